This design comes from an exercise in tuning for small area, a short achievable clock period and few clock cycles per item on the open sky130 flow, not from production work. Where RTL was checked, it was by simulation tests only, not by an equivalence proof against the original. Order is by start time. A run may have started before the one above it ended, and the first run may already hold edits. Not every run is shown, and edits may drop behaviour that the tests do not exercise. The RTL of runs 1 to 8, 11, 13 to 22, 24 to 28 and 30 to 32 was laid out without a check of its function.

--- flow/config.mk ---
export PLATFORM = sky130hd
export DESIGN_NAME = block_solver
export DESIGN_NICKNAME = block_solver
export VERILOG_FILES = /design/flow/design.v
export SDC_FILE = /design/flow/constraint.sdc
export NUM_CORES = 8
export LEC_CHECK = 0
export CAP_MARGIN = 20
export CORE_MARGIN = 2
export CORE_UTILIZATION = 40
export SLEW_MARGIN = 20
--- flow/constraint.sdc ---
create_clock -name core_clock -period 16.0 [get_ports {clk}]
set_input_delay 3.2000 -clock core_clock [delete_from_list [all_inputs] [get_ports {clk}]]
set_output_delay 3.2000 -clock core_clock [all_outputs]
set_load 0.01 [all_outputs]
--- flow/design.v ---
`timescale 1ns / 1ps
module k_table(
    input [5:0] round,
    output reg [31:0] constant
    );
    always @*
    begin
    case (round)
        6'h00 : constant <= 32'h428a2f98;
        6'h01 : constant <= 32'h71374491;
        6'h02 : constant <= 32'hb5c0fbcf;
        6'h03 : constant <= 32'he9b5dba5;
        6'h04 : constant <= 32'h3956c25b;
        6'h05 : constant <= 32'h59f111f1;
        6'h06 : constant <= 32'h923f82a4;
        6'h07 : constant <= 32'hab1c5ed5;
        6'h08 : constant <= 32'hd807aa98;
        6'h09 : constant <= 32'h12835b01;
        6'h0a : constant <= 32'h243185be;
        6'h0b : constant <= 32'h550c7dc3;
        6'h0c : constant <= 32'h72be5d74;
        6'h0d : constant <= 32'h80deb1fe;
        6'h0e : constant <= 32'h9bdc06a7;
        6'h0f : constant <= 32'hc19bf174;
        6'h10 : constant <= 32'he49b69c1;
        6'h11 : constant <= 32'hefbe4786;
        6'h12 : constant <= 32'h0fc19dc6;
        6'h13 : constant <= 32'h240ca1cc;
        6'h14 : constant <= 32'h2de92c6f;
        6'h15 : constant <= 32'h4a7484aa;
        6'h16 : constant <= 32'h5cb0a9dc;
        6'h17 : constant <= 32'h76f988da;
        6'h18 : constant <= 32'h983e5152;
        6'h19 : constant <= 32'ha831c66d;
        6'h1a : constant <= 32'hb00327c8;
        6'h1b : constant <= 32'hbf597fc7;
        6'h1c : constant <= 32'hc6e00bf3;
        6'h1d : constant <= 32'hd5a79147;
        6'h1e : constant <= 32'h06ca6351;
        6'h1f : constant <= 32'h14292967;
        6'h20 : constant <= 32'h27b70a85;
        6'h21 : constant <= 32'h2e1b2138;
        6'h22 : constant <= 32'h4d2c6dfc;
        6'h23 : constant <= 32'h53380d13;
        6'h24 : constant <= 32'h650a7354;
        6'h25 : constant <= 32'h766a0abb;
        6'h26 : constant <= 32'h81c2c92e;
        6'h27 : constant <= 32'h92722c85;
        6'h28 : constant <= 32'ha2bfe8a1;
        6'h29 : constant <= 32'ha81a664b;
        6'h2a : constant <= 32'hc24b8b70;
        6'h2b : constant <= 32'hc76c51a3;
        6'h2c : constant <= 32'hd192e819;
        6'h2d : constant <= 32'hd6990624;
        6'h2e : constant <= 32'hf40e3585;
        6'h2f : constant <= 32'h106aa070;
        6'h30 : constant <= 32'h19a4c116;
        6'h31 : constant <= 32'h1e376c08;
        6'h32 : constant <= 32'h2748774c;
        6'h33 : constant <= 32'h34b0bcb5;
        6'h34 : constant <= 32'h391c0cb3;
        6'h35 : constant <= 32'h4ed8aa4a;
        6'h36 : constant <= 32'h5b9cca4f;
        6'h37 : constant <= 32'h682e6ff3;
        6'h38 : constant <= 32'h748f82ee;
        6'h39 : constant <= 32'h78a5636f;
        6'h3a : constant <= 32'h84c87814;
        6'h3b : constant <= 32'h8cc70208;
        6'h3c : constant <= 32'h90befffa;
        6'h3d : constant <= 32'ha4506ceb;
        6'h3e : constant <= 32'hbef9a3f7;
        default: constant <= 32'hc67178f2;
endcase
end
endmodule
`timescale 1ns / 1ps
module sha_round(start_state, round_constant, message, result);
input [255:0] start_state;
input [31:0] round_constant;
input [31:0] message;
output [255:0] result;
wire [31:0] a;
wire [31:0] b;
wire [31:0] c;
wire [31:0] d;
wire [31:0] e;
wire [31:0] f;
wire [31:0] g;
wire [31:0] h;
wire [31:0] a_out;
wire [31:0] b_out;
wire [31:0] c_out;
wire [31:0] d_out;
wire [31:0] e_out;
wire [31:0] f_out;
wire [31:0] g_out;
wire [31:0] h_out;
wire [31:0]ch;
wire [31:0]ma;
wire [31:0]sum0;
wire [31:0]sum1;
wire [31:0] temp;
assign a = start_state[255:224];
assign b = start_state[223:192];
assign c = start_state[191:160];
assign d = start_state[159:128];
assign e = start_state[127:96];
assign f = start_state[95:64];
assign g = start_state[63:32];
assign h = start_state[31:0];
assign ch = (e & f) ^ (~e & g);
assign ma = (a & b) ^ (a & c) ^ (b & c);
assign sum0 = {a[1:0], a[31:2]} ^ {a[12:0], a[31:13]} ^ {a[21:0], a[31:22]};
assign sum1 = {e[5:0], e[31:6]} ^ {e[10:0], e[31:11]} ^ {e[24:0], e[31:25]};
assign temp = h + round_constant + message + ch + sum1;
assign a_out = temp + ma + sum0;
assign b_out = a;
assign c_out = b;
assign d_out = c;
assign e_out = d + temp;
assign f_out = e;
assign g_out = f;
assign h_out = g;
assign result = {a_out, b_out, c_out, d_out, e_out, f_out, g_out, h_out};
endmodule
`timescale 1ns / 1ps
module message_schedule(addr_a, addr_b, addr_c, addr_d, a, b, c, d, round, message);
output [5:0] addr_a;
output [5:0] addr_b;
output [5:0] addr_c;
output [5:0] addr_d;
input [5:0] round;
input [31:0] a;
input [31:0] b;
input [31:0] c;
input [31:0] d;
output [31:0] message;
wire [31:0] s0;
wire [31:0] s1;
assign s0 = {a[6:0], a[31:7]} ^ {a[17:0], a[31:18]} ^ {3'b0, a[31:3]};
assign s1 = {b[16:0], b[31:17]} ^ {b[18:0], b[31:19]} ^ {10'b0, b[31:10]};
assign addr_a = (round < 6'd16) ? round : round - 15;
assign addr_b = round - 2;
assign addr_c = round - 16;
assign addr_d = round - 7;
assign message = (round < 16) ? a : c + s0 + d + s1;
endmodule
`timescale 1ns / 1ps
module sha_core(
    input [255:0] start_state,
    input start,
    input clk,
    input [511:0] input_message,
    input rst,
    output [255:0] result,
    output done
    );
    reg state;
    reg [255:0] current_state;
    reg [5:0] round;
    reg [31:0] message_state [0:15];
    wire [31:0] round_constant;
    wire [255:0] output_state;
    wire [31:0] current_message;
    wire [31:0] word_a;
    wire [31:0] word_b;
    wire [31:0] word_c;
    wire [31:0] word_d;
    wire [5:0] addr_a;
    wire [5:0] addr_b;
    wire [5:0] addr_c;
    wire [5:0] addr_d;
    wire [31:0] message_chunk [0:15];
    wire [31:0] combined_result_chunk [0:7];
    wire [255:0] combined_result;
    generate
    genvar i;
    for (i = 0; i < 16; i=i+1) assign message_chunk[i] = input_message[511 - i * 32: 512 - (i + 1) * 32];
    for (i = 0; i < 8; i=i+1)
    begin
        assign combined_result_chunk[i] = output_state[255 - i * 32: 256 - (i + 1) * 32] + start_state[255 - i * 32: 256 - (i + 1) * 32];
        assign result[255 - i * 32: 256 - (i + 1) * 32] = combined_result_chunk[i];
    end
    endgenerate
    assign word_a = (addr_a < 16) ? message_chunk[addr_a[3:0]] : message_state[addr_a[3:0]];
    assign word_b = (addr_b < 16) ? message_chunk[addr_b[3:0]] : message_state[addr_b[3:0]];
    assign word_c = (addr_c < 16) ? message_chunk[addr_c[3:0]] : message_state[addr_c[3:0]];
    assign word_d = (addr_d < 16) ? message_chunk[addr_d[3:0]] : message_state[addr_d[3:0]];
    assign done = (round == 6'b111111) ? 1 : 0;
    k_table constants (
        .round (round),
        .constant (round_constant)
    );
    sha_round core_op (
        .start_state (current_state),
        .result (output_state),
        .round_constant (round_constant),
        .message (current_message)
    );
    message_schedule messages (
        .addr_a (addr_a),
        .addr_b (addr_b),
        .addr_c (addr_c),
        .addr_d (addr_d),
        .a (word_a),
        .b (word_b),
        .c (word_c),
        .d (word_d),
        .message (current_message),
        .round(round)
    );
    always @ (posedge clk)
    begin
        if (!rst) begin
            state <= 0;
        end
        else begin
            case (state)
                1'b0 : begin
                    if (start) begin
                        state <= 1;
                        current_state <= start_state;
                        round <= 0;
                    end
                end
                1'b1 : begin
                    if (round == 6'b111111) begin
                        state <= 0;
                    end
                    else
                    begin
                        current_state <= output_state;
                        round <= round + 1;
                        if (round >= 16) begin
                            message_state[round[3:0]] <= current_message;
                        end
                    end
                end
            endcase
        end
    end
endmodule
`timescale 1ns / 1ps
module block_solver (
	input clk,     
	input rst_n,   
	input [255:0] midstate,
	input [95:0] header_leftovers,
	input [255:0] target,
	input [31:0] nonce_start,
	output [2:0] state_out,
	output [31:0] current_nonce
);
reg [2:0] state;
reg [31:0] nonce;
reg inner_valid;
reg [255:0] inner_hash;
reg [31:0] inner_nonce;
reg outer_valid;
reg [255:0] outer_hash;
reg [31:0] outer_nonce;
wire [255:0] reversed_hash;
wire [511:0] first_hash_start = {header_leftovers, nonce, 8'h80, 360'b0, 16'h0280};
wire [511:0] second_hash_start = {inner_hash, 8'h80, 232'b0, 16'h0100};
wire [255:0] sha_initial_values = {
	32'h6a09e667,
    32'hbb67ae85,
    32'h3c6ef372,
    32'ha54ff53a,
    32'h510e527f,
    32'h9b05688c,
    32'h1f83d9ab,
    32'h5be0cd19
};
wire [255:0] finished_inner;
wire [255:0] finished_outer;
wire inner_sha_done;
wire outer_sha_done;
wire inner_sha_start;
wire sha_start;
wire outer_sha_start;
sha_core inner_score(
	.clk(clk),
	.start_state  (midstate),
	.input_message(first_hash_start),
	.result       (finished_inner),
	.start        (inner_sha_start),
	.done         (inner_sha_done),
	.rst          (rst_n)
	);
sha_core outer_score(
	.clk          (clk),
	.start_state  (sha_initial_values),
	.input_message(second_hash_start),
	.result       (finished_outer),
	.start        (outer_sha_start),
	.done         (outer_sha_done),
	.rst          (rst_n)
	);
generate 
	genvar i;
	for (i = 0; i < 32; i=i+1)
	begin: something
		localparam integer j = 31 - i;
		assign reversed_hash[8 * (i + 1) - 1 : 8 * i] = outer_hash[8 * (j + 1) - 1 : 8 * j];
	end
endgenerate
parameter WORKING = 0;
parameter TRANSITION = 1;
parameter SOLUTION_FOUND = 2;
parameter NO_SOLUTION = 3;
assign state_out = state;
assign inner_sha_start = (state == TRANSITION && (!inner_valid || nonce != 0)) ? 1 : 0;
assign outer_sha_start = (state == TRANSITION && inner_valid) ? 1 : 0;
assign current_nonce = outer_nonce;
always @ (posedge clk)
begin
	if (!rst_n) begin
		nonce <= nonce_start;
		state <= TRANSITION;
		inner_valid <= 0;
		outer_valid <= 0;
	end
	else
	begin
		case (state)
			WORKING: begin
				if (inner_sha_done && (outer_sha_done || !inner_valid)) begin
					state <= TRANSITION;
					nonce <= nonce + 1;
					inner_nonce <= nonce;
					outer_nonce <= inner_nonce;
					inner_valid <= 1;
					outer_valid <= inner_valid;
					inner_hash  <= finished_inner;
					outer_hash  <= finished_outer;
				end
			end
			TRANSITION: begin
				if (reversed_hash < target && outer_valid) begin
					state <= SOLUTION_FOUND;
				end
				else if (outer_valid && outer_nonce == {32{1'b1}}) begin
					state <= NO_SOLUTION;
				end
				else begin
					state <= WORKING;
				end
			end
			default: begin
				state <= state;
			end
		endcase
	end
end
endmodule
--- flow/run.sh ---
#!/bin/bash
# synth_recipe.tcl (not shown) runs the flow's synth.tcl, then flattens the netlist and writes it again
# the make line also repeats each setting of config.mk as NAME=value (left out here)
make -C /OpenROAD-flow-scripts/flow DESIGN_CONFIG=/design/flow/config.mk WORK_HOME=/design/flow/orfs CLKGATE_MAP_FILE= SYNTH_SCRIPT=/design/flow/synth_recipe.tcl finish
==> results_dict.tcl, run 1 <==
set metrics [dict create \
    hold_violations 0 \
    numCtsBuffers 271 \
    drc 0 \
    ys_seq_area_share_pct 39.23 \
    yosys-top-cells-count "edfxtp_1, mux4_2, inv_1, a21oi_1, nand2_1" \
    die_w_um 653.3 \
    fmax_mhz 65.13 \
    r2r_setup_slack_ns 0.65 \
    cap_viol_max_count 0 \
    cp_slowest_cell "and3_1" \
    cts_root_buf "clkbuf_16" \
    cts_tree "done" \
    syn_to_final_growth_pct 15.18 \
    grt-ovfl-total 0 \
    grt_pass1_wl_um 999000 \
    ys.flop_type "edfxtp_1" \
    drt_wl_total_um 726100 \
    syn_area_per_cell_sq_um 11.86 \
    dieArea_sq_mm 0.4267 \
    top_layer_used "met5" \
    grt_max_degree 192 \
    nNetsFinal 16770 \
    clk_path_buf_depth 4 \
    antenna_found_initial 59 \
    dr.pass1.iters 13 \
    timing.final.ws_setup_ns 0.6452 \
    dp_cells 20170 \
    track_usage_pct 33.03 \
    worst_pin_slew_ns 1.285 \
    clk_latency_ns 0.97 \
    io_buffers 675 \
    synth_edf_count 2156 \
    cpPeakStageDelay_ns 0.89 \
    synth_cell_types 95 \
    synth-seq-cells 2226 \
    wl_met1_um 276900 \
    htreeDepth 5 \
    yosysWarningCount 3 \
    post-synth-top-count-cell "edfxtp_1" \
    status "finished clean" \
    clk_pin_slew_worst_paths_ns 0.06 \
    critPathKind "flop to flop" \
    period_minus_slack_ns 15.35 \
    crit_path_end "outer_hash[255]$_DFFE_PP_" \
    drive_gt1_share_pct 18.39 \
    synthesis.area_sq_mm 0.1686 \
    hp-class "flop to flop" \
    dr_wl_met3_um 85750 \
    hold_ws_ns 0.4066 \
    core_sq_mm 0.4199 \
    r2r_cells 48 \
    worstSetupStartpointType "flop" \
    ctsHoldBuffers 0 \
    die_h_um 653.3 \
    crit_start "outer_score.round[3]$_DFFE_PP_" \
    drtIter0Drc 21050 \
    critPathRequiredTime_ns 16.66 \
    synth_top_area_share_pct 38.40 \
    slew_headroom_pct 13.42 \
    routedWlPerCell_um 35.10 \
    start_util_pct 40.16 \
    fillerInstances 37940 \
    via_per_inst 6.536 \
    arrival_ns 16.02 \
    setup_viol 0 \
    drtAntennaViolNets 0 \
    worstReg2RegEnd "outer_hash[255]$_DFFE_PP_" \
    path_max_fanout 13 \
    hold_path_startpoint "inner_nonce[14]$_DFFE_PP_" \
    fp-row-count 238 \
    rr_startpoint "outer_score.round[3]$_DFFE_PP_" \
    wl_met2_um 317900 \
    dp_hpwl_um 542400 \
    synth.area.top_cells "edfxtp_1, mux4_2, ha_1" \
    cts_sinks 2226 \
    fin_crit_sh_pct 95.97 \
    maxSlewViolCount 0 \
    path_common_cell "a21oi_1" \
    rsz0062_at_grt "no" \
    boundaryPins 677 \
    num_vias 135200 \
    final-instance-count-excl-fill 20690 \
    place_congestion 1.048 \
    dp_worst_setup_slack_ns -0.2269 \
    synth_top_area_cell "edfxtp_1" \
    setup.worst_path.end_class "flop" \
    grt_pass1_vias 128200 \
    fin_skew_ns 0.08468 \
    synthCells 14210 \
    synthArstFlopShare_pct 0 \
    synthesis.nets 16050 \
]
cells in the final DEF (no fill, tap or decap), types with 159 or more instances in the layout:
| cell type | n |
|---|---|
| nand3_1 | 237 |
| nand2b_1 | 208 |
| a21o_1 | 298 |
| a22oi_1 | 287 |
| xor2_1 | 329 |
| o21ai_0 | 654 |
| nor2_1 | 648 |
| clkbuf_16 | 279 |
| a222oi_1 | 171 |
| nand2_1 | 869 |
| mux2_2 | 303 |
| inv_1 | 884 |
| clkdlybuf4s50_1 | 674 |
| fa_1 | 382 |
| ha_1 | 805 |
| xnor2_1 | 835 |
| a21oi_1 | 860 |
| buf_4 | 655 |
| mux4_2 | 1210 |
| edfxtp_1 | 2156 |
| and2_1 | 159 |
flip-flops by register name, indices dropped and copies added, names as in the netlist, 2 cells and up:
signal,count
inner_score.message_state,512
outer_score.message_state,512
inner_hash,256
inner_score.current_state,256
outer_hash,256
outer_score.current_state,256
inner_nonce,32
inner_score.core_op.round_constant,32
nonce,32
outer_nonce,32
outer_score.core_op.round_constant,32
inner_score.round,6
outer_score.round,6
state,2
critical path: cells and delay by family, from the launching register on:
| kind | cells | cell delay (ns) |
|---|---|---|
| xor gates and xnor gates | 6 | 1.63 |
| and+or+nand+nor | 9 | 2.04 |
| buffers and inverters | 5 | 0.86 |
| DFF | 1 | 0.82 |
| adders and majority gates | 8 | 3.83 |
| AOI/OAI and AO/OA | 20 | 5.83 |
what timing repair did:
action                                 4_1_cts  5_1_grt
buffers inserted                             0        7
resized for setup                            0       17
endpoints found under the hold margin        0        0
setup endpoints to repair                    0       17
worst min path at each step:
stage,end,depth (start not counted)
2_1_floorplan,outer_nonce[0]$_DFFE_PP_,0
5_1_grt,outer_nonce[0]$_DFFE_PP_,0
3_3_place_gp,outer_nonce[25]$_DFFE_PP_,0
6_report,outer_nonce[14]$_DFFE_PP_,0
3_5_place_dp,outer_nonce[6]$_DFFE_PP_,0
4_1_cts,outer_nonce[14]$_DFFE_PP_,0
logic make-up after synthesis:
family          after synthesis  synth area share, %
compound gates             3280                12.76
xor+xnor                   1191                6.285
fa+ha+maj                  1247                10.87
buf+inv                    1821                4.074
flops                      2226                39.23
mux                        1591                18.65
other cells                   1             0.002224
simple gates               2857                8.135
routing by layer:
layer,GRT usage [%],vias to the layer above
met2,49.96,9200
met1,43.63,68010
met3,9.127,1854
met4,16.35,38
li1,-,56120
met5,0,-
cell type report:
| class | instances | area, sq um | share of cell area [%] |
|---|---|---|---|
| diodes | 27 | 67.56 | 0.03479 |
| clock buffers | 335 | 7222 | 3.719 |
| clock inverters | 147 | 1607 | 0.8273 |
| inverters | 895 | 3372 | 1.736 |
| multi-input cells | 10170 | 96380 | 49.63 |
| flip-flops and latches | 2226 | 66150 | 34.06 |
| well taps | 5520 | 6907 | 3.556 |
| repair buffers | 1371 | 12500 | 6.436 |
per-stage QoR:
stage | utilization [%] | setup TNS [ns] | instance area, sq um
floorplan | - | 0 | 168600
global placement | 44.09 | -0.4109 | 185100
detailed placement | 44.09 | -0.2269 | 185100
CTS | 46.20 | 0 | 194000
global route | 46.24 | 0 | 194200
finish | 46.25 | 0 | 194200
Power of run 1 is not shown: default switching activity piles up to over one toggle a cycle in this logic, so the estimate is an artifact.
==> run 2, diff against run 1 <==
==> flow/design.v (replaced) <==
`timescale 1ns / 1ps
module k_table(
    input [5:0] round,
    output reg [31:0] constant
    );
    always @*
    begin
    case (round)
        6'h00 : constant <= 32'h428a2f98;
        6'h01 : constant <= 32'h71374491;
        6'h02 : constant <= 32'hb5c0fbcf;
        6'h03 : constant <= 32'he9b5dba5;
        6'h04 : constant <= 32'h3956c25b;
        6'h05 : constant <= 32'h59f111f1;
        6'h06 : constant <= 32'h923f82a4;
        6'h07 : constant <= 32'hab1c5ed5;
        6'h08 : constant <= 32'hd807aa98;
        6'h09 : constant <= 32'h12835b01;
        6'h0a : constant <= 32'h243185be;
        6'h0b : constant <= 32'h550c7dc3;
        6'h0c : constant <= 32'h72be5d74;
        6'h0d : constant <= 32'h80deb1fe;
        6'h0e : constant <= 32'h9bdc06a7;
        6'h0f : constant <= 32'hc19bf174;
        6'h10 : constant <= 32'he49b69c1;
        6'h11 : constant <= 32'hefbe4786;
        6'h12 : constant <= 32'h0fc19dc6;
        6'h13 : constant <= 32'h240ca1cc;
        6'h14 : constant <= 32'h2de92c6f;
        6'h15 : constant <= 32'h4a7484aa;
        6'h16 : constant <= 32'h5cb0a9dc;
        6'h17 : constant <= 32'h76f988da;
        6'h18 : constant <= 32'h983e5152;
        6'h19 : constant <= 32'ha831c66d;
        6'h1a : constant <= 32'hb00327c8;
        6'h1b : constant <= 32'hbf597fc7;
        6'h1c : constant <= 32'hc6e00bf3;
        6'h1d : constant <= 32'hd5a79147;
        6'h1e : constant <= 32'h06ca6351;
        6'h1f : constant <= 32'h14292967;
        6'h20 : constant <= 32'h27b70a85;
        6'h21 : constant <= 32'h2e1b2138;
        6'h22 : constant <= 32'h4d2c6dfc;
        6'h23 : constant <= 32'h53380d13;
        6'h24 : constant <= 32'h650a7354;
        6'h25 : constant <= 32'h766a0abb;
        6'h26 : constant <= 32'h81c2c92e;
        6'h27 : constant <= 32'h92722c85;
        6'h28 : constant <= 32'ha2bfe8a1;
        6'h29 : constant <= 32'ha81a664b;
        6'h2a : constant <= 32'hc24b8b70;
        6'h2b : constant <= 32'hc76c51a3;
        6'h2c : constant <= 32'hd192e819;
        6'h2d : constant <= 32'hd6990624;
        6'h2e : constant <= 32'hf40e3585;
        6'h2f : constant <= 32'h106aa070;
        6'h30 : constant <= 32'h19a4c116;
        6'h31 : constant <= 32'h1e376c08;
        6'h32 : constant <= 32'h2748774c;
        6'h33 : constant <= 32'h34b0bcb5;
        6'h34 : constant <= 32'h391c0cb3;
        6'h35 : constant <= 32'h4ed8aa4a;
        6'h36 : constant <= 32'h5b9cca4f;
        6'h37 : constant <= 32'h682e6ff3;
        6'h38 : constant <= 32'h748f82ee;
        6'h39 : constant <= 32'h78a5636f;
        6'h3a : constant <= 32'h84c87814;
        6'h3b : constant <= 32'h8cc70208;
        6'h3c : constant <= 32'h90befffa;
        6'h3d : constant <= 32'ha4506ceb;
        6'h3e : constant <= 32'hbef9a3f7;
        default: constant <= 32'hc67178f2;
endcase
end
endmodule
`timescale 1ns / 1ps
module sha_round(start_state, round_constant, message, result);
input [255:0] start_state;
input [31:0] round_constant;
input [31:0] message;
output [255:0] result;
function [63:0] csa;
    input [31:0] x;
    input [31:0] y;
    input [31:0] z;
    reg [31:0] cy;
    begin
        cy = (x & y) | (z & (x | y));
        csa = {cy[30:0], 1'b0, x ^ y ^ z};
    end
endfunction
wire [31:0] a = start_state[255:224];
wire [31:0] b = start_state[223:192];
wire [31:0] c = start_state[191:160];
wire [31:0] d = start_state[159:128];
wire [31:0] e = start_state[127:96];
wire [31:0] f = start_state[95:64];
wire [31:0] g = start_state[63:32];
wire [31:0] h = start_state[31:0];
wire [31:0] ch = (e & f) ^ (~e & g);
wire [31:0] ma = (a & b) | (c & (a | b));
wire [31:0] sum0 = {a[1:0], a[31:2]} ^ {a[12:0], a[31:13]} ^ {a[21:0], a[31:22]};
wire [31:0] sum1 = {e[5:0], e[31:6]} ^ {e[10:0], e[31:11]} ^ {e[24:0], e[31:25]};
wire [63:0] x = csa(h, round_constant, message);       
wire [63:0] ey = csa(d, ch, sum1);
wire [63:0] ez = csa(x[31:0], x[63:32], ey[31:0]);
wire [63:0] ev = csa(ez[31:0], ez[63:32], ey[63:32]);
wire [31:0] e_out = ev[31:0] + ev[63:32];
wire [63:0] ap = csa(ch, sum1, sum0);
wire [63:0] aq = csa(x[31:0], x[63:32], ma);
wire [63:0] ar = csa(ap[31:0], ap[63:32], aq[31:0]);
wire [63:0] au = csa(ar[31:0], ar[63:32], aq[63:32]);
wire [31:0] a_out = au[31:0] + au[63:32];
assign result = {a_out, a, b, c, e_out, e, f, g};
endmodule
`timescale 1ns / 1ps
module message_schedule(w0, w1, w9, w14, message);
input [31:0] w0;
input [31:0] w1;
input [31:0] w9;
input [31:0] w14;
output [31:0] message;
wire [31:0] s0 = {w1[6:0], w1[31:7]} ^ {w1[17:0], w1[31:18]} ^ {3'b0, w1[31:3]};
wire [31:0] s1 = {w14[16:0], w14[31:17]} ^ {w14[18:0], w14[31:19]} ^ {10'b0, w14[31:10]};
wire [31:0] p = w0 ^ w9 ^ s0;
wire [31:0] pc = (w0 & w9) | (s0 & (w0 | w9));
wire [31:0] pcs = {pc[30:0], 1'b0};
wire [31:0] q = p ^ pcs ^ s1;
wire [31:0] qc = (p & pcs) | (s1 & (p | pcs));
wire [31:0] qcs = {qc[30:0], 1'b0};
assign message = q + qcs;
endmodule
`timescale 1ns / 1ps
module sha_core #(parameter LOADLO = 0) (
    input clk,
    input ld,
    input [31:0] k,
    input [255:0] init,
    input head_comp,
    input [31:0] head_alt,
    input [31:0] wa,
    input [31:0] we,
    input r61,
    input r62,
    input r63,
    output [255:0] st
);
    reg [255:0] s;
    reg [511:0] w;
    wire [255:0] s_next;
    wire [31:0] wnew;
    sha_round core_op (
        .start_state (s),
        .round_constant (k),
        .message (w[31:0]),
        .result (s_next)
    );
    message_schedule messages (
        .w0 (w[31:0]),
        .w1 (w[63:32]),
        .w9 (w[9*32 +: 32]),
        .w14 (w[14*32 +: 32]),
        .message (wnew)
    );
    wire [31:0] head = head_comp ? wnew : head_alt;
    wire [511:0] shifted = {head, w[511:32]};
    always @(posedge clk) begin
        s <= ld ? init : s_next;
        if (LOADLO) begin
            w[511:352] <= shifted[511:352];
            w[351:320] <= r61 ? we : shifted[351:320];                  
            w[319:288] <= shifted[319:288];
            w[287:256] <= r62 ? we : shifted[287:256];                  
            w[255:224] <= shifted[255:224];
            w[223:192] <= r61 ? wa : (r63 ? we : shifted[223:192]);     
            w[191:160] <= shifted[191:160];
            w[159:128] <= r62 ? wa : (ld ? we : shifted[159:128]);      
            w[127:96]  <= shifted[127:96];
            w[95:64]   <= r63 ? wa : shifted[95:64];                    
            w[63:32]   <= shifted[63:32];
            w[31:0]    <= ld ? wa : shifted[31:0];                      
        end else begin
            w <= shifted;
        end
    end
    assign st = s;
endmodule
`timescale 1ns / 1ps
module block_solver (
	input clk,
	input rst_n,
	input [255:0] midstate,
	input [95:0] header_leftovers,
	input [255:0] target,
	input [31:0] nonce_start,
	output [2:0] state_out,
	output [31:0] current_nonce
);
localparam [255:0] IV = {
	32'h6a09e667, 32'hbb67ae85, 32'h3c6ef372, 32'ha54ff53a,
	32'h510e527f, 32'h9b05688c, 32'h1f83d9ab, 32'h5be0cd19};
reg [5:0] t;         
reg ld;              
reg [1:0] fill;      
reg done;
reg nosol;
reg [31:0] cur;      
reg [31:0] mwa, mwe;  
reg hlt, hgt, llt, lgt;    
reg r61, r62, r63;         
reg p0;                    
wire [31:0] k;
k_table constants (.round(t), .constant(k));
wire [255:0] s_in;
wire [255:0] s_out;
wire [31:0] cur1 = cur + 32'd1;
wire [31:0] feed = fill[1] ? {cur[31:1] + 31'd1, cur[0]} : (fill[0] ? cur1 : cur);
reg [31:0] in_alt;
always @(*) begin
	in_alt = 32'h0;
	if (ld) in_alt = 32'h00000280;
	else case (t)
		6'd49: in_alt = header_leftovers[95:64];
		6'd50: in_alt = header_leftovers[63:32];
		6'd51: in_alt = header_leftovers[31:0];
		6'd52: in_alt = feed;    
		6'd53: in_alt = 32'h80000000;
		default: in_alt = 32'h0;
	endcase
end
wire head_comp = !ld && (t < 6'd48);
wire [31:0] out_alt = ld ? 32'h00000100 : (t == 6'd57 ? 32'h80000000 : 32'h0);
reg [31:0] ia_w, ie_w, ta_w, te_w;
always @(*) begin
	if (r61) begin
		ia_w = IV[159:128];       ie_w = IV[31:0];
		ta_w = target[127:96];    te_w = target[255:224];
	end else if (r62) begin
		ia_w = IV[191:160];       ie_w = IV[63:32];
		ta_w = target[95:64];     te_w = target[223:192];
	end else if (r63) begin
		ia_w = IV[223:192];       ie_w = IV[95:64];
		ta_w = target[63:32];     te_w = target[191:160];
	end else begin
		ia_w = IV[255:224];       ie_w = IV[127:96];
		ta_w = target[31:0];      te_w = target[159:128];
	end
end
always @(posedge clk) begin
	if (!ld && t == 6'd60) begin
		mwa <= midstate[159:128]; mwe <= midstate[31:0];
	end else if (r61) begin
		mwa <= midstate[191:160]; mwe <= midstate[63:32];
	end else if (r62) begin
		mwa <= midstate[223:192]; mwe <= midstate[95:64];
	end else begin
		mwa <= midstate[255:224]; mwe <= midstate[127:96];
	end
end
wire [31:0] h1a = s_in[255:224] + mwa;
wire [31:0] h1e = s_in[127:96] + mwe;
wire [31:0] h2a = s_out[255:224] + ia_w;
wire [31:0] h2e = s_out[127:96] + ie_w;
wire [31:0] hva = {h2a[7:0], h2a[15:8], h2a[23:16], h2a[31:24]};
wire [31:0] hve = {h2e[7:0], h2e[15:8], h2e[23:16], h2e[31:24]};
sha_core #(.LOADLO(0)) inner_core (
	.clk(clk), .ld(ld), .k(k), .init(midstate),
	.head_comp(head_comp), .head_alt(in_alt),
	.wa(32'b0), .we(32'b0), .r61(r61), .r62(r62), .r63(r63), .st(s_in));
sha_core #(.LOADLO(1)) outer_core (
	.clk(clk), .ld(ld), .k(k), .init(IV),
	.head_comp(head_comp), .head_alt(out_alt),
	.wa(h1a), .we(h1e), .r61(r61), .r62(r62), .r63(r63), .st(s_out));
wire hi_lt = hve < te_w;
wire hi_gt = hve > te_w;
wire lo_lt = hva < ta_w;
wire lo_gt = hva > ta_w;
wire hlt_n = (hlt | (!hgt & hi_lt)) & !r61 | r61 & hi_lt;
wire hgt_n = (hgt | (!hlt & hi_gt)) & !r61 | r61 & hi_gt;
wire llt_n = (llt | (!lgt & lo_lt)) & !r61 | r61 & lo_lt;
wire lgt_n = (lgt | (!llt & lo_gt)) & !r61 | r61 & lo_gt;
wire found = hlt | (!hgt & llt);
wire last = &cur;    
always @(posedge clk) begin
	hlt <= hlt_n;
	hgt <= hgt_n;
	llt <= llt_n;
	lgt <= lgt_n;
	if (!rst_n) begin
		t <= 6'd49;
		ld <= 1'b0;
		fill <= 2'd0;
		done <= 1'b0;
		nosol <= 1'b0;
		cur <= nonce_start;
		r61 <= 1'b0;
		r62 <= 1'b0;
		r63 <= 1'b0;
		p0 <= 1'b0;
	end else begin
		r61 <= !ld && (t == 6'd60);
		r62 <= r61;
		r63 <= r62;
		p0 <= ld;
		if (!ld) t <= t + 6'd1;
		ld <= r63;
		if (p0 && !done) begin
			if (fill != 2'd2) begin
				fill <= fill + 2'd1;
			end else if (found) begin
				done <= 1'b1;
			end else if (last) begin
				done <= 1'b1;
				nosol <= 1'b1;
			end else begin
				cur <= cur1;
			end
		end
	end
end
assign state_out = {1'b0, done, nosol};
assign current_nonce = cur;
endmodule
==> results_dict.tcl, run 2 <==
set metrics [dict create \
    synthCells 8515 \
    final_common_cell "dfxtp_1" \
    die_w_um 470.2 \
    clk_pin_slew_worst_paths_ns 0.06 \
    slew_headroom_pct 21.96 \
    fin_skew_ns 0.08430 \
    ctsHoldBuffers 0 \
    worst_pin_slew_ns 1.160 \
    r2r_setup_slack_ns 9.34 \
    grt_pass1_vias 65100 \
    dp_hpwl_um 268000 \
    cts_setup_buffers 0 \
    whs_path_depth 0 \
    dieArea_sq_mm 0.2211 \
    rsz0062_at_grt "no" \
    whs_endpoint "outer_core.w[380]$_DFF_P_" \
    io_buffers 675 \
    grt_max_degree 217 \
    synth_top_area_share_pct 38.01 \
    grt-ovfl-total 0 \
    worstReg2RegEnd "inner_core.s[126]$_DFF_P_" \
    dr.pass1.iters 7 \
    synthesis.nets 10150 \
    fin_crit_sh_pct 41.65 \
    period_minus_slack_ns 6.664 \
    start_util_pct 40.16 \
    status "finished clean" \
    nNetsFinal 10680 \
    synthesis.area_sq_mm 0.08695 \
    synth_cell_types 96 \
    place_congestion 0.9926 \
    worstSetupStartpointType "flop" \
    crit_start "inner_core.s[123]$_DFF_P_" \
    arrival_ns 7.31 \
    clk_latency_ns 0.86 \
    num_vias 64590 \
    syn_to_final_growth_pct 18.37 \
    boundaryPins 677 \
    path_max_fanout 6 \
    synth.area.top_cells "dfxtp_1, fa_1, xnor2_1" \
    track_usage_pct 29.47 \
    cts_resized 0 \
    yosys-top-cells-count "dfxtp_1, xnor2_1, fa_1, inv_1, nor2_1" \
    core_sq_mm 0.2165 \
    drive_gt1_share_pct 10.05 \
    cts_root_buf "clkbuf_16" \
    via_per_inst 5.357 \
    clk_path_buf_depth 3 \
    drc 0 \
    routedWlPerCell_um 27.51 \
    hp-class "flop to flop" \
    hold_violations 0 \
    ys.flop_type "dfxtp_1" \
    synth_edf_count 32 \
    final.setup.tns_ns 0 \
    drt_wl_total_um 331700 \
    setup_viol 0 \
    grt_pass1_wl_um 470800 \
    yosysWarningCount 5 \
    antenna_found_initial 26 \
    maxSlewViolCount 0 \
    rr_startpoint "inner_core.s[123]$_DFF_P_" \
    fp-row-count 171 \
    post-synth-top-count-cell "dfxtp_1" \
    critPathRequiredTime_ns 16.65 \
    die_h_um 470.2 \
    cts_sinks 1683 \
    ys_seq_area_share_pct 39.12 \
    synthArstFlopShare_pct 0 \
    drtAntennaViolNets 0 \
    fmax_mhz 150.1 \
    layout_common_cells "dfxtp_1, clkdlybuf4s50_1, xnor2_1, fa_1, inv_1" \
    htreeDepth 4 \
    r2r_cells 21 \
    numCtsBuffers 181 \
    synth-seq-cells 1683 \
    drtIter0Drc 5243 \
    synth_top_area_cell "dfxtp_1" \
    hold_path_startpoint "outer_core.w[412]$_DFF_P_" \
    cts_tree "done" \
    cap_viol_max_count 0 \
    syn_area_per_cell_sq_um 10.21 \
    critPathKind "flop to flop" \
    setup.worst_path.end_class "flop" \
]
==> run 2: cell types whose count changed in the layout (fill, tap and decap cells not counted), moves of 302 or more <==
cell      delta
ha_1       -433
buf_4      -557
a21oi_1    -302
edfxtp_1  -2124
mux4_2    -1209
nand2_1    -395
dfxtp_1   +1579
==> run 2: metrics by stage <==
step | worst slack [ns] | util, % | area (sq um) | hold WS (ns) | std cells
finish | 9.336 | 47.53 | 102900 | 0.2763 | 12060
global route | 9.101 | 47.53 | 102900 | 0.2654 | 12060
CTS | 9.461 | 47.52 | 102900 | 0.2657 | 12050
detailed placement | 9.064 | 44.58 | 96520 | 0.3121 | 11720
global placement | 8.661 | 44.56 | 96490 | 0.3095 | 11720
floorplan | 10.26 | - | 86950 | 0.3096 | 8515
==> run 2: cell families (layout without fill, tap and decap cells) <==
kind of cell	count (synthesis)	count (layout)	share of synthesized area, %
xor gates and xnor gates	858	858	8.643
and+or+nand+nor	1689	1689	9.077
DFF	1683	1683	39.12
adders and majority gates	1031	1031	20.03
other	1	5	0.004313
buffers and inverters	1041	1726	4.530
muxes	531	531	6.619
AOI/OAI and AO/OA	1681	1681	11.98
==> run 2: critical path: stages, from the launching register on <==
cell and delay, ns:
dfxtp_1 0.48, xnor2_1 0.54, xnor2_1 0.24, fa_1 0.55, inv_1 0.06, fa_1 0.53, inv_1 0.05, fa_1 0.43
ha_1 0.23, inv_1 0.09, fa_1 0.21, nor2b_1 0.05, o21ai_0 0.20, a21oi_1 0.17, o2111ai_1 0.58, a311oi_1 0.31
o31ai_1 0.54, a41oi_1 0.30, or4_1 0.45, a31oi_1 0.20, xor2_1 0.17, o21ai_0 0.09
==> run 2: metal layers <==
layer / GRT usage, % / routed length, um / up-vias
li1: - / - / 29600
met1: 39.34 / 142500 / 32220
met2: 47.29 / 151600 / 2294
met3: 4.218 / 20430 / 467
met4: 13.35 / 17080 / 10
met5: 0 / 60 / -
==> run 2: final cells by class <==
type / count / area [sq um]
clock inverters: 89 / 1256
repair buffers: 777 / 7575
flip-flops and latches: 1683 / 34030
fillers: 20090 / 113600
multi-input cells: 5791 / 49050
clock buffers: 241 / 5109
inverters: 619 / 2323
well taps: 2854 / 3571
diodes: 4 / 10.01
==> run 2: how the worst max path moves through the flow <==
| stage | endpoint | slack (ns) |
|---|---|---|
| detailed placement | inner_core.core_op.round_constant[1]$_DFF_P_ | 9.06 |
| finish | inner_core.s[126]$_DFF_P_ | 9.34 |
| CTS | inner_core.s[126]$_DFF_P_ | 9.46 |
| global route | lgt$_DFF_P_ | 9.10 |
| floorplan | cur[0]$_DFFE_PP_ | 10.26 |
| global placement | inner_core.core_op.round_constant[0]$_DFF_P_ | 8.66 |
Power of run 2 is left out for the same reason.
==> run 3, diff against run 2 <==
--- a/flow/config.mk
+++ b/flow/config.mk
@@ -5,7 +5,7 @@
 export SDC_FILE = /design/flow/constraint.sdc
 export NUM_CORES = 8
 export LEC_CHECK = 0
-export CAP_MARGIN = 20
+export CAP_MARGIN = 80
 export CORE_MARGIN = 2
 export CORE_UTILIZATION = 40
-export SLEW_MARGIN = 20
+export SLEW_MARGIN = 80
==> results_dict.tcl, run 3 <==
set metrics [dict create \
    grt_pass1_vias 66930 \
    synth.area.top_cells "dfxtp_1, fa_1, xnor2_1" \
    synth_top_area_share_pct 38.01 \
    setup.worst_path.end_class "flop" \
    fillerInstances 19130 \
    rsz0062_at_grt "no" \
    grt_pass1_wl_um 477000 \
    clk_path_buf_depth 3 \
    clk_pin_slew_worst_paths_ns 0.07 \
    path_common_cell "o21a_1" \
    cts_resized 0 \
    hold_violations 0 \
    cts_sinks 1683 \
    syn_area_per_cell_sq_um 10.21 \
    drive_gt1_share_pct 23.49 \
    die_h_um 470.2 \
    yosysWarningCount 5 \
    synthesis.nets 10150 \
    drtAntennaViolNets 0 \
    post-synth-top-count-cell "dfxtp_1" \
    fmax_mhz 148.4 \
    drc 0 \
    ys.flop_type "dfxtp_1" \
    io_buffers 675 \
    numCtsBuffers 182 \
    dieArea_sq_mm 0.2211 \
    grt_max_degree 52 \
    synth_edf_count 32 \
    drtIter0Drc 5080 \
    whs_path_depth 0 \
    final.setup.tns_ns 0 \
    final_common_cell "dfxtp_1" \
    die_w_um 470.2 \
    r2r_cells 34 \
    nNetsFinal 11010 \
    synthesis.area_sq_mm 0.08695 \
    ys_seq_area_share_pct 39.12 \
    grt-ovfl-total 0 \
    critPathKind "flop to flop" \
    status "finished clean" \
    dp_hpwl_um 277700 \
    rr_startpoint "r61$_SDFF_PN0_" \
    hold_path_startpoint "outer_core.w[416]$_DFF_P_" \
    dr.pass1.iters 9 \
    fp-row-count 171 \
    hp-class "flop to flop" \
    cap_viol_max_count 0 \
    syn_to_final_growth_pct 28.98 \
    ctsHoldBuffers 0 \
    cts_tree "done" \
    whs_endpoint "outer_core.w[384]$_DFF_P_" \
    clk_latency_ns 0.87 \
    fin_crit_sh_pct 42.12 \
    start_util_pct 40.16 \
    worstReg2RegEnd "hgt$_DFF_P_" \
    track_usage_pct 29.77 \
    synth_cell_types 96 \
    yosys-top-cells-count "dfxtp_1, xnor2_1, fa_1, inv_1, nor2_1" \
    cts_setup_buffers 0 \
    period_minus_slack_ns 6.739 \
    synthArstFlopShare_pct 0 \
    arrival_ns 7.43 \
    place_congestion 0.9926 \
    synth_top_area_cell "dfxtp_1" \
    synthCells 8515 \
    cp_slowest_cell "dfxtp_4" \
    path_max_fanout 36 \
    routedWlPerCell_um 27.11 \
    via_per_inst 5.349 \
    core_sq_mm 0.2165 \
    cpPeakStageDelay_ns 0.40 \
    worstSetupStartpointType "flop" \
    critPathRequiredTime_ns 16.69 \
    cts_root_buf "clkbuf_16" \
    antenna_found_initial 23 \
    maxSlewViolCount 0 \
    synth-seq-cells 1683 \
    boundaryPins 677 \
    fin_skew_ns 0.08400 \
    drt_wl_total_um 335900 \
    setup_viol 0 \
    htreeDepth 4 \
    r2r_setup_slack_ns 9.26 \
    num_vias 66290 \
    layout_common_cells "dfxtp_1, fa_1, clkdlybuf4s50_1, inv_1, nor2_1" \
]
==> run 3: cell counts after synthesis <==
No cell type changed its count.
==> run 3: metrics by stage <==
step | setup WS, ns | hold WS (ns) | utilization [%] | instances | area [sq um]
floorplan | 10.26 | 0.3096 | - | 8515 | 86950
global placement | 8.661 | 0.3095 | 44.56 | 11720 | 96490
detailed placement | 9.697 | 0.3120 | 48.17 | 12020 | 104300
CTS | 9.638 | 0.2957 | 51.15 | 12370 | 110800
global route | 8.896 | 0.3005 | 51.79 | 12390 | 112100
finish | 9.261 | 0.2930 | 51.79 | 12390 | 112100
==> run 3: critical path: cells and delay by family (launching register included) <==
family          cells  cell delay [ns]
xor+xnor            1             0.14
compound gates     18             3.02
flops               1             0.40
simple gates        4             0.49
buf+inv             9             1.95
fa+ha+maj           2             0.54
==> run 3: layer usage <==
layer,wire length (um),global-route usage [%],share of wire (%)
met5,76,0,0.023
met3,21080,4.791,6.3
met2,152700,47.49,45
met4,19520,14.86,5.8
met1,142500,39.14,42
==> run 3: layout make-up <==
cell class | instances | area [sq um] | area share [%]
sequential | 1683 | 34590 | 30.84
clock inverter | 84 | 1205 | 1.074
tap | 2854 | 3571 | 3.184
timing repair buffer | 1103 | 10760 | 9.595
multi-input combinational | 5791 | 54440 | 48.55
inverter | 619 | 2330 | 2.077
antenna | 1 | 2.502 | 0.002231
clock buffer | 257 | 5241 | 4.674
==> run 3: worst max-delay path by stage <==
| stage | startpoint | to | slack (ns) | depth (start not counted) |
|---|---|---|---|---|
| 6_report | r61$_SDFF_PN0_ | hgt$_DFF_P_ | 9.26 | 34 |
| 5_1_grt | r61$_SDFF_PN0_ | hgt$_DFF_P_ | 8.90 | 34 |
| 2_1_floorplan | rst_n | cur[0]$_DFFE_PP_ | 10.26 | 4 |
| 3_5_place_dp | target[129] | hgt$_DFF_P_ | 9.70 | 18 |
| 3_3_place_gp | rst_n | inner_core.core_op.round_constant[0]$_DFF_P_ | 8.66 | 9 |
| 4_1_cts | inner_core.core_op.round_constant[2]$_DFF_P_ | inner_core.s[254]$_DFF_P_ | 9.64 | 23 |
==> run 3: kinds of logic (layout without fill, tap and decap cells) <==
family,Yosys count,after routing,synth area share [%]
muxes,531,531,6.619
adders and majority gates,1031,1031,20.03
AOI/OAI and AO/OA,1681,1681,11.98
buffers and inverters,1041,2063,4.530
xor gates and xnor gates,858,858,8.643
and+or+nand+nor,1689,1689,9.077
other,1,2,0.004313
DFF,1683,1683,39.12
Power of run 3 is left out for the same reason.
==> run 4, diff against run 3 <==
==> flow/flow/run.sh (new file) <==
#!/bin/bash
# Standard layout, with the resizer asked for 11 ns of setup slack (a 5 ns
# period) instead of none.
set -euo pipefail
export SETUP_SLACK_MARGIN=11
bash standard.sh > standard.log 2>&1
==> flow/standard.sh (new file) <==
#!/bin/bash
# synth_recipe.tcl (not shown) runs the flow's synth.tcl, then flattens the netlist and writes it again
# the make line also repeats each setting of config.mk as NAME=value (left out here)
make -C /OpenROAD-flow-scripts/flow DESIGN_CONFIG=/design/flow/config.mk WORK_HOME=/design/flow/orfs CLKGATE_MAP_FILE= SYNTH_SCRIPT=/design/flow/synth_recipe.tcl "${@:-finish}"
--- a/flow/config.mk
+++ b/flow/config.mk
@@ -5,7 +5,7 @@
 export SDC_FILE = /design/flow/constraint.sdc
 export NUM_CORES = 8
 export LEC_CHECK = 0
-export CAP_MARGIN = 80
+export CAP_MARGIN = 20
 export CORE_MARGIN = 2
 export CORE_UTILIZATION = 40
-export SLEW_MARGIN = 80
+export SLEW_MARGIN = 20
removed: flow/run.sh
==> results_dict.tcl, run 4 <==
set metrics [dict create \
    whs_path_depth 0 \
    ys_seq_area_share_pct 39.12 \
    clk_path_buf_depth 3 \
    clk_pin_slew_worst_paths_ns 0.06 \
    critPathTopFamily "adder cells" \
    maxSlewViolCount 0 \
    cp_cell_sequence "buf_6 > buf_12 > fa_1 > inv_2 > fa_1 > inv_1 > fa_1 > fa_1 > ha_2 > inv_2 > fa_2 > nor2b_1 > o21a_1 > o21ai_2 > a21oi_2 > a31o_4 > a2111oi_4 > buf_4 > nor3_4 > o211ai_1 > buf_4 > a21oi_2 > mux2i_1 > nand2_1" \
    cp_slowest_cell "fa_1" \
    drtIter0Drc 6168 \
    period_minus_slack_ns 5.421 \
    synth.area.top_cells "dfxtp_1, fa_1, xnor2_1" \
    grt_pass1_wl_um 474700 \
    num_vias 66370 \
    fin_skew_ns 0.05324 \
    track_usage_pct 29.72 \
    synth_top_area_share_pct 38.01 \
    dieArea_sq_mm 0.2211 \
    rr_startpoint "inner_core.core_op.round_constant[1]$_DFF_P_" \
    hold_path_startpoint "outer_core.w[84]$_DFF_P_" \
    htreeDepth 4 \
    final.setup.tns_ns 0 \
    whs_endpoint "outer_core.w[52]$_DFF_P_" \
    yosysWarningCount 5 \
    grt_pass1_vias 66170 \
    core_sq_mm 0.2165 \
    worst_pin_slew_ns 1.211 \
    fp-row-count 171 \
    drive_gt1_share_pct 17.32 \
    routedWlPerCell_um 27.54 \
    cts_tree "done" \
    yosys-top-cells-count "dfxtp_1, xnor2_1, fa_1, inv_1, nor2_1" \
    synth_edf_count 32 \
    dr.pass1.iters 7 \
    r2r_cells 24 \
    rsz0062_at_grt "yes" \
    nNetsFinal 10890 \
    grt-ovfl-total 0 \
    status "finished clean" \
    fin_crit_sh_pct 33.88 \
    layout_common_cells "dfxtp_1, clkdlybuf4s50_1, fa_1, inv_1, nor2_1" \
    dr_wl_met3_um 23390 \
    die_w_um 470.2 \
    ys.flop_type "dfxtp_1" \
    syn_area_per_cell_sq_um 10.21 \
    drc 0 \
    final_common_cell "dfxtp_1" \
    synthesis.area_sq_mm 0.08695 \
    io_buffers 675 \
    critPathRequiredTime_ns 16.72 \
    synth_cell_types 96 \
    dp_hpwl_um 264200 \
    via_per_inst 5.408 \
    synthesis.nets 10150 \
    synth_top_area_cell "dfxtp_1" \
    syn_to_final_growth_pct 24.09 \
    boundaryPins 677 \
    arrival_ns 6.14 \
    setup.worst_path.end_class "flop" \
    place_congestion 1.010 \
    worstSetupStartpointType "flop" \
    start_util_pct 40.16 \
    synthArstFlopShare_pct 0 \
    antenna_found_initial 16 \
    slew_headroom_pct 18.71 \
    synthCells 8515 \
    hp-class "flop to flop" \
    setup_viol 0 \
    grt_max_degree 178 \
    path_max_fanout 2 \
    r2r_setup_slack_ns 10.58 \
    cts_sinks 1683 \
    post-synth-top-count-cell "dfxtp_1" \
    ctsHoldBuffers 0 \
    wl_met1_um 142300 \
    numCtsBuffers 176 \
    cts_root_buf "clkbuf_16" \
    die_h_um 470.2 \
    cpPeakStageDelay_ns 0.51 \
    cap_viol_max_count 0 \
    critPathKind "flop to flop" \
    synth-seq-cells 1683 \
    drtAntennaViolNets 0 \
    drt_wl_total_um 338000 \
    clk_latency_ns 0.84 \
    crit_buf_inv 7 \
    top_layer_used "met5" \
    wl_met2_um 151200 \
    fmax_mhz 184.5 \
    hold_violations 0 \
    worstReg2RegEnd "inner_core.s[254]$_DFF_P_" \
    path_common_cell "fa_1" \
]
==> run 4: layout make-up <==
cell class | count | area [sq um]
fill | 19820 | 108600
multi-input combinational | 5791 | 51750
sequential | 1683 | 34340
timing repair buffer | 990 | 9751
clock buffer | 228 | 4871
tap | 2854 | 3571
inverter | 619 | 2364
clock inverter | 92 | 1206
antenna | 16 | 40.04
==> run 4: through the flow <==
step           cell area (sq um)  hold WS [ns]  setup WS, ns  util (%)  instances
2_1_floorplan              87000        0.3096         10.52         -       8515
3_3_place_gp               96570        0.3096         8.444     44.60      11730
3_5_place_dp               96610        0.3121         9.074     44.62      11730
4_1_cts                   106300        0.3143         10.59     49.11      12200
5_1_grt                   107900        0.3233         10.46     49.82      12260
6_report                  107900        0.3182         10.58     49.83      12270
==> run 4: what timing repair did <==
action | CTS | global route
setup buffers | 145 | 54
pin swaps | 178 | 122
setup endpoints to repair | 157 | 74
gates cloned | 3 | 4
gates resized for setup | 611 | 221
==> run 4: cell families (layout without fill, tap and decap cells) <==
group                    Yosys count  in the layout  synth area share (%)
AO/OA/AOI/OAI                   1681           1681                 11.98
XOR/XNOR                         858            858                 8.643
adder cells (fa/ha/maj)         1031           1031                 20.03
buffers and inverters           1041           1929                 4.530
flip-flops                      1683           1683                 39.12
multiplexers                     531            531                 6.619
other                              1             17              0.004313
AND/OR/NAND/NOR                 1689           1689                 9.077
==> run 4: worst max path at each step <==
stage | depth (start not counted) | from | end | slack [ns]
2_1_floorplan | 17 | target[161] | hgt$_DFF_P_ | 10.52
3_3_place_gp | 11 | rst_n | inner_core.core_op.round_constant[2]$_DFF_P_ | 8.44
3_5_place_dp | 11 | rst_n | inner_core.core_op.round_constant[3]$_DFF_P_ | 9.07
4_1_cts | 20 | outer_core.w[2]$_DFF_P_ | outer_core.s[254]$_SDFF_PP1_ | 10.59
5_1_grt | 24 | inner_core.core_op.round_constant[1]$_DFF_P_ | inner_core.s[254]$_DFF_P_ | 10.46
6_report | 24 | inner_core.core_op.round_constant[1]$_DFF_P_ | inner_core.s[254]$_DFF_P_ | 10.58
==> run 4: per-layer routing <==
metal	global-route usage, %	vias up
li1	-	30090
met1	39.27	32920
met2	46.58	2721
met3	4.953	625
met4	15.80	8
met5	0	-
==> run 4: worst reg2reg max path, stage by stage (launching register included) <==
cell       delay [ns]
dfxtp_4          0.40
buf_6            0.15
buf_12           0.12
fa_1             0.37
inv_2            0.10
fa_1             0.41
inv_1            0.09
fa_1             0.44
fa_1             0.51
ha_2             0.20
inv_2            0.05
fa_2             0.36
nor2b_1          0.13
o21a_1           0.19
o21ai_2          0.09
a21oi_2          0.24
a31o_4           0.23
a2111oi_4        0.08
buf_4            0.15
nor3_4           0.25
o211ai_1         0.13
buf_4            0.18
a21oi_2          0.15
mux2i_1          0.21
nand2_1          0.06
Power of run 4 is left out for the same reason.
==> run 5, diff against run 4 <==
==> flow/flow/run.sh (replaced) <==
#!/bin/bash
# Standard layout, with the resizer asked for 12 ns of setup slack (a 4 ns
# period) instead of none.
set -euo pipefail
export SETUP_SLACK_MARGIN=12
bash standard.sh > standard.log 2>&1
==> results_dict.tcl, run 5 <==
set metrics [dict create \
    fmax_mhz 179.3 \
    arrival_ns 6.34 \
    drtIter0Drc 5812 \
    cpPeakStageDelay_ns 0.54 \
    clk_latency_ns 0.88 \
    crit_buf_inv 3 \
    drtAntennaViolNets 0 \
    fin_crit_sh_pct 34.85 \
    synthesis.nets 10150 \
    crit_path_end "outer_core.s[254]$_SDFF_PP1_" \
    start_util_pct 40.16 \
    drive_gt1_share_pct 23.75 \
    path_common_cell "fa_1" \
    cp_slowest_cell "fa_1" \
    io_buffers 675 \
    final.setup.tns_ns 0 \
    final_common_cell "dfxtp_1" \
    status "finished clean" \
    drc 0 \
    fillerInstances 19020 \
    place_congestion 0.9869 \
    post-synth-top-count-cell "dfxtp_1" \
    final-instance-count-excl-fill 12470 \
    core_sq_mm 0.2165 \
    antenna_found_initial 14 \
    fp-row-count 171 \
    boundaryPins 677 \
    fin_skew_ns 0.06884 \
    grt-ovfl-total 0 \
    maxSlewViolCount 0 \
    yosys-top-cells-count "dfxtp_1, xnor2_1, fa_1, inv_1, nor2_1" \
    cp_cell_sequence "fa_1 > fa_1 > inv_1 > fa_1 > fa_2 > inv_2 > ha_4 > inv_2 > fa_2 > nor2b_4 > o21ai_2 > a21oi_2 > o21ai_2 > o22ai_4 > a221o_2 > a2111o_1 > a41o_1 > o21ba_4 > a31oi_4 > mux2i_1" \
    cap_viol_max_count 0 \
    dieArea_sq_mm 0.2211 \
    worstSetupStartpointType "flop" \
    syn_area_per_cell_sq_um 10.21 \
    nNetsFinal 11080 \
    path_depth 20 \
    cts_tree "done" \
    synth_edf_count 32 \
    cts_sinks 1683 \
    ctsHoldBuffers 0 \
    period_minus_slack_ns 5.576 \
    rr_startpoint "inner_core.core_op.round_constant[2]$_DFF_P_" \
    die_w_um 470.2 \
    numCtsBuffers 180 \
    synthArstFlopShare_pct 0 \
    synth.area.top_cells "dfxtp_1, fa_1, xnor2_1" \
    synthesis.area_sq_mm 0.08695 \
    slew_headroom_pct 26.70 \
    yosysWarningCount 5 \
    synth_cell_types 96 \
    critPathKind "flop to flop" \
    ys.flop_type "dfxtp_1" \
    multi_input_area_sq_mm 0.05479 \
    synthCells 8515 \
    critPathRequiredTime_ns 16.77 \
    critPathTopFamily "adder cells" \
    worst_pin_slew_ns 1.092 \
    synth_top_area_share_pct 38.01 \
    dp_cells 11720 \
    rsz0062_at_grt "yes" \
    cts_root_buf "clkbuf_16" \
    via_per_inst 5.385 \
    setup_viol 0 \
    r2r_cells 20 \
    r2r_setup_slack_ns 10.42 \
    grt_max_degree 170 \
    clk_pin_slew_worst_paths_ns 0.07 \
    hp-class "flop to flop" \
    routedWlPerCell_um 27.05 \
    path_max_fanout 3 \
    layout_common_cells "dfxtp_1, clkdlybuf4s50_1, fa_1, inv_1, nor2_1" \
    hold_ws_ns 0.2839 \
    crit_start "inner_core.core_op.round_constant[2]$_DFF_P_" \
    track_usage_pct 29.69 \
    grt_pass1_vias 67820 \
    worstReg2RegEnd "outer_core.s[254]$_SDFF_PP1_" \
    ys_seq_area_share_pct 39.12 \
    drt_wl_total_um 337200 \
    grt_pass1_wl_um 477400 \
    hold_violations 0 \
    syn_to_final_growth_pct 30.63 \
    synth_top_area_cell "dfxtp_1" \
    setup.worst_path.end_class "flop" \
    seq_area_sq_mm 0.03443 \
    dp_hpwl_um 256500 \
    dr.pass1.iters 6 \
    htreeDepth 4 \
    synth-seq-cells 1683 \
    die_h_um 470.2 \
    num_vias 67120 \
    clk_path_buf_depth 3 \
]
run 5: cell counts after synthesis:
No cell type changed its count.
run 5: timing repair:
| item | 4_1_cts | 5_1_grt |
|---|---|---|
| buffers inserted | 254 | 131 |
| pin swaps | 318 | 298 |
| setup endpoints to repair | 330 | 256 |
| endpoints found under the hold margin | 0 | 0 |
| resized for setup | 988 | 436 |
| gates cloned | 21 | 0 |
run 5: worst min-delay path by stage:
stage	from	endpoint	slack [ns]	cells past startpoint
2_1_floorplan	inner_core.w[72]$_DFF_P_	inner_core.w[40]$_DFF_P_	0.31	0
3_3_place_gp	inner_core.w[398]$_DFF_P_	inner_core.w[366]$_DFF_P_	0.31	0
3_5_place_dp	inner_core.w[86]$_DFF_P_	inner_core.w[54]$_DFF_P_	0.31	0
4_1_cts	outer_core.w[212]$_DFF_P_	outer_core.w[180]$_DFF_P_	0.30	0
5_1_grt	outer_core.w[212]$_DFF_P_	outer_core.w[180]$_DFF_P_	0.30	0
6_report	outer_core.w[212]$_DFF_P_	outer_core.w[180]$_DFF_P_	0.28	0
run 5: kinds of logic after synthesis:
family	after synthesis	synth area share, %
AND/OR/NAND/NOR	1689	9.077
buffers and inverters	1041	4.530
other	1	0.004313
multiplexers	531	6.619
adder cells (fa/ha/maj)	1031	20.03
AO/OA/AOI/OAI	1681	11.98
flip-flops	1683	39.12
XOR/XNOR	858	8.643
run 5: through the flow:
step	setup slack [ns]	util, %	area (sq um)
final	10.42	52.46	113600
after global routing	10.29	52.45	113600
after CTS	10.54	50.98	110400
after detailed placement	9.106	45.16	97780
after global placement	9.019	45.16	97770
after floorplan	10.52	-	88930
run 5: layer usage:
layer | up-vias | GRT usage [%] | wire [um]
met2 | 2678 | 47.04 | 152700
met3 | 660 | 4.912 | 23920
met4 | 2 | 15.35 | 20180
met5 | - | 0 | 13
li1 | 30440 | - | -
met1 | 33350 | 38.99 | 140400
run 5: layout make-up:
class / count / share of cell area (%)
Multi-Input combinational cell: 5796 / 48.24
Antenna cell: 7 / 0.01542
Inverter: 619 / 2.135
Clock inverter: 98 / 1.286
Tap cell: 2854 / 3.144
Clock buffer: 237 / 4.465
Sequential cell: 1683 / 30.31
Timing Repair Buffer: 1171 / 10.40
Power of run 5 is left out for the same reason.
==> run 6, diff against run 5 <==
--- a/flow/design.v
+++ b/flow/design.v
@@ -74,10 +74,9 @@
 end
 endmodule
 `timescale 1ns / 1ps
-module sha_round(start_state, round_constant, message, result);
+module sha_round(start_state, p, result);
 input [255:0] start_state;
-input [31:0] round_constant;
-input [31:0] message;
+input [31:0] p;
 output [255:0] result;
 function [63:0] csa;
     input [31:0] x;
@@ -96,21 +95,17 @@
 wire [31:0] e = start_state[127:96];
 wire [31:0] f = start_state[95:64];
 wire [31:0] g = start_state[63:32];
-wire [31:0] h = start_state[31:0];
 wire [31:0] ch = (e & f) ^ (~e & g);
 wire [31:0] ma = (a & b) | (c & (a | b));
 wire [31:0] sum0 = {a[1:0], a[31:2]} ^ {a[12:0], a[31:13]} ^ {a[21:0], a[31:22]};
 wire [31:0] sum1 = {e[5:0], e[31:6]} ^ {e[10:0], e[31:11]} ^ {e[24:0], e[31:25]};
-wire [63:0] x = csa(h, round_constant, message);       
-wire [63:0] ey = csa(d, ch, sum1);
-wire [63:0] ez = csa(x[31:0], x[63:32], ey[31:0]);
-wire [63:0] ev = csa(ez[31:0], ez[63:32], ey[63:32]);
-wire [31:0] e_out = ev[31:0] + ev[63:32];
-wire [63:0] ap = csa(ch, sum1, sum0);
-wire [63:0] aq = csa(x[31:0], x[63:32], ma);
-wire [63:0] ar = csa(ap[31:0], ap[63:32], aq[31:0]);
-wire [63:0] au = csa(ar[31:0], ar[63:32], aq[63:32]);
-wire [31:0] a_out = au[31:0] + au[63:32];
+wire [63:0] e1 = csa(p, d, ch);
+wire [63:0] e2 = csa(e1[31:0], e1[63:32], sum1);
+wire [31:0] e_out = e2[31:0] + e2[63:32];
+wire [63:0] a1 = csa(p, ch, ma);
+wire [63:0] a2 = csa(sum0, sum1, a1[31:0]);
+wire [63:0] a3 = csa(a2[31:0], a2[63:32], a1[63:32]);
+wire [31:0] a_out = a3[31:0] + a3[63:32];
 assign result = {a_out, a, b, c, e_out, e, f, g};
 endmodule
 `timescale 1ns / 1ps
@@ -134,25 +129,27 @@
 module sha_core #(parameter LOADLO = 0) (
     input clk,
     input ld,
-    input [31:0] k,
+    input [31:0] kn,
     input [255:0] init,
+    input [31:0] init_h,
     input head_comp,
     input [31:0] head_alt,
     input [31:0] wa,
     input [31:0] we,
-    input r61,
-    input r62,
-    input r63,
+    input q61,
+    input q62,
+    input q63,
+    input q64,
     output [255:0] st
 );
     reg [255:0] s;
     reg [511:0] w;
+    reg [31:0] p;
     wire [255:0] s_next;
     wire [31:0] wnew;
     sha_round core_op (
         .start_state (s),
-        .round_constant (k),
-        .message (w[31:0]),
+        .p (p),
         .result (s_next)
     );
     message_schedule messages (
@@ -164,21 +161,27 @@
     );
     wire [31:0] head = head_comp ? wnew : head_alt;
     wire [511:0] shifted = {head, w[511:32]};
+    wire [31:0] hn = ld ? init_h : s[63:32];
+    wire [31:0] wn = w[63:32];
+    wire [31:0] pc = (hn & kn) | (wn & (hn | kn));
+    wire [31:0] p_next = (hn ^ kn ^ wn) + {pc[30:0], 1'b0};
     always @(posedge clk) begin
         s <= ld ? init : s_next;
+        p <= p_next;
         if (LOADLO) begin
-            w[511:352] <= shifted[511:352];
-            w[351:320] <= r61 ? we : shifted[351:320];                  
-            w[319:288] <= shifted[319:288];
-            w[287:256] <= r62 ? we : shifted[287:256];                  
-            w[255:224] <= shifted[255:224];
-            w[223:192] <= r61 ? wa : (r63 ? we : shifted[223:192]);     
-            w[191:160] <= shifted[191:160];
-            w[159:128] <= r62 ? wa : (ld ? we : shifted[159:128]);      
-            w[127:96]  <= shifted[127:96];
-            w[95:64]   <= r63 ? wa : shifted[95:64];                    
-            w[63:32]   <= shifted[63:32];
-            w[31:0]    <= ld ? wa : shifted[31:0];                      
+            w[511:384] <= shifted[511:384];
+            w[383:352] <= q61 ? we : shifted[383:352];                  
+            w[351:320] <= shifted[351:320];
+            w[319:288] <= q62 ? we : shifted[319:288];                  
+            w[287:256] <= shifted[287:256];
+            w[255:224] <= q61 ? wa : (q63 ? we : shifted[255:224]);     
+            w[223:192] <= shifted[223:192];
+            w[191:160] <= q62 ? wa : (q64 ? we : shifted[191:160]);     
+            w[159:128] <= shifted[159:128];
+            w[127:96]  <= q63 ? wa : shifted[127:96];                   
+            w[95:64]   <= shifted[95:64];
+            w[63:32]   <= q64 ? wa : shifted[63:32];                    
+            w[31:0]    <= shifted[31:0];
         end else begin
             w <= shifted;
         end
@@ -201,16 +204,18 @@
 	32'h510e527f, 32'h9b05688c, 32'h1f83d9ab, 32'h5be0cd19};
 reg [5:0] t;         
 reg ld;              
+reg q61, q62, q63;   
+reg p0, p1;          
 reg [1:0] fill;      
 reg done;
 reg nosol;
 reg [31:0] cur;      
 reg [31:0] mwa, mwe;  
+reg [31:0] mid_h;    
 reg hlt, hgt, llt, lgt;    
-reg r61, r62, r63;         
-reg p0;                    
-wire [31:0] k;
-k_table constants (.round(t), .constant(k));
+reg [31:0] k_out;    
+wire [31:0] k_in;
+k_table constants (.round(ld ? t : t + 6'd1), .constant(k_in));
 wire [255:0] s_in;
 wire [255:0] s_out;
 wire [31:0] cur1 = cur + 32'd1;
@@ -228,17 +233,40 @@
 		default: in_alt = 32'h0;
 	endcase
 end
-wire head_comp = !ld && (t < 6'd48);
-wire [31:0] out_alt = ld ? 32'h00000100 : (t == 6'd57 ? 32'h80000000 : 32'h0);
+wire in_comp = !ld && (t < 6'd48);
+wire [31:0] out_alt = p0 ? 32'h00000100 : (!ld && t == 6'd58 ? 32'h80000000 : 32'h0);
+wire out_comp = !ld && !p0 && (t <= 6'd48);
+always @(posedge clk) begin
+	mid_h <= midstate[31:0];
+	if (!ld && t == 6'd60) begin
+		mwa <= midstate[159:128]; mwe <= midstate[31:0];
+	end else if (q61) begin
+		mwa <= midstate[191:160]; mwe <= midstate[63:32];
+	end else if (q62) begin
+		mwa <= midstate[223:192]; mwe <= midstate[95:64];
+	end else begin
+		mwa <= midstate[255:224]; mwe <= midstate[127:96];
+	end
+end
+wire [31:0] h1a = s_in[255:224] + mwa;
+wire [31:0] h1e = s_in[127:96] + mwe;
+sha_core #(.LOADLO(0)) inner_core (
+	.clk(clk), .ld(ld), .kn(k_in), .init(midstate), .init_h(mid_h),
+	.head_comp(in_comp), .head_alt(in_alt),
+	.wa(32'b0), .we(32'b0), .q61(q61), .q62(q62), .q63(q63), .q64(ld), .st(s_in));
+sha_core #(.LOADLO(1)) outer_core (
+	.clk(clk), .ld(p0), .kn(k_out), .init(IV), .init_h(IV[31:0]),
+	.head_comp(out_comp), .head_alt(out_alt),
+	.wa(h1a), .we(h1e), .q61(q61), .q62(q62), .q63(q63), .q64(ld), .st(s_out));
 reg [31:0] ia_w, ie_w, ta_w, te_w;
 always @(*) begin
-	if (r61) begin
+	if (q62) begin
 		ia_w = IV[159:128];       ie_w = IV[31:0];
 		ta_w = target[127:96];    te_w = target[255:224];
-	end else if (r62) begin
+	end else if (q63) begin
 		ia_w = IV[191:160];       ie_w = IV[63:32];
 		ta_w = target[95:64];     te_w = target[223:192];
-	end else if (r63) begin
+	end else if (ld) begin
 		ia_w = IV[223:192];       ie_w = IV[95:64];
 		ta_w = target[63:32];     te_w = target[191:160];
 	end else begin
@@ -246,39 +274,18 @@
 		ta_w = target[31:0];      te_w = target[159:128];
 	end
 end
-always @(posedge clk) begin
-	if (!ld && t == 6'd60) begin
-		mwa <= midstate[159:128]; mwe <= midstate[31:0];
-	end else if (r61) begin
-		mwa <= midstate[191:160]; mwe <= midstate[63:32];
-	end else if (r62) begin
-		mwa <= midstate[223:192]; mwe <= midstate[95:64];
-	end else begin
-		mwa <= midstate[255:224]; mwe <= midstate[127:96];
-	end
-end
-wire [31:0] h1a = s_in[255:224] + mwa;
-wire [31:0] h1e = s_in[127:96] + mwe;
 wire [31:0] h2a = s_out[255:224] + ia_w;
 wire [31:0] h2e = s_out[127:96] + ie_w;
 wire [31:0] hva = {h2a[7:0], h2a[15:8], h2a[23:16], h2a[31:24]};
 wire [31:0] hve = {h2e[7:0], h2e[15:8], h2e[23:16], h2e[31:24]};
-sha_core #(.LOADLO(0)) inner_core (
-	.clk(clk), .ld(ld), .k(k), .init(midstate),
-	.head_comp(head_comp), .head_alt(in_alt),
-	.wa(32'b0), .we(32'b0), .r61(r61), .r62(r62), .r63(r63), .st(s_in));
-sha_core #(.LOADLO(1)) outer_core (
-	.clk(clk), .ld(ld), .k(k), .init(IV),
-	.head_comp(head_comp), .head_alt(out_alt),
-	.wa(h1a), .we(h1e), .r61(r61), .r62(r62), .r63(r63), .st(s_out));
 wire hi_lt = hve < te_w;
 wire hi_gt = hve > te_w;
 wire lo_lt = hva < ta_w;
 wire lo_gt = hva > ta_w;
-wire hlt_n = (hlt | (!hgt & hi_lt)) & !r61 | r61 & hi_lt;
-wire hgt_n = (hgt | (!hlt & hi_gt)) & !r61 | r61 & hi_gt;
-wire llt_n = (llt | (!lgt & lo_lt)) & !r61 | r61 & lo_lt;
-wire lgt_n = (lgt | (!llt & lo_gt)) & !r61 | r61 & lo_gt;
+wire hlt_n = (hlt | (!hgt & hi_lt)) & !q62 | q62 & hi_lt;
+wire hgt_n = (hgt | (!hlt & hi_gt)) & !q62 | q62 & hi_gt;
+wire llt_n = (llt | (!lgt & lo_lt)) & !q62 | q62 & lo_lt;
+wire lgt_n = (lgt | (!llt & lo_gt)) & !q62 | q62 & lo_gt;
 wire found = hlt | (!hgt & llt);
 wire last = &cur;    
 always @(posedge clk) begin
@@ -286,25 +293,28 @@
 	hgt <= hgt_n;
 	llt <= llt_n;
 	lgt <= lgt_n;
+	k_out <= k_in;
 	if (!rst_n) begin
 		t <= 6'd49;
 		ld <= 1'b0;
+		q61 <= 1'b0;
+		q62 <= 1'b0;
+		q63 <= 1'b0;
+		p0 <= 1'b0;
+		p1 <= 1'b0;
 		fill <= 2'd0;
 		done <= 1'b0;
 		nosol <= 1'b0;
 		cur <= nonce_start;
-		r61 <= 1'b0;
-		r62 <= 1'b0;
-		r63 <= 1'b0;
-		p0 <= 1'b0;
 	end else begin
-		r61 <= !ld && (t == 6'd60);
-		r62 <= r61;
-		r63 <= r62;
-		p0 <= ld;
 		if (!ld) t <= t + 6'd1;
-		ld <= r63;
-		if (p0 && !done) begin
+		q61 <= !ld && (t == 6'd60);
+		q62 <= q61;
+		q63 <= q62;
+		ld <= q63;
+		p0 <= ld;
+		p1 <= p0;
+		if (p1 && !done) begin
 			if (fill != 2'd2) begin
 				fill <= fill + 2'd1;
 			end else if (found) begin
==> flow/flow/run.sh (replaced) <==
#!/bin/bash
# Standard layout, with the resizer asked for 11 ns of setup slack (a 5 ns
# period) instead of none.
set -euo pipefail
export SETUP_SLACK_MARGIN=11
bash standard.sh > standard.log 2>&1
==> results_dict.tcl, run 6 <==
set metrics [dict create \
    cts_tree "done" \
    start_util_pct 40.32 \
    hold_violations 0 \
    synthCells 8989 \
    ys_seq_area_share_pct 39.06 \
    status "finished clean" \
    fin_skew_ns 0.07542 \
    cts_root_buf "clkbuf_16" \
    setup.worst_path.end_class "flop" \
    die_w_um 475.1 \
    path_max_fanout 28 \
    synth_edf_count 32 \
    r2r_setup_slack_ns 10.48 \
    io_buffers 675 \
    clk_pin_slew_worst_paths_ns 0.06 \
    syn_to_final_growth_pct 23.72 \
    critPathKind "flop to flop" \
    dp_hpwl_um 275300 \
    final_area_sq_mm 0.1098 \
    final_common_cell "dfxtp_1" \
    final.setup.tns_ns 0 \
    hp-class "flop to flop" \
    grt_max_degree 106 \
    fin_crit_sh_pct 34.47 \
    place_congestion 0.9745 \
    worst_pin_slew_ns 1.243 \
    synth.area.top_cells "dfxtp_1, fa_1, xnor2_1" \
    routedWlPerCell_um 27.51 \
    dieArea_sq_mm 0.2257 \
    num_vias 69390 \
    synthesis.area_sq_mm 0.08877 \
    clk_path_buf_depth 3 \
    synthArstFlopShare_pct 0 \
    rsz0062_at_grt "yes" \
    clk_latency_ns 0.89 \
    drtIter0Drc 5603 \
    final-instance-count-excl-fill 12910 \
    layout_common_cells "dfxtp_1, inv_1, clkdlybuf4s50_1, xnor2_1, nor2_1" \
    die_h_um 475.1 \
    drive_gt1_share_pct 15.26 \
    placed_area_sq_mm 0.09885 \
    period_minus_slack_ns 5.515 \
    grt-ovfl-total 0 \
    synth-seq-cells 1716 \
    numCtsBuffers 184 \
    dr.pass1.iters 6 \
    nNetsFinal 11350 \
    synth_cell_types 91 \
    synthesis.nets 10570 \
    setup_viol 0 \
    cap_viol_max_count 0 \
    fillerInstances 20120 \
    boundaryPins 677 \
    syn_area_per_cell_sq_um 9.875 \
    antenna_found_initial 37 \
    grt_pass1_wl_um 497100 \
    drc 0 \
    drtAntennaViolNets 0 \
    maxSlewViolCount 0 \
    yosysWarningCount 5 \
    worstSetupStartpointType "flop" \
    fmax_mhz 181.3 \
    fp-row-count 172 \
    track_usage_pct 30.74 \
    arrival_ns 6.25 \
    yosys-top-cells-count "dfxtp_1, inv_1, xnor2_1, nor2_1, a21oi_1" \
    via_per_inst 5.375 \
    dp_cells 12330 \
    dp_worst_setup_slack_ns 9.303 \
    drt_wl_total_um 355100 \
    critPathRequiredTime_ns 16.73 \
    synth_top_area_cell "dfxtp_1" \
    slew_headroom_pct 16.56 \
    timing.final.ws_setup_ns 10.48 \
    core_sq_mm 0.2202 \
    grt_pass1_vias 68460 \
    ctsHoldBuffers 0 \
    ys.flop_type "dfxtp_1" \
    cts_sinks 1716 \
    htreeDepth 4 \
    synth_top_area_share_pct 37.98 \
    post-synth-top-count-cell "dfxtp_1" \
]
run 6: cell types whose count changed in the layout (fill, tap and decap cells not counted), moves of 57 or more:
cell	before	now
a21oi_1	442	520
buf_4	335	253
buf_6	111	22
dfxtp_1	1477	1605
dfxtp_2	96	39
fa_1	592	494
ha_1	297	385
inv_1	578	914
xnor2_1	500	609
xnor2_2	96	16
xor2_1	202	272
run 6: layout make-up:
cell class                 instances  area (sq um)  area share, %
sequential                      1716         34870          31.75
clock inverter                    84          1321          1.203
antenna                           28         70.07        0.06380
multi-input combinational       5935         51240          46.66
timing repair inverter             1         8.758       0.007975
inverter                         943          3612          3.289
tap                             2958          3701          3.370
clock buffer                     255          5231          4.763
timing repair buffer             988          9767          8.893
run 6: worst max-delay path, cell delays in order, from the launching register on:
cell and delay (ns):
dfxtp_4 0.41, nor2b_4 0.21, nand3_1 0.27, xor2_4 0.19, buf_4 0.37, buf_6 0.31
o31ai_1 0.10, a21oi_1 0.15, o21ai_0 0.26, o311a_1 0.26, a31oi_1 0.66, inv_1 0.16
fa_1 0.54, inv_1 0.04, ha_1 0.37, inv_1 0.12, o21ai_0 0.09, o21a_1 0.23
buf_6 0.13, a211o_1 0.29, a21oi_2 0.14, xnor2_1 0.08
run 6: path summary, 6_finish.rpt:
| path | startpoint | endpoint | depth (start not counted) |
|---|---|---|---|
| setup / recovery | t[2]$_SDFF_PN0_ | inner_core.p[31]$_DFF_P_ | 21 |
| hold / removal | outer_core.w[495]$_SDFF_PN0_ | outer_core.w[463]$_DFF_P_ | 0 |
| setup reg to reg | t[2]$_SDFF_PN0_ | inner_core.p[31]$_DFF_P_ | 21 |
| hold reg to reg | outer_core.w[495]$_SDFF_PN0_ | outer_core.w[463]$_DFF_P_ | 0 |
run 6: repair_timing:
item	4_1_cts	5_1_grt
endpoints found under the setup margin	143	66
pin swaps	131	90
buffers inserted	151	47
endpoints found under the hold margin	0	0
resized for setup	528	144
gates cloned	12	1
run 6: kinds of logic (layout without fill, tap and decap cells):
family / count (synthesis) / after routing / share of synthesized area, %
simple gates: 1745 / 1745 / 9.202
compound gates: 1727 / 1727 / 12.22
flops: 1716 / 1716 / 39.06
buf+inv: 1339 / 2271 / 5.690
fa+ha+maj: 1006 / 1006 / 18.21
xor+xnor: 906 / 907 / 8.939
mux: 549 / 549 / 6.676
other cells: 1 / 29 / 0.004225
run 6: metrics by stage:
stage	hold slack, ns	utilization, %
after floorplan	0.3096	-
final	0.3022	49.88
after CTS	0.2901	49.38
after global placement	0.3097	44.89
after global routing	0.3012	49.87
after detailed placement	0.3121	44.90
run 6: per-layer routing:
layer	GRT usage (%)	vias to the layer above	wire length, um
met4	15.76	18	19860
met3	5.324	665	24620
met1	39.46	34300	148000
li1	-	31500	-
met2	49.52	2910	162500
met5	0	-	118
Power of run 6 is left out for the same reason.
==> run 7, diff against run 6 <==
--- a/flow/design.v
+++ b/flow/design.v
@@ -213,9 +213,11 @@
 reg [31:0] mwa, mwe;  
 reg [31:0] mid_h;    
 reg hlt, hgt, llt, lgt;    
+reg [31:0] k_in;     
 reg [31:0] k_out;    
-wire [31:0] k_in;
-k_table constants (.round(ld ? t : t + 6'd1), .constant(k_in));
+reg [31:0] twa, twe;  
+wire [31:0] k_rom;
+k_table constants (.round(ld ? 6'd1 : (t == 6'd63 ? 6'd0 : t + 6'd2)), .constant(k_rom));
 wire [255:0] s_in;
 wire [255:0] s_out;
 wire [31:0] cur1 = cur + 32'd1;
@@ -258,30 +260,40 @@
 	.clk(clk), .ld(p0), .kn(k_out), .init(IV), .init_h(IV[31:0]),
 	.head_comp(out_comp), .head_alt(out_alt),
 	.wa(h1a), .we(h1e), .q61(q61), .q62(q62), .q63(q63), .q64(ld), .st(s_out));
-reg [31:0] ia_w, ie_w, ta_w, te_w;
+reg [1:0] lp;         
+always @(posedge clk) lp <= q61 ? 2'd0 : lp + 2'd1;
+reg [31:0] ia_w, ie_w;
 always @(*) begin
-	if (q62) begin
-		ia_w = IV[159:128];       ie_w = IV[31:0];
-		ta_w = target[127:96];    te_w = target[255:224];
+	case (lp)
+	2'd0: begin ia_w = IV[159:128]; ie_w = IV[31:0];   end
+	2'd1: begin ia_w = IV[191:160]; ie_w = IV[63:32];  end
+	2'd2: begin ia_w = IV[223:192]; ie_w = IV[95:64];  end
+	default: begin ia_w = IV[255:224]; ie_w = IV[127:96]; end
+	endcase
+end
+always @(posedge clk) begin
+	if (q61) begin
+		twa <= target[127:96];    twe <= target[255:224];
+	end else if (q62) begin
+		twa <= target[95:64];     twe <= target[223:192];
 	end else if (q63) begin
-		ia_w = IV[191:160];       ie_w = IV[63:32];
-		ta_w = target[95:64];     te_w = target[223:192];
-	end else if (ld) begin
-		ia_w = IV[223:192];       ie_w = IV[95:64];
-		ta_w = target[63:32];     te_w = target[191:160];
+		twa <= target[63:32];     twe <= target[191:160];
 	end else begin
-		ia_w = IV[255:224];       ie_w = IV[127:96];
-		ta_w = target[31:0];      te_w = target[159:128];
+		twa <= target[31:0];      twe <= target[159:128];
 	end
 end
 wire [31:0] h2a = s_out[255:224] + ia_w;
 wire [31:0] h2e = s_out[127:96] + ie_w;
 wire [31:0] hva = {h2a[7:0], h2a[15:8], h2a[23:16], h2a[31:24]};
 wire [31:0] hve = {h2e[7:0], h2e[15:8], h2e[23:16], h2e[31:24]};
-wire hi_lt = hve < te_w;
-wire hi_gt = hve > te_w;
-wire lo_lt = hva < ta_w;
-wire lo_gt = hva > ta_w;
+wire [32:0] hi_d = {1'b0, hve} - {1'b0, twe};
+wire [32:0] lo_d = {1'b0, hva} - {1'b0, twa};
+wire hi_eq = hve == twe;
+wire lo_eq = hva == twa;
+wire hi_lt = hi_d[32];
+wire hi_gt = !hi_d[32] && !hi_eq;
+wire lo_lt = lo_d[32];
+wire lo_gt = !lo_d[32] && !lo_eq;
 wire hlt_n = (hlt | (!hgt & hi_lt)) & !q62 | q62 & hi_lt;
 wire hgt_n = (hgt | (!hlt & hi_gt)) & !q62 | q62 & hi_gt;
 wire llt_n = (llt | (!lgt & lo_lt)) & !q62 | q62 & lo_lt;
@@ -293,6 +305,7 @@
 	hgt <= hgt_n;
 	llt <= llt_n;
 	lgt <= lgt_n;
+	k_in <= k_rom;
 	k_out <= k_in;
 	if (!rst_n) begin
 		t <= 6'd49;
==> flow/flow/run.sh (replaced) <==
#!/bin/bash
set -euo pipefail
export SETUP_SLACK_MARGIN=11
export BUFFER_PORTS_ARGS="-buffer_cell sky130_fd_sc_hd__buf_1"
bash standard.sh > standard.log 2>&1
==> results_dict.tcl, run 7 <==
set metrics [dict create \
    status "finished clean" \
    nNetsFinal 11320 \
    die_h_um 481.7 \
    syn_area_per_cell_sq_um 9.969 \
    grt_pass1_vias 67220 \
    critPathRequiredTime_ns 16.74 \
    drt_wl_total_um 319100 \
    via_per_inst 5.281 \
    setup.worst_path.end_class "flop" \
    clk_latency_ns 0.87 \
    rsz0062_at_grt "yes" \
    synth_cell_types 85 \
    synth_edf_count 32 \
    fp-row-count 175 \
    synthArstFlopShare_pct 0 \
    syn_to_final_growth_pct 15.12 \
    critPathKind "flop to flop" \
    maxSlewViolCount 0 \
    path_max_fanout 6 \
    die_w_um 481.7 \
    dp_hpwl_um 251100 \
    setup_viol 0 \
    drc 0 \
    post-synth-top-count-cell "dfxtp_1" \
    fin_crit_sh_pct 30.67 \
    period_minus_slack_ns 4.908 \
    yosys-top-cells-count "dfxtp_1, inv_1, xnor2_1, a21oi_1" \
    synthesis.nets 10750 \
    core_sq_mm 0.2271 \
    ys.flop_type "dfxtp_1" \
    ys_seq_area_share_pct 40.14 \
    dieArea_sq_mm 0.2320 \
    drtIter0Drc 5438 \
    synth.area.top_cells "dfxtp_1, fa_1, ha_1" \
    track_usage_pct 26.80 \
    grt_pass1_wl_um 456200 \
    grt_max_degree 103 \
    synthesis.area_sq_mm 0.09128 \
    fmax_mhz 203.8 \
    numCtsBuffers 195 \
    synth-seq-cells 1814 \
    io_buffers 675 \
    clk_pin_slew_worst_paths_ns 0.06 \
    arrival_ns 5.65 \
    hold_violations 0 \
    final.setup.tns_ns 0 \
    drtAntennaViolNets 0 \
    slew_headroom_pct 13.33 \
    routedWlPerCell_um 24.70 \
    fin_skew_ns 0.05621 \
    start_util_pct 40.20 \
    cts_root_buf "clkbuf_16" \
    synth_top_area_share_pct 39.08 \
    boundaryPins 677 \
    place_congestion 0.9783 \
    dr.pass1.iters 8 \
    cap_viol_max_count 0 \
    drive_gt1_share_pct 12.24 \
    num_vias 68210 \
    grt-ovfl-total 0 \
    synthCells 9156 \
    yosysWarningCount 5 \
    antenna_found_initial 23 \
    final_common_cell "dfxtp_1" \
    synth_top_area_cell "dfxtp_1" \
    hp-class "flop to flop" \
    cts_tree "done" \
    cts_sinks 1814 \
    worst_pin_slew_ns 1.296 \
    htreeDepth 4 \
    layout_common_cells "dfxtp_1, inv_1, buf_1, xnor2_1, a21oi_1" \
    clk_path_buf_depth 3 \
    worstSetupStartpointType "flop" \
]
==> run 7: critical path, stage by stage, from the launching register on <==
cell and delay (ns):
dfxtp_4 0.43, mux2_4 0.35, fa_1 0.50, inv_1 0.05, fa_1 0.50, inv_1 0.04
ha_2 0.33, a2111o_1 0.47, o211ai_2 0.18, nand2_1 0.12, o41a_1 0.45, a41o_1 0.27
o41a_1 0.48, a31oi_4 0.25, xnor2_1 0.09, mux2_2 0.25
==> run 7: per-layer routing <==
layer | routed length, um | share of wire (%) | global-route usage, % | vias up
met4 | 11290 | 3.5 | 9.082 | 4
met5 | 27 | 0.0085 | 0 | -
li1 | - | - | - | 31720
met2 | 145300 | 46 | 43.01 | 2419
met3 | 19190 | 6.0 | 3.317 | 441
met1 | 143300 | 45 | 37.19 | 33620
==> run 7: repair_timing <==
item,CTS,global route
pin swaps,20,54
setup buffers,23,35
setup endpoints to repair,87,74
hold buffers,0,0
gates resized for setup,166,180
==> run 7: metrics by stage <==
step                      cell area, sq um  cells  hold slack [ns]  worst slack, ns  utilization, %
after floorplan                      91280   9156           0.3096            11.11               -
after global placement               96570  12490           0.3097            9.757           42.53
after detailed placement             96590  12490           0.3121            9.759           42.54
after CTS                           104200  12870           0.2936            11.00           45.89
after global routing                105100  12910           0.2914            10.88           46.27
final                               105100  12920           0.2868            11.09           46.28
==> run 7: path summary, 6_finish.rpt <==
check | startpoint | slack, ns | to | cells after the start
max | inner_core.s[104]$_DFF_P_ | 11.09 | inner_core.s[127]$_DFF_P_ | 15
min | outer_core.w[498]$_SDFF_PN0_ | 0.29 | outer_core.w[466]$_DFF_P_ | 0
max reg2reg | inner_core.s[104]$_DFF_P_ | 11.09 | inner_core.s[127]$_DFF_P_ | 15
min reg2reg | outer_core.w[498]$_SDFF_PN0_ | 0.29 | outer_core.w[466]$_DFF_P_ | 0
==> run 7: cells by family after synthesis <==
kind of cell / synth area share, %
other: 0.004108
adders and majority gates: 17.76
xor gates and xnor gates: 8.607
and+or+nand+nor: 8.890
muxes: 6.657
buffers and inverters: 5.448
AOI/OAI and AO/OA: 12.50
DFF: 40.14
==> run 7: layout make-up <==
type	count	area [sq um]
Fill cell	21400	122000
Timing Repair Buffer	802	3593
Antenna cell	9	22.52
Clock buffer	254	5424
Inverter	897	3387
Sequential cell	1814	36840
Multi-Input combinational cell	6022	50620
Tap cell	3009	3765
Clock inverter	108	1425
Power of run 7 is left out for the same reason.
==> run 8, diff against run 7 <==
--- a/flow/config.mk
+++ b/flow/config.mk
@@ -8,4 +8,6 @@
 export CAP_MARGIN = 20
 export CORE_MARGIN = 2
 export CORE_UTILIZATION = 40
+export CTS_BUF_LIST = sky130_fd_sc_hd__clkbuf_8
+export CTS_CLUSTER_SIZE = 20
 export SLEW_MARGIN = 20
==> results_dict.tcl, run 8 <==
set metrics [dict create \
    layout_common_cells "dfxtp_1, inv_1, buf_1, xnor2_1, a21oi_1" \
    final.setup.tns_ns 0 \
    fmax_mhz 203.5 \
    worstSetupStartpointType "flop" \
    worst_pin_slew_ns 1.292 \
    grt_max_degree 103 \
    final-instance-count-excl-fill 13160 \
    status "finished clean" \
    drt_wl_total_um 320900 \
    synthCells 9156 \
    drtIter0Drc 5435 \
    htreeDepth 5 \
    track_usage_pct 26.96 \
    hold_violations 0 \
    synth_top_area_cell "dfxtp_1" \
    timing.final.ws_setup_ns 11.09 \
    cpPeakStageDelay_ns 0.42 \
    synthArstFlopShare_pct 0 \
    synthesis.nets 10750 \
    clk_path_buf_depth 4 \
    seq_area_sq_mm 0.03685 \
    arrival_ns 1.71 \
    synth_xor_area_share_pct 8.607 \
    cts_sinks 1814 \
    cts_tree "done" \
    via_per_inst 5.251 \
    clk_pin_slew_worst_paths_ns 0.06 \
    muxShareOfSynthArea_pct 6.657 \
    place_congestion 0.9783 \
    synth_cell_types 85 \
    ys.flop_type "dfxtp_1" \
    setup_viol 0 \
    dp_cells 12490 \
    post-synth-top-count-cell "dfxtp_1" \
    cts_root_buf "clkbuf_8" \
    drc 0 \
    nNetsFinal 11490 \
    routedWlPerCell_um 24.39 \
    synth_top_area_share_pct 39.08 \
    die_w_um 481.7 \
    fillerInstances 21560 \
    rsz0062_at_grt "yes" \
    fp-row-count 175 \
    dp_worst_setup_slack_ns 9.759 \
    io_buffers 675 \
    core_sq_mm 0.2271 \
    yosysWarningCount 5 \
    cap_viol_max_count 0 \
    antenna_found_initial 23 \
    grt-ovfl-total 0 \
    numCtsBuffers 329 \
    final_core_util_pct 46.34 \
    start_util_pct 40.20 \
    fin_crit_sh_pct 30.72 \
    final_common_cell "dfxtp_1" \
    ctsHoldBuffers 0 \
    slew_headroom_pct 12.93 \
    grt_util_met1_pct 36.93 \
    die_h_um 481.7 \
    hp-class "flop to flop" \
    drtAntennaViolNets 0 \
    grtUsageMet3_pct 4.196 \
    cp_slowest_cell "edfxtp_1" \
    drive_gt1_share_pct 13.81 \
    syn_to_final_growth_pct 15.29 \
    grt_pass1_vias 68620 \
    critPathKind "flop to output pin" \
    maxSlewViolCount 0 \
    synthesis.area_sq_mm 0.09128 \
    critPathRequiredTime_ns 12.80 \
    path_max_fanout 2 \
    synth_top_family_by_area "adder cells" \
    dr.pass1.iters 8 \
    period_minus_slack_ns 4.915 \
    dp_hpwl_um 251100 \
    boundaryPins 677 \
    synth-adder-area-share_pct 17.76 \
    fin_skew_ns 0.09721 \
    grt-busiest-layer "met2" \
    grt_pass1_wl_um 459700 \
    dieArea_sq_mm 0.2320 \
    setup.worst_path.end_class "output pin" \
    ys_seq_area_share_pct 40.14 \
    synth-simple-area-share_pct 8.890 \
    gr-usage-met2_pct 42.98 \
    synth-seq-cells 1814 \
    synth_compound_area_share_pct 12.50 \
    clk_latency_ns 1.09 \
    cp_cell_sequence "buf_12 > buf_6" \
    yosys-top-cells-count "dfxtp_1, inv_1, xnor2_1, a21oi_1" \
    syn_area_per_cell_sq_um 9.969 \
    synth_edf_count 32 \
    num_vias 69070 \
    multi_input_area_sq_mm 0.05072 \
    synth.area.top_cells "dfxtp_1, fa_1, ha_1" \
]
[run 8: cell counts after synthesis]
No cell type changed its count.
[run 8: path summary, 6_finish.rpt]
kind,startpoint,cells past startpoint,endpoint,slack [ns]
min,outer_core.w[353]$_DFF_P_,0,outer_core.w[321]$_DFF_P_,0.28
max,cur[0]$_DFFE_PP_,2,current_nonce[0],11.09
max reg2reg,inner_core.s[104]$_DFF_P_,15,inner_core.s[127]$_DFF_P_,11.10
min reg2reg,outer_core.w[353]$_DFF_P_,0,outer_core.w[321]$_DFF_P_,0.28
[run 8: per-layer routing]
metal	wire (um)	vias up	part of all wire [%]
met2	145100	2575	45
li1	-	32090	-
met1	142600	33890	44
met4	11680	4	3.6
met5	27	-	0.0084
met3	21440	510	6.7
[run 8: logic make-up after synthesis]
group	count (synthesis)
and+or+nand+nor	1724
adders and majority gates	1006
other	1
muxes	560
buffers and inverters	1320
AOI/OAI and AO/OA	1834
DFF	1814
xor gates and xnor gates	897
[run 8: cell type report]
type	count	share of cell area [%]
clock buffers	400	5.232
repair buffers	840	3.701
well taps	3009	3.578
inverters	897	3.219
diodes	15	0.03567
flip-flops and latches	1814	35.02
clock inverters	158	1.014
multi-input cells	6022	48.20
[run 8: timing repair]
action / in CTS / in global routing
gates resized for setup: 177 / 201
pin swaps: 21 / 59
buffers inserted: 51 / 44
endpoints found under the setup margin: 104 / 78
hold endpoints to repair: 0 / 0
[run 8: metrics by stage]
step	area, sq um	hold slack [ns]
after floorplan	91280	0.3096
after global placement	96570	0.3097
after detailed placement	96590	0.3121
after CTS	104100	0.2742
after global routing	105200	0.2948
final	105200	0.2827
[run 8: critical path: cells and delay by family, from the launching register on]
family                 cells  cell delay (ns)
flip-flops                 1             0.42
buffers and inverters      2             0.26
Power of run 8 is left out for the same reason.
==> run 9, diff against run 8 <==
--- a/flow/design.v
+++ b/flow/design.v
@@ -286,20 +286,32 @@
 wire [31:0] h2e = s_out[127:96] + ie_w;
 wire [31:0] hva = {h2a[7:0], h2a[15:8], h2a[23:16], h2a[31:24]};
 wire [31:0] hve = {h2e[7:0], h2e[15:8], h2e[23:16], h2e[31:24]};
-wire [32:0] hi_d = {1'b0, hve} - {1'b0, twe};
-wire [32:0] lo_d = {1'b0, hva} - {1'b0, twa};
-wire hi_eq = hve == twe;
-wire lo_eq = hva == twa;
-wire hi_lt = hi_d[32];
-wire hi_gt = !hi_d[32] && !hi_eq;
-wire lo_lt = lo_d[32];
-wire lo_gt = !lo_d[32] && !lo_eq;
+function [1:0] cmp32;
+	input [31:0] x;
+	input [31:0] y;
+	reg [31:0] lt, gt;
+	integer l, i;
+	begin
+		lt = ~x & y;
+		gt = x & ~y;
+		for (l = 1; l < 32; l = l * 2)
+			for (i = 0; i < 32; i = i + 2 * l) begin
+				lt[i] = lt[i + l] | (~gt[i + l] & lt[i]);
+				gt[i] = gt[i + l] | (~lt[i + l] & gt[i]);
+			end
+		cmp32 = {lt[0], gt[0]};
+	end
+endfunction
+wire hi_lt, hi_gt, lo_lt, lo_gt;
+assign {hi_lt, hi_gt} = cmp32(hve, twe);
+assign {lo_lt, lo_gt} = cmp32(hva, twa);
 wire hlt_n = (hlt | (!hgt & hi_lt)) & !q62 | q62 & hi_lt;
 wire hgt_n = (hgt | (!hlt & hi_gt)) & !q62 | q62 & hi_gt;
 wire llt_n = (llt | (!lgt & lo_lt)) & !q62 | q62 & lo_lt;
 wire lgt_n = (lgt | (!llt & lo_gt)) & !q62 | q62 & lo_gt;
 wire found = hlt | (!hgt & llt);
 wire last = &cur;    
+wire step = p1 && !done && fill == 2'd2 && !found && !last;
 always @(posedge clk) begin
 	hlt <= hlt_n;
 	hgt <= hgt_n;
@@ -327,6 +339,7 @@
 		ld <= q63;
 		p0 <= ld;
 		p1 <= p0;
+		cur <= cur + {31'b0, step};
 		if (p1 && !done) begin
 			if (fill != 2'd2) begin
 				fill <= fill + 2'd1;
@@ -335,8 +348,6 @@
 			end else if (last) begin
 				done <= 1'b1;
 				nosol <= 1'b1;
-			end else begin
-				cur <= cur1;
 			end
 		end
 	end
==> flow/flow/run.sh (replaced) <==
#!/bin/bash
set -euo pipefail
export SETUP_SLACK_MARGIN=11.3
export BUFFER_PORTS_ARGS="-buffer_cell sky130_fd_sc_hd__buf_1"
bash standard.sh > standard.log 2>&1
--- a/flow/config.mk
+++ b/flow/config.mk
@@ -8,6 +8,4 @@
 export CAP_MARGIN = 20
 export CORE_MARGIN = 2
 export CORE_UTILIZATION = 40
-export CTS_BUF_LIST = sky130_fd_sc_hd__clkbuf_8
-export CTS_CLUSTER_SIZE = 20
 export SLEW_MARGIN = 20
==> results_dict.tcl, run 9 <==
set metrics [dict create \
    cts_root_buf "clkbuf_16" \
    rr_startpoint "inner_core.s[228]$_DFF_P_" \
    fp-row-count 174 \
    cts_sinks 1814 \
    r2r_setup_slack_ns 10.77 \
    clk_latency_ns 0.88 \
    r2r_cells 22 \
    synth_top_area_cell "dfxtp_1" \
    start_util_pct 40.29 \
    fmax_mhz 191.2 \
    via_per_inst 5.261 \
    drt_wl_total_um 313200 \
    nNetsFinal 11490 \
    worstSetupStartpointType "flop" \
    drc 0 \
    ys.flop_type "dfxtp_1" \
    synth_cell_types 97 \
    dp_worst_setup_slack_ns 9.287 \
    drtAntennaViolNets 0 \
    whs_endpoint "inner_core.w[457]$_DFF_P_" \
    final_common_cell "dfxtp_1" \
    grt_max_degree 199 \
    routedWlPerCell_um 23.85 \
    ys_seq_area_share_pct 40.08 \
    dp_hpwl_um 238300 \
    clk_pin_slew_worst_paths_ns 0.06 \
    maxSlewViolCount 0 \
    period_minus_slack_ns 5.230 \
    critPathRequiredTime_ns 16.74 \
    synth.area.top_cells "dfxtp_1, fa_1, xnor2_1" \
    clk_path_buf_depth 3 \
    numCtsBuffers 191 \
    grt_pass1_vias 67690 \
    cp_slowest_cell "fa_1" \
    wl_met2_um 143400 \
    antenna_found_initial 18 \
    hold_path_startpoint "inner_core.w[489]$_DFF_P_" \
    syn_area_per_cell_sq_um 9.883 \
    arrival_ns 5.97 \
    synthArstFlopShare_pct 0 \
    wl_met1_um 139300 \
    setup_viol 0 \
    whs_path_depth 0 \
    worst_pin_slew_ns 1.248 \
    grt-ovfl-total 0 \
    io_buffers 675 \
    fillerInstances 20830 \
    fin_crit_sh_pct 32.69 \
    num_vias 69070 \
    slew_headroom_pct 15.94 \
    cpPeakStageDelay_ns 0.53 \
    path_max_fanout 6 \
    rsz0062_at_grt "yes" \
    critPathTopFamily "adder cells" \
    yosys-top-cells-count "dfxtp_1, inv_1, nand2_1, xnor2_1, nor2_1" \
    synthesis.area_sq_mm 0.09060 \
    boundaryPins 677 \
    timing.final.ws_setup_ns 10.77 \
    dr.pass1.iters 7 \
    critPathKind "flop to flop" \
    htreeDepth 4 \
    die_h_um 479.9 \
    synth_edf_count 0 \
    dr_wl_met3_um 20640 \
    dieArea_sq_mm 0.2303 \
    core_sq_mm 0.2249 \
    status "finished clean" \
    drive_gt1_share_pct 17.41 \
    synth-seq-cells 1814 \
    hp-class "flop to flop" \
    post-synth-top-count-cell "dfxtp_1" \
    die_w_um 479.9 \
    cts_tree "done" \
    top_layer_used "met5" \
    cp_cell_sequence "maj3_2 > fa_1 > inv_1 > fa_1 > inv_1 > fa_1 > ha_4 > nor2b_2 > o21ai_2 > a21boi_2 > o21ai_2 > a21boi_2 > o21ai_2 > a21oi_4 > o31ai_4 > buf_6 > o211ai_1 > a41o_1 > a211o_1 > a21oi_2 > xor2_1 > o21ai_1" \
    synthCells 9167 \
    cap_viol_max_count 0 \
    layout_common_cells "dfxtp_1, inv_1, buf_1, nand2_1, xnor2_1" \
    track_usage_pct 26.30 \
    grt_pass1_wl_um 449600 \
    drtIter0Drc 5854 \
    setup.worst_path.end_class "flop" \
    place_congestion 0.9692 \
    crit_buf_inv 3 \
    worstReg2RegEnd "inner_core.s[248]$_DFF_P_" \
    fin_skew_ns 0.07371 \
    final.setup.tns_ns 0 \
    hold_violations 0 \
    synthesis.nets 10690 \
    synth_top_area_share_pct 40.08 \
    yosysWarningCount 5 \
    syn_to_final_growth_pct 19.65 \
]
==> run 9: cell count changes after synthesis, sizes merged, moves of 26 or more <==
cell,change
a21o,-76
a21oi,-44
a31oi,-26
clkbuf,-28
dfxtp,+32
edfxtp,-32
ha,-69
maj3,+51
nand2,+84
nand2b,-42
nor2,+62
o21a,-30
==> run 9: what timing repair did <==
action                                  in CTS  in global routing
endpoints found under the setup margin     219                144
endpoints found under the hold margin        0                  0
pin swaps                                  178                259
gates cloned                                 5                  1
setup buffers                              167                 85
gates resized for setup                    424                366
hold buffers                                 0                  0
==> run 9: layer usage <==
layer / vias to the layer above / track usage (%)
met4: 4 / 7.525
met3: 421 / 3.962
met2: 2420 / 42.35
met5: - / 0
met1: 34100 / 36.49
li1: 32130 / -
==> run 9: worst reg2reg max path, stage by stage, from the launching register on <==
cell and delay (ns):
dfxtp_4 0.39, maj3_2 0.35, fa_1 0.51, inv_1 0.05
fa_1 0.53, inv_1 0.05, fa_1 0.52, ha_4 0.22
nor2b_2 0.16, o21ai_2 0.16, a21boi_2 0.09, o21ai_2 0.20
a21boi_2 0.10, o21ai_2 0.22, a21oi_4 0.10, o31ai_4 0.19
buf_6 0.17, o211ai_1 0.14, a41o_1 0.27, a211o_1 0.33
a21oi_2 0.13, xor2_1 0.17, o21ai_1 0.07
==> run 9: worst max-delay path by stage <==
stage	startpoint	to	slack (ns)	depth (start not counted)
after floorplan	outer_core.s[98]$_SDFF_PP1_	outer_core.s[248]$_SDFF_PP0_	10.95	24
final	inner_core.s[228]$_DFF_P_	inner_core.s[248]$_DFF_P_	10.77	22
after global routing	outer_core.s[98]$_SDFF_PP1_	outer_core.s[248]$_SDFF_PP0_	10.54	24
after detailed placement	ld$_SDFF_PN0_	inner_core.p[30]$_DFF_P_	9.29	17
after global placement	ld$_SDFF_PN0_	inner_core.p[30]$_DFF_P_	9.28	17
after CTS	outer_core.s[98]$_SDFF_PP1_	outer_core.s[248]$_SDFF_PP0_	10.74	24
==> run 9: area by class of cell <==
| cell class | instances | area (sq um) | share of cell area (%) |
|---|---|---|---|
| sequential | 1814 | 36630 | 33.79 |
| multi-input combinational | 6044 | 51930 | 47.90 |
| clock buffer | 257 | 5399 | 4.980 |
| inverter | 903 | 3423 | 3.158 |
| timing repair buffer | 1010 | 5644 | 5.207 |
| tap | 2992 | 3744 | 3.453 |
| antenna | 7 | 17.52 | 0.01616 |
| clock inverter | 101 | 1614 | 1.489 |
==> run 9: kinds of logic after synthesis <==
family / share of synthesized area [%]
AND/OR/NAND/NOR: 9.669
flip-flops: 40.08
AO/OA/AOI/OAI: 11.73
buffers and inverters: 5.472
adder cells (fa/ha/maj): 17.51
XOR/XNOR: 8.565
multiplexers: 6.966
other: 0.004139
==> run 9: metrics by stage <==
step / cells / util [%] / cell area [sq um] / hold WS [ns]
6_report: 13130 / 48.20 / 108400 / 0.3003
3_3_place_gp: 12510 / 42.82 / 96300 / 0.3095
3_5_place_dp: 12510 / 42.82 / 96300 / 0.3121
4_1_cts: 13040 / 47.27 / 106300 / 0.2908
5_1_grt: 13130 / 48.20 / 108400 / 0.2997
2_1_floorplan: 9167 / - / 91050 / 0.3096
Testbench counts for the RTL of run 9, summed over its fixed seeds: cycles 861,407, nonces 13,087.
Power of run 9 is left out for the same reason.
==> run 10, diff against run 9 <==
==> flow/flow/run.sh (replaced) <==
#!/bin/bash
set -euo pipefail
export SETUP_SLACK_MARGIN=11.6
export BUFFER_PORTS_ARGS="-buffer_cell sky130_fd_sc_hd__buf_1"
bash standard.sh > standard.log 2>&1
==> results_dict.tcl, run 10 <==
set metrics [dict create \
    status "finished clean" \
    fp-row-count 174 \
    yosys-top-cells-count "dfxtp_1, inv_1, nand2_1, xnor2_1, nor2_1" \
    drtIter0Drc 5317 \
    cts_sinks 1814 \
    whs_path_depth 0 \
    track_usage_pct 26.49 \
    synthArstFlopShare_pct 0 \
    io_buffers 675 \
    num_vias 70160 \
    boundaryPins 677 \
    fin_skew_ns 0.06055 \
    synth_top_area_share_pct 40.08 \
    routedWlPerCell_um 23.89 \
    drt_wl_total_um 316700 \
    synth-seq-cells 1814 \
    cp_cell_sequence "maj3_2 > fa_1 > inv_1 > fa_1 > inv_1 > fa_1 > ha_4 > nor2b_2 > o21ai_2 > a21boi_2 > o21ai_2 > a21boi_2 > o21ai_2 > a21oi_4 > o31ai_4 > o211ai_1 > a41o_1 > a211o_1 > a21oi_2 > xor2_1 > o21ai_1" \
    grt_pass1_wl_um 453100 \
    fin_crit_sh_pct 32.58 \
    synthCells 9167 \
    final.setup.tns_ns 0 \
    critPathTopFamily "compound AO/OA/AOI/OAI gates" \
    dp_hpwl_um 237200 \
    synth_top_area_cell "dfxtp_1" \
    setup.worst_path.end_class "flop" \
    drc 0 \
    grt_max_degree 187 \
    die_w_um 479.9 \
    worstReg2RegEnd "inner_core.s[248]$_DFF_P_" \
    numCtsBuffers 190 \
    period_minus_slack_ns 5.213 \
    final_area_sq_mm 0.1105 \
    synthesis.area_sq_mm 0.09060 \
    grt-ovfl-total 0 \
    dr.pass1.iters 6 \
    syn_to_final_growth_pct 21.94 \
    critPathKind "flop to flop" \
    post-synth-top-count-cell "dfxtp_1" \
    hold_violations 0 \
    synthesis.nets 10690 \
    rr_startpoint "inner_core.s[228]$_DFF_P_" \
    core_sq_mm 0.2249 \
    drtAntennaViolNets 0 \
    setup_viol 0 \
    clk_path_buf_depth 3 \
    die_h_um 479.9 \
    htreeDepth 4 \
    via_per_inst 5.292 \
    place_congestion 0.9841 \
    placed_area_sq_mm 0.09657 \
    maxSlewViolCount 0 \
    worst_pin_slew_ns 1.168 \
    fmax_mhz 191.8 \
    final-instance-count-excl-fill 13260 \
    worstSetupStartpointType "flop" \
    cpPeakStageDelay_ns 0.53 \
    cp_slowest_cell "fa_1" \
    clk_pin_slew_worst_paths_ns 0.06 \
    synth_edf_count 0 \
    layout_common_cells "dfxtp_1, inv_1, buf_1, nand2_1, xnor2_1" \
    r2r_cells 21 \
    crit_buf_inv 2 \
    synth.area.top_cells "dfxtp_1, fa_1, xnor2_1" \
    grt_pass1_vias 68490 \
    cts_tree "done" \
    path_depth 21 \
    ys.flop_type "dfxtp_1" \
    rsz0062_at_grt "yes" \
    critPathRequiredTime_ns 16.73 \
    ys_seq_area_share_pct 40.08 \
    final_common_cell "dfxtp_1" \
    hold_ws_ns 0.2974 \
    syn_area_per_cell_sq_um 9.883 \
    antenna_found_initial 24 \
    ctsHoldBuffers 0 \
    nNetsFinal 11610 \
    arrival_ns 5.94 \
    slew_headroom_pct 21.33 \
    yosysWarningCount 5 \
    path_max_fanout 6 \
    drive_gt1_share_pct 19.87 \
    crit_path_end "inner_core.s[248]$_DFF_P_" \
    synth_cell_types 97 \
    crit_start "inner_core.s[228]$_DFF_P_" \
    r2r_setup_slack_ns 10.79 \
    clk_latency_ns 0.87 \
    dieArea_sq_mm 0.2303 \
    start_util_pct 40.29 \
    dp_cells 12510 \
    cap_viol_max_count 0 \
    hp-class "flop to flop" \
    cts_root_buf "clkbuf_16" \
    fillerInstances 20490 \
]
-- run 10: timing repair --
item	CTS	global route
setup endpoints to repair	246	217
pin swaps	283	306
gates cloned	4	7
setup buffers	248	122
resized for setup	620	384
-- run 10: worst min-delay path by stage --
stage	from	to	slack [ns]
final	inner_core.w[260]$_DFF_P_	inner_core.w[228]$_DFF_P_	0.30
after global routing	inner_core.w[109]$_DFF_P_	inner_core.w[77]$_DFF_P_	0.30
after CTS	inner_core.w[239]$_DFF_P_	inner_core.w[207]$_DFF_P_	0.29
after detailed placement	outer_core.w[495]$_SDFF_PN0_	outer_core.w[463]$_DFF_P_	0.31
after global placement	inner_core.w[359]$_DFF_P_	inner_core.w[327]$_DFF_P_	0.31
after floorplan	inner_core.w[83]$_DFF_P_	inner_core.w[51]$_DFF_P_	0.31
-- run 10: routing by layer --
layer / GRT usage, % / up-vias / routed length (um)
li1: - / 32400 / -
met1: 35.78 / 34630 / 136700
met2: 42.58 / 2543 / 144400
met3: 4.484 / 574 / 22280
met4: 9.487 / 6 / 13260
met5: 0 / - / 44
-- run 10: metrics by stage --
step	utilization, %	setup slack [ns]
after floorplan	-	10.95
after global placement	42.94	9.997
after detailed placement	42.94	9.882
after CTS	47.92	10.75
after global routing	49.11	10.65
final	49.13	10.79
-- run 10: area by class of cell --
class	instances	area [sq um]	area share, %
repair buffers	1140	6975	6.314
diodes	12	30.03	0.02718
clock inverters	99	1439	1.302
flip-flops and latches	1814	36740	33.25
well taps	2992	3744	3.388
multi-input cells	6044	52670	47.68
inverters	903	3443	3.117
clock buffers	254	5436	4.921
-- run 10: worst register-to-register path, cell delays in order, from the launching register on --
cell      delay, ns
dfxtp_4        0.38
maj3_2         0.34
fa_1           0.52
inv_1          0.06
fa_1           0.53
inv_1          0.05
fa_1           0.52
ha_4           0.22
nor2b_2        0.16
o21ai_2        0.18
a21boi_2       0.10
o21ai_2        0.19
a21boi_2       0.10
o21ai_2        0.21
a21oi_4        0.10
o31ai_4        0.33
o211ai_1       0.20
a41o_1         0.28
a211o_1        0.29
a21oi_2        0.13
xor2_1         0.15
o21ai_1        0.08
-- run 10: logic make-up after synthesis --
family,share of synthesized area (%)
AND/OR/NAND/NOR,9.669
AO/OA/AOI/OAI,11.73
XOR/XNOR,8.565
other,0.004139
buffers and inverters,5.472
adder cells (fa/ha/maj),17.51
flip-flops,40.08
multiplexers,6.966
Power of run 10 is left out for the same reason.
==> run 11, diff against run 10 <==
--- a/flow/design.v
+++ b/flow/design.v
@@ -286,32 +286,20 @@
 wire [31:0] h2e = s_out[127:96] + ie_w;
 wire [31:0] hva = {h2a[7:0], h2a[15:8], h2a[23:16], h2a[31:24]};
 wire [31:0] hve = {h2e[7:0], h2e[15:8], h2e[23:16], h2e[31:24]};
-function [1:0] cmp32;
-	input [31:0] x;
-	input [31:0] y;
-	reg [31:0] lt, gt;
-	integer l, i;
-	begin
-		lt = ~x & y;
-		gt = x & ~y;
-		for (l = 1; l < 32; l = l * 2)
-			for (i = 0; i < 32; i = i + 2 * l) begin
-				lt[i] = lt[i + l] | (~gt[i + l] & lt[i]);
-				gt[i] = gt[i + l] | (~lt[i + l] & gt[i]);
-			end
-		cmp32 = {lt[0], gt[0]};
-	end
-endfunction
-wire hi_lt, hi_gt, lo_lt, lo_gt;
-assign {hi_lt, hi_gt} = cmp32(hve, twe);
-assign {lo_lt, lo_gt} = cmp32(hva, twa);
+wire [32:0] hi_d = {1'b0, hve} - {1'b0, twe};
+wire [32:0] lo_d = {1'b0, hva} - {1'b0, twa};
+wire hi_eq = hve == twe;
+wire lo_eq = hva == twa;
+wire hi_lt = hi_d[32];
+wire hi_gt = !hi_d[32] && !hi_eq;
+wire lo_lt = lo_d[32];
+wire lo_gt = !lo_d[32] && !lo_eq;
 wire hlt_n = (hlt | (!hgt & hi_lt)) & !q62 | q62 & hi_lt;
 wire hgt_n = (hgt | (!hlt & hi_gt)) & !q62 | q62 & hi_gt;
 wire llt_n = (llt | (!lgt & lo_lt)) & !q62 | q62 & lo_lt;
 wire lgt_n = (lgt | (!llt & lo_gt)) & !q62 | q62 & lo_gt;
 wire found = hlt | (!hgt & llt);
 wire last = &cur;    
-wire step = p1 && !done && fill == 2'd2 && !found && !last;
 always @(posedge clk) begin
 	hlt <= hlt_n;
 	hgt <= hgt_n;
@@ -339,7 +327,6 @@
 		ld <= q63;
 		p0 <= ld;
 		p1 <= p0;
-		cur <= cur + {31'b0, step};
 		if (p1 && !done) begin
 			if (fill != 2'd2) begin
 				fill <= fill + 2'd1;
@@ -348,6 +335,8 @@
 			end else if (last) begin
 				done <= 1'b1;
 				nosol <= 1'b1;
+			end else begin
+				cur <= cur1;
 			end
 		end
 	end
==> flow/flow/run.sh (replaced) <==
#!/bin/bash
set -euo pipefail
export SETUP_SLACK_MARGIN=11.3
export BUFFER_PORTS_ARGS="-buffer_cell sky130_fd_sc_hd__buf_1"
bash standard.sh > standard.log 2>&1
--- a/flow/config.mk
+++ b/flow/config.mk
@@ -5,6 +5,7 @@
 export SDC_FILE = /design/flow/constraint.sdc
 export NUM_CORES = 8
 export LEC_CHECK = 0
+export ABC_AREA = 1
 export CAP_MARGIN = 20
 export CORE_MARGIN = 2
 export CORE_UTILIZATION = 40
==> results_dict.tcl, run 11 <==
set metrics [dict create \
    status "finished clean" \
    drtAntennaViolNets 0 \
    path_max_fanout 2 \
    numCtsBuffers 192 \
    dr.pass1.iters 6 \
    ys.flop_type "dfxtp_1" \
    fmax_mhz 207.6 \
    drt_wl_total_um 395100 \
    maxSlewViolCount 0 \
    track_usage_pct 30.98 \
    wl_met2_um 180600 \
    hold_violations 0 \
    top_layer_used "met5" \
    hp-class "flop to flop" \
    clk_latency_ns 0.92 \
    ctsHoldBuffers 0 \
    critPathTopFamily "flip-flops" \
    num_vias 86470 \
    yosys-top-cells-count "nand2_1, inv_1, dfxtp_1, o21ai_0, nor2_1" \
    cp_slowest_cell "edfxtp_1" \
    synthesis.area_sq_mm 0.09819 \
    drive_gt1_share_pct 5.063 \
    cap_viol_max_count 0 \
    ys_seq_area_share_pct 37.31 \
    clk_path_buf_depth 3 \
    fin_skew_ns 0.1025 \
    clk_pin_slew_worst_paths_ns 0.07 \
    drc 0 \
    fp-row-count 181 \
    cts_sinks 1814 \
    fin_crit_sh_pct 30.10 \
    io_buffers 675 \
    cts_tree "done" \
    final.setup.tns_ns 0 \
    syn_area_per_cell_sq_um 7.707 \
    routedWlPerCell_um 23.62 \
    synth_cell_types 56 \
    critPathKind "flop to output pin" \
    r2r_cells 13 \
    synthCells 12740 \
    arrival_ns 1.62 \
    dp_hpwl_um 321600 \
    cp_cell_sequence "clkbuf_2" \
    grt_pass1_vias 83050 \
    grt_pass1_wl_um 566300 \
    cts_root_buf "clkbuf_16" \
    place_congestion 1.045 \
    whs_path_depth 0 \
    synthArstFlopShare_pct 0 \
    antenna_found_initial 45 \
    layout_common_cells "nand2_1, inv_1, dfxtp_1, o21ai_0, nor2_1" \
    post-synth-top-count-cell "nand2_1" \
    dr_wl_met3_um 28140 \
    boundaryPins 677 \
    synth-seq-cells 1814 \
    die_w_um 499.5 \
    setup_viol 0 \
    htreeDepth 4 \
    start_util_pct 40.30 \
    syn_to_final_growth_pct 13.33 \
    worst_pin_slew_ns 1.082 \
    setup.worst_path.end_class "output pin" \
    synth_top_area_cell "dfxtp_1" \
    slew_headroom_pct 27.09 \
    die_h_um 499.5 \
    critPathRequiredTime_ns 12.80 \
    synth_top_area_share_pct 36.33 \
    synth.area.top_cells "dfxtp_1, nand2_1, fa_1" \
    yosysWarningCount 5 \
    grt_max_degree 120 \
    core_sq_mm 0.2437 \
    via_per_inst 5.170 \
    rsz0062_at_grt "yes" \
    path_depth 1 \
    synth_edf_count 32 \
    synthesis.nets 14330 \
    nNetsFinal 14920 \
    crit_buf_inv 1 \
    worstSetupStartpointType "flop" \
    wl_met1_um 160400 \
    cpPeakStageDelay_ns 0.51 \
    period_minus_slack_ns 4.816 \
    drtIter0Drc 8338 \
    dieArea_sq_mm 0.2495 \
    grt-ovfl-total 0 \
    final_common_cell "nand2_1" \
]
[run 11: changes by cell type after synthesis, moves of 68 or more]
cell     before   now
nor2_1      557   864
mux2i_1     203     2
nand3_1     114   744
a21oi_1     503   622
maj3_1      101    21
ha_1        377   446
nor2b_1     141     0
a21o_1      110    32
xnor2_1     584   327
nand2_1     586  3094
mux2_2      376     0
inv_1       901  1912
o21ai_0     500  1012
buf_2         8    76
[run 11: final timing paths]
path	startpoint	end	slack, ns
worst max-delay path	cur[28]$_DFFE_PP_	current_nonce[28]	11.18
worst min-delay path	outer_core.w[228]$_DFF_P_	outer_core.w[196]$_DFF_P_	0.28
worst max register to register	outer_core.s[103]$_SDFF_PP0_	outer_core.s[115]$_SDFF_PP1_	11.40
worst min register to register	outer_core.w[228]$_DFF_P_	outer_core.w[196]$_DFF_P_	0.28
[run 11: what timing repair did]
action                     4_1_cts  5_1_grt
resized for setup               29      122
setup endpoints to repair       59      108
pin swaps                        0        0
buffers inserted                37        3
[run 11: stage by stage]
step | setup WS (ns) | area (sq um) | utilization [%] | hold WS [ns] | cells
finish | 11.18 | 111300 | 45.66 | 0.2799 | 16730
global route | 11.15 | 111300 | 45.66 | 0.2906 | 16720
CTS | 11.18 | 111000 | 45.53 | 0.2786 | 16690
detailed placement | 10.95 | 103700 | 42.55 | 0.3121 | 16300
global placement | 10.97 | 103700 | 42.55 | 0.3097 | 16300
floorplan | 11.51 | 98190 | - | 0.3096 | 12740
[run 11: cell families (layout without fill, tap and decap cells)]
kind of cell    after synthesis  in the layout  share of synthesized area (%)
flops                      1814           1814                          37.31
fa+ha+maj                   969            969                          16.13
simple gates               5037           5037                          21.03
compound gates             1948           1948                          10.66
buf+inv                    2316           3066                          9.019
xor+xnor                    653            653                          5.825
other cells                   1             34                       0.003819
mux                           2              2                        0.02039
[run 11: area by class of cell]
class	instances	area (sq um)
Fill cell	24780	132400
Inverter	1931	7281
Clock buffer	248	5418
Clock inverter	108	1501
Sequential cell	1814	36710
Timing Repair Buffer	779	3415
Antenna cell	33	82.58
Multi-Input combinational cell	8610	52860
Tap cell	3202	4006
[run 11: per-layer routing]
layer  track usage, %  up-vias
met5                0        -
met4            17.49        6
met3            4.666      930
met2            50.75     3730
met1            38.95    40580
li1                 -    41220
Power of run 11 is left out for the same reason.
==> run 12, diff against run 11 <==
--- a/flow/design.v
+++ b/flow/design.v
@@ -286,20 +286,32 @@
 wire [31:0] h2e = s_out[127:96] + ie_w;
 wire [31:0] hva = {h2a[7:0], h2a[15:8], h2a[23:16], h2a[31:24]};
 wire [31:0] hve = {h2e[7:0], h2e[15:8], h2e[23:16], h2e[31:24]};
-wire [32:0] hi_d = {1'b0, hve} - {1'b0, twe};
-wire [32:0] lo_d = {1'b0, hva} - {1'b0, twa};
-wire hi_eq = hve == twe;
-wire lo_eq = hva == twa;
-wire hi_lt = hi_d[32];
-wire hi_gt = !hi_d[32] && !hi_eq;
-wire lo_lt = lo_d[32];
-wire lo_gt = !lo_d[32] && !lo_eq;
+function [1:0] cmp32;
+	input [31:0] x;
+	input [31:0] y;
+	reg [31:0] lt, gt;
+	integer l, i;
+	begin
+		lt = ~x & y;
+		gt = x & ~y;
+		for (l = 1; l < 32; l = l * 2)
+			for (i = 0; i < 32; i = i + 2 * l) begin
+				lt[i] = lt[i + l] | (~gt[i + l] & lt[i]);
+				gt[i] = gt[i + l] | (~lt[i + l] & gt[i]);
+			end
+		cmp32 = {lt[0], gt[0]};
+	end
+endfunction
+wire hi_lt, hi_gt, lo_lt, lo_gt;
+assign {hi_lt, hi_gt} = cmp32(hve, twe);
+assign {lo_lt, lo_gt} = cmp32(hva, twa);
 wire hlt_n = (hlt | (!hgt & hi_lt)) & !q62 | q62 & hi_lt;
 wire hgt_n = (hgt | (!hlt & hi_gt)) & !q62 | q62 & hi_gt;
 wire llt_n = (llt | (!lgt & lo_lt)) & !q62 | q62 & lo_lt;
 wire lgt_n = (lgt | (!llt & lo_gt)) & !q62 | q62 & lo_gt;
 wire found = hlt | (!hgt & llt);
 wire last = &cur;    
+wire step = p1 && !done && fill == 2'd2 && !found && !last;
 always @(posedge clk) begin
 	hlt <= hlt_n;
 	hgt <= hgt_n;
@@ -327,6 +339,7 @@
 		ld <= q63;
 		p0 <= ld;
 		p1 <= p0;
+		cur <= cur + {31'b0, step};
 		if (p1 && !done) begin
 			if (fill != 2'd2) begin
 				fill <= fill + 2'd1;
@@ -335,8 +348,6 @@
 			end else if (last) begin
 				done <= 1'b1;
 				nosol <= 1'b1;
-			end else begin
-				cur <= cur1;
 			end
 		end
 	end
==> results_dict.tcl, run 12 <==
set metrics [dict create \
    worstSetupStartpointType "flop" \
    synthesis.nets 13050 \
    dr.pass1.iters 6 \
    drc 0 \
    htreeDepth 4 \
    dieArea_sq_mm 0.2368 \
    multi_input_area_sq_mm 0.04899 \
    core_sq_mm 0.2321 \
    syn_area_per_cell_sq_um 8.084 \
    r2r_cells 24 \
    grt_max_degree 179 \
    seq_area_sq_mm 0.03656 \
    ys.flop_type "dfxtp_1" \
    die_h_um 486.6 \
    status "finished clean" \
    via_per_inst 5.093 \
    fillerInstances 23070 \
    synth_top_area_cell "dfxtp_1" \
    clk_pin_slew_worst_paths_ns 0.07 \
    final_common_cell "nand2_1" \
    io_buffers 675 \
    synth_top_area_share_pct 38.98 \
    r2r_setup_slack_ns 11.33 \
    whs_path_depth 0 \
    ys_seq_area_share_pct 38.98 \
    whs_endpoint "inner_core.w[129]$_DFF_P_" \
    ctsHoldBuffers 0 \
    fmax_mhz 214.3 \
    rr_startpoint "inner_core.s[226]$_DFF_P_" \
    grt-ovfl-total 0 \
    arrival_ns 5.40 \
    cts_root_buf "clkbuf_16" \
    hold_path_startpoint "inner_core.w[161]$_DFF_P_" \
    boundaryPins 677 \
    maxSlewViolCount 0 \
    drt_wl_total_um 347000 \
    place_congestion 1.021 \
    dp_hpwl_um 279200 \
    crit_start "inner_core.s[226]$_DFF_P_" \
    routedWlPerCell_um 22.64 \
    synth_cell_types 72 \
    grt_pass1_wl_um 496500 \
    worst_pin_slew_ns 1.145 \
    die_w_um 486.6 \
    critPathRequiredTime_ns 16.73 \
    fin_skew_ns 0.09636 \
    setup.worst_path.end_class "flop" \
    synth_edf_count 0 \
    cts_tree "done" \
    clk_latency_ns 0.90 \
    critPathKind "flop to flop" \
    track_usage_pct 28.59 \
    clk_path_buf_depth 3 \
    period_minus_slack_ns 4.666 \
    fin_crit_sh_pct 29.16 \
    drive_gt1_share_pct 7.313 \
    yosysWarningCount 5 \
    cap_viol_max_count 0 \
    synthCells 11530 \
    path_max_fanout 3 \
    yosys-top-cells-count "nand2_1, dfxtp_1, inv_1, o21ai_0, nor2_1" \
    drtIter0Drc 6450 \
    synthesis.area_sq_mm 0.09317 \
    worstReg2RegEnd "inner_core.s[254]$_DFF_P_" \
    rsz0062_at_grt "yes" \
    start_util_pct 40.15 \
    grt_pass1_vias 74170 \
    final.setup.tns_ns 0 \
    hp-class "flop to flop" \
    layout_common_cells "nand2_1, inv_1, dfxtp_1, o21ai_0, buf_1" \
    fp-row-count 177 \
    nNetsFinal 13620 \
    synth-seq-cells 1814 \
    antenna_found_initial 26 \
    syn_to_final_growth_pct 14.30 \
    setup_viol 0 \
    cts_sinks 1814 \
    synth.area.top_cells "dfxtp_1, fa_1, nand2_1" \
    synthArstFlopShare_pct 0 \
    hold_violations 0 \
    drtAntennaViolNets 0 \
    numCtsBuffers 193 \
    num_vias 78060 \
    slew_headroom_pct 23.13 \
    post-synth-top-count-cell "nand2_1" \
]
-- run 12: changes by cell type in the layout (fill, tap and decap cells not counted), moves of 53 or more --
cell and delta:
dfxtp_1 -53, inv_1 -158, nand3_1 -347, dfxtp_2 +58, a21oi_1 -85, o21ai_0 +56, nor2_1 -286, nand2_1 -594
ha_1 -71
-- run 12: cell type report --
cell class                 count  share of cell area [%]
multi-input combinational   7539                   46.00
sequential                  1814                   34.33
inverter                    1780                   6.309
clock buffer                 250                   5.086
tap                         3043                   3.575
timing repair buffer         775                   3.219
clock inverter               108                   1.447
antenna                       16                 0.03759
-- run 12: worst max path at each step --
stage	end	slack, ns	depth (start not counted)
after floorplan	inner_core.s[250]$_DFF_P_	11.32	30
after global placement	outer_core.s[250]$_SDFF_PP0_	10.82	22
after detailed placement	outer_core.s[250]$_SDFF_PP0_	10.79	22
after CTS	outer_core.s[250]$_SDFF_PP0_	11.25	22
after global routing	inner_core.s[250]$_DFF_P_	11.11	29
final	inner_core.s[254]$_DFF_P_	11.33	24
-- run 12: critical path, cell delays in order (launching register included) --
cell and delay (ns):
dfxtp_4 0.34, maj3_2 0.30, fa_1 0.54, inv_1 0.05, fa_1 0.52, inv_2 0.05
fa_1 0.56, ha_4 0.17, inv_2 0.04, fa_2 0.34, nor2_2 0.14, nand2_1 0.08
nand3_2 0.09, inv_2 0.04, nor2_2 0.10, nor2_2 0.07, nor2_1 0.13, nor2_2 0.08
buf_4 0.14, o31ai_4 0.23, nand4_1 0.15, nand2_1 0.10, o21ai_0 0.07, a21oi_1 0.16
a21oi_1 0.05
-- run 12: routing by layer --
metal,wire length (um),global-route usage (%),up-vias
met5,68,0,-
met2,157400,46.33,3209
met3,25100,4.578,741
met1,142000,36.22,36630
met4,22510,16.08,10
li1,-,-,37470
-- run 12: kinds of logic (layout without fill, tap and decap cells) --
group / Yosys count / after routing / synth area share [%]
AND/OR/NAND/NOR: 3839 / 3839 / 17.00
buffers and inverters: 2173 / 2913 / 8.860
AO/OA/AOI/OAI: 2062 / 2062 / 12.12
flip-flops: 1814 / 1814 / 38.98
adder cells (fa/ha/maj): 907 / 907 / 16.15
XOR/XNOR: 726 / 726 / 6.849
multiplexers: 4 / 4 / 0.04297
other: 1 / 17 / 0.004025
-- run 12: repair_timing --
action,CTS,global route
gates resized for setup,169,188
pin swaps,6,40
buffers inserted,7,20
setup endpoints to repair,104,84
-- run 12: through the flow --
stage / instance area, sq um / std cells / setup slack (ns) / utilization, % / hold slack (ns)
floorplan: 93170 / 11530 / 11.32 / - / 0.3096
detailed placement: 98590 / 14920 / 10.79 / 42.48 / 0.3121
CTS: 105900 / 15290 / 11.25 / 45.62 / 0.2893
finish: 106500 / 15330 / 11.33 / 45.89 / 0.2826
global route: 106500 / 15320 / 11.11 / 45.88 / 0.3094
global placement: 98590 / 14920 / 10.82 / 42.48 / 0.3095
Testbench counts for the RTL of run 12, summed over its fixed seeds: cycles 861,407, nonces 13,087.
Power of run 12 is left out for the same reason.
==> run 13, diff against run 12 <==
--- a/flow/design.v
+++ b/flow/design.v
@@ -132,6 +132,7 @@
     input [31:0] kn,
     input [255:0] init,
     input [31:0] init_h,
+    input l63,
     input head_comp,
     input [31:0] head_alt,
     input [31:0] wa,
@@ -161,12 +162,13 @@
     );
     wire [31:0] head = head_comp ? wnew : head_alt;
     wire [511:0] shifted = {head, w[511:32]};
-    wire [31:0] hn = ld ? init_h : s[63:32];
+    wire [31:0] hn = s[63:32];
     wire [31:0] wn = w[63:32];
     wire [31:0] pc = (hn & kn) | (wn & (hn | kn));
     wire [31:0] p_next = (hn ^ kn ^ wn) + {pc[30:0], 1'b0};
     always @(posedge clk) begin
-        s <= ld ? init : s_next;
+        s[255:64] <= ld ? init[255:64] : s_next[255:64];
+        s[63:32] <= ld ? init[63:32] : (l63 ? init_h : s_next[63:32]);
         p <= p_next;
         if (LOADLO) begin
             w[511:384] <= shifted[511:384];
@@ -211,7 +213,6 @@
 reg nosol;
 reg [31:0] cur;      
 reg [31:0] mwa, mwe;  
-reg [31:0] mid_h;    
 reg hlt, hgt, llt, lgt;    
 reg [31:0] k_in;     
 reg [31:0] k_out;    
@@ -220,8 +221,7 @@
 k_table constants (.round(ld ? 6'd1 : (t == 6'd63 ? 6'd0 : t + 6'd2)), .constant(k_rom));
 wire [255:0] s_in;
 wire [255:0] s_out;
-wire [31:0] cur1 = cur + 32'd1;
-wire [31:0] feed = fill[1] ? {cur[31:1] + 31'd1, cur[0]} : (fill[0] ? cur1 : cur);
+wire [31:0] feed = cur + {30'b0, fill == 2'd2, fill == 2'd1};
 reg [31:0] in_alt;
 always @(*) begin
 	in_alt = 32'h0;
@@ -239,7 +239,6 @@
 wire [31:0] out_alt = p0 ? 32'h00000100 : (!ld && t == 6'd58 ? 32'h80000000 : 32'h0);
 wire out_comp = !ld && !p0 && (t <= 6'd48);
 always @(posedge clk) begin
-	mid_h <= midstate[31:0];
 	if (!ld && t == 6'd60) begin
 		mwa <= midstate[159:128]; mwe <= midstate[31:0];
 	end else if (q61) begin
@@ -253,11 +252,11 @@
 wire [31:0] h1a = s_in[255:224] + mwa;
 wire [31:0] h1e = s_in[127:96] + mwe;
 sha_core #(.LOADLO(0)) inner_core (
-	.clk(clk), .ld(ld), .kn(k_in), .init(midstate), .init_h(mid_h),
+	.clk(clk), .ld(ld), .kn(k_in), .init(midstate), .init_h(midstate[31:0]), .l63(q63),
 	.head_comp(in_comp), .head_alt(in_alt),
 	.wa(32'b0), .we(32'b0), .q61(q61), .q62(q62), .q63(q63), .q64(ld), .st(s_in));
 sha_core #(.LOADLO(1)) outer_core (
-	.clk(clk), .ld(p0), .kn(k_out), .init(IV), .init_h(IV[31:0]),
+	.clk(clk), .ld(p0), .kn(k_out), .init(IV), .init_h(IV[31:0]), .l63(ld),
 	.head_comp(out_comp), .head_alt(out_alt),
 	.wa(h1a), .we(h1e), .q61(q61), .q62(q62), .q63(q63), .q64(ld), .st(s_out));
 reg [1:0] lp;         
==> results_dict.tcl, run 13 <==
set metrics [dict create \
    synthesis.nets 12860 \
    synth_cell_types 69 \
    post-synth-top-count-cell "nand2_1" \
    grt_pass1_wl_um 554800 \
    fp-row-count 175 \
    grt-busiest-layer "met2" \
    dr.pass1.iters 6 \
    grtUsageMet3_pct 4.921 \
    synth-seq-cells 1782 \
    clk_latency_ns 0.87 \
    maxSlewViolCount 0 \
    fin_skew_ns 0.1092 \
    worstReg2RegEnd "inner_core.s[252]$_DFF_P_" \
    cts_root_buf "clkbuf_16" \
    boundaryPins 677 \
    htreeDepth 4 \
    path_max_fanout 3 \
    io_buffers 675 \
    cap_viol_max_count 0 \
    start_util_pct 40.31 \
    grt_max_degree 134 \
    grt_util_met1_pct 39.69 \
    worst_pin_slew_ns 1.107 \
    timing.final.ws_setup_ns 11.25 \
    track_usage_pct 32.74 \
    setup_viol 0 \
    grt-ovfl-total 0 \
    fillerInstances 22730 \
    cts_tree "done" \
    r2r_cells 25 \
    rr_startpoint "inner_core.s[226]$_DFF_P_" \
    synthesis.area_sq_mm 0.09188 \
    fmax_mhz 210.7 \
    synthCells 11340 \
    synth_top_area_cell "dfxtp_1" \
    die_h_um 483.3 \
    die_w_um 483.3 \
    grt_pass1_vias 78250 \
    place_congestion 1.064 \
    final_core_util_pct 46.43 \
    clk_pin_slew_worst_paths_ns 0.06 \
    r2r_setup_slack_ns 11.25 \
    drtAntennaViolNets 0 \
    synth_top_area_share_pct 38.83 \
    fin_crit_sh_pct 29.67 \
    dp_hpwl_um 319300 \
    critPathKind "flop to flop" \
    gr-usage-met2_pct 54.81 \
    whs_endpoint "outer_core.w[343]$_DFF_P_" \
    synthArstFlopShare_pct 0 \
    worstSetupStartpointType "flop" \
    layout_common_cells "nand2_1, inv_1, dfxtp_1, o21ai_0, buf_1" \
    whs_path_depth 0 \
    synth.area.top_cells "dfxtp_1, fa_1, nand2_1" \
    status "finished clean" \
    routedWlPerCell_um 25.81 \
    dp_worst_setup_slack_ns 10.44 \
    syn_to_final_growth_pct 15.19 \
    final_common_cell "nand2_1" \
    final.setup.tns_ns 0 \
    clk_path_buf_depth 3 \
    hold_violations 0 \
    syn_area_per_cell_sq_um 8.105 \
    yosys-top-cells-count "nand2_1, dfxtp_1, inv_1, o21ai_0, a21oi_1" \
    hp-class "flop to flop" \
    ys_seq_area_share_pct 38.83 \
    dieArea_sq_mm 0.2336 \
    critPathRequiredTime_ns 16.73 \
    antenna_found_initial 55 \
    core_sq_mm 0.2279 \
    cts_sinks 1782 \
    synth_edf_count 0 \
    drive_gt1_share_pct 7.694 \
    rsz0062_at_grt "yes" \
    period_minus_slack_ns 4.747 \
    numCtsBuffers 192 \
    setup.worst_path.end_class "flop" \
    ys.flop_type "dfxtp_1" \
    drt_wl_total_um 391600 \
    yosysWarningCount 5 \
    slew_headroom_pct 25.97 \
    drtIter0Drc 6538 \
    num_vias 79150 \
    via_per_inst 5.217 \
    nNetsFinal 13500 \
    arrival_ns 5.48 \
    hold_path_startpoint "outer_core.w[375]$_DFF_P_" \
    drc 0 \
]
-- run 13: cell count changes after synthesis, moves of 12 or more --
cell      before   now
nor3_1        61    73
inv_1       1760  1706
nand2_1     2509  2396
xor2_1       371   353
a22oi_1        5    31
dfxtp_1     1814  1782
o21ai_0     1091  1050
nand4_1       64    86
clkbuf_1     332   290
a21oi_1      544   624
nand2_2       31    11
-- run 13: critical path: stages (launching register included) --
cell,delay (ns)
dfxtp_4,0.34
maj3_2,0.33
fa_1,0.53
inv_2,0.04
fa_1,0.49
inv_1,0.05
fa_1,0.49
ha_2,0.19
inv_2,0.05
fa_2,0.39
or2_4,0.27
o21ai_4,0.17
nand2_2,0.07
nand2_2,0.08
inv_2,0.05
nor2_4,0.10
nor2_4,0.06
o21ai_2,0.19
buf_4,0.14
buf_6,0.08
buf_6,0.08
nand2_2,0.04
o211ai_1,0.10
o21ai_1,0.10
a21oi_1,0.16
a21oi_1,0.05
-- run 13: area by class of cell --
cell class                      instances  area (sq um)  share of cell area [%]
Clock inverter                        109          1595                   1.507
Inverter                             1725          6525                   6.165
Antenna cell                           23         57.56                 0.05438
Timing Repair Buffer                  802          3565                   3.368
Clock buffer                          247          5333                   5.038
Sequential cell                      1782         35960                   33.98
Multi-Input combinational cell       7475         49040                   46.33
Tap cell                             3009          3765                   3.557
-- run 13: worst max-delay path by stage --
stage / from / slack, ns / depth (start not counted) / end
after floorplan: inner_core.s[226]$_DFF_P_ / 11.31 / 29 / inner_core.s[250]$_DFF_P_
after global placement: outer_core.s[98]$_SDFF_PP1_ / 10.49 / 21 / outer_core.s[250]$_SDFF_PP0_
after detailed placement: outer_core.s[98]$_SDFF_PP1_ / 10.44 / 20 / outer_core.s[250]$_SDFF_PP0_
after CTS: inner_core.s[226]$_DFF_P_ / 11.27 / 28 / inner_core.s[250]$_DFF_P_
after global routing: inner_core.s[226]$_DFF_P_ / 11.06 / 28 / inner_core.s[250]$_DFF_P_
final: inner_core.s[226]$_DFF_P_ / 11.25 / 25 / inner_core.s[252]$_DFF_P_
-- run 13: layer usage --
layer / routed length [um] / up-vias / part of all wire [%]
met1: 156000 / 38050 / 40
met2: 183800 / 3028 / 47
met4: 27660 / 20 / 7.1
li1: - / 37280 / -
met3: 23940 / 768 / 6.1
met5: 138 / - / 0.035
-- run 13: repair_timing --
item,4_1_cts,5_1_grt
setup endpoints to repair,109,77
setup buffers,15,24
hold endpoints to repair,0,0
gates cloned,0,0
pin swaps,20,35
hold buffers,0,0
gates resized for setup,237,218
-- run 13: metrics by stage --
step / hold WS, ns / cells / cell area, sq um
2_1_floorplan: 0.3096 / 11340 / 91890
3_3_place_gp: 0.3095 / 14750 / 97540
3_5_place_dp: 0.3121 / 14750 / 97550
4_1_cts: 0.2740 / 15130 / 105000
5_1_grt: 0.2797 / 15160 / 105800
6_report: 0.2767 / 15170 / 105800
-- run 13: kinds of logic (layout without fill, tap and decap cells) --
group / after synthesis / count (layout) / share of synthesized area, %
AOI/OAI and AO/OA: 2131 / 2131 / 12.76
xor gates and xnor gates: 702 / 702 / 6.708
adders and majority gates: 909 / 909 / 16.41
buffers and inverters: 2080 / 2883 / 8.575
DFF: 1782 / 1782 / 38.83
other: 1 / 24 / 0.004081
and+or+nand+nor: 3732 / 3732 / 16.72
Power of run 13 is left out for the same reason.
==> run 14, diff against run 13 <==
==> flow/flow/run.sh (replaced) <==
#!/bin/bash
set -euo pipefail
export SETUP_SLACK_MARGIN=11.6
export BUFFER_PORTS_ARGS="-buffer_cell sky130_fd_sc_hd__buf_1"
bash standard.sh > standard.log 2>&1
==> results_dict.tcl, run 14 <==
set metrics [dict create \
    drt_wl_total_um 398100 \
    yosysWarningCount 5 \
    rsz0062_at_grt "yes" \
    path_max_fanout 3 \
    cts_tree "done" \
    crit_path_end "inner_core.s[250]$_DFF_P_" \
    cap_viol_max_count 0 \
    dp_hpwl_um 323500 \
    crit_buf_inv 5 \
    routedWlPerCell_um 26.04 \
    worst_pin_slew_ns 1.129 \
    final-instance-count-excl-fill 15290 \
    htreeDepth 4 \
    status "finished clean" \
    nNetsFinal 13620 \
    grt_pass1_wl_um 560600 \
    numCtsBuffers 187 \
    worstSetupStartpointType "flop" \
    arrival_ns 5.43 \
    synth_cell_types 69 \
    critPathRequiredTime_ns 16.73 \
    dieArea_sq_mm 0.2336 \
    r2r_setup_slack_ns 11.30 \
    synth_edf_count 0 \
    die_w_um 483.3 \
    io_buffers 675 \
    cts_root_buf "clkbuf_16" \
    period_minus_slack_ns 4.701 \
    layout_common_cells "nand2_1, inv_1, dfxtp_1, o21ai_0, buf_1" \
    ys.flop_type "dfxtp_1" \
    core_sq_mm 0.2279 \
    setup.worst_path.end_class "flop" \
    grt-ovfl-total 0 \
    post-synth-top-count-cell "nand2_1" \
    synth.area.top_cells "dfxtp_1, fa_1, nand2_1" \
    ys_seq_area_share_pct 38.83 \
    r2r_cells 28 \
    rr_startpoint "inner_core.s[226]$_DFF_P_" \
    dr.pass1.iters 9 \
    yosys-top-cells-count "nand2_1, dfxtp_1, inv_1, o21ai_0, a21oi_1" \
    clk_latency_ns 0.86 \
    via_per_inst 5.212 \
    fin_skew_ns 0.07093 \
    final.setup.tns_ns 0 \
    place_congestion 1.006 \
    ctsHoldBuffers 0 \
    synth-seq-cells 1782 \
    hold_violations 0 \
    seq_area_sq_mm 0.03615 \
    hp-class "flop to flop" \
    critPathTopFamily "adder cells" \
    clk_path_buf_depth 3 \
    die_h_um 483.3 \
    crit_start "inner_core.s[226]$_DFF_P_" \
    final_common_cell "nand2_1" \
    critPathKind "flop to flop" \
    worstReg2RegEnd "inner_core.s[250]$_DFF_P_" \
    fillerInstances 22630 \
    track_usage_pct 33.20 \
    multi_input_area_sq_mm 0.04979 \
    dp_cells 14760 \
    maxSlewViolCount 0 \
    drc 0 \
    synthCells 11340 \
    drtAntennaViolNets 0 \
    synthArstFlopShare_pct 0 \
    synthesis.nets 12860 \
    synth_top_area_cell "dfxtp_1" \
    synth_top_area_share_pct 38.83 \
    fmax_mhz 212.7 \
    drive_gt1_share_pct 10.18 \
    cp_slowest_cell "fa_1" \
    grt_max_degree 91 \
    slew_headroom_pct 24.25 \
    fin_crit_sh_pct 29.38 \
    boundaryPins 677 \
    syn_to_final_growth_pct 17.43 \
    clk_pin_slew_worst_paths_ns 0.07 \
    drtIter0Drc 6415 \
    setup_viol 0 \
    synthesis.area_sq_mm 0.09188 \
    syn_area_per_cell_sq_um 8.105 \
    hold_path_startpoint "outer_core.w[490]$_SDFF_PN0_" \
    grt_pass1_vias 78610 \
    cpPeakStageDelay_ns 0.53 \
    path_depth 28 \
    fp-row-count 175 \
    start_util_pct 40.31 \
    antenna_found_initial 63 \
    num_vias 79680 \
    cts_sinks 1782 \
]
[run 14: cell counts after synthesis]
Identical to the previous run, type by type.
[run 14: timing repair]
item,in CTS,in global routing
buffers inserted,86,61
endpoints found under the setup margin,150,124
cloned,0,1
gates resized for setup,516,304
pin swaps,48,85
[run 14: cells by family after synthesis]
| kind of cell | Yosys count | synth area share (%) |
|---|---|---|
| and+or+nand+nor | 3732 | 16.72 |
| AOI/OAI and AO/OA | 2131 | 12.76 |
| buffers and inverters | 2080 | 8.575 |
| DFF | 1782 | 38.83 |
| adders and majority gates | 909 | 16.41 |
| xor gates and xnor gates | 702 | 6.708 |
| other | 1 | 0.004081 |
[run 14: per-layer routing]
layer	wire, um	part of all wire (%)	track usage (%)
met5	124	0.031	0
met4	27280	6.9	19.47
met3	22630	5.7	4.992
met2	189300	48	56.43
met1	158700	40	39.79
[run 14: cell type report]
class	instances	area share [%]
inverters	1725	6.076
flip-flops and latches	1782	33.50
clock buffers	250	4.957
diodes	25	0.05798
clock inverters	101	1.408
multi-input cells	7476	46.14
well taps	3009	3.489
repair buffers	920	4.367
[run 14: worst min path at each step]
stage | to | slack (ns) | depth (start not counted)
finish | outer_core.w[458]$_DFF_P_ | 0.29 | 0
floorplan | inner_core.w[100]$_DFF_P_ | 0.31 | 0
global placement | outer_core.w[85]$_DFF_P_ | 0.31 | 0
CTS | outer_core.w[458]$_DFF_P_ | 0.28 | 0
global route | outer_core.w[458]$_DFF_P_ | 0.29 | 0
detailed placement | inner_core.w[55]$_DFF_P_ | 0.31 | 0
[run 14: stage by stage]
stage | util (%) | hold WS [ns] | setup WS (ns) | area (sq um)
6_report | 47.34 | 0.2877 | 11.30 | 107900
5_1_grt | 47.32 | 0.2865 | 11.13 | 107900
4_1_cts | 46.69 | 0.2757 | 11.29 | 106400
3_5_place_dp | 42.83 | 0.3121 | 10.73 | 97610
3_3_place_gp | 42.82 | 0.3095 | 10.73 | 97600
2_1_floorplan | - | 0.3096 | 11.48 | 91910
Power of run 14 is left out for the same reason.
==> run 15, diff against run 14 <==
==> flow/flow/run.sh (replaced) <==
#!/bin/bash
set -euo pipefail
export SETUP_SLACK_MARGIN=11.3
export BUFFER_PORTS_ARGS="-buffer_cell sky130_fd_sc_hd__buf_1"
bash standard.sh > standard.log 2>&1
--- a/flow/config.mk
+++ b/flow/config.mk
@@ -8,5 +8,5 @@
 export ABC_AREA = 1
 export CAP_MARGIN = 20
 export CORE_MARGIN = 2
-export CORE_UTILIZATION = 40
+export CORE_UTILIZATION = 55
 export SLEW_MARGIN = 20
==> results_dict.tcl, run 15 <==
set metrics [dict create \
    critPathKind "flop to flop" \
    grt-ovfl-total 0 \
    drive_gt1_share_pct 6.882 \
    ys_seq_area_share_pct 38.83 \
    setup.worst_path.end_class "flop" \
    post-synth-top-count-cell "nand2_1" \
    rr_startpoint "outer_core.s[119]$_SDFF_PP0_" \
    synth_edf_count 0 \
    dieArea_sq_mm 0.1703 \
    yosys-top-cells-count "nand2_1, dfxtp_1, inv_1, o21ai_0, a21oi_1" \
    clk_pin_slew_worst_paths_ns 0.06 \
    critPathRequiredTime_ns 16.80 \
    syn_area_per_cell_sq_um 8.105 \
    worst_pin_slew_ns 1.183 \
    cap_viol_max_count 0 \
    track_usage_pct 42.33 \
    ctsHoldBuffers 0 \
    status "finished clean" \
    grtUsageMet3_pct 9.698 \
    cpPeakStageDelay_ns 0.71 \
    num_vias 81420 \
    worstSetupStartpointType "flop" \
    r2r_cells 18 \
    setup_viol 0 \
    drc 0 \
    fmax_mhz 213.8 \
    whs_path_depth 0 \
    clk_path_buf_depth 3 \
    multi_input_area_sq_mm 0.04881 \
    fillerInstances 14290 \
    grt_pass1_vias 78350 \
    fin_crit_sh_pct 29.23 \
    grt_max_degree 167 \
    path_common_cell "inv_1" \
    synthArstFlopShare_pct 0 \
    final_common_cell "nand2_1" \
    routedWlPerCell_um 25.86 \
    crit_start "outer_core.s[119]$_SDFF_PP0_" \
    cp_slowest_cell "dfxtp_1" \
    grt-busiest-layer "met2" \
    hp-class "flop to flop" \
    worstReg2RegEnd "outer_core.s[254]$_SDFF_PP1_" \
    boundaryPins 677 \
    start_util_pct 55.19 \
    path_max_fanout 5 \
    hold_violations 0 \
    ys.flop_type "dfxtp_1" \
    synthesis.nets 12860 \
    htreeDepth 4 \
    synth.area.top_cells "dfxtp_1, fa_1, nand2_1" \
    dr.pass1.iters 12 \
    yosysWarningCount 5 \
    clk_latency_ns 0.87 \
    seq_area_sq_mm 0.03592 \
    cts_sinks 1782 \
    io_buffers 675 \
    synthesis.area_sq_mm 0.09188 \
    r2r_setup_slack_ns 11.32 \
    rsz0062_at_grt "yes" \
    final.setup.tns_ns 0 \
    synth_top_area_share_pct 38.83 \
    period_minus_slack_ns 4.676 \
    cts_root_buf "clkbuf_16" \
    numCtsBuffers 181 \
    via_per_inst 5.688 \
    maxSlewViolCount 0 \
    antenna_found_initial 38 \
    drtAntennaViolNets 0 \
    die_w_um 412.7 \
    synthCells 11340 \
    fin_skew_ns 0.06702 \
    dp_hpwl_um 296700 \
    nNetsFinal 13460 \
    drt_wl_total_um 370100 \
    arrival_ns 5.47 \
    hold_path_startpoint "inner_core.w[265]$_DFF_P_" \
    synth-seq-cells 1782 \
    place_congestion 1.057 \
    drtIter0Drc 8464 \
    die_h_um 412.7 \
    synth_cell_types 69 \
    gr-usage-met2_pct 67.58 \
    layout_common_cells "nand2_1, inv_1, dfxtp_1, o21ai_0, buf_1" \
    grt_util_met1_pct 48.10 \
    grt_pass1_wl_um 520000 \
    cts_tree "done" \
    cp_cell_sequence "inv_1 > o21ai_1 > fa_1 > inv_1 > fa_1 > inv_1 > fa_1 > ha_1 > nand2_1 > nor2_1 > a211oi_1 > o211ai_1 > a41oi_1 > inv_1 > a21oi_1 > o21bai_1 > or2_2 > nand2_1" \
    core_sq_mm 0.1665 \
    syn_to_final_growth_pct 13.16 \
    whs_endpoint "inner_core.w[233]$_DFF_P_" \
    slew_headroom_pct 20.89 \
    fp-row-count 150 \
    synth_top_area_cell "dfxtp_1" \
]
==> run 15: cell type report <==
class / instances / area share (%)
Tap cell: 2204 / 2.652
Timing Repair Buffer: 775 / 3.197
Clock inverter: 101 / 1.560
Sequential cell: 1782 / 34.55
Multi-Input combinational cell: 7475 / 46.95
Clock buffer: 232 / 4.771
Inverter: 1725 / 6.278
Antenna cell: 19 / 0.04573
==> run 15: worst max path at each step <==
stage	end	slack [ns]	cells past startpoint
4_1_cts	outer_core.s[251]$_SDFF_PP1_	11.30	23
2_1_floorplan	inner_core.s[250]$_DFF_P_	11.31	29
5_1_grt	outer_core.s[254]$_SDFF_PP1_	11.06	21
3_5_place_dp	inner_core.s[246]$_DFF_P_	10.71	24
6_report	outer_core.s[254]$_SDFF_PP1_	11.32	18
3_3_place_gp	inner_core.s[246]$_DFF_P_	10.66	24
==> run 15: cell families (layout without fill, tap and decap cells) <==
| kind of cell | after synthesis | in the layout | synth area share [%] |
|---|---|---|---|
| adder cells (fa/ha/maj) | 909 | 909 | 16.41 |
| other | 1 | 20 | 0.004081 |
| AO/OA/AOI/OAI | 2131 | 2131 | 12.76 |
| buffers and inverters | 2080 | 2833 | 8.575 |
| flip-flops | 1782 | 1782 | 38.83 |
| XOR/XNOR | 702 | 702 | 6.708 |
| AND/OR/NAND/NOR | 3732 | 3732 | 16.72 |
==> run 15: repair_timing <==
| action | in CTS | in global routing |
|---|---|---|
| setup buffers | 10 | 26 |
| gates resized for setup | 159 | 217 |
| pin swaps | 15 | 36 |
| endpoints found under the setup margin | 94 | 74 |
==> run 15: critical path, delay by kind of cell (launching register included) <==
family | cells | cell delay, ns
buffers and inverters | 4 | 0.42
AND/OR/NAND/NOR | 4 | 0.50
flip-flops | 1 | 0.71
adder cells (fa/ha/maj) | 4 | 1.69
AO/OA/AOI/OAI | 6 | 1.28
==> run 15: stage by stage <==
stage / util, % / cells / instance area, sq um / hold slack [ns] / setup WS (ns)
detailed placement: 57.87 / 13930 / 96340 / 0.3121 / 10.71
CTS: 62.02 / 14270 / 103200 / 0.2957 / 11.30
finish: 62.46 / 14310 / 104000 / 0.2902 / 11.32
global placement: 57.87 / 13930 / 96340 / 0.3095 / 10.66
global route: 62.44 / 14300 / 103900 / 0.3082 / 11.06
floorplan: - / 11340 / 91890 / 0.3096 / 11.31
==> run 15: routing by layer <==
metal  vias up  part of all wire [%]  routed length [um]
met5         -                 0.020                  73
met4        10                    10               37240
met3      1341                   9.0               33440
met2      4465                    45              166300
met1     38430                    36              133100
li1      37170                     -                   -
Power of run 15 is left out for the same reason.
==> run 16, diff against run 15 <==
--- a/flow/design.v
+++ b/flow/design.v
@@ -88,6 +88,20 @@
         csa = {cy[30:0], 1'b0, x ^ y ^ z};
     end
 endfunction
+function [63:0] c42;
+    input [31:0] x;
+    input [31:0] y;
+    input [31:0] z;
+    input [31:0] w;
+    reg [31:0] t, co, ci, cy;
+    begin
+        co = (x & y) | (z & (x | y));
+        ci = {co[30:0], 1'b0};
+        t = x ^ y ^ z;
+        cy = ((t ^ w) & ci) | (~(t ^ w) & w);
+        c42 = {cy[30:0], 1'b0, t ^ w ^ ci};
+    end
+endfunction
 wire [31:0] a = start_state[255:224];
 wire [31:0] b = start_state[223:192];
 wire [31:0] c = start_state[191:160];
@@ -99,12 +113,10 @@
 wire [31:0] ma = (a & b) | (c & (a | b));
 wire [31:0] sum0 = {a[1:0], a[31:2]} ^ {a[12:0], a[31:13]} ^ {a[21:0], a[31:22]};
 wire [31:0] sum1 = {e[5:0], e[31:6]} ^ {e[10:0], e[31:11]} ^ {e[24:0], e[31:25]};
-wire [63:0] e1 = csa(p, d, ch);
-wire [63:0] e2 = csa(e1[31:0], e1[63:32], sum1);
+wire [63:0] e2 = c42(p, d, ch, sum1);
 wire [31:0] e_out = e2[31:0] + e2[63:32];
-wire [63:0] a1 = csa(p, ch, ma);
-wire [63:0] a2 = csa(sum0, sum1, a1[31:0]);
-wire [63:0] a3 = csa(a2[31:0], a2[63:32], a1[63:32]);
+wire [63:0] a2 = c42(ch, ma, sum0, sum1);
+wire [63:0] a3 = csa(p, a2[31:0], a2[63:32]);
 wire [31:0] a_out = a3[31:0] + a3[63:32];
 assign result = {a_out, a, b, c, e_out, e, f, g};
 endmodule
==> flow/flow/run.sh (replaced) <==
#!/bin/bash
set -euo pipefail
export SETUP_SLACK_MARGIN=11.5
export BUFFER_PORTS_ARGS="-buffer_cell sky130_fd_sc_hd__buf_1"
bash standard.sh > standard.log 2>&1
==> results_dict.tcl, run 16 <==
set metrics [dict create \
    synth-seq-cells 1782 \
    seq_area_sq_mm 0.03610 \
    grt_pass1_wl_um 526100 \
    drtAntennaViolNets 0 \
    synth_cell_types 65 \
    drc 0 \
    ys.flop_type "dfxtp_1" \
    post-synth-top-count-cell "nand2_1" \
    grt_max_degree 209 \
    hp-class "flop to flop" \
    dr.pass1.iters 7 \
    hold_violations 0 \
    antenna_found_initial 31 \
    clk_pin_slew_worst_paths_ns 0.07 \
    routedWlPerCell_um 24.73 \
    synthesis.nets 13200 \
    clk_path_buf_depth 3 \
    crit_path_end "inner_core.s[249]$_DFF_P_" \
    r2r_cells 28 \
    critPathRequiredTime_ns 16.71 \
    fp-row-count 150 \
    num_vias 84960 \
    synth_edf_count 0 \
    core_sq_mm 0.1674 \
    die_w_um 415.0 \
    final.setup.tns_ns 0 \
    place_congestion 1.077 \
    rr_startpoint "inner_core.s[247]$_DFF_P_" \
    synth_top_area_share_pct 38.41 \
    worstReg2RegEnd "inner_core.s[249]$_DFF_P_" \
    io_buffers 675 \
    r2r_setup_slack_ns 11.30 \
    fillerInstances 14300 \
    ys_seq_area_share_pct 38.41 \
    drive_gt1_share_pct 8.440 \
    path_max_fanout 3 \
    cts_sinks 1782 \
    layout_common_cells "nand2_1, inv_1, dfxtp_1, o21ai_0, nor2_1" \
    fin_skew_ns 0.08350 \
    nNetsFinal 13890 \
    synthArstFlopShare_pct 0 \
    cap_viol_max_count 0 \
    cts_root_buf "clkbuf_16" \
    path_common_cell "inv_2" \
    start_util_pct 55.49 \
    clk_latency_ns 0.89 \
    worstSetupStartpointType "flop" \
    maxSlewViolCount 0 \
    numCtsBuffers 182 \
    synth_top_area_cell "dfxtp_1" \
    track_usage_pct 41.20 \
    drtIter0Drc 9086 \
    final_common_cell "nand2_1" \
    die_h_um 415.0 \
    grt_pass1_vias 82690 \
    cts_tree "done" \
    cp_slowest_cell "fa_1" \
    fin_crit_sh_pct 29.39 \
    setup.worst_path.end_class "flop" \
    synthesis.area_sq_mm 0.09289 \
    arrival_ns 5.41 \
    crit_start "inner_core.s[247]$_DFF_P_" \
    yosys-top-cells-count "nand2_1, dfxtp_1, inv_1, o21ai_0, nor2_1" \
    dieArea_sq_mm 0.1722 \
    fmax_mhz 212.6 \
    boundaryPins 677 \
    multi_input_area_sq_mm 0.05070 \
    period_minus_slack_ns 4.703 \
    syn_area_per_cell_sq_um 7.881 \
    synthCells 11790 \
    rsz0062_at_grt "yes" \
    htreeDepth 4 \
    grt-ovfl-total 0 \
    status "finished clean" \
    drt_wl_total_um 367400 \
    setup_viol 0 \
    syn_to_final_growth_pct 15.22 \
    dp_hpwl_um 287800 \
    via_per_inst 5.719 \
    cpPeakStageDelay_ns 0.49 \
    yosysWarningCount 5 \
    critPathKind "flop to flop" \
    slew_headroom_pct 20.96 \
    worst_pin_slew_ns 1.173 \
    synth.area.top_cells "dfxtp_1, nand2_1, fa_1" \
]
==> run 16: timing repair <==
item	in CTS	in global routing
pin swaps	54	89
hold buffers	0	0
endpoints found under the setup margin	125	130
gates resized for setup	372	315
endpoints found under the hold margin	0	0
setup buffers	70	61
==> run 16: cell type report <==
type	instances	share of cell area (%)
sequential	1782	33.73
multi-input combinational	7921	47.37
timing repair buffer	856	3.939
antenna	11	0.02572
clock buffer	239	4.736
clock inverter	102	1.477
inverter	1742	6.146
tap	2204	2.577
==> run 16: worst min path at each step <==
stage | from | cells past startpoint | endpoint
after CTS | outer_core.w[366]$_DFF_P_ | 0 | outer_core.w[334]$_DFF_P_
after global placement | inner_core.w[142]$_DFF_P_ | 0 | inner_core.w[110]$_DFF_P_
after floorplan | inner_core.w[132]$_DFF_P_ | 0 | inner_core.w[100]$_DFF_P_
after detailed placement | inner_core.w[147]$_DFF_P_ | 0 | inner_core.w[115]$_DFF_P_
final | outer_core.w[366]$_DFF_P_ | 0 | outer_core.w[334]$_DFF_P_
after global routing | outer_core.w[366]$_DFF_P_ | 0 | outer_core.w[334]$_DFF_P_
==> run 16: per-stage QoR <==
stage	area (sq um)	std cells	hold slack (ns)	utilization [%]	worst slack, ns
floorplan	92890	11790	0.3096	-	11.58
global placement	97310	14370	0.3095	58.13	10.27
detailed placement	97310	14370	0.3121	58.13	10.37
CTS	105400	14790	0.2693	62.95	11.26
global route	107000	14850	0.2793	63.92	11.12
finish	107000	14860	0.2682	63.93	11.30
==> run 16: kinds of logic after synthesis <==
group / after synthesis / synth area share [%]
XOR/XNOR: 875 / 8.250
adder cells (fa/ha/maj): 798 / 13.74
other: 1 / 0.004037
flip-flops: 1782 / 38.41
buffers and inverters: 2083 / 8.482
AO/OA/AOI/OAI: 2331 / 13.83
AND/OR/NAND/NOR: 3916 / 17.28
==> run 16: critical path: cells and delay by family, from the launching register on <==
kind	cells	cell delay, ns
AND/OR/NAND/NOR	5	0.35
buffers and inverters	9	0.70
adder cells (fa/ha/maj)	4	1.47
AO/OA/AOI/OAI	5	0.77
flip-flops	1	0.39
XOR/XNOR	5	0.84
==> run 16: layer usage <==
layer	up-vias	wire, um	global-route usage, %
li1	39040	-	-
met1	40160	132200	47.01
met2	4471	167700	67.01
met3	1258	31760	8.385
met4	36	35500	33.60
met5	-	227	0
Power of run 16 is left out for the same reason.
==> run 17, diff against run 16 <==
==> flow/flow/run.sh (replaced) <==
#!/bin/bash
set -euo pipefail
export SETUP_SLACK_MARGIN=11.3
export BUFFER_PORTS_ARGS="-buffer_cell sky130_fd_sc_hd__buf_1"
bash standard.sh > standard.log 2>&1
==> results_dict.tcl, run 17 <==
set metrics [dict create \
    status "finished clean" \
    clk_pin_slew_worst_paths_ns 0.07 \
    numCtsBuffers 182 \
    die_h_um 415.0 \
    hp-class "flop to flop" \
    synthesis.nets 13200 \
    grt-ovfl-total 0 \
    rsz0062_at_grt "yes" \
    dp_hpwl_um 287800 \
    cap_viol_max_count 0 \
    slew_headroom_pct 20.87 \
    grt_pass1_wl_um 522700 \
    critPathKind "flop to flop" \
    cpPeakStageDelay_ns 0.49 \
    setup_viol 0 \
    antenna_found_initial 32 \
    track_usage_pct 40.93 \
    synth_top_area_cell "dfxtp_1" \
    synthArstFlopShare_pct 0 \
    ctsHoldBuffers 0 \
    arrival_ns 5.41 \
    drtAntennaViolNets 0 \
    drt_wl_total_um 363600 \
    fmax_mhz 212.7 \
    ys.flop_type "dfxtp_1" \
    layout_common_cells "nand2_1, inv_1, dfxtp_1, o21ai_0, nor2_1" \
    critPathRequiredTime_ns 16.71 \
    timing.final.ws_setup_ns 11.30 \
    synthCells 11790 \
    worst_pin_slew_ns 1.175 \
    post-synth-top-count-cell "nand2_1" \
    final_core_util_pct 62.96 \
    dieArea_sq_mm 0.1722 \
    path_common_cell "inv_2" \
    setup.worst_path.end_class "flop" \
    syn_area_per_cell_sq_um 7.881 \
    synth-seq-cells 1782 \
    cts_root_buf "clkbuf_16" \
    hold_violations 0 \
    num_vias 84200 \
    grt_pass1_vias 82120 \
    synth_top_area_share_pct 38.41 \
    final_common_cell "nand2_1" \
    synthesis.area_sq_mm 0.09289 \
    start_util_pct 55.49 \
    path_max_fanout 4 \
    synth.area.top_cells "dfxtp_1, nand2_1, fa_1" \
    ys_seq_area_share_pct 38.41 \
    maxSlewViolCount 0 \
    clk_path_buf_depth 3 \
    cts_sinks 1782 \
    grt_max_degree 209 \
    synth_edf_count 0 \
    boundaryPins 677 \
    dr.pass1.iters 8 \
    cts_tree "done" \
    period_minus_slack_ns 4.701 \
    fin_skew_ns 0.08945 \
    final.setup.tns_ns 0 \
    fp-row-count 150 \
    clk_latency_ns 0.90 \
    core_sq_mm 0.1674 \
    via_per_inst 5.701 \
    cp_slowest_cell "fa_1" \
    yosysWarningCount 5 \
    syn_to_final_growth_pct 13.47 \
    yosys-top-cells-count "nand2_1, dfxtp_1, inv_1, o21ai_0, nor2_1" \
    die_w_um 415.0 \
    hold_ws_ns 0.2696 \
    synth_cell_types 65 \
    drc 0 \
    dp_worst_setup_slack_ns 10.37 \
    htreeDepth 4 \
    fin_crit_sh_pct 29.38 \
    place_congestion 1.077 \
    nNetsFinal 13800 \
    drtIter0Drc 9017 \
    routedWlPerCell_um 24.62 \
    fillerInstances 14470 \
    drive_gt1_share_pct 6.654 \
    worstSetupStartpointType "flop" \
    io_buffers 675 \
]
==> run 17: cell type report <==
cell class	instances	area (sq um)	area share, %
Multi-Input combinational cell	7921	50200	47.63
Sequential cell	1782	35950	34.11
Inverter	1742	6566	6.230
Clock buffer	239	5069	4.809
Timing Repair Buffer	763	3239	3.073
Tap cell	2204	2758	2.616
Clock inverter	102	1580	1.499
Antenna cell	16	40.04	0.03799
==> run 17: path summary, 6_finish.rpt <==
| kind | startpoint | endpoint | slack [ns] | cells after the start |
|---|---|---|---|---|
| setup / recovery | inner_core.s[247]$_DFF_P_ | inner_core.s[255]$_DFF_P_ | 11.30 | 30 |
| hold / removal | outer_core.w[366]$_DFF_P_ | outer_core.w[334]$_DFF_P_ | 0.27 | 0 |
| setup reg to reg | inner_core.s[247]$_DFF_P_ | inner_core.s[255]$_DFF_P_ | 11.30 | 30 |
| hold reg to reg | outer_core.w[366]$_DFF_P_ | outer_core.w[334]$_DFF_P_ | 0.27 | 0 |
==> run 17: per-layer routing <==
layer	global-route usage, %	wire length [um]
met1	46.69	131500
met2	66.51	164900
met3	8.269	31290
met4	33.62	35720
met5	0	220
==> run 17: critical path, delay by kind of cell (launching register included) <==
kind            cells  cell delay (ns)
fa+ha+maj           4             1.46
simple gates       11             0.76
buf+inv             6             0.38
flops               1             0.39
compound gates      5             0.81
xor+xnor            4             0.74
==> run 17: through the flow <==
stage	cells	instance area, sq um
2_1_floorplan	11790	92890
3_3_place_gp	14370	97310
3_5_place_dp	14370	97310
4_1_cts	14720	104300
5_1_grt	14760	105400
6_report	14770	105400
==> run 17: cells by family (layout without fill, tap and decap cells) <==
kind of cell	Yosys count	count (layout)	synth area share, %
fa+ha+maj	798	798	13.74
other cells	1	17	0.004037
flops	1782	1782	38.41
simple gates	3916	3916	17.28
compound gates	2331	2331	13.83
xor+xnor	875	875	8.250
buf+inv	2083	2846	8.482
==> run 17: what timing repair did <==
item	CTS	global route
gates resized for setup	173	244
buffers inserted	7	31
setup endpoints to repair	94	83
gates cloned	0	0
pin swaps	17	59
Power of run 17 is left out for the same reason.
==> run 18, diff against run 17 <==
--- a/flow/config.mk
+++ b/flow/config.mk
@@ -9,4 +9,5 @@
 export CAP_MARGIN = 20
 export CORE_MARGIN = 2
 export CORE_UTILIZATION = 55
+export PLACE_DENSITY = 0.85
 export SLEW_MARGIN = 20
==> results_dict.tcl, run 18 <==
set metrics [dict create \
    synth_top_area_share_pct 38.41 \
    fin_crit_sh_pct 29.34 \
    cts_sinks 1782 \
    synth-simple-area-share_pct 17.28 \
    synth_compound_area_share_pct 13.83 \
    via_per_inst 5.696 \
    rr_startpoint "inner_core.s[246]$_DFF_P_" \
    post-synth-top-count-cell "nand2_1" \
    cpPeakStageDelay_ns 0.43 \
    setup.worst_path.end_class "output pin" \
    cts_root_buf "clkbuf_16" \
    synth_top_area_cell "dfxtp_1" \
    track_usage_pct 39.97 \
    slew_headroom_pct 23.15 \
    ctsHoldBuffers 0 \
    dr.pass1.iters 7 \
    whs_endpoint "outer_core.w[468]$_DFF_P_" \
    synthArstFlopShare_pct 0 \
    die_w_um 415.0 \
    fp-row-count 150 \
    place_congestion 1.063 \
    drt_wl_total_um 355000 \
    final.setup.tns_ns 0 \
    cap_viol_max_count 0 \
    htreeDepth 4 \
    syn_area_per_cell_sq_um 7.881 \
    grt_pass1_wl_um 511500 \
    critPathRequiredTime_ns 12.80 \
    whs_path_depth 0 \
    setup_viol 0 \
    synth.area.top_cells "dfxtp_1, nand2_1, fa_1" \
    nNetsFinal 13790 \
    hp-class "flop to flop" \
    routedWlPerCell_um 24.01 \
    drtIter0Drc 9390 \
    grt-ovfl-total 0 \
    synthesis.area_sq_mm 0.09289 \
    drive_gt1_share_pct 6.254 \
    fin_skew_ns 0.1017 \
    final_common_cell "nand2_1" \
    hold_violations 0 \
    final_core_util_pct 62.68 \
    clk_path_buf_depth 3 \
    status "finished clean" \
    synth_edf_count 0 \
    critPathKind "flop to output pin" \
    drc 0 \
    worstSetupStartpointType "flop" \
    path_depth 1 \
    layout_common_cells "nand2_1, inv_1, dfxtp_1, o21ai_0, nor2_1" \
    arrival_ns 1.49 \
    grtUsageMet3_pct 8.165 \
    numCtsBuffers 179 \
    synthCells 11790 \
    crit_buf_inv 1 \
    rsz0062_at_grt "yes" \
    cts_tree "done" \
    synth_cell_types 65 \
    hold_path_startpoint "outer_core.w[500]$_SDFF_PN0_" \
    r2r_setup_slack_ns 11.35 \
    start_util_pct 55.49 \
    clk_pin_slew_worst_paths_ns 0.07 \
    synth_top_family_by_area "simple AND/OR/NAND/NOR gates" \
    grt_pass1_vias 80630 \
    r2r_cells 19 \
    grt-busiest-layer "met2" \
    dp_hpwl_um 277800 \
    grt_max_degree 174 \
    drtAntennaViolNets 0 \
    yosys-top-cells-count "nand2_1, dfxtp_1, inv_1, o21ai_0, nor2_1" \
    critPathTopFamily "flip-flops" \
    cp_slowest_cell "dfxtp_1" \
    path_max_fanout 5 \
    cp_cell_sequence "buf_1" \
    die_h_um 415.0 \
    synth_xor_area_share_pct 8.250 \
    syn_to_final_growth_pct 12.97 \
    num_vias 84210 \
    worstReg2RegEnd "inner_core.s[251]$_DFF_P_" \
    maxSlewViolCount 0 \
    dieArea_sq_mm 0.1722 \
    synthesis.nets 13200 \
    yosysWarningCount 5 \
    io_buffers 675 \
    worst_pin_slew_ns 1.153 \
    ys.flop_type "dfxtp_1" \
    grt_util_met1_pct 45.59 \
    synth-seq-cells 1782 \
    antenna_found_initial 58 \
    gr-usage-met2_pct 63.21 \
    clk_latency_ns 0.90 \
    boundaryPins 677 \
    muxShareOfSynthArea_pct 0 \
    core_sq_mm 0.1674 \
    synth-adder-area-share_pct 13.74 \
    ys_seq_area_share_pct 38.41 \
    period_minus_slack_ns 4.694 \
    fmax_mhz 213.0 \
]
[run 18: cell type report]
class / count / area (sq um)
clock inverters: 100 / 1484
fillers: 14340 / 62480
repair buffers: 758 / 3173
inverters: 1742 / 6566
well taps: 2204 / 2758
multi-input cells: 7921 / 49970
clock buffers: 232 / 4950
flip-flops and latches: 1782 / 35920
diodes: 45 / 112.6
[run 18: worst max path at each step]
stage / start / endpoint / slack [ns]
after floorplan: inner_core.s[227]$_DFF_P_ / inner_core.s[253]$_DFF_P_ / 11.58
after global placement: inner_core.s[97]$_DFF_P_ / inner_core.s[255]$_DFF_P_ / 10.69
after detailed placement: inner_core.s[97]$_DFF_P_ / inner_core.s[255]$_DFF_P_ / 10.60
after CTS: cur[16]$_DFF_P_ / current_nonce[16] / 11.30
after global routing: inner_core.s[247]$_DFF_P_ / inner_core.s[255]$_DFF_P_ / 11.13
final: cur[29]$_DFF_P_ / current_nonce[29] / 11.31
[run 18: kinds of logic (layout without fill, tap and decap cells)]
| kind of cell | after synthesis | after routing |
|---|---|---|
| AO/OA/AOI/OAI | 2331 | 2331 |
| XOR/XNOR | 875 | 875 |
| adder cells (fa/ha/maj) | 798 | 798 |
| buffers and inverters | 2083 | 2832 |
| flip-flops | 1782 | 1782 |
| other | 1 | 46 |
| AND/OR/NAND/NOR | 3916 | 3916 |
[run 18: what timing repair did]
action                                  CTS  global route
pin swaps                                12            52
gates resized for setup                 125           232
endpoints found under the setup margin   92            91
buffers inserted                          6            36
[run 18: routing by layer]
metal	vias to the layer above	wire, um
met5	-	92
met4	16	39560
met3	1471	32530
met2	4856	156700
met1	38990	126100
li1	38880	-
[run 18: stage by stage]
step / hold slack, ns / setup slack [ns] / instance area, sq um / std cells
after floorplan: 0.3096 / 11.58 / 92890 / 11790
after global placement: 0.3095 / 10.69 / 97230 / 14370
after detailed placement: 0.3121 / 10.60 / 97230 / 14370
after CTS: 0.2453 / 11.30 / 103900 / 14700
after global routing: 0.2410 / 11.13 / 104900 / 14770
final: 0.2519 / 11.31 / 104900 / 14780
Power of run 18 is left out for the same reason.
==> run 19, diff against run 18 <==
--- a/flow/config.mk
+++ b/flow/config.mk
@@ -9,5 +9,5 @@
 export CAP_MARGIN = 20
 export CORE_MARGIN = 2
 export CORE_UTILIZATION = 55
-export PLACE_DENSITY = 0.85
+export CTS_BUF_LIST = sky130_fd_sc_hd__clkbuf_4 sky130_fd_sc_hd__clkbuf_8 sky130_fd_sc_hd__clkbuf_16
 export SLEW_MARGIN = 20
==> results_dict.tcl, run 19 <==
set metrics [dict create \
    status "finished clean" \
    clk_path_buf_depth 3 \
    synth_top_area_share_pct 38.41 \
    rsz0062_at_grt "yes" \
    place_congestion 1.077 \
    boundaryPins 677 \
    antenna_found_initial 31 \
    cts_tree "done" \
    critPathKind "flop to flop" \
    routedWlPerCell_um 24.57 \
    yosys-top-cells-count "nand2_1, dfxtp_1, inv_1, o21ai_0, nor2_1" \
    grt-ovfl-total 0 \
    hold_violations 0 \
    cpPeakStageDelay_ns 0.71 \
    fillerInstances 14470 \
    grt_pass1_vias 82080 \
    layout_common_cells "nand2_1, inv_1, dfxtp_1, o21ai_0, nor2_1" \
    grt_max_degree 209 \
    fin_skew_ns 0.08434 \
    cap_viol_max_count 0 \
    maxSlewViolCount 0 \
    final_common_cell "nand2_1" \
    drc 0 \
    clk_latency_ns 0.89 \
    setup.worst_path.end_class "flop" \
    drtAntennaViolNets 0 \
    nNetsFinal 13800 \
    clk_pin_slew_worst_paths_ns 0.07 \
    synth_top_area_cell "dfxtp_1" \
    syn_area_per_cell_sq_um 7.881 \
    syn_to_final_growth_pct 13.59 \
    dieArea_sq_mm 0.1722 \
    ctsHoldBuffers 0 \
    fmax_mhz 213.5 \
    synthCells 11790 \
    cts_sinks 1782 \
    slew_headroom_pct 21.92 \
    synthArstFlopShare_pct 0 \
    track_usage_pct 40.92 \
    start_util_pct 55.49 \
    cp_cell_sequence "inv_1 > o21ai_1 > fa_1 > inv_1 > xor2_1 > xnor2_1 > fa_1 > inv_1 > ha_1 > nand2_1 > nor2_1 > inv_1 > o221a_2 > o21ai_4 > nand2_2 > nand2_4 > or2_2 > nand3_1 > o21ai_0" \
    seq_area_sq_mm 0.03595 \
    die_h_um 415.0 \
    cp_slowest_cell "dfxtp_1" \
    synth_cell_types 65 \
    drt_wl_total_um 362900 \
    fin_crit_sh_pct 29.27 \
    hold_ws_ns 0.2706 \
    dp_hpwl_um 287800 \
    synthesis.area_sq_mm 0.09289 \
    die_w_um 415.0 \
    final.setup.tns_ns 0 \
    synthesis.nets 13200 \
    worstSetupStartpointType "flop" \
    cts_root_buf "clkbuf_16" \
    path_common_cell "inv_1" \
    ys.flop_type "dfxtp_1" \
    htreeDepth 4 \
    fp-row-count 150 \
    synth-seq-cells 1782 \
    hp-class "flop to flop" \
    arrival_ns 5.38 \
    synth.area.top_cells "dfxtp_1, nand2_1, fa_1" \
    post-synth-top-count-cell "nand2_1" \
    io_buffers 675 \
    via_per_inst 5.712 \
    worst_pin_slew_ns 1.159 \
    dr.pass1.iters 6 \
    setup_viol 0 \
    period_minus_slack_ns 4.684 \
    yosysWarningCount 5 \
    num_vias 84350 \
    synth_edf_count 0 \
    core_sq_mm 0.1674 \
    multi_input_area_sq_mm 0.05020 \
    drive_gt1_share_pct 6.883 \
    numCtsBuffers 182 \
    path_max_fanout 5 \
    drtIter0Drc 8785 \
    ys_seq_area_share_pct 38.41 \
    grt_pass1_wl_um 522400 \
    critPathRequiredTime_ns 16.70 \
]
## run 19: logic make-up (layout without fill, tap and decap cells)
group / Yosys count / count (layout) / share of synthesized area, %
fa+ha+maj: 798 / 798 / 13.74
flops: 1782 / 1782 / 38.41
buf+inv: 2083 / 2849 / 8.482
compound gates: 2331 / 2331 / 13.83
xor+xnor: 875 / 875 / 8.250
simple gates: 3916 / 3916 / 17.28
other cells: 1 / 13 / 0.004037
## run 19: path summary, 6_finish.rpt
check	startpoint	to	slack, ns	cells after the start
worst min register to register	outer_core.w[366]$_DFF_P_	outer_core.w[334]$_DFF_P_	0.27	0
worst min-delay path	outer_core.w[366]$_DFF_P_	outer_core.w[334]$_DFF_P_	0.27	0
worst max register to register	inner_core.s[120]$_DFF_P_	inner_core.s[251]$_DFF_P_	11.32	19
worst max-delay path	inner_core.s[120]$_DFF_P_	inner_core.s[251]$_DFF_P_	11.32	19
## run 19: cell type report
class / instances / area share [%]
sequential: 1782 / 34.07
clock buffer: 239 / 4.900
clock inverter: 102 / 1.498
antenna: 12 / 0.02846
timing repair buffer: 766 / 3.091
tap: 2204 / 2.614
inverter: 1742 / 6.223
multi-input combinational: 7921 / 47.57
## run 19: worst max-delay path: cells and delay by family (launching register included)
kind                       cells  cell delay, ns
buffers and inverters          4            0.47
adders and majority gates      3            1.38
xor gates and xnor gates       2            0.41
and+or+nand+nor                6            0.68
DFF                            1            0.71
AOI/OAI and AO/OA              4            0.89
## run 19: timing repair
item	CTS	global route
pin swaps	16	63
resized for setup	173	241
setup endpoints to repair	93	81
setup buffers	7	34
## run 19: layer usage
metal / global-route usage, % / vias up / part of all wire [%]
met5: 0 / - / 0.058
li1: - / 38840 / -
met3: 7.927 / 1263 / 8.5
met2: 66.52 / 4448 / 45
met4: 33.46 / 32 / 9.7
met1: 46.92 / 39770 / 36
## run 19: per-stage QoR
| step | instance area (sq um) | utilization [%] | std cells | setup slack (ns) |
|---|---|---|---|---|
| global placement | 97310 | 58.13 | 14370 | 10.27 |
| floorplan | 92890 | - | 11790 | 11.58 |
| global route | 105500 | 63.01 | 14760 | 11.13 |
| detailed placement | 97310 | 58.13 | 14370 | 10.37 |
| CTS | 104400 | 62.37 | 14720 | 11.26 |
| finish | 105500 | 63.03 | 14770 | 11.32 |
Power of run 19 is left out for the same reason.
==> run 20, diff against run 19 <==
--- a/flow/design.v
+++ b/flow/design.v
@@ -202,6 +202,83 @@
     end
     assign st = s;
 endmodule
+module sha_pair (
+    input clk,
+    input ld,
+    input q61,
+    input q62,
+    input q63,
+    input p0,
+    input [1:0] lp,
+    input [31:0] k_in,
+    input [31:0] k_out,
+    input [255:0] midstate,
+    input [31:0] mwa,
+    input [31:0] mwe,
+    input [31:0] twa,
+    input [31:0] twe,
+    input in_comp,
+    input [31:0] in_alt,
+    input out_comp,
+    input [31:0] out_alt,
+    output found
+);
+    localparam [255:0] IV = {
+        32'h6a09e667, 32'hbb67ae85, 32'h3c6ef372, 32'ha54ff53a,
+        32'h510e527f, 32'h9b05688c, 32'h1f83d9ab, 32'h5be0cd19};
+    reg hlt, hgt, llt, lgt;    
+    wire [255:0] s_in;
+    wire [255:0] s_out;
+    wire [31:0] h1a = s_in[255:224] + mwa;
+    wire [31:0] h1e = s_in[127:96] + mwe;
+    sha_core #(.LOADLO(0)) inner_core (
+        .clk(clk), .ld(ld), .kn(k_in), .init(midstate), .init_h(midstate[31:0]), .l63(q63),
+        .head_comp(in_comp), .head_alt(in_alt),
+        .wa(32'b0), .we(32'b0), .q61(q61), .q62(q62), .q63(q63), .q64(ld), .st(s_in));
+    sha_core #(.LOADLO(1)) outer_core (
+        .clk(clk), .ld(p0), .kn(k_out), .init(IV), .init_h(IV[31:0]), .l63(ld),
+        .head_comp(out_comp), .head_alt(out_alt),
+        .wa(h1a), .we(h1e), .q61(q61), .q62(q62), .q63(q63), .q64(ld), .st(s_out));
+    reg [31:0] ia_w, ie_w;
+    always @(*) begin
+        case (lp)
+        2'd0: begin ia_w = IV[159:128]; ie_w = IV[31:0];   end
+        2'd1: begin ia_w = IV[191:160]; ie_w = IV[63:32];  end
+        2'd2: begin ia_w = IV[223:192]; ie_w = IV[95:64];  end
+        default: begin ia_w = IV[255:224]; ie_w = IV[127:96]; end
+        endcase
+    end
+    wire [31:0] h2a = s_out[255:224] + ia_w;
+    wire [31:0] h2e = s_out[127:96] + ie_w;
+    wire [31:0] hva = {h2a[7:0], h2a[15:8], h2a[23:16], h2a[31:24]};
+    wire [31:0] hve = {h2e[7:0], h2e[15:8], h2e[23:16], h2e[31:24]};
+    function [1:0] cmp32;
+        input [31:0] x;
+        input [31:0] y;
+        reg [31:0] lt, gt;
+        integer l, i;
+        begin
+            lt = ~x & y;
+            gt = x & ~y;
+            for (l = 1; l < 32; l = l * 2)
+                for (i = 0; i < 32; i = i + 2 * l) begin
+                    lt[i] = lt[i + l] | (~gt[i + l] & lt[i]);
+                    gt[i] = gt[i + l] | (~lt[i + l] & gt[i]);
+                end
+            cmp32 = {lt[0], gt[0]};
+        end
+    endfunction
+    wire hi_lt, hi_gt, lo_lt, lo_gt;
+    assign {hi_lt, hi_gt} = cmp32(hve, twe);
+    assign {lo_lt, lo_gt} = cmp32(hva, twa);
+    always @(posedge clk) begin
+        hlt <= (hlt | (!hgt & hi_lt)) & !q62 | q62 & hi_lt;
+        hgt <= (hgt | (!hlt & hi_gt)) & !q62 | q62 & hi_gt;
+        llt <= (llt | (!lgt & lo_lt)) & !q62 | q62 & lo_lt;
+        lgt <= (lgt | (!llt & lo_gt)) & !q62 | q62 & lo_gt;
+    end
+    assign found = hlt | (!hgt & llt);
+endmodule
 `timescale 1ns / 1ps
 module block_solver (
 	input clk,
@@ -213,9 +290,7 @@
 	output [2:0] state_out,
 	output [31:0] current_nonce
 );
-localparam [255:0] IV = {
-	32'h6a09e667, 32'hbb67ae85, 32'h3c6ef372, 32'ha54ff53a,
-	32'h510e527f, 32'h9b05688c, 32'h1f83d9ab, 32'h5be0cd19};
+localparam integer NP = 2;    
 reg [5:0] t;         
 reg ld;              
 reg q61, q62, q63;   
@@ -225,15 +300,13 @@
 reg nosol;
 reg [31:0] cur;      
 reg [31:0] mwa, mwe;  
-reg hlt, hgt, llt, lgt;    
 reg [31:0] k_in;     
 reg [31:0] k_out;    
 reg [31:0] twa, twe;  
+reg [1:0] lp;        
 wire [31:0] k_rom;
 k_table constants (.round(ld ? 6'd1 : (t == 6'd63 ? 6'd0 : t + 6'd2)), .constant(k_rom));
-wire [255:0] s_in;
-wire [255:0] s_out;
-wire [31:0] feed = cur + {30'b0, fill == 2'd2, fill == 2'd1};
+wire [31:0] feed = cur + (fill == 2'd2 ? 2 * NP : (fill == 2'd1 ? NP : 0));
 reg [31:0] in_alt;
 always @(*) begin
 	in_alt = 32'h0;
@@ -242,11 +315,11 @@
 		6'd49: in_alt = header_leftovers[95:64];
 		6'd50: in_alt = header_leftovers[63:32];
 		6'd51: in_alt = header_leftovers[31:0];
-		6'd52: in_alt = feed;    
 		6'd53: in_alt = 32'h80000000;
 		default: in_alt = 32'h0;
 	endcase
 end
+wire in_nonce = !ld && t == 6'd52;
 wire in_comp = !ld && (t < 6'd48);
 wire [31:0] out_alt = p0 ? 32'h00000100 : (!ld && t == 6'd58 ? 32'h80000000 : 32'h0);
 wire out_comp = !ld && !p0 && (t <= 6'd48);
@@ -260,29 +333,6 @@
 	end else begin
 		mwa <= midstate[255:224]; mwe <= midstate[127:96];
 	end
-end
-wire [31:0] h1a = s_in[255:224] + mwa;
-wire [31:0] h1e = s_in[127:96] + mwe;
-sha_core #(.LOADLO(0)) inner_core (
-	.clk(clk), .ld(ld), .kn(k_in), .init(midstate), .init_h(midstate[31:0]), .l63(q63),
-	.head_comp(in_comp), .head_alt(in_alt),
-	.wa(32'b0), .we(32'b0), .q61(q61), .q62(q62), .q63(q63), .q64(ld), .st(s_in));
-sha_core #(.LOADLO(1)) outer_core (
-	.clk(clk), .ld(p0), .kn(k_out), .init(IV), .init_h(IV[31:0]), .l63(ld),
-	.head_comp(out_comp), .head_alt(out_alt),
-	.wa(h1a), .we(h1e), .q61(q61), .q62(q62), .q63(q63), .q64(ld), .st(s_out));
-reg [1:0] lp;         
-always @(posedge clk) lp <= q61 ? 2'd0 : lp + 2'd1;
-reg [31:0] ia_w, ie_w;
-always @(*) begin
-	case (lp)
-	2'd0: begin ia_w = IV[159:128]; ie_w = IV[31:0];   end
-	2'd1: begin ia_w = IV[191:160]; ie_w = IV[63:32];  end
-	2'd2: begin ia_w = IV[223:192]; ie_w = IV[95:64];  end
-	default: begin ia_w = IV[255:224]; ie_w = IV[127:96]; end
-	endcase
-end
-always @(posedge clk) begin
 	if (q61) begin
 		twa <= target[127:96];    twe <= target[255:224];
 	end else if (q62) begin
@@ -292,44 +342,40 @@
 	end else begin
 		twa <= target[31:0];      twe <= target[159:128];
 	end
+	lp <= q61 ? 2'd0 : lp + 2'd1;
+	k_in <= k_rom;
+	k_out <= k_in;
 end
-wire [31:0] h2a = s_out[255:224] + ia_w;
-wire [31:0] h2e = s_out[127:96] + ie_w;
-wire [31:0] hva = {h2a[7:0], h2a[15:8], h2a[23:16], h2a[31:24]};
-wire [31:0] hve = {h2e[7:0], h2e[15:8], h2e[23:16], h2e[31:24]};
-function [1:0] cmp32;
-	input [31:0] x;
-	input [31:0] y;
-	reg [31:0] lt, gt;
-	integer l, i;
-	begin
-		lt = ~x & y;
-		gt = x & ~y;
-		for (l = 1; l < 32; l = l * 2)
-			for (i = 0; i < 32; i = i + 2 * l) begin
-				lt[i] = lt[i + l] | (~gt[i + l] & lt[i]);
-				gt[i] = gt[i + l] | (~lt[i + l] & gt[i]);
-			end
-		cmp32 = {lt[0], gt[0]};
+wire [NP-1:0] found;
+genvar j;
+generate
+	for (j = 0; j < NP; j = j + 1) begin : pipe
+		sha_pair pair (
+			.clk(clk), .ld(ld), .q61(q61), .q62(q62), .q63(q63), .p0(p0), .lp(lp),
+			.k_in(k_in), .k_out(k_out), .midstate(midstate),
+			.mwa(mwa), .mwe(mwe), .twa(twa), .twe(twe),
+			.in_comp(in_comp), .in_alt(in_nonce ? feed + j : in_alt),
+			.out_comp(out_comp), .out_alt(out_alt), .found(found[j]));
+	end
+endgenerate
+reg stop;
+reg stop_found;
+reg [31:0] inc;
+integer i;
+always @(*) begin
+	stop = 1'b0;
+	stop_found = 1'b0;
+	inc = NP;
+	for (i = NP - 1; i >= 0; i = i - 1) begin
+		if (found[i] || cur == 32'hffffffff - i) begin
+			stop = 1'b1;
+			stop_found = found[i];
+			inc = i;
+		end
 	end
-endfunction
-wire hi_lt, hi_gt, lo_lt, lo_gt;
-assign {hi_lt, hi_gt} = cmp32(hve, twe);
-assign {lo_lt, lo_gt} = cmp32(hva, twa);
-wire hlt_n = (hlt | (!hgt & hi_lt)) & !q62 | q62 & hi_lt;
-wire hgt_n = (hgt | (!hlt & hi_gt)) & !q62 | q62 & hi_gt;
-wire llt_n = (llt | (!lgt & lo_lt)) & !q62 | q62 & lo_lt;
-wire lgt_n = (lgt | (!llt & lo_gt)) & !q62 | q62 & lo_gt;
-wire found = hlt | (!hgt & llt);
-wire last = &cur;    
-wire step = p1 && !done && fill == 2'd2 && !found && !last;
+end
+wire step = p1 && !done && fill == 2'd2;
 always @(posedge clk) begin
-	hlt <= hlt_n;
-	hgt <= hgt_n;
-	llt <= llt_n;
-	lgt <= lgt_n;
-	k_in <= k_rom;
-	k_out <= k_in;
 	if (!rst_n) begin
 		t <= 6'd49;
 		ld <= 1'b0;
@@ -350,15 +396,13 @@
 		ld <= q63;
 		p0 <= ld;
 		p1 <= p0;
-		cur <= cur + {31'b0, step};
+		cur <= cur + (step ? inc : 32'd0);
 		if (p1 && !done) begin
 			if (fill != 2'd2) begin
 				fill <= fill + 2'd1;
-			end else if (found) begin
-				done <= 1'b1;
-			end else if (last) begin
+			end else if (stop) begin
 				done <= 1'b1;
-				nosol <= 1'b1;
+				nosol <= !stop_found;
 			end
 		end
 	end
--- a/flow/config.mk
+++ b/flow/config.mk
@@ -9,5 +9,5 @@
 export CAP_MARGIN = 20
 export CORE_MARGIN = 2
 export CORE_UTILIZATION = 55
-export CTS_BUF_LIST = sky130_fd_sc_hd__clkbuf_4 sky130_fd_sc_hd__clkbuf_8 sky130_fd_sc_hd__clkbuf_16
+export PLACE_DENSITY = 0.85
 export SLEW_MARGIN = 20
==> results_dict.tcl, run 20 <==
set metrics [dict create \
    rr_startpoint "pipe[0].pair.inner_core.s[122]$_DFF_P_" \
    worstReg2RegEnd "pipe[0].pair.inner_core.s[247]$_DFF_P_" \
    die_h_um 561.2 \
    track_usage_pct 48.53 \
    final_common_cell "nand2_1" \
    fin_skew_ns 0.1020 \
    drtIter0Drc 18890 \
    syn_area_per_cell_sq_um 8.032 \
    antenna_found_initial 61 \
    synthCells 21260 \
    layout_common_cells "nand2_1, inv_1, dfxtp_1, o21ai_0, nor2_1" \
    r2r_cells 24 \
    setup.worst_path.end_class "flop" \
    boundaryPins 677 \
    clk_path_buf_depth 4 \
    grt-ovfl-total 0 \
    yosys-top-cells-count "nand2_1, dfxtp_1, inv_1, o21ai_0, nor2_1" \
    setup_viol 0 \
    synthArstFlopShare_pct 0 \
    synthesis.nets 23400 \
    whs_path_depth 0 \
    grt_max_degree 166 \
    rsz0062_at_grt "yes" \
    synth.area.top_cells "dfxtp_1, nand2_1, fa_1" \
    synthesis.area_sq_mm 0.1707 \
    cap_viol_max_count 0 \
    core_sq_mm 0.3088 \
    whs_endpoint "pipe[0].pair.inner_core.w[50]$_DFF_P_" \
    grt_pass1_wl_um 1087000 \
    hold_violations 0 \
    synth_edf_count 0 \
    r2r_setup_slack_ns 11.04 \
    cts_sinks 3322 \
    drt_wl_total_um 792000 \
    clk_latency_ns 1.00 \
    cts_root_buf "clkbuf_16" \
    dp_worst_setup_slack_ns 9.879 \
    period_minus_slack_ns 4.964 \
    slew_headroom_pct 9.425 \
    start_util_pct 55.28 \
    die_w_um 561.2 \
    hp-class "flop to flop" \
    routedWlPerCell_um 29.85 \
    via_per_inst 5.923 \
    htreeDepth 5 \
    hold_path_startpoint "pipe[0].pair.inner_core.w[82]$_DFF_P_" \
    post-synth-top-count-cell "nand2_1" \
    worst_pin_slew_ns 1.354 \
    synth_top_area_cell "dfxtp_1" \
    ys_seq_area_share_pct 38.95 \
    grt_pass1_vias 151900 \
    dr.pass1.iters 17 \
    maxSlewViolCount 0 \
    fmax_mhz 201.4 \
    place_congestion 1.145 \
    ys.flop_type "dfxtp_1" \
    io_buffers 675 \
    clk_pin_slew_worst_paths_ns 0.07 \
    nNetsFinal 24240 \
    synth_cell_types 80 \
    path_max_fanout 6 \
    yosysWarningCount 6 \
    status "finished clean" \
    ctsHoldBuffers 0 \
    numCtsBuffers 339 \
    timing.final.ws_setup_ns 11.04 \
    synth-seq-cells 3322 \
    worstSetupStartpointType "flop" \
    cts_tree "done" \
    synth_top_area_share_pct 38.95 \
    fin_crit_sh_pct 31.03 \
    num_vias 157200 \
    drc 0 \
    final.setup.tns_ns 0 \
    drive_gt1_share_pct 9.287 \
    drtAntennaViolNets 0 \
    dieArea_sq_mm 0.3149 \
    dp_hpwl_um 617600 \
    syn_to_final_growth_pct 14.44 \
    arrival_ns 5.77 \
    critPathRequiredTime_ns 16.80 \
    fp-row-count 204 \
    critPathKind "flop to flop" \
]
==> run 20: cells by family after synthesis <==
logic type	synth area share, %
AO/OA/AOI/OAI	12.63
XOR/XNOR	8.760
adder cells (fa/ha/maj)	14.47
buffers and inverters	8.365
flip-flops	38.95
multiplexers	0.05276
other	0.002196
AND/OR/NAND/NOR	16.76
==> run 20: critical path, cell delays in order, from the launching register on <==
cell	delay, ns
dfxtp_1	0.75
xor2_2	0.45
buf_4	0.22
xor2_1	0.16
xor2_1	0.20
fa_1	0.44
inv_1	0.07
ha_2	0.19
inv_2	0.04
fa_2	0.38
o21ai_4	0.20
inv_2	0.06
nor2_4	0.12
nor2_4	0.07
o21ai_4	0.25
buf_6	0.15
nand3_2	0.07
nand2_2	0.10
nand2_1	0.06
o211ai_1	0.15
nand2_1	0.12
nand2_2	0.10
a21oi_2	0.07
xor2_2	0.24
o21ai_1	0.08
==> run 20: cell type report <==
class                   count  area, sq um
diodes                     39        97.59
clock buffers             449         9603
clock inverters           169         2364
fillers                 25570       113400
inverters                3204        12110
multi-input cells       14160        92940
flip-flops and latches   3322        67190
well taps                4120         5155
repair buffers           1070         5951
==> run 20: metal layers <==
layer  GRT usage [%]  wire length (um)  up-vias
met5         0.01506               138        -
met4           51.60            104000       20
met3           13.11             85020     3661
met2           75.15            344200    10660
met1           51.90            258700    73730
li1                -                 -    69110
==> run 20: stage by stage <==
step | util (%) | instances | hold slack [ns] | instance area (sq um)
after global placement | 57.45 | 25630 | 0.3095 | 177400
after global routing | 63.24 | 26500 | 0.2801 | 195300
after detailed placement | 57.47 | 25630 | 0.3121 | 177500
after CTS | 62.27 | 26370 | 0.2861 | 192300
after floorplan | - | 21260 | 0.3096 | 170700
final | 63.27 | 26540 | 0.2739 | 195400
==> run 20: worst max-delay path by stage <==
stage	start	endpoint	cells past startpoint
5_1_grt	pipe[0].pair.inner_core.s[227]$_DFF_P_	pipe[0].pair.inner_core.s[255]$_DFF_P_	27
3_5_place_dp	pipe[1].pair.outer_core.s[225]$_SDFF_PP1_	pipe[1].pair.outer_core.s[251]$_SDFF_PP1_	25
2_1_floorplan	pipe[1].pair.outer_core.s[227]$_SDFF_PP0_	pipe[1].pair.outer_core.s[251]$_SDFF_PP1_	27
3_3_place_gp	pipe[1].pair.outer_core.s[225]$_SDFF_PP1_	pipe[1].pair.outer_core.s[251]$_SDFF_PP1_	25
6_report	pipe[0].pair.inner_core.s[122]$_DFF_P_	pipe[0].pair.inner_core.s[247]$_DFF_P_	24
4_1_cts	pipe[1].pair.inner_core.s[227]$_DFF_P_	pipe[1].pair.inner_core.s[255]$_DFF_P_	30
==> run 20: what timing repair did <==
| action | in CTS | in global routing |
|---|---|---|
| buffers inserted | 123 | 120 |
| endpoints found under the hold margin | 0 | 0 |
| gates resized for setup | 726 | 555 |
| setup endpoints to repair | 261 | 195 |
| pin swaps | 106 | 129 |
Power of run 20 is left out for the same reason.
==> run 21, diff against run 20 <==
--- a/flow/design.v
+++ b/flow/design.v
@@ -74,10 +74,17 @@
 end
 endmodule
 `timescale 1ns / 1ps
-module sha_round(start_state, p, result);
-input [255:0] start_state;
+module sha_round(a, b, c, d, e, f, g, p, a_out, e_out);
+input [31:0] a;
+input [31:0] b;
+input [31:0] c;
+input [31:0] d;
+input [31:0] e;
+input [31:0] f;
+input [31:0] g;
 input [31:0] p;
-output [255:0] result;
+output [31:0] a_out;
+output [31:0] e_out;
 function [63:0] csa;
     input [31:0] x;
     input [31:0] y;
@@ -102,23 +109,15 @@
         c42 = {cy[30:0], 1'b0, t ^ w ^ ci};
     end
 endfunction
-wire [31:0] a = start_state[255:224];
-wire [31:0] b = start_state[223:192];
-wire [31:0] c = start_state[191:160];
-wire [31:0] d = start_state[159:128];
-wire [31:0] e = start_state[127:96];
-wire [31:0] f = start_state[95:64];
-wire [31:0] g = start_state[63:32];
 wire [31:0] ch = (e & f) ^ (~e & g);
 wire [31:0] ma = (a & b) | (c & (a | b));
 wire [31:0] sum0 = {a[1:0], a[31:2]} ^ {a[12:0], a[31:13]} ^ {a[21:0], a[31:22]};
 wire [31:0] sum1 = {e[5:0], e[31:6]} ^ {e[10:0], e[31:11]} ^ {e[24:0], e[31:25]};
 wire [63:0] e2 = c42(p, d, ch, sum1);
-wire [31:0] e_out = e2[31:0] + e2[63:32];
+assign e_out = e2[31:0] + e2[63:32];
 wire [63:0] a2 = c42(ch, ma, sum0, sum1);
 wire [63:0] a3 = csa(p, a2[31:0], a2[63:32]);
-wire [31:0] a_out = a3[31:0] + a3[63:32];
-assign result = {a_out, a, b, c, e_out, e, f, g};
+assign a_out = a3[31:0] + a3[63:32];
 endmodule
 `timescale 1ns / 1ps
 module message_schedule(w0, w1, w9, w14, message);
@@ -138,147 +137,6 @@
 assign message = q + qcs;
 endmodule
 `timescale 1ns / 1ps
-module sha_core #(parameter LOADLO = 0) (
-    input clk,
-    input ld,
-    input [31:0] kn,
-    input [255:0] init,
-    input [31:0] init_h,
-    input l63,
-    input head_comp,
-    input [31:0] head_alt,
-    input [31:0] wa,
-    input [31:0] we,
-    input q61,
-    input q62,
-    input q63,
-    input q64,
-    output [255:0] st
-);
-    reg [255:0] s;
-    reg [511:0] w;
-    reg [31:0] p;
-    wire [255:0] s_next;
-    wire [31:0] wnew;
-    sha_round core_op (
-        .start_state (s),
-        .p (p),
-        .result (s_next)
-    );
-    message_schedule messages (
-        .w0 (w[31:0]),
-        .w1 (w[63:32]),
-        .w9 (w[9*32 +: 32]),
-        .w14 (w[14*32 +: 32]),
-        .message (wnew)
-    );
-    wire [31:0] head = head_comp ? wnew : head_alt;
-    wire [511:0] shifted = {head, w[511:32]};
-    wire [31:0] hn = s[63:32];
-    wire [31:0] wn = w[63:32];
-    wire [31:0] pc = (hn & kn) | (wn & (hn | kn));
-    wire [31:0] p_next = (hn ^ kn ^ wn) + {pc[30:0], 1'b0};
-    always @(posedge clk) begin
-        s[255:64] <= ld ? init[255:64] : s_next[255:64];
-        s[63:32] <= ld ? init[63:32] : (l63 ? init_h : s_next[63:32]);
-        p <= p_next;
-        if (LOADLO) begin
-            w[511:384] <= shifted[511:384];
-            w[383:352] <= q61 ? we : shifted[383:352];                  
-            w[351:320] <= shifted[351:320];
-            w[319:288] <= q62 ? we : shifted[319:288];                  
-            w[287:256] <= shifted[287:256];
-            w[255:224] <= q61 ? wa : (q63 ? we : shifted[255:224]);     
-            w[223:192] <= shifted[223:192];
-            w[191:160] <= q62 ? wa : (q64 ? we : shifted[191:160]);     
-            w[159:128] <= shifted[159:128];
-            w[127:96]  <= q63 ? wa : shifted[127:96];                   
-            w[95:64]   <= shifted[95:64];
-            w[63:32]   <= q64 ? wa : shifted[63:32];                    
-            w[31:0]    <= shifted[31:0];
-        end else begin
-            w <= shifted;
-        end
-    end
-    assign st = s;
-endmodule
-module sha_pair (
-    input clk,
-    input ld,
-    input q61,
-    input q62,
-    input q63,
-    input p0,
-    input [1:0] lp,
-    input [31:0] k_in,
-    input [31:0] k_out,
-    input [255:0] midstate,
-    input [31:0] mwa,
-    input [31:0] mwe,
-    input [31:0] twa,
-    input [31:0] twe,
-    input in_comp,
-    input [31:0] in_alt,
-    input out_comp,
-    input [31:0] out_alt,
-    output found
-);
-    localparam [255:0] IV = {
-        32'h6a09e667, 32'hbb67ae85, 32'h3c6ef372, 32'ha54ff53a,
-        32'h510e527f, 32'h9b05688c, 32'h1f83d9ab, 32'h5be0cd19};
-    reg hlt, hgt, llt, lgt;    
-    wire [255:0] s_in;
-    wire [255:0] s_out;
-    wire [31:0] h1a = s_in[255:224] + mwa;
-    wire [31:0] h1e = s_in[127:96] + mwe;
-    sha_core #(.LOADLO(0)) inner_core (
-        .clk(clk), .ld(ld), .kn(k_in), .init(midstate), .init_h(midstate[31:0]), .l63(q63),
-        .head_comp(in_comp), .head_alt(in_alt),
-        .wa(32'b0), .we(32'b0), .q61(q61), .q62(q62), .q63(q63), .q64(ld), .st(s_in));
-    sha_core #(.LOADLO(1)) outer_core (
-        .clk(clk), .ld(p0), .kn(k_out), .init(IV), .init_h(IV[31:0]), .l63(ld),
-        .head_comp(out_comp), .head_alt(out_alt),
-        .wa(h1a), .we(h1e), .q61(q61), .q62(q62), .q63(q63), .q64(ld), .st(s_out));
-    reg [31:0] ia_w, ie_w;
-    always @(*) begin
-        case (lp)
-        2'd0: begin ia_w = IV[159:128]; ie_w = IV[31:0];   end
-        2'd1: begin ia_w = IV[191:160]; ie_w = IV[63:32];  end
-        2'd2: begin ia_w = IV[223:192]; ie_w = IV[95:64];  end
-        default: begin ia_w = IV[255:224]; ie_w = IV[127:96]; end
-        endcase
-    end
-    wire [31:0] h2a = s_out[255:224] + ia_w;
-    wire [31:0] h2e = s_out[127:96] + ie_w;
-    wire [31:0] hva = {h2a[7:0], h2a[15:8], h2a[23:16], h2a[31:24]};
-    wire [31:0] hve = {h2e[7:0], h2e[15:8], h2e[23:16], h2e[31:24]};
-    function [1:0] cmp32;
-        input [31:0] x;
-        input [31:0] y;
-        reg [31:0] lt, gt;
-        integer l, i;
-        begin
-            lt = ~x & y;
-            gt = x & ~y;
-            for (l = 1; l < 32; l = l * 2)
-                for (i = 0; i < 32; i = i + 2 * l) begin
-                    lt[i] = lt[i + l] | (~gt[i + l] & lt[i]);
-                    gt[i] = gt[i + l] | (~lt[i + l] & gt[i]);
-                end
-            cmp32 = {lt[0], gt[0]};
-        end
-    endfunction
-    wire hi_lt, hi_gt, lo_lt, lo_gt;
-    assign {hi_lt, hi_gt} = cmp32(hve, twe);
-    assign {lo_lt, lo_gt} = cmp32(hva, twa);
-    always @(posedge clk) begin
-        hlt <= (hlt | (!hgt & hi_lt)) & !q62 | q62 & hi_lt;
-        hgt <= (hgt | (!hlt & hi_gt)) & !q62 | q62 & hi_gt;
-        llt <= (llt | (!lgt & lo_lt)) & !q62 | q62 & lo_lt;
-        lgt <= (lgt | (!llt & lo_gt)) & !q62 | q62 & lo_gt;
-    end
-    assign found = hlt | (!hgt & llt);
-endmodule
 `timescale 1ns / 1ps
 module block_solver (
 	input clk,
@@ -290,7 +148,7 @@
 	output [2:0] state_out,
 	output [31:0] current_nonce
 );
-localparam integer NP = 2;    
+localparam integer NP = 1;    
 reg [5:0] t;         
 reg ld;              
 reg q61, q62, q63;   
@@ -347,15 +205,106 @@
 	k_out <= k_in;
 end
 wire [NP-1:0] found;
-genvar j;
+localparam [255:0] IV = {
+	32'h6a09e667, 32'hbb67ae85, 32'h3c6ef372, 32'ha54ff53a,
+	32'h510e527f, 32'h9b05688c, 32'h1f83d9ab, 32'h5be0cd19};
+reg [31:0] ia_w, ie_w;
+always @(*) begin
+	case (lp)
+	2'd0: begin ia_w = IV[159:128]; ie_w = IV[31:0];   end
+	2'd1: begin ia_w = IV[191:160]; ie_w = IV[63:32];  end
+	2'd2: begin ia_w = IV[223:192]; ie_w = IV[95:64];  end
+	default: begin ia_w = IV[255:224]; ie_w = IV[127:96]; end
+	endcase
+end
+function [1:0] cmp32;
+	input [31:0] x;
+	input [31:0] y;
+	reg [31:0] lt, gt;
+	integer l, i;
+	begin
+		lt = ~x & y;
+		gt = x & ~y;
+		for (l = 1; l < 32; l = l * 2)
+			for (i = 0; i < 32; i = i + 2 * l) begin
+				lt[i] = lt[i + l] | (~gt[i + l] & lt[i]);
+				gt[i] = gt[i + l] | (~lt[i + l] & gt[i]);
+			end
+		cmp32 = {lt[0], gt[0]};
+	end
+endfunction
+genvar j, k;
 generate
 	for (j = 0; j < NP; j = j + 1) begin : pipe
-		sha_pair pair (
-			.clk(clk), .ld(ld), .q61(q61), .q62(q62), .q63(q63), .p0(p0), .lp(lp),
-			.k_in(k_in), .k_out(k_out), .midstate(midstate),
-			.mwa(mwa), .mwe(mwe), .twa(twa), .twe(twe),
-			.in_comp(in_comp), .in_alt(in_nonce ? feed + j : in_alt),
-			.out_comp(out_comp), .out_alt(out_alt), .found(found[j]));
+		wire [223:0] st [0:1];
+		wire [31:0] h1a, h1e;
+		for (k = 0; k < 2; k = k + 1) begin : eng
+			reg [223:0] s;       
+			reg [511:0] w;
+			reg [31:0] p;
+			wire [31:0] a_out, e_out;
+			wire [31:0] wnew;
+			wire eld = k ? p0 : ld;             
+			wire e63 = k ? ld : q63;            
+			wire [223:0] init = k ? IV[255:32] : midstate[255:32];
+			wire [31:0] init_h = k ? IV[31:0] : midstate[31:0];
+			wire [31:0] kn = k ? k_out : k_in;
+			sha_round core_op (
+				.a(s[223:192]), .b(s[191:160]), .c(s[159:128]), .d(s[127:96]),
+				.e(s[95:64]), .f(s[63:32]), .g(s[31:0]), .p(p),
+				.a_out(a_out), .e_out(e_out));
+			message_schedule messages (
+				.w0(w[31:0]), .w1(w[63:32]), .w9(w[9*32 +: 32]), .w14(w[14*32 +: 32]),
+				.message(wnew));
+			wire hcomp = k ? out_comp : in_comp;
+			wire [31:0] halt = k ? out_alt : (in_nonce ? feed + j : in_alt);
+			wire [31:0] head = hcomp ? wnew : halt;
+			wire [511:0] shifted = {head, w[511:32]};
+			wire [31:0] hn = s[31:0];
+			wire [31:0] wn = w[63:32];
+			wire [31:0] pc = (hn & kn) | (wn & (hn | kn));
+			wire [31:0] p_next = (hn ^ kn ^ wn) + {pc[30:0], 1'b0};
+			always @(posedge clk) begin
+				s[223:32] <= eld ? init[223:32] : {a_out, s[223:128], e_out, s[95:64]};
+				s[31:0] <= eld ? init[31:0] : (e63 ? init_h : s[63:32]);
+				p <= p_next;
+				if (k) begin
+					w[511:384] <= shifted[511:384];
+					w[383:352] <= q61 ? h1e : shifted[383:352];                 
+					w[351:320] <= shifted[351:320];
+					w[319:288] <= q62 ? h1e : shifted[319:288];                 
+					w[287:256] <= shifted[287:256];
+					w[255:224] <= q61 ? h1a : (q63 ? h1e : shifted[255:224]);   
+					w[223:192] <= shifted[223:192];
+					w[191:160] <= q62 ? h1a : (ld ? h1e : shifted[191:160]);    
+					w[159:128] <= shifted[159:128];
+					w[127:96]  <= q63 ? h1a : shifted[127:96];                  
+					w[95:64]   <= shifted[95:64];
+					w[63:32]   <= ld ? h1a : shifted[63:32];                    
+					w[31:0]    <= shifted[31:0];
+				end else begin
+					w <= shifted;
+				end
+			end
+			assign st[k] = s;
+		end
+		assign h1a = st[0][223:192] + mwa;
+		assign h1e = st[0][95:64] + mwe;
+		wire [31:0] h2a = st[1][223:192] + ia_w;
+		wire [31:0] h2e = st[1][95:64] + ie_w;
+		wire [31:0] hva = {h2a[7:0], h2a[15:8], h2a[23:16], h2a[31:24]};
+		wire [31:0] hve = {h2e[7:0], h2e[15:8], h2e[23:16], h2e[31:24]};
+		wire hi_lt, hi_gt, lo_lt, lo_gt;
+		assign {hi_lt, hi_gt} = cmp32(hve, twe);
+		assign {lo_lt, lo_gt} = cmp32(hva, twa);
+		reg hlt, hgt, llt, lgt;    
+		always @(posedge clk) begin
+			hlt <= (hlt | (!hgt & hi_lt)) & !q62 | q62 & hi_lt;
+			hgt <= (hgt | (!hlt & hi_gt)) & !q62 | q62 & hi_gt;
+			llt <= (llt | (!lgt & lo_lt)) & !q62 | q62 & lo_lt;
+			lgt <= (lgt | (!llt & lo_gt)) & !q62 | q62 & lo_gt;
+		end
+		assign found[j] = hlt | (!hgt & llt);
 	end
 endgenerate
 reg stop;
==> flow/flow/run.sh (replaced) <==
#!/bin/bash
set -euo pipefail
export SETUP_SLACK_MARGIN=11.6
export BUFFER_PORTS_ARGS="-buffer_cell sky130_fd_sc_hd__buf_1"
bash standard.sh > standard.log 2>&1
--- a/flow/config.mk
+++ b/flow/config.mk
@@ -11,3 +11,5 @@
 export CORE_UTILIZATION = 55
 export PLACE_DENSITY = 0.85
 export SLEW_MARGIN = 20
+export SYNTH_HIERARCHICAL = 1
+export SYNTH_MINIMUM_KEEP_SIZE = 1500
==> results_dict.tcl, run 21 <==
set metrics [dict create \
    clk_pin_slew_worst_paths_ns 0.07 \
    critPathTopFamily "flip-flops" \
    fmax_mhz 219.1 \
    layout_common_cells "nand2_1, dfxtp_1, inv_1, nor2_1, o21ai_0" \
    numCtsBuffers 180 \
    grt_max_degree 107 \
    routedWlPerCell_um 24.20 \
    cts_root_buf "clkbuf_16" \
    worst_pin_slew_ns 1.152 \
    synthCells 12250 \
    place_congestion 1.097 \
    synth_edf_count 0 \
    start_util_pct 55.38 \
    dp_hpwl_um 294600 \
    ctsHoldBuffers 0 \
    critPathRequiredTime_ns 12.80 \
    ys.flop_type "dfxtp_1" \
    whs_path_depth 0 \
    dr.pass1.iters 10 \
    whs_endpoint "pipe[0].eng[1].w[389]$_DFF_P_" \
    post-synth-top-count-cell "nand2_1" \
    synthArstFlopShare_pct 0 \
    cp_slowest_cell "dfxtp_4" \
    fin_skew_ns 0.06859 \
    drive_gt1_share_pct 7.691 \
    io_buffers 675 \
    fin_crit_sh_pct 28.53 \
    fp-row-count 152 \
    r2r_setup_slack_ns 11.60 \
    nNetsFinal 14300 \
    drtAntennaViolNets 0 \
    crit_buf_inv 1 \
    arrival_ns 1.37 \
    hold_path_startpoint "pipe[0].eng[1].w[421]$_DFF_P_" \
    final.setup.tns_ns 0 \
    final_common_cell "nand2_1" \
    grt_pass1_vias 81510 \
    fillerInstances 14870 \
    via_per_inst 5.649 \
    period_minus_slack_ns 4.565 \
    clk_latency_ns 0.89 \
    htreeDepth 4 \
    antenna_found_initial 107 \
    syn_to_final_growth_pct 13.39 \
    r2r_cells 16 \
    synthesis.area_sq_mm 0.09511 \
    num_vias 87130 \
    worstReg2RegEnd "pipe[0].eng[1].s[95]$_SDFF_PP0_" \
    track_usage_pct 41.12 \
    largest_reg_flops 1024 \
    hold_violations 0 \
    synth_top_area_share_pct 37.51 \
    worstSetupStartpointType "flop" \
    slew_headroom_pct 23.18 \
    syn_area_per_cell_sq_um 7.765 \
    path_max_fanout 2 \
    setup_viol 0 \
    drc 0 \
    setup.worst_path.end_class "output pin" \
    maxSlewViolCount 0 \
    dieArea_sq_mm 0.1763 \
    cpPeakStageDelay_ns 0.36 \
    cts_tree "done" \
    hp-class "flop to flop" \
    synth.area.top_cells "dfxtp_1, nand2_1, fa_1" \
    yosysWarningCount 9 \
    rr_startpoint "pipe[0].eng[1].s[94]$_SDFF_PP1_" \
    critPathKind "flop to output pin" \
    die_h_um 419.8 \
    synthesis.nets 13660 \
    grt_pass1_wl_um 529500 \
    drt_wl_total_um 373200 \
    status "finished clean" \
    synth-seq-cells 1782 \
    cts_sinks 1782 \
    core_sq_mm 0.1717 \
    rsz0062_at_grt "yes" \
    synth_cell_types 75 \
    clk_path_buf_depth 3 \
    cap_viol_max_count 0 \
    cp_cell_sequence "buf_6" \
    yosys-top-cells-count "nand2_1, dfxtp_1, inv_1, nor2_1, o21ai_0" \
    boundaryPins 677 \
    top_register "pipe.eng.w" \
    synth_top_area_cell "dfxtp_1" \
    grt-ovfl-total 0 \
    drtIter0Drc 10120 \
    die_w_um 419.8 \
    ys_seq_area_share_pct 37.51 \
]
-- run 21: cell types whose count changed after synthesis, moves of 381 or more --
cell and delta:
a21oi_1 -612, inv_1 -1711, nand2_1 -960, nor2_1 -601, dfxtp_1 -1540, fa_1 -381
o21ai_0 -1139, xor2_1 -481
-- run 21: per-stage QoR --
step	hold slack, ns	instance area, sq um	worst slack, ns	util, %	cells
2_1_floorplan	0.3096	95110	11.97	-	12250
3_3_place_gp	0.3095	99700	11.30	58.06	14980
3_5_place_dp	0.3121	99700	11.27	58.06	14980
4_1_cts	0.2877	106900	11.42	62.24	15340
5_1_grt	0.2977	107800	11.40	62.78	15410
6_report	0.2933	107800	11.44	62.80	15420
-- run 21: worst max path at each step --
stage | cells after the start | from | endpoint
after floorplan | 3 | rst_n | cur[9]$_DFF_P_
after global placement | 21 | pipe[0].eng[0].w[40]$_DFF_P_ | pipe[0].eng[0].w[511]$_DFF_P_
after detailed placement | 21 | pipe[0].eng[0].w[40]$_DFF_P_ | pipe[0].eng[0].w[511]$_DFF_P_
after CTS | 1 | cur[0]$_DFF_P_ | current_nonce[0]
after global routing | 17 | pipe[0].eng[1].s[94]$_SDFF_PP1_ | pipe[0].eng[1].s[95]$_SDFF_PP0_
final | 1 | cur[0]$_DFF_P_ | current_nonce[0]
-- run 21: kinds of logic (layout without fill, tap and decap cells) --
kind of cell / count (synthesis) / in the layout / share of synthesized area [%]
buffers and inverters: 1782 / 2576 / 7.171
AO/OA/AOI/OAI: 1680 / 1680 / 9.663
multiplexers: 38 / 38 / 0.4433
XOR/XNOR: 924 / 924 / 8.588
flip-flops: 1782 / 1782 / 37.51
adder cells (fa/ha/maj): 849 / 849 / 13.96
AND/OR/NAND/NOR: 5192 / 5192 / 22.67
other: 1 / 73 / 0.003943
-- run 21: cell type report --
type / count / area (sq um) / share of cell area [%]
tap: 2310 / 2890 / 2.680
clock inverter: 95 / 1469 / 1.362
clock buffer: 232 / 5000 / 4.636
sequential: 1782 / 36070 / 33.45
multi-input combinational: 8684 / 53110 / 49.25
inverter: 1474 / 5564 / 5.159
antenna: 72 / 180.2 / 0.1671
timing repair buffer: 775 / 3560 / 3.301
-- run 21: Yosys stat by module, one instance, submodules excluded --
module,flops+latches,cells inside,times used
k_table,0,606,1
block_solver,1782,8590,1
sha_round,0,1526,2
-- run 21: what timing repair did --
item | CTS | global route
hold endpoints to repair | 0 | 0
gates resized for setup | 188 | 230
endpoints found under the setup margin | 74 | 116
pin swaps | 0 | 11
buffers inserted | 33 | 16
-- run 21: routing by layer --
metal,track usage [%],up-vias,routed length (um)
met3,9.186,1460,38940
met5,0,-,131
li1,-,40070,-
met2,62.47,5179,160600
met1,50.24,40400,137800
met4,32.92,20,35740
Power of run 21 is left out for the same reason.
==> run 22, diff against run 21 <==
==> flow/flow/run.sh (replaced) <==
#!/bin/bash
set -euo pipefail
export SETUP_SLACK_MARGIN=11.7
export BUFFER_PORTS_ARGS="-buffer_cell sky130_fd_sc_hd__buf_1"
bash standard.sh > standard.log 2>&1
--- a/flow/config.mk
+++ b/flow/config.mk
@@ -12,4 +12,4 @@
 export PLACE_DENSITY = 0.85
 export SLEW_MARGIN = 20
 export SYNTH_HIERARCHICAL = 1
-export SYNTH_MINIMUM_KEEP_SIZE = 1500
+export SYNTH_MINIMUM_KEEP_SIZE = 400
==> results_dict.tcl, run 22 <==
set metrics [dict create \
    io_buffers 675 \
    cts_sinks 1782 \
    fillerInstances 14840 \
    top_register "pipe.eng.w" \
    final_common_cell "nand2_1" \
    synth_top_family_by_area "simple AND/OR/NAND/NOR gates" \
    ctsHoldBuffers 0 \
    htreeDepth 4 \
    worst_pin_slew_ns 1.081 \
    cts_tree "done" \
    ys.flop_type "dfxtp_1" \
    via_per_inst 5.552 \
    setup_viol 0 \
    drc 0 \
    grt-ovfl-total 0 \
    synth_cell_types 63 \
    clk_path_buf_depth 3 \
    critPathKind "flop to output pin" \
    synth_edf_count 0 \
    synthesis.area_sq_mm 0.09666 \
    dieArea_sq_mm 0.1791 \
    dr.pass1.iters 7 \
    routedWlPerCell_um 22.67 \
    whs_path_depth 0 \
    synth-simple-area-share_pct 24.43 \
    cpPeakStageDelay_ns 0.40 \
    cp_cell_sequence "buf_6" \
    syn_area_per_cell_sq_um 7.582 \
    synth.area.top_cells "dfxtp_1, nand2_1, fa_1" \
    synthArstFlopShare_pct 0 \
    cp_slowest_cell "dfxtp_4" \
    critPathRequiredTime_ns 12.80 \
    grt_pass1_vias 83760 \
    critPathTopFamily "flip-flops" \
    fin_crit_sh_pct 28.61 \
    synth_compound_area_share_pct 8.342 \
    multi_input_area_sq_mm 0.05403 \
    period_minus_slack_ns 4.578 \
    yosysWarningCount 9 \
    path_max_fanout 2 \
    maxSlewViolCount 0 \
    rsz0062_at_grt "yes" \
    muxShareOfSynthArea_pct 0.4453 \
    status "finished clean" \
    drive_gt1_share_pct 7.177 \
    hold_violations 0 \
    yosys-top-cells-count "nand2_1, dfxtp_1, inv_1, nor2_1, nand3_1" \
    arrival_ns 1.38 \
    fin_skew_ns 0.04893 \
    synthCells 12750 \
    path_depth 1 \
    grt_pass1_wl_um 524400 \
    final.setup.tns_ns 0 \
    cts_root_buf "clkbuf_16" \
    seq_area_sq_mm 0.03609 \
    largest_reg_flops 1024 \
    hp-class "flop to flop" \
    r2r_cells 18 \
    synth_top_area_cell "dfxtp_1" \
    num_vias 88240 \
    boundaryPins 677 \
    drtAntennaViolNets 0 \
    layout_common_cells "nand2_1, dfxtp_1, inv_1, nor2_1, nand3_1" \
    cap_viol_max_count 0 \
    synth_xor_area_share_pct 8.427 \
    drt_wl_total_um 360300 \
    clk_pin_slew_worst_paths_ns 0.07 \
    ys_seq_area_share_pct 36.91 \
    crit_buf_inv 1 \
    core_sq_mm 0.1742 \
    setup.worst_path.end_class "output pin" \
    die_h_um 423.2 \
    numCtsBuffers 179 \
    synth_top_area_share_pct 36.91 \
    post-synth-top-count-cell "nand2_1" \
    drtIter0Drc 10030 \
    syn_to_final_growth_pct 12.88 \
    clk_latency_ns 0.87 \
    place_congestion 1.072 \
    start_util_pct 55.48 \
    synth-adder-area-share_pct 13.74 \
    synth-seq-cells 1782 \
    worstSetupStartpointType "flop" \
    fmax_mhz 218.4 \
    grt_max_degree 196 \
    dp_hpwl_um 279400 \
    fp-row-count 153 \
    nNetsFinal 14790 \
    slew_headroom_pct 27.86 \
    die_w_um 423.2 \
    synthesis.nets 14160 \
    track_usage_pct 39.10 \
    antenna_found_initial 61 \
]
==> run 22: worst paths after layout <==
check | start | endpoint | slack [ns]
worst min register to register | pipe[0].eng[1].w[364]$_DFF_P_ | pipe[0].eng[1].w[332]$_DFF_P_ | 0.30
worst max-delay path | cur[10]$_DFF_P_ | current_nonce[10] | 11.42
worst min-delay path | pipe[0].eng[1].w[364]$_DFF_P_ | pipe[0].eng[1].w[332]$_DFF_P_ | 0.30
worst max register to register | pipe[0].eng[1].s[91]$_SDFF_PP0_ | pipe[0].eng[1].s[222]$_SDFF_PP1_ | 11.72
==> run 22: logic make-up (layout without fill, tap and decap cells) <==
kind of cell | Yosys count | count (layout)
AO/OA/AOI/OAI | 1481 | 1481
XOR/XNOR | 924 | 924
other | 1 | 41
AND/OR/NAND/NOR | 5734 | 5734
buffers and inverters | 1938 | 2719
multiplexers | 39 | 39
adder cells (fa/ha/maj) | 849 | 849
flip-flops | 1782 | 1782
==> run 22: layout make-up <==
cell class / count / share of cell area [%]
well taps: 2325 / 2.666
multi-input cells: 9028 / 49.52
repair buffers: 762 / 3.166
inverters: 1626 / 5.627
clock inverters: 91 / 1.294
clock buffers: 240 / 4.555
flip-flops and latches: 1782 / 33.08
diodes: 40 / 0.09174
==> run 22: timing repair <==
action | in CTS | in global routing
buffers inserted | 33 | 10
gates resized for setup | 205 | 205
pin swaps | 1 | 15
hold endpoints to repair | 0 | 0
setup endpoints to repair | 77 | 91
==> run 22: stage by stage <==
| stage | utilization [%] | setup slack, ns | std cells | hold slack, ns | cell area [sq um] |
|---|---|---|---|---|---|
| 5_1_grt | 62.62 | 11.40 | 15890 | 0.3156 | 109100 |
| 6_report | 62.63 | 11.42 | 15890 | 0.3006 | 109100 |
| 3_5_place_dp | 58.09 | 11.26 | 15480 | 0.3121 | 101200 |
| 2_1_floorplan | - | 12.00 | 12750 | 0.3096 | 96660 |
| 4_1_cts | 62.19 | 11.40 | 15840 | 0.3070 | 108300 |
| 3_3_place_gp | 58.09 | 11.23 | 15480 | 0.3095 | 101200 |
==> run 22: Yosys stat by module, one instance, submodules excluded <==
module            cells inside  copies in the design  area (sq um)
block_solver              7518                     1         63750
sha_round                 1515                     2          9915
k_table                    638                     1          3002
message_schedule           781                     2          5035
==> run 22: routing by layer <==
metal	global-route usage [%]	share of wire, %	vias up
met5	0	0.033	-
met4	28.37	8.5	20
met3	8.664	9.9	1277
met2	60.19	44	4784
met1	48.30	38	41030
li1	-	-	41130
Power of run 22 is left out for the same reason.
==> run 23, diff against run 22 <==
--- a/flow/design.v
+++ b/flow/design.v
@@ -148,7 +148,7 @@
 	output [2:0] state_out,
 	output [31:0] current_nonce
 );
-localparam integer NP = 1;    
+localparam integer NP = 2;    
 reg [5:0] t;         
 reg ld;              
 reg q61, q62, q63;   
==> results_dict.tcl, run 23 <==
set metrics [dict create \
    grt_pass1_wl_um 1262000 \
    ys.flop_type "dfxtp_1" \
    cts_root_buf "clkbuf_16" \
    stop_stage "5_1_grt" \
    io_buffers 675 \
    synth_edf_count 0 \
    start_util_pct 55.18 \
    clk_path_buf_depth 4 \
    die_w_um 573.9 \
    synthesis.nets 25200 \
    fp-row-count 209 \
    yosysWarningCount 9 \
    yosys-top-cells-count "nand2_1, dfxtp_1, inv_1, nor2_1, o21ai_0" \
    track_usage_pct 54.48 \
    syn_area_per_cell_sq_um 7.747 \
    ctsHoldBuffers 0 \
    place_congestion 1.212 \
    synth_top_area_cell "dfxtp_1" \
    grt-ovfl-total 21 \
    dp_worst_setup_slack_ns 10.26 \
    synthCells 23060 \
    stop_error "[ERROR GRT-0116] Global routing finished with congestion. Check the congestion regions in the DRC Viewer." \
    ys_seq_area_share_pct 37.23 \
    synth.area.top_cells "dfxtp_1, nand2_1, fa_1" \
    numCtsBuffers 341 \
    grt_max_degree 193 \
    cts_sinks 3322 \
    grt_pass1_vias 172900 \
    status "aborted with a tool error" \
    post-synth-top-count-cell "nand2_1" \
    dp_hpwl_um 691200 \
    synthArstFlopShare_pct 0 \
    synth_top_area_share_pct 37.23 \
    htreeDepth 5 \
    synth-seq-cells 3322 \
    synth_cell_types 71 \
    boundaryPins 677 \
    die_h_um 573.9 \
    synthesis.area_sq_mm 0.1786 \
]
==> run 23: how the worst max path moves through the flow <==
| stage | startpoint | to | slack (ns) |
|---|---|---|---|
| global placement | lp[0]$_SDFF_PP0_ | pipe[0].hlt$_DFF_P_ | 10.37 |
| floorplan | rst_n | cur[1]$_DFF_P_ | 11.87 |
| detailed placement | lp[0]$_SDFF_PP0_ | pipe[1].hlt$_DFF_P_ | 10.26 |
| CTS | cur[0]$_DFF_P_ | current_nonce[0] | 11.29 |
==> run 23: what timing repair did <==
| item | CTS |
|---|---|
| cloned | 0 |
| pin swaps | 56 |
| resized for setup | 878 |
| endpoints found under the setup margin | 202 |
| buffers inserted | 89 |
==> run 23: per-module statistics from Yosys (local to each module, per instance) <==
module,copies in the design,flops+latches
k_table,1,0
message_schedule,4,0
sha_round,4,0
block_solver,1,3322
==> run 23: cell families after synthesis <==
family | after synthesis | synth area share, %
AO/OA/AOI/OAI | 2542 | 7.879
XOR/XNOR | 1847 | 9.111
adder cells (fa/ha/maj) | 1668 | 14.65
buffers and inverters | 3585 | 7.626
flip-flops | 3322 | 37.23
multiplexers | 71 | 0.4399
other | 1 | 0.002099
AND/OR/NAND/NOR | 10020 | 23.07
==> run 23: layer usage <==
metal  overflow  track usage, %
met4          6           51.01
met2         10           76.52
met3          2           26.00
met5          1           5.610
met1          2           59.78
==> run 23: through the flow <==
stage / cell area (sq um) / cells
after floorplan: 178600 / 23060
after global placement: 185900 / 27740
after detailed placement: 185900 / 27740
after CTS: 201600 / 28460
Testbench counts for the RTL of run 23, summed over its fixed seeds: cycles 438,127, nonces 13,087.
==> run 24, diff against run 23 <==
--- a/flow/design.v
+++ b/flow/design.v
@@ -148,7 +148,7 @@
 	output [2:0] state_out,
 	output [31:0] current_nonce
 );
-localparam integer NP = 2;    
+localparam integer NP = 1;    
 reg [5:0] t;         
 reg ld;              
 reg q61, q62, q63;   
@@ -157,6 +157,8 @@
 reg done;
 reg nosol;
 reg [31:0] cur;      
+reg [31:0] cur_o;
+reg done_o, nosol_o;
 reg [31:0] mwa, mwe;  
 reg [31:0] k_in;     
 reg [31:0] k_out;    
@@ -337,6 +339,9 @@
 		done <= 1'b0;
 		nosol <= 1'b0;
 		cur <= nonce_start;
+		done_o <= 1'b0;
+		nosol_o <= 1'b0;
+		cur_o <= nonce_start;
 	end else begin
 		if (!ld) t <= t + 6'd1;
 		q61 <= !ld && (t == 6'd60);
@@ -346,16 +351,19 @@
 		p0 <= ld;
 		p1 <= p0;
 		cur <= cur + (step ? inc : 32'd0);
+		cur_o <= cur_o + (step ? inc : 32'd0);
 		if (p1 && !done) begin
 			if (fill != 2'd2) begin
 				fill <= fill + 2'd1;
 			end else if (stop) begin
 				done <= 1'b1;
 				nosol <= !stop_found;
+				done_o <= 1'b1;
+				nosol_o <= !stop_found;
 			end
 		end
 	end
 end
-assign state_out = {1'b0, done, nosol};
-assign current_nonce = cur;
+assign state_out = {1'b0, done_o, nosol_o};
+assign current_nonce = cur_o;
 endmodule
==> flow/flow/run.sh (replaced) <==
#!/bin/bash
set -euo pipefail
export SETUP_SLACK_MARGIN=11.75
export BUFFER_PORTS_ARGS="-buffer_cell sky130_fd_sc_hd__buf_1"
bash standard.sh > standard.log 2>&1
==> results_dict.tcl, run 24 <==
set metrics [dict create \
    status "finished clean" \
    r2r_cells 17 \
    crit_start "cur_o[28]$_DFF_P_" \
    grt-ovfl-total 0 \
    cp_cell_sequence "buf_6" \
    critPathKind "flop to output pin" \
    clk_pin_slew_worst_paths_ns 0.06 \
    die_w_um 426.0 \
    whs_path_depth 0 \
    final.setup.tns_ns 0 \
    cpPeakStageDelay_ns 0.38 \
    syn_area_per_cell_sq_um 7.604 \
    cap_viol_max_count 0 \
    io_buffers 675 \
    worstSetupStartpointType "flop" \
    rr_startpoint "pipe[0].eng[1].s[206]$_SDFF_PP1_" \
    htreeDepth 4 \
    drtIter0Drc 9919 \
    via_per_inst 5.648 \
    maxSlewViolCount 0 \
    setup_viol 0 \
    clk_path_buf_depth 3 \
    cts_root_buf "clkbuf_16" \
    hp-class "flop to flop" \
    num_vias 90820 \
    synthArstFlopShare_pct 0 \
    final_area_sq_mm 0.1117 \
    ctsHoldBuffers 0 \
    hold_violations 0 \
    crit_path_end "current_nonce[28]" \
    numCtsBuffers 184 \
    yosysWarningCount 9 \
    placed_area_sq_mm 0.1025 \
    synthesis.area_sq_mm 0.09795 \
    synth_top_area_share_pct 37.07 \
    dieArea_sq_mm 0.1815 \
    fin_crit_sh_pct 28.68 \
    path_depth 1 \
    worstReg2RegEnd "pipe[0].eng[1].s[211]$_SDFF_PP1_" \
    final_common_cell "nand2_1" \
    grt_pass1_wl_um 559300 \
    fp-row-count 154 \
    drc 0 \
    routedWlPerCell_um 24.76 \
    grt_pass1_vias 85420 \
    synth_cell_types 71 \
    track_usage_pct 42.39 \
    syn_to_final_growth_pct 13.99 \
    synth-seq-cells 1814 \
    synth_top_area_cell "dfxtp_1" \
    post-synth-top-count-cell "nand2_1" \
    setup.worst_path.end_class "output pin" \
    worst_pin_slew_ns 1.149 \
    boundaryPins 677 \
    synthesis.nets 14290 \
    clk_latency_ns 0.90 \
    dp_hpwl_um 309500 \
    r2r_setup_slack_ns 11.80 \
    ys.flop_type "dfxtp_1" \
    ys_seq_area_share_pct 37.07 \
    start_util_pct 55.50 \
    critPathRequiredTime_ns 12.80 \
    yosys-top-cells-count "nand2_1, dfxtp_1, inv_1, nor2_1, o21ai_0" \
    period_minus_slack_ns 4.589 \
    arrival_ns 1.39 \
    layout_common_cells "nand2_1, inv_1, dfxtp_1, nor2_1, o21ai_0" \
    die_h_um 426.0 \
    core_sq_mm 0.1765 \
    multi_input_area_sq_mm 0.05500 \
    antenna_found_initial 79 \
    dr.pass1.iters 7 \
    top_register "pipe.eng.w" \
    fillerInstances 15110 \
    nNetsFinal 14950 \
    synth.area.top_cells "dfxtp_1, nand2_1, fa_1" \
    grt_max_degree 172 \
    drt_wl_total_um 398200 \
    fmax_mhz 217.9 \
    drive_gt1_share_pct 8.626 \
    critPathTopFamily "flip-flops" \
    drtAntennaViolNets 0 \
    place_congestion 1.088 \
    slew_headroom_pct 23.38 \
    cts_sinks 1814 \
    largest_reg_flops 1024 \
    synth_edf_count 0 \
    path_max_fanout 5 \
    cts_tree "done" \
    rsz0062_at_grt "yes" \
    seq_area_sq_mm 0.03683 \
    crit_buf_inv 1 \
    synthCells 12880 \
    cp_slowest_cell "dfxtp_4" \
    fin_skew_ns 0.07592 \
]
[run 24: cell types whose count changed after synthesis, moves of 323 or more]
cell,previous run,this run
a21oi_1,885,562
dfxtp_1,3322,1814
fa_1,762,381
ha_1,734,386
inv_1,3101,1659
nand2_1,6516,3577
nand3_1,1013,615
nor2_1,1625,939
o21ai_0,1062,723
xnor2_1,1001,477
xor2_1,833,413
[run 24: how the worst min path moves through the flow]
stage                                        from  slack [ns]                            end
floorplan           pipe[0].eng[0].w[132]$_DFF_P_        0.31  pipe[0].eng[0].w[100]$_DFF_P_
global placement    pipe[0].eng[0].w[483]$_DFF_P_        0.31  pipe[0].eng[0].w[451]$_DFF_P_
detailed placement  pipe[0].eng[0].w[338]$_DFF_P_        0.31  pipe[0].eng[0].w[306]$_DFF_P_
CTS                 pipe[0].eng[0].w[213]$_DFF_P_        0.30  pipe[0].eng[0].w[181]$_DFF_P_
global route        pipe[0].eng[0].w[208]$_DFF_P_        0.31  pipe[0].eng[0].w[176]$_DFF_P_
finish              pipe[0].eng[0].w[213]$_DFF_P_        0.29  pipe[0].eng[0].w[181]$_DFF_P_
[run 24: layer usage]
| layer | up-vias | GRT usage (%) | wire [um] |
|---|---|---|---|
| li1 | 41800 | - | - |
| met1 | 42340 | 50.26 | 144700 |
| met3 | 1480 | 10.07 | 38880 |
| met2 | 5172 | 64.19 | 172500 |
| met4 | 40 | 37.36 | 41820 |
| met5 | - | 0.1852 | 271 |
[run 24: cell type report]
class                           instances  share of cell area [%]
Multi-Input combinational cell       9069                   49.25
Sequential cell                      1814                   32.99
Inverter                             1681                   5.684
Clock buffer                          231                   4.560
Timing Repair Buffer                  786                   3.293
Tap cell                             2340                   2.622
Clock inverter                        110                   1.490
Antenna cell                           49                  0.1098
[run 24: cells by family (layout without fill, tap and decap cells)]
group / Yosys count / in the layout / synth area share [%]
other: 1 / 50 / 0.003828
xor gates and xnor gates: 905 / 905 / 8.207
buffers and inverters: 1999 / 2808 / 7.834
and+or+nand+nor: 5626 / 5626 / 23.65
DFF: 1814 / 1814 / 37.07
muxes: 42 / 42 / 0.4726
AOI/OAI and AO/OA: 1652 / 1652 / 9.267
adders and majority gates: 843 / 843 / 13.49
[run 24: repair_timing]
item	CTS	global route
setup buffers	28	43
endpoints found under the setup margin	87	124
gates resized for setup	233	351
pin swaps	0	28
[run 24: per-module statistics from Yosys, one instance, submodules excluded]
module,cells inside,copies in the design,flops+latches,area [sq um]
block_solver,7744,1,1814,65280
message_schedule,781,2,0,5035
k_table,654,1,0,3004
sha_round,1461,2,0,9799
[run 24: stage by stage]
stage	worst slack, ns	std cells	hold slack (ns)	util, %
floorplan	11.94	12880	0.3096	-
global placement	11.08	15620	0.3096	58.06
detailed placement	11.05	15620	0.3121	58.06
CTS	11.39	15990	0.2969	62.32
global route	11.39	16060	0.3073	63.24
finish	11.41	16080	0.2947	63.26
Power of run 24 is left out for the same reason.
==> run 25, diff against run 24 <==
--- a/flow/design.v
+++ b/flow/design.v
@@ -339,9 +339,6 @@
 		done <= 1'b0;
 		nosol <= 1'b0;
 		cur <= nonce_start;
-		done_o <= 1'b0;
-		nosol_o <= 1'b0;
-		cur_o <= nonce_start;
 	end else begin
 		if (!ld) t <= t + 6'd1;
 		q61 <= !ld && (t == 6'd60);
@@ -351,19 +348,21 @@
 		p0 <= ld;
 		p1 <= p0;
 		cur <= cur + (step ? inc : 32'd0);
-		cur_o <= cur_o + (step ? inc : 32'd0);
 		if (p1 && !done) begin
 			if (fill != 2'd2) begin
 				fill <= fill + 2'd1;
 			end else if (stop) begin
 				done <= 1'b1;
 				nosol <= !stop_found;
-				done_o <= 1'b1;
-				nosol_o <= !stop_found;
 			end
 		end
 	end
 end
+always @(posedge clk) begin
+	cur_o <= cur;
+	done_o <= rst_n && done;
+	nosol_o <= nosol;
+end
 assign state_out = {1'b0, done_o, nosol_o};
 assign current_nonce = cur_o;
 endmodule
==> results_dict.tcl, run 25 <==
set metrics [dict create \
    critPathKind "flop to output pin" \
    cts_sinks 1816 \
    grt_pass1_wl_um 519100 \
    synth_edf_count 0 \
    critPathRequiredTime_ns 12.80 \
    grt-busiest-layer "met2" \
    whs_path_depth 0 \
    period_minus_slack_ns 4.502 \
    numCtsBuffers 180 \
    clk_path_buf_depth 3 \
    place_congestion 1.097 \
    maxSlewViolCount 0 \
    rsz0062_at_grt "yes" \
    final_core_util_pct 62.20 \
    fillerInstances 14940 \
    timing.final.ws_setup_ns 11.50 \
    start_util_pct 55.24 \
    fp-row-count 154 \
    dp_hpwl_um 277300 \
    ys_seq_area_share_pct 37.41 \
    grt_max_degree 154 \
    largest_reg_flops 1024 \
    slew_headroom_pct 27.84 \
    placed_area_sq_mm 0.1018 \
    synthCells 12730 \
    multi_input_area_sq_mm 0.05410 \
    dr.pass1.iters 8 \
    drc 0 \
    whs_endpoint "pipe[0].eng[0].w[190]$_DFF_P_" \
    cp_cell_sequence "buf_2" \
    nNetsFinal 14740 \
    hp-class "flop to flop" \
    arrival_ns 1.30 \
    fin_crit_sh_pct 28.14 \
    routedWlPerCell_um 22.44 \
    worstReg2RegEnd "pipe[0].eng[0].s[221]$_DFF_P_" \
    drtIter0Drc 9149 \
    crit_buf_inv 1 \
    clk_latency_ns 0.87 \
    dieArea_sq_mm 0.1801 \
    gr-usage-met2_pct 59.25 \
    r2r_cells 17 \
    htreeDepth 4 \
    synthesis.nets 14140 \
    synth_cell_types 64 \
    die_h_um 424.3 \
    final_area_sq_mm 0.1094 \
    io_buffers 675 \
    die_w_um 424.3 \
    ctsHoldBuffers 0 \
    synth_top_area_share_pct 37.41 \
    synth_top_area_cell "dfxtp_1" \
    final_common_cell "nand2_1" \
    drtAntennaViolNets 0 \
    post-synth-top-count-cell "nand2_1" \
    dp_worst_setup_slack_ns 11.35 \
    track_usage_pct 38.53 \
    synthArstFlopShare_pct 0 \
    r2r_setup_slack_ns 11.67 \
    fin_skew_ns 0.03964 \
    rr_startpoint "pipe[0].eng[0].s[83]$_DFF_P_" \
    boundaryPins 677 \
    hold_violations 0 \
    syn_to_final_growth_pct 12.60 \
    antenna_found_initial 61 \
    core_sq_mm 0.1759 \
    cts_root_buf "clkbuf_16" \
    yosysWarningCount 9 \
    final.setup.tns_ns 0 \
    setup.worst_path.end_class "output pin" \
    cts_tree "done" \
    drt_wl_total_um 355900 \
    path_max_fanout 1 \
    cpPeakStageDelay_ns 0.31 \
    grtUsageMet3_pct 8.441 \
    ys.flop_type "dfxtp_1" \
    status "finished clean" \
    fmax_mhz 222.1 \
    cap_viol_max_count 0 \
    drive_gt1_share_pct 7.419 \
    seq_area_sq_mm 0.03671 \
    worstSetupStartpointType "flop" \
    grt_pass1_vias 83380 \
    critPathTopFamily "flip-flops" \
    synth.area.top_cells "dfxtp_1, nand2_1, fa_1" \
    top_register "pipe.eng.w" \
    num_vias 87910 \
    cp_slowest_cell "dfxtp_1" \
    grt-ovfl-total 0 \
    yosys-top-cells-count "nand2_1, dfxtp_1, inv_1, nor2_1, o21ai_0" \
    grt_util_met1_pct 47.33 \
    synthesis.area_sq_mm 0.09718 \
    setup_viol 0 \
    worst_pin_slew_ns 1.082 \
    via_per_inst 5.542 \
    layout_common_cells "nand2_1, dfxtp_1, inv_1, nor2_1, buf_1" \
    syn_area_per_cell_sq_um 7.636 \
    clk_pin_slew_worst_paths_ns 0.07 \
    synth-seq-cells 1816 \
    hold_path_startpoint "pipe[0].eng[0].w[222]$_DFF_P_" \
]
## run 25: cell count changes in the layout (fill, tap and decap cells not counted), moves of 50 or more
cell,before,now
buf_4,106,54
dfxtp_4,116,66
nor2_1,898,842
o21ai_0,712,627
inv_1,1653,1593
nand2_1,3565,3698
## run 25: per-stage QoR
stage,hold WS (ns),instances
2_1_floorplan,0.3096,12730
3_3_place_gp,0.3095,15480
3_5_place_dp,0.3121,15480
4_1_cts,0.2956,15810
5_1_grt,0.3046,15850
6_report,0.2956,15860
## run 25: area by class of cell
| cell class | instances | area share, % |
|---|---|---|
| clock inverters | 79 | 0.9777 |
| multi-input cells | 8986 | 49.44 |
| well taps | 2340 | 2.676 |
| flip-flops and latches | 1816 | 33.55 |
| repair buffers | 731 | 2.892 |
| inverters | 1614 | 5.566 |
| clock buffers | 253 | 4.799 |
| diodes | 43 | 0.09834 |
## run 25: routing by layer
metal  vias to the layer above  wire length [um]
li1                      41050                 -
met4                        22             31440
met5                         -               128
met3                      1281             35840
met1                     40740            133300
met2                      4826            155200
## run 25: what timing repair did
action,4_1_cts,5_1_grt
pin swaps,2,14
gates resized for setup,132,276
setup endpoints to repair,87,103
buffers inserted,2,7
## run 25: logic make-up (layout without fill, tap and decap cells)
| logic type | Yosys count | count (layout) | share of synthesized area, % |
|---|---|---|---|
| AO/OA/AOI/OAI | 1494 | 1494 | 8.420 |
| adder cells (fa/ha/maj) | 849 | 849 | 13.67 |
| other | 1 | 44 | 0.003859 |
| buffers and inverters | 1925 | 2677 | 7.607 |
| multiplexers | 36 | 36 | 0.4120 |
| flip-flops | 1816 | 1816 | 37.41 |
| XOR/XNOR | 926 | 926 | 8.415 |
| AND/OR/NAND/NOR | 5680 | 5680 | 24.06 |
## run 25: worst max path at each step
stage	startpoint	to	slack (ns)	depth (start not counted)
after floorplan	rst_n	t[0]$_SDFFE_PN1N_	11.80	5
after global placement	pipe[0].eng[0].s[208]$_DFF_P_	pipe[0].eng[0].s[220]$_DFF_P_	11.31	20
after detailed placement	pipe[0].eng[0].s[208]$_DFF_P_	pipe[0].eng[0].s[220]$_DFF_P_	11.35	20
after CTS	cur_o[9]$_DFF_P_	current_nonce[9]	11.46	1
after global routing	cur_o[31]$_DFF_P_	current_nonce[31]	11.48	1
final	cur_o[20]$_DFF_P_	current_nonce[20]	11.50	1
## run 25: modules after synthesis, one instance, submodules excluded
module | copies in the design | cells | cell area, sq um | flip-flops and latches
sha_round | 2 | 1487 | 9832 | 0
message_schedule | 2 | 781 | 5035 | 0
block_solver | 1 | 7553 | 64450 | 1816
k_table | 1 | 638 | 3002 | 0
Power of run 25 is left out for the same reason.
==> run 26, diff against run 25 <==
--- a/flow/design.v
+++ b/flow/design.v
@@ -148,7 +148,7 @@
 	output [2:0] state_out,
 	output [31:0] current_nonce
 );
-localparam integer NP = 1;    
+localparam integer NP = 2;    
 reg [5:0] t;         
 reg ld;              
 reg q61, q62, q63;   
==> flow/flow/run.sh (replaced) <==
#!/bin/bash
set -euo pipefail
export SETUP_SLACK_MARGIN=11.7
export BUFFER_PORTS_ARGS="-buffer_cell sky130_fd_sc_hd__buf_1"
bash standard.sh > standard.log 2>&1
--- a/flow/config.mk
+++ b/flow/config.mk
@@ -9,7 +9,7 @@
 export CAP_MARGIN = 20
 export CORE_MARGIN = 2
 export CORE_UTILIZATION = 55
-export PLACE_DENSITY = 0.85
+export PLACE_DENSITY = 0.75
 export SLEW_MARGIN = 20
 export SYNTH_HIERARCHICAL = 1
 export SYNTH_MINIMUM_KEEP_SIZE = 400
==> results_dict.tcl, run 26 <==
set metrics [dict create \
    status "finished clean" \
    drt_wl_total_um 785700 \
    hp-class "flop to flop" \
    synthesis.area_sq_mm 0.1792 \
    top_register "pipe.eng.w" \
    synth_top_area_share_pct 37.49 \
    synth.area.top_cells "dfxtp_1, nand2_1, fa_1" \
    period_minus_slack_ns 4.801 \
    routedWlPerCell_um 27.40 \
    syn_area_per_cell_sq_um 7.756 \
    syn_to_final_growth_pct 14.45 \
    via_per_inst 5.708 \
    clk_path_buf_depth 4 \
    maxSlewViolCount 0 \
    clk_pin_slew_worst_paths_ns 0.06 \
    synthesis.nets 25240 \
    synth-seq-cells 3356 \
    num_vias 163700 \
    critPathKind "flop to flop" \
    synth_cell_types 69 \
    final.setup.tns_ns 0 \
    drc 0 \
    fmax_mhz 208.3 \
    cap_viol_max_count 0 \
    whs_endpoint "pipe[1].eng[1].w[144]$_DFF_P_" \
    worstReg2RegEnd "pipe[0].eng[0].s[95]$_DFF_P_" \
    yosys-top-cells-count "nand2_1, dfxtp_1, inv_1, nor2_1, o21ai_0" \
    dp_hpwl_um 630700 \
    critPathRequiredTime_ns 16.88 \
    hold_violations 0 \
    whs_path_depth 0 \
    cts_root_buf "clkbuf_16" \
    synthCells 23110 \
    ys.flop_type "dfxtp_1" \
    hold_path_startpoint "pipe[1].eng[1].w[176]$_DFF_P_" \
    antenna_found_initial 115 \
    io_buffers 675 \
    start_util_pct 55.26 \
    grt_pass1_vias 151200 \
    cts_tree "done" \
    worstSetupStartpointType "flop" \
    place_congestion 1.152 \
    drtAntennaViolNets 0 \
    boundaryPins 677 \
    fin_crit_sh_pct 30.01 \
    worst_pin_slew_ns 1.287 \
    synth_edf_count 0 \
    numCtsBuffers 342 \
    cp_slowest_cell "xnor2_1" \
    post-synth-top-count-cell "nand2_1" \
    r2r_cells 17 \
    rsz0062_at_grt "yes" \
    track_usage_pct 46.01 \
    die_h_um 574.8 \
    setup.worst_path.end_class "flop" \
    rr_startpoint "pipe[0].eng[0].s[92]$_DFF_P_" \
    cts_sinks 3356 \
    setup_viol 0 \
    arrival_ns 5.68 \
    htreeDepth 5 \
    nNetsFinal 26130 \
    cp_cell_sequence "nand2_1 > o21ai_4 > inv_1 > fa_1 > or2_1 > nand2_1 > xnor2_1 > ha_1 > a21o_1 > nand3_1 > nand2_1 > a21oi_1 > nand3_1 > nand3_1 > nand2_1 > nand2_1 > nand2_1" \
    fillerInstances 28140 \
    die_w_um 574.8 \
    grt_max_degree 207 \
    ys_seq_area_share_pct 37.49 \
    slew_headroom_pct 13.29 \
    yosysWarningCount 9 \
    dr.pass1.iters 18 \
    drtIter0Drc 21600 \
    r2r_setup_slack_ns 11.20 \
    fin_skew_ns 0.1351 \
    clk_latency_ns 1.08 \
    fp-row-count 209 \
    grt-ovfl-total 0 \
    drive_gt1_share_pct 9.841 \
    path_common_cell "nand2_1" \
    final_common_cell "nand2_1" \
    cpPeakStageDelay_ns 0.77 \
    largest_reg_flops 2048 \
    core_sq_mm 0.3243 \
    path_max_fanout 8 \
    layout_common_cells "nand2_1, inv_1, dfxtp_1, nor2_1, o21ai_0" \
    grt_pass1_wl_um 1085000 \
    synthArstFlopShare_pct 0 \
    synth_top_area_cell "dfxtp_1" \
    dieArea_sq_mm 0.3304 \
]
## run 26: cell types whose count changed after synthesis, moves of 440 or more
| cell | change |
|---|---|
| nand2_1 | +2841 |
| xnor2_1 | +491 |
| inv_1 | +1531 |
| dfxtp_1 | +1540 |
| o21ai_0 | +440 |
| nor2_1 | +767 |
## run 26: cells by family (layout without fill, tap and decap cells)
kind of cell / after synthesis / in the layout / share of synthesized area (%)
and+or+nand+nor: 10040 / 10040 / 23.00
buffers and inverters: 3597 / 4767 / 7.617
DFF: 3356 / 3356 / 37.49
AOI/OAI and AO/OA: 2534 / 2534 / 7.817
xor gates and xnor gates: 1844 / 1844 / 9.059
adders and majority gates: 1668 / 1668 / 14.60
muxes: 67 / 67 / 0.4161
other: 1 / 75 / 0.002093
## run 26: worst max-delay path: cells and delay by family (launching register included)
kind	cells	cell delay (ns)
simple gates	10	1.40
xor+xnor	1	0.77
fa+ha+maj	2	1.09
flops	1	0.54
compound gates	3	0.70
buf+inv	1	0.12
## run 26: metrics by stage
stage	hold slack, ns	cells	utilization, %	instance area [sq um]	setup WS [ns]
finish	0.2721	28680	63.25	205100	11.20
detailed placement	0.3121	27800	57.52	186500	10.53
global placement	0.3095	27800	57.52	186500	10.61
CTS	0.2669	28460	61.94	200900	11.29
floorplan	0.3096	23110	-	179200	11.85
global route	0.2782	28640	63.22	205000	11.30
## run 26: cell type report
cell class	count	area (sq um)	area share, %
inverter	3152	11930	5.817
multi-input combinational	16150	101900	49.68
timing repair buffer	989	5498	2.681
clock inverter	174	2710	1.321
tap	4325	5411	2.639
sequential	3356	67970	33.14
antenna	74	185.2	0.09029
clock buffer	452	9504	4.634
## run 26: what timing repair did
| item | CTS | global route |
|---|---|---|
| cloned | 0 | 0 |
| setup endpoints to repair | 250 | 208 |
| pin swaps | 39 | 152 |
| setup buffers | 37 | 139 |
| resized for setup | 620 | 744 |
| hold buffers | 0 | 0 |
## run 26: per-module statistics from Yosys, one instance, submodules excluded
module,cell area [sq um],cells
block_solver,116600,13330
sha_round,9876,1504
message_schedule,5035,781
k_table,2912,632
## run 26: how the worst max path moves through the flow
stage,to,cells past startpoint,slack (ns),startpoint
3_5_place_dp,pipe[1].hlt$_DFF_P_,24,10.53,lp[0]$_SDFF_PP0_
5_1_grt,current_nonce[11],1,11.30,cur_o[11]$_DFF_P_
4_1_cts,current_nonce[11],1,11.29,cur_o[11]$_DFF_P_
3_3_place_gp,pipe[1].lgt$_DFF_P_,25,10.61,lp[0]$_SDFF_PP0_
6_report,pipe[0].eng[0].s[95]$_DFF_P_,17,11.20,pipe[0].eng[0].s[92]$_DFF_P_
2_1_floorplan,cur[1]$_DFF_P_,5,11.85,rst_n
## run 26: per-layer routing
layer  vias to the layer above  part of all wire [%]  wire [um]  global-route usage [%]
met5                         -                 0.026        203                       0
met4                        32                   9.8      76990                   36.82
met3                      2659                    13     101100                   13.38
met2                     10630                    40     312900                   64.95
met1                     76570                    37     294600                   58.57
li1                      73780                     -          -                       -
Power of run 26 is left out for the same reason.
==> run 27, diff against run 26 <==
--- a/flow/design.v
+++ b/flow/design.v
@@ -148,7 +148,7 @@
 	output [2:0] state_out,
 	output [31:0] current_nonce
 );
-localparam integer NP = 2;    
+localparam integer NP = 1;    
 reg [5:0] t;         
 reg ld;              
 reg q61, q62, q63;   
==> flow/flow/run.sh (replaced) <==
#!/bin/bash
set -euo pipefail
export SETUP_SLACK_MARGIN=11.75
export BUFFER_PORTS_ARGS="-buffer_cell sky130_fd_sc_hd__buf_1"
bash standard.sh > standard.log 2>&1
--- a/flow/config.mk
+++ b/flow/config.mk
@@ -9,7 +9,9 @@
 export CAP_MARGIN = 20
 export CORE_MARGIN = 2
 export CORE_UTILIZATION = 55
-export PLACE_DENSITY = 0.75
+export CTS_CLUSTER_DIAMETER = 35
+export CTS_CLUSTER_SIZE = 30
+export PLACE_DENSITY = 0.85
 export SLEW_MARGIN = 20
 export SYNTH_HIERARCHICAL = 1
 export SYNTH_MINIMUM_KEEP_SIZE = 400
==> results_dict.tcl, run 27 <==
set metrics [dict create \
    status "finished clean" \
    drt_wl_total_um 367600 \
    synth_cell_types 64 \
    track_usage_pct 39.46 \
    worstSetupStartpointType "flop" \
    path_max_fanout 1 \
    hp-class "flop to flop" \
    rsz0062_at_grt "yes" \
    syn_area_per_cell_sq_um 7.636 \
    synth_top_area_share_pct 37.41 \
    io_buffers 675 \
    grt_pass1_vias 85890 \
    drc 0 \
    cp_cell_sequence "buf_2" \
    drive_gt1_share_pct 9.096 \
    synthesis.area_sq_mm 0.09718 \
    yosysWarningCount 9 \
    period_minus_slack_ns 4.570 \
    crit_buf_inv 1 \
    critPathTopFamily "flip-flops" \
    critPathKind "flop to output pin" \
    die_h_um 424.3 \
    grt-ovfl-total 0 \
    setup.worst_path.end_class "output pin" \
    synth-seq-cells 1816 \
    die_w_um 424.3 \
    clk_pin_slew_worst_paths_ns 0.06 \
    cts_root_buf "clkbuf_16" \
    largest_reg_flops 1024 \
    synthArstFlopShare_pct 0 \
    grt_pass1_wl_um 532500 \
    start_util_pct 55.24 \
    cts_sinks 1816 \
    synthCells 12730 \
    cts_tree "done" \
    yosys-top-cells-count "nand2_1, dfxtp_1, inv_1, nor2_1, o21ai_0" \
    dp_hpwl_um 277300 \
    synth.area.top_cells "dfxtp_1, nand2_1, fa_1" \
    cp_slowest_cell "dfxtp_1" \
    antenna_found_initial 62 \
    fin_skew_ns 0.06873 \
    drtIter0Drc 9630 \
    via_per_inst 5.599 \
    setup_viol 0 \
    post-synth-top-count-cell "nand2_1" \
    cpPeakStageDelay_ns 0.31 \
    place_congestion 1.097 \
    htreeDepth 5 \
    critPathRequiredTime_ns 12.80 \
    final_common_cell "nand2_1" \
    synth_edf_count 0 \
    dieArea_sq_mm 0.1801 \
    num_vias 89950 \
    top_register "pipe.eng.w" \
    fp-row-count 154 \
    final.setup.tns_ns 0 \
    arrival_ns 1.37 \
    nNetsFinal 14870 \
    worst_pin_slew_ns 1.095 \
    boundaryPins 677 \
    fmax_mhz 218.8 \
    numCtsBuffers 298 \
    layout_common_cells "nand2_1, dfxtp_1, inv_1, nor2_1, buf_1" \
    slew_headroom_pct 27.02 \
    ys.flop_type "dfxtp_1" \
    core_sq_mm 0.1759 \
    drtAntennaViolNets 0 \
    dr.pass1.iters 8 \
    routedWlPerCell_um 22.89 \
    clk_latency_ns 0.96 \
    syn_to_final_growth_pct 16.70 \
    ys_seq_area_share_pct 37.41 \
    clk_path_buf_depth 4 \
    maxSlewViolCount 0 \
    fin_crit_sh_pct 28.56 \
    synthesis.nets 14140 \
    hold_violations 0 \
    synth_top_area_cell "dfxtp_1" \
    cap_viol_max_count 0 \
    grt_max_degree 154 \
]
==> run 27: timing repair <==
action / in CTS / in global routing
hold buffers: 0 / 0
setup buffers: 1 / 24
gates resized for setup: 135 / 308
setup endpoints to repair: 91 / 111
pin swaps: 1 / 24
hold endpoints to repair: 0 / 0
==> run 27: cells by family after synthesis <==
kind of cell    synth area share (%)
buf+inv                        7.607
flops                          37.41
fa+ha+maj                      13.67
compound gates                 8.420
mux                           0.4120
xor+xnor                       8.415
simple gates                   24.06
other cells                 0.003859
==> run 27: path summary, 6_finish.rpt <==
path / slack [ns] / to / start / depth (start not counted)
hold reg to reg: 0.26 / pipe[0].eng[1].w[195]$_DFF_P_ / pipe[0].eng[1].w[227]$_DFF_P_ / 0
setup reg to reg: 11.73 / pipe[0].eng[0].p[22]$_DFF_P_ / pipe[0].eng[0].w[35]$_DFF_P_ / 13
setup / recovery: 11.43 / current_nonce[1] / cur_o[1]$_DFF_P_ / 1
hold / removal: 0.26 / pipe[0].eng[1].w[195]$_DFF_P_ / pipe[0].eng[1].w[227]$_DFF_P_ / 0
==> run 27: routing by layer <==
layer,GRT usage (%),vias up,routed length [um]
met5,0,-,292
met2,61.10,5446,160700
met4,30.60,28,34000
met1,47.75,41530,134900
li1,-,41410,-
met3,8.791,1540,37790
==> run 27: metrics by stage <==
step | util, % | hold WS [ns] | worst slack, ns | instance area (sq um) | cells
3_3_place_gp | 57.85 | 0.3095 | 11.31 | 101800 | 15480
3_5_place_dp | 57.85 | 0.3121 | 11.35 | 101800 | 15480
6_report | 64.47 | 0.2636 | 11.43 | 113400 | 16060
4_1_cts | 63.74 | 0.2583 | 11.40 | 112100 | 16000
2_1_floorplan | - | 0.3096 | 11.80 | 97180 | 12730
5_1_grt | 64.45 | 0.2697 | 11.41 | 113400 | 16050
==> run 27: cell type report <==
cell class / count / area, sq um
diodes: 36 / 90.09
flip-flops and latches: 1816 / 36730
inverters: 1614 / 6095
clock inverters: 184 / 2135
repair buffers: 747 / 3284
well taps: 2340 / 2928
multi-input cells: 8986 / 54210
fillers: 14350 / 62510
clock buffers: 341 / 7938
==> run 27: modules after synthesis (local to each module, per instance) <==
module | cells inside | flops+latches | copies in the design
block_solver | 7553 | 1816 | 1
k_table | 638 | 0 | 1
message_schedule | 781 | 0 | 2
sha_round | 1487 | 0 | 2
Power of run 27 is left out for the same reason.
==> run 28, diff against run 27 <==
--- a/flow/design.v
+++ b/flow/design.v
@@ -148,7 +148,7 @@
 	output [2:0] state_out,
 	output [31:0] current_nonce
 );
-localparam integer NP = 1;    
+localparam integer NP = 2;    
 reg [5:0] t;         
 reg ld;              
 reg q61, q62, q63;   
==> flow/flow/run.sh (replaced) <==
#!/bin/bash
set -euo pipefail
export SETUP_SLACK_MARGIN=11.4
export BUFFER_PORTS_ARGS="-buffer_cell sky130_fd_sc_hd__buf_1"
bash standard.sh > standard.log 2>&1
--- a/flow/config.mk
+++ b/flow/config.mk
@@ -9,8 +9,6 @@
 export CAP_MARGIN = 20
 export CORE_MARGIN = 2
 export CORE_UTILIZATION = 55
-export CTS_CLUSTER_DIAMETER = 35
-export CTS_CLUSTER_SIZE = 30
 export PLACE_DENSITY = 0.85
 export SLEW_MARGIN = 20
 export SYNTH_HIERARCHICAL = 1
==> results_dict.tcl, run 28 <==
set metrics [dict create \
    die_w_um 574.8 \
    period_minus_slack_ns 4.676 \
    drive_gt1_share_pct 7.124 \
    multi_input_area_sq_mm 0.09924 \
    drtAntennaViolNets 0 \
    critPathTopFamily "compound AO/OA/AOI/OAI gates" \
    hp-class "flop to flop" \
    ys_seq_area_share_pct 37.49 \
    numCtsBuffers 344 \
    slew_headroom_pct 9.577 \
    fin_skew_ns 0.1160 \
    critPathKind "flop to flop" \
    dr.pass1.iters 9 \
    cpPeakStageDelay_ns 0.82 \
    seq_area_sq_mm 0.06766 \
    antenna_found_initial 119 \
    cts_tree "done" \
    grt-ovfl-total 0 \
    clk_pin_slew_worst_paths_ns 0.07 \
    crit_buf_inv 2 \
    whs_endpoint "pipe[0].eng[1].w[149]$_DFF_P_" \
    synth_edf_count 0 \
    cp_cell_sequence "inv_1 > fa_1 > o21ai_0 > a21oi_1 > o21a_1 > o21ai_1 > nand2_1 > nand2_1 > nand4_1 > nand3_1 > xor2_1 > inv_1 > o21ai_0" \
    synth_top_area_cell "dfxtp_1" \
    synthesis.area_sq_mm 0.1792 \
    core_sq_mm 0.3243 \
    status "finished clean" \
    synthesis.nets 25240 \
    worst_pin_slew_ns 1.342 \
    hold_path_startpoint "pipe[0].eng[1].w[181]$_DFF_P_" \
    clk_latency_ns 1.01 \
    io_buffers 675 \
    place_congestion 1.174 \
    rsz0062_at_grt "yes" \
    yosys-top-cells-count "nand2_1, dfxtp_1, inv_1, nor2_1, o21ai_0" \
    dp_hpwl_um 687700 \
    synth-seq-cells 3356 \
    num_vias 166400 \
    synthCells 23110 \
    post-synth-top-count-cell "nand2_1" \
    worstSetupStartpointType "flop" \
    via_per_inst 5.842 \
    whs_path_depth 0 \
    fillerInstances 27630 \
    worstReg2RegEnd "pipe[0].eng[1].w[48]$_DFF_P_" \
    cp_slowest_cell "xor2_1" \
    r2r_cells 13 \
    fin_crit_sh_pct 29.23 \
    synth_cell_types 69 \
    synth.area.top_cells "dfxtp_1, nand2_1, fa_1" \
    largest_reg_flops 2048 \
    syn_area_per_cell_sq_um 7.756 \
    ctsHoldBuffers 0 \
    fmax_mhz 213.8 \
    maxSlewViolCount 0 \
    clk_path_buf_depth 4 \
    yosysWarningCount 9 \
    layout_common_cells "nand2_1, inv_1, dfxtp_1, nor2_1, o21ai_0" \
    drc 0 \
    final_common_cell "nand2_1" \
    top_register "pipe.eng.w" \
    drtIter0Drc 21580 \
    setup_viol 0 \
    final.setup.tns_ns 0 \
    critPathRequiredTime_ns 16.93 \
    final-instance-count-excl-fill 28490 \
    dp_cells 27780 \
    ys.flop_type "dfxtp_1" \
    syn_to_final_growth_pct 11.63 \
    die_h_um 574.8 \
    synthArstFlopShare_pct 0 \
    arrival_ns 5.61 \
    rr_startpoint "mwa[1]$_DFF_P_" \
    htreeDepth 5 \
    start_util_pct 55.26 \
    setup.worst_path.end_class "flop" \
    grt_max_degree 187 \
    track_usage_pct 50.69 \
    routedWlPerCell_um 30.32 \
    nNetsFinal 25960 \
    boundaryPins 677 \
    grt_pass1_wl_um 1180000 \
    grt_pass1_vias 159500 \
    cap_viol_max_count 0 \
    dieArea_sq_mm 0.3304 \
    cts_sinks 3356 \
    fp-row-count 209 \
    drt_wl_total_um 864000 \
    r2r_setup_slack_ns 11.32 \
    synth_top_area_share_pct 37.49 \
    hold_violations 0 \
    path_max_fanout 4 \
    cts_root_buf "clkbuf_16" \
]
## run 28: cell types whose count changed in the layout (fill, tap and decap cells not counted), sizes merged, moves of 446 or more
cell / previous run / this run
nor2: 879 / 1658
o21ai: 671 / 1117
xnor2: 515 / 1004
inv: 1687 / 3177
dfxtp: 1816 / 3356
nand2: 3769 / 6631
## run 28: worst max-delay path by stage
stage / slack [ns] / endpoint / cells past startpoint / from
after CTS: 11.35 / current_nonce[16] / 1 / cur_o[16]$_DFF_P_
after global placement: 10.32 / pipe[1].llt$_DFF_P_ / 23 / lp[0]$_SDFF_PP0_
after global routing: 11.28 / pipe[1].eng[1].s[221]$_SDFF_PP1_ / 22 / pipe[1].eng[1].s[207]$_SDFF_PP1_
final: 11.32 / pipe[0].eng[1].w[48]$_DFF_P_ / 13 / mwa[1]$_DFF_P_
after floorplan: 11.85 / cur[1]$_DFF_P_ / 5 / rst_n
after detailed placement: 10.23 / pipe[0].hgt$_DFF_P_ / 25 / lp[0]$_SDFF_PP0_
## run 28: timing repair
action,4_1_cts,5_1_grt
gates resized for setup,199,347
buffers inserted,1,17
setup endpoints to repair,171,182
pin swaps,0,12
## run 28: Yosys stat by module, one instance, submodules excluded
module	flops+latches	area [sq um]	cells inside
message_schedule	0	5035	781
block_solver	3356	116600	13330
sha_round	0	9876	1504
k_table	0	2912	632
## run 28: cell families (layout without fill, tap and decap cells)
| family | Yosys count | count (layout) | share of synthesized area (%) |
|---|---|---|---|
| AND/OR/NAND/NOR | 10040 | 10040 | 23.00 |
| buffers and inverters | 3597 | 4578 | 7.617 |
| flip-flops | 3356 | 3356 | 37.49 |
| AO/OA/AOI/OAI | 2534 | 2534 | 7.817 |
| XOR/XNOR | 1844 | 1844 | 9.059 |
| adder cells (fa/ha/maj) | 1668 | 1668 | 14.60 |
| multiplexers | 67 | 67 | 0.4161 |
| other | 1 | 82 | 0.002093 |
## run 28: layout make-up
| class | instances | area share, % |
|---|---|---|
| Multi-Input combinational cell | 16150 | 49.61 |
| Tap cell | 4325 | 2.705 |
| Clock inverter | 168 | 1.120 |
| Clock buffer | 447 | 4.789 |
| Antenna cell | 81 | 0.1013 |
| Sequential cell | 3356 | 33.82 |
| Timing Repair Buffer | 811 | 1.915 |
| Inverter | 3152 | 5.941 |
## run 28: routing by layer
layer	global-route usage [%]	part of all wire, %
met5	0.01435	0.034
met4	54.51	13
met3	15.42	11
met2	75.75	42
met1	55.22	33
## run 28: through the flow
stage	setup WS (ns)	util, %	hold slack, ns	instance area [sq um]
after floorplan	11.85	-	0.3096	179200
after global routing	11.28	61.66	0.2694	199900
after detailed placement	10.23	57.48	0.3121	186400
after CTS	11.35	61.24	0.2678	198600
after global placement	10.32	57.47	0.3095	186400
final	11.32	61.69	0.2686	200000
## run 28: worst reg2reg max path, delay by kind of cell, from the launching register on
kind,cells,cell delay (ns)
AO/OA/AOI/OAI,5,1.31
buffers and inverters,2,0.60
adder cells (fa/ha/maj),1,0.54
AND/OR/NAND/NOR,4,0.62
flip-flops,1,0.69
XOR/XNOR,1,0.82
Power of run 28 is left out for the same reason.
==> run 29, diff against run 28 <==
--- a/flow/design.v
+++ b/flow/design.v
@@ -157,8 +157,6 @@
 reg done;
 reg nosol;
 reg [31:0] cur;      
-reg [31:0] cur_o;
-reg done_o, nosol_o;
 reg [31:0] mwa, mwe;  
 reg [31:0] k_in;     
 reg [31:0] k_out;    
@@ -358,11 +356,6 @@
 		end
 	end
 end
-always @(posedge clk) begin
-	cur_o <= cur;
-	done_o <= rst_n && done;
-	nosol_o <= nosol;
-end
-assign state_out = {1'b0, done_o, nosol_o};
-assign current_nonce = cur_o;
+assign state_out = {1'b0, done, nosol};
+assign current_nonce = cur;
 endmodule
==> flow/flow/run.sh (replaced) <==
#!/bin/bash
set -euo pipefail
export SETUP_SLACK_MARGIN=11.6
export BUFFER_PORTS_ARGS="-buffer_cell sky130_fd_sc_hd__buf_1"
bash standard.sh > standard.log 2>&1
--- a/flow/config.mk
+++ b/flow/config.mk
@@ -12,4 +12,4 @@
 export PLACE_DENSITY = 0.85
 export SLEW_MARGIN = 20
 export SYNTH_HIERARCHICAL = 1
-export SYNTH_MINIMUM_KEEP_SIZE = 400
+export SYNTH_MINIMUM_KEEP_SIZE = 1500
==> results_dict.tcl, run 29 <==
set metrics [dict create \
    status "finished clean" \
    via_per_inst 5.829 \
    die_w_um 567.9 \
    dieArea_sq_mm 0.3225 \
    critPathTopFamily "flip-flops" \
    final.setup.tns_ns 0 \
    cts_tree "done" \
    cts_sinks 3322 \
    synth_top_area_cell "dfxtp_1" \
    syn_to_final_growth_pct 13.35 \
    dr.pass1.iters 13 \
    nNetsFinal 25000 \
    cp_slowest_cell "dfxtp_4" \
    slew_headroom_pct 13.64 \
    grt_pass1_vias 150500 \
    fin_skew_ns 0.1165 \
    cap_viol_max_count 0 \
    grt_pass1_wl_um 1063000 \
    die_h_um 567.9 \
    cts_root_buf "clkbuf_16" \
    rr_startpoint "pipe[0].eng[0].w[48]$_DFF_P_" \
    path_depth 1 \
    hp-class "flop to flop" \
    place_congestion 1.151 \
    fmax_mhz 211.6 \
    crit_buf_inv 1 \
    synth_top_area_share_pct 38.03 \
    cpPeakStageDelay_ns 0.40 \
    synth_edf_count 0 \
    synth_cell_types 70 \
    clk_latency_ns 1.01 \
    fin_crit_sh_pct 29.54 \
    ys.flop_type "dfxtp_1" \
    clk_path_buf_depth 4 \
    routedWlPerCell_um 28.27 \
    synthArstFlopShare_pct 0 \
    cp_cell_sequence "buf_6" \
    critPathKind "flop to output pin" \
    hold_violations 0 \
    final_common_cell "nand2_1" \
    io_buffers 675 \
    worstReg2RegEnd "pipe[0].eng[0].w[508]$_DFF_P_" \
    synthCells 22070 \
    dp_hpwl_um 607200 \
    fp-row-count 207 \
    layout_common_cells "nand2_1, dfxtp_1, inv_1, nor2_1, nand3_1" \
    largest_reg_flops 2048 \
    drc 0 \
    r2r_setup_slack_ns 11.36 \
    arrival_ns 1.53 \
    synth.area.top_cells "dfxtp_1, nand2_1, fa_1" \
    fillerInstances 26780 \
    r2r_cells 17 \
    setup_viol 0 \
    synthesis.area_sq_mm 0.1749 \
    yosys-top-cells-count "nand2_1, dfxtp_1, inv_1, nor2_1" \
    grt_max_degree 172 \
    numCtsBuffers 335 \
    drt_wl_total_um 773200 \
    top_register "pipe.eng.w" \
    rsz0062_at_grt "yes" \
    drive_gt1_share_pct 8.917 \
    drtIter0Drc 21030 \
    antenna_found_initial 60 \
    crit_start "cur[15]$_DFF_P_" \
    start_util_pct 55.12 \
    synth-seq-cells 3322 \
    setup.worst_path.end_class "output pin" \
    worst_pin_slew_ns 1.282 \
    maxSlewViolCount 0 \
    period_minus_slack_ns 4.726 \
    post-synth-top-count-cell "nand2_1" \
    synthesis.nets 24200 \
    worstSetupStartpointType "flop" \
    crit_path_end "current_nonce[15]" \
    track_usage_pct 46.03 \
    num_vias 159500 \
    ys_seq_area_share_pct 38.03 \
    syn_area_per_cell_sq_um 7.926 \
    path_max_fanout 2 \
    boundaryPins 677 \
    htreeDepth 5 \
    drtAntennaViolNets 0 \
    core_sq_mm 0.3173 \
    clk_pin_slew_worst_paths_ns 0.07 \
    critPathRequiredTime_ns 12.80 \
    grt-ovfl-total 0 \
    yosysWarningCount 9 \
]
==> run 29: changes by cell type in the layout (fill, tap and decap cells not counted), moves of 103 or more <==
cell	previous run	this run
dfxtp_1	3088	2981
inv_1	3119	2783
a21oi_1	859	962
dfxtp_4	56	235
nand2_1	6538	5746
dfxtp_2	212	106
==> run 29: area by class of cell <==
class	count	area, sq um	share of cell area [%]
Multi-Input combinational cell	15480	98130	49.50
Sequential cell	3322	67520	34.06
Inverter	2808	10590	5.344
Clock buffer	447	9488	4.786
Tap cell	4180	5230	2.638
Timing Repair Buffer	917	4972	2.508
Clock inverter	165	2202	1.111
Antenna cell	39	97.59	0.04923
==> run 29: per-stage QoR <==
step	utilization [%]	hold WS (ns)	setup slack, ns	cells	instance area [sq um]
floorplan	-	0.3096	11.99	22070	174900
global placement	57.28	0.3095	10.72	26560	181700
detailed placement	57.28	0.3121	10.70	26560	181700
CTS	61.45	0.2804	11.27	27220	195000
global route	62.47	0.2752	11.28	27340	198200
finish	62.48	0.2762	11.27	27350	198200
==> run 29: logic make-up after synthesis <==
group                    synth area share (%)
AND/OR/NAND/NOR                         21.50
flip-flops                              38.03
buffers and inverters                   7.067
AO/OA/AOI/OAI                           8.659
XOR/XNOR                                9.312
adder cells (fa/ha/maj)                 14.99
multiplexers                           0.4436
other                                0.002144
==> run 29: per-layer routing <==
metal	track usage (%)	up-vias	part of all wire (%)
met4	42.71	24	11
met3	13.01	3189	12
li1	-	70970	-
met5	0.1339	-	0.027
met1	54.75	74310	35
met2	67.06	10960	41
==> run 29: how the worst min path moves through the flow <==
stage | startpoint | cells after the start | slack, ns | end
after floorplan | pipe[0].eng[0].w[132]$_DFF_P_ | 0 | 0.31 | pipe[0].eng[0].w[100]$_DFF_P_
after global placement | pipe[1].eng[1].w[106]$_DFF_P_ | 0 | 0.31 | pipe[1].eng[1].w[74]$_DFF_P_
after detailed placement | pipe[1].eng[0].w[78]$_DFF_P_ | 0 | 0.31 | pipe[1].eng[0].w[46]$_DFF_P_
after CTS | pipe[0].eng[1].w[160]$_DFF_P_ | 0 | 0.28 | pipe[0].eng[1].w[128]$_DFF_P_
after global routing | pipe[0].eng[1].w[233]$_DFF_P_ | 0 | 0.28 | pipe[0].eng[1].w[201]$_DFF_P_
final | pipe[0].eng[1].w[160]$_DFF_P_ | 0 | 0.28 | pipe[0].eng[1].w[128]$_DFF_P_
==> run 29: timing repair <==
| item | CTS | global route |
|---|---|---|
| setup buffers | 43 | 96 |
| resized for setup | 550 | 651 |
| hold buffers | 0 | 0 |
| pin swaps | 11 | 67 |
| setup endpoints to repair | 359 | 275 |
==> run 29: per-module statistics from Yosys, one instance, submodules excluded <==
module	copies in the design	cells	cell area, sq um	flip-flops and latches
k_table	1	596	2745	0
sha_round	4	1520	9941	0
block_solver	1	15390	132400	3322
Testbench counts for the RTL of run 29, summed over its fixed seeds: cycles 438,127, nonces 13,087.
Power of run 29 is left out for the same reason.
==> run 30, diff against run 29 <==
--- a/flow/design.v
+++ b/flow/design.v
@@ -157,6 +157,8 @@
 reg done;
 reg nosol;
 reg [31:0] cur;      
+reg [31:0] cur_o;
+reg done_o, nosol_o;
 reg [31:0] mwa, mwe;  
 reg [31:0] k_in;     
 reg [31:0] k_out;    
@@ -191,15 +193,6 @@
 	end else begin
 		mwa <= midstate[255:224]; mwe <= midstate[127:96];
 	end
-	if (q61) begin
-		twa <= target[127:96];    twe <= target[255:224];
-	end else if (q62) begin
-		twa <= target[95:64];     twe <= target[223:192];
-	end else if (q63) begin
-		twa <= target[63:32];     twe <= target[191:160];
-	end else begin
-		twa <= target[31:0];      twe <= target[159:128];
-	end
 	lp <= q61 ? 2'd0 : lp + 2'd1;
 	k_in <= k_rom;
 	k_out <= k_in;
@@ -208,6 +201,14 @@
 localparam [255:0] IV = {
 	32'h6a09e667, 32'hbb67ae85, 32'h3c6ef372, 32'ha54ff53a,
 	32'h510e527f, 32'h9b05688c, 32'h1f83d9ab, 32'h5be0cd19};
+always @(*) begin
+	case (lp)
+	2'd0: begin twa = target[127:96]; twe = target[255:224]; end
+	2'd1: begin twa = target[95:64];  twe = target[223:192]; end
+	2'd2: begin twa = target[63:32];  twe = target[191:160]; end
+	default: begin twa = target[31:0]; twe = target[159:128]; end
+	endcase
+end
 reg [31:0] ia_w, ie_w;
 always @(*) begin
 	case (lp)
@@ -356,6 +357,11 @@
 		end
 	end
 end
-assign state_out = {1'b0, done, nosol};
-assign current_nonce = cur;
+always @(posedge clk) begin
+	cur_o <= cur;
+	done_o <= rst_n && done;
+	nosol_o <= nosol;
+end
+assign state_out = {1'b0, done_o, nosol_o};
+assign current_nonce = cur_o;
 endmodule
--- a/flow/config.mk
+++ b/flow/config.mk
@@ -8,8 +8,8 @@
 export ABC_AREA = 1
 export CAP_MARGIN = 20
 export CORE_MARGIN = 2
-export CORE_UTILIZATION = 55
-export PLACE_DENSITY = 0.85
+export CORE_UTILIZATION = 60
+export PLACE_DENSITY = 0.75
 export SLEW_MARGIN = 20
 export SYNTH_HIERARCHICAL = 1
-export SYNTH_MINIMUM_KEEP_SIZE = 1500
+export SYNTH_MINIMUM_KEEP_SIZE = 400
==> results_dict.tcl, run 30 <==
set metrics [dict create \
    grt_util_met1_pct 60.12 \
    cts_tree "done" \
    post-synth-top-count-cell "nand2_1" \
    boundaryPins 677 \
    ys.flop_type "dfxtp_1" \
    clk_pin_slew_worst_paths_ns 0.07 \
    top_register "pipe.eng.w" \
    syn_area_per_cell_sq_um 7.765 \
    synth_edf_count 0 \
    hold_violations 0 \
    clk_path_buf_depth 4 \
    die_h_um 548.0 \
    fin_skew_ns 0.1163 \
    synthArstFlopShare_pct 0 \
    dp_hpwl_um 627800 \
    grt_max_degree 192 \
    worstReg2RegEnd "pipe[1].eng[0].s[199]$_DFF_P_" \
    synth-seq-cells 3292 \
    cts_root_buf "clkbuf_16" \
    yosysWarningCount 9 \
    synthesis.nets 25030 \
    synth_top_area_cell "dfxtp_1" \
    cp_cell_sequence "buf_6" \
    io_buffers 675 \
    arrival_ns 1.47 \
    cp_slowest_cell "dfxtp_4" \
    grtUsageMet3_pct 20.16 \
    synth_cell_types 66 \
    track_usage_pct 51.00 \
    crit_path_end "current_nonce[17]" \
    ctsHoldBuffers 0 \
    status "finished clean" \
    setup_viol 0 \
    drtIter0Drc 23200 \
    r2r_setup_slack_ns 11.36 \
    antenna_found_initial 96 \
    synthCells 22870 \
    path_max_fanout 1 \
    drive_gt1_share_pct 8.661 \
    slew_headroom_pct 5.106 \
    rr_startpoint "pipe[1].eng[0].s[199]$_DFF_P_" \
    rsz0062_at_grt "yes" \
    fmax_mhz 214.0 \
    maxSlewViolCount 0 \
    cpPeakStageDelay_ns 0.39 \
    yosys-top-cells-count "nand2_1, dfxtp_1, inv_1, nor2_1, xnor2_1" \
    die_w_um 548.0 \
    hold_path_startpoint "pipe[0].eng[0].w[86]$_DFF_P_" \
    cts_sinks 3292 \
    place_congestion 1.225 \
    grt-busiest-layer "met2" \
    final.setup.tns_ns 0 \
    via_per_inst 5.957 \
    hp-class "flop to flop" \
    crit_start "cur_o[17]$_DFF_P_" \
    drtAntennaViolNets 0 \
    synthesis.area_sq_mm 0.1776 \
    drc 0 \
    final_common_cell "nand2_1" \
    dr.pass1.iters 13 \
    critPathKind "flop to output pin" \
    clk_latency_ns 0.99 \
    nNetsFinal 25770 \
    crit_buf_inv 1 \
    critPathRequiredTime_ns 12.80 \
    grt_pass1_wl_um 1095000 \
    grt_pass1_vias 155700 \
    start_util_pct 60.34 \
    worstSetupStartpointType "flop" \
    fin_crit_sh_pct 29.21 \
    numCtsBuffers 333 \
    routedWlPerCell_um 28.49 \
    gr-usage-met2_pct 72.18 \
    r2r_cells 17 \
    cap_viol_max_count 0 \
    num_vias 166000 \
    core_sq_mm 0.2943 \
    dieArea_sq_mm 0.3003 \
    path_depth 1 \
    fp-row-count 199 \
    synth_top_area_share_pct 37.11 \
    ys_seq_area_share_pct 37.11 \
    worst_pin_slew_ns 1.413 \
    synth.area.top_cells "dfxtp_1, nand2_1, fa_1" \
    period_minus_slack_ns 4.674 \
    htreeDepth 5 \
    largest_reg_flops 2048 \
    drt_wl_total_um 794200 \
    grt-ovfl-total 0 \
    syn_to_final_growth_pct 12.66 \
    setup.worst_path.end_class "output pin" \
    layout_common_cells "nand2_1, inv_1, dfxtp_1, nor2_1, nand3_1" \
    critPathTopFamily "flip-flops" \
]
-- run 30: layout make-up --
class / count / area [sq um]
Sequential cell: 3292 / 66630
Multi-Input combinational cell: 16010 / 100700
Tap cell: 3919 / 4903
Timing Repair Buffer: 832 / 4038
Clock buffer: 428 / 9174
Fill cell: 23520 / 94240
Inverter: 3139 / 11840
Antenna cell: 80 / 200.2
Clock inverter: 174 / 2534
-- run 30: routing by layer --
layer	vias up	part of all wire [%]	wire length, um
li1	72880	-	-
met1	77620	35	277500
met2	12030	40	314900
met3	3450	15	115200
met4	72	11	85840
met5	-	0.094	744
-- run 30: per-module statistics from Yosys (local to each module, per instance) --
module | cells inside | flops+latches | area [sq um]
message_schedule | 781 | 0 | 5035
k_table | 610 | 0 | 2843
block_solver | 13120 | 3292 | 115100
sha_round | 1504 | 0 | 9876
-- run 30: worst min path at each step --
stage,end,slack [ns],cells past startpoint
after floorplan,pipe[0].eng[0].w[100]$_DFF_P_,0.31,0
after global placement,pipe[0].eng[0].w[250]$_DFF_P_,0.31,0
after detailed placement,pipe[1].eng[0].w[211]$_DFF_P_,0.31,0
after CTS,pipe[1].eng[1].w[206]$_DFF_P_,0.28,0
after global routing,pipe[1].eng[1].w[345]$_DFF_P_,0.29,0
final,pipe[0].eng[0].w[54]$_DFF_P_,0.28,0
-- run 30: logic make-up (layout without fill, tap and decap cells) --
kind of cell	Yosys count	count (layout)	synth area share, %
other cells	1	81	0.002112
simple gates	9849	9849	22.74
mux	67	67	0.4199
fa+ha+maj	1687	1687	14.87
xor+xnor	1827	1827	9.057
compound gates	2580	2580	8.195
buf+inv	3566	4573	7.609
flops	3292	3292	37.11
-- run 30: timing repair --
| item | CTS | global route |
|---|---|---|
| setup endpoints to repair | 166 | 190 |
| pin swaps | 10 | 82 |
| setup buffers | 11 | 62 |
| resized for setup | 392 | 644 |
-- run 30: metrics by stage --
step                setup slack, ns  instances  instance area, sq um  hold WS, ns  util [%]
floorplan                     11.34      22870                177700       0.3096         -
global placement              10.42      27120                184100       0.3095     62.57
detailed placement            10.46      27120                184100       0.3121     62.57
CTS                           11.29      27730                197100       0.2820     66.96
global route                  11.32      27810                199900       0.2901     67.92
finish                        11.33      27880                200100       0.2766     67.98
Power of run 30 is left out for the same reason.
==> run 31, diff against run 30 <==
--- a/flow/config.mk
+++ b/flow/config.mk
@@ -8,8 +8,8 @@
 export ABC_AREA = 1
 export CAP_MARGIN = 20
 export CORE_MARGIN = 2
-export CORE_UTILIZATION = 60
-export PLACE_DENSITY = 0.75
+export CORE_UTILIZATION = 58
+export PLACE_DENSITY = 0.7
 export SLEW_MARGIN = 20
 export SYNTH_HIERARCHICAL = 1
 export SYNTH_MINIMUM_KEEP_SIZE = 400
==> results_dict.tcl, run 31 <==
set metrics [dict create \
    status "finished clean" \
    routedWlPerCell_um 29.49 \
    arrival_ns 1.52 \
    yosys-top-cells-count "nand2_1, dfxtp_1, inv_1, nor2_1, xnor2_1" \
    grt_pass1_vias 159000 \
    fillerInstances 24920 \
    yosysWarningCount 9 \
    fin_skew_ns 0.1535 \
    fmax_mhz 211.9 \
    maxSlewViolCount 0 \
    synthArstFlopShare_pct 0 \
    synth_top_area_cell "dfxtp_1" \
    cp_cell_sequence "buf_6" \
    synthCells 22870 \
    muxShareOfSynthArea_pct 0.4199 \
    synth_compound_area_share_pct 8.195 \
    synth_cell_types 66 \
    num_vias 168300 \
    dieArea_sq_mm 0.3106 \
    syn_to_final_growth_pct 13.20 \
    dr.pass1.iters 16 \
    io_buffers 675 \
    dp_hpwl_um 651700 \
    ys.flop_type "dfxtp_1" \
    crit_buf_inv 1 \
    rsz0062_at_grt "yes" \
    antenna_found_initial 110 \
    period_minus_slack_ns 4.719 \
    start_util_pct 58.17 \
    cts_tree "done" \
    cap_viol_max_count 0 \
    post-synth-top-count-cell "nand2_1" \
    cp_slowest_cell "dfxtp_2" \
    track_usage_pct 51.62 \
    clk_latency_ns 1.04 \
    clk_pin_slew_worst_paths_ns 0.07 \
    synth_top_area_share_pct 37.11 \
    die_h_um 557.3 \
    cpPeakStageDelay_ns 0.33 \
    numCtsBuffers 332 \
    cts_sinks 3292 \
    fin_crit_sh_pct 29.49 \
    synth-adder-area-share_pct 14.87 \
    critPathKind "flop to output pin" \
    worstSetupStartpointType "flop" \
    synth_top_family_by_area "simple AND/OR/NAND/NOR gates" \
    hold_violations 0 \
    synth_xor_area_share_pct 9.057 \
    worst_pin_slew_ns 1.169 \
    drt_wl_total_um 828900 \
    nNetsFinal 25790 \
    top_register "pipe.eng.w" \
    fp-row-count 203 \
    clk_path_buf_depth 4 \
    synthesis.area_sq_mm 0.1776 \
    synthesis.nets 25030 \
    place_congestion 1.197 \
    syn_area_per_cell_sq_um 7.765 \
    boundaryPins 677 \
    synth-simple-area-share_pct 22.74 \
    final_common_cell "nand2_1" \
    critPathRequiredTime_ns 12.80 \
    largest_reg_flops 2048 \
    grt_pass1_wl_um 1136000 \
    ys_seq_area_share_pct 37.11 \
    r2r_setup_slack_ns 11.33 \
    grt-ovfl-total 0 \
    drive_gt1_share_pct 9.121 \
    cts_root_buf "clkbuf_16" \
    path_max_fanout 1 \
    synth-seq-cells 3292 \
    synth.area.top_cells "dfxtp_1, nand2_1, fa_1" \
    critPathTopFamily "flip-flops" \
    htreeDepth 5 \
    synth_edf_count 0 \
    drtIter0Drc 25140 \
    setup.worst_path.end_class "output pin" \
    via_per_inst 5.988 \
    hp-class "flop to flop" \
    die_w_um 557.3 \
    drc 0 \
    final.setup.tns_ns 0 \
    layout_common_cells "nand2_1, inv_1, dfxtp_1, nor2_1, nand3_1" \
    core_sq_mm 0.3053 \
    drtAntennaViolNets 0 \
    slew_headroom_pct 21.49 \
    grt_max_degree 152 \
    setup_viol 0 \
]
## run 31: final cells by class
class | count | area, sq um | share of cell area, %
inverters | 3139 | 11840 | 5.890
multi-input cells | 16010 | 101100 | 50.28
clock buffers | 434 | 9318 | 4.635
diodes | 94 | 235.2 | 0.1170
clock inverters | 176 | 2297 | 1.143
well taps | 4100 | 5130 | 2.552
repair buffers | 861 | 4442 | 2.210
flip-flops and latches | 3292 | 66680 | 33.17
## run 31: timing repair
item                                    in CTS  in global routing
gates cloned                                 0                  2
endpoints found under the setup margin     175                179
buffers inserted                             4                 86
pin swaps                                   10                 83
hold buffers                                 0                  0
resized for setup                          455                710
## run 31: final timing paths
path	start	endpoint	cells past startpoint
worst max-delay path	cur_o[28]$_DFF_P_	current_nonce[28]	1
worst min-delay path	pipe[1].eng[1].w[240]$_DFF_P_	pipe[1].eng[1].w[208]$_DFF_P_	0
worst max register to register	pipe[0].eng[0].w[42]$_DFF_P_	pipe[0].eng[0].w[505]$_DFF_P_	15
worst min register to register	pipe[1].eng[1].w[240]$_DFF_P_	pipe[1].eng[1].w[208]$_DFF_P_	0
## run 31: kinds of logic after synthesis
logic type                 count (synthesis)
AOI/OAI and AO/OA                       2580
xor gates and xnor gates                1827
adders and majority gates               1687
buffers and inverters                   3566
DFF                                     3292
muxes                                     67
other                                      1
and+or+nand+nor                         9849
## run 31: through the flow
stage          worst slack, ns  instance area (sq um)  utilization (%)  hold WS [ns]  std cells
2_1_floorplan            11.34                 177700                -        0.3096      22870
3_3_place_gp             10.34                 184400            60.41        0.3095      27310
3_5_place_dp             10.43                 184400            60.41        0.3121      27310
4_1_cts                  11.29                 197400            64.65        0.2281      27920
5_1_grt                  11.27                 200900            65.80        0.2139      28050
6_report                 11.28                 201000            65.85        0.2119      28110
## run 31: per-module statistics from Yosys, one instance, submodules excluded
module            times used  flops+latches
block_solver               1           3292
k_table                    1              0
sha_round                  4              0
message_schedule           4              0
## run 31: worst register-to-register path, stage by stage (launching register included)
cell and delay (ns):
dfxtp_1 1.06, xor2_1 0.27, fa_1 0.57, fa_1 0.60, inv_1 0.08, ha_1 0.37
nand2_1 0.16, nor2_1 0.20, nand2_1 0.11, nand2_1 0.15, nand3_1 0.14, nand3_1 0.12
nand2_1 0.06, nand2_1 0.09, nor2_1 0.09, a21oi_1 0.44
## run 31: layer usage
metal  vias to the layer above  global-route usage, %  wire length, um
met5                         -                  1.467              769
met4                        60                  43.37            87260
met3                      3812                  21.06           121900
met2                     12890                  72.93           329400
met1                     78620                  60.76           289600
li1                      72930                      -                -
Power of run 31 is left out for the same reason.
==> run 32, diff against run 31 <==
--- a/flow/design.v
+++ b/flow/design.v
@@ -148,7 +148,7 @@
 	output [2:0] state_out,
 	output [31:0] current_nonce
 );
-localparam integer NP = 2;    
+localparam integer NP = 1;    
 reg [5:0] t;         
 reg ld;              
 reg q61, q62, q63;   
--- a/flow/config.mk
+++ b/flow/config.mk
@@ -8,8 +8,8 @@
 export ABC_AREA = 1
 export CAP_MARGIN = 20
 export CORE_MARGIN = 2
-export CORE_UTILIZATION = 58
-export PLACE_DENSITY = 0.7
+export CORE_UTILIZATION = 55
+export PLACE_DENSITY = 0.75
 export SLEW_MARGIN = 20
 export SYNTH_HIERARCHICAL = 1
 export SYNTH_MINIMUM_KEEP_SIZE = 400
==> results_dict.tcl, run 32 <==
set metrics [dict create \
    die_h_um 421.1 \
    critPathRequiredTime_ns 12.80 \
    arrival_ns 1.32 \
    grt_pass1_wl_um 589000 \
    setup.worst_path.end_class "output pin" \
    core_sq_mm 0.1734 \
    dieArea_sq_mm 0.1773 \
    top_register "pipe.eng.w" \
    critPathTopFamily "flip-flops" \
    layout_common_cells "nand2_1, inv_1, dfxtp_1, nor2_1, buf_1" \
    post-synth-top-count-cell "nand2_1" \
    synth.area.top_cells "dfxtp_1, nand2_1, fa_1" \
    cts_root_buf "clkbuf_16" \
    worst_pin_slew_ns 1.212 \
    synthesis.area_sq_mm 0.09568 \
    critPathKind "flop to output pin" \
    track_usage_pct 45.06 \
    grt_max_degree 147 \
    synth_cell_types 65 \
    drtIter0Drc 11670 \
    period_minus_slack_ns 4.520 \
    io_buffers 675 \
    cp_slowest_cell "dfxtp_2" \
    final.setup.tns_ns 0 \
    nNetsFinal 14570 \
    clk_pin_slew_worst_paths_ns 0.07 \
    fin_skew_ns 0.05792 \
    synthArstFlopShare_pct 0 \
    drtAntennaViolNets 0 \
    hold_violations 0 \
    hp-class "flop to flop" \
    clk_path_buf_depth 3 \
    synth-seq-cells 1752 \
    num_vias 91770 \
    grt-ovfl-total 0 \
    status "finished clean" \
    path_max_fanout 1 \
    worstSetupStartpointType "flop" \
    synth_top_area_share_pct 36.66 \
    fin_crit_sh_pct 28.25 \
    via_per_inst 5.871 \
    fillerInstances 14520 \
    setup_viol 0 \
    die_w_um 421.1 \
    yosysWarningCount 9 \
    grt_pass1_vias 90040 \
    fmax_mhz 221.3 \
    yosys-top-cells-count "nand2_1, dfxtp_1, inv_1, nor2_1, nand3_1" \
    cp_cell_sequence "buf_6" \
    fp-row-count 153 \
    start_util_pct 55.17 \
    place_congestion 1.082 \
    synthesis.nets 13960 \
    clk_latency_ns 0.89 \
    boundaryPins 677 \
    routedWlPerCell_um 26.61 \
    final_area_sq_mm 0.1077 \
    maxSlewViolCount 0 \
    drt_wl_total_um 415900 \
    cap_viol_max_count 0 \
    dp_hpwl_um 317600 \
    numCtsBuffers 174 \
    synth_edf_count 0 \
    rsz0062_at_grt "yes" \
    synth_top_area_cell "dfxtp_1" \
    ys_seq_area_share_pct 36.66 \
    placed_area_sq_mm 0.1003 \
    slew_headroom_pct 19.23 \
    cpPeakStageDelay_ns 0.32 \
    ys.flop_type "dfxtp_1" \
    final_common_cell "nand2_1" \
    crit_buf_inv 1 \
    syn_area_per_cell_sq_um 7.633 \
    final_core_util_pct 62.11 \
    synthCells 12540 \
    dr.pass1.iters 10 \
    drc 0 \
    syn_to_final_growth_pct 12.59 \
    cts_tree "done" \
    drive_gt1_share_pct 7.163 \
    antenna_found_initial 30 \
    cts_sinks 1752 \
    htreeDepth 4 \
    largest_reg_flops 1024 \
]
==> run 32: logic make-up after synthesis <==
kind of cell | synth area share, %
XOR/XNOR | 8.497
multiplexers | 0.4407
AO/OA/AOI/OAI | 8.921
buffers and inverters | 7.726
flip-flops | 36.66
AND/OR/NAND/NOR | 23.76
adder cells (fa/ha/maj) | 14.00
other | 0.003919
==> run 32: timing repair <==
item / CTS / global route
buffers inserted: 0 / 20
hold buffers: 0 / 0
pin swaps: 0 / 12
endpoints found under the setup margin: 89 / 91
resized for setup: 196 / 203
hold endpoints to repair: 0 / 0
==> run 32: worst paths after layout <==
check	start	endpoint	slack, ns	cells past startpoint
worst max-delay path	cur_o[30]$_DFF_P_	current_nonce[30]	11.48	1
worst min-delay path	pipe[0].eng[0].w[140]$_DFF_P_	pipe[0].eng[0].w[108]$_DFF_P_	0.29	0
worst max register to register	pipe[0].eng[1].s[67]$_SDFF_PP1_	pipe[0].eng[1].s[92]$_SDFF_PP1_	11.51	17
worst min register to register	pipe[0].eng[0].w[140]$_DFF_P_	pipe[0].eng[0].w[108]$_DFF_P_	0.29	0
==> run 32: modules after synthesis, one instance, submodules excluded <==
module            times used  flip-flops and latches
block_solver               1                    1752
message_schedule           2                       0
k_table                    1                       0
sha_round                  2                       0
==> run 32: area by class of cell <==
| cell class | instances | area [sq um] | area share (%) |
|---|---|---|---|
| multi-input cells | 8863 | 53740 | 49.89 |
| diodes | 14 | 35.03 | 0.03252 |
| inverters | 1623 | 6128 | 5.689 |
| repair buffers | 736 | 3247 | 3.014 |
| clock buffers | 239 | 5012 | 4.653 |
| clock inverters | 78 | 1210 | 1.123 |
| well taps | 2325 | 2909 | 2.700 |
| flip-flops and latches | 1752 | 35440 | 32.90 |
==> run 32: routing by layer <==
layer	vias up	routed length [um]	global-route usage, %
met5	-	195	0.2419
met1	43060	145100	52.44
li1	40500	-	-
met3	1970	48610	12.83
met2	6217	180000	69.19
met4	22	42090	36.83
==> run 32: stage by stage <==
stage | hold slack, ns | setup slack [ns] | cells
3_5_place_dp | 0.3121 | 10.94 | 15280
4_1_cts | 0.2812 | 11.45 | 15600
5_1_grt | 0.2874 | 11.37 | 15620
2_1_floorplan | 0.3096 | 11.53 | 12540
3_3_place_gp | 0.3097 | 10.85 | 15280
6_report | 0.2862 | 11.48 | 15630
Power of run 32 is left out for the same reason.

## what the ideal ports hide
Ports are ideal in the flow. The routed layouts listed here were re-timed in OpenROAD.
Step 1 sets driving cells, clkbuf_16 on the clock port and buf_2 on the other inputs (assumed; they add their load-dependent delay and slew).
Step 2 also shifts input and output timing later by t, the mid clock arrival at the registers, as if the neighbouring blocks saw the same clock.
a / b / c = ideal / step 1 / step 2; a / b = the first two.
run | shift t [ns] | slack for setup (ns) | worst setup path after step 2 | worst slew at a driven data input, ns | pins driven straight from the clock port
run 1 | 1.050 | 0.645 / 0.645 / -0.122 | input to register | 0.33 | 1
run 2 | 0.922 | 9.336 / 9.336 / 8.866 | input to register | 0.15 | 1
run 3 | 0.924 | 9.261 / 9.261 / 9.261 | register to register | 0.16 | 1
run 4 | 0.925 | 10.579 / 10.579 / 9.840 | input to register | 0.15 | 1
run 5 | 0.939 | 10.424 / 10.424 / 9.710 | input to register | 0.25 | 1
run 6 | 0.949 | 10.485 / 10.485 / 9.732 | input to register | 0.29 | 1
run 7 | 0.933 | 11.092 / 11.070 / 10.897 | input to register | 0.24 | 1
run 8 | 1.122 | 11.085 / 11.002 / 10.847 | input to register | 0.23 | 1
run 9 | 0.945 | 10.770 / 10.770 / 10.770 | register to register | 0.10 | 1
run 10 | 0.933 | 10.787 / 10.787 / 10.787 | register to register | 0.16 | 1
run 11 | 0.972 | 11.184 / 11.078 / 11.054 | input to register | 0.28 | 1
run 12 | 0.964 | 11.334 / 11.238 / 10.940 | input to register | 0.25 | 1
run 13 | 0.907 | 11.253 / 11.253 / 10.755 | input to register | 0.29 | 1
run 14 | 0.923 | 11.299 / 11.299 / 11.163 | input to register | 0.28 | 1
run 15 | 0.943 | 11.324 / 11.239 / 11.246 | input to register | 0.21 | 1
run 16 | 0.939 | 11.297 / 11.297 / 11.066 | input to register | 0.13 | 1
run 17 | 0.950 | 11.299 / 11.228 / 11.075 | input to register | 0.12 | 1
run 18 | 0.949 | 11.306 / 11.209 / 11.304 | input to register | 0.36 | 1
run 19 | 0.950 | 11.316 / 11.236 / 11.073 | input to register | 0.12 | 1
run 20 | 1.067 | 11.036 / 11.036 / 11.036 | register to register | 0.24 | 1
run 21 | 0.955 | 11.435 / 11.332 / 11.362 | input to register | 0.37 | 1
run 22 | 0.936 | 11.422 / 11.332 / 11.553 | input to register | 0.27 | 1
run 24 | 0.948 | 11.411 / 11.328 / 10.983 | input to register | 0.40 | 1
run 25 | 0.943 | 11.497 / 11.400 / 11.422 | input to register | 0.33 | 1
run 26 | 1.115 | 11.199 / 11.199 / 10.978 | input to register | 0.37 | 1
run 27 | 1.018 | 11.431 / 11.335 / 11.390 | input to register | 0.36 | 1
run 28 | 1.085 | 11.324 / 11.205 / 10.959 | input to register | 0.27 | 1
run 29 | 1.079 | 11.274 / 11.152 / 10.911 | input to register | 0.16 | 1
run 30 | 1.046 | 11.326 / 11.210 / 10.603 | input to register | 0.32 | 1
run 31 | 1.079 | 11.281 / 11.163 / 10.617 | input to register | 0.35 | 1
run 32 | 0.954 | 11.480 / 11.386 / 10.959 | input to register | 0.48 | 1
Met with ideal ports but missed after step 2: setup timing in run 1. The setup slack of run 1, which loses most, moves by 0.000 ns with the drivers and by -0.767 ns with both steps.
